Background: an optimization exercise with open tools, aiming at small area and a short achievable clock period. Do not read the settings as production practice.
RTL that was checked went through simulation tests only; none was proved equivalent to the original.
The runs stand in the order in which they began. Some may have run side by side, so a run need not build on the results above it, and the first need not be the original design.
Some runs may be left out. An edit can pass the tests and still lose a function that they never use.
Function not checked in runs 3 to 7, 11 and 12: the RTL went through the layout flow alone.
Power figures rest on the tool's default switching activity, not on a simulated workload.

===== run.sh =====
#!/bin/bash
# synth_recipe.tcl (not shown) runs the flow's synth.tcl, then flattens the netlist and writes it again
# the make line also repeats each setting of config.mk as NAME=value (left out here)
make -C /OpenROAD-flow-scripts/flow DESIGN_CONFIG=/design/flow/config.mk WORK_HOME=/design/flow/orfs CLKGATE_MAP_FILE= SYNTH_SCRIPT=/design/flow/synth_recipe.tcl finish

===== config.mk =====
export PLATFORM = sky130hd
export DESIGN_NAME = MMU
export DESIGN_NICKNAME = MMU
export VERILOG_FILES = /design/flow/design.v
export SDC_FILE = /design/flow/constraint.sdc
export NUM_CORES = 4
export LEC_CHECK = 0
export CAP_MARGIN = 20
export CORE_MARGIN = 2
export CORE_UTILIZATION = 40
export SLEW_MARGIN = 20

===== constraint.sdc =====
create_clock -name core_clock -period 7.0 [get_ports {clk}]
set_input_delay 1.4000 -clock core_clock [delete_from_list [all_inputs] [get_ports {clk}]]
set_output_delay 1.4000 -clock core_clock [all_outputs]
set_load 0.01 [all_outputs]

===== design.v =====
`timescale 1ns / 1ns
module MAC #(parameter bit_width=8, acc_width=32)(
    clk,
    control,
    acc_in,     
    acc_out,    
    data_in,    
    wt_path_in,       
    data_out,  
    wt_path_out      
 );
   input clk;
   input control;  
   input [acc_width-1:0] acc_in;  
   input [bit_width-1:0] data_in;   
   input [bit_width-1:0] wt_path_in;    
   output reg [acc_width-1:0] acc_out;   
   output reg [bit_width-1:0] data_out;     
   output reg [bit_width-1:0] wt_path_out;       
   reg [bit_width-1:0] mac_weight;
   wire [acc_width-1:0] mlt;
   assign mlt = control ? 'h0 : data_in*mac_weight;
   always@(posedge clk) begin
      if (control) begin
         data_out    <= 'h0;
         acc_out     <= 'h0;
         mac_weight  <= wt_path_in;
         wt_path_out <= wt_path_in;
      end else begin
         data_out    <= data_in;
         acc_out     <= acc_in + mlt;
      end
   end
endmodule
`timescale 1ns / 1ns
module MMU#(parameter depth=4, bit_width=8, acc_width=32, size=4)
(
   clk,
   control,
   data_arr,
   wt_arr,
   acc_out
);
   input clk;
   input control; 
   input [(bit_width*depth)-1:0] data_arr;
   input [(bit_width*depth)-1:0] wt_arr;
   output reg [acc_width*size-1:0] acc_out;
   wire [(bit_width*depth)-1:0] mac_wt_in0, mac_wt_in1, mac_wt_in2, mac_wt_in3;
   wire [(bit_width*depth)-1:0] mac_wt_out0, mac_wt_out1, mac_wt_out2, mac_wt_out3;
   wire [(bit_width*depth)-1:0] mac_data_in0, mac_data_in1, mac_data_in2, mac_data_in3;
   wire [(bit_width*depth)-1:0] mac_data_out0, mac_data_out1, mac_data_out2, mac_data_out3;
   wire [acc_width*size-1:0] mac_acc_in0, mac_acc_in1, mac_acc_in2, mac_acc_in3;
   wire [acc_width*size-1:0] mac_acc_out0, mac_acc_out1, mac_acc_out2, mac_acc_out3;
   assign mac_acc_in0 = 'h0;
   assign mac_acc_in1 = mac_acc_out0;
   assign mac_acc_in2 = mac_acc_out1;
   assign mac_acc_in3 = mac_acc_out2;
   assign mac_data_in0 = control ? 'h0 : data_arr;  
   assign mac_data_in1 = mac_data_out0;
   assign mac_data_in2 = mac_data_out1;
   assign mac_data_in3 = mac_data_out2;
   assign mac_wt_in0 = control ? wt_arr : 'h0;
   assign mac_wt_in1 = control ? mac_wt_out0 : 'h0;
   assign mac_wt_in2 = control ? mac_wt_out1 : 'h0;
   assign mac_wt_in3 = control ? mac_wt_out2 : 'h0;
   MAC u_MAC11 (
      .clk         (clk),
      .control     (control),
      .data_in     (mac_data_in0[7:0]),
      .wt_path_in  (mac_wt_in0[7:0]),
      .acc_in      (mac_acc_in0[acc_width-1:0]),
      .data_out    (mac_data_out0[7:0]),
      .wt_path_out (mac_wt_out0[7:0]),
      .acc_out     (mac_acc_out0[acc_width-1:0])
   );
   MAC u_MAC12 (
      .clk         (clk),
      .control     (control),
      .data_in     (mac_data_in0[15:8]),
      .wt_path_in  (mac_wt_in1[7:0]),
      .acc_in      (mac_acc_in1[acc_width-1:0]),
      .data_out    (mac_data_out0[15:8]),
      .wt_path_out (mac_wt_out1[7:0]),
      .acc_out     (mac_acc_out1[acc_width-1:0])
   );
   MAC u_MAC13 (
      .clk         (clk),
      .control     (control),
      .data_in     (mac_data_in0[23:16]),
      .wt_path_in  (mac_wt_in2[7:0]),
      .acc_in      (mac_acc_in2[acc_width-1:0]),
      .data_out    (mac_data_out0[23:16]),
      .wt_path_out (mac_wt_out2[7:0]),
      .acc_out     (mac_acc_out2[acc_width-1:0])
   );
   MAC u_MAC14 (
      .clk         (clk),
      .control     (control),
      .data_in     (mac_data_in0[31:24]),
      .wt_path_in  (mac_wt_in3[7:0]),
      .acc_in      (mac_acc_in3[acc_width-1:0]),
      .data_out    (mac_data_out0[31:24]),
      .wt_path_out (mac_wt_out3[7:0]),
      .acc_out     (mac_acc_out3[acc_width-1:0])
   );
   MAC u_MAC21 (
      .clk         (clk),
      .control     (control),
      .data_in     (mac_data_in1[7:0]),
      .wt_path_in  (mac_wt_in0[15:8]),
      .acc_in      (mac_acc_in0[2*acc_width-1:acc_width]),
      .data_out    (mac_data_out1[7:0]),
      .wt_path_out (mac_wt_out0[15:8]),
      .acc_out     (mac_acc_out0[2*acc_width-1:acc_width])
   );
   MAC u_MAC22 (
      .clk         (clk),
      .control     (control),
      .data_in     (mac_data_in1[15:8]),
      .wt_path_in  (mac_wt_in1[15:8]),
      .acc_in      (mac_acc_in1[2*acc_width-1:acc_width]),
      .data_out    (mac_data_out1[15:8]),
      .wt_path_out (mac_wt_out1[15:8]),
      .acc_out     (mac_acc_out1[2*acc_width-1:acc_width])
   );
   MAC u_MAC23 (
      .clk         (clk),
      .control     (control),
      .data_in     (mac_data_in1[23:16]),
      .wt_path_in  (mac_wt_in2[15:8]),
      .acc_in      (mac_acc_in2[2*acc_width-1:acc_width]),
      .data_out    (mac_data_out1[23:16]),
      .wt_path_out (mac_wt_out2[15:8]),
      .acc_out     (mac_acc_out2[2*acc_width-1:acc_width])
   );
   MAC u_MAC24 (
      .clk         (clk),
      .control     (control),
      .data_in     (mac_data_in1[31:24]),
      .wt_path_in  (mac_wt_in3[15:8]),
      .acc_in      (mac_acc_in3[2*acc_width-1:acc_width]),
      .data_out    (mac_data_out1[31:24]),
      .wt_path_out (mac_wt_out3[15:8]),
      .acc_out     (mac_acc_out3[2*acc_width-1:acc_width])
   );
   MAC u_MAC31 (
      .clk         (clk),
      .control     (control),
      .data_in     (mac_data_in2[7:0]),
      .wt_path_in  (mac_wt_in0[23:16]),
      .acc_in      (mac_acc_in0[3*acc_width-1:2*acc_width]),
      .data_out    (mac_data_out2[7:0]),
      .wt_path_out (mac_wt_out0[23:16]),
      .acc_out     (mac_acc_out0[3*acc_width-1:2*acc_width])
   );
   MAC u_MAC32 (
      .clk         (clk),
      .control     (control),
      .data_in     (mac_data_in2[15:8]),
      .wt_path_in  (mac_wt_in1[23:16]),
      .acc_in      (mac_acc_in1[3*acc_width-1:2*acc_width]),
      .data_out    (mac_data_out2[15:8]),
      .wt_path_out (mac_wt_out1[23:16]),
      .acc_out     (mac_acc_out1[3*acc_width-1:2*acc_width])
   );
   MAC u_MAC33 (
      .clk         (clk),
      .control     (control),
      .data_in     (mac_data_in2[23:16]),
      .wt_path_in  (mac_wt_in2[23:16]),
      .acc_in      (mac_acc_in2[3*acc_width-1:2*acc_width]),
      .data_out    (mac_data_out2[23:16]),
      .wt_path_out (mac_wt_out2[23:16]),
      .acc_out     (mac_acc_out2[3*acc_width-1:2*acc_width])
   );
   MAC u_MAC34 (
      .clk         (clk),
      .control     (control),
      .data_in     (mac_data_in2[31:24]),
      .wt_path_in  (mac_wt_in3[23:16]),
      .acc_in      (mac_acc_in3[3*acc_width-1:2*acc_width]),
      .data_out    (mac_data_out2[31:24]),
      .wt_path_out (mac_wt_out3[23:16]),
      .acc_out     (mac_acc_out3[3*acc_width-1:2*acc_width])
   );
   MAC u_MAC41 (
      .clk         (clk),
      .control     (control),
      .data_in     (mac_data_in3[7:0]),
      .wt_path_in  (mac_wt_in0[31:24]),
      .acc_in      (mac_acc_in0[4*acc_width-1:3*acc_width]),
      .data_out    (mac_data_out3[7:0]),
      .wt_path_out (mac_wt_out0[31:24]),
      .acc_out     (mac_acc_out0[4*acc_width-1:3*acc_width])
   );
   MAC u_MAC42 (
      .clk         (clk),
      .control     (control),
      .data_in     (mac_data_in3[15:8]),
      .wt_path_in  (mac_wt_in1[31:24]),
      .acc_in      (mac_acc_in1[4*acc_width-1:3*acc_width]),
      .data_out    (mac_data_out3[15:8]),
      .wt_path_out (mac_wt_out1[31:24]),
      .acc_out     (mac_acc_out1[4*acc_width-1:3*acc_width])
   );
   MAC u_MAC43 (
      .clk         (clk),
      .control     (control),
      .data_in     (mac_data_in3[23:16]),
      .wt_path_in  (mac_wt_in2[31:24]),
      .acc_in      (mac_acc_in2[4*acc_width-1:3*acc_width]),
      .data_out    (mac_data_out3[23:16]),
      .wt_path_out (mac_wt_out2[31:24]),
      .acc_out     (mac_acc_out2[4*acc_width-1:3*acc_width])
   );
   MAC u_MAC44 (
      .clk         (clk),
      .control     (control),
      .data_in     (mac_data_in3[31:24]),
      .wt_path_in  (mac_wt_in3[31:24]),
      .acc_in      (mac_acc_in3[4*acc_width-1:3*acc_width]),
      .data_out    (mac_data_out3[31:24]),
      .wt_path_out (mac_wt_out3[31:24]),
      .acc_out     (mac_acc_out3[4*acc_width-1:3*acc_width])
   );
   always@(posedge clk) begin
      acc_out <= mac_acc_out3;
   end
endmodule

==> out/results.ini, run 1 <==
[timing]
setup_viol = 0
max_slew_margin_pct = 47.1
clock_skew_ns = 0.0208
hold_viol_final = 0
slew_viol_final = 0
finalCritPeriodShare_pct = 94.1
fin_crit_ns = 6.59
tightest_slew_ns = 0.792
max_freq_mhz = 152

[floorplan]
die_y_microns = 385
fp.coreArea_sq_mm = 0.144
dieArea_sq_mm = 0.148
rows = 139
start_util_pct = 40.4
io_pins = 194
fp.dieW_microns = 385

[logic_synthesis]
ys_ff_latch = 580
ys_warn_count = 2
post_synth_inst_count = 6351
yosysUniqueCellTypes = 71
synth_ff_type = dfxtp_1
synth.area.top_cells = fa_1, ha_1, dfxtp_1
async_reset_ff_share_pct = 0
yosys.area.top_type_share_pct = 20.3
synth_edf_count = 128
syn_area_per_cell_sq_um = 9.15
yosysSeqAreaShare_pct = 22.2
synth.cell_area_sq_mm = 0.0581
synth.largest_area_cell = fa_1

[layout]
fin_nets = 8011
n_fill_cell = 13800
seqCellArea_sq_mm = 0.0129
instances_no_fill = 8550
multiInputGateArea_sq_mm = 0.0413
syn_to_final_growth_pct = 11.7
drive_gt1_share_pct = 5.07

[global_routing]
grt_pass1_vias = 43900
grt_max_degree = 162
grt-ovfl-total = 0
grt_pass1_wl_microns = 224000
antenna_found_initial = 1
track_usage_pct = 18.4

[clock_tree]
clkTransAtPathRegs_ns = 0.06
cts_tree = done
cts_max_level = 3
clockRootBuffer = clkbuf_16
cts_hold_buf = 0
clock-sinks = 580
worstSkewPairLatency_ns = 0.67
numCtsBuffers = 71
clk_path_buf_depth = 3

[critical_path]
cp-end-kind = flop
crit_slowest_cell = fa_1
cp_max_fo = 5
worstSetupPathType = primary input to flop
path_delay_family = adder cells
r2r_start = u_MAC34.mac_weight[2]
path_common_cell = fa_1
crit_arrival_ns = 7.14
worstPathRequired_ns = 7.56
crit_start = data_arr[28]
path_cells = clkdlybuf4s50_1 -> nor2b_2 -> nand2_1 -> fa_1 -> fa_1 -> inv_1 -> fa_1 -> inv_1 -> fa_1 -> inv_1 -> ha_1 -> or3_1 -> o21bai_1 -> a21oi_1 -> xor2_1 -> nor2_1 -> ha_1 -> nand2_1 -> nor2_1 -> a211oi_1 -> o21ai_1 -> a311oi_2 -> mux2_2
startpoint_type = primary input
critPathMaxStageDelay_ns = 0.55
path_buf_inv = 4

[run]
cap_violations = 0

[power]
vdd_drop_max_uv = 169
leakage_nw = 31.8
power_density_mw_per_mm2 = 192
power_mw = 12.4

[detailed_routing]
viasPerCell = 5.03
vias = 43000
initialDrtViolationCount = 2242
dr.pass1.iters = 5
routed_wl_microns = 134000
drc = 0
ant_nets = 0
routedWlPerCell_microns = 15.6

[placement]
hpwl_microns = 107000
placed_cells = 8419
gp_congestion = 0.857
io_buffers = 141

[hold_path]
hold_start = u_MAC44.acc_out[12]
hold_path.class = flop to flop

[status]
status = timing/DRC/antenna clean

[state kept, by name, indices dropped and copies added (netlist names), 17 cells and up]
name             cells
u_MAC44.acc_out     19
u_MAC32.acc_out     17
u_MAC34.acc_out     19
acc_out             76
u_MAC42.acc_out     17
u_MAC14.acc_out     19
u_MAC43.acc_out     18
u_MAC23.acc_out     18
u_MAC24.acc_out     19
u_MAC13.acc_out     18
u_MAC33.acc_out     18
u_MAC12.acc_out     17
u_MAC22.acc_out     17
[stage by stage]
| stage | instance area [sq um] | utilization (%) | setup WS, ns | hold slack, ns | setup TNS [ns] |
|---|---|---|---|---|---|
| after floorplan | 58300 | - | 0.0763 | 0.310 | 0 |
| after global routing | 64900 | 45.1 | -0.0527 | 0.327 | -0.0527 |
| final | 64900 | 45.1 | 0.411 | 0.324 | 0 |
| after global placement | 62400 | 43.4 | -0.425 | 0.312 | -2.13 |
| after detailed placement | 62400 | 43.4 | -0.452 | 0.312 | -2.78 |
| after CTS | 64900 | 45.1 | 0.240 | 0.324 | 0 |
[cells by family (layout without fill, tap and decap cells)]
kind of cell    after synthesis  after routing  share of synthesized area (%)
buf+inv                    1059           1303                           7.19
xor+xnor                    227            227                           3.42
compound gates              971            971                           11.1
other cells                   1             53                        0.00645
fa+ha+maj                  1356           1356                           36.8
simple gates               2120           2120                           18.6
mux                          37             37                          0.698
flops                       580            580                           22.2
[metal layers]
| layer | routed length [microns] | track usage, % |
|---|---|---|
| met1 | 65400 | 25.9 |
| met2 | 60600 | 30.2 |
| met3 | 5360 | 1.99 |
| met4 | 2280 | 4.50 |
| met5 | 0 | 0 |
[timing repair]
action                     in CTS  in global routing
buffers inserted                0                  0
hold endpoints to repair        0                  0
setup endpoints to repair       0                  2
gates resized for setup         0                  6
[report_power, final]
part | internal (mW) | total [mW] | switching (mW)
sequential | 3.83 | 4.19 | 0.363
combinational | 2.00 | 4.43 | 2.43
clock | 2.23 | 3.83 | 1.60
total | 8.06 | 12.4 | 4.39
[layout by cell type (no fill, tap or decap), types with 15 or more instances in the layout]
master and n:
inv_1 873, ha_1 768, and2_1 649, fa_1 588
nand2_1 519, dfxtp_1 452, nor2_1 420, nor2b_1 223
a21oi_1 209, o21ai_0 182, buf_4 154, clkdlybuf4s50_1 140
xnor2_1 137, edfxtp_1 128, a21o_1 123, nor3_1 102
a211oi_1 99, xor2_1 90, clkbuf_16 79, o21a_1 64
conb_1 52, o21bai_1 42, nand4_1 39, o211ai_1 35
a31oi_1 34, and3_1 29, nand2b_1 27, a2111oi_0 24
a21boi_0 23, or3_1 23, mux2_2 23, nand3_1 22
a311oi_1 20, or4_1 16, o31ai_1 15
[worst paths after layout]
| path | end | slack, ns | cells after the start |
|---|---|---|---|
| setup / recovery | u_MAC14.acc_out[16] | 0.41 | 23 |
| hold / removal | acc_out[108] | 0.32 | 0 |
| setup reg to reg | u_MAC34.acc_out[17] | 0.69 | 22 |
| hold reg to reg | acc_out[108] | 0.32 | 0 |
[synthesized netlist by cell type (all sizes together) (39+ instances only)]
cell / n
ha: 768
fa: 588
o21a: 64
nor2: 420
inv: 873
and2: 649
xnor2: 137
a21oi: 209
buf: 66
nor3: 102
dfxtp: 452
a211oi: 101
nand4: 39
o21bai: 42
clkbuf: 119
xor2: 90
nor2b: 228
nand2: 519
edfxtp: 128
a21o: 123
o21ai: 192
[layout make-up]
| class | count | share of cell area [%] |
|---|---|---|
| multi-input combinational | 4763 | 63.6 |
| sequential | 580 | 19.9 |
| inverter | 874 | 5.06 |
| timing repair buffer | 299 | 4.09 |
| tap | 1903 | 3.67 |
| clock buffer | 90 | 3.17 |
| clock inverter | 40 | 0.578 |
| antenna | 1 | 0.00386 |
==> run 2, diff against run 1 <==
==> design.v (replaced) <==
`timescale 1ns / 1ns
module MAC #(parameter IW = 16, OW = 16)(
   input               clk,
   input               ld,       
   input               clr,      
   input               en,       
   input      [7:0]    x,
   input      [7:0]    wt_in,
   input      [IW-1:0] acc_in,
   output reg [7:0]    wt_out,
   output reg [OW-1:0] acc_out
);
   wire [7:0]    xg = (en && !clr) ? x : 8'h00;
   wire [IW-1:0] sg = clr ? {IW{1'b0}} : acc_in;
   always @(posedge clk) begin
      if (ld) wt_out <= wt_in;
      acc_out <= sg + xg * wt_out;
   end
endmodule
`timescale 1ns / 1ns
module MMU #(parameter depth=4, bit_width=8, acc_width=32, size=4)
(
   input          clk,
   input          control,
   input  [31:0]  data_arr,
   input  [31:0]  wt_arr,
   output [127:0] acc_out
);
   reg        c1;           
   reg [31:0] d1;           
   reg [31:0] dn [0:2];     
   reg [2:0]  vn;           
   always @(posedge clk) begin
      c1    <= control;
      d1    <= data_arr;
      dn[0] <= d1;
      dn[1] <= dn[0];
      dn[2] <= dn[1];
      vn    <= {vn[1:0], 1'b1} & {3{~c1}};
   end
   wire [7:0]  w  [0:3][0:4];
   wire [17:0] a  [0:3][0:4];
   genvar r, c;
   generate
      for (r = 0; r < 4; r = r + 1) begin : row
         wire [31:0] xr = (r == 0) ? d1 : dn[r-1];
         wire        er = (r == 0) ? 1'b1 : vn[r-1];
         assign w[r][0] = wt_arr[8*r +: 8];
         assign a[r][0] = 18'd0;
         for (c = 0; c < 4; c = c + 1) begin : col
            localparam IW = (c == 0) ? 1 : (c == 1) ? 16 : (c == 2) ? 17 : 18;
            localparam OW = (c == 0) ? 16 : (c == 1) ? 17 : 18;
            wire [OW-1:0] ao;
            MAC #(.IW(IW), .OW(OW)) u_mac (
               .clk     (clk),
               .ld      (control),
               .clr     (c1),
               .en      (er),
               .x       (xr[8*c +: 8]),
               .wt_in   (w[r][c]),
               .acc_in  (a[r][c][IW-1:0]),
               .wt_out  (w[r][c+1]),
               .acc_out (ao)
            );
            assign a[r][c+1] = {{(18-OW){1'b0}}, ao};
         end
         assign acc_out[32*r +: 32] = {14'd0, a[r][4]};
      end
   endgenerate
endmodule
==> run 2 against run 1 <==
Against the previous run: largest power group is now sequential cells; clock skew is 0.0063 ns higher; via count down 4.4%; maximum frequency is 0.56% higher; largest cell class unchanged; highest routed layer is now met5; first-iteration DRC count shrank 6.6%.
==> out/results.ini, run 2 <==
[clock_tree]
worstSkewPairLatency_ns = 0.68
clock-sinks = 536
clkTransAtPathRegs_ns = 0.06
cts_tree = done
numCtsBuffers = 68
cts_max_level = 3
clockRootBuffer = clkbuf_16
clk_path_buf_depth = 3

[detailed_routing]
wl_met3_microns = 5880
routedWlPerCell_microns = 16.4
wl_met2_microns = 64300
dr.pass1.iters = 5
top_layer_used = met5
met1Wirelength_microns = 58400
initialDrtViolationCount = 2094
ant_nets = 0
routed_wl_microns = 131000
vias = 41100
viasPerCell = 5.15
drc = 0

[critical_path]
crit_start = c1
startpoint_type = flop
critPathMaxStageDelay_ns = 0.54
cp-end-kind = flop
r2r_cells = 23
rrSetupSlack_ns = 0.45
r2r_start = c1
rr_endpoint = row[1].col[2].u_mac.acc_out[17]
path_buf_inv = 5
path_common_cell = fa_1
crit_slowest_cell = fa_1
path_delay_family = adder cells
worstPathRequired_ns = 7.54
crit_arrival_ns = 7.09
path_cells = nor2b_4 -> buf_12 -> buf_4 -> nand3_1 -> fa_1 -> fa_1 -> inv_1 -> fa_1 -> inv_1 -> fa_1 -> inv_1 -> ha_1 -> nand2_1 -> o211ai_1 -> a31oi_1 -> xnor2_1 -> ha_1 -> a41o_1 -> a21oi_1 -> nor2b_1 -> a31o_2 -> o41ai_4 -> o21ai_0
cp_max_fo = 49
worstSetupPathType = flop to flop

[layout]
final_cell_mix = inv_1, ha_1, and3_1
fin_nets = 7466
drive_gt1_share_pct = 3.33
top_regs = row.col.u_mac.acc_out (276), row.col.u_mac.wt_out (128), dn (96)
largest-register = row.col.u_mac.acc_out
largest_reg_flops = 276
final_util_pct = 44.3
syn_to_final_growth_pct = 10.3
mostFrequentLayoutCell = inv_1

[logic_synthesis]
yosysUniqueCellTypes = 83
synth.area.top_cells = fa_1, ha_1, dfxtp_1
ys_ff_latch = 536
synth_most_common_cell = inv_1
synth_edf_count = 128
syn_area_per_cell_sq_um = 9.41
yosysSeqAreaShare_pct = 21.5
synth.largest_area_cell = fa_1
ys_warn_count = 7
post_synth_inst_count = 5934
synth_ff_type = dfxtp_1
async_reset_ff_share_pct = 0
synth.cell_area_sq_mm = 0.0559
yosys-top-cells-count = inv_1, ha_1, and3_1
yosys.area.top_type_share_pct = 21.1

[timing]
finalCritPeriodShare_pct = 93.6
tightest_slew_ns = 0.934
tns_ns = 0
max_slew_margin_pct = 37.4
slew_viol_final = 0
max_freq_mhz = 153
rsz0062_at_grt = no
setup_viol = 0
hold_viol_final = 0
fin_crit_ns = 6.55
clock_skew_ns = 0.0271

[run]
cap_violations = 0

[floorplan]
rows = 137
die_y_microns = 378
dieArea_sq_mm = 0.143
start_util_pct = 40.2
fp.dieW_microns = 378
io_pins = 194
fp.coreArea_sq_mm = 0.139

[status]
status = timing/DRC/antenna clean

[placement]
hpwl_microns = 105000
io_buffers = 137
gp_congestion = 0.859

[global_routing]
track_usage_pct = 18.7
antenna_found_initial = 7
grt_pass1_vias = 42100
grt_pass1_wl_microns = 217000
grt_max_degree = 77
grt-ovfl-total = 0

[power]
vdd_drop_max_uv = 188
power_density_mw_per_mm2 = 187
leakage_nw = 32.5

[hold_path]
whs_endpoint = dn[0][13]
hold_path_depth = 0
hold_start = d1[13]
hold_path.class = flop to flop

## run 2: worst max-delay path by stage
| stage | to | slack [ns] | depth (start not counted) |
|---|---|---|---|
| after global placement | row[2].col[3].u_mac.acc_out[17] | 0.43 | 23 |
| after global routing | row[2].col[2].u_mac.acc_out[16] | 0.02 | 24 |
| after detailed placement | row[2].col[3].u_mac.acc_out[17] | 0.35 | 23 |
| after CTS | row[2].col[1].u_mac.acc_out[15] | 0.30 | 25 |
| after floorplan | row[1].col[3].u_mac.acc_out[17] | 0.65 | 27 |
| final | row[1].col[2].u_mac.acc_out[17] | 0.45 | 23 |
## run 2: area by class of cell
class	count	area (sq um)
Fill cell	13500	77400
Multi-Input combinational cell	4403	39900
Sequential cell	536	12000
Inverter	870	3270
Tap cell	1876	2350
Clock buffer	93	2000
Timing Repair Buffer	165	1640
Clock inverter	33	412
Antenna cell	1	2.50
## run 2: timing repair
action,in CTS,in global routing
endpoints found under the setup margin,0,7
resized for setup,0,2
hold buffers,0,0
buffers inserted,0,0
endpoints found under the hold margin,0,0
## run 2: power breakdown
part           internal [mW]  leakage [nW]  switching (mW)  total (mW)
Sequential              3.65          4.65           0.322        3.97
Clock                   2.26          1.17            1.49        3.75
Combinational           1.72          26.7            2.07        3.78
## run 2: cells by family after synthesis
group | after synthesis | share of synthesized area [%]
AND/OR/NAND/NOR | 1882 | 18.4
adder cells (fa/ha/maj) | 1356 | 38.3
buffers and inverters | 1051 | 7.44
AO/OA/AOI/OAI | 780 | 9.20
flip-flops | 536 | 21.5
XOR/XNOR | 324 | 5.08
multiplexers | 4 | 0.0784
other | 1 | 0.00671
## run 2: per-layer routing
layer	up-vias	GRT usage [%]
met3	155	2.43
met1	20200	24.2
met4	2	5.12
met5	-	0
met2	777	32.8
li1	20000	-
## run 2: through the flow
stage / cells / worst slack (ns) / hold slack (ns) / power [mW] / cell area [sq um]
detailed placement: 7849 / 0.351 / 0.335 / 7.83 / 59200
floorplan: 5989 / 0.645 / 0.324 / 6.68 / 56100
finish: 7977 / 0.448 / 0.338 / 11.5 / 61600
CTS: 7975 / 0.299 / 0.334 / 11.7 / 61600
global placement: 7849 / 0.430 / 0.332 / 7.78 / 59200
global route: 7976 / 0.0170 / 0.336 / 12.3 / 61600
==> run 3, diff against run 2 <==
==> design.v (replaced) <==
`timescale 1ns / 1ns
module MAC_0_16 (
   input              clk,
   input              ld,
   input              clr,
   input      [7:0]   x,
   input      [7:0]   wt_in,
   output reg [7:0]   wt_out,
   output reg [15:0]  acc_out
);
   wire [63:0] pp;
   genvar i;
   generate for (i = 0; i < 64; i = i + 1) begin : g_pp
      assign pp[i] = x[i/8] & wt_out[i%8];
   end endgenerate
   wire t_s1;
   wire t_c2;
   wire t_s3;
   wire t_c4;
   wire t_s5;
   wire t_c6;
   wire t_s7;
   wire t_c8;
   wire t_s9;
   wire t_c10;
   wire t_s11;
   wire t_c12;
   wire t_s13;
   wire t_c14;
   wire t_s15;
   wire t_c16;
   wire t_s17;
   wire t_c18;
   wire t_s19;
   wire t_c20;
   wire t_s21;
   wire t_c22;
   wire t_s23;
   wire t_c24;
   wire t_s25;
   wire t_c26;
   wire t_s27;
   wire t_c28;
   wire t_s29;
   wire t_c30;
   wire t_s31;
   wire t_c32;
   wire t_s33;
   wire t_c34;
   wire t_s35;
   wire t_c36;
   wire t_s37;
   wire t_c38;
   wire t_s39;
   wire t_c40;
   wire t_s41;
   wire t_c42;
   wire t_s43;
   wire t_c44;
   wire t_s45;
   wire t_c46;
   wire t_s47;
   wire t_c48;
   wire t_s49;
   wire t_c50;
   wire t_s51;
   wire t_c52;
   wire t_s53;
   wire t_c54;
   wire t_s55;
   wire t_c56;
   wire t_s57;
   wire t_c58;
   wire t_s59;
   wire t_c60;
   wire t_s61;
   wire t_c62;
   wire t_s63;
   wire t_c64;
   wire t_s65;
   wire t_c66;
   wire t_s67;
   wire t_c68;
   wire t_s69;
   wire t_c70;
   wire t_s71;
   wire t_c72;
   wire t_s73;
   wire t_c74;
   wire t_s75;
   wire t_c76;
   wire t_s77;
   wire t_c78;
   wire t_s79;
   wire t_c80;
   wire t_s81;
   wire t_c82;
   wire t_s83;
   wire t_c84;
   assign t_s1 = pp[6] ^ pp[13];
   assign t_c2 = pp[6] & pp[13];
   assign t_s3 = pp[7] ^ pp[14] ^ pp[21];
   assign t_c4 = (pp[7] & pp[14]) | (pp[7] & pp[21]) | (pp[14] & pp[21]);
   assign t_s5 = pp[28] ^ pp[35];
   assign t_c6 = pp[28] & pp[35];
   assign t_s7 = pp[15] ^ pp[22] ^ pp[29];
   assign t_c8 = (pp[15] & pp[22]) | (pp[15] & pp[29]) | (pp[22] & pp[29]);
   assign t_s9 = pp[36] ^ pp[43];
   assign t_c10 = pp[36] & pp[43];
   assign t_s11 = pp[23] ^ pp[30] ^ pp[37];
   assign t_c12 = (pp[23] & pp[30]) | (pp[23] & pp[37]) | (pp[30] & pp[37]);
   assign t_s13 = pp[4] ^ pp[11];
   assign t_c14 = pp[4] & pp[11];
   assign t_s15 = pp[5] ^ pp[12] ^ pp[19];
   assign t_c16 = (pp[5] & pp[12]) | (pp[5] & pp[19]) | (pp[12] & pp[19]);
   assign t_s17 = pp[26] ^ pp[33];
   assign t_c18 = pp[26] & pp[33];
   assign t_s19 = t_s1 ^ pp[20] ^ pp[27];
   assign t_c20 = (t_s1 & pp[20]) | (t_s1 & pp[27]) | (pp[20] & pp[27]);
   assign t_s21 = pp[34] ^ pp[41] ^ pp[48];
   assign t_c22 = (pp[34] & pp[41]) | (pp[34] & pp[48]) | (pp[41] & pp[48]);
   assign t_s23 = t_c2 ^ t_s3 ^ t_s5;
   assign t_c24 = (t_c2 & t_s3) | (t_c2 & t_s5) | (t_s3 & t_s5);
   assign t_s25 = pp[42] ^ pp[49] ^ pp[56];
   assign t_c26 = (pp[42] & pp[49]) | (pp[42] & pp[56]) | (pp[49] & pp[56]);
   assign t_s27 = t_c4 ^ t_c6 ^ t_s7;
   assign t_c28 = (t_c4 & t_c6) | (t_c4 & t_s7) | (t_c6 & t_s7);
   assign t_s29 = t_s9 ^ pp[50] ^ pp[57];
   assign t_c30 = (t_s9 & pp[50]) | (t_s9 & pp[57]) | (pp[50] & pp[57]);
   assign t_s31 = t_c8 ^ t_c10 ^ t_s11;
   assign t_c32 = (t_c8 & t_c10) | (t_c8 & t_s11) | (t_c10 & t_s11);
   assign t_s33 = pp[44] ^ pp[51] ^ pp[58];
   assign t_c34 = (pp[44] & pp[51]) | (pp[44] & pp[58]) | (pp[51] & pp[58]);
   assign t_s35 = t_c12 ^ pp[31] ^ pp[38];
   assign t_c36 = (t_c12 & pp[31]) | (t_c12 & pp[38]) | (pp[31] & pp[38]);
   assign t_s37 = pp[45] ^ pp[52] ^ pp[59];
   assign t_c38 = (pp[45] & pp[52]) | (pp[45] & pp[59]) | (pp[52] & pp[59]);
   assign t_s39 = pp[39] ^ pp[46] ^ pp[53];
   assign t_c40 = (pp[39] & pp[46]) | (pp[39] & pp[53]) | (pp[46] & pp[53]);
   assign t_s41 = pp[3] ^ pp[10];
   assign t_c42 = pp[3] & pp[10];
   assign t_s43 = t_s13 ^ pp[18] ^ pp[25];
   assign t_c44 = (t_s13 & pp[18]) | (t_s13 & pp[25]) | (pp[18] & pp[25]);
   assign t_s45 = t_c14 ^ t_s15 ^ t_s17;
   assign t_c46 = (t_c14 & t_s15) | (t_c14 & t_s17) | (t_s15 & t_s17);
   assign t_s47 = t_c16 ^ t_c18 ^ t_s19;
   assign t_c48 = (t_c16 & t_c18) | (t_c16 & t_s19) | (t_c18 & t_s19);
   assign t_s49 = t_c20 ^ t_c22 ^ t_s23;
   assign t_c50 = (t_c20 & t_c22) | (t_c20 & t_s23) | (t_c22 & t_s23);
   assign t_s51 = t_c24 ^ t_c26 ^ t_s27;
   assign t_c52 = (t_c24 & t_c26) | (t_c24 & t_s27) | (t_c26 & t_s27);
   assign t_s53 = t_c28 ^ t_c30 ^ t_s31;
   assign t_c54 = (t_c28 & t_c30) | (t_c28 & t_s31) | (t_c30 & t_s31);
   assign t_s55 = t_c32 ^ t_c34 ^ t_s35;
   assign t_c56 = (t_c32 & t_c34) | (t_c32 & t_s35) | (t_c34 & t_s35);
   assign t_s57 = t_c36 ^ t_c38 ^ t_s39;
   assign t_c58 = (t_c36 & t_c38) | (t_c36 & t_s39) | (t_c38 & t_s39);
   assign t_s59 = t_c40 ^ pp[47] ^ pp[54];
   assign t_c60 = (t_c40 & pp[47]) | (t_c40 & pp[54]) | (pp[47] & pp[54]);
   assign t_s61 = pp[2] ^ pp[9];
   assign t_c62 = pp[2] & pp[9];
   assign t_s63 = t_s41 ^ pp[17] ^ pp[24];
   assign t_c64 = (t_s41 & pp[17]) | (t_s41 & pp[24]) | (pp[17] & pp[24]);
   assign t_s65 = t_c42 ^ t_s43 ^ pp[32];
   assign t_c66 = (t_c42 & t_s43) | (t_c42 & pp[32]) | (t_s43 & pp[32]);
   assign t_s67 = t_c44 ^ t_s45 ^ pp[40];
   assign t_c68 = (t_c44 & t_s45) | (t_c44 & pp[40]) | (t_s45 & pp[40]);
   assign t_s69 = t_c46 ^ t_s47 ^ t_s21;
   assign t_c70 = (t_c46 & t_s47) | (t_c46 & t_s21) | (t_s47 & t_s21);
   assign t_s71 = t_c48 ^ t_s49 ^ t_s25;
   assign t_c72 = (t_c48 & t_s49) | (t_c48 & t_s25) | (t_s49 & t_s25);
   assign t_s73 = t_c50 ^ t_s51 ^ t_s29;
   assign t_c74 = (t_c50 & t_s51) | (t_c50 & t_s29) | (t_s51 & t_s29);
   assign t_s75 = t_c52 ^ t_s53 ^ t_s33;
   assign t_c76 = (t_c52 & t_s53) | (t_c52 & t_s33) | (t_s53 & t_s33);
   assign t_s77 = t_c54 ^ t_s55 ^ t_s37;
   assign t_c78 = (t_c54 & t_s55) | (t_c54 & t_s37) | (t_s55 & t_s37);
   assign t_s79 = t_c56 ^ t_s57 ^ pp[60];
   assign t_c80 = (t_c56 & t_s57) | (t_c56 & pp[60]) | (t_s57 & pp[60]);
   assign t_s81 = t_c58 ^ t_s59 ^ pp[61];
   assign t_c82 = (t_c58 & t_s59) | (t_c58 & pp[61]) | (t_s59 & pp[61]);
   assign t_s83 = t_c60 ^ pp[55] ^ pp[62];
   assign t_c84 = (t_c60 & pp[55]) | (t_c60 & pp[62]) | (pp[55] & pp[62]);
   wire [15:0] ra = {1'b0, t_c84, t_c82, t_c80, t_c78, t_c76, t_c74, t_c72, t_c70, t_c68, t_c66, t_c64, t_c62, t_s61, pp[1], pp[0]};
   wire [15:0] rb = {1'b0, pp[63], t_s83, t_s81, t_s79, t_s77, t_s75, t_s73, t_s71, t_s69, t_s67, t_s65, t_s63, pp[16], pp[8], 1'b0};
   always @(posedge clk) begin
      if (ld) wt_out <= wt_in;
      acc_out <= clr ? 16'd0 : ra + rb;
   end
endmodule
module MAC_16_17 (
   input              clk,
   input              ld,
   input              clr,
   input      [7:0]   x,
   input      [7:0]   wt_in,
   input      [15:0]  acc_in,
   output reg [7:0]   wt_out,
   output reg [16:0]  acc_out
);
   wire [63:0] pp;
   genvar i;
   generate for (i = 0; i < 64; i = i + 1) begin : g_pp
      assign pp[i] = x[i/8] & wt_out[i%8];
   end endgenerate
   wire t_s1;
   wire t_c2;
   wire t_s3;
   wire t_c4;
   wire t_s5;
   wire t_c6;
   wire t_s7;
   wire t_c8;
   wire t_s9;
   wire t_c10;
   wire t_s11;
   wire t_c12;
   wire t_s13;
   wire t_c14;
   wire t_s15;
   wire t_c16;
   wire t_s17;
   wire t_c18;
   wire t_s19;
   wire t_c20;
   wire t_s21;
   wire t_c22;
   wire t_s23;
   wire t_c24;
   wire t_s25;
   wire t_c26;
   wire t_s27;
   wire t_c28;
   wire t_s29;
   wire t_c30;
   wire t_s31;
   wire t_c32;
   wire t_s33;
   wire t_c34;
   wire t_s35;
   wire t_c36;
   wire t_s37;
   wire t_c38;
   wire t_s39;
   wire t_c40;
   wire t_s41;
   wire t_c42;
   wire t_s43;
   wire t_c44;
   wire t_s45;
   wire t_c46;
   wire t_s47;
   wire t_c48;
   wire t_s49;
   wire t_c50;
   wire t_s51;
   wire t_c52;
   wire t_s53;
   wire t_c54;
   wire t_s55;
   wire t_c56;
   wire t_s57;
   wire t_c58;
   wire t_s59;
   wire t_c60;
   wire t_s61;
   wire t_c62;
   wire t_s63;
   wire t_c64;
   wire t_s65;
   wire t_c66;
   wire t_s67;
   wire t_c68;
   wire t_s69;
   wire t_c70;
   wire t_s71;
   wire t_c72;
   wire t_s73;
   wire t_c74;
   wire t_s75;
   wire t_c76;
   wire t_s77;
   wire t_c78;
   wire t_s79;
   wire t_c80;
   wire t_s81;
   wire t_c82;
   wire t_s83;
   wire t_c84;
   wire t_s85;
   wire t_c86;
   wire t_s87;
   wire t_c88;
   wire t_s89;
   wire t_c90;
   wire t_s91;
   wire t_c92;
   wire t_s93;
   wire t_c94;
   wire t_s95;
   wire t_c96;
   wire t_s97;
   wire t_c98;
   wire t_s99;
   wire t_c100;
   wire t_s101;
   wire t_c102;
   wire t_s103;
   wire t_c104;
   wire t_s105;
   wire t_c106;
   wire t_s107;
   wire t_c108;
   wire t_s109;
   wire t_c110;
   wire t_s111;
   wire t_c112;
   assign t_s1 = pp[5] ^ pp[12];
   assign t_c2 = pp[5] & pp[12];
   assign t_s3 = pp[6] ^ pp[13] ^ pp[20];
   assign t_c4 = (pp[6] & pp[13]) | (pp[6] & pp[20]) | (pp[13] & pp[20]);
   assign t_s5 = pp[27] ^ pp[34];
   assign t_c6 = pp[27] & pp[34];
   assign t_s7 = pp[7] ^ pp[14] ^ pp[21];
   assign t_c8 = (pp[7] & pp[14]) | (pp[7] & pp[21]) | (pp[14] & pp[21]);
   assign t_s9 = pp[28] ^ pp[35] ^ pp[42];
   assign t_c10 = (pp[28] & pp[35]) | (pp[28] & pp[42]) | (pp[35] & pp[42]);
   assign t_s11 = pp[49] ^ pp[56];
   assign t_c12 = pp[49] & pp[56];
   assign t_s13 = pp[15] ^ pp[22] ^ pp[29];
   assign t_c14 = (pp[15] & pp[22]) | (pp[15] & pp[29]) | (pp[22] & pp[29]);
   assign t_s15 = pp[36] ^ pp[43] ^ pp[50];
   assign t_c16 = (pp[36] & pp[43]) | (pp[36] & pp[50]) | (pp[43] & pp[50]);
   assign t_s17 = pp[57] ^ acc_in[8];
   assign t_c18 = pp[57] & acc_in[8];
   assign t_s19 = pp[23] ^ pp[30] ^ pp[37];
   assign t_c20 = (pp[23] & pp[30]) | (pp[23] & pp[37]) | (pp[30] & pp[37]);
   assign t_s21 = pp[44] ^ pp[51] ^ pp[58];
   assign t_c22 = (pp[44] & pp[51]) | (pp[44] & pp[58]) | (pp[51] & pp[58]);
   assign t_s23 = pp[31] ^ pp[38] ^ pp[45];
   assign t_c24 = (pp[31] & pp[38]) | (pp[31] & pp[45]) | (pp[38] & pp[45]);
   assign t_s25 = pp[3] ^ pp[10];
   assign t_c26 = pp[3] & pp[10];
   assign t_s27 = pp[4] ^ pp[11] ^ pp[18];
   assign t_c28 = (pp[4] & pp[11]) | (pp[4] & pp[18]) | (pp[11] & pp[18]);
   assign t_s29 = pp[25] ^ pp[32];
   assign t_c30 = pp[25] & pp[32];
   assign t_s31 = t_s1 ^ pp[19] ^ pp[26];
   assign t_c32 = (t_s1 & pp[19]) | (t_s1 & pp[26]) | (pp[19] & pp[26]);
   assign t_s33 = pp[33] ^ pp[40] ^ acc_in[5];
   assign t_c34 = (pp[33] & pp[40]) | (pp[33] & acc_in[5]) | (pp[40] & acc_in[5]);
   assign t_s35 = t_c2 ^ t_s3 ^ t_s5;
   assign t_c36 = (t_c2 & t_s3) | (t_c2 & t_s5) | (t_s3 & t_s5);
   assign t_s37 = pp[41] ^ pp[48] ^ acc_in[6];
   assign t_c38 = (pp[41] & pp[48]) | (pp[41] & acc_in[6]) | (pp[48] & acc_in[6]);
   assign t_s39 = t_c4 ^ t_c6 ^ t_s7;
   assign t_c40 = (t_c4 & t_c6) | (t_c4 & t_s7) | (t_c6 & t_s7);
   assign t_s41 = t_s9 ^ t_s11 ^ acc_in[7];
   assign t_c42 = (t_s9 & t_s11) | (t_s9 & acc_in[7]) | (t_s11 & acc_in[7]);
   assign t_s43 = t_c8 ^ t_c10 ^ t_c12;
   assign t_c44 = (t_c8 & t_c10) | (t_c8 & t_c12) | (t_c10 & t_c12);
   assign t_s45 = t_s13 ^ t_s15 ^ t_s17;
   assign t_c46 = (t_s13 & t_s15) | (t_s13 & t_s17) | (t_s15 & t_s17);
   assign t_s47 = t_c14 ^ t_c16 ^ t_c18;
   assign t_c48 = (t_c14 & t_c16) | (t_c14 & t_c18) | (t_c16 & t_c18);
   assign t_s49 = t_s19 ^ t_s21 ^ acc_in[9];
   assign t_c50 = (t_s19 & t_s21) | (t_s19 & acc_in[9]) | (t_s21 & acc_in[9]);
   assign t_s51 = t_c20 ^ t_c22 ^ t_s23;
   assign t_c52 = (t_c20 & t_c22) | (t_c20 & t_s23) | (t_c22 & t_s23);
   assign t_s53 = pp[52] ^ pp[59] ^ acc_in[10];
   assign t_c54 = (pp[52] & pp[59]) | (pp[52] & acc_in[10]) | (pp[59] & acc_in[10]);
   assign t_s55 = t_c24 ^ pp[39] ^ pp[46];
   assign t_c56 = (t_c24 & pp[39]) | (t_c24 & pp[46]) | (pp[39] & pp[46]);
   assign t_s57 = pp[53] ^ pp[60] ^ acc_in[11];
   assign t_c58 = (pp[53] & pp[60]) | (pp[53] & acc_in[11]) | (pp[60] & acc_in[11]);
   assign t_s59 = pp[47] ^ pp[54] ^ pp[61];
   assign t_c60 = (pp[47] & pp[54]) | (pp[47] & pp[61]) | (pp[54] & pp[61]);
   assign t_s61 = pp[2] ^ pp[9];
   assign t_c62 = pp[2] & pp[9];
   assign t_s63 = t_s25 ^ pp[17] ^ pp[24];
   assign t_c64 = (t_s25 & pp[17]) | (t_s25 & pp[24]) | (pp[17] & pp[24]);
   assign t_s65 = t_c26 ^ t_s27 ^ t_s29;
   assign t_c66 = (t_c26 & t_s27) | (t_c26 & t_s29) | (t_s27 & t_s29);
   assign t_s67 = t_c28 ^ t_c30 ^ t_s31;
   assign t_c68 = (t_c28 & t_c30) | (t_c28 & t_s31) | (t_c30 & t_s31);
   assign t_s69 = t_c32 ^ t_c34 ^ t_s35;
   assign t_c70 = (t_c32 & t_c34) | (t_c32 & t_s35) | (t_c34 & t_s35);
   assign t_s71 = t_c36 ^ t_c38 ^ t_s39;
   assign t_c72 = (t_c36 & t_c38) | (t_c36 & t_s39) | (t_c38 & t_s39);
   assign t_s73 = t_c40 ^ t_c42 ^ t_s43;
   assign t_c74 = (t_c40 & t_c42) | (t_c40 & t_s43) | (t_c42 & t_s43);
   assign t_s75 = t_c44 ^ t_c46 ^ t_s47;
   assign t_c76 = (t_c44 & t_c46) | (t_c44 & t_s47) | (t_c46 & t_s47);
   assign t_s77 = t_c48 ^ t_c50 ^ t_s51;
   assign t_c78 = (t_c48 & t_c50) | (t_c48 & t_s51) | (t_c50 & t_s51);
   assign t_s79 = t_c52 ^ t_c54 ^ t_s55;
   assign t_c80 = (t_c52 & t_c54) | (t_c52 & t_s55) | (t_c54 & t_s55);
   assign t_s81 = t_c56 ^ t_c58 ^ t_s59;
   assign t_c82 = (t_c56 & t_c58) | (t_c56 & t_s59) | (t_c58 & t_s59);
   assign t_s83 = t_c60 ^ pp[55] ^ pp[62];
   assign t_c84 = (t_c60 & pp[55]) | (t_c60 & pp[62]) | (pp[55] & pp[62]);
   assign t_s85 = pp[1] ^ pp[8];
   assign t_c86 = pp[1] & pp[8];
   assign t_s87 = t_s61 ^ pp[16] ^ acc_in[2];
   assign t_c88 = (t_s61 & pp[16]) | (t_s61 & acc_in[2]) | (pp[16] & acc_in[2]);
   assign t_s89 = t_c62 ^ t_s63 ^ acc_in[3];
   assign t_c90 = (t_c62 & t_s63) | (t_c62 & acc_in[3]) | (t_s63 & acc_in[3]);
   assign t_s91 = t_c64 ^ t_s65 ^ acc_in[4];
   assign t_c92 = (t_c64 & t_s65) | (t_c64 & acc_in[4]) | (t_s65 & acc_in[4]);
   assign t_s93 = t_c66 ^ t_s67 ^ t_s33;
   assign t_c94 = (t_c66 & t_s67) | (t_c66 & t_s33) | (t_s67 & t_s33);
   assign t_s95 = t_c68 ^ t_s69 ^ t_s37;
   assign t_c96 = (t_c68 & t_s69) | (t_c68 & t_s37) | (t_s69 & t_s37);
   assign t_s97 = t_c70 ^ t_s71 ^ t_s41;
   assign t_c98 = (t_c70 & t_s71) | (t_c70 & t_s41) | (t_s71 & t_s41);
   assign t_s99 = t_c72 ^ t_s73 ^ t_s45;
   assign t_c100 = (t_c72 & t_s73) | (t_c72 & t_s45) | (t_s73 & t_s45);
   assign t_s101 = t_c74 ^ t_s75 ^ t_s49;
   assign t_c102 = (t_c74 & t_s75) | (t_c74 & t_s49) | (t_s75 & t_s49);
   assign t_s103 = t_c76 ^ t_s77 ^ t_s53;
   assign t_c104 = (t_c76 & t_s77) | (t_c76 & t_s53) | (t_s77 & t_s53);
   assign t_s105 = t_c78 ^ t_s79 ^ t_s57;
   assign t_c106 = (t_c78 & t_s79) | (t_c78 & t_s57) | (t_s79 & t_s57);
   assign t_s107 = t_c80 ^ t_s81 ^ acc_in[12];
   assign t_c108 = (t_c80 & t_s81) | (t_c80 & acc_in[12]) | (t_s81 & acc_in[12]);
   assign t_s109 = t_c82 ^ t_s83 ^ acc_in[13];
   assign t_c110 = (t_c82 & t_s83) | (t_c82 & acc_in[13]) | (t_s83 & acc_in[13]);
   assign t_s111 = t_c84 ^ pp[63] ^ acc_in[14];
   assign t_c112 = (t_c84 & pp[63]) | (t_c84 & acc_in[14]) | (pp[63] & acc_in[14]);
   wire [16:0] ra = {1'b0, t_c112, t_c110, t_c108, t_c106, t_c104, t_c102, t_c100, t_c98, t_c96, t_c94, t_c92, t_c90, t_c88, t_c86, t_s85, pp[0]};
   wire [16:0] rb = {1'b0, acc_in[15], t_s111, t_s109, t_s107, t_s105, t_s103, t_s101, t_s99, t_s97, t_s95, t_s93, t_s91, t_s89, t_s87, acc_in[1], acc_in[0]};
   always @(posedge clk) begin
      if (ld) wt_out <= wt_in;
      acc_out <= clr ? 17'd0 : ra + rb;
   end
endmodule
module MAC_17_18 (
   input              clk,
   input              ld,
   input              clr,
   input      [7:0]   x,
   input      [7:0]   wt_in,
   input      [16:0]  acc_in,
   output reg [7:0]   wt_out,
   output reg [17:0]  acc_out
);
   wire [63:0] pp;
   genvar i;
   generate for (i = 0; i < 64; i = i + 1) begin : g_pp
      assign pp[i] = x[i/8] & wt_out[i%8];
   end endgenerate
   wire t_s1;
   wire t_c2;
   wire t_s3;
   wire t_c4;
   wire t_s5;
   wire t_c6;
   wire t_s7;
   wire t_c8;
   wire t_s9;
   wire t_c10;
   wire t_s11;
   wire t_c12;
   wire t_s13;
   wire t_c14;
   wire t_s15;
   wire t_c16;
   wire t_s17;
   wire t_c18;
   wire t_s19;
   wire t_c20;
   wire t_s21;
   wire t_c22;
   wire t_s23;
   wire t_c24;
   wire t_s25;
   wire t_c26;
   wire t_s27;
   wire t_c28;
   wire t_s29;
   wire t_c30;
   wire t_s31;
   wire t_c32;
   wire t_s33;
   wire t_c34;
   wire t_s35;
   wire t_c36;
   wire t_s37;
   wire t_c38;
   wire t_s39;
   wire t_c40;
   wire t_s41;
   wire t_c42;
   wire t_s43;
   wire t_c44;
   wire t_s45;
   wire t_c46;
   wire t_s47;
   wire t_c48;
   wire t_s49;
   wire t_c50;
   wire t_s51;
   wire t_c52;
   wire t_s53;
   wire t_c54;
   wire t_s55;
   wire t_c56;
   wire t_s57;
   wire t_c58;
   wire t_s59;
   wire t_c60;
   wire t_s61;
   wire t_c62;
   wire t_s63;
   wire t_c64;
   wire t_s65;
   wire t_c66;
   wire t_s67;
   wire t_c68;
   wire t_s69;
   wire t_c70;
   wire t_s71;
   wire t_c72;
   wire t_s73;
   wire t_c74;
   wire t_s75;
   wire t_c76;
   wire t_s77;
   wire t_c78;
   wire t_s79;
   wire t_c80;
   wire t_s81;
   wire t_c82;
   wire t_s83;
   wire t_c84;
   wire t_s85;
   wire t_c86;
   wire t_s87;
   wire t_c88;
   wire t_s89;
   wire t_c90;
   wire t_s91;
   wire t_c92;
   wire t_s93;
   wire t_c94;
   wire t_s95;
   wire t_c96;
   wire t_s97;
   wire t_c98;
   wire t_s99;
   wire t_c100;
   wire t_s101;
   wire t_c102;
   wire t_s103;
   wire t_c104;
   wire t_s105;
   wire t_c106;
   wire t_s107;
   wire t_c108;
   wire t_s109;
   wire t_c110;
   wire t_s111;
   wire t_c112;
   assign t_s1 = pp[5] ^ pp[12];
   assign t_c2 = pp[5] & pp[12];
   assign t_s3 = pp[6] ^ pp[13] ^ pp[20];
   assign t_c4 = (pp[6] & pp[13]) | (pp[6] & pp[20]) | (pp[13] & pp[20]);
   assign t_s5 = pp[27] ^ pp[34];
   assign t_c6 = pp[27] & pp[34];
   assign t_s7 = pp[7] ^ pp[14] ^ pp[21];
   assign t_c8 = (pp[7] & pp[14]) | (pp[7] & pp[21]) | (pp[14] & pp[21]);
   assign t_s9 = pp[28] ^ pp[35] ^ pp[42];
   assign t_c10 = (pp[28] & pp[35]) | (pp[28] & pp[42]) | (pp[35] & pp[42]);
   assign t_s11 = pp[49] ^ pp[56];
   assign t_c12 = pp[49] & pp[56];
   assign t_s13 = pp[15] ^ pp[22] ^ pp[29];
   assign t_c14 = (pp[15] & pp[22]) | (pp[15] & pp[29]) | (pp[22] & pp[29]);
   assign t_s15 = pp[36] ^ pp[43] ^ pp[50];
   assign t_c16 = (pp[36] & pp[43]) | (pp[36] & pp[50]) | (pp[43] & pp[50]);
   assign t_s17 = pp[57] ^ acc_in[8];
   assign t_c18 = pp[57] & acc_in[8];
   assign t_s19 = pp[23] ^ pp[30] ^ pp[37];
   assign t_c20 = (pp[23] & pp[30]) | (pp[23] & pp[37]) | (pp[30] & pp[37]);
   assign t_s21 = pp[44] ^ pp[51] ^ pp[58];
   assign t_c22 = (pp[44] & pp[51]) | (pp[44] & pp[58]) | (pp[51] & pp[58]);
   assign t_s23 = pp[31] ^ pp[38] ^ pp[45];
   assign t_c24 = (pp[31] & pp[38]) | (pp[31] & pp[45]) | (pp[38] & pp[45]);
   assign t_s25 = pp[3] ^ pp[10];
   assign t_c26 = pp[3] & pp[10];
   assign t_s27 = pp[4] ^ pp[11] ^ pp[18];
   assign t_c28 = (pp[4] & pp[11]) | (pp[4] & pp[18]) | (pp[11] & pp[18]);
   assign t_s29 = pp[25] ^ pp[32];
   assign t_c30 = pp[25] & pp[32];
   assign t_s31 = t_s1 ^ pp[19] ^ pp[26];
   assign t_c32 = (t_s1 & pp[19]) | (t_s1 & pp[26]) | (pp[19] & pp[26]);
   assign t_s33 = pp[33] ^ pp[40] ^ acc_in[5];
   assign t_c34 = (pp[33] & pp[40]) | (pp[33] & acc_in[5]) | (pp[40] & acc_in[5]);
   assign t_s35 = t_c2 ^ t_s3 ^ t_s5;
   assign t_c36 = (t_c2 & t_s3) | (t_c2 & t_s5) | (t_s3 & t_s5);
   assign t_s37 = pp[41] ^ pp[48] ^ acc_in[6];
   assign t_c38 = (pp[41] & pp[48]) | (pp[41] & acc_in[6]) | (pp[48] & acc_in[6]);
   assign t_s39 = t_c4 ^ t_c6 ^ t_s7;
   assign t_c40 = (t_c4 & t_c6) | (t_c4 & t_s7) | (t_c6 & t_s7);
   assign t_s41 = t_s9 ^ t_s11 ^ acc_in[7];
   assign t_c42 = (t_s9 & t_s11) | (t_s9 & acc_in[7]) | (t_s11 & acc_in[7]);
   assign t_s43 = t_c8 ^ t_c10 ^ t_c12;
   assign t_c44 = (t_c8 & t_c10) | (t_c8 & t_c12) | (t_c10 & t_c12);
   assign t_s45 = t_s13 ^ t_s15 ^ t_s17;
   assign t_c46 = (t_s13 & t_s15) | (t_s13 & t_s17) | (t_s15 & t_s17);
   assign t_s47 = t_c14 ^ t_c16 ^ t_c18;
   assign t_c48 = (t_c14 & t_c16) | (t_c14 & t_c18) | (t_c16 & t_c18);
   assign t_s49 = t_s19 ^ t_s21 ^ acc_in[9];
   assign t_c50 = (t_s19 & t_s21) | (t_s19 & acc_in[9]) | (t_s21 & acc_in[9]);
   assign t_s51 = t_c20 ^ t_c22 ^ t_s23;
   assign t_c52 = (t_c20 & t_c22) | (t_c20 & t_s23) | (t_c22 & t_s23);
   assign t_s53 = pp[52] ^ pp[59] ^ acc_in[10];
   assign t_c54 = (pp[52] & pp[59]) | (pp[52] & acc_in[10]) | (pp[59] & acc_in[10]);
   assign t_s55 = t_c24 ^ pp[39] ^ pp[46];
   assign t_c56 = (t_c24 & pp[39]) | (t_c24 & pp[46]) | (pp[39] & pp[46]);
   assign t_s57 = pp[53] ^ pp[60] ^ acc_in[11];
   assign t_c58 = (pp[53] & pp[60]) | (pp[53] & acc_in[11]) | (pp[60] & acc_in[11]);
   assign t_s59 = pp[47] ^ pp[54] ^ pp[61];
   assign t_c60 = (pp[47] & pp[54]) | (pp[47] & pp[61]) | (pp[54] & pp[61]);
   assign t_s61 = pp[2] ^ pp[9];
   assign t_c62 = pp[2] & pp[9];
   assign t_s63 = t_s25 ^ pp[17] ^ pp[24];
   assign t_c64 = (t_s25 & pp[17]) | (t_s25 & pp[24]) | (pp[17] & pp[24]);
   assign t_s65 = t_c26 ^ t_s27 ^ t_s29;
   assign t_c66 = (t_c26 & t_s27) | (t_c26 & t_s29) | (t_s27 & t_s29);
   assign t_s67 = t_c28 ^ t_c30 ^ t_s31;
   assign t_c68 = (t_c28 & t_c30) | (t_c28 & t_s31) | (t_c30 & t_s31);
   assign t_s69 = t_c32 ^ t_c34 ^ t_s35;
   assign t_c70 = (t_c32 & t_c34) | (t_c32 & t_s35) | (t_c34 & t_s35);
   assign t_s71 = t_c36 ^ t_c38 ^ t_s39;
   assign t_c72 = (t_c36 & t_c38) | (t_c36 & t_s39) | (t_c38 & t_s39);
   assign t_s73 = t_c40 ^ t_c42 ^ t_s43;
   assign t_c74 = (t_c40 & t_c42) | (t_c40 & t_s43) | (t_c42 & t_s43);
   assign t_s75 = t_c44 ^ t_c46 ^ t_s47;
   assign t_c76 = (t_c44 & t_c46) | (t_c44 & t_s47) | (t_c46 & t_s47);
   assign t_s77 = t_c48 ^ t_c50 ^ t_s51;
   assign t_c78 = (t_c48 & t_c50) | (t_c48 & t_s51) | (t_c50 & t_s51);
   assign t_s79 = t_c52 ^ t_c54 ^ t_s55;
   assign t_c80 = (t_c52 & t_c54) | (t_c52 & t_s55) | (t_c54 & t_s55);
   assign t_s81 = t_c56 ^ t_c58 ^ t_s59;
   assign t_c82 = (t_c56 & t_c58) | (t_c56 & t_s59) | (t_c58 & t_s59);
   assign t_s83 = t_c60 ^ pp[55] ^ pp[62];
   assign t_c84 = (t_c60 & pp[55]) | (t_c60 & pp[62]) | (pp[55] & pp[62]);
   assign t_s85 = pp[1] ^ pp[8];
   assign t_c86 = pp[1] & pp[8];
   assign t_s87 = t_s61 ^ pp[16] ^ acc_in[2];
   assign t_c88 = (t_s61 & pp[16]) | (t_s61 & acc_in[2]) | (pp[16] & acc_in[2]);
   assign t_s89 = t_c62 ^ t_s63 ^ acc_in[3];
   assign t_c90 = (t_c62 & t_s63) | (t_c62 & acc_in[3]) | (t_s63 & acc_in[3]);
   assign t_s91 = t_c64 ^ t_s65 ^ acc_in[4];
   assign t_c92 = (t_c64 & t_s65) | (t_c64 & acc_in[4]) | (t_s65 & acc_in[4]);
   assign t_s93 = t_c66 ^ t_s67 ^ t_s33;
   assign t_c94 = (t_c66 & t_s67) | (t_c66 & t_s33) | (t_s67 & t_s33);
   assign t_s95 = t_c68 ^ t_s69 ^ t_s37;
   assign t_c96 = (t_c68 & t_s69) | (t_c68 & t_s37) | (t_s69 & t_s37);
   assign t_s97 = t_c70 ^ t_s71 ^ t_s41;
   assign t_c98 = (t_c70 & t_s71) | (t_c70 & t_s41) | (t_s71 & t_s41);
   assign t_s99 = t_c72 ^ t_s73 ^ t_s45;
   assign t_c100 = (t_c72 & t_s73) | (t_c72 & t_s45) | (t_s73 & t_s45);
   assign t_s101 = t_c74 ^ t_s75 ^ t_s49;
   assign t_c102 = (t_c74 & t_s75) | (t_c74 & t_s49) | (t_s75 & t_s49);
   assign t_s103 = t_c76 ^ t_s77 ^ t_s53;
   assign t_c104 = (t_c76 & t_s77) | (t_c76 & t_s53) | (t_s77 & t_s53);
   assign t_s105 = t_c78 ^ t_s79 ^ t_s57;
   assign t_c106 = (t_c78 & t_s79) | (t_c78 & t_s57) | (t_s79 & t_s57);
   assign t_s107 = t_c80 ^ t_s81 ^ acc_in[12];
   assign t_c108 = (t_c80 & t_s81) | (t_c80 & acc_in[12]) | (t_s81 & acc_in[12]);
   assign t_s109 = t_c82 ^ t_s83 ^ acc_in[13];
   assign t_c110 = (t_c82 & t_s83) | (t_c82 & acc_in[13]) | (t_s83 & acc_in[13]);
   assign t_s111 = t_c84 ^ pp[63] ^ acc_in[14];
   assign t_c112 = (t_c84 & pp[63]) | (t_c84 & acc_in[14]) | (pp[63] & acc_in[14]);
   wire [17:0] ra = {1'b0, acc_in[16], t_c112, t_c110, t_c108, t_c106, t_c104, t_c102, t_c100, t_c98, t_c96, t_c94, t_c92, t_c90, t_c88, t_c86, t_s85, pp[0]};
   wire [17:0] rb = {1'b0, 1'b0, acc_in[15], t_s111, t_s109, t_s107, t_s105, t_s103, t_s101, t_s99, t_s97, t_s95, t_s93, t_s91, t_s89, t_s87, acc_in[1], acc_in[0]};
   always @(posedge clk) begin
      if (ld) wt_out <= wt_in;
      acc_out <= clr ? 18'd0 : ra + rb;
   end
endmodule
module MAC_18_18 (
   input              clk,
   input              ld,
   input              clr,
   input      [7:0]   x,
   input      [7:0]   wt_in,
   input      [17:0]  acc_in,
   output reg [7:0]   wt_out,
   output reg [17:0]  acc_out
);
   wire [63:0] pp;
   genvar i;
   generate for (i = 0; i < 64; i = i + 1) begin : g_pp
      assign pp[i] = x[i/8] & wt_out[i%8];
   end endgenerate
   wire t_s1;
   wire t_c2;
   wire t_s3;
   wire t_c4;
   wire t_s5;
   wire t_c6;
   wire t_s7;
   wire t_c8;
   wire t_s9;
   wire t_c10;
   wire t_s11;
   wire t_c12;
   wire t_s13;
   wire t_c14;
   wire t_s15;
   wire t_c16;
   wire t_s17;
   wire t_c18;
   wire t_s19;
   wire t_c20;
   wire t_s21;
   wire t_c22;
   wire t_s23;
   wire t_c24;
   wire t_s25;
   wire t_c26;
   wire t_s27;
   wire t_c28;
   wire t_s29;
   wire t_c30;
   wire t_s31;
   wire t_c32;
   wire t_s33;
   wire t_c34;
   wire t_s35;
   wire t_c36;
   wire t_s37;
   wire t_c38;
   wire t_s39;
   wire t_c40;
   wire t_s41;
   wire t_c42;
   wire t_s43;
   wire t_c44;
   wire t_s45;
   wire t_c46;
   wire t_s47;
   wire t_c48;
   wire t_s49;
   wire t_c50;
   wire t_s51;
   wire t_c52;
   wire t_s53;
   wire t_c54;
   wire t_s55;
   wire t_c56;
   wire t_s57;
   wire t_c58;
   wire t_s59;
   wire t_c60;
   wire t_s61;
   wire t_c62;
   wire t_s63;
   wire t_c64;
   wire t_s65;
   wire t_c66;
   wire t_s67;
   wire t_c68;
   wire t_s69;
   wire t_c70;
   wire t_s71;
   wire t_c72;
   wire t_s73;
   wire t_c74;
   wire t_s75;
   wire t_c76;
   wire t_s77;
   wire t_c78;
   wire t_s79;
   wire t_c80;
   wire t_s81;
   wire t_c82;
   wire t_s83;
   wire t_c84;
   wire t_s85;
   wire t_c86;
   wire t_s87;
   wire t_c88;
   wire t_s89;
   wire t_c90;
   wire t_s91;
   wire t_c92;
   wire t_s93;
   wire t_c94;
   wire t_s95;
   wire t_c96;
   wire t_s97;
   wire t_c98;
   wire t_s99;
   wire t_c100;
   wire t_s101;
   wire t_c102;
   wire t_s103;
   wire t_c104;
   wire t_s105;
   wire t_c106;
   wire t_s107;
   wire t_c108;
   wire t_s109;
   wire t_c110;
   wire t_s111;
   wire t_c112;
   assign t_s1 = pp[5] ^ pp[12];
   assign t_c2 = pp[5] & pp[12];
   assign t_s3 = pp[6] ^ pp[13] ^ pp[20];
   assign t_c4 = (pp[6] & pp[13]) | (pp[6] & pp[20]) | (pp[13] & pp[20]);
   assign t_s5 = pp[27] ^ pp[34];
   assign t_c6 = pp[27] & pp[34];
   assign t_s7 = pp[7] ^ pp[14] ^ pp[21];
   assign t_c8 = (pp[7] & pp[14]) | (pp[7] & pp[21]) | (pp[14] & pp[21]);
   assign t_s9 = pp[28] ^ pp[35] ^ pp[42];
   assign t_c10 = (pp[28] & pp[35]) | (pp[28] & pp[42]) | (pp[35] & pp[42]);
   assign t_s11 = pp[49] ^ pp[56];
   assign t_c12 = pp[49] & pp[56];
   assign t_s13 = pp[15] ^ pp[22] ^ pp[29];
   assign t_c14 = (pp[15] & pp[22]) | (pp[15] & pp[29]) | (pp[22] & pp[29]);
   assign t_s15 = pp[36] ^ pp[43] ^ pp[50];
   assign t_c16 = (pp[36] & pp[43]) | (pp[36] & pp[50]) | (pp[43] & pp[50]);
   assign t_s17 = pp[57] ^ acc_in[8];
   assign t_c18 = pp[57] & acc_in[8];
   assign t_s19 = pp[23] ^ pp[30] ^ pp[37];
   assign t_c20 = (pp[23] & pp[30]) | (pp[23] & pp[37]) | (pp[30] & pp[37]);
   assign t_s21 = pp[44] ^ pp[51] ^ pp[58];
   assign t_c22 = (pp[44] & pp[51]) | (pp[44] & pp[58]) | (pp[51] & pp[58]);
   assign t_s23 = pp[31] ^ pp[38] ^ pp[45];
   assign t_c24 = (pp[31] & pp[38]) | (pp[31] & pp[45]) | (pp[38] & pp[45]);
   assign t_s25 = pp[3] ^ pp[10];
   assign t_c26 = pp[3] & pp[10];
   assign t_s27 = pp[4] ^ pp[11] ^ pp[18];
   assign t_c28 = (pp[4] & pp[11]) | (pp[4] & pp[18]) | (pp[11] & pp[18]);
   assign t_s29 = pp[25] ^ pp[32];
   assign t_c30 = pp[25] & pp[32];
   assign t_s31 = t_s1 ^ pp[19] ^ pp[26];
   assign t_c32 = (t_s1 & pp[19]) | (t_s1 & pp[26]) | (pp[19] & pp[26]);
   assign t_s33 = pp[33] ^ pp[40] ^ acc_in[5];
   assign t_c34 = (pp[33] & pp[40]) | (pp[33] & acc_in[5]) | (pp[40] & acc_in[5]);
   assign t_s35 = t_c2 ^ t_s3 ^ t_s5;
   assign t_c36 = (t_c2 & t_s3) | (t_c2 & t_s5) | (t_s3 & t_s5);
   assign t_s37 = pp[41] ^ pp[48] ^ acc_in[6];
   assign t_c38 = (pp[41] & pp[48]) | (pp[41] & acc_in[6]) | (pp[48] & acc_in[6]);
   assign t_s39 = t_c4 ^ t_c6 ^ t_s7;
   assign t_c40 = (t_c4 & t_c6) | (t_c4 & t_s7) | (t_c6 & t_s7);
   assign t_s41 = t_s9 ^ t_s11 ^ acc_in[7];
   assign t_c42 = (t_s9 & t_s11) | (t_s9 & acc_in[7]) | (t_s11 & acc_in[7]);
   assign t_s43 = t_c8 ^ t_c10 ^ t_c12;
   assign t_c44 = (t_c8 & t_c10) | (t_c8 & t_c12) | (t_c10 & t_c12);
   assign t_s45 = t_s13 ^ t_s15 ^ t_s17;
   assign t_c46 = (t_s13 & t_s15) | (t_s13 & t_s17) | (t_s15 & t_s17);
   assign t_s47 = t_c14 ^ t_c16 ^ t_c18;
   assign t_c48 = (t_c14 & t_c16) | (t_c14 & t_c18) | (t_c16 & t_c18);
   assign t_s49 = t_s19 ^ t_s21 ^ acc_in[9];
   assign t_c50 = (t_s19 & t_s21) | (t_s19 & acc_in[9]) | (t_s21 & acc_in[9]);
   assign t_s51 = t_c20 ^ t_c22 ^ t_s23;
   assign t_c52 = (t_c20 & t_c22) | (t_c20 & t_s23) | (t_c22 & t_s23);
   assign t_s53 = pp[52] ^ pp[59] ^ acc_in[10];
   assign t_c54 = (pp[52] & pp[59]) | (pp[52] & acc_in[10]) | (pp[59] & acc_in[10]);
   assign t_s55 = t_c24 ^ pp[39] ^ pp[46];
   assign t_c56 = (t_c24 & pp[39]) | (t_c24 & pp[46]) | (pp[39] & pp[46]);
   assign t_s57 = pp[53] ^ pp[60] ^ acc_in[11];
   assign t_c58 = (pp[53] & pp[60]) | (pp[53] & acc_in[11]) | (pp[60] & acc_in[11]);
   assign t_s59 = pp[47] ^ pp[54] ^ pp[61];
   assign t_c60 = (pp[47] & pp[54]) | (pp[47] & pp[61]) | (pp[54] & pp[61]);
   assign t_s61 = pp[2] ^ pp[9];
   assign t_c62 = pp[2] & pp[9];
   assign t_s63 = t_s25 ^ pp[17] ^ pp[24];
   assign t_c64 = (t_s25 & pp[17]) | (t_s25 & pp[24]) | (pp[17] & pp[24]);
   assign t_s65 = t_c26 ^ t_s27 ^ t_s29;
   assign t_c66 = (t_c26 & t_s27) | (t_c26 & t_s29) | (t_s27 & t_s29);
   assign t_s67 = t_c28 ^ t_c30 ^ t_s31;
   assign t_c68 = (t_c28 & t_c30) | (t_c28 & t_s31) | (t_c30 & t_s31);
   assign t_s69 = t_c32 ^ t_c34 ^ t_s35;
   assign t_c70 = (t_c32 & t_c34) | (t_c32 & t_s35) | (t_c34 & t_s35);
   assign t_s71 = t_c36 ^ t_c38 ^ t_s39;
   assign t_c72 = (t_c36 & t_c38) | (t_c36 & t_s39) | (t_c38 & t_s39);
   assign t_s73 = t_c40 ^ t_c42 ^ t_s43;
   assign t_c74 = (t_c40 & t_c42) | (t_c40 & t_s43) | (t_c42 & t_s43);
   assign t_s75 = t_c44 ^ t_c46 ^ t_s47;
   assign t_c76 = (t_c44 & t_c46) | (t_c44 & t_s47) | (t_c46 & t_s47);
   assign t_s77 = t_c48 ^ t_c50 ^ t_s51;
   assign t_c78 = (t_c48 & t_c50) | (t_c48 & t_s51) | (t_c50 & t_s51);
   assign t_s79 = t_c52 ^ t_c54 ^ t_s55;
   assign t_c80 = (t_c52 & t_c54) | (t_c52 & t_s55) | (t_c54 & t_s55);
   assign t_s81 = t_c56 ^ t_c58 ^ t_s59;
   assign t_c82 = (t_c56 & t_c58) | (t_c56 & t_s59) | (t_c58 & t_s59);
   assign t_s83 = t_c60 ^ pp[55] ^ pp[62];
   assign t_c84 = (t_c60 & pp[55]) | (t_c60 & pp[62]) | (pp[55] & pp[62]);
   assign t_s85 = pp[1] ^ pp[8];
   assign t_c86 = pp[1] & pp[8];
   assign t_s87 = t_s61 ^ pp[16] ^ acc_in[2];
   assign t_c88 = (t_s61 & pp[16]) | (t_s61 & acc_in[2]) | (pp[16] & acc_in[2]);
   assign t_s89 = t_c62 ^ t_s63 ^ acc_in[3];
   assign t_c90 = (t_c62 & t_s63) | (t_c62 & acc_in[3]) | (t_s63 & acc_in[3]);
   assign t_s91 = t_c64 ^ t_s65 ^ acc_in[4];
   assign t_c92 = (t_c64 & t_s65) | (t_c64 & acc_in[4]) | (t_s65 & acc_in[4]);
   assign t_s93 = t_c66 ^ t_s67 ^ t_s33;
   assign t_c94 = (t_c66 & t_s67) | (t_c66 & t_s33) | (t_s67 & t_s33);
   assign t_s95 = t_c68 ^ t_s69 ^ t_s37;
   assign t_c96 = (t_c68 & t_s69) | (t_c68 & t_s37) | (t_s69 & t_s37);
   assign t_s97 = t_c70 ^ t_s71 ^ t_s41;
   assign t_c98 = (t_c70 & t_s71) | (t_c70 & t_s41) | (t_s71 & t_s41);
   assign t_s99 = t_c72 ^ t_s73 ^ t_s45;
   assign t_c100 = (t_c72 & t_s73) | (t_c72 & t_s45) | (t_s73 & t_s45);
   assign t_s101 = t_c74 ^ t_s75 ^ t_s49;
   assign t_c102 = (t_c74 & t_s75) | (t_c74 & t_s49) | (t_s75 & t_s49);
   assign t_s103 = t_c76 ^ t_s77 ^ t_s53;
   assign t_c104 = (t_c76 & t_s77) | (t_c76 & t_s53) | (t_s77 & t_s53);
   assign t_s105 = t_c78 ^ t_s79 ^ t_s57;
   assign t_c106 = (t_c78 & t_s79) | (t_c78 & t_s57) | (t_s79 & t_s57);
   assign t_s107 = t_c80 ^ t_s81 ^ acc_in[12];
   assign t_c108 = (t_c80 & t_s81) | (t_c80 & acc_in[12]) | (t_s81 & acc_in[12]);
   assign t_s109 = t_c82 ^ t_s83 ^ acc_in[13];
   assign t_c110 = (t_c82 & t_s83) | (t_c82 & acc_in[13]) | (t_s83 & acc_in[13]);
   assign t_s111 = t_c84 ^ pp[63] ^ acc_in[14];
   assign t_c112 = (t_c84 & pp[63]) | (t_c84 & acc_in[14]) | (pp[63] & acc_in[14]);
   wire [17:0] ra = {acc_in[17], acc_in[16], t_c112, t_c110, t_c108, t_c106, t_c104, t_c102, t_c100, t_c98, t_c96, t_c94, t_c92, t_c90, t_c88, t_c86, t_s85, pp[0]};
   wire [17:0] rb = {1'b0, 1'b0, acc_in[15], t_s111, t_s109, t_s107, t_s105, t_s103, t_s101, t_s99, t_s97, t_s95, t_s93, t_s91, t_s89, t_s87, acc_in[1], acc_in[0]};
   always @(posedge clk) begin
      if (ld) wt_out <= wt_in;
      acc_out <= clr ? 18'd0 : ra + rb;
   end
endmodule
`timescale 1ns / 1ns
module MMU #(parameter depth=4, bit_width=8, acc_width=32, size=4)
(
   input          clk,
   input          control,
   input  [31:0]  data_arr,
   input  [31:0]  wt_arr,
   output [127:0] acc_out
);
   reg        c1;           
   reg [31:0] d1;           
   reg [31:0] dn [0:2];     
   always @(posedge clk) begin
      c1    <= control;
      d1    <= data_arr;
      dn[0] <= c1 ? 32'd0 : d1;
      dn[1] <= c1 ? 32'd0 : dn[0];
      dn[2] <= c1 ? 32'd0 : dn[1];
   end
   genvar r;
   generate
      for (r = 0; r < 4; r = r + 1) begin : row
         wire [31:0] xr = (r == 0) ? d1 : dn[r-1];
         wire [7:0]  w1, w2, w3, w4;
         wire [15:0] a1;
         wire [16:0] a2;
         wire [17:0] a3, a4;
         MAC_0_16 u_c0 (.clk(clk), .ld(control), .clr(c1), .x(xr[7:0]),
            .wt_in(wt_arr[8*r +: 8]), .wt_out(w1), .acc_out(a1));
         MAC_16_17 u_c1 (.clk(clk), .ld(control), .clr(c1), .x(xr[15:8]),
            .wt_in(w1), .acc_in(a1), .wt_out(w2), .acc_out(a2));
         MAC_17_18 u_c2 (.clk(clk), .ld(control), .clr(c1), .x(xr[23:16]),
            .wt_in(w2), .acc_in(a2), .wt_out(w3), .acc_out(a3));
         MAC_18_18 u_c3 (.clk(clk), .ld(control), .clr(c1), .x(xr[31:24]),
            .wt_in(w3), .acc_in(a3), .wt_out(w4), .acc_out(a4));
         assign acc_out[32*r +: 32] = {14'd0, a4};
      end
   endgenerate
endmodule
--- a/config.mk
+++ b/config.mk
@@ -6,6 +6,8 @@
 export NUM_CORES = 4
 export LEC_CHECK = 0
+export ABC_CLOCK_PERIOD_IN_PS = 3000
 export CAP_MARGIN = 20
 export CORE_MARGIN = 2
 export CORE_UTILIZATION = 40
+export SETUP_SLACK_MARGIN = 2.5
 export SLEW_MARGIN = 20
==> run 3 against run 2 <==
Against the previous run: cell count fell by 7.0%; utilization rose by 3.5 points; setup slack improved by 1.9 ns; flip-flop and latch count fell by 3; non-clock buffer count rose by 235; total power rose by 49%; critical path type unchanged; largest cell class unchanged; clock skew fell by 0.0039 ns; first-iteration DRC count fell by 33%.
==> out/results.ini, run 3 <==
[status]
status = timing/DRC/antenna clean

[global_routing]
grt-ovfl-total = 0
grt_pass1_wl_microns = 191000
grt_max_degree = 163
track_usage_pct = 18.2
grt_pass1_vias = 36800
antenna_found_initial = 3

[floorplan]
start_util_pct = 40.2
die_y_microns = 359
rows = 130
io_pins = 194
fp.coreArea_sq_mm = 0.125
fp.dieW_microns = 359
dieArea_sq_mm = 0.129

[detailed_routing]
dr.pass1.iters = 5
routedWlPerCell_microns = 15.8
wl_met2_microns = 59900
routed_wl_microns = 117000
initialDrtViolationCount = 1404
vias = 35100
viasPerCell = 4.73
wl_met3_microns = 3250
drc = 0
ant_nets = 0
met1Wirelength_microns = 51900
top_layer_used = met4

[timing]
rsz0062_at_grt = yes
max_freq_mhz = 215
setup_viol = 0
clock_skew_ns = 0.0232
tns_ns = 0
tightest_slew_ns = 0.960
finalCritPeriodShare_pct = 66.3
max_slew_margin_pct = 36.0
slew_viol_final = 0
fin_crit_ns = 4.64
hold_viol_final = 0

[clock_tree]
worstSkewPairLatency_ns = 0.66
clkTransAtPathRegs_ns = 0.06
clk_path_buf_depth = 3
cts_max_level = 3
cts_tree = done
clockRootBuffer = clkbuf_16
numCtsBuffers = 69
clock-sinks = 533

[critical_path]
cp_max_fo = 7
worstPathRequired_ns = 7.54
crit_arrival_ns = 5.18
cp-end-kind = flop
worstSetupPathType = flop to flop
startpoint_type = flop

[placement]
gp_congestion = 0.847
io_buffers = 137
hpwl_microns = 89400

[layout]
largest_reg_flops = 96
top_regs = dn (96), row.u_c2.acc_out (72), row.u_c3.acc_out (72)
drive_gt1_share_pct = 14.3
fin_nets = 6884
largest-register = dn
mostFrequentLayoutCell = inv_1
final_cell_mix = inv_1, fa_1, and2_1
final_util_pct = 47.8
syn_to_final_growth_pct = 18.8

[logic_synthesis]
ys_warn_count = 6
synth.largest_area_cell = fa_1
synth_ff_type = dfxtp_1
yosys-top-cells-count = inv_1, fa_1, and2_1
yosysUniqueCellTypes = 82
yosys.area.top_type_share_pct = 29.0
yosysSeqAreaShare_pct = 23.7
post_synth_inst_count = 5301
synth.area.top_cells = fa_1, dfxtp_1, ha_1
synth_edf_count = 128
synth.cell_area_sq_mm = 0.0505
synth_most_common_cell = inv_1
async_reset_ff_share_pct = 0
syn_area_per_cell_sq_um = 9.52
ys_ff_latch = 533

[power]
leakage_nw = 28.4
power_density_mw_per_mm2 = 285
vdd_drop_max_uv = 236

[run]
cap_violations = 0

[hold_path]
hold_path.class = flop to flop

## run 3: logic make-up (layout without fill, tap and decap cells)
group           Yosys count  count (layout)  share of synthesized area [%]
compound gates          556             556                           7.37
xor+xnor                196             196                           3.40
fa+ha+maj              1104            1104                           38.3
buf+inv                1228            1641                           9.55
flops                   533             533                           23.7
mux                      10              10                          0.213
other cells               1              58                        0.00743
simple gates           1673            1673                           17.5
## run 3: path summary, 6_finish.rpt
path              slack (ns)  cells past startpoint                      end                    start
hold / removal          0.53                      2  row[2].u_c3.acc_out[17]  row[2].u_c2.acc_out[17]
setup / recovery        2.36                     17  row[3].u_c2.acc_out[16]    row[3].u_c2.wt_out[6]
setup reg to reg        2.36                     17  row[3].u_c2.acc_out[16]    row[3].u_c2.wt_out[6]
hold reg to reg         0.53                      2  row[2].u_c3.acc_out[17]  row[2].u_c2.acc_out[17]
## run 3: per-stage QoR
| stage | setup WS, ns | instances | power [mW] | instance area [sq um] | hold slack (ns) |
|---|---|---|---|---|---|
| after floorplan | 2.49 | 5356 | 9.68 | 50700 | 0.445 |
| after global placement | 2.12 | 7033 | 11.4 | 53600 | 0.485 |
| after detailed placement | 2.11 | 7033 | 11.5 | 53600 | 0.506 |
| after CTS | 2.33 | 7297 | 16.0 | 57600 | 0.512 |
| after global routing | 2.18 | 7419 | 18.5 | 59900 | 0.547 |
| final | 2.36 | 7421 | 17.1 | 60000 | 0.525 |
## run 3: area by class of cell
type | instances | area, sq um
Inverter | 1115 | 4190
Fill cell | 11900 | 65500
Multi-Input combinational cell | 3595 | 35700
Clock buffer | 87 | 1930
Antenna cell | 2 | 5.00
Tap cell | 1650 | 2060
Sequential cell | 533 | 12100
Timing Repair Buffer | 400 | 3470
Clock inverter | 39 | 455
## run 3: what timing repair did
action / in CTS / in global routing
resized for setup: 171 / 376
buffers inserted: 138 / 122
setup endpoints to repair: 69 / 94
hold buffers: 0 / 0
pin swaps: 56 / 253
## run 3: worst max-delay path, cell delays in order (launching register included)
cell and delay (ns):
edfxtp_1 0.49, and2_4 0.19, fa_1 0.52, inv_1 0.05, fa_1 0.47, inv_1 0.05
fa_1 0.47, inv_1 0.04, fa_1 0.49, inv_2 0.05, ha_4 0.23, a2111o_1 0.37
a21oi_2 0.17, o311a_1 0.23, o31ai_2 0.09, a21o_1 0.18, a21oi_2 0.15, mux2_4 0.30
## run 3: metal layers
layer  track usage [%]  vias up
li1                  -    17000
met1              23.2    17500
met2              32.8      424
met3              2.27      131
met4              4.08        0
met5                 0        -
## run 3: report_power, final
group	internal (mW)	total [mW]	switching, mW
logic	4.38	9.33	4.95
clock network	2.27	3.77	1.50
registers	3.63	4.01	0.374
==> run 4, diff against run 3 <==
--- a/config.mk
+++ b/config.mk
@@ -6,8 +6,6 @@
 export NUM_CORES = 4
 export LEC_CHECK = 0
-export ABC_CLOCK_PERIOD_IN_PS = 3000
 export CAP_MARGIN = 20
 export CORE_MARGIN = 2
 export CORE_UTILIZATION = 40
-export SETUP_SLACK_MARGIN = 2.5
 export SLEW_MARGIN = 20
==> run 4 against run 3 <==
Against the previous run: still clean; area after synthesis is the same; first-iteration DRC count grew 0.93%; clock skew grew 0.014 ns; via count shrank 3.0%; utilization shrank 3.2 points; register-to-register slack lost 0.40 ns; worst hold slack lost 0.044 ns; total power shrank 12%; setup slack lost 0.40 ns; sequential share of layout area grew 1.2 points; critical endpoint unchanged; highest routed layer unchanged.
==> out/results.ini, run 4 <==
[global_routing]
grt_pass1_wl_microns = 185000
grt_max_degree = 148
track_usage_pct = 17.6
antenna_found_initial = 3
grt-ovfl-total = 0
grt_pass1_vias = 35900

[layout]
largest-register = dn
fin_nets = 6625
final_area_sq_mm = 0.0559
mostFrequentLayoutCell = inv_1
top_regs = dn (96), row.u_c2.acc_out (72), row.u_c3.acc_out (72)
drive_gt1_share_pct = 2.76
largest_reg_flops = 96
final_cell_mix = inv_1, fa_1, and2_1
final_util_pct = 44.6
syn_to_final_growth_pct = 10.8

[timing]
tns_ns = 0
holdWs_ns = 0.481
max_slew_margin_pct = 32.7
fin_crit_ns = 5.04
slew_viol_final = 0
hold_viol_final = 0
finalCritPeriodShare_pct = 72.0
tightest_slew_ns = 1.01
max_freq_mhz = 198
rsz0062_at_grt = no
setup_viol = 0
clock_skew_ns = 0.0372

[clock_tree]
clockRootBuffer = clkbuf_16
cts_hold_buf = 0
cts_resized = 0
cts_tree = done
clkTransAtPathRegs_ns = 0.06
clk_path_buf_depth = 3
cts_max_level = 3
worstSkewPairLatency_ns = 0.67
clock-sinks = 533
numCtsBuffers = 69
postCtsSetupRepairBufs = 0

[critical_path]
worstPathRequired_ns = 7.54
path_cells = and2_1 -> fa_1 -> inv_1 -> fa_1 -> inv_1 -> fa_1 -> inv_1 -> fa_1 -> inv_1 -> ha_1 -> a2111o_1 -> a21oi_1 -> o311a_1 -> o31ai_2 -> a21o_1 -> a21oi_1 -> mux2_2
startpoint_type = flop
crit_slowest_cell = fa_1
critPathMaxStageDelay_ns = 0.54
crit_arrival_ns = 5.58
worstSetupPathType = flop to flop
cp-end-kind = flop
cp_max_fo = 9

[logic_synthesis]
async_reset_ff_share_pct = 0
yosys-top-cells-count = inv_1, fa_1, and2_1
post_synth_inst_count = 5301
synth_ff_type = dfxtp_1
synth.cell_area_sq_mm = 0.0505
yosysSeqAreaShare_pct = 23.7
synth_edf_count = 128
synth_most_common_cell = inv_1
ys_warn_count = 6
synth.area.top_cells = fa_1, dfxtp_1, ha_1
synth.largest_area_cell = fa_1
ys_ff_latch = 533
syn_area_per_cell_sq_um = 9.52
yosysUniqueCellTypes = 82
yosys.area.top_type_share_pct = 29.0

[power]
vdd_drop_max_uv = 188
leakage_nw = 27.0
power_mw = 15.0
power_density_mw_per_mm2 = 268

[detailed_routing]
viasPerCell = 4.75
dr.pass1.iters = 5
drc = 0
routedWlPerCell_microns = 15.5
routed_wl_microns = 111000
initialDrtViolationCount = 1417
vias = 34000
ant_nets = 0

[floorplan]
fp.dieW_microns = 359
rows = 130
io_pins = 194
fp.coreArea_sq_mm = 0.125
dieArea_sq_mm = 0.129
die_y_microns = 359
start_util_pct = 40.2

[placement]
io_buffers = 137
gp_congestion = 0.839
hpwl_microns = 88300
placed_area_sq_mm = 0.0535

[hold_path]
hold_path.class = flop to flop

[run]
cap_violations = 0

[status]
status = timing/DRC/antenna clean

[run 4: path summary, 6_finish.rpt]
check                           cells past startpoint                     from                       to  slack [ns]
worst min-delay path                                2  row[3].u_c2.acc_out[17]  row[3].u_c3.acc_out[17]        0.48
worst max register to register                     17    row[3].u_c2.wt_out[7]  row[3].u_c2.acc_out[16]        1.96
worst max-delay path                               17    row[3].u_c2.wt_out[7]  row[3].u_c2.acc_out[16]        1.96
worst min register to register                      2  row[3].u_c2.acc_out[17]  row[3].u_c3.acc_out[17]        0.48
[run 4: logic make-up after synthesis]
kind of cell | after synthesis | synth area share [%]
AOI/OAI and AO/OA | 556 | 7.37
xor gates and xnor gates | 196 | 3.40
adders and majority gates | 1104 | 38.3
buffers and inverters | 1228 | 9.55
DFF | 533 | 23.7
muxes | 10 | 0.213
other | 1 | 0.00743
and+or+nand+nor | 1673 | 17.5
[run 4: metrics by stage]
step / setup slack [ns] / std cells
after floorplan: 2.27 / 5356
after global placement: 1.97 / 7034
after detailed placement: 1.96 / 7034
after CTS: 1.95 / 7162
after global routing: 1.63 / 7162
final: 1.96 / 7163
[run 4: critical path: cells and delay by family, from the launching register on]
| kind | cells | cell delay (ns) |
|---|---|---|
| fa+ha+maj | 5 | 2.33 |
| buf+inv | 4 | 0.20 |
| mux | 1 | 0.34 |
| flops | 1 | 0.51 |
| compound gates | 6 | 1.35 |
| simple gates | 1 | 0.21 |
[run 4: routing by layer]
metal	global-route usage [%]	routed length, microns
met5	0	0
met4	3.99	2100
met3	2.36	2990
met2	31.6	56200
met1	22.5	49800
[run 4: final cells by class]
| type | count | area [sq um] |
|---|---|---|
| Antenna cell | 1 | 2.50 |
| Clock buffer | 98 | 2050 |
| Clock inverter | 30 | 334 |
| Fill cell | 12100 | 69500 |
| Inverter | 1115 | 4190 |
| Multi-Input combinational cell | 3595 | 33900 |
| Sequential cell | 533 | 12000 |
| Tap cell | 1650 | 2060 |
| Timing Repair Buffer | 141 | 1430 |
[run 4: report_power, final]
group | internal [mW] | total (mW) | switching [mW]
combinational | 3.18 | 7.24 | 4.07
clock | 2.21 | 3.69 | 1.47
sequential | 3.63 | 4.05 | 0.421
total | 9.03 | 15.0 | 5.96
==> run 5: too many edits to list; what changed since run 4 <==
design.v: 967 -> 1919 lines; modules unchanged: 0
  MAC_R0_0_16: new, 191 lines, not shown
  MAC_R0_16_17: new, 248 lines, not shown
  MAC_R0_17_18: new, 248 lines, not shown
  MAC_R0_18_18: new, 248 lines, shown in part
  MAC_RN_0_16: new, 191 lines, not shown
  MAC_RN_16_17: new, 248 lines, not shown
  MAC_RN_17_18: new, 248 lines, not shown
  MAC_RN_18_18: new, 248 lines, not shown
  MMU: edited, 38 -> 47 lines
  removed: MAC_0_16, MAC_16_17, MAC_17_18, MAC_18_18
==> module MAC_R0_18_18 as of run 5, first 109 of 248 lines <==
module MAC_R0_18_18 (
   input              clk,
   input              ld,
   input              clr,
   input      [7:0]   x,
   input      [7:0]   wt_in,
   input      [17:0]  acc_in,
   output reg [7:0]   wt_out,
   output reg [17:0]  acc_out
);
   wire [63:0] pp;
   genvar i;
   generate for (i = 0; i < 64; i = i + 1) begin : g_pp
      assign pp[i] = x[i/8] & wt_out[i%8];
   end endgenerate
   reg [39:0] m;    
   wire p_s1;
   wire p_c2;
   wire p_s3;
   wire p_c4;
   wire p_s5;
   wire p_c6;
   wire p_s7;
   wire p_c8;
   wire p_s9;
   wire p_c10;
   wire p_s11;
   wire p_c12;
   wire p_s13;
   wire p_c14;
   wire p_s15;
   wire p_c16;
   wire p_s17;
   wire p_c18;
   wire p_s19;
   wire p_c20;
   wire p_s21;
   wire p_c22;
   wire p_s23;
   wire p_c24;
   wire p_s25;
   wire p_c26;
   wire p_s27;
   wire p_c28;
   wire p_s29;
   wire p_c30;
   wire p_s31;
   wire p_c32;
   wire p_s33;
   wire p_c34;
   wire p_s35;
   wire p_c36;
   wire p_s37;
   wire p_c38;
   wire p_s39;
   wire p_c40;
   wire p_s41;
   wire p_c42;
   wire p_s43;
   wire p_c44;
   wire p_s45;
   wire p_c46;
   wire p_s47;
   wire p_c48;
   wire p_s49;
   wire p_c50;
   wire p_s51;
   wire p_c52;
   wire p_s53;
   wire p_c54;
   wire p_s55;
   wire p_c56;
   wire p_s57;
   wire p_c58;
   wire p_s59;
   wire p_c60;
   wire q_s1;
   wire q_c2;
   wire q_s3;
   wire q_c4;
   wire q_s5;
   wire q_c6;
   wire q_s7;
   wire q_c8;
   wire q_s9;
   wire q_c10;
   wire q_s11;
   wire q_c12;
   wire q_s13;
   wire q_c14;
   wire q_s15;
   wire q_c16;
   wire q_s17;
   wire q_c18;
   wire q_s19;
   wire q_c20;
   wire q_s21;
   wire q_c22;
   wire q_s23;
   wire q_c24;
   wire q_s25;
   wire q_c26;
   wire q_s27;
   wire q_c28;
   wire q_s29;
   wire q_c30;
   wire q_s31;
   wire q_c32;
   wire q_s33;
==> module MMU as of run 5 <==
module MMU #(parameter depth=4, bit_width=8, acc_width=32, size=4)
(
   input          clk,
   input          control,
   input  [31:0]  data_arr,
   input  [31:0]  wt_arr,
   output [127:0] acc_out
);
   reg        c1;           
   reg [31:0] d [0:2];      
   always @(posedge clk) begin
      c1   <= control;
      d[0] <= control ? 32'd0 : data_arr;
      d[1] <= control ? 32'd0 : d[0];
      d[2] <= control ? 32'd0 : d[1];
   end
   genvar r;
   generate
      for (r = 0; r < 4; r = r + 1) begin : row
         wire [31:0] xr = (r == 0) ? data_arr : d[r-1];
         wire [7:0]  w1, w2, w3, w4;
         wire [15:0] a1;
         wire [16:0] a2;
         wire [17:0] a3, a4;
         if (r == 0) begin : g0
            MAC_R0_0_16 u_c0 (.clk(clk), .ld(control), .clr(c1), .x(xr[7:0]),
               .wt_in(wt_arr[8*r +: 8]), .wt_out(w1), .acc_out(a1));
            MAC_R0_16_17 u_c1 (.clk(clk), .ld(control), .clr(c1), .x(xr[15:8]),
               .wt_in(w1), .acc_in(a1), .wt_out(w2), .acc_out(a2));
            MAC_R0_17_18 u_c2 (.clk(clk), .ld(control), .clr(c1), .x(xr[23:16]),
               .wt_in(w2), .acc_in(a2), .wt_out(w3), .acc_out(a3));
            MAC_R0_18_18 u_c3 (.clk(clk), .ld(control), .clr(c1), .x(xr[31:24]),
               .wt_in(w3), .acc_in(a3), .wt_out(w4), .acc_out(a4));
         end else begin : gn
            MAC_RN_0_16 u_c0 (.clk(clk), .ld(control), .clr(c1), .x(xr[7:0]),
               .wt_in(wt_arr[8*r +: 8]), .wt_out(w1), .acc_out(a1));
            MAC_RN_16_17 u_c1 (.clk(clk), .ld(control), .clr(c1), .x(xr[15:8]),
               .wt_in(w1), .acc_in(a1), .wt_out(w2), .acc_out(a2));
            MAC_RN_17_18 u_c2 (.clk(clk), .ld(control), .clr(c1), .x(xr[23:16]),
               .wt_in(w2), .acc_in(a2), .wt_out(w3), .acc_out(a3));
            MAC_RN_18_18 u_c3 (.clk(clk), .ld(control), .clr(c1), .x(xr[31:24]),
               .wt_in(w3), .acc_in(a3), .wt_out(w4), .acc_out(a4));
         end
         assign acc_out[32*r +: 32] = {14'd0, a4};
      end
   endgenerate
endmodule
==> run 5 against run 4 <==
Against the previous run: critical path type unchanged; worst hold slack lost 0.018 ns; utilization grew 0.99 points; non-clock buffer count shrank 1; register-to-register slack gained 1.6 ns; largest cell class unchanged; clock-buffer cell count grew 48; global-route usage shrank 1.0 points; critical endpoint is now row[0].g0.u_c3.acc_out[16].
==> out/results.ini, run 5 <==
[status]
status = timing/DRC/antenna clean

[clock_tree]
cts_max_level = 3
numCtsBuffers = 114
clock-sinks = 1009
cts_resized = 0
clkTransAtPathRegs_ns = 0.06
cts_tree = done
worstSkewPairLatency_ns = 0.76
clockRootBuffer = clkbuf_16
cts_hold_buf = 0
clk_path_buf_depth = 3
postCtsSetupRepairBufs = 0

[detailed_routing]
routedWlPerCell_microns = 16.0
viasPerCell = 4.71
ant_nets = 0
dr.pass1.iters = 16
drc = 0
vias = 34800
routed_wl_microns = 119000
initialDrtViolationCount = 1496

[critical_path]
path_buf_inv = 0
rr_endpoint = row[0].g0.u_c3.acc_out[16]
path_cells = fa_1 -> fa_1 -> ha_1 -> o21ai_0 -> o21ai_0 -> a31oi_2 -> o21ai_1 -> a211oi_2 -> o21bai_1 -> a21oi_1 -> mux2_2
cp_max_fo = 5
crit_cells = 11
worstSetupPathType = flop to flop
critPathMaxStageDelay_ns = 0.56
crit_arrival_ns = 4.09
path_delay_family = compound AO/OA/AOI/OAI gates
crit_slowest_cell = fa_1
worstPathRequired_ns = 7.61
rrSetupSlack_ns = 3.52
r2r_cells = 11
cp-end-kind = flop
r2r_start = row[0].g0.u_c3.m[6]
startpoint_type = flop

[global_routing]
antenna_found_initial = 0
grt_pass1_wl_microns = 198000
grt_max_degree = 183
track_usage_pct = 16.6
grt-ovfl-total = 0
grt_pass1_vias = 37600

[timing]
clock_skew_ns = 0.0435
fin_crit_ns = 3.48
finalCritPeriodShare_pct = 49.7
tns_ns = 0
max_slew_margin_pct = 42.6
holdWs_ns = 0.463
tightest_slew_ns = 0.860
setup_viol = 0
rsz0062_at_grt = no
max_freq_mhz = 287
slew_viol_final = 0
hold_viol_final = 0

[layout]
drive_gt1_share_pct = 4.15
mostFrequentLayoutCell = dfxtp_1
final_cell_mix = dfxtp_1, and2_1, fa_1
diodes = 0
largest_reg_flops = 96
syn_to_final_growth_pct = 13.0
fin_nets = 6569
largest-register = d

[run]
cap_violations = 0

[logic_synthesis]
yosys.area.top_type_share_pct = 30.4
syn_area_per_cell_sq_um = 11.2
synth.cell_area_sq_mm = 0.0579
async_reset_ff_share_pct = 0
synth_most_common_cell = dfxtp_1
synth_ff_type = dfxtp_1
post_synth_inst_count = 5193
synth-compound-area-share_pct = 6.31
yosysSeqAreaShare_pct = 37.1
synth_simple_gate_area_share_pct = 16.1
synth.largest_area_cell = dfxtp_1
synthMuxAreaShare_pct = 0.0389
synth_xor_area_share_pct = 2.81
ys_ff_latch = 1009
ys_warn_count = 10
synth_top_family_by_area = adder cells
yosysUniqueCellTypes = 68
synth-adder-area-share_pct = 33.3
yosys-top-cells-count = dfxtp_1, and2_1, fa_1
synth.area.top_cells = dfxtp_1, fa_1, and2_1
synth_edf_count = 128

[floorplan]
start_util_pct = 40.3
die_y_microns = 385
fp.dieW_microns = 385
fp.coreArea_sq_mm = 0.144
rows = 139
dieArea_sq_mm = 0.148
io_pins = 194

[power]
vdd_drop_max_uv = 229
power_mw = 20.0
leakage_nw = 29.9
power_density_mw_per_mm2 = 306

[placement]
gp_congestion = 0.853
hpwl_microns = 91600
io_buffers = 137

[hold_path]
hold_start = row[0].g0.u_c0.m[0]
whs_endpoint = row[0].g0.u_c0.acc_out[0]
hold_path.class = flop to flop
hold_path_depth = 1

==> run 5: cell count changes after synthesis, moves of 31 or more <==
cell / previous run / this run
o21a_1: 15 / 46
dfxtp_1: 405 / 881
and2_1: 710 / 843
nor2_1: 257 / 310
nand2_1: 391 / 277
inv_1: 1115 / 499
==> run 5: per-stage QoR <==
| step | util, % | cells | instance area (sq um) | worst slack, ns |
|---|---|---|---|---|
| 6_report | 45.6 | 7403 | 65500 | 3.52 |
| 5_1_grt | 45.6 | 7403 | 65500 | 3.31 |
| 4_1_cts | 45.6 | 7403 | 65500 | 3.49 |
| 3_5_place_dp | 42.7 | 7186 | 61300 | 3.09 |
| 3_3_place_gp | 42.7 | 7186 | 61300 | 3.14 |
| 2_1_floorplan | - | 5248 | 58100 | 3.77 |
==> run 5: worst max path at each step <==
stage	from	end	slack (ns)
after global routing	row[0].g0.u_c1.m[9]	row[0].g0.u_c1.acc_out[16]	3.31
after CTS	row[0].g0.u_c3.m[6]	row[0].g0.u_c3.acc_out[16]	3.49
after detailed placement	data_arr[26]	row[0].g0.u_c3.m[19]	3.09
after floorplan	row[0].g0.u_c1.m[9]	row[0].g0.u_c1.acc_out[16]	3.77
final	row[0].g0.u_c3.m[6]	row[0].g0.u_c3.acc_out[16]	3.52
after global placement	data_arr[27]	row[0].g0.u_c3.m[22]	3.14
==> run 5: cell type report <==
type | instances | area [sq um]
Clock buffer | 146 | 3180
Clock inverter | 71 | 963
Fill cell | 13400 | 78200
Inverter | 499 | 1870
Multi-Input combinational cell | 3635 | 34200
Sequential cell | 1009 | 21500
Tap cell | 1903 | 2380
Timing Repair Buffer | 140 | 1420
==> run 5: report_power, final <==
part	switching [mW]	leakage, nW	internal, mW
Sequential	0.592	8.51	6.67
Clock	2.56	2.01	3.84
Combinational	3.53	19.4	2.82
Total	6.68	29.9	13.3
==> run 5: cells by family after synthesis <==
| logic type | count (synthesis) |
|---|---|
| DFF | 1009 |
| and+or+nand+nor | 1740 |
| muxes | 2 |
| adders and majority gates | 1104 |
| xor gates and xnor gates | 186 |
| other | 1 |
| buffers and inverters | 604 |
| AOI/OAI and AO/OA | 547 |
==> run 5: metal layers <==
| layer | share of wire, % | GRT usage (%) | up-vias |
|---|---|---|---|
| met4 | 2.1 | 4.55 | 0 |
| met2 | 46 | 27.0 | 510 |
| met1 | 48 | 23.3 | 17300 |
| met3 | 3.5 | 2.30 | 154 |
| li1 | - | - | 16900 |
| met5 | 0 | 0 | - |
==> run 5: worst register-to-register path, cell delays in order (launching register included) <==
cell and delay [ns]:
dfxtp_1 0.31, fa_1 0.56, fa_1 0.42, ha_1 0.36, o21ai_0 0.23, o21ai_0 0.14, a31oi_2 0.31, o21ai_1 0.18
a211oi_2 0.29, o21bai_1 0.09, a21oi_1 0.15, mux2_2 0.34
==> run 6, diff against run 5 <==
--- a/config.mk
+++ b/config.mk
@@ -9,3 +9,4 @@
 export CORE_MARGIN = 2
 export CORE_UTILIZATION = 40
+export SETUP_SLACK_MARGIN = 4.0
 export SLEW_MARGIN = 20
==> run 6 against run 5 <==
Against the previous run: still clean; utilization up 0.48 points; total power up 0.88%; area after synthesis unchanged; critical endpoint is now row[0].g0.u_c1.acc_out[16]; largest power group unchanged; highest routed layer unchanged.
==> out/results.ini, run 6 <==
[status]
status = timing/DRC/antenna clean

[clock_tree]
cts_hold_buf = 0
clockRootBuffer = clkbuf_16
cts_max_level = 3
numCtsBuffers = 113
worstSkewPairLatency_ns = 0.73
clk_path_buf_depth = 3
cts_tree = done
clock-sinks = 1009
clkTransAtPathRegs_ns = 0.06

[logic_synthesis]
ys_ff_latch = 1009
yosysUniqueCellTypes = 68
async_reset_ff_share_pct = 0
post_synth_inst_count = 5193
synth.largest_area_cell = dfxtp_1
yosysSeqAreaShare_pct = 37.1
synth_ff_type = dfxtp_1
synth_most_common_cell = dfxtp_1
yosys-top-cells-count = dfxtp_1, and2_1, fa_1
synth.area.top_cells = dfxtp_1, fa_1, and2_1
yosys.area.top_type_share_pct = 30.4
syn_area_per_cell_sq_um = 11.2
synth.cell_area_sq_mm = 0.0579
synth_edf_count = 128
ys_warn_count = 10

[critical_path]
cp_max_fo = 5
worstPathRequired_ns = 7.59
worstSetupPathType = flop to flop
path_cells = fa_1 -> fa_1 -> ha_4 -> a21oi_4 -> o21ai_2 -> a2111oi_4 -> o31ai_2 -> or3_1 -> a31o_1 -> a21oi_2 -> nor2_1
path_buf_inv = 0
crit_arrival_ns = 3.91
path_delay_family = adder cells
crit_slowest_cell = fa_1
startpoint_type = flop
critPathMaxStageDelay_ns = 0.59
path_common_cell = fa_1
cp-end-kind = flop

[run]
cap_violations = 0

[floorplan]
die_y_microns = 385
dieArea_sq_mm = 0.148
start_util_pct = 40.3
fp.dieW_microns = 385
fp.coreArea_sq_mm = 0.144
rows = 139
io_pins = 194

[detailed_routing]
vias = 35100
initialDrtViolationCount = 1693
drc = 0
routedWlPerCell_microns = 16.1
viasPerCell = 4.71
dr.pass1.iters = 16
ant_nets = 0
routed_wl_microns = 120000

[power]
power_density_mw_per_mm2 = 305
power_mw = 20.2
leakage_nw = 30.5
vdd_drop_max_uv = 255

[global_routing]
grt-ovfl-total = 0
grt_pass1_vias = 37600
antenna_found_initial = 1
grt_pass1_wl_microns = 198000
grt_max_degree = 153
track_usage_pct = 16.6

[placement]
place_ws_ns = 3.16
gp_congestion = 0.842
placed_area_sq_mm = 0.0614
placed_cells = 7186
hpwl_microns = 91800
io_buffers = 137

[timing]
setup_slack_ns = 3.68
tightest_slew_ns = 0.950
holdWs_ns = 0.453
setup_viol = 0
hold_viol_final = 0
fin_crit_ns = 3.32
tns_ns = 0
clock_skew_ns = 0.0229
slew_viol_final = 0
max_freq_mhz = 301
max_slew_margin_pct = 36.7
finalCritPeriodShare_pct = 47.4
rsz0062_at_grt = yes

[layout]
fin_nets = 6621
final_util_pct = 46.1
final_cell_mix = dfxtp_1, and2_1, fa_1
largest-register = d
largest_reg_flops = 96
syn_to_final_growth_pct = 14.2
mostFrequentLayoutCell = dfxtp_1
diodes = 0
final_area_sq_mm = 0.0662
instances_no_fill = 7453
drive_gt1_share_pct = 6.77
n_fill_cell = 13300

[hold_path]
hold_path.class = flop to flop

==> run 6: cell counts after synthesis <==
Identical to the previous run, type by type.
==> run 6: what timing repair did <==
item                       in CTS  in global routing
gates resized for setup       120                 73
setup endpoints to repair     105                 87
pin swaps                      25                 52
buffers inserted                5                 48
==> run 6: where the power goes <==
part,switching (mW),internal (mW)
combinational,3.74,3.12
clock,2.51,3.57
sequential,0.587,6.66
total,6.83,13.4
==> run 6: layout make-up <==
cell class / count / area [sq um] / share of cell area [%]
Multi-Input combinational cell: 3635 / 34800 / 52.6
Inverter: 499 / 1870 / 2.83
Clock inverter: 72 / 749 / 1.13
Tap cell: 1903 / 2380 / 3.60
Timing Repair Buffer: 193 / 1760 / 2.66
Clock buffer: 142 / 3130 / 4.73
Sequential cell: 1009 / 21500 / 32.5
==> run 6: kinds of logic after synthesis <==
kind of cell / after synthesis / share of synthesized area, %
multiplexers: 2 / 0.0389
other: 1 / 0.00647
AND/OR/NAND/NOR: 1740 / 16.1
buffers and inverters: 604 / 4.28
flip-flops: 1009 / 37.1
XOR/XNOR: 186 / 2.81
adder cells (fa/ha/maj): 1104 / 33.3
AO/OA/AOI/OAI: 547 / 6.31
==> run 6: worst paths after layout <==
check	start	slack (ns)	endpoint	depth (start not counted)
hold / removal	row[0].g0.u_c0.m[0]	0.45	row[0].g0.u_c0.acc_out[0]	1
hold reg to reg	row[0].g0.u_c0.m[0]	0.45	row[0].g0.u_c0.acc_out[0]	1
setup reg to reg	row[0].g0.u_c1.m[9]	3.68	row[0].g0.u_c1.acc_out[16]	11
setup / recovery	row[0].g0.u_c1.m[9]	3.68	row[0].g0.u_c1.acc_out[16]	11
==> run 6: worst reg2reg max path: cells and delay by family, from the launching register on <==
| kind | cells | cell delay, ns |
|---|---|---|
| adders and majority gates | 3 | 1.34 |
| and+or+nand+nor | 2 | 0.40 |
| DFF | 1 | 0.32 |
| AOI/OAI and AO/OA | 6 | 1.13 |
==> run 6: per-layer routing <==
layer  track usage (%)  wire length, microns
met5                 0                     0
met4              4.93                  2600
met3              2.13                  4020
met2              27.3                 55800
met1              23.0                 57600
==> run 7, diff against run 6 <==
--- a/design.v
+++ b/design.v
@@ -14,5 +14,5 @@
       assign pp[i] = x[i/8] & wt_out[i%8];
    end endgenerate
-   reg [39:0] m;    
+   reg [28:0] m;    
    wire p_s1;
    wire p_c2;
@@ -75,28 +75,28 @@
    wire p_s59;
    wire p_c60;
-   wire q_s1;
-   wire q_c2;
-   wire q_s3;
-   wire q_c4;
-   wire q_s5;
-   wire q_c6;
-   wire q_s7;
-   wire q_c8;
-   wire q_s9;
-   wire q_c10;
-   wire q_s11;
-   wire q_c12;
-   wire q_s13;
-   wire q_c14;
-   wire q_s15;
-   wire q_c16;
-   wire q_s17;
-   wire q_c18;
-   wire q_s19;
-   wire q_c20;
-   wire q_s21;
-   wire q_c22;
-   wire q_s23;
-   wire q_c24;
+   wire p_s61;
+   wire p_c62;
+   wire p_s63;
+   wire p_c64;
+   wire p_s65;
+   wire p_c66;
+   wire p_s67;
+   wire p_c68;
+   wire p_s69;
+   wire p_c70;
+   wire p_s71;
+   wire p_c72;
+   wire p_s73;
+   wire p_c74;
+   wire p_s75;
+   wire p_c76;
+   wire p_s77;
+   wire p_c78;
+   wire p_s79;
+   wire p_c80;
+   wire p_s81;
+   wire p_c82;
+   wire p_s83;
+   wire p_c84;
    assign p_s1 = pp[6] ^ pp[13];
    assign p_c2 = pp[6] & pp[13];
@@ -159,33 +159,33 @@
    assign p_s59 = p_c40 ^ pp[47] ^ pp[54];
    assign p_c60 = (p_c40 & pp[47]) | (p_c40 & pp[54]) | (pp[47] & pp[54]);
-   assign q_s1 = m[3] ^ m[4];
-   assign q_c2 = m[3] & m[4];
-   assign q_s3 = m[6] ^ m[7] ^ m[8];
-   assign q_c4 = (m[6] & m[7]) | (m[6] & m[8]) | (m[7] & m[8]);
-   assign q_s5 = m[9] ^ m[10] ^ m[11];
-   assign q_c6 = (m[9] & m[10]) | (m[9] & m[11]) | (m[10] & m[11]);
-   assign q_s7 = m[12] ^ m[13] ^ m[14];
-   assign q_c8 = (m[12] & m[13]) | (m[12] & m[14]) | (m[13] & m[14]);
-   assign q_s9 = m[15] ^ m[16] ^ m[17];
-   assign q_c10 = (m[15] & m[16]) | (m[15] & m[17]) | (m[16] & m[17]);
-   assign q_s11 = m[18] ^ m[19] ^ m[20];
-   assign q_c12 = (m[18] & m[19]) | (m[18] & m[20]) | (m[19] & m[20]);
-   assign q_s13 = m[21] ^ m[22] ^ m[23];
-   assign q_c14 = (m[21] & m[22]) | (m[21] & m[23]) | (m[22] & m[23]);
-   assign q_s15 = m[24] ^ m[25] ^ m[26];
-   assign q_c16 = (m[24] & m[25]) | (m[24] & m[26]) | (m[25] & m[26]);
-   assign q_s17 = m[27] ^ m[28] ^ m[29];
-   assign q_c18 = (m[27] & m[28]) | (m[27] & m[29]) | (m[28] & m[29]);
-   assign q_s19 = m[30] ^ m[31] ^ m[32];
-   assign q_c20 = (m[30] & m[31]) | (m[30] & m[32]) | (m[31] & m[32]);
-   assign q_s21 = m[33] ^ m[34] ^ m[35];
-   assign q_c22 = (m[33] & m[34]) | (m[33] & m[35]) | (m[34] & m[35]);
-   assign q_s23 = m[36] ^ m[37] ^ m[38];
-   assign q_c24 = (m[36] & m[37]) | (m[36] & m[38]) | (m[37] & m[38]);
-   wire [15:0] ra = {1'b0, q_c24, q_c22, q_c20, q_c18, q_c16, q_c14, q_c12, q_c10, q_c8, q_c6, q_c4, q_c2, q_s1, m[1], m[0]};
-   wire [15:0] rb = {1'b0, m[39], q_s23, q_s21, q_s19, q_s17, q_s15, q_s13, q_s11, q_s9, q_s7, q_s5, q_s3, m[5], m[2], 1'b0};
+   assign p_s61 = pp[2] ^ pp[9];
+   assign p_c62 = pp[2] & pp[9];
+   assign p_s63 = p_s41 ^ pp[17] ^ pp[24];
+   assign p_c64 = (p_s41 & pp[17]) | (p_s41 & pp[24]) | (pp[17] & pp[24]);
+   assign p_s65 = p_c42 ^ p_s43 ^ pp[32];
+   assign p_c66 = (p_c42 & p_s43) | (p_c42 & pp[32]) | (p_s43 & pp[32]);
+   assign p_s67 = p_c44 ^ p_s45 ^ pp[40];
+   assign p_c68 = (p_c44 & p_s45) | (p_c44 & pp[40]) | (p_s45 & pp[40]);
+   assign p_s69 = p_c46 ^ p_s47 ^ p_s21;
+   assign p_c70 = (p_c46 & p_s47) | (p_c46 & p_s21) | (p_s47 & p_s21);
+   assign p_s71 = p_c48 ^ p_s49 ^ p_s25;
+   assign p_c72 = (p_c48 & p_s49) | (p_c48 & p_s25) | (p_s49 & p_s25);
+   assign p_s73 = p_c50 ^ p_s51 ^ p_s29;
+   assign p_c74 = (p_c50 & p_s51) | (p_c50 & p_s29) | (p_s51 & p_s29);
+   assign p_s75 = p_c52 ^ p_s53 ^ p_s33;
+   assign p_c76 = (p_c52 & p_s53) | (p_c52 & p_s33) | (p_s53 & p_s33);
+   assign p_s77 = p_c54 ^ p_s55 ^ p_s37;
+   assign p_c78 = (p_c54 & p_s55) | (p_c54 & p_s37) | (p_s55 & p_s37);
+   assign p_s79 = p_c56 ^ p_s57 ^ pp[60];
+   assign p_c80 = (p_c56 & p_s57) | (p_c56 & pp[60]) | (p_s57 & pp[60]);
+   assign p_s81 = p_c58 ^ p_s59 ^ pp[61];
+   assign p_c82 = (p_c58 & p_s59) | (p_c58 & pp[61]) | (p_s59 & pp[61]);
+   assign p_s83 = p_c60 ^ pp[55] ^ pp[62];
+   assign p_c84 = (p_c60 & pp[55]) | (p_c60 & pp[62]) | (pp[55] & pp[62]);
+   wire [15:0] ra = {1'b0, m[27], m[25], m[23], m[21], m[19], m[17], m[15], m[13], m[11], m[9], m[7], m[5], m[3], m[1], m[0]};
+   wire [15:0] rb = {1'b0, m[28], m[26], m[24], m[22], m[20], m[18], m[16], m[14], m[12], m[10], m[8], m[6], m[4], m[2], 1'b0};
    always @(posedge clk) begin
       if (ld) wt_out <= wt_in;
-      m <= {pp[63], pp[62], pp[55], p_c60, pp[61], p_s59, p_c58, pp[60], p_s57, p_c56, p_s37, p_s55, p_c54, p_s33, p_s53, p_c52, p_s29, p_s51, p_c50, p_s25, p_s49, p_c48, p_s21, p_s47, p_c46, pp[40], p_s45, p_c44, pp[32], p_s43, p_c42, pp[24], pp[17], p_s41, pp[16], pp[9], pp[2], pp[8], pp[1], pp[0]};
+      m <= {pp[63], p_c84, p_s83, p_c82, p_s81, p_c80, p_s79, p_c78, p_s77, p_c76, p_s75, p_c74, p_s73, p_c72, p_s71, p_c70, p_s69, p_c68, p_s67, p_c66, p_s65, p_c64, p_s63, p_c62, pp[16], p_s61, pp[8], pp[1], pp[0]};
       acc_out <= clr ? 16'd0 : ra + rb;
    end
@@ -206,5 +206,5 @@
       assign pp[i] = x[i/8] & wt_out[i%8];
    end endgenerate
-   reg [39:0] m;    
+   reg [28:0] m;    
    wire p_s1;
    wire p_c2;
@@ -267,4 +267,28 @@
    wire p_s59;
    wire p_c60;
+   wire p_s61;
+   wire p_c62;
+   wire p_s63;
+   wire p_c64;
+   wire p_s65;
+   wire p_c66;
+   wire p_s67;
+   wire p_c68;
+   wire p_s69;
+   wire p_c70;
+   wire p_s71;
+   wire p_c72;
+   wire p_s73;
+   wire p_c74;
+   wire p_s75;
+   wire p_c76;
+   wire p_s77;
+   wire p_c78;
+   wire p_s79;
+   wire p_c80;
+   wire p_s81;
+   wire p_c82;
+   wire p_s83;
+   wire p_c84;
    wire q_s1;
    wire q_c2;
@@ -295,28 +319,4 @@
    wire q_s27;
    wire q_c28;
-   wire q_s29;
-   wire q_c30;
-   wire q_s31;
-   wire q_c32;
-   wire q_s33;
-   wire q_c34;
-   wire q_s35;
-   wire q_c36;
-   wire q_s37;
-   wire q_c38;
-   wire q_s39;
-   wire q_c40;
-   wire q_s41;
-   wire q_c42;
-   wire q_s43;
-   wire q_c44;
-   wire q_s45;
-   wire q_c46;
-   wire q_s47;
-   wire q_c48;
-   wire q_s49;
-   wire q_c50;
-   wire q_s51;
-   wire q_c52;
    assign p_s1 = pp[6] ^ pp[13];
    assign p_c2 = pp[6] & pp[13];
@@ -379,61 +379,61 @@
    assign p_s59 = p_c40 ^ pp[47] ^ pp[54];
    assign p_c60 = (p_c40 & pp[47]) | (p_c40 & pp[54]) | (pp[47] & pp[54]);
-   assign q_s1 = m[3] ^ m[4];
-   assign q_c2 = m[3] & m[4];
-   assign q_s3 = m[6] ^ m[7] ^ m[8];
-   assign q_c4 = (m[6] & m[7]) | (m[6] & m[8]) | (m[7] & m[8]);
-   assign q_s5 = m[9] ^ m[10] ^ m[11];
-   assign q_c6 = (m[9] & m[10]) | (m[9] & m[11]) | (m[10] & m[11]);
-   assign q_s7 = m[12] ^ m[13] ^ m[14];
-   assign q_c8 = (m[12] & m[13]) | (m[12] & m[14]) | (m[13] & m[14]);
-   assign q_s9 = m[15] ^ m[16] ^ m[17];
-   assign q_c10 = (m[15] & m[16]) | (m[15] & m[17]) | (m[16] & m[17]);
-   assign q_s11 = m[18] ^ m[19] ^ m[20];
-   assign q_c12 = (m[18] & m[19]) | (m[18] & m[20]) | (m[19] & m[20]);
-   assign q_s13 = m[21] ^ m[22] ^ m[23];
-   assign q_c14 = (m[21] & m[22]) | (m[21] & m[23]) | (m[22] & m[23]);
-   assign q_s15 = m[24] ^ m[25] ^ m[26];
-   assign q_c16 = (m[24] & m[25]) | (m[24] & m[26]) | (m[25] & m[26]);
-   assign q_s17 = m[27] ^ m[28] ^ m[29];
-   assign q_c18 = (m[27] & m[28]) | (m[27] & m[29]) | (m[28] & m[29]);
-   assign q_s19 = m[30] ^ m[31] ^ m[32];
-   assign q_c20 = (m[30] & m[31]) | (m[30] & m[32]) | (m[31] & m[32]);
-   assign q_s21 = m[33] ^ m[34] ^ m[35];
-   assign q_c22 = (m[33] & m[34]) | (m[33] & m[35]) | (m[34] & m[35]);
-   assign q_s23 = m[36] ^ m[37] ^ m[38];
-   assign q_c24 = (m[36] & m[37]) | (m[36] & m[38]) | (m[37] & m[38]);
-   assign q_s25 = m[1] ^ m[2];
-   assign q_c26 = m[1] & m[2];
-   assign q_s27 = q_s1 ^ m[5] ^ acc_in[2];
-   assign q_c28 = (q_s1 & m[5]) | (q_s1 & acc_in[2]) | (m[5] & acc_in[2]);
-   assign q_s29 = q_c2 ^ q_s3 ^ acc_in[3];
-   assign q_c30 = (q_c2 & q_s3) | (q_c2 & acc_in[3]) | (q_s3 & acc_in[3]);
-   assign q_s31 = q_c4 ^ q_s5 ^ acc_in[4];
-   assign q_c32 = (q_c4 & q_s5) | (q_c4 & acc_in[4]) | (q_s5 & acc_in[4]);
-   assign q_s33 = q_c6 ^ q_s7 ^ acc_in[5];
-   assign q_c34 = (q_c6 & q_s7) | (q_c6 & acc_in[5]) | (q_s7 & acc_in[5]);
-   assign q_s35 = q_c8 ^ q_s9 ^ acc_in[6];
-   assign q_c36 = (q_c8 & q_s9) | (q_c8 & acc_in[6]) | (q_s9 & acc_in[6]);
-   assign q_s37 = q_c10 ^ q_s11 ^ acc_in[7];
-   assign q_c38 = (q_c10 & q_s11) | (q_c10 & acc_in[7]) | (q_s11 & acc_in[7]);
-   assign q_s39 = q_c12 ^ q_s13 ^ acc_in[8];
-   assign q_c40 = (q_c12 & q_s13) | (q_c12 & acc_in[8]) | (q_s13 & acc_in[8]);
-   assign q_s41 = q_c14 ^ q_s15 ^ acc_in[9];
-   assign q_c42 = (q_c14 & q_s15) | (q_c14 & acc_in[9]) | (q_s15 & acc_in[9]);
-   assign q_s43 = q_c16 ^ q_s17 ^ acc_in[10];
-   assign q_c44 = (q_c16 & q_s17) | (q_c16 & acc_in[10]) | (q_s17 & acc_in[10]);
-   assign q_s45 = q_c18 ^ q_s19 ^ acc_in[11];
-   assign q_c46 = (q_c18 & q_s19) | (q_c18 & acc_in[11]) | (q_s19 & acc_in[11]);
-   assign q_s47 = q_c20 ^ q_s21 ^ acc_in[12];
-   assign q_c48 = (q_c20 & q_s21) | (q_c20 & acc_in[12]) | (q_s21 & acc_in[12]);
-   assign q_s49 = q_c22 ^ q_s23 ^ acc_in[13];
-   assign q_c50 = (q_c22 & q_s23) | (q_c22 & acc_in[13]) | (q_s23 & acc_in[13]);
-   assign q_s51 = q_c24 ^ m[39] ^ acc_in[14];
-   assign q_c52 = (q_c24 & m[39]) | (q_c24 & acc_in[14]) | (m[39] & acc_in[14]);
-   wire [16:0] ra = {1'b0, q_c52, q_c50, q_c48, q_c46, q_c44, q_c42, q_c40, q_c38, q_c36, q_c34, q_c32, q_c30, q_c28, q_c26, q_s25, m[0]};
-   wire [16:0] rb = {1'b0, acc_in[15], q_s51, q_s49, q_s47, q_s45, q_s43, q_s41, q_s39, q_s37, q_s35, q_s33, q_s31, q_s29, q_s27, acc_in[1], acc_in[0]};
+   assign p_s61 = pp[2] ^ pp[9];
+   assign p_c62 = pp[2] & pp[9];
+   assign p_s63 = p_s41 ^ pp[17] ^ pp[24];
+   assign p_c64 = (p_s41 & pp[17]) | (p_s41 & pp[24]) | (pp[17] & pp[24]);
+   assign p_s65 = p_c42 ^ p_s43 ^ pp[32];
+   assign p_c66 = (p_c42 & p_s43) | (p_c42 & pp[32]) | (p_s43 & pp[32]);
+   assign p_s67 = p_c44 ^ p_s45 ^ pp[40];
+   assign p_c68 = (p_c44 & p_s45) | (p_c44 & pp[40]) | (p_s45 & pp[40]);
+   assign p_s69 = p_c46 ^ p_s47 ^ p_s21;
+   assign p_c70 = (p_c46 & p_s47) | (p_c46 & p_s21) | (p_s47 & p_s21);
+   assign p_s71 = p_c48 ^ p_s49 ^ p_s25;
+   assign p_c72 = (p_c48 & p_s49) | (p_c48 & p_s25) | (p_s49 & p_s25);
+   assign p_s73 = p_c50 ^ p_s51 ^ p_s29;
+   assign p_c74 = (p_c50 & p_s51) | (p_c50 & p_s29) | (p_s51 & p_s29);
+   assign p_s75 = p_c52 ^ p_s53 ^ p_s33;
+   assign p_c76 = (p_c52 & p_s53) | (p_c52 & p_s33) | (p_s53 & p_s33);
+   assign p_s77 = p_c54 ^ p_s55 ^ p_s37;
+   assign p_c78 = (p_c54 & p_s55) | (p_c54 & p_s37) | (p_s55 & p_s37);
+   assign p_s79 = p_c56 ^ p_s57 ^ pp[60];
+   assign p_c80 = (p_c56 & p_s57) | (p_c56 & pp[60]) | (p_s57 & pp[60]);
+   assign p_s81 = p_c58 ^ p_s59 ^ pp[61];
+   assign p_c82 = (p_c58 & p_s59) | (p_c58 & pp[61]) | (p_s59 & pp[61]);
+   assign p_s83 = p_c60 ^ pp[55] ^ pp[62];
+   assign p_c84 = (p_c60 & pp[55]) | (p_c60 & pp[62]) | (pp[55] & pp[62]);
+   assign q_s1 = m[1] ^ m[2];
+   assign q_c2 = m[1] & m[2];
+   assign q_s3 = m[3] ^ m[4] ^ acc_in[2];
+   assign q_c4 = (m[3] & m[4]) | (m[3] & acc_in[2]) | (m[4] & acc_in[2]);
+   assign q_s5 = m[5] ^ m[6] ^ acc_in[3];
+   assign q_c6 = (m[5] & m[6]) | (m[5] & acc_in[3]) | (m[6] & acc_in[3]);
+   assign q_s7 = m[7] ^ m[8] ^ acc_in[4];
+   assign q_c8 = (m[7] & m[8]) | (m[7] & acc_in[4]) | (m[8] & acc_in[4]);
+   assign q_s9 = m[9] ^ m[10] ^ acc_in[5];
+   assign q_c10 = (m[9] & m[10]) | (m[9] & acc_in[5]) | (m[10] & acc_in[5]);
+   assign q_s11 = m[11] ^ m[12] ^ acc_in[6];
+   assign q_c12 = (m[11] & m[12]) | (m[11] & acc_in[6]) | (m[12] & acc_in[6]);
+   assign q_s13 = m[13] ^ m[14] ^ acc_in[7];
+   assign q_c14 = (m[13] & m[14]) | (m[13] & acc_in[7]) | (m[14] & acc_in[7]);
+   assign q_s15 = m[15] ^ m[16] ^ acc_in[8];
+   assign q_c16 = (m[15] & m[16]) | (m[15] & acc_in[8]) | (m[16] & acc_in[8]);
+   assign q_s17 = m[17] ^ m[18] ^ acc_in[9];
+   assign q_c18 = (m[17] & m[18]) | (m[17] & acc_in[9]) | (m[18] & acc_in[9]);
+   assign q_s19 = m[19] ^ m[20] ^ acc_in[10];
+   assign q_c20 = (m[19] & m[20]) | (m[19] & acc_in[10]) | (m[20] & acc_in[10]);
+   assign q_s21 = m[21] ^ m[22] ^ acc_in[11];
+   assign q_c22 = (m[21] & m[22]) | (m[21] & acc_in[11]) | (m[22] & acc_in[11]);
+   assign q_s23 = m[23] ^ m[24] ^ acc_in[12];
+   assign q_c24 = (m[23] & m[24]) | (m[23] & acc_in[12]) | (m[24] & acc_in[12]);
+   assign q_s25 = m[25] ^ m[26] ^ acc_in[13];
+   assign q_c26 = (m[25] & m[26]) | (m[25] & acc_in[13]) | (m[26] & acc_in[13]);
+   assign q_s27 = m[27] ^ m[28] ^ acc_in[14];
+   assign q_c28 = (m[27] & m[28]) | (m[27] & acc_in[14]) | (m[28] & acc_in[14]);
+   wire [16:0] ra = {1'b0, q_c28, q_c26, q_c24, q_c22, q_c20, q_c18, q_c16, q_c14, q_c12, q_c10, q_c8, q_c6, q_c4, q_c2, q_s1, m[0]};
+   wire [16:0] rb = {1'b0, acc_in[15], q_s27, q_s25, q_s23, q_s21, q_s19, q_s17, q_s15, q_s13, q_s11, q_s9, q_s7, q_s5, q_s3, acc_in[1], acc_in[0]};
    always @(posedge clk) begin
       if (ld) wt_out <= wt_in;
-      m <= {pp[63], pp[62], pp[55], p_c60, pp[61], p_s59, p_c58, pp[60], p_s57, p_c56, p_s37, p_s55, p_c54, p_s33, p_s53, p_c52, p_s29, p_s51, p_c50, p_s25, p_s49, p_c48, p_s21, p_s47, p_c46, pp[40], p_s45, p_c44, pp[32], p_s43, p_c42, pp[24], pp[17], p_s41, pp[16], pp[9], pp[2], pp[8], pp[1], pp[0]};
+      m <= {pp[63], p_c84, p_s83, p_c82, p_s81, p_c80, p_s79, p_c78, p_s77, p_c76, p_s75, p_c74, p_s73, p_c72, p_s71, p_c70, p_s69, p_c68, p_s67, p_c66, p_s65, p_c64, p_s63, p_c62, pp[16], p_s61, pp[8], pp[1], pp[0]};
       acc_out <= clr ? 17'd0 : ra + rb;
    end
@@ -454,5 +454,5 @@
       assign pp[i] = x[i/8] & wt_out[i%8];
    end endgenerate
-   reg [39:0] m;    
+   reg [28:0] m;    
    wire p_s1;
    wire p_c2;
@@ -515,4 +515,28 @@
    wire p_s59;
    wire p_c60;
+   wire p_s61;
+   wire p_c62;
+   wire p_s63;
+   wire p_c64;
+   wire p_s65;
+   wire p_c66;
+   wire p_s67;
+   wire p_c68;
+   wire p_s69;
+   wire p_c70;
+   wire p_s71;
+   wire p_c72;
+   wire p_s73;
+   wire p_c74;
+   wire p_s75;
+   wire p_c76;
+   wire p_s77;
+   wire p_c78;
+   wire p_s79;
+   wire p_c80;
+   wire p_s81;
+   wire p_c82;
+   wire p_s83;
+   wire p_c84;
    wire q_s1;
    wire q_c2;
@@ -543,28 +567,4 @@
    wire q_s27;
    wire q_c28;
-   wire q_s29;
-   wire q_c30;
-   wire q_s31;
-   wire q_c32;
-   wire q_s33;
-   wire q_c34;
-   wire q_s35;
-   wire q_c36;
-   wire q_s37;
-   wire q_c38;
-   wire q_s39;
-   wire q_c40;
-   wire q_s41;
-   wire q_c42;
-   wire q_s43;
-   wire q_c44;
-   wire q_s45;
-   wire q_c46;
-   wire q_s47;
-   wire q_c48;
-   wire q_s49;
-   wire q_c50;
-   wire q_s51;
-   wire q_c52;
    assign p_s1 = pp[6] ^ pp[13];
    assign p_c2 = pp[6] & pp[13];
@@ -627,61 +627,61 @@
    assign p_s59 = p_c40 ^ pp[47] ^ pp[54];
    assign p_c60 = (p_c40 & pp[47]) | (p_c40 & pp[54]) | (pp[47] & pp[54]);
-   assign q_s1 = m[3] ^ m[4];
-   assign q_c2 = m[3] & m[4];
-   assign q_s3 = m[6] ^ m[7] ^ m[8];
-   assign q_c4 = (m[6] & m[7]) | (m[6] & m[8]) | (m[7] & m[8]);
-   assign q_s5 = m[9] ^ m[10] ^ m[11];
-   assign q_c6 = (m[9] & m[10]) | (m[9] & m[11]) | (m[10] & m[11]);
-   assign q_s7 = m[12] ^ m[13] ^ m[14];
-   assign q_c8 = (m[12] & m[13]) | (m[12] & m[14]) | (m[13] & m[14]);
-   assign q_s9 = m[15] ^ m[16] ^ m[17];
-   assign q_c10 = (m[15] & m[16]) | (m[15] & m[17]) | (m[16] & m[17]);
-   assign q_s11 = m[18] ^ m[19] ^ m[20];
-   assign q_c12 = (m[18] & m[19]) | (m[18] & m[20]) | (m[19] & m[20]);
-   assign q_s13 = m[21] ^ m[22] ^ m[23];
-   assign q_c14 = (m[21] & m[22]) | (m[21] & m[23]) | (m[22] & m[23]);
-   assign q_s15 = m[24] ^ m[25] ^ m[26];
-   assign q_c16 = (m[24] & m[25]) | (m[24] & m[26]) | (m[25] & m[26]);
-   assign q_s17 = m[27] ^ m[28] ^ m[29];
-   assign q_c18 = (m[27] & m[28]) | (m[27] & m[29]) | (m[28] & m[29]);
-   assign q_s19 = m[30] ^ m[31] ^ m[32];
-   assign q_c20 = (m[30] & m[31]) | (m[30] & m[32]) | (m[31] & m[32]);
-   assign q_s21 = m[33] ^ m[34] ^ m[35];
-   assign q_c22 = (m[33] & m[34]) | (m[33] & m[35]) | (m[34] & m[35]);
-   assign q_s23 = m[36] ^ m[37] ^ m[38];
-   assign q_c24 = (m[36] & m[37]) | (m[36] & m[38]) | (m[37] & m[38]);
-   assign q_s25 = m[1] ^ m[2];
-   assign q_c26 = m[1] & m[2];
-   assign q_s27 = q_s1 ^ m[5] ^ acc_in[2];
-   assign q_c28 = (q_s1 & m[5]) | (q_s1 & acc_in[2]) | (m[5] & acc_in[2]);
-   assign q_s29 = q_c2 ^ q_s3 ^ acc_in[3];
-   assign q_c30 = (q_c2 & q_s3) | (q_c2 & acc_in[3]) | (q_s3 & acc_in[3]);
-   assign q_s31 = q_c4 ^ q_s5 ^ acc_in[4];
-   assign q_c32 = (q_c4 & q_s5) | (q_c4 & acc_in[4]) | (q_s5 & acc_in[4]);
-   assign q_s33 = q_c6 ^ q_s7 ^ acc_in[5];
-   assign q_c34 = (q_c6 & q_s7) | (q_c6 & acc_in[5]) | (q_s7 & acc_in[5]);
-   assign q_s35 = q_c8 ^ q_s9 ^ acc_in[6];
-   assign q_c36 = (q_c8 & q_s9) | (q_c8 & acc_in[6]) | (q_s9 & acc_in[6]);
-   assign q_s37 = q_c10 ^ q_s11 ^ acc_in[7];
-   assign q_c38 = (q_c10 & q_s11) | (q_c10 & acc_in[7]) | (q_s11 & acc_in[7]);
-   assign q_s39 = q_c12 ^ q_s13 ^ acc_in[8];
-   assign q_c40 = (q_c12 & q_s13) | (q_c12 & acc_in[8]) | (q_s13 & acc_in[8]);
-   assign q_s41 = q_c14 ^ q_s15 ^ acc_in[9];
-   assign q_c42 = (q_c14 & q_s15) | (q_c14 & acc_in[9]) | (q_s15 & acc_in[9]);
-   assign q_s43 = q_c16 ^ q_s17 ^ acc_in[10];
-   assign q_c44 = (q_c16 & q_s17) | (q_c16 & acc_in[10]) | (q_s17 & acc_in[10]);
-   assign q_s45 = q_c18 ^ q_s19 ^ acc_in[11];
-   assign q_c46 = (q_c18 & q_s19) | (q_c18 & acc_in[11]) | (q_s19 & acc_in[11]);
-   assign q_s47 = q_c20 ^ q_s21 ^ acc_in[12];
-   assign q_c48 = (q_c20 & q_s21) | (q_c20 & acc_in[12]) | (q_s21 & acc_in[12]);
-   assign q_s49 = q_c22 ^ q_s23 ^ acc_in[13];
-   assign q_c50 = (q_c22 & q_s23) | (q_c22 & acc_in[13]) | (q_s23 & acc_in[13]);
-   assign q_s51 = q_c24 ^ m[39] ^ acc_in[14];
-   assign q_c52 = (q_c24 & m[39]) | (q_c24 & acc_in[14]) | (m[39] & acc_in[14]);
-   wire [17:0] ra = {1'b0, acc_in[16], q_c52, q_c50, q_c48, q_c46, q_c44, q_c42, q_c40, q_c38, q_c36, q_c34, q_c32, q_c30, q_c28, q_c26, q_s25, m[0]};
-   wire [17:0] rb = {1'b0, 1'b0, acc_in[15], q_s51, q_s49, q_s47, q_s45, q_s43, q_s41, q_s39, q_s37, q_s35, q_s33, q_s31, q_s29, q_s27, acc_in[1], acc_in[0]};
+   assign p_s61 = pp[2] ^ pp[9];
+   assign p_c62 = pp[2] & pp[9];
+   assign p_s63 = p_s41 ^ pp[17] ^ pp[24];
+   assign p_c64 = (p_s41 & pp[17]) | (p_s41 & pp[24]) | (pp[17] & pp[24]);
+   assign p_s65 = p_c42 ^ p_s43 ^ pp[32];
+   assign p_c66 = (p_c42 & p_s43) | (p_c42 & pp[32]) | (p_s43 & pp[32]);
+   assign p_s67 = p_c44 ^ p_s45 ^ pp[40];
+   assign p_c68 = (p_c44 & p_s45) | (p_c44 & pp[40]) | (p_s45 & pp[40]);
+   assign p_s69 = p_c46 ^ p_s47 ^ p_s21;
+   assign p_c70 = (p_c46 & p_s47) | (p_c46 & p_s21) | (p_s47 & p_s21);
+   assign p_s71 = p_c48 ^ p_s49 ^ p_s25;
+   assign p_c72 = (p_c48 & p_s49) | (p_c48 & p_s25) | (p_s49 & p_s25);
+   assign p_s73 = p_c50 ^ p_s51 ^ p_s29;
+   assign p_c74 = (p_c50 & p_s51) | (p_c50 & p_s29) | (p_s51 & p_s29);
+   assign p_s75 = p_c52 ^ p_s53 ^ p_s33;
+   assign p_c76 = (p_c52 & p_s53) | (p_c52 & p_s33) | (p_s53 & p_s33);
+   assign p_s77 = p_c54 ^ p_s55 ^ p_s37;
+   assign p_c78 = (p_c54 & p_s55) | (p_c54 & p_s37) | (p_s55 & p_s37);
+   assign p_s79 = p_c56 ^ p_s57 ^ pp[60];
+   assign p_c80 = (p_c56 & p_s57) | (p_c56 & pp[60]) | (p_s57 & pp[60]);
+   assign p_s81 = p_c58 ^ p_s59 ^ pp[61];
+   assign p_c82 = (p_c58 & p_s59) | (p_c58 & pp[61]) | (p_s59 & pp[61]);
+   assign p_s83 = p_c60 ^ pp[55] ^ pp[62];
+   assign p_c84 = (p_c60 & pp[55]) | (p_c60 & pp[62]) | (pp[55] & pp[62]);
+   assign q_s1 = m[1] ^ m[2];
+   assign q_c2 = m[1] & m[2];
+   assign q_s3 = m[3] ^ m[4] ^ acc_in[2];
+   assign q_c4 = (m[3] & m[4]) | (m[3] & acc_in[2]) | (m[4] & acc_in[2]);
+   assign q_s5 = m[5] ^ m[6] ^ acc_in[3];
+   assign q_c6 = (m[5] & m[6]) | (m[5] & acc_in[3]) | (m[6] & acc_in[3]);
+   assign q_s7 = m[7] ^ m[8] ^ acc_in[4];
+   assign q_c8 = (m[7] & m[8]) | (m[7] & acc_in[4]) | (m[8] & acc_in[4]);
+   assign q_s9 = m[9] ^ m[10] ^ acc_in[5];
+   assign q_c10 = (m[9] & m[10]) | (m[9] & acc_in[5]) | (m[10] & acc_in[5]);
+   assign q_s11 = m[11] ^ m[12] ^ acc_in[6];
+   assign q_c12 = (m[11] & m[12]) | (m[11] & acc_in[6]) | (m[12] & acc_in[6]);
+   assign q_s13 = m[13] ^ m[14] ^ acc_in[7];
+   assign q_c14 = (m[13] & m[14]) | (m[13] & acc_in[7]) | (m[14] & acc_in[7]);
+   assign q_s15 = m[15] ^ m[16] ^ acc_in[8];
+   assign q_c16 = (m[15] & m[16]) | (m[15] & acc_in[8]) | (m[16] & acc_in[8]);
+   assign q_s17 = m[17] ^ m[18] ^ acc_in[9];
+   assign q_c18 = (m[17] & m[18]) | (m[17] & acc_in[9]) | (m[18] & acc_in[9]);
+   assign q_s19 = m[19] ^ m[20] ^ acc_in[10];
+   assign q_c20 = (m[19] & m[20]) | (m[19] & acc_in[10]) | (m[20] & acc_in[10]);
+   assign q_s21 = m[21] ^ m[22] ^ acc_in[11];
+   assign q_c22 = (m[21] & m[22]) | (m[21] & acc_in[11]) | (m[22] & acc_in[11]);
+   assign q_s23 = m[23] ^ m[24] ^ acc_in[12];
+   assign q_c24 = (m[23] & m[24]) | (m[23] & acc_in[12]) | (m[24] & acc_in[12]);
+   assign q_s25 = m[25] ^ m[26] ^ acc_in[13];
+   assign q_c26 = (m[25] & m[26]) | (m[25] & acc_in[13]) | (m[26] & acc_in[13]);
+   assign q_s27 = m[27] ^ m[28] ^ acc_in[14];
+   assign q_c28 = (m[27] & m[28]) | (m[27] & acc_in[14]) | (m[28] & acc_in[14]);
+   wire [17:0] ra = {1'b0, acc_in[16], q_c28, q_c26, q_c24, q_c22, q_c20, q_c18, q_c16, q_c14, q_c12, q_c10, q_c8, q_c6, q_c4, q_c2, q_s1, m[0]};
+   wire [17:0] rb = {1'b0, 1'b0, acc_in[15], q_s27, q_s25, q_s23, q_s21, q_s19, q_s17, q_s15, q_s13, q_s11, q_s9, q_s7, q_s5, q_s3, acc_in[1], acc_in[0]};
    always @(posedge clk) begin
       if (ld) wt_out <= wt_in;
-      m <= {pp[63], pp[62], pp[55], p_c60, pp[61], p_s59, p_c58, pp[60], p_s57, p_c56, p_s37, p_s55, p_c54, p_s33, p_s53, p_c52, p_s29, p_s51, p_c50, p_s25, p_s49, p_c48, p_s21, p_s47, p_c46, pp[40], p_s45, p_c44, pp[32], p_s43, p_c42, pp[24], pp[17], p_s41, pp[16], pp[9], pp[2], pp[8], pp[1], pp[0]};
+      m <= {pp[63], p_c84, p_s83, p_c82, p_s81, p_c80, p_s79, p_c78, p_s77, p_c76, p_s75, p_c74, p_s73, p_c72, p_s71, p_c70, p_s69, p_c68, p_s67, p_c66, p_s65, p_c64, p_s63, p_c62, pp[16], p_s61, pp[8], pp[1], pp[0]};
       acc_out <= clr ? 18'd0 : ra + rb;
    end
@@ -702,5 +702,5 @@
       assign pp[i] = x[i/8] & wt_out[i%8];
    end endgenerate
-   reg [39:0] m;    
+   reg [28:0] m;    
    wire p_s1;
    wire p_c2;
@@ -763,4 +763,28 @@
    wire p_s59;
    wire p_c60;
+   wire p_s61;
+   wire p_c62;
+   wire p_s63;
+   wire p_c64;
+   wire p_s65;
+   wire p_c66;
+   wire p_s67;
+   wire p_c68;
+   wire p_s69;
+   wire p_c70;
+   wire p_s71;
+   wire p_c72;
+   wire p_s73;
+   wire p_c74;
+   wire p_s75;
+   wire p_c76;
+   wire p_s77;
+   wire p_c78;
+   wire p_s79;
+   wire p_c80;
+   wire p_s81;
+   wire p_c82;
+   wire p_s83;
+   wire p_c84;
    wire q_s1;
    wire q_c2;
@@ -791,28 +815,4 @@
    wire q_s27;
    wire q_c28;
-   wire q_s29;
-   wire q_c30;
-   wire q_s31;
-   wire q_c32;
-   wire q_s33;
-   wire q_c34;
-   wire q_s35;
-   wire q_c36;
-   wire q_s37;
-   wire q_c38;
-   wire q_s39;
-   wire q_c40;
-   wire q_s41;
-   wire q_c42;
-   wire q_s43;
-   wire q_c44;
-   wire q_s45;
-   wire q_c46;
-   wire q_s47;
-   wire q_c48;
-   wire q_s49;
-   wire q_c50;
-   wire q_s51;
-   wire q_c52;
    assign p_s1 = pp[6] ^ pp[13];
    assign p_c2 = pp[6] & pp[13];
@@ -875,61 +875,61 @@
    assign p_s59 = p_c40 ^ pp[47] ^ pp[54];
    assign p_c60 = (p_c40 & pp[47]) | (p_c40 & pp[54]) | (pp[47] & pp[54]);
-   assign q_s1 = m[3] ^ m[4];
-   assign q_c2 = m[3] & m[4];
-   assign q_s3 = m[6] ^ m[7] ^ m[8];
-   assign q_c4 = (m[6] & m[7]) | (m[6] & m[8]) | (m[7] & m[8]);
-   assign q_s5 = m[9] ^ m[10] ^ m[11];
-   assign q_c6 = (m[9] & m[10]) | (m[9] & m[11]) | (m[10] & m[11]);
-   assign q_s7 = m[12] ^ m[13] ^ m[14];
-   assign q_c8 = (m[12] & m[13]) | (m[12] & m[14]) | (m[13] & m[14]);
-   assign q_s9 = m[15] ^ m[16] ^ m[17];
-   assign q_c10 = (m[15] & m[16]) | (m[15] & m[17]) | (m[16] & m[17]);
-   assign q_s11 = m[18] ^ m[19] ^ m[20];
-   assign q_c12 = (m[18] & m[19]) | (m[18] & m[20]) | (m[19] & m[20]);
-   assign q_s13 = m[21] ^ m[22] ^ m[23];
-   assign q_c14 = (m[21] & m[22]) | (m[21] & m[23]) | (m[22] & m[23]);
-   assign q_s15 = m[24] ^ m[25] ^ m[26];
-   assign q_c16 = (m[24] & m[25]) | (m[24] & m[26]) | (m[25] & m[26]);
-   assign q_s17 = m[27] ^ m[28] ^ m[29];
-   assign q_c18 = (m[27] & m[28]) | (m[27] & m[29]) | (m[28] & m[29]);
-   assign q_s19 = m[30] ^ m[31] ^ m[32];
-   assign q_c20 = (m[30] & m[31]) | (m[30] & m[32]) | (m[31] & m[32]);
-   assign q_s21 = m[33] ^ m[34] ^ m[35];
-   assign q_c22 = (m[33] & m[34]) | (m[33] & m[35]) | (m[34] & m[35]);
-   assign q_s23 = m[36] ^ m[37] ^ m[38];
-   assign q_c24 = (m[36] & m[37]) | (m[36] & m[38]) | (m[37] & m[38]);
-   assign q_s25 = m[1] ^ m[2];
-   assign q_c26 = m[1] & m[2];
-   assign q_s27 = q_s1 ^ m[5] ^ acc_in[2];
-   assign q_c28 = (q_s1 & m[5]) | (q_s1 & acc_in[2]) | (m[5] & acc_in[2]);
-   assign q_s29 = q_c2 ^ q_s3 ^ acc_in[3];
-   assign q_c30 = (q_c2 & q_s3) | (q_c2 & acc_in[3]) | (q_s3 & acc_in[3]);
-   assign q_s31 = q_c4 ^ q_s5 ^ acc_in[4];
-   assign q_c32 = (q_c4 & q_s5) | (q_c4 & acc_in[4]) | (q_s5 & acc_in[4]);
-   assign q_s33 = q_c6 ^ q_s7 ^ acc_in[5];
-   assign q_c34 = (q_c6 & q_s7) | (q_c6 & acc_in[5]) | (q_s7 & acc_in[5]);
-   assign q_s35 = q_c8 ^ q_s9 ^ acc_in[6];
-   assign q_c36 = (q_c8 & q_s9) | (q_c8 & acc_in[6]) | (q_s9 & acc_in[6]);
-   assign q_s37 = q_c10 ^ q_s11 ^ acc_in[7];
-   assign q_c38 = (q_c10 & q_s11) | (q_c10 & acc_in[7]) | (q_s11 & acc_in[7]);
-   assign q_s39 = q_c12 ^ q_s13 ^ acc_in[8];
-   assign q_c40 = (q_c12 & q_s13) | (q_c12 & acc_in[8]) | (q_s13 & acc_in[8]);
-   assign q_s41 = q_c14 ^ q_s15 ^ acc_in[9];
-   assign q_c42 = (q_c14 & q_s15) | (q_c14 & acc_in[9]) | (q_s15 & acc_in[9]);
-   assign q_s43 = q_c16 ^ q_s17 ^ acc_in[10];
-   assign q_c44 = (q_c16 & q_s17) | (q_c16 & acc_in[10]) | (q_s17 & acc_in[10]);
-   assign q_s45 = q_c18 ^ q_s19 ^ acc_in[11];
-   assign q_c46 = (q_c18 & q_s19) | (q_c18 & acc_in[11]) | (q_s19 & acc_in[11]);
-   assign q_s47 = q_c20 ^ q_s21 ^ acc_in[12];
-   assign q_c48 = (q_c20 & q_s21) | (q_c20 & acc_in[12]) | (q_s21 & acc_in[12]);
-   assign q_s49 = q_c22 ^ q_s23 ^ acc_in[13];
-   assign q_c50 = (q_c22 & q_s23) | (q_c22 & acc_in[13]) | (q_s23 & acc_in[13]);
-   assign q_s51 = q_c24 ^ m[39] ^ acc_in[14];
-   assign q_c52 = (q_c24 & m[39]) | (q_c24 & acc_in[14]) | (m[39] & acc_in[14]);
-   wire [17:0] ra = {acc_in[17], acc_in[16], q_c52, q_c50, q_c48, q_c46, q_c44, q_c42, q_c40, q_c38, q_c36, q_c34, q_c32, q_c30, q_c28, q_c26, q_s25, m[0]};
-   wire [17:0] rb = {1'b0, 1'b0, acc_in[15], q_s51, q_s49, q_s47, q_s45, q_s43, q_s41, q_s39, q_s37, q_s35, q_s33, q_s31, q_s29, q_s27, acc_in[1], acc_in[0]};
+   assign p_s61 = pp[2] ^ pp[9];
+   assign p_c62 = pp[2] & pp[9];
+   assign p_s63 = p_s41 ^ pp[17] ^ pp[24];
+   assign p_c64 = (p_s41 & pp[17]) | (p_s41 & pp[24]) | (pp[17] & pp[24]);
+   assign p_s65 = p_c42 ^ p_s43 ^ pp[32];
+   assign p_c66 = (p_c42 & p_s43) | (p_c42 & pp[32]) | (p_s43 & pp[32]);
+   assign p_s67 = p_c44 ^ p_s45 ^ pp[40];
+   assign p_c68 = (p_c44 & p_s45) | (p_c44 & pp[40]) | (p_s45 & pp[40]);
+   assign p_s69 = p_c46 ^ p_s47 ^ p_s21;
+   assign p_c70 = (p_c46 & p_s47) | (p_c46 & p_s21) | (p_s47 & p_s21);
+   assign p_s71 = p_c48 ^ p_s49 ^ p_s25;
+   assign p_c72 = (p_c48 & p_s49) | (p_c48 & p_s25) | (p_s49 & p_s25);
+   assign p_s73 = p_c50 ^ p_s51 ^ p_s29;
+   assign p_c74 = (p_c50 & p_s51) | (p_c50 & p_s29) | (p_s51 & p_s29);
+   assign p_s75 = p_c52 ^ p_s53 ^ p_s33;
+   assign p_c76 = (p_c52 & p_s53) | (p_c52 & p_s33) | (p_s53 & p_s33);
+   assign p_s77 = p_c54 ^ p_s55 ^ p_s37;
+   assign p_c78 = (p_c54 & p_s55) | (p_c54 & p_s37) | (p_s55 & p_s37);
+   assign p_s79 = p_c56 ^ p_s57 ^ pp[60];
+   assign p_c80 = (p_c56 & p_s57) | (p_c56 & pp[60]) | (p_s57 & pp[60]);
+   assign p_s81 = p_c58 ^ p_s59 ^ pp[61];
+   assign p_c82 = (p_c58 & p_s59) | (p_c58 & pp[61]) | (p_s59 & pp[61]);
+   assign p_s83 = p_c60 ^ pp[55] ^ pp[62];
+   assign p_c84 = (p_c60 & pp[55]) | (p_c60 & pp[62]) | (pp[55] & pp[62]);
+   assign q_s1 = m[1] ^ m[2];
+   assign q_c2 = m[1] & m[2];
+   assign q_s3 = m[3] ^ m[4] ^ acc_in[2];
+   assign q_c4 = (m[3] & m[4]) | (m[3] & acc_in[2]) | (m[4] & acc_in[2]);
+   assign q_s5 = m[5] ^ m[6] ^ acc_in[3];
+   assign q_c6 = (m[5] & m[6]) | (m[5] & acc_in[3]) | (m[6] & acc_in[3]);
+   assign q_s7 = m[7] ^ m[8] ^ acc_in[4];
+   assign q_c8 = (m[7] & m[8]) | (m[7] & acc_in[4]) | (m[8] & acc_in[4]);
+   assign q_s9 = m[9] ^ m[10] ^ acc_in[5];
+   assign q_c10 = (m[9] & m[10]) | (m[9] & acc_in[5]) | (m[10] & acc_in[5]);
+   assign q_s11 = m[11] ^ m[12] ^ acc_in[6];
+   assign q_c12 = (m[11] & m[12]) | (m[11] & acc_in[6]) | (m[12] & acc_in[6]);
+   assign q_s13 = m[13] ^ m[14] ^ acc_in[7];
+   assign q_c14 = (m[13] & m[14]) | (m[13] & acc_in[7]) | (m[14] & acc_in[7]);
+   assign q_s15 = m[15] ^ m[16] ^ acc_in[8];
+   assign q_c16 = (m[15] & m[16]) | (m[15] & acc_in[8]) | (m[16] & acc_in[8]);
+   assign q_s17 = m[17] ^ m[18] ^ acc_in[9];
+   assign q_c18 = (m[17] & m[18]) | (m[17] & acc_in[9]) | (m[18] & acc_in[9]);
+   assign q_s19 = m[19] ^ m[20] ^ acc_in[10];
+   assign q_c20 = (m[19] & m[20]) | (m[19] & acc_in[10]) | (m[20] & acc_in[10]);
+   assign q_s21 = m[21] ^ m[22] ^ acc_in[11];
+   assign q_c22 = (m[21] & m[22]) | (m[21] & acc_in[11]) | (m[22] & acc_in[11]);
+   assign q_s23 = m[23] ^ m[24] ^ acc_in[12];
+   assign q_c24 = (m[23] & m[24]) | (m[23] & acc_in[12]) | (m[24] & acc_in[12]);
+   assign q_s25 = m[25] ^ m[26] ^ acc_in[13];
+   assign q_c26 = (m[25] & m[26]) | (m[25] & acc_in[13]) | (m[26] & acc_in[13]);
+   assign q_s27 = m[27] ^ m[28] ^ acc_in[14];
+   assign q_c28 = (m[27] & m[28]) | (m[27] & acc_in[14]) | (m[28] & acc_in[14]);
+   wire [17:0] ra = {acc_in[17], acc_in[16], q_c28, q_c26, q_c24, q_c22, q_c20, q_c18, q_c16, q_c14, q_c12, q_c10, q_c8, q_c6, q_c4, q_c2, q_s1, m[0]};
+   wire [17:0] rb = {1'b0, 1'b0, acc_in[15], q_s27, q_s25, q_s23, q_s21, q_s19, q_s17, q_s15, q_s13, q_s11, q_s9, q_s7, q_s5, q_s3, acc_in[1], acc_in[0]};
    always @(posedge clk) begin
       if (ld) wt_out <= wt_in;
-      m <= {pp[63], pp[62], pp[55], p_c60, pp[61], p_s59, p_c58, pp[60], p_s57, p_c56, p_s37, p_s55, p_c54, p_s33, p_s53, p_c52, p_s29, p_s51, p_c50, p_s25, p_s49, p_c48, p_s21, p_s47, p_c46, pp[40], p_s45, p_c44, pp[32], p_s43, p_c42, pp[24], pp[17], p_s41, pp[16], pp[9], pp[2], pp[8], pp[1], pp[0]};
+      m <= {pp[63], p_c84, p_s83, p_c82, p_s81, p_c80, p_s79, p_c78, p_s77, p_c76, p_s75, p_c74, p_s73, p_c72, p_s71, p_c70, p_s69, p_c68, p_s67, p_c66, p_s65, p_c64, p_s63, p_c62, pp[16], p_s61, pp[8], pp[1], pp[0]};
       acc_out <= clr ? 18'd0 : ra + rb;
    end
--- a/config.mk
+++ b/config.mk
@@ -9,4 +9,4 @@
 export CORE_MARGIN = 2
 export CORE_UTILIZATION = 40
-export SETUP_SLACK_MARGIN = 4.0
+export SETUP_SLACK_MARGIN = 4.2
 export SLEW_MARGIN = 20
==> run 7 against run 6 <==
Against the previous run: still clean; via count is 2.7% higher; total power down 0.17%; die area shrank 0.30%; setup slack better by 0.29 ns; non-clock buffer count increased by 102; clock power up 3%; sequential power decreased by 2.8%; cell area rose by 2.8%; critical endpoint is now row[0].g0.u_c3.m[14]; largest cell class unchanged.
==> out/results.ini, run 7 <==
[timing]
finalCritPeriodShare_pct = 43.3
rsz0062_at_grt = yes
tightest_slew_ns = 1.06
max_slew_margin_pct = 29.1
max_freq_mhz = 330
tns_ns = 0
hold_viol_final = 0
slew_viol_final = 0
setup_slack_ns = 3.97
clock_skew_ns = 0.0310
fin_crit_ns = 3.03
setup_viol = 0

[critical_path]
cp-end-kind = flop
critPathMaxStageDelay_ns = 0.50
worstSetupPathType = primary input to flop
path_cells = buf_12 -> and2_4 -> fa_2 -> fa_1 -> inv_1 -> fa_1 -> inv_1 -> fa_2
path_delay_family = adder cells
worstPathRequired_ns = 7.66
path_buf_inv = 3
startpoint_type = primary input
cp_max_fo = 8
crit_slowest_cell = fa_1
crit_arrival_ns = 3.69

[placement]
io_buffers = 137
hpwl_microns = 91200
place_ws_ns = 2.58
gp_congestion = 0.823

[logic_synthesis]
yosys-top-cells-count = dfxtp_1, and2_1, fa_1
synth_most_common_cell = dfxtp_1
synth.area.top_cells = dfxtp_1, fa_1, and2_1
synth.cell_area_sq_mm = 0.0578
yosysUniqueCellTypes = 84
ys_warn_count = 10
syn_area_per_cell_sq_um = 10.8
yosys.area.top_type_share_pct = 29.0
synth_ff_type = dfxtp_1
async_reset_ff_share_pct = 0
synth.largest_area_cell = dfxtp_1
ys_ff_latch = 965
yosysSeqAreaShare_pct = 35.7
post_synth_inst_count = 5332
synth_edf_count = 128

[power]
leakage_nw = 31.3
vdd_drop_max_uv = 217
power_density_mw_per_mm2 = 296

[layout]
fin_nets = 6857
n_fill_cell = 13200
final_cell_mix = dfxtp_1, fa_1, and2_1
drive_gt1_share_pct = 15.4
diodes = 0
mostFrequentLayoutCell = dfxtp_1
syn_to_final_growth_pct = 17.8
largest_reg_flops = 96
largest-register = d

[clock_tree]
cts_hold_buf = 0
worstSkewPairLatency_ns = 0.74
numCtsBuffers = 111
clock-sinks = 965
clk_path_buf_depth = 3
cts_max_level = 3
cts_tree = done
clockRootBuffer = clkbuf_16
clkTransAtPathRegs_ns = 0.06

[global_routing]
grt-ovfl-total = 0
grt_pass1_vias = 38300
grt_pass1_wl_microns = 200000
track_usage_pct = 16.7
grt_max_degree = 110
antenna_found_initial = 4

[floorplan]
start_util_pct = 40.3
fp.dieW_microns = 384
io_pins = 194
die_y_microns = 384
dieArea_sq_mm = 0.147
rows = 139
fp.coreArea_sq_mm = 0.143

[detailed_routing]
viasPerCell = 4.69
dr.pass1.iters = 5
vias = 36100
routed_wl_microns = 121000
routedWlPerCell_microns = 15.7
drc = 0
initialDrtViolationCount = 1481
ant_nets = 0

[run]
cap_violations = 0

[hold_path]
hold_path.class = flop to flop

[status]
status = timing/DRC/antenna clean

[run 7: cell types whose count changed after synthesis, moves of 16 or more]
cell / before / now
xnor2_1: 99 / 83
a21o_1: 95 / 75
nand2_1: 277 / 357
nor2b_1: 159 / 181
xor2_1: 87 / 61
a21oi_1: 136 / 155
inv_1: 499 / 633
nor2_1: 310 / 279
dfxtp_1: 881 / 837
and2_1: 843 / 759
[run 7: layout make-up]
class                   count  area (sq um)  share of cell area [%]
clock inverters            73           932                    1.37
flip-flops and latches    965         20700                    30.4
clock buffers             138          3100                    4.55
well taps                1903          2380                    3.50
inverters                 634          2380                    3.50
multi-input cells        3680         36000                    52.9
repair buffers            295          2600                    3.82
[run 7: final timing paths]
check	start	to	slack, ns	depth (start not counted)
min reg2reg	row[2].gn.u_c0.m[0]	row[2].gn.u_c0.acc_out[0]	0.45	1
min	row[2].gn.u_c0.m[0]	row[2].gn.u_c0.acc_out[0]	0.45	1
max reg2reg	row[2].gn.u_c0.acc_out[2]	row[2].gn.u_c1.acc_out[14]	4.03	11
max	data_arr[26]	row[0].g0.u_c3.m[14]	3.97	8
[run 7: worst register-to-register path, cell delays in order (launching register included)]
cell and delay (ns):
dfxtp_2 0.32, inv_2 0.04, fa_1 0.54, inv_2 0.05
ha_4 0.22, nor2b_4 0.13, o31a_1 0.26, o41a_1 0.38
a2111oi_4 0.33, o21ai_2 0.10, a31oi_1 0.17, mux2_1 0.33
[run 7: per-stage QoR]
stage,total power [mW],utilization (%),std cells,instance area (sq um),hold WS (ns)
after global routing,21.6,47.4,7688,68000,0.470
final,20.1,47.4,7688,68000,0.454
after CTS,20.0,46.7,7630,66900,0.459
after floorplan,11.6,-,5387,58300,0.414
after detailed placement,13.4,42.9,7324,61500,0.437
after global placement,13.3,42.9,7324,61500,0.428
[run 7: kinds of logic after synthesis]
kind of cell | Yosys count | share of synthesized area, %
adders and majority gates | 1104 | 33.4
other | 1 | 0.00649
DFF | 965 | 35.7
and+or+nand+nor | 1787 | 16.6
AOI/OAI and AO/OA | 562 | 6.40
xor gates and xnor gates | 144 | 2.18
buffers and inverters | 742 | 5.21
muxes | 27 | 0.522
[run 7: per-layer routing]
metal,vias to the layer above,routed length [microns],global-route usage [%]
li1,17600,-,-
met4,6,2220,4.58
met1,17800,59100,23.4
met3,144,4230,2.55
met5,-,31,0
met2,461,55100,26.8
[run 7: repair_timing]
action | CTS | global route
setup endpoints to repair | 291 | 192
pin swaps | 97 | 162
hold endpoints to repair | 0 | 0
resized for setup | 452 | 233
buffers inserted | 93 | 58
cloned | 2 | 0
[run 7: power breakdown]
group / switching, mW / internal, mW / leakage [nW]
clock: 2.43 / 3.82 / 1.97
combinational: 3.75 / 3.10 / 21.2
sequential: 0.594 / 6.46 / 8.17
total: 6.78 / 13.4 / 31.3
--- run 8: outline of the changes from run 7 ---
design.v: 1919 -> 1573 lines; modules unchanged: 4
  MAC_R0_0_16: edited, 191 -> 103 lines
  MAC_R0_16_17: edited, 248 -> 160 lines, not shown
  MAC_R0_17_18: edited, 248 -> 160 lines, not shown
  MAC_R0_18_18: edited, 248 -> 160 lines, shown in part
  MMU: edited, 47 -> 53 lines
==> module MAC_R0_0_16 as of run 8 <==
module MAC_R0_0_16 (
   input              clk,
   input              ld,
   input              clr,
   input      [7:0]   x,
   input      [7:0]   wt_in,
   input      [9:0]   w3_in,
   output reg [9:0]   w3_out,
   output reg [7:0]   wt_out,
   output reg [15:0]  acc_out
);
   wire [9:0] w1 = {2'b00, wt_out};
   wire [9:0] w2 = {1'b0, wt_out, 1'b0};
   wire s01 = ~x[1] &  x[0];
   wire s02 =  x[1] & ~x[0];
   wire s03 =  x[1] &  x[0];
   wire [9:0] pr0 = ({10{s01}} & w1) | ({10{s02}} & w2) | ({10{s03}} & w3_out);
   wire s11 = ~x[3] &  x[2];
   wire s12 =  x[3] & ~x[2];
   wire s13 =  x[3] &  x[2];
   wire [9:0] pr1 = ({10{s11}} & w1) | ({10{s12}} & w2) | ({10{s13}} & w3_out);
   wire s21 = ~x[5] &  x[4];
   wire s22 =  x[5] & ~x[4];
   wire s23 =  x[5] &  x[4];
   wire [9:0] pr2 = ({10{s21}} & w1) | ({10{s22}} & w2) | ({10{s23}} & w3_out);
   wire s31 = ~x[7] &  x[6];
   wire s32 =  x[7] & ~x[6];
   wire s33 =  x[7] &  x[6];
   wire [9:0] pr3 = ({10{s31}} & w1) | ({10{s32}} & w2) | ({10{s33}} & w3_out);
   reg [28:0] m;    
   wire p_s1;
   wire p_c2;
   wire p_s3;
   wire p_c4;
   wire p_s5;
   wire p_c6;
   wire p_s7;
   wire p_c8;
   wire p_s9;
   wire p_c10;
   wire p_s11;
   wire p_c12;
   wire p_s13;
   wire p_c14;
   wire p_s15;
   wire p_c16;
   wire p_s17;
   wire p_c18;
   wire p_s19;
   wire p_c20;
   wire p_s21;
   wire p_c22;
   wire p_s23;
   wire p_c24;
   wire p_s25;
   wire p_c26;
   wire p_s27;
   wire p_c28;
   wire p_s29;
   wire p_c30;
   wire p_s31;
   wire p_c32;
   assign p_s1 = pr0[6] ^ pr1[4];
   assign p_c2 = pr0[6] & pr1[4];
   assign p_s3 = pr0[7] ^ pr1[5] ^ pr2[3];
   assign p_c4 = (pr0[7] & pr1[5]) | (pr0[7] & pr2[3]) | (pr1[5] & pr2[3]);
   assign p_s5 = pr0[8] ^ pr1[6] ^ pr2[4];
   assign p_c6 = (pr0[8] & pr1[6]) | (pr0[8] & pr2[4]) | (pr1[6] & pr2[4]);
   assign p_s7 = pr0[9] ^ pr1[7] ^ pr2[5];
   assign p_c8 = (pr0[9] & pr1[7]) | (pr0[9] & pr2[5]) | (pr1[7] & pr2[5]);
   assign p_s9 = pr1[8] ^ pr2[6];
   assign p_c10 = pr1[8] & pr2[6];
   assign p_s11 = pr1[9] ^ pr2[7];
   assign p_c12 = pr1[9] & pr2[7];
   assign p_s13 = pr0[4] ^ pr1[2];
   assign p_c14 = pr0[4] & pr1[2];
   assign p_s15 = pr0[5] ^ pr1[3] ^ pr2[1];
   assign p_c16 = (pr0[5] & pr1[3]) | (pr0[5] & pr2[1]) | (pr1[3] & pr2[1]);
   assign p_s17 = p_s1 ^ pr2[2] ^ pr3[0];
   assign p_c18 = (p_s1 & pr2[2]) | (p_s1 & pr3[0]) | (pr2[2] & pr3[0]);
   assign p_s19 = p_c2 ^ p_s3 ^ pr3[1];
   assign p_c20 = (p_c2 & p_s3) | (p_c2 & pr3[1]) | (p_s3 & pr3[1]);
   assign p_s21 = p_c4 ^ p_s5 ^ pr3[2];
   assign p_c22 = (p_c4 & p_s5) | (p_c4 & pr3[2]) | (p_s5 & pr3[2]);
   assign p_s23 = p_c6 ^ p_s7 ^ pr3[3];
   assign p_c24 = (p_c6 & p_s7) | (p_c6 & pr3[3]) | (p_s7 & pr3[3]);
   assign p_s25 = p_c8 ^ p_s9 ^ pr3[4];
   assign p_c26 = (p_c8 & p_s9) | (p_c8 & pr3[4]) | (p_s9 & pr3[4]);
   assign p_s27 = p_c10 ^ p_s11 ^ pr3[5];
   assign p_c28 = (p_c10 & p_s11) | (p_c10 & pr3[5]) | (p_s11 & pr3[5]);
   assign p_s29 = p_c12 ^ pr2[8] ^ pr3[6];
   assign p_c30 = (p_c12 & pr2[8]) | (p_c12 & pr3[6]) | (pr2[8] & pr3[6]);
   assign p_s31 = pr2[9] ^ pr3[7];
   assign p_c32 = pr2[9] & pr3[7];
   wire [15:0] ra = {m[28], m[26], m[24], m[22], m[20], m[18], m[16], m[14], m[12], m[10], m[8], m[6], m[4], m[2], m[1], m[0]};
   wire [15:0] rb = {1'b0, m[27], m[25], m[23], m[21], m[19], m[17], m[15], m[13], m[11], m[9], m[7], m[5], m[3], 1'b0, 1'b0};
   always @(posedge clk) begin
      if (ld) wt_out <= wt_in;
      if (ld) w3_out <= w3_in;
      m <= {pr3[9], pr3[8], p_c32, p_s31, p_c30, p_s29, p_c28, p_s27, p_c26, p_s25, p_c24, p_s23, p_c22, p_s21, p_c20, p_s19, p_c18, p_s17, p_c16, p_s15, p_c14, pr2[0], p_s13, pr1[1], pr0[3], pr1[0], pr0[2], pr0[1], pr0[0]};
      acc_out <= clr ? 16'd0 : ra + rb;
   end
endmodule
==> module MAC_R0_18_18, changes in run 8, first 72 of 277 lines <==
@@ -5,13 +5,28 @@
    input      [7:0]   x,
    input      [7:0]   wt_in,
+   input      [9:0]   w3_in,
+   output reg [9:0]   w3_out,
    input      [17:0]  acc_in,
    output reg [7:0]   wt_out,
    output reg [17:0]  acc_out
 );
-   wire [63:0] pp;
-   genvar i;
-   generate for (i = 0; i < 64; i = i + 1) begin : g_pp
-      assign pp[i] = x[i/8] & wt_out[i%8];
-   end endgenerate
+   wire [9:0] w1 = {2'b00, wt_out};
+   wire [9:0] w2 = {1'b0, wt_out, 1'b0};
+   wire s01 = ~x[1] &  x[0];
+   wire s02 =  x[1] & ~x[0];
+   wire s03 =  x[1] &  x[0];
+   wire [9:0] pr0 = ({10{s01}} & w1) | ({10{s02}} & w2) | ({10{s03}} & w3_out);
+   wire s11 = ~x[3] &  x[2];
+   wire s12 =  x[3] & ~x[2];
+   wire s13 =  x[3] &  x[2];
+   wire [9:0] pr1 = ({10{s11}} & w1) | ({10{s12}} & w2) | ({10{s13}} & w3_out);
+   wire s21 = ~x[5] &  x[4];
+   wire s22 =  x[5] & ~x[4];
+   wire s23 =  x[5] &  x[4];
+   wire [9:0] pr2 = ({10{s21}} & w1) | ({10{s22}} & w2) | ({10{s23}} & w3_out);
+   wire s31 = ~x[7] &  x[6];
+   wire s32 =  x[7] & ~x[6];
+   wire s33 =  x[7] &  x[6];
+   wire [9:0] pr3 = ({10{s31}} & w1) | ({10{s32}} & w2) | ({10{s33}} & w3_out);
    reg [28:0] m;    
    wire p_s1;
@@ -47,56 +62,4 @@
    wire p_s31;
    wire p_c32;
-   wire p_s33;
-   wire p_c34;
-   wire p_s35;
-   wire p_c36;
-   wire p_s37;
-   wire p_c38;
-   wire p_s39;
-   wire p_c40;
-   wire p_s41;
-   wire p_c42;
-   wire p_s43;
-   wire p_c44;
-   wire p_s45;
-   wire p_c46;
-   wire p_s47;
-   wire p_c48;
-   wire p_s49;
-   wire p_c50;
-   wire p_s51;
-   wire p_c52;
-   wire p_s53;
-   wire p_c54;
-   wire p_s55;
-   wire p_c56;
-   wire p_s57;
-   wire p_c58;
-   wire p_s59;
-   wire p_c60;
-   wire p_s61;
-   wire p_c62;
-   wire p_s63;
-   wire p_c64;
-   wire p_s65;
-   wire p_c66;
-   wire p_s67;
==> module MMU, changes in run 8 <==
@@ -24,12 +24,18 @@
          wire [17:0] a3, a4;
          if (r == 0) begin : g0
+            wire [9:0] t1, t2, t3, t4;
+            wire [9:0] t0 = {2'b00, wt_arr[7:0]} + {1'b0, wt_arr[7:0], 1'b0};
             MAC_R0_0_16 u_c0 (.clk(clk), .ld(control), .clr(c1), .x(xr[7:0]),
-               .wt_in(wt_arr[8*r +: 8]), .wt_out(w1), .acc_out(a1));
+               .wt_in(wt_arr[8*r +: 8]), .w3_in(t0), .wt_out(w1), .w3_out(t1),
+               .acc_out(a1));
             MAC_R0_16_17 u_c1 (.clk(clk), .ld(control), .clr(c1), .x(xr[15:8]),
-               .wt_in(w1), .acc_in(a1), .wt_out(w2), .acc_out(a2));
+               .wt_in(w1), .w3_in(t1), .acc_in(a1), .wt_out(w2), .w3_out(t2),
+               .acc_out(a2));
             MAC_R0_17_18 u_c2 (.clk(clk), .ld(control), .clr(c1), .x(xr[23:16]),
-               .wt_in(w2), .acc_in(a2), .wt_out(w3), .acc_out(a3));
+               .wt_in(w2), .w3_in(t2), .acc_in(a2), .wt_out(w3), .w3_out(t3),
+               .acc_out(a3));
             MAC_R0_18_18 u_c3 (.clk(clk), .ld(control), .clr(c1), .x(xr[31:24]),
-               .wt_in(w3), .acc_in(a3), .wt_out(w4), .acc_out(a4));
+               .wt_in(w3), .w3_in(t3), .acc_in(a3), .wt_out(w4), .w3_out(t4),
+               .acc_out(a4));
          end else begin : gn
             MAC_RN_0_16 u_c0 (.clk(clk), .ld(control), .clr(c1), .x(xr[7:0]),
--- a/config.mk
+++ b/config.mk
@@ -8,5 +8,6 @@
 export CAP_MARGIN = 20
 export CORE_MARGIN = 2
-export CORE_UTILIZATION = 40
+export CORE_UTILIZATION = 60
 export SETUP_SLACK_MARGIN = 4.2
 export SLEW_MARGIN = 20
+export TNS_END_PERCENT = 5
==> run 8 against run 7 <==
Against the previous run: worst hold slack worse by 0.0095 ns; routed wire length up 1.5%; non-clock buffer count down 83; critical endpoint is now acc_out[5]; global-route usage up 8.4 points; flip-flop and latch count up 36; utilization up 21 points; combinational power down 13%; first-iteration DRC count up 39%; via count up 3.4%; still clean on timing, DRC and antenna; clock-buffer cell count up 11.
==> out/results.ini, run 8 <==
[status]
status = timing/DRC/antenna clean

[floorplan]
dieArea_sq_mm = 0.101
start_util_pct = 60.7
fp.coreArea_sq_mm = 0.0969
die_y_microns = 317
fp.dieW_microns = 317
io_pins = 194
rows = 114

[hold_path]
hold_path_depth = 1
hold_path.class = flop to flop
whs_endpoint = row[2].gn.u_c0.acc_out[0]
hold_start = row[2].gn.u_c0.m[0]

[critical_path]
worstSetupPathType = flop to output pin
critPathMaxStageDelay_ns = 0.58
rr_endpoint = row[1].gn.u_c1.m[16]
crit_start = row[0].g0.u_c3.acc_out[5]
path_delay_family = buffers and inverters
worstPathRequired_ns = 5.60
cp_max_fo = 1
r2r_start = row[1].gn.u_c1.wt_out[5]
cp-end-kind = output pin
path_buf_inv = 1
rrSetupSlack_ns = 4.03
path_cells = clkdlybuf4s50_1
crit_arrival_ns = 1.58
startpoint_type = flop
crit_slowest_cell = clkdlybuf4s50_1
r2r_cells = 7

[placement]
io_buffers = 137
hpwl_microns = 92400
placed_area_sq_mm = 0.0612
gp_congestion = 0.881

[logic_synthesis]
yosysUniqueCellTypes = 89
yosysSeqAreaShare_pct = 36.9
yosys-top-cells-count = dfxtp_1, fa_1, and2_1
synth.cell_area_sq_mm = 0.0588
yosys.area.top_type_share_pct = 28.5
synth_edf_count = 164
syn_area_per_cell_sq_um = 10.9
ys_ff_latch = 1001
async_reset_ff_share_pct = 0
synth_ff_type = dfxtp_1
synth.largest_area_cell = dfxtp_1
synth_most_common_cell = dfxtp_1
ys_warn_count = 10
post_synth_inst_count = 5408
synth.area.top_cells = dfxtp_1, fa_1, edfxtp_1

[layout]
fin_nets = 6683
n_fill_cell = 7581
diodes = 0
largest-register = d
final_area_sq_mm = 0.0662
final_cell_mix = dfxtp_1, fa_1, and2_1
mostFrequentLayoutCell = dfxtp_1
syn_to_final_growth_pct = 12.5
largest_reg_flops = 96
drive_gt1_share_pct = 10.3

[timing]
setup_viol = 0
hold_viol_final = 0
clock_skew_ns = 0.0288
tightest_slew_ns = 0.999
holdWs_ns = 0.444
max_slew_margin_pct = 33.4
tns_ns = 0
finalCritPeriodShare_pct = 42.5
max_freq_mhz = 336
slew_viol_final = 0
fin_crit_ns = 2.98
rsz0062_at_grt = yes

[global_routing]
track_usage_pct = 25.1
grt-ovfl-total = 0
grt_pass1_vias = 38300
grt_max_degree = 109
antenna_found_initial = 0
grt_pass1_wl_microns = 201000

[clock_tree]
cts_max_level = 3
cts_hold_buf = 0
clockRootBuffer = clkbuf_16
clkTransAtPathRegs_ns = 0.06
numCtsBuffers = 109
clk_path_buf_depth = 3
clock-sinks = 1001
cts_tree = done
worstSkewPairLatency_ns = 0.69

[detailed_routing]
initialDrtViolationCount = 2061
routed_wl_microns = 122000
routedWlPerCell_microns = 17.6
vias = 37300
drc = 0
viasPerCell = 5.35
ant_nets = 0
dr.pass1.iters = 5

[power]
power_density_mw_per_mm2 = 294
vdd_drop_max_uv = 241
leakage_nw = 30.7

[run]
cap_violations = 0

-- run 8: changes by cell type after synthesis, moves of 38 or more --
cell	before	now
and2_1	759	594
mux2_2	16	120
fa_1	732	634
a21o_1	75	113
inv_1	633	530
clkbuf_1	49	111
a22o_1	0	77
-- run 8: metrics by stage --
step	instances	utilization [%]	total power, mW	setup slack, ns
floorplan	5463	-	11.7	3.91
global placement	6702	63.2	13.1	2.97
detailed placement	6702	63.2	13.2	2.89
CTS	6910	67.4	19.5	3.94
global route	6974	68.3	20.7	3.95
finish	6974	68.3	19.4	4.02
-- run 8: kinds of logic after synthesis --
kind of cell    Yosys count  share of synthesized area (%)
simple gates           1654                           14.9
mux                     143                           2.72
flops                  1001                           36.9
fa+ha+maj              1011                           29.6
xor+xnor                177                           2.64
buf+inv                 711                           4.96
compound gates          710                           8.26
other cells               1                        0.00638
-- run 8: metal layers --
| layer | track usage (%) | wire length (microns) | vias up |
|---|---|---|---|
| li1 | - | - | 18000 |
| met1 | 37.7 | 60700 | 18400 |
| met2 | 38.8 | 54100 | 682 |
| met3 | 3.28 | 5180 | 175 |
| met4 | 6.25 | 2480 | 0 |
| met5 | 0 | 0 | - |
-- run 8: power by group --
part	internal (mW)	total (mW)	switching (mW)
clock	3.81	6.21	2.39
sequential	6.66	7.29	0.637
combinational	2.66	5.94	3.28
-- run 8: worst max-delay path by stage --
stage          depth (start not counted)  slack, ns              endpoint
4_1_cts                                7       3.94  row[2].gn.u_c1.m[16]
3_3_place_gp                           6       2.97  row[0].g0.u_c1.m[17]
3_5_place_dp                           6       2.89  row[0].g0.u_c1.m[17]
5_1_grt                                7       3.95  row[2].gn.u_c3.m[18]
6_report                               1       4.02            acc_out[5]
2_1_floorplan                          7       3.91  row[0].g0.u_c0.m[13]
-- run 8: layout make-up --
type                            count  area (sq um)  area share, %
Clock inverter                     54           759           1.15
Tap cell                         1276          1600           2.41
Multi-Input combinational cell   3751         35000           52.9
Sequential cell                  1001         21700           32.8
Inverter                          531          1990           3.01
Timing Repair Buffer              212          1930           2.91
Clock buffer                      149          3180           4.80
-- run 8: timing repair --
action | CTS | global route
pin swaps | 0 | 79
buffers inserted | 5 | 64
endpoints found under the setup margin | 252 | 285
gates resized for setup | 52 | 149
==> run 9, diff against run 8 <==
--- a/config.mk
+++ b/config.mk
@@ -9,4 +9,5 @@
 export CORE_MARGIN = 2
 export CORE_UTILIZATION = 60
+export CTS_BUF_LIST = sky130_fd_sc_hd__clkbuf_4 sky130_fd_sc_hd__clkbuf_8
 export SETUP_SLACK_MARGIN = 4.2
 export SLEW_MARGIN = 20
==> run 9 against run 8 <==
Against the previous run: still clean; total power shrank 2.6%; sequential share of layout area hardly changed; setup slack gained 0.047 ns; non-clock buffer count is 12 higher; sequential power hardly changed; global-route usage up 0.28 points; routed wire length rose by 0.22%; clock skew down 0.00059 ns; cell area about the same; die area unchanged; critical endpoint is now row[0].g0.u_c1.m[17].
==> out/results.ini, run 9 <==
[detailed_routing]
routedWlPerCell_microns = 17.3
routed_wl_microns = 123000
ant_nets = 0
vias = 37700
viasPerCell = 5.31
initialDrtViolationCount = 2017
dr.pass1.iters = 5
drc = 0

[clock_tree]
numCtsBuffers = 167
clock-sinks = 1001
cts_max_level = 4
clkTransAtPathRegs_ns = 0.06
clockRootBuffer = clkbuf_8
worstSkewPairLatency_ns = 0.84
clk_path_buf_depth = 3
cts_tree = done

[timing]
holdWs_ns = 0.445
tightest_slew_ns = 0.991
max_freq_mhz = 341
max_slew_margin_pct = 33.9
setup_viol = 0
fin_crit_ns = 2.93
rsz0062_at_grt = yes
clock_skew_ns = 0.0282
slew_viol_final = 0
hold_viol_final = 0
finalCritPeriodShare_pct = 41.9
tns_ns = 0

[floorplan]
die_y_microns = 317
fp.dieW_microns = 317
fp.coreArea_sq_mm = 0.0969
start_util_pct = 60.7
rows = 114
io_pins = 194
dieArea_sq_mm = 0.101

[critical_path]
worstSetupPathType = primary input to flop
r2r_start = row[1].gn.u_c1.wt_out[5]
crit_start = data_arr[10]
worstPathRequired_ns = 7.71
crit_arrival_ns = 3.64
cp-end-kind = flop
cp_max_fo = 12
startpoint_type = primary input

[logic_synthesis]
syn_area_per_cell_sq_um = 10.9
yosys-top-cells-count = dfxtp_1, fa_1, and2_1
synthMuxAreaShare_pct = 2.72
synth.largest_area_cell = dfxtp_1
async_reset_ff_share_pct = 0
yosysUniqueCellTypes = 89
synth-compound-area-share_pct = 8.26
synth_simple_gate_area_share_pct = 14.9
synth_top_family_by_area = adder cells
ys_warn_count = 10
yosysSeqAreaShare_pct = 36.9
synth-adder-area-share_pct = 29.6
yosys.area.top_type_share_pct = 28.5
synth.area.top_cells = dfxtp_1, fa_1, edfxtp_1
synth_xor_area_share_pct = 2.64
synth_edf_count = 164
post_synth_inst_count = 5408
synth_ff_type = dfxtp_1
synth_most_common_cell = dfxtp_1
synth.cell_area_sq_mm = 0.0588
ys_ff_latch = 1001

[global_routing]
met2_usage_pct = 38.8
met3_usage_pct = 3.90
track_usage_pct = 25.4
grt_pass1_vias = 38900
antenna_found_initial = 1
busiest_layer = met2
grt-ovfl-total = 0
grt_pass1_wl_microns = 203000
grt_max_degree = 109
use_met1_pct = 37.6

[layout]
fin_nets = 6753
drive_gt1_share_pct = 12.9
final_area_sq_mm = 0.0662
mostFrequentLayoutCell = dfxtp_1
syn_to_final_growth_pct = 12.5
final_cell_mix = dfxtp_1, fa_1, and2_1
final_util_pct = 68.3
largest-register = d
largest_reg_flops = 96

[power]
vdd_drop_max_uv = 201
power_density_mw_per_mm2 = 286
power_frac_comb_pct = 31.4
leakage_nw = 31.0
switching_power_mw = 6.31
internal_power_mw = 12.6
pwr-share-seq_pct = 38.5
switching_share_pct = 33.3
p_clk_share_pct = 30.2

[placement]
io_buffers = 137
gp_congestion = 0.881
hpwl_microns = 92400
placed_area_sq_mm = 0.0612

[run]
cap_violations = 0

[hold_path]
hold_path.class = flop to flop
hold_start = row[2].gn.u_c0.m[0]

[status]
status = timing/DRC/antenna clean

run 9: timing repair:
item | 4_1_cts | 5_1_grt
buffers inserted | 66 | 15
gates resized for setup | 262 | 80
pin swaps | 75 | 30
endpoints found under the setup margin | 232 | 265
hold buffers | 0 | 0
run 9: critical path, cell delays in order:
cell and delay, ns:
clkdlybuf4s50_1 0.69, nor2b_4 0.36, a22oi_2 0.14, fa_1 0.54, inv_1 0.06, fa_1 0.46
run 9: per-stage QoR:
| stage | worst slack, ns | power [mW] | std cells |
|---|---|---|---|
| 2_1_floorplan | 3.91 | 11.7 | 5463 |
| 3_3_place_gp | 2.97 | 13.1 | 6702 |
| 3_5_place_dp | 2.89 | 13.2 | 6702 |
| 4_1_cts | 4.11 | 19.0 | 7081 |
| 5_1_grt | 4.00 | 20.2 | 7101 |
| 6_report | 4.07 | 18.9 | 7101 |
run 9: power groups by stage:
| stage | clock network [mW] | registers, mW | logic, mW |
|---|---|---|---|
| after CTS | 5.87 | 7.29 | 5.83 |
| after global placement | 0 | 7.42 | 5.69 |
| after floorplan | 0 | 7.17 | 4.51 |
| after global routing | 6.12 | 7.37 | 6.75 |
| final | 5.71 | 7.29 | 5.94 |
| after detailed placement | 0 | 7.43 | 5.78 |
run 9: worst paths after layout:
kind | to | slack (ns) | depth (start not counted)
worst max-delay path | row[0].g0.u_c1.m[17] | 4.07 | 6
worst min-delay path | row[2].gn.u_c0.acc_out[0] | 0.45 | 1
worst max register to register | row[1].gn.u_c1.m[16] | 4.09 | 7
worst min register to register | row[2].gn.u_c0.acc_out[0] | 0.45 | 1
run 9: routing by layer:
layer,vias to the layer above,part of all wire [%]
met1,18500,49
met5,-,0
met2,755,44
met4,0,2.2
met3,215,4.4
li1,18200,-
run 9: cell families after synthesis:
kind of cell | Yosys count
xor gates and xnor gates | 177
and+or+nand+nor | 1654
adders and majority gates | 1011
AOI/OAI and AO/OA | 710
buffers and inverters | 711
other | 1
DFF | 1001
muxes | 143
run 9: layout make-up:
class,count,area [sq um]
Multi-Input combinational cell,3751,35100
Sequential cell,1001,21700
Timing Repair Buffer,224,1970
Antenna cell,5,12.5
Clock inverter,52,558
Fill cell,7645,30700
Inverter,531,1990
Tap cell,1276,1600
Clock buffer,261,3220
==> run 10, diff against run 9 <==
--- a/config.mk
+++ b/config.mk
@@ -8,7 +8,5 @@
 export CAP_MARGIN = 20
 export CORE_MARGIN = 2
-export CORE_UTILIZATION = 60
-export CTS_BUF_LIST = sky130_fd_sc_hd__clkbuf_4 sky130_fd_sc_hd__clkbuf_8
+export CORE_UTILIZATION = 40
 export SETUP_SLACK_MARGIN = 4.2
 export SLEW_MARGIN = 20
-export TNS_END_PERCENT = 5
==> run 10 against run 9 <==
Against the previous run: worst hold slack worse by 0.0016 ns; global-route usage shrank 7.9 points; area after synthesis did not move; maximum frequency increased by 1.9%; largest cell class unchanged; highest routed layer is now met5.
==> out/results.ini, run 10 <==
[timing]
slew_viol_final = 0
clock_skew_ns = 0.0294
max_freq_mhz = 348
setup_slack_ns = 4.12
finalCritPeriodShare_pct = 41.1
hold_viol_final = 0
max_slew_margin_pct = 39.9
rsz0062_at_grt = yes
tightest_slew_ns = 0.901
fin_crit_ns = 2.88
holdWs_ns = 0.444
setup_viol = 0
tns_ns = 0

[layout]
drive_gt1_share_pct = 15.6
final_cell_mix = dfxtp_1, fa_1, inv_1
largest-register = d
largest_reg_flops = 96
syn_to_final_growth_pct = 16.0
diodes = 0
mostFrequentLayoutCell = dfxtp_1
fin_nets = 6740

[floorplan]
die_y_microns = 387
start_util_pct = 40.3
fp.dieW_microns = 387
rows = 140
fp.coreArea_sq_mm = 0.146
dieArea_sq_mm = 0.150
io_pins = 194

[global_routing]
grt-ovfl-total = 0
grt_pass1_vias = 39500
grt_pass1_wl_microns = 213000
antenna_found_initial = 1
track_usage_pct = 17.5
grt_max_degree = 172

[placement]
place_ws_ns = 2.85
hpwl_microns = 97200
gp_congestion = 0.841
io_buffers = 137

[logic_synthesis]
synth.cell_area_sq_mm = 0.0588
yosys.area.top_type_share_pct = 28.5
synth_most_common_cell = dfxtp_1
synth.area.top_cells = dfxtp_1, fa_1, edfxtp_1
post_synth_inst_count = 5408
async_reset_ff_share_pct = 0
yosys-top-cells-count = dfxtp_1, fa_1, and2_1
synth_ff_type = dfxtp_1
syn_area_per_cell_sq_um = 10.9
synth.largest_area_cell = dfxtp_1
ys_warn_count = 10
yosysSeqAreaShare_pct = 36.9
synth_edf_count = 164
ys_ff_latch = 1001
yosysUniqueCellTypes = 89

[clock_tree]
cts_max_level = 3
cts_hold_buf = 0
clock-sinks = 1001
clk_path_buf_depth = 3
clockRootBuffer = clkbuf_16
cts_tree = done
clkTransAtPathRegs_ns = 0.06
numCtsBuffers = 111
worstSkewPairLatency_ns = 0.73

[power]
leakage_nw = 31.2
power_mw = 19.8
vdd_drop_max_uv = 206
power_density_mw_per_mm2 = 290

[detailed_routing]
drc = 0
viasPerCell = 4.87
ant_nets = 0
initialDrtViolationCount = 1662
dr.pass1.iters = 5
vias = 37300
routed_wl_microns = 130000
routedWlPerCell_microns = 17.0

[critical_path]
cp_max_fo = 3
startpoint_type = flop
worstSetupPathType = flop to flop
crit_arrival_ns = 3.52
cp-end-kind = flop
worstPathRequired_ns = 7.64

[run]
cap_violations = 0

[hold_path]
hold_path.class = flop to flop

[status]
status = timing/DRC/antenna clean

## run 10: timing repair
action	4_1_cts	5_1_grt
gates cloned	1	0
resized for setup	298	200
setup endpoints to repair	243	183
pin swaps	167	145
buffers inserted	82	43
## run 10: cell families after synthesis
logic type,count (synthesis),share of synthesized area [%]
AND/OR/NAND/NOR,1654,14.9
adder cells (fa/ha/maj),1011,29.6
flip-flops,1001,36.9
buffers and inverters,711,4.96
AO/OA/AOI/OAI,710,8.26
XOR/XNOR,177,2.64
multiplexers,143,2.72
other,1,0.00638
## run 10: worst paths after layout
path	endpoint	startpoint	slack, ns	cells after the start
setup reg to reg	row[3].gn.u_c1.m[18]	row[3].gn.u_c1.wt_out[7]	4.12	8
setup / recovery	row[3].gn.u_c1.m[18]	row[3].gn.u_c1.wt_out[7]	4.12	8
hold reg to reg	row[2].gn.u_c0.acc_out[0]	row[2].gn.u_c0.m[0]	0.44	1
hold / removal	row[2].gn.u_c0.acc_out[0]	row[2].gn.u_c0.m[0]	0.44	1
## run 10: worst max-delay path, cell delays in order (launching register included)
cell and delay (ns):
edfxtp_1 0.47, buf_6 0.16, and2_4 0.13, fa_2 0.46, fa_1 0.49, inv_1 0.05, fa_1 0.47, inv_1 0.05
fa_2 0.53
## run 10: report_power, final
group / switching, mW / internal (mW) / total, mW
registers: 0.625 / 6.66 / 7.28
logic: 3.52 / 2.80 / 6.32
clock network: 2.48 / 3.67 / 6.15
## run 10: cell type report
cell class / count / area, sq um
Fill cell: 13500 / 77500
Multi-Input combinational cell: 3751 / 35900
Sequential cell: 1001 / 21800
Clock buffer: 144 / 3180
Tap cell: 1917 / 2400
Timing Repair Buffer: 267 / 2290
Inverter: 531 / 1990
Clock inverter: 64 / 753
## run 10: stage by stage
stage | area, sq um | util, % | instances
floorplan | 59800 | - | 5463
global placement | 62300 | 42.8 | 7341
detailed placement | 62300 | 42.8 | 7341
CTS | 67200 | 46.1 | 7632
global route | 68200 | 46.8 | 7675
finish | 68200 | 46.8 | 7675
## run 10: layer usage
metal  vias up  wire [microns]  global-route usage [%]
li1      18100               -                       -
met1     18500           63000                    24.4
met2       553           60300                    28.7
met3       157            4350                    2.22
met4         2            2590                    4.79
met5         -              10                       0
==> run 11: too many edits to list; what changed since run 10 <==
design.v: 1573 -> 2353 lines; modules unchanged: 1
  MAC_R0_0_16: edited, 103 -> 180 lines
  MAC_R0_16_17: edited, 160 -> 259 lines, not shown
  MAC_R0_17_18: edited, 160 -> 265 lines, not shown
  MAC_R0_18_18: edited, 160 -> 265 lines, not shown
  MAC_RN_0_16: edited, 191 -> 276 lines, not shown
  MAC_RN_16_17: edited, 248 -> 347 lines, not shown
  MAC_RN_17_18: edited, 248 -> 353 lines, not shown
  MAC_RN_18_18: edited, 248 -> 353 lines, shown in part
==> module MAC_R0_0_16, changes in run 11 <==
@@ -93,11 +93,88 @@
    assign p_s31 = pr2[9] ^ pr3[7];
    assign p_c32 = pr2[9] & pr3[7];
-   wire [15:0] ra = {m[28], m[26], m[24], m[22], m[20], m[18], m[16], m[14], m[12], m[10], m[8], m[6], m[4], m[2], m[1], m[0]};
-   wire [15:0] rb = {1'b0, m[27], m[25], m[23], m[21], m[19], m[17], m[15], m[13], m[11], m[9], m[7], m[5], m[3], 1'b0, 1'b0};
+   wire c_g0_0 = m[2] & m[3];
+   wire c_p0_0 = m[2] ^ m[3];
+   wire c_g0_1 = m[4] & m[5];
+   wire c_p0_1 = m[4] ^ m[5];
+   wire c_g0_2 = m[6] & m[7];
+   wire c_p0_2 = m[6] ^ m[7];
+   wire c_g0_3 = m[8] & m[9];
+   wire c_p0_3 = m[8] ^ m[9];
+   wire c_g0_4 = m[10] & m[11];
+   wire c_p0_4 = m[10] ^ m[11];
+   wire c_g0_5 = m[12] & m[13];
+   wire c_p0_5 = m[12] ^ m[13];
+   wire c_g0_6 = m[14] & m[15];
+   wire c_p0_6 = m[14] ^ m[15];
+   wire c_g0_7 = m[16] & m[17];
+   wire c_p0_7 = m[16] ^ m[17];
+   wire c_g0_8 = m[18] & m[19];
+   wire c_p0_8 = m[18] ^ m[19];
+   wire c_g0_9 = m[20] & m[21];
+   wire c_p0_9 = m[20] ^ m[21];
+   wire c_g0_10 = m[22] & m[23];
+   wire c_p0_10 = m[22] ^ m[23];
+   wire c_g0_11 = m[24] & m[25];
+   wire c_p0_11 = m[24] ^ m[25];
+   wire c_g0_12 = m[26] & m[27];
+   wire c_p0_12 = m[26] ^ m[27];
+   wire c_g0_13 = m[28] & 1'b0;
+   wire c_p0_13 = m[28] ^ 1'b0;
+   wire c_g1_1 = c_g0_1 | (c_p0_1 & c_g0_0);
+   wire c_p1_1 = c_p0_1 & c_p0_0;
+   wire c_g1_3 = c_g0_3 | (c_p0_3 & c_g0_2);
+   wire c_p1_3 = c_p0_3 & c_p0_2;
+   wire c_g1_5 = c_g0_5 | (c_p0_5 & c_g0_4);
+   wire c_p1_5 = c_p0_5 & c_p0_4;
+   wire c_g1_7 = c_g0_7 | (c_p0_7 & c_g0_6);
+   wire c_p1_7 = c_p0_7 & c_p0_6;
+   wire c_g1_9 = c_g0_9 | (c_p0_9 & c_g0_8);
+   wire c_p1_9 = c_p0_9 & c_p0_8;
+   wire c_g1_11 = c_g0_11 | (c_p0_11 & c_g0_10);
+   wire c_p1_11 = c_p0_11 & c_p0_10;
+   wire c_g1_13 = c_g0_13 | (c_p0_13 & c_g0_12);
+   wire c_p1_13 = c_p0_13 & c_p0_12;
+   wire c_g2_2 = c_g0_2 | (c_p0_2 & c_g1_1);
+   wire c_p2_2 = c_p0_2 & c_p1_1;
+   wire c_g2_3 = c_g1_3 | (c_p1_3 & c_g1_1);
+   wire c_p2_3 = c_p1_3 & c_p1_1;
+   wire c_g2_6 = c_g0_6 | (c_p0_6 & c_g1_5);
+   wire c_p2_6 = c_p0_6 & c_p1_5;
+   wire c_g2_7 = c_g1_7 | (c_p1_7 & c_g1_5);
+   wire c_p2_7 = c_p1_7 & c_p1_5;
+   wire c_g2_10 = c_g0_10 | (c_p0_10 & c_g1_9);
+   wire c_p2_10 = c_p0_10 & c_p1_9;
+   wire c_g2_11 = c_g1_11 | (c_p1_11 & c_g1_9);
+   wire c_p2_11 = c_p1_11 & c_p1_9;
+   wire c_g3_4 = c_g0_4 | (c_p0_4 & c_g2_3);
+   wire c_p3_4 = c_p0_4 & c_p2_3;
+   wire c_g3_5 = c_g1_5 | (c_p1_5 & c_g2_3);
+   wire c_p3_5 = c_p1_5 & c_p2_3;
+   wire c_g3_6 = c_g2_6 | (c_p2_6 & c_g2_3);
+   wire c_p3_6 = c_p2_6 & c_p2_3;
+   wire c_g3_7 = c_g2_7 | (c_p2_7 & c_g2_3);
+   wire c_p3_7 = c_p2_7 & c_p2_3;
+   wire c_g3_12 = c_g0_12 | (c_p0_12 & c_g2_11);
+   wire c_p3_12 = c_p0_12 & c_p2_11;
+   wire c_g3_13 = c_g1_13 | (c_p1_13 & c_g2_11);
+   wire c_p3_13 = c_p1_13 & c_p2_11;
+   wire c_g4_8 = c_g0_8 | (c_p0_8 & c_g3_7);
+   wire c_p4_8 = c_p0_8 & c_p3_7;
+   wire c_g4_9 = c_g1_9 | (c_p1_9 & c_g3_7);
+   wire c_p4_9 = c_p1_9 & c_p3_7;
+   wire c_g4_10 = c_g2_10 | (c_p2_10 & c_g3_7);
+   wire c_p4_10 = c_p2_10 & c_p3_7;
+   wire c_g4_11 = c_g2_11 | (c_p2_11 & c_g3_7);
+   wire c_p4_11 = c_p2_11 & c_p3_7;
+   wire c_g4_12 = c_g3_12 | (c_p3_12 & c_g3_7);
+   wire c_p4_12 = c_p3_12 & c_p3_7;
+   wire c_g4_13 = c_g3_13 | (c_p3_13 & c_g3_7);
+   wire c_p4_13 = c_p3_13 & c_p3_7;
+   wire [15:0] sum = {(c_p0_13 ^ c_g4_12), (c_p0_12 ^ c_g4_11), (c_p0_11 ^ c_g4_10), (c_p0_10 ^ c_g4_9), (c_p0_9 ^ c_g4_8), (c_p0_8 ^ c_g3_7), (c_p0_7 ^ c_g3_6), (c_p0_6 ^ c_g3_5), (c_p0_5 ^ c_g3_4), (c_p0_4 ^ c_g2_3), (c_p0_3 ^ c_g2_2), (c_p0_2 ^ c_g1_1), (c_p0_1 ^ c_g0_0), c_p0_0, m[1], m[0]};
    always @(posedge clk) begin
       if (ld) wt_out <= wt_in;
       if (ld) w3_out <= w3_in;
       m <= {pr3[9], pr3[8], p_c32, p_s31, p_c30, p_s29, p_c28, p_s27, p_c26, p_s25, p_c24, p_s23, p_c22, p_s21, p_c20, p_s19, p_c18, p_s17, p_c16, p_s15, p_c14, pr2[0], p_s13, pr1[1], pr0[3], pr1[0], pr0[2], pr0[1], pr0[0]};
-      acc_out <= clr ? 16'd0 : ra + rb;
+      acc_out <= clr ? 16'd0 : sum;
    end
 endmodule
==> module MAC_RN_18_18, changes in run 11, first 43 of 119 lines <==
@@ -239,10 +239,115 @@
    assign q_s27 = m[27] ^ m[28] ^ acc_in[14];
    assign q_c28 = (m[27] & m[28]) | (m[27] & acc_in[14]) | (m[28] & acc_in[14]);
-   wire [17:0] ra = {acc_in[17], acc_in[16], q_c28, q_c26, q_c24, q_c22, q_c20, q_c18, q_c16, q_c14, q_c12, q_c10, q_c8, q_c6, q_c4, q_c2, q_s1, m[0]};
-   wire [17:0] rb = {1'b0, 1'b0, acc_in[15], q_s27, q_s25, q_s23, q_s21, q_s19, q_s17, q_s15, q_s13, q_s11, q_s9, q_s7, q_s5, q_s3, acc_in[1], acc_in[0]};
+   wire c_g0_0 = m[0] & acc_in[0];
+   wire c_p0_0 = m[0] ^ acc_in[0];
+   wire c_g0_1 = q_s1 & acc_in[1];
+   wire c_p0_1 = q_s1 ^ acc_in[1];
+   wire c_g0_2 = q_c2 & q_s3;
+   wire c_p0_2 = q_c2 ^ q_s3;
+   wire c_g0_3 = q_c4 & q_s5;
+   wire c_p0_3 = q_c4 ^ q_s5;
+   wire c_g0_4 = q_c6 & q_s7;
+   wire c_p0_4 = q_c6 ^ q_s7;
+   wire c_g0_5 = q_c8 & q_s9;
+   wire c_p0_5 = q_c8 ^ q_s9;
+   wire c_g0_6 = q_c10 & q_s11;
+   wire c_p0_6 = q_c10 ^ q_s11;
+   wire c_g0_7 = q_c12 & q_s13;
+   wire c_p0_7 = q_c12 ^ q_s13;
+   wire c_g0_8 = q_c14 & q_s15;
+   wire c_p0_8 = q_c14 ^ q_s15;
+   wire c_g0_9 = q_c16 & q_s17;
+   wire c_p0_9 = q_c16 ^ q_s17;
+   wire c_g0_10 = q_c18 & q_s19;
+   wire c_p0_10 = q_c18 ^ q_s19;
+   wire c_g0_11 = q_c20 & q_s21;
+   wire c_p0_11 = q_c20 ^ q_s21;
+   wire c_g0_12 = q_c22 & q_s23;
+   wire c_p0_12 = q_c22 ^ q_s23;
+   wire c_g0_13 = q_c24 & q_s25;
+   wire c_p0_13 = q_c24 ^ q_s25;
+   wire c_g0_14 = q_c26 & q_s27;
+   wire c_p0_14 = q_c26 ^ q_s27;
+   wire c_g0_15 = q_c28 & acc_in[15];
+   wire c_p0_15 = q_c28 ^ acc_in[15];
+   wire c_g0_16 = acc_in[16] & 1'b0;
+   wire c_p0_16 = acc_in[16] ^ 1'b0;
+   wire c_g0_17 = acc_in[17] & 1'b0;
+   wire c_p0_17 = acc_in[17] ^ 1'b0;
+   wire c_g1_1 = c_g0_1 | (c_p0_1 & c_g0_0);
+   wire c_p1_1 = c_p0_1 & c_p0_0;
==> run 11 against run 10 <==
Against the previous run: flip-flop and latch count unchanged; highest routed layer unchanged; combinational power fell by 9.8%; sequential share of layout area grew 0.50 points; cell count down 3.6%; clock skew down 0.0019 ns; area after synthesis down 2.7%; critical endpoint is now row[3].gn.u_c3.acc_out[16]; clock power decreased by 4.9%; maximum frequency down 0.31%.
==> out/results.ini, run 11 <==
[status]
status = timing/DRC/antenna clean

[hold_path]
hold_path_depth = 1
hold_path.class = flop to flop

[detailed_routing]
drc = 0
routed_wl_microns = 120000
viasPerCell = 4.69
vias = 34700
dr.pass1.iters = 5
routedWlPerCell_microns = 16.2
ant_nets = 0
initialDrtViolationCount = 1487

[layout]
largest_reg_flops = 96
final_cell_mix = dfxtp_1, inv_1, fa_1
drive_gt1_share_pct = 17.3
diodes = 0
fin_nets = 6526
syn_to_final_growth_pct = 17.6
instances_no_fill = 7395
largest-register = d
mostFrequentLayoutCell = dfxtp_1
final_area_sq_mm = 0.0673

[timing]
max_slew_margin_pct = 37.9
tns_ns = 0
hold_viol_final = 0
rsz0062_at_grt = yes
setup_viol = 0
tightest_slew_ns = 0.932
max_freq_mhz = 347
finalCritPeriodShare_pct = 41.2
fin_crit_ns = 2.88
slew_viol_final = 0
clock_skew_ns = 0.0275
holdWs_ns = 0.461

[power]
power_density_mw_per_mm2 = 280
leakage_nw = 30.5
power_mw = 18.8
vdd_drop_max_uv = 212

[critical_path]
worstSetupPathType = flop to flop
cp-end-kind = flop
crit_slowest_cell = fa_1
crit_arrival_ns = 3.47
cp_max_fo = 2
worstPathRequired_ns = 7.58
startpoint_type = flop
critPathMaxStageDelay_ns = 0.59
r2r_cells = 12
path_cells = inv_2 -> fa_1 -> inv_2 -> ha_4 -> a21oi_2 -> nand4b_1 -> a21o_1 -> a31oi_4 -> o21a_1 -> or2_4 -> ha_4 -> nor2b_1

[logic_synthesis]
post_synth_inst_count = 5104
yosysSeqAreaShare_pct = 37.9
yosys.area.top_type_share_pct = 29.3
ys_warn_count = 10
async_reset_ff_share_pct = 0
synth.area.top_cells = dfxtp_1, fa_1, edfxtp_1
synth.largest_area_cell = dfxtp_1
yosysUniqueCellTypes = 63
synth_ff_type = dfxtp_1
syn_area_per_cell_sq_um = 11.2
yosys-top-cells-count = dfxtp_1, fa_1, inv_1
synth.cell_area_sq_mm = 0.0572
ys_ff_latch = 1001
synth_most_common_cell = dfxtp_1
synth_edf_count = 164

[floorplan]
io_pins = 194
die_y_microns = 382
fp.coreArea_sq_mm = 0.142
dieArea_sq_mm = 0.146
rows = 138
fp.dieW_microns = 382
start_util_pct = 40.4

[global_routing]
grt-ovfl-total = 0
grt_max_degree = 181
antenna_found_initial = 2
track_usage_pct = 16.7
grt_pass1_vias = 36900
grt_pass1_wl_microns = 198000

[clock_tree]
clockRootBuffer = clkbuf_16
cts_tree = done
worstSkewPairLatency_ns = 0.72
cts_max_level = 3
clkTransAtPathRegs_ns = 0.07
clock-sinks = 1001
clk_path_buf_depth = 3
numCtsBuffers = 110

[placement]
placed_area_sq_mm = 0.0606
placed_cells = 7023
gp_congestion = 0.839
hpwl_microns = 89500
io_buffers = 137

[run]
cap_violations = 0

-- run 11: cell types whose count changed after synthesis, sizes merged, moves of 16 or more --
cell / delta
a21o: -43
a21oi: -67
and2: -109
and3: -16
fa: +50
inv: +129
nand2: +45
nor2: -59
nor3: -23
o21ai: -79
xnor2: -24
xor2: -19
-- run 11: metal layers --
metal / up-vias / track usage, % / part of all wire, %
met3: 172 / 2.66 / 3.9
met1: 17200 / 23.9 / 49
met2: 538 / 26.3 / 45
met5: - / 0 / 0.022
met4: 4 / 4.64 / 2.1
li1: 16800 / - / -
-- run 11: logic make-up after synthesis --
kind of cell / count (synthesis) / synth area share [%]
AND/OR/NAND/NOR: 1444 / 13.1
flip-flops: 1001 / 37.9
other: 1 / 0.00656
XOR/XNOR: 134 / 2.05
multiplexers: 154 / 3.01
AO/OA/AOI/OAI: 493 / 6.16
buffers and inverters: 828 / 5.80
adder cells (fa/ha/maj): 1049 / 31.9
-- run 11: area by class of cell --
| type | instances | area (sq um) |
|---|---|---|
| clock buffers | 156 | 3220 |
| flip-flops and latches | 1001 | 21800 |
| multi-input cells | 3330 | 34300 |
| inverters | 660 | 2480 |
| repair buffers | 308 | 2620 |
| fillers | 12900 | 74500 |
| clock inverters | 50 | 507 |
| well taps | 1890 | 2360 |
-- run 11: through the flow --
| step | util (%) | setup slack, ns |
|---|---|---|
| global placement | 42.8 | 2.85 |
| finish | 47.4 | 4.12 |
| global route | 47.4 | 4.02 |
| detailed placement | 42.8 | 2.80 |
| CTS | 46.5 | 4.09 |
| floorplan | - | 3.99 |
-- run 11: timing repair --
item | 4_1_cts | 5_1_grt
resized for setup | 332 | 282
pin swaps | 120 | 202
buffers inserted | 112 | 54
setup endpoints to repair | 249 | 179
hold buffers | 0 | 0
gates cloned | 0 | 0
-- run 11: where the power goes --
group / total, mW / internal (mW) / switching (mW)
combinational: 5.70 / 2.69 / 3.01
clock: 5.85 / 3.44 / 2.40
sequential: 7.26 / 6.66 / 0.596
total: 18.8 / 12.8 / 6.01
-- run 11: final timing paths --
kind	from	endpoint	slack, ns
setup / recovery	row[3].gn.u_c2.acc_out[2]	row[3].gn.u_c3.acc_out[16]	4.12
hold / removal	row[0].g0.u_c0.m[1]	row[0].g0.u_c0.acc_out[1]	0.46
setup reg to reg	row[3].gn.u_c2.acc_out[2]	row[3].gn.u_c3.acc_out[16]	4.12
hold reg to reg	row[0].g0.u_c0.m[1]	row[0].g0.u_c0.acc_out[1]	0.46
-- run 11: critical path: cells and delay by family, from the launching register on --
| family | cells | cell delay (ns) |
|---|---|---|
| fa+ha+maj | 3 | 1.03 |
| compound gates | 4 | 0.76 |
| simple gates | 3 | 0.53 |
| flops | 1 | 0.32 |
| buf+inv | 2 | 0.09 |
## Run 12: large edit since run 11, in outline
design.v: 2353 -> 2695 lines; modules unchanged: 1
  MAC_R0_0_16: edited, 180 -> 212 lines, not shown
  MAC_R0_16_17: edited, 259 -> 301 lines, not shown
  MAC_R0_17_18: edited, 265 -> 313 lines, shown in part
  MAC_R0_18_18: edited, 265 -> 313 lines, not shown
  MAC_RN_0_16: edited, 276 -> 310 lines, not shown
  MAC_RN_16_17: edited, 347 -> 389 lines, not shown
  MAC_RN_17_18: edited, 353 -> 401 lines, not shown
  MAC_RN_18_18: edited, 353 -> 401 lines, not shown
==> module MAC_R0_17_18, changes in run 12, first 43 of 159 lines <==
@@ -188,72 +188,120 @@
    wire c_g1_1 = c_g0_1 | (c_p0_1 & c_g0_0);
    wire c_p1_1 = c_p0_1 & c_p0_0;
+   wire c_g1_2 = c_g0_2 | (c_p0_2 & c_g0_1);
+   wire c_p1_2 = c_p0_2 & c_p0_1;
    wire c_g1_3 = c_g0_3 | (c_p0_3 & c_g0_2);
    wire c_p1_3 = c_p0_3 & c_p0_2;
+   wire c_g1_4 = c_g0_4 | (c_p0_4 & c_g0_3);
+   wire c_p1_4 = c_p0_4 & c_p0_3;
    wire c_g1_5 = c_g0_5 | (c_p0_5 & c_g0_4);
    wire c_p1_5 = c_p0_5 & c_p0_4;
+   wire c_g1_6 = c_g0_6 | (c_p0_6 & c_g0_5);
+   wire c_p1_6 = c_p0_6 & c_p0_5;
    wire c_g1_7 = c_g0_7 | (c_p0_7 & c_g0_6);
    wire c_p1_7 = c_p0_7 & c_p0_6;
+   wire c_g1_8 = c_g0_8 | (c_p0_8 & c_g0_7);
+   wire c_p1_8 = c_p0_8 & c_p0_7;
    wire c_g1_9 = c_g0_9 | (c_p0_9 & c_g0_8);
    wire c_p1_9 = c_p0_9 & c_p0_8;
+   wire c_g1_10 = c_g0_10 | (c_p0_10 & c_g0_9);
+   wire c_p1_10 = c_p0_10 & c_p0_9;
    wire c_g1_11 = c_g0_11 | (c_p0_11 & c_g0_10);
    wire c_p1_11 = c_p0_11 & c_p0_10;
+   wire c_g1_12 = c_g0_12 | (c_p0_12 & c_g0_11);
+   wire c_p1_12 = c_p0_12 & c_p0_11;
    wire c_g1_13 = c_g0_13 | (c_p0_13 & c_g0_12);
    wire c_p1_13 = c_p0_13 & c_p0_12;
+   wire c_g1_14 = c_g0_14 | (c_p0_14 & c_g0_13);
+   wire c_p1_14 = c_p0_14 & c_p0_13;
    wire c_g1_15 = c_g0_15 | (c_p0_15 & c_g0_14);
    wire c_p1_15 = c_p0_15 & c_p0_14;
+   wire c_g1_16 = c_g0_16 | (c_p0_16 & c_g0_15);
+   wire c_p1_16 = c_p0_16 & c_p0_15;
    wire c_g1_17 = c_g0_17 | (c_p0_17 & c_g0_16);
    wire c_p1_17 = c_p0_17 & c_p0_16;
-   wire c_g2_2 = c_g0_2 | (c_p0_2 & c_g1_1);
-   wire c_p2_2 = c_p0_2 & c_p1_1;
+   wire c_g2_2 = c_g1_2 | (c_p1_2 & c_g0_0);
+   wire c_p2_2 = c_p1_2 & c_p0_0;
    wire c_g2_3 = c_g1_3 | (c_p1_3 & c_g1_1);
    wire c_p2_3 = c_p1_3 & c_p1_1;
-   wire c_g2_6 = c_g0_6 | (c_p0_6 & c_g1_5);
-   wire c_p2_6 = c_p0_6 & c_p1_5;
removed: run.sh
==> flow/run.sh (new file) <==
#!/bin/bash
# Layout flow: the standard flow (standard.sh), with one change to
# synthesis: Yosys's synth runs without the quick ABC pass of its fine stage
# (synth -noabc), so that extract_fa meets the full and half adders as the
# RTL writes them and maps them without inverters around them. Registers
# and everything after synthesis are as in the standard flow.
set -euo pipefail
work=$(pwd)
sed 's/yosys synth -nofsm -noshare {\*}\$args/yosys synth -nofsm -noshare -noabc {*}$args/' \
  synth_recipe.tcl > own_synth.tcl
grep -q -- '-noabc' own_synth.tcl
bash standard.sh SYNTH_SCRIPT="$work/own_synth.tcl" finish > standard.log 2>&1
==> standard.sh (new file) <==
#!/bin/bash
# synth_recipe.tcl (not shown) runs the flow's synth.tcl, then flattens the netlist and writes it again
# the make line also repeats each setting of config.mk as NAME=value (left out here)
make -C /OpenROAD-flow-scripts/flow DESIGN_CONFIG=/design/flow/config.mk WORK_HOME=/design/flow/orfs CLKGATE_MAP_FILE= SYNTH_SCRIPT=/design/flow/synth_recipe.tcl "${@:-finish}"
==> run 12 against run 11 <==
Against the previous run: clock power rose by 6.8%; critical endpoint is now row[2].gn.u_c2.m[14]; non-clock buffer count fell by 72; synthesized cell count fell by 5.6%; flip-flop and latch count did not move; maximum frequency rose by 1.6%; largest cell class unchanged.
==> out/results.ini, run 12 <==
[status]
status = timing/DRC/antenna clean

[detailed_routing]
viasPerCell = 4.92
routed_wl_microns = 123000
drc = 0
routedWlPerCell_microns = 17.5
vias = 34800
initialDrtViolationCount = 1729
ant_nets = 0
dr.pass1.iters = 5

[power]
vdd_drop_max_uv = 223
power_density_mw_per_mm2 = 295
internal_power_mw = 13.1
pwr-share-seq_pct = 37.5
switching_power_mw = 6.32
p_clk_share_pct = 32.2
power_frac_comb_pct = 30.3
leakage_nw = 29.9
switching_share_pct = 32.6

[layout]
largest_reg_flops = 96
mostFrequentLayoutCell = dfxtp_1
final_cell_mix = dfxtp_1, and2_1, fa_1
final_util_pct = 46.5
fin_nets = 6148
largest-register = d
n_fill_cell = 12800
drive_gt1_share_pct = 13.5
syn_to_final_growth_pct = 15.6
diodes = 0

[logic_synthesis]
post_synth_inst_count = 4819
yosysSeqAreaShare_pct = 38.1
ys_ff_latch = 1001
ys_warn_count = 10
synth.largest_area_cell = dfxtp_1
yosys-top-cells-count = dfxtp_1, and2_1, fa_1
synth_edf_count = 164
synth.area.top_cells = dfxtp_1, fa_1, and2_1
yosys.area.top_type_share_pct = 29.5
syn_area_per_cell_sq_um = 11.8
synth.cell_area_sq_mm = 0.0569
async_reset_ff_share_pct = 0
synth_ff_type = dfxtp_1
synth_most_common_cell = dfxtp_1
yosysUniqueCellTypes = 76

[clock_tree]
cts_max_level = 3
worstSkewPairLatency_ns = 0.74
cts_hold_buf = 0
clkTransAtPathRegs_ns = 0.06
numCtsBuffers = 113
clk_path_buf_depth = 3
clock-sinks = 1001
clockRootBuffer = clkbuf_16
cts_tree = done

[global_routing]
grt_max_degree = 143
grt-ovfl-total = 0
antenna_found_initial = 5
grt_pass1_vias = 37000
grt_pass1_wl_microns = 200000
track_usage_pct = 17.1

[timing]
setup_viol = 0
tightest_slew_ns = 0.973
tns_ns = 0
finalCritPeriodShare_pct = 40.5
slew_viol_final = 0
hold_viol_final = 0
clock_skew_ns = 0.0385
max_freq_mhz = 352
rsz0062_at_grt = yes
fin_crit_ns = 2.84
max_slew_margin_pct = 35.1

[floorplan]
io_pins = 194
fp.coreArea_sq_mm = 0.141
die_y_microns = 381
rows = 138
fp.dieW_microns = 381
dieArea_sq_mm = 0.145
start_util_pct = 40.2

[run]
cap_violations = 0

[critical_path]
startpoint_type = flop
cp-end-kind = flop
worstPathRequired_ns = 7.59
worstSetupPathType = flop to flop
crit_slowest_cell = fa_2
cp_max_fo = 4
path_cells = buf_4 -> and2_4 -> fa_2 -> fa_2 -> fa_1 -> fa_1
critPathMaxStageDelay_ns = 0.53
crit_arrival_ns = 3.42

[placement]
hpwl_microns = 93700
gp_congestion = 0.844
io_buffers = 137

[hold_path]
hold_path.class = flop to flop

[run 12: power by group through the flow]
| stage | clock [mW] | sequential, mW | combinational, mW |
|---|---|---|---|
| after floorplan | 0 | 7.17 | 4.19 |
| after global placement | 0 | 7.43 | 5.47 |
| after detailed placement | 0 | 7.43 | 5.52 |
| after CTS | 6.45 | 7.29 | 5.65 |
| after global routing | 6.67 | 7.37 | 6.65 |
| final | 6.25 | 7.28 | 5.89 |
[run 12: stage by stage]
stage	setup slack, ns	cell area, sq um	instances	total power [mW]	hold slack [ns]
after floorplan	3.89	57400	4874	11.4	0.414
after global placement	3.02	60200	6754	12.9	0.429
after detailed placement	2.93	60200	6754	12.9	0.429
after CTS	4.12	64900	7028	19.4	0.440
after global routing	4.12	65700	7059	20.7	0.466
final	4.16	65700	7059	19.4	0.437
[run 12: final timing paths]
path,slack [ns],endpoint,startpoint,depth (start not counted)
max,4.16,row[2].gn.u_c2.m[14],row[2].gn.u_c2.wt_out[7],6
max reg2reg,4.16,row[2].gn.u_c2.m[14],row[2].gn.u_c2.wt_out[7],6
min,0.44,row[3].gn.u_c0.acc_out[0],row[3].gn.u_c0.m[0],1
min reg2reg,0.44,row[3].gn.u_c0.acc_out[0],row[3].gn.u_c0.m[0],1
[run 12: per-layer routing]
metal,vias to the layer above,part of all wire [%],GRT usage (%)
li1,16800,-,-
met4,10,2.5,5.34
met1,17100,49,24.1
met5,-,0.049,0
met2,560,45,27.2
met3,195,3.7,2.42
[run 12: critical path, delay by kind of cell, from the launching register on]
family                     cells  cell delay [ns]
DFF                            1             0.47
and+or+nand+nor                1             0.15
buffers and inverters          1             0.18
adders and majority gates      4             1.90
[run 12: kinds of logic (layout without fill, tap and decap cells)]
logic type	after synthesis	in the layout	share of synthesized area, %
simple gates	1576	1576	15.6
buf+inv	207	502	1.74
other cells	1	56	0.00659
flops	1001	1001	38.1
mux	141	141	2.75
compound gates	705	705	8.41
xor+xnor	178	178	2.74
fa+ha+maj	1010	1010	30.6
[run 12: cell type report]
class	instances	area, sq um	share of cell area [%]
inverter	54	203	0.308
multi-input combinational	3666	35400	53.8
sequential	1001	21700	33.1
clock buffer	155	3370	5.12
tap	1890	2360	3.60
timing repair buffer	236	2020	3.08
clock inverter	57	669	1.02
[run 12: repair_timing]
action                     CTS  global route
setup buffers               62            31
setup endpoints to repair  243           171
pin swaps                   72           159
resized for setup          213           197
==> run 13, diff against run 12 <==
--- a/design.v
+++ b/design.v
@@ -78,18 +78,18 @@
    assign p_s15 = pr0[5] ^ pr1[3] ^ pr2[1];
    assign p_c16 = (pr0[5] & pr1[3]) | (pr0[5] & pr2[1]) | (pr1[3] & pr2[1]);
-   assign p_s17 = p_s1 ^ pr2[2] ^ pr3[0];
-   assign p_c18 = (p_s1 & pr2[2]) | (p_s1 & pr3[0]) | (pr2[2] & pr3[0]);
-   assign p_s19 = p_c2 ^ p_s3 ^ pr3[1];
-   assign p_c20 = (p_c2 & p_s3) | (p_c2 & pr3[1]) | (p_s3 & pr3[1]);
-   assign p_s21 = p_c4 ^ p_s5 ^ pr3[2];
-   assign p_c22 = (p_c4 & p_s5) | (p_c4 & pr3[2]) | (p_s5 & pr3[2]);
-   assign p_s23 = p_c6 ^ p_s7 ^ pr3[3];
-   assign p_c24 = (p_c6 & p_s7) | (p_c6 & pr3[3]) | (p_s7 & pr3[3]);
-   assign p_s25 = p_c8 ^ p_s9 ^ pr3[4];
-   assign p_c26 = (p_c8 & p_s9) | (p_c8 & pr3[4]) | (p_s9 & pr3[4]);
-   assign p_s27 = p_c10 ^ p_s11 ^ pr3[5];
-   assign p_c28 = (p_c10 & p_s11) | (p_c10 & pr3[5]) | (p_s11 & pr3[5]);
-   assign p_s29 = p_c12 ^ pr2[8] ^ pr3[6];
-   assign p_c30 = (p_c12 & pr2[8]) | (p_c12 & pr3[6]) | (pr2[8] & pr3[6]);
+   assign p_s17 = pr2[2] ^ pr3[0] ^ p_s1;
+   assign p_c18 = (pr2[2] & pr3[0]) | (pr2[2] & p_s1) | (pr3[0] & p_s1);
+   assign p_s19 = pr3[1] ^ p_c2 ^ p_s3;
+   assign p_c20 = (pr3[1] & p_c2) | (pr3[1] & p_s3) | (p_c2 & p_s3);
+   assign p_s21 = pr3[2] ^ p_c4 ^ p_s5;
+   assign p_c22 = (pr3[2] & p_c4) | (pr3[2] & p_s5) | (p_c4 & p_s5);
+   assign p_s23 = pr3[3] ^ p_c6 ^ p_s7;
+   assign p_c24 = (pr3[3] & p_c6) | (pr3[3] & p_s7) | (p_c6 & p_s7);
+   assign p_s25 = pr3[4] ^ p_s9 ^ p_c8;
+   assign p_c26 = (pr3[4] & p_s9) | (pr3[4] & p_c8) | (p_s9 & p_c8);
+   assign p_s27 = pr3[5] ^ p_c10 ^ p_s11;
+   assign p_c28 = (pr3[5] & p_c10) | (pr3[5] & p_s11) | (p_c10 & p_s11);
+   assign p_s29 = pr2[8] ^ pr3[6] ^ p_c12;
+   assign p_c30 = (pr2[8] & pr3[6]) | (pr2[8] & p_c12) | (pr3[6] & p_c12);
    assign p_s31 = pr2[9] ^ pr3[7];
    assign p_c32 = pr2[9] & pr3[7];
@@ -319,18 +319,18 @@
    assign p_s15 = pr0[5] ^ pr1[3] ^ pr2[1];
    assign p_c16 = (pr0[5] & pr1[3]) | (pr0[5] & pr2[1]) | (pr1[3] & pr2[1]);
-   assign p_s17 = p_s1 ^ pr2[2] ^ pr3[0];
-   assign p_c18 = (p_s1 & pr2[2]) | (p_s1 & pr3[0]) | (pr2[2] & pr3[0]);
-   assign p_s19 = p_c2 ^ p_s3 ^ pr3[1];
-   assign p_c20 = (p_c2 & p_s3) | (p_c2 & pr3[1]) | (p_s3 & pr3[1]);
-   assign p_s21 = p_c4 ^ p_s5 ^ pr3[2];
-   assign p_c22 = (p_c4 & p_s5) | (p_c4 & pr3[2]) | (p_s5 & pr3[2]);
-   assign p_s23 = p_c6 ^ p_s7 ^ pr3[3];
-   assign p_c24 = (p_c6 & p_s7) | (p_c6 & pr3[3]) | (p_s7 & pr3[3]);
-   assign p_s25 = p_c8 ^ p_s9 ^ pr3[4];
-   assign p_c26 = (p_c8 & p_s9) | (p_c8 & pr3[4]) | (p_s9 & pr3[4]);
-   assign p_s27 = p_c10 ^ p_s11 ^ pr3[5];
-   assign p_c28 = (p_c10 & p_s11) | (p_c10 & pr3[5]) | (p_s11 & pr3[5]);
-   assign p_s29 = p_c12 ^ pr2[8] ^ pr3[6];
-   assign p_c30 = (p_c12 & pr2[8]) | (p_c12 & pr3[6]) | (pr2[8] & pr3[6]);
+   assign p_s17 = pr2[2] ^ pr3[0] ^ p_s1;
+   assign p_c18 = (pr2[2] & pr3[0]) | (pr2[2] & p_s1) | (pr3[0] & p_s1);
+   assign p_s19 = pr3[1] ^ p_c2 ^ p_s3;
+   assign p_c20 = (pr3[1] & p_c2) | (pr3[1] & p_s3) | (p_c2 & p_s3);
+   assign p_s21 = pr3[2] ^ p_c4 ^ p_s5;
+   assign p_c22 = (pr3[2] & p_c4) | (pr3[2] & p_s5) | (p_c4 & p_s5);
+   assign p_s23 = pr3[3] ^ p_c6 ^ p_s7;
+   assign p_c24 = (pr3[3] & p_c6) | (pr3[3] & p_s7) | (p_c6 & p_s7);
+   assign p_s25 = pr3[4] ^ p_s9 ^ p_c8;
+   assign p_c26 = (pr3[4] & p_s9) | (pr3[4] & p_c8) | (p_s9 & p_c8);
+   assign p_s27 = pr3[5] ^ p_c10 ^ p_s11;
+   assign p_c28 = (pr3[5] & p_c10) | (pr3[5] & p_s11) | (p_c10 & p_s11);
+   assign p_s29 = pr2[8] ^ pr3[6] ^ p_c12;
+   assign p_c30 = (pr2[8] & pr3[6]) | (pr2[8] & p_c12) | (pr3[6] & p_c12);
    assign p_s31 = pr2[9] ^ pr3[7];
    assign p_c32 = pr2[9] & pr3[7];
@@ -620,18 +620,18 @@
    assign p_s15 = pr0[5] ^ pr1[3] ^ pr2[1];
    assign p_c16 = (pr0[5] & pr1[3]) | (pr0[5] & pr2[1]) | (pr1[3] & pr2[1]);
-   assign p_s17 = p_s1 ^ pr2[2] ^ pr3[0];
-   assign p_c18 = (p_s1 & pr2[2]) | (p_s1 & pr3[0]) | (pr2[2] & pr3[0]);
-   assign p_s19 = p_c2 ^ p_s3 ^ pr3[1];
-   assign p_c20 = (p_c2 & p_s3) | (p_c2 & pr3[1]) | (p_s3 & pr3[1]);
-   assign p_s21 = p_c4 ^ p_s5 ^ pr3[2];
-   assign p_c22 = (p_c4 & p_s5) | (p_c4 & pr3[2]) | (p_s5 & pr3[2]);
-   assign p_s23 = p_c6 ^ p_s7 ^ pr3[3];
-   assign p_c24 = (p_c6 & p_s7) | (p_c6 & pr3[3]) | (p_s7 & pr3[3]);
-   assign p_s25 = p_c8 ^ p_s9 ^ pr3[4];
-   assign p_c26 = (p_c8 & p_s9) | (p_c8 & pr3[4]) | (p_s9 & pr3[4]);
-   assign p_s27 = p_c10 ^ p_s11 ^ pr3[5];
-   assign p_c28 = (p_c10 & p_s11) | (p_c10 & pr3[5]) | (p_s11 & pr3[5]);
-   assign p_s29 = p_c12 ^ pr2[8] ^ pr3[6];
-   assign p_c30 = (p_c12 & pr2[8]) | (p_c12 & pr3[6]) | (pr2[8] & pr3[6]);
+   assign p_s17 = pr2[2] ^ pr3[0] ^ p_s1;
+   assign p_c18 = (pr2[2] & pr3[0]) | (pr2[2] & p_s1) | (pr3[0] & p_s1);
+   assign p_s19 = pr3[1] ^ p_c2 ^ p_s3;
+   assign p_c20 = (pr3[1] & p_c2) | (pr3[1] & p_s3) | (p_c2 & p_s3);
+   assign p_s21 = pr3[2] ^ p_c4 ^ p_s5;
+   assign p_c22 = (pr3[2] & p_c4) | (pr3[2] & p_s5) | (p_c4 & p_s5);
+   assign p_s23 = pr3[3] ^ p_c6 ^ p_s7;
+   assign p_c24 = (pr3[3] & p_c6) | (pr3[3] & p_s7) | (p_c6 & p_s7);
+   assign p_s25 = pr3[4] ^ p_s9 ^ p_c8;
+   assign p_c26 = (pr3[4] & p_s9) | (pr3[4] & p_c8) | (p_s9 & p_c8);
+   assign p_s27 = pr3[5] ^ p_c10 ^ p_s11;
+   assign p_c28 = (pr3[5] & p_c10) | (pr3[5] & p_s11) | (p_c10 & p_s11);
+   assign p_s29 = pr2[8] ^ pr3[6] ^ p_c12;
+   assign p_c30 = (pr2[8] & pr3[6]) | (pr2[8] & p_c12) | (pr3[6] & p_c12);
    assign p_s31 = pr2[9] ^ pr3[7];
    assign p_c32 = pr2[9] & pr3[7];
@@ -933,18 +933,18 @@
    assign p_s15 = pr0[5] ^ pr1[3] ^ pr2[1];
    assign p_c16 = (pr0[5] & pr1[3]) | (pr0[5] & pr2[1]) | (pr1[3] & pr2[1]);
-   assign p_s17 = p_s1 ^ pr2[2] ^ pr3[0];
-   assign p_c18 = (p_s1 & pr2[2]) | (p_s1 & pr3[0]) | (pr2[2] & pr3[0]);
-   assign p_s19 = p_c2 ^ p_s3 ^ pr3[1];
-   assign p_c20 = (p_c2 & p_s3) | (p_c2 & pr3[1]) | (p_s3 & pr3[1]);
-   assign p_s21 = p_c4 ^ p_s5 ^ pr3[2];
-   assign p_c22 = (p_c4 & p_s5) | (p_c4 & pr3[2]) | (p_s5 & pr3[2]);
-   assign p_s23 = p_c6 ^ p_s7 ^ pr3[3];
-   assign p_c24 = (p_c6 & p_s7) | (p_c6 & pr3[3]) | (p_s7 & pr3[3]);
-   assign p_s25 = p_c8 ^ p_s9 ^ pr3[4];
-   assign p_c26 = (p_c8 & p_s9) | (p_c8 & pr3[4]) | (p_s9 & pr3[4]);
-   assign p_s27 = p_c10 ^ p_s11 ^ pr3[5];
-   assign p_c28 = (p_c10 & p_s11) | (p_c10 & pr3[5]) | (p_s11 & pr3[5]);
-   assign p_s29 = p_c12 ^ pr2[8] ^ pr3[6];
-   assign p_c30 = (p_c12 & pr2[8]) | (p_c12 & pr3[6]) | (pr2[8] & pr3[6]);
+   assign p_s17 = pr2[2] ^ pr3[0] ^ p_s1;
+   assign p_c18 = (pr2[2] & pr3[0]) | (pr2[2] & p_s1) | (pr3[0] & p_s1);
+   assign p_s19 = pr3[1] ^ p_c2 ^ p_s3;
+   assign p_c20 = (pr3[1] & p_c2) | (pr3[1] & p_s3) | (p_c2 & p_s3);
+   assign p_s21 = pr3[2] ^ p_c4 ^ p_s5;
+   assign p_c22 = (pr3[2] & p_c4) | (pr3[2] & p_s5) | (p_c4 & p_s5);
+   assign p_s23 = pr3[3] ^ p_c6 ^ p_s7;
+   assign p_c24 = (pr3[3] & p_c6) | (pr3[3] & p_s7) | (p_c6 & p_s7);
+   assign p_s25 = pr3[4] ^ p_s9 ^ p_c8;
+   assign p_c26 = (pr3[4] & p_s9) | (pr3[4] & p_c8) | (p_s9 & p_c8);
+   assign p_s27 = pr3[5] ^ p_c10 ^ p_s11;
+   assign p_c28 = (pr3[5] & p_c10) | (pr3[5] & p_s11) | (p_c10 & p_s11);
+   assign p_s29 = pr2[8] ^ pr3[6] ^ p_c12;
+   assign p_c30 = (pr2[8] & pr3[6]) | (pr2[8] & p_c12) | (pr3[6] & p_c12);
    assign p_s31 = pr2[9] ^ pr3[7];
    assign p_c32 = pr2[9] & pr3[7];
@@ -1256,70 +1256,70 @@
    assign p_s17 = pp[26] ^ pp[33];
    assign p_c18 = pp[26] & pp[33];
-   assign p_s19 = p_s1 ^ pp[20] ^ pp[27];
-   assign p_c20 = (p_s1 & pp[20]) | (p_s1 & pp[27]) | (pp[20] & pp[27]);
-   assign p_s21 = pp[34] ^ pp[41] ^ pp[48];
-   assign p_c22 = (pp[34] & pp[41]) | (pp[34] & pp[48]) | (pp[41] & pp[48]);
-   assign p_s23 = p_c2 ^ p_s3 ^ p_s5;
-   assign p_c24 = (p_c2 & p_s3) | (p_c2 & p_s5) | (p_s3 & p_s5);
-   assign p_s25 = pp[42] ^ pp[49] ^ pp[56];
-   assign p_c26 = (pp[42] & pp[49]) | (pp[42] & pp[56]) | (pp[49] & pp[56]);
-   assign p_s27 = p_c4 ^ p_c6 ^ p_s7;
-   assign p_c28 = (p_c4 & p_c6) | (p_c4 & p_s7) | (p_c6 & p_s7);
-   assign p_s29 = p_s9 ^ pp[50] ^ pp[57];
-   assign p_c30 = (p_s9 & pp[50]) | (p_s9 & pp[57]) | (pp[50] & pp[57]);
-   assign p_s31 = p_c8 ^ p_c10 ^ p_s11;
-   assign p_c32 = (p_c8 & p_c10) | (p_c8 & p_s11) | (p_c10 & p_s11);
-   assign p_s33 = pp[44] ^ pp[51] ^ pp[58];
-   assign p_c34 = (pp[44] & pp[51]) | (pp[44] & pp[58]) | (pp[51] & pp[58]);
-   assign p_s35 = p_c12 ^ pp[31] ^ pp[38];
-   assign p_c36 = (p_c12 & pp[31]) | (p_c12 & pp[38]) | (pp[31] & pp[38]);
-   assign p_s37 = pp[45] ^ pp[52] ^ pp[59];
-   assign p_c38 = (pp[45] & pp[52]) | (pp[45] & pp[59]) | (pp[52] & pp[59]);
+   assign p_s19 = pp[20] ^ pp[27] ^ pp[34];
+   assign p_c20 = (pp[20] & pp[27]) | (pp[20] & pp[34]) | (pp[27] & pp[34]);
+   assign p_s21 = pp[41] ^ pp[48] ^ p_s1;
+   assign p_c22 = (pp[41] & pp[48]) | (pp[41] & p_s1) | (pp[48] & p_s1);
+   assign p_s23 = pp[42] ^ pp[49] ^ pp[56];
+   assign p_c24 = (pp[42] & pp[49]) | (pp[42] & pp[56]) | (pp[49] & pp[56]);
+   assign p_s25 = p_c2 ^ p_s5 ^ p_s3;
+   assign p_c26 = (p_c2 & p_s5) | (p_c2 & p_s3) | (p_s5 & p_s3);
+   assign p_s27 = pp[50] ^ pp[57] ^ p_c6;
+   assign p_c28 = (pp[50] & pp[57]) | (pp[50] & p_c6) | (pp[57] & p_c6);
+   assign p_s29 = p_s9 ^ p_c4 ^ p_s7;
+   assign p_c30 = (p_s9 & p_c4) | (p_s9 & p_s7) | (p_c4 & p_s7);
+   assign p_s31 = pp[44] ^ pp[51] ^ pp[58];
+   assign p_c32 = (pp[44] & pp[51]) | (pp[44] & pp[58]) | (pp[51] & pp[58]);
+   assign p_s33 = p_c10 ^ p_c8 ^ p_s11;
+   assign p_c34 = (p_c10 & p_c8) | (p_c10 & p_s11) | (p_c8 & p_s11);
+   assign p_s35 = pp[31] ^ pp[38] ^ pp[45];
+   assign p_c36 = (pp[31] & pp[38]) | (pp[31] & pp[45]) | (pp[38] & pp[45]);
+   assign p_s37 = pp[52] ^ pp[59] ^ p_c12;
+   assign p_c38 = (pp[52] & pp[59]) | (pp[52] & p_c12) | (pp[59] & p_c12);
    assign p_s39 = pp[39] ^ pp[46] ^ pp[53];
    assign p_c40 = (pp[39] & pp[46]) | (pp[39] & pp[53]) | (pp[46] & pp[53]);
    assign p_s41 = pp[3] ^ pp[10];
    assign p_c42 = pp[3] & pp[10];
-   assign p_s43 = p_s13 ^ pp[18] ^ pp[25];
-   assign p_c44 = (p_s13 & pp[18]) | (p_s13 & pp[25]) | (pp[18] & pp[25]);
-   assign p_s45 = p_c14 ^ p_s15 ^ p_s17;
-   assign p_c46 = (p_c14 & p_s15) | (p_c14 & p_s17) | (p_s15 & p_s17);
-   assign p_s47 = p_c16 ^ p_c18 ^ p_s19;
-   assign p_c48 = (p_c16 & p_c18) | (p_c16 & p_s19) | (p_c18 & p_s19);
-   assign p_s49 = p_c20 ^ p_c22 ^ p_s23;
-   assign p_c50 = (p_c20 & p_c22) | (p_c20 & p_s23) | (p_c22 & p_s23);
-   assign p_s51 = p_c24 ^ p_c26 ^ p_s27;
-   assign p_c52 = (p_c24 & p_c26) | (p_c24 & p_s27) | (p_c26 & p_s27);
-   assign p_s53 = p_c28 ^ p_c30 ^ p_s31;
-   assign p_c54 = (p_c28 & p_c30) | (p_c28 & p_s31) | (p_c30 & p_s31);
-   assign p_s55 = p_c32 ^ p_c34 ^ p_s35;
-   assign p_c56 = (p_c32 & p_c34) | (p_c32 & p_s35) | (p_c34 & p_s35);
-   assign p_s57 = p_c36 ^ p_c38 ^ p_s39;
-   assign p_c58 = (p_c36 & p_c38) | (p_c36 & p_s39) | (p_c38 & p_s39);
-   assign p_s59 = p_c40 ^ pp[47] ^ pp[54];
-   assign p_c60 = (p_c40 & pp[47]) | (p_c40 & pp[54]) | (pp[47] & pp[54]);
+   assign p_s43 = pp[18] ^ pp[25] ^ pp[32];
+   assign p_c44 = (pp[18] & pp[25]) | (pp[18] & pp[32]) | (pp[25] & pp[32]);
+   assign p_s45 = pp[40] ^ p_c14 ^ p_s17;
+   assign p_c46 = (pp[40] & p_c14) | (pp[40] & p_s17) | (p_c14 & p_s17);
+   assign p_s47 = p_c18 ^ p_c16 ^ p_s19;
+   assign p_c48 = (p_c18 & p_c16) | (p_c18 & p_s19) | (p_c16 & p_s19);
+   assign p_s49 = p_c20 ^ p_s23 ^ p_c22;
+   assign p_c50 = (p_c20 & p_s23) | (p_c20 & p_c22) | (p_s23 & p_c22);
+   assign p_s51 = p_c24 ^ p_s27 ^ p_c26;
+   assign p_c52 = (p_c24 & p_s27) | (p_c24 & p_c26) | (p_s27 & p_c26);
+   assign p_s53 = p_s31 ^ p_c28 ^ p_c30;
+   assign p_c54 = (p_s31 & p_c28) | (p_s31 & p_c30) | (p_c28 & p_c30);
+   assign p_s55 = p_c32 ^ p_s35 ^ p_s37;
+   assign p_c56 = (p_c32 & p_s35) | (p_c32 & p_s37) | (p_s35 & p_s37);
+   assign p_s57 = pp[60] ^ p_c36 ^ p_s39;
+   assign p_c58 = (pp[60] & p_c36) | (pp[60] & p_s39) | (p_c36 & p_s39);
+   assign p_s59 = pp[47] ^ pp[54] ^ pp[61];
+   assign p_c60 = (pp[47] & pp[54]) | (pp[47] & pp[61]) | (pp[54] & pp[61]);
    assign p_s61 = pp[2] ^ pp[9];
    assign p_c62 = pp[2] & pp[9];
-   assign p_s63 = p_s41 ^ pp[17] ^ pp[24];
-   assign p_c64 = (p_s41 & pp[17]) | (p_s41 & pp[24]) | (pp[17] & pp[24]);
-   assign p_s65 = p_c42 ^ p_s43 ^ pp[32];
-   assign p_c66 = (p_c42 & p_s43) | (p_c42 & pp[32]) | (p_s43 & pp[32]);
-   assign p_s67 = p_c44 ^ p_s45 ^ pp[40];
-   assign p_c68 = (p_c44 & p_s45) | (p_c44 & pp[40]) | (p_s45 & pp[40]);
-   assign p_s69 = p_c46 ^ p_s47 ^ p_s21;
-   assign p_c70 = (p_c46 & p_s47) | (p_c46 & p_s21) | (p_s47 & p_s21);
-   assign p_s71 = p_c48 ^ p_s49 ^ p_s25;
-   assign p_c72 = (p_c48 & p_s49) | (p_c48 & p_s25) | (p_s49 & p_s25);
-   assign p_s73 = p_c50 ^ p_s51 ^ p_s29;
-   assign p_c74 = (p_c50 & p_s51) | (p_c50 & p_s29) | (p_s51 & p_s29);
-   assign p_s75 = p_c52 ^ p_s53 ^ p_s33;
-   assign p_c76 = (p_c52 & p_s53) | (p_c52 & p_s33) | (p_s53 & p_s33);
-   assign p_s77 = p_c54 ^ p_s55 ^ p_s37;
-   assign p_c78 = (p_c54 & p_s55) | (p_c54 & p_s37) | (p_s55 & p_s37);
-   assign p_s79 = p_c56 ^ p_s57 ^ pp[60];
-   assign p_c80 = (p_c56 & p_s57) | (p_c56 & pp[60]) | (p_s57 & pp[60]);
-   assign p_s81 = p_c58 ^ p_s59 ^ pp[61];
-   assign p_c82 = (p_c58 & p_s59) | (p_c58 & pp[61]) | (p_s59 & pp[61]);
-   assign p_s83 = p_c60 ^ pp[55] ^ pp[62];
-   assign p_c84 = (p_c60 & pp[55]) | (p_c60 & pp[62]) | (pp[55] & pp[62]);
+   assign p_s63 = pp[17] ^ pp[24] ^ p_s41;
+   assign p_c64 = (pp[17] & pp[24]) | (pp[17] & p_s41) | (pp[24] & p_s41);
+   assign p_s65 = p_c42 ^ p_s13 ^ p_s43;
+   assign p_c66 = (p_c42 & p_s13) | (p_c42 & p_s43) | (p_s13 & p_s43);
+   assign p_s67 = p_c44 ^ p_s15 ^ p_s45;
+   assign p_c68 = (p_c44 & p_s15) | (p_c44 & p_s45) | (p_s15 & p_s45);
+   assign p_s69 = p_c46 ^ p_s21 ^ p_s47;
+   assign p_c70 = (p_c46 & p_s21) | (p_c46 & p_s47) | (p_s21 & p_s47);
+   assign p_s71 = p_c48 ^ p_s25 ^ p_s49;
+   assign p_c72 = (p_c48 & p_s25) | (p_c48 & p_s49) | (p_s25 & p_s49);
+   assign p_s73 = p_s29 ^ p_c50 ^ p_s51;
+   assign p_c74 = (p_s29 & p_c50) | (p_s29 & p_s51) | (p_c50 & p_s51);
+   assign p_s75 = p_s33 ^ p_c52 ^ p_s53;
+   assign p_c76 = (p_s33 & p_c52) | (p_s33 & p_s53) | (p_c52 & p_s53);
+   assign p_s77 = p_c34 ^ p_c54 ^ p_s55;
+   assign p_c78 = (p_c34 & p_c54) | (p_c34 & p_s55) | (p_c54 & p_s55);
+   assign p_s79 = p_c38 ^ p_s57 ^ p_c56;
+   assign p_c80 = (p_c38 & p_s57) | (p_c38 & p_c56) | (p_s57 & p_c56);
+   assign p_s81 = p_c40 ^ p_s59 ^ p_c58;
+   assign p_c82 = (p_c40 & p_s59) | (p_c40 & p_c58) | (p_s59 & p_c58);
+   assign p_s83 = pp[55] ^ pp[62] ^ p_c60;
+   assign p_c84 = (pp[55] & pp[62]) | (pp[55] & p_c60) | (pp[62] & p_c60);
    wire c_g0_0 = m[1] & m[2];
    wire c_p0_0 = m[1] ^ m[2];
@@ -1595,70 +1595,70 @@
    assign p_s17 = pp[26] ^ pp[33];
    assign p_c18 = pp[26] & pp[33];
-   assign p_s19 = p_s1 ^ pp[20] ^ pp[27];
-   assign p_c20 = (p_s1 & pp[20]) | (p_s1 & pp[27]) | (pp[20] & pp[27]);
-   assign p_s21 = pp[34] ^ pp[41] ^ pp[48];
-   assign p_c22 = (pp[34] & pp[41]) | (pp[34] & pp[48]) | (pp[41] & pp[48]);
-   assign p_s23 = p_c2 ^ p_s3 ^ p_s5;
-   assign p_c24 = (p_c2 & p_s3) | (p_c2 & p_s5) | (p_s3 & p_s5);
-   assign p_s25 = pp[42] ^ pp[49] ^ pp[56];
-   assign p_c26 = (pp[42] & pp[49]) | (pp[42] & pp[56]) | (pp[49] & pp[56]);
-   assign p_s27 = p_c4 ^ p_c6 ^ p_s7;
-   assign p_c28 = (p_c4 & p_c6) | (p_c4 & p_s7) | (p_c6 & p_s7);
-   assign p_s29 = p_s9 ^ pp[50] ^ pp[57];
-   assign p_c30 = (p_s9 & pp[50]) | (p_s9 & pp[57]) | (pp[50] & pp[57]);
-   assign p_s31 = p_c8 ^ p_c10 ^ p_s11;
-   assign p_c32 = (p_c8 & p_c10) | (p_c8 & p_s11) | (p_c10 & p_s11);
-   assign p_s33 = pp[44] ^ pp[51] ^ pp[58];
-   assign p_c34 = (pp[44] & pp[51]) | (pp[44] & pp[58]) | (pp[51] & pp[58]);
-   assign p_s35 = p_c12 ^ pp[31] ^ pp[38];
-   assign p_c36 = (p_c12 & pp[31]) | (p_c12 & pp[38]) | (pp[31] & pp[38]);
-   assign p_s37 = pp[45] ^ pp[52] ^ pp[59];
-   assign p_c38 = (pp[45] & pp[52]) | (pp[45] & pp[59]) | (pp[52] & pp[59]);
+   assign p_s19 = pp[20] ^ pp[27] ^ pp[34];
+   assign p_c20 = (pp[20] & pp[27]) | (pp[20] & pp[34]) | (pp[27] & pp[34]);
+   assign p_s21 = pp[41] ^ pp[48] ^ p_s1;
+   assign p_c22 = (pp[41] & pp[48]) | (pp[41] & p_s1) | (pp[48] & p_s1);
+   assign p_s23 = pp[42] ^ pp[49] ^ pp[56];
+   assign p_c24 = (pp[42] & pp[49]) | (pp[42] & pp[56]) | (pp[49] & pp[56]);
+   assign p_s25 = p_c2 ^ p_s5 ^ p_s3;
+   assign p_c26 = (p_c2 & p_s5) | (p_c2 & p_s3) | (p_s5 & p_s3);
+   assign p_s27 = pp[50] ^ pp[57] ^ p_c6;
+   assign p_c28 = (pp[50] & pp[57]) | (pp[50] & p_c6) | (pp[57] & p_c6);
+   assign p_s29 = p_s9 ^ p_c4 ^ p_s7;
+   assign p_c30 = (p_s9 & p_c4) | (p_s9 & p_s7) | (p_c4 & p_s7);
+   assign p_s31 = pp[44] ^ pp[51] ^ pp[58];
+   assign p_c32 = (pp[44] & pp[51]) | (pp[44] & pp[58]) | (pp[51] & pp[58]);
+   assign p_s33 = p_c10 ^ p_c8 ^ p_s11;
+   assign p_c34 = (p_c10 & p_c8) | (p_c10 & p_s11) | (p_c8 & p_s11);
+   assign p_s35 = pp[31] ^ pp[38] ^ pp[45];
+   assign p_c36 = (pp[31] & pp[38]) | (pp[31] & pp[45]) | (pp[38] & pp[45]);
+   assign p_s37 = pp[52] ^ pp[59] ^ p_c12;
+   assign p_c38 = (pp[52] & pp[59]) | (pp[52] & p_c12) | (pp[59] & p_c12);
    assign p_s39 = pp[39] ^ pp[46] ^ pp[53];
    assign p_c40 = (pp[39] & pp[46]) | (pp[39] & pp[53]) | (pp[46] & pp[53]);
    assign p_s41 = pp[3] ^ pp[10];
    assign p_c42 = pp[3] & pp[10];
-   assign p_s43 = p_s13 ^ pp[18] ^ pp[25];
-   assign p_c44 = (p_s13 & pp[18]) | (p_s13 & pp[25]) | (pp[18] & pp[25]);
-   assign p_s45 = p_c14 ^ p_s15 ^ p_s17;
-   assign p_c46 = (p_c14 & p_s15) | (p_c14 & p_s17) | (p_s15 & p_s17);
-   assign p_s47 = p_c16 ^ p_c18 ^ p_s19;
-   assign p_c48 = (p_c16 & p_c18) | (p_c16 & p_s19) | (p_c18 & p_s19);
-   assign p_s49 = p_c20 ^ p_c22 ^ p_s23;
-   assign p_c50 = (p_c20 & p_c22) | (p_c20 & p_s23) | (p_c22 & p_s23);
-   assign p_s51 = p_c24 ^ p_c26 ^ p_s27;
-   assign p_c52 = (p_c24 & p_c26) | (p_c24 & p_s27) | (p_c26 & p_s27);
-   assign p_s53 = p_c28 ^ p_c30 ^ p_s31;
-   assign p_c54 = (p_c28 & p_c30) | (p_c28 & p_s31) | (p_c30 & p_s31);
-   assign p_s55 = p_c32 ^ p_c34 ^ p_s35;
-   assign p_c56 = (p_c32 & p_c34) | (p_c32 & p_s35) | (p_c34 & p_s35);
-   assign p_s57 = p_c36 ^ p_c38 ^ p_s39;
-   assign p_c58 = (p_c36 & p_c38) | (p_c36 & p_s39) | (p_c38 & p_s39);
-   assign p_s59 = p_c40 ^ pp[47] ^ pp[54];
-   assign p_c60 = (p_c40 & pp[47]) | (p_c40 & pp[54]) | (pp[47] & pp[54]);
+   assign p_s43 = pp[18] ^ pp[25] ^ pp[32];
+   assign p_c44 = (pp[18] & pp[25]) | (pp[18] & pp[32]) | (pp[25] & pp[32]);
+   assign p_s45 = pp[40] ^ p_c14 ^ p_s17;
+   assign p_c46 = (pp[40] & p_c14) | (pp[40] & p_s17) | (p_c14 & p_s17);
+   assign p_s47 = p_c18 ^ p_c16 ^ p_s19;
+   assign p_c48 = (p_c18 & p_c16) | (p_c18 & p_s19) | (p_c16 & p_s19);
+   assign p_s49 = p_c20 ^ p_s23 ^ p_c22;
+   assign p_c50 = (p_c20 & p_s23) | (p_c20 & p_c22) | (p_s23 & p_c22);
+   assign p_s51 = p_c24 ^ p_s27 ^ p_c26;
+   assign p_c52 = (p_c24 & p_s27) | (p_c24 & p_c26) | (p_s27 & p_c26);
+   assign p_s53 = p_s31 ^ p_c28 ^ p_c30;
+   assign p_c54 = (p_s31 & p_c28) | (p_s31 & p_c30) | (p_c28 & p_c30);
+   assign p_s55 = p_c32 ^ p_s35 ^ p_s37;
+   assign p_c56 = (p_c32 & p_s35) | (p_c32 & p_s37) | (p_s35 & p_s37);
+   assign p_s57 = pp[60] ^ p_c36 ^ p_s39;
+   assign p_c58 = (pp[60] & p_c36) | (pp[60] & p_s39) | (p_c36 & p_s39);
+   assign p_s59 = pp[47] ^ pp[54] ^ pp[61];
+   assign p_c60 = (pp[47] & pp[54]) | (pp[47] & pp[61]) | (pp[54] & pp[61]);
    assign p_s61 = pp[2] ^ pp[9];
    assign p_c62 = pp[2] & pp[9];
-   assign p_s63 = p_s41 ^ pp[17] ^ pp[24];
-   assign p_c64 = (p_s41 & pp[17]) | (p_s41 & pp[24]) | (pp[17] & pp[24]);
-   assign p_s65 = p_c42 ^ p_s43 ^ pp[32];
-   assign p_c66 = (p_c42 & p_s43) | (p_c42 & pp[32]) | (p_s43 & pp[32]);
-   assign p_s67 = p_c44 ^ p_s45 ^ pp[40];
-   assign p_c68 = (p_c44 & p_s45) | (p_c44 & pp[40]) | (p_s45 & pp[40]);
-   assign p_s69 = p_c46 ^ p_s47 ^ p_s21;
-   assign p_c70 = (p_c46 & p_s47) | (p_c46 & p_s21) | (p_s47 & p_s21);
-   assign p_s71 = p_c48 ^ p_s49 ^ p_s25;
-   assign p_c72 = (p_c48 & p_s49) | (p_c48 & p_s25) | (p_s49 & p_s25);
-   assign p_s73 = p_c50 ^ p_s51 ^ p_s29;
-   assign p_c74 = (p_c50 & p_s51) | (p_c50 & p_s29) | (p_s51 & p_s29);
-   assign p_s75 = p_c52 ^ p_s53 ^ p_s33;
-   assign p_c76 = (p_c52 & p_s53) | (p_c52 & p_s33) | (p_s53 & p_s33);
-   assign p_s77 = p_c54 ^ p_s55 ^ p_s37;
-   assign p_c78 = (p_c54 & p_s55) | (p_c54 & p_s37) | (p_s55 & p_s37);
-   assign p_s79 = p_c56 ^ p_s57 ^ pp[60];
-   assign p_c80 = (p_c56 & p_s57) | (p_c56 & pp[60]) | (p_s57 & pp[60]);
-   assign p_s81 = p_c58 ^ p_s59 ^ pp[61];
-   assign p_c82 = (p_c58 & p_s59) | (p_c58 & pp[61]) | (p_s59 & pp[61]);
-   assign p_s83 = p_c60 ^ pp[55] ^ pp[62];
-   assign p_c84 = (p_c60 & pp[55]) | (p_c60 & pp[62]) | (pp[55] & pp[62]);
+   assign p_s63 = pp[17] ^ pp[24] ^ p_s41;
+   assign p_c64 = (pp[17] & pp[24]) | (pp[17] & p_s41) | (pp[24] & p_s41);
+   assign p_s65 = p_c42 ^ p_s13 ^ p_s43;
+   assign p_c66 = (p_c42 & p_s13) | (p_c42 & p_s43) | (p_s13 & p_s43);
+   assign p_s67 = p_c44 ^ p_s15 ^ p_s45;
+   assign p_c68 = (p_c44 & p_s15) | (p_c44 & p_s45) | (p_s15 & p_s45);
+   assign p_s69 = p_c46 ^ p_s21 ^ p_s47;
+   assign p_c70 = (p_c46 & p_s21) | (p_c46 & p_s47) | (p_s21 & p_s47);
+   assign p_s71 = p_c48 ^ p_s25 ^ p_s49;
+   assign p_c72 = (p_c48 & p_s25) | (p_c48 & p_s49) | (p_s25 & p_s49);
+   assign p_s73 = p_s29 ^ p_c50 ^ p_s51;
+   assign p_c74 = (p_s29 & p_c50) | (p_s29 & p_s51) | (p_c50 & p_s51);
+   assign p_s75 = p_s33 ^ p_c52 ^ p_s53;
+   assign p_c76 = (p_s33 & p_c52) | (p_s33 & p_s53) | (p_c52 & p_s53);
+   assign p_s77 = p_c34 ^ p_c54 ^ p_s55;
+   assign p_c78 = (p_c34 & p_c54) | (p_c34 & p_s55) | (p_c54 & p_s55);
+   assign p_s79 = p_c38 ^ p_s57 ^ p_c56;
+   assign p_c80 = (p_c38 & p_s57) | (p_c38 & p_c56) | (p_s57 & p_c56);
+   assign p_s81 = p_c40 ^ p_s59 ^ p_c58;
+   assign p_c82 = (p_c40 & p_s59) | (p_c40 & p_c58) | (p_s59 & p_c58);
+   assign p_s83 = pp[55] ^ pp[62] ^ p_c60;
+   assign p_c84 = (pp[55] & pp[62]) | (pp[55] & p_c60) | (pp[62] & p_c60);
    assign q_s1 = m[1] ^ m[2];
    assign q_c2 = m[1] & m[2];
@@ -1984,70 +1984,70 @@
    assign p_s17 = pp[26] ^ pp[33];
    assign p_c18 = pp[26] & pp[33];
-   assign p_s19 = p_s1 ^ pp[20] ^ pp[27];
-   assign p_c20 = (p_s1 & pp[20]) | (p_s1 & pp[27]) | (pp[20] & pp[27]);
-   assign p_s21 = pp[34] ^ pp[41] ^ pp[48];
-   assign p_c22 = (pp[34] & pp[41]) | (pp[34] & pp[48]) | (pp[41] & pp[48]);
-   assign p_s23 = p_c2 ^ p_s3 ^ p_s5;
-   assign p_c24 = (p_c2 & p_s3) | (p_c2 & p_s5) | (p_s3 & p_s5);
-   assign p_s25 = pp[42] ^ pp[49] ^ pp[56];
-   assign p_c26 = (pp[42] & pp[49]) | (pp[42] & pp[56]) | (pp[49] & pp[56]);
-   assign p_s27 = p_c4 ^ p_c6 ^ p_s7;
-   assign p_c28 = (p_c4 & p_c6) | (p_c4 & p_s7) | (p_c6 & p_s7);
-   assign p_s29 = p_s9 ^ pp[50] ^ pp[57];
-   assign p_c30 = (p_s9 & pp[50]) | (p_s9 & pp[57]) | (pp[50] & pp[57]);
-   assign p_s31 = p_c8 ^ p_c10 ^ p_s11;
-   assign p_c32 = (p_c8 & p_c10) | (p_c8 & p_s11) | (p_c10 & p_s11);
-   assign p_s33 = pp[44] ^ pp[51] ^ pp[58];
-   assign p_c34 = (pp[44] & pp[51]) | (pp[44] & pp[58]) | (pp[51] & pp[58]);
-   assign p_s35 = p_c12 ^ pp[31] ^ pp[38];
-   assign p_c36 = (p_c12 & pp[31]) | (p_c12 & pp[38]) | (pp[31] & pp[38]);
-   assign p_s37 = pp[45] ^ pp[52] ^ pp[59];
-   assign p_c38 = (pp[45] & pp[52]) | (pp[45] & pp[59]) | (pp[52] & pp[59]);
+   assign p_s19 = pp[20] ^ pp[27] ^ pp[34];
+   assign p_c20 = (pp[20] & pp[27]) | (pp[20] & pp[34]) | (pp[27] & pp[34]);
+   assign p_s21 = pp[41] ^ pp[48] ^ p_s1;
+   assign p_c22 = (pp[41] & pp[48]) | (pp[41] & p_s1) | (pp[48] & p_s1);
+   assign p_s23 = pp[42] ^ pp[49] ^ pp[56];
+   assign p_c24 = (pp[42] & pp[49]) | (pp[42] & pp[56]) | (pp[49] & pp[56]);
+   assign p_s25 = p_c2 ^ p_s5 ^ p_s3;
+   assign p_c26 = (p_c2 & p_s5) | (p_c2 & p_s3) | (p_s5 & p_s3);
+   assign p_s27 = pp[50] ^ pp[57] ^ p_c6;
+   assign p_c28 = (pp[50] & pp[57]) | (pp[50] & p_c6) | (pp[57] & p_c6);
+   assign p_s29 = p_s9 ^ p_c4 ^ p_s7;
+   assign p_c30 = (p_s9 & p_c4) | (p_s9 & p_s7) | (p_c4 & p_s7);
+   assign p_s31 = pp[44] ^ pp[51] ^ pp[58];
+   assign p_c32 = (pp[44] & pp[51]) | (pp[44] & pp[58]) | (pp[51] & pp[58]);
+   assign p_s33 = p_c10 ^ p_c8 ^ p_s11;
+   assign p_c34 = (p_c10 & p_c8) | (p_c10 & p_s11) | (p_c8 & p_s11);
+   assign p_s35 = pp[31] ^ pp[38] ^ pp[45];
+   assign p_c36 = (pp[31] & pp[38]) | (pp[31] & pp[45]) | (pp[38] & pp[45]);
+   assign p_s37 = pp[52] ^ pp[59] ^ p_c12;
+   assign p_c38 = (pp[52] & pp[59]) | (pp[52] & p_c12) | (pp[59] & p_c12);
    assign p_s39 = pp[39] ^ pp[46] ^ pp[53];
    assign p_c40 = (pp[39] & pp[46]) | (pp[39] & pp[53]) | (pp[46] & pp[53]);
    assign p_s41 = pp[3] ^ pp[10];
    assign p_c42 = pp[3] & pp[10];
-   assign p_s43 = p_s13 ^ pp[18] ^ pp[25];
-   assign p_c44 = (p_s13 & pp[18]) | (p_s13 & pp[25]) | (pp[18] & pp[25]);
-   assign p_s45 = p_c14 ^ p_s15 ^ p_s17;
-   assign p_c46 = (p_c14 & p_s15) | (p_c14 & p_s17) | (p_s15 & p_s17);
-   assign p_s47 = p_c16 ^ p_c18 ^ p_s19;
-   assign p_c48 = (p_c16 & p_c18) | (p_c16 & p_s19) | (p_c18 & p_s19);
-   assign p_s49 = p_c20 ^ p_c22 ^ p_s23;
-   assign p_c50 = (p_c20 & p_c22) | (p_c20 & p_s23) | (p_c22 & p_s23);
-   assign p_s51 = p_c24 ^ p_c26 ^ p_s27;
-   assign p_c52 = (p_c24 & p_c26) | (p_c24 & p_s27) | (p_c26 & p_s27);
-   assign p_s53 = p_c28 ^ p_c30 ^ p_s31;
-   assign p_c54 = (p_c28 & p_c30) | (p_c28 & p_s31) | (p_c30 & p_s31);
-   assign p_s55 = p_c32 ^ p_c34 ^ p_s35;
-   assign p_c56 = (p_c32 & p_c34) | (p_c32 & p_s35) | (p_c34 & p_s35);
-   assign p_s57 = p_c36 ^ p_c38 ^ p_s39;
-   assign p_c58 = (p_c36 & p_c38) | (p_c36 & p_s39) | (p_c38 & p_s39);
-   assign p_s59 = p_c40 ^ pp[47] ^ pp[54];
-   assign p_c60 = (p_c40 & pp[47]) | (p_c40 & pp[54]) | (pp[47] & pp[54]);
+   assign p_s43 = pp[18] ^ pp[25] ^ pp[32];
+   assign p_c44 = (pp[18] & pp[25]) | (pp[18] & pp[32]) | (pp[25] & pp[32]);
+   assign p_s45 = pp[40] ^ p_c14 ^ p_s17;
+   assign p_c46 = (pp[40] & p_c14) | (pp[40] & p_s17) | (p_c14 & p_s17);
+   assign p_s47 = p_c18 ^ p_c16 ^ p_s19;
+   assign p_c48 = (p_c18 & p_c16) | (p_c18 & p_s19) | (p_c16 & p_s19);
+   assign p_s49 = p_c20 ^ p_s23 ^ p_c22;
+   assign p_c50 = (p_c20 & p_s23) | (p_c20 & p_c22) | (p_s23 & p_c22);
+   assign p_s51 = p_c24 ^ p_s27 ^ p_c26;
+   assign p_c52 = (p_c24 & p_s27) | (p_c24 & p_c26) | (p_s27 & p_c26);
+   assign p_s53 = p_s31 ^ p_c28 ^ p_c30;
+   assign p_c54 = (p_s31 & p_c28) | (p_s31 & p_c30) | (p_c28 & p_c30);
+   assign p_s55 = p_c32 ^ p_s35 ^ p_s37;
+   assign p_c56 = (p_c32 & p_s35) | (p_c32 & p_s37) | (p_s35 & p_s37);
+   assign p_s57 = pp[60] ^ p_c36 ^ p_s39;
+   assign p_c58 = (pp[60] & p_c36) | (pp[60] & p_s39) | (p_c36 & p_s39);
+   assign p_s59 = pp[47] ^ pp[54] ^ pp[61];
+   assign p_c60 = (pp[47] & pp[54]) | (pp[47] & pp[61]) | (pp[54] & pp[61]);
    assign p_s61 = pp[2] ^ pp[9];
    assign p_c62 = pp[2] & pp[9];
-   assign p_s63 = p_s41 ^ pp[17] ^ pp[24];
-   assign p_c64 = (p_s41 & pp[17]) | (p_s41 & pp[24]) | (pp[17] & pp[24]);
-   assign p_s65 = p_c42 ^ p_s43 ^ pp[32];
-   assign p_c66 = (p_c42 & p_s43) | (p_c42 & pp[32]) | (p_s43 & pp[32]);
-   assign p_s67 = p_c44 ^ p_s45 ^ pp[40];
-   assign p_c68 = (p_c44 & p_s45) | (p_c44 & pp[40]) | (p_s45 & pp[40]);
-   assign p_s69 = p_c46 ^ p_s47 ^ p_s21;
-   assign p_c70 = (p_c46 & p_s47) | (p_c46 & p_s21) | (p_s47 & p_s21);
-   assign p_s71 = p_c48 ^ p_s49 ^ p_s25;
-   assign p_c72 = (p_c48 & p_s49) | (p_c48 & p_s25) | (p_s49 & p_s25);
-   assign p_s73 = p_c50 ^ p_s51 ^ p_s29;
-   assign p_c74 = (p_c50 & p_s51) | (p_c50 & p_s29) | (p_s51 & p_s29);
-   assign p_s75 = p_c52 ^ p_s53 ^ p_s33;
-   assign p_c76 = (p_c52 & p_s53) | (p_c52 & p_s33) | (p_s53 & p_s33);
-   assign p_s77 = p_c54 ^ p_s55 ^ p_s37;
-   assign p_c78 = (p_c54 & p_s55) | (p_c54 & p_s37) | (p_s55 & p_s37);
-   assign p_s79 = p_c56 ^ p_s57 ^ pp[60];
-   assign p_c80 = (p_c56 & p_s57) | (p_c56 & pp[60]) | (p_s57 & pp[60]);
-   assign p_s81 = p_c58 ^ p_s59 ^ pp[61];
-   assign p_c82 = (p_c58 & p_s59) | (p_c58 & pp[61]) | (p_s59 & pp[61]);
-   assign p_s83 = p_c60 ^ pp[55] ^ pp[62];
-   assign p_c84 = (p_c60 & pp[55]) | (p_c60 & pp[62]) | (pp[55] & pp[62]);
+   assign p_s63 = pp[17] ^ pp[24] ^ p_s41;
+   assign p_c64 = (pp[17] & pp[24]) | (pp[17] & p_s41) | (pp[24] & p_s41);
+   assign p_s65 = p_c42 ^ p_s13 ^ p_s43;
+   assign p_c66 = (p_c42 & p_s13) | (p_c42 & p_s43) | (p_s13 & p_s43);
+   assign p_s67 = p_c44 ^ p_s15 ^ p_s45;
+   assign p_c68 = (p_c44 & p_s15) | (p_c44 & p_s45) | (p_s15 & p_s45);
+   assign p_s69 = p_c46 ^ p_s21 ^ p_s47;
+   assign p_c70 = (p_c46 & p_s21) | (p_c46 & p_s47) | (p_s21 & p_s47);
+   assign p_s71 = p_c48 ^ p_s25 ^ p_s49;
+   assign p_c72 = (p_c48 & p_s25) | (p_c48 & p_s49) | (p_s25 & p_s49);
+   assign p_s73 = p_s29 ^ p_c50 ^ p_s51;
+   assign p_c74 = (p_s29 & p_c50) | (p_s29 & p_s51) | (p_c50 & p_s51);
+   assign p_s75 = p_s33 ^ p_c52 ^ p_s53;
+   assign p_c76 = (p_s33 & p_c52) | (p_s33 & p_s53) | (p_c52 & p_s53);
+   assign p_s77 = p_c34 ^ p_c54 ^ p_s55;
+   assign p_c78 = (p_c34 & p_c54) | (p_c34 & p_s55) | (p_c54 & p_s55);
+   assign p_s79 = p_c38 ^ p_s57 ^ p_c56;
+   assign p_c80 = (p_c38 & p_s57) | (p_c38 & p_c56) | (p_s57 & p_c56);
+   assign p_s81 = p_c40 ^ p_s59 ^ p_c58;
+   assign p_c82 = (p_c40 & p_s59) | (p_c40 & p_c58) | (p_s59 & p_c58);
+   assign p_s83 = pp[55] ^ pp[62] ^ p_c60;
+   assign p_c84 = (pp[55] & pp[62]) | (pp[55] & p_c60) | (pp[62] & p_c60);
    assign q_s1 = m[1] ^ m[2];
    assign q_c2 = m[1] & m[2];
@@ -2385,70 +2385,70 @@
    assign p_s17 = pp[26] ^ pp[33];
    assign p_c18 = pp[26] & pp[33];
-   assign p_s19 = p_s1 ^ pp[20] ^ pp[27];
-   assign p_c20 = (p_s1 & pp[20]) | (p_s1 & pp[27]) | (pp[20] & pp[27]);
-   assign p_s21 = pp[34] ^ pp[41] ^ pp[48];
-   assign p_c22 = (pp[34] & pp[41]) | (pp[34] & pp[48]) | (pp[41] & pp[48]);
-   assign p_s23 = p_c2 ^ p_s3 ^ p_s5;
-   assign p_c24 = (p_c2 & p_s3) | (p_c2 & p_s5) | (p_s3 & p_s5);
-   assign p_s25 = pp[42] ^ pp[49] ^ pp[56];
-   assign p_c26 = (pp[42] & pp[49]) | (pp[42] & pp[56]) | (pp[49] & pp[56]);
-   assign p_s27 = p_c4 ^ p_c6 ^ p_s7;
-   assign p_c28 = (p_c4 & p_c6) | (p_c4 & p_s7) | (p_c6 & p_s7);
-   assign p_s29 = p_s9 ^ pp[50] ^ pp[57];
-   assign p_c30 = (p_s9 & pp[50]) | (p_s9 & pp[57]) | (pp[50] & pp[57]);
-   assign p_s31 = p_c8 ^ p_c10 ^ p_s11;
-   assign p_c32 = (p_c8 & p_c10) | (p_c8 & p_s11) | (p_c10 & p_s11);
-   assign p_s33 = pp[44] ^ pp[51] ^ pp[58];
-   assign p_c34 = (pp[44] & pp[51]) | (pp[44] & pp[58]) | (pp[51] & pp[58]);
-   assign p_s35 = p_c12 ^ pp[31] ^ pp[38];
-   assign p_c36 = (p_c12 & pp[31]) | (p_c12 & pp[38]) | (pp[31] & pp[38]);
-   assign p_s37 = pp[45] ^ pp[52] ^ pp[59];
-   assign p_c38 = (pp[45] & pp[52]) | (pp[45] & pp[59]) | (pp[52] & pp[59]);
+   assign p_s19 = pp[20] ^ pp[27] ^ pp[34];
+   assign p_c20 = (pp[20] & pp[27]) | (pp[20] & pp[34]) | (pp[27] & pp[34]);
+   assign p_s21 = pp[41] ^ pp[48] ^ p_s1;
+   assign p_c22 = (pp[41] & pp[48]) | (pp[41] & p_s1) | (pp[48] & p_s1);
+   assign p_s23 = pp[42] ^ pp[49] ^ pp[56];
+   assign p_c24 = (pp[42] & pp[49]) | (pp[42] & pp[56]) | (pp[49] & pp[56]);
+   assign p_s25 = p_c2 ^ p_s5 ^ p_s3;
+   assign p_c26 = (p_c2 & p_s5) | (p_c2 & p_s3) | (p_s5 & p_s3);
+   assign p_s27 = pp[50] ^ pp[57] ^ p_c6;
+   assign p_c28 = (pp[50] & pp[57]) | (pp[50] & p_c6) | (pp[57] & p_c6);
+   assign p_s29 = p_s9 ^ p_c4 ^ p_s7;
+   assign p_c30 = (p_s9 & p_c4) | (p_s9 & p_s7) | (p_c4 & p_s7);
+   assign p_s31 = pp[44] ^ pp[51] ^ pp[58];
+   assign p_c32 = (pp[44] & pp[51]) | (pp[44] & pp[58]) | (pp[51] & pp[58]);
+   assign p_s33 = p_c10 ^ p_c8 ^ p_s11;
+   assign p_c34 = (p_c10 & p_c8) | (p_c10 & p_s11) | (p_c8 & p_s11);
+   assign p_s35 = pp[31] ^ pp[38] ^ pp[45];
+   assign p_c36 = (pp[31] & pp[38]) | (pp[31] & pp[45]) | (pp[38] & pp[45]);
+   assign p_s37 = pp[52] ^ pp[59] ^ p_c12;
+   assign p_c38 = (pp[52] & pp[59]) | (pp[52] & p_c12) | (pp[59] & p_c12);
    assign p_s39 = pp[39] ^ pp[46] ^ pp[53];
    assign p_c40 = (pp[39] & pp[46]) | (pp[39] & pp[53]) | (pp[46] & pp[53]);
    assign p_s41 = pp[3] ^ pp[10];
    assign p_c42 = pp[3] & pp[10];
-   assign p_s43 = p_s13 ^ pp[18] ^ pp[25];
-   assign p_c44 = (p_s13 & pp[18]) | (p_s13 & pp[25]) | (pp[18] & pp[25]);
-   assign p_s45 = p_c14 ^ p_s15 ^ p_s17;
-   assign p_c46 = (p_c14 & p_s15) | (p_c14 & p_s17) | (p_s15 & p_s17);
-   assign p_s47 = p_c16 ^ p_c18 ^ p_s19;
-   assign p_c48 = (p_c16 & p_c18) | (p_c16 & p_s19) | (p_c18 & p_s19);
-   assign p_s49 = p_c20 ^ p_c22 ^ p_s23;
-   assign p_c50 = (p_c20 & p_c22) | (p_c20 & p_s23) | (p_c22 & p_s23);
-   assign p_s51 = p_c24 ^ p_c26 ^ p_s27;
-   assign p_c52 = (p_c24 & p_c26) | (p_c24 & p_s27) | (p_c26 & p_s27);
-   assign p_s53 = p_c28 ^ p_c30 ^ p_s31;
-   assign p_c54 = (p_c28 & p_c30) | (p_c28 & p_s31) | (p_c30 & p_s31);
-   assign p_s55 = p_c32 ^ p_c34 ^ p_s35;
-   assign p_c56 = (p_c32 & p_c34) | (p_c32 & p_s35) | (p_c34 & p_s35);
-   assign p_s57 = p_c36 ^ p_c38 ^ p_s39;
-   assign p_c58 = (p_c36 & p_c38) | (p_c36 & p_s39) | (p_c38 & p_s39);
-   assign p_s59 = p_c40 ^ pp[47] ^ pp[54];
-   assign p_c60 = (p_c40 & pp[47]) | (p_c40 & pp[54]) | (pp[47] & pp[54]);
+   assign p_s43 = pp[18] ^ pp[25] ^ pp[32];
+   assign p_c44 = (pp[18] & pp[25]) | (pp[18] & pp[32]) | (pp[25] & pp[32]);
+   assign p_s45 = pp[40] ^ p_c14 ^ p_s17;
+   assign p_c46 = (pp[40] & p_c14) | (pp[40] & p_s17) | (p_c14 & p_s17);
+   assign p_s47 = p_c18 ^ p_c16 ^ p_s19;
+   assign p_c48 = (p_c18 & p_c16) | (p_c18 & p_s19) | (p_c16 & p_s19);
+   assign p_s49 = p_c20 ^ p_s23 ^ p_c22;
+   assign p_c50 = (p_c20 & p_s23) | (p_c20 & p_c22) | (p_s23 & p_c22);
+   assign p_s51 = p_c24 ^ p_s27 ^ p_c26;
+   assign p_c52 = (p_c24 & p_s27) | (p_c24 & p_c26) | (p_s27 & p_c26);
+   assign p_s53 = p_s31 ^ p_c28 ^ p_c30;
+   assign p_c54 = (p_s31 & p_c28) | (p_s31 & p_c30) | (p_c28 & p_c30);
+   assign p_s55 = p_c32 ^ p_s35 ^ p_s37;
+   assign p_c56 = (p_c32 & p_s35) | (p_c32 & p_s37) | (p_s35 & p_s37);
+   assign p_s57 = pp[60] ^ p_c36 ^ p_s39;
+   assign p_c58 = (pp[60] & p_c36) | (pp[60] & p_s39) | (p_c36 & p_s39);
+   assign p_s59 = pp[47] ^ pp[54] ^ pp[61];
+   assign p_c60 = (pp[47] & pp[54]) | (pp[47] & pp[61]) | (pp[54] & pp[61]);
    assign p_s61 = pp[2] ^ pp[9];
    assign p_c62 = pp[2] & pp[9];
-   assign p_s63 = p_s41 ^ pp[17] ^ pp[24];
-   assign p_c64 = (p_s41 & pp[17]) | (p_s41 & pp[24]) | (pp[17] & pp[24]);
-   assign p_s65 = p_c42 ^ p_s43 ^ pp[32];
-   assign p_c66 = (p_c42 & p_s43) | (p_c42 & pp[32]) | (p_s43 & pp[32]);
-   assign p_s67 = p_c44 ^ p_s45 ^ pp[40];
-   assign p_c68 = (p_c44 & p_s45) | (p_c44 & pp[40]) | (p_s45 & pp[40]);
-   assign p_s69 = p_c46 ^ p_s47 ^ p_s21;
-   assign p_c70 = (p_c46 & p_s47) | (p_c46 & p_s21) | (p_s47 & p_s21);
-   assign p_s71 = p_c48 ^ p_s49 ^ p_s25;
-   assign p_c72 = (p_c48 & p_s49) | (p_c48 & p_s25) | (p_s49 & p_s25);
-   assign p_s73 = p_c50 ^ p_s51 ^ p_s29;
-   assign p_c74 = (p_c50 & p_s51) | (p_c50 & p_s29) | (p_s51 & p_s29);
-   assign p_s75 = p_c52 ^ p_s53 ^ p_s33;
-   assign p_c76 = (p_c52 & p_s53) | (p_c52 & p_s33) | (p_s53 & p_s33);
-   assign p_s77 = p_c54 ^ p_s55 ^ p_s37;
-   assign p_c78 = (p_c54 & p_s55) | (p_c54 & p_s37) | (p_s55 & p_s37);
-   assign p_s79 = p_c56 ^ p_s57 ^ pp[60];
-   assign p_c80 = (p_c56 & p_s57) | (p_c56 & pp[60]) | (p_s57 & pp[60]);
-   assign p_s81 = p_c58 ^ p_s59 ^ pp[61];
-   assign p_c82 = (p_c58 & p_s59) | (p_c58 & pp[61]) | (p_s59 & pp[61]);
-   assign p_s83 = p_c60 ^ pp[55] ^ pp[62];
-   assign p_c84 = (p_c60 & pp[55]) | (p_c60 & pp[62]) | (pp[55] & pp[62]);
+   assign p_s63 = pp[17] ^ pp[24] ^ p_s41;
+   assign p_c64 = (pp[17] & pp[24]) | (pp[17] & p_s41) | (pp[24] & p_s41);
+   assign p_s65 = p_c42 ^ p_s13 ^ p_s43;
+   assign p_c66 = (p_c42 & p_s13) | (p_c42 & p_s43) | (p_s13 & p_s43);
+   assign p_s67 = p_c44 ^ p_s15 ^ p_s45;
+   assign p_c68 = (p_c44 & p_s15) | (p_c44 & p_s45) | (p_s15 & p_s45);
+   assign p_s69 = p_c46 ^ p_s21 ^ p_s47;
+   assign p_c70 = (p_c46 & p_s21) | (p_c46 & p_s47) | (p_s21 & p_s47);
+   assign p_s71 = p_c48 ^ p_s25 ^ p_s49;
+   assign p_c72 = (p_c48 & p_s25) | (p_c48 & p_s49) | (p_s25 & p_s49);
+   assign p_s73 = p_s29 ^ p_c50 ^ p_s51;
+   assign p_c74 = (p_s29 & p_c50) | (p_s29 & p_s51) | (p_c50 & p_s51);
+   assign p_s75 = p_s33 ^ p_c52 ^ p_s53;
+   assign p_c76 = (p_s33 & p_c52) | (p_s33 & p_s53) | (p_c52 & p_s53);
+   assign p_s77 = p_c34 ^ p_c54 ^ p_s55;
+   assign p_c78 = (p_c34 & p_c54) | (p_c34 & p_s55) | (p_c54 & p_s55);
+   assign p_s79 = p_c38 ^ p_s57 ^ p_c56;
+   assign p_c80 = (p_c38 & p_s57) | (p_c38 & p_c56) | (p_s57 & p_c56);
+   assign p_s81 = p_c40 ^ p_s59 ^ p_c58;
+   assign p_c82 = (p_c40 & p_s59) | (p_c40 & p_c58) | (p_s59 & p_c58);
+   assign p_s83 = pp[55] ^ pp[62] ^ p_c60;
+   assign p_c84 = (pp[55] & pp[62]) | (pp[55] & p_c60) | (pp[62] & p_c60);
    assign q_s1 = m[1] ^ m[2];
    assign q_c2 = m[1] & m[2];
==> run 13 against run 12 <==
Against the previous run: still clean on timing, DRC and antenna; utilization shrank 0.22 points; sequential share of layout area is 0.083 points higher; synthesized cell count barely moved; setup slack better by 0.028 ns; critical path type unchanged; critical endpoint is now row[0].g0.u_c3.acc_out[17]; largest cell class unchanged.
==> out/results.ini, run 13 <==
[timing]
fin_crit_ns = 2.81
setup_slack_ns = 4.19
clock_skew_ns = 0.0346
setup_viol = 0
finalCritPeriodShare_pct = 40.1
holdWs_ns = 0.439
rsz0062_at_grt = yes
hold_viol_final = 0
max_freq_mhz = 356
tns_ns = 0
tightest_slew_ns = 0.964
slew_viol_final = 0
max_slew_margin_pct = 35.7

[detailed_routing]
dr.pass1.iters = 5
routedWlPerCell_microns = 17.1
drc = 0
vias = 34400
wl_met3_microns = 4470
met1Wirelength_microns = 59900
viasPerCell = 4.88
wl_met2_microns = 54100
ant_nets = 0
top_layer_used = met4
initialDrtViolationCount = 1582
routed_wl_microns = 121000

[layout]
n_fill_cell = 13000
final_cell_mix = dfxtp_1, and2_1, fa_1
instances_no_fill = 7051
fin_nets = 6146
drive_gt1_share_pct = 12.7
largest-register = d
final_util_pct = 46.3
largest_reg_flops = 96
syn_to_final_growth_pct = 14.8
mostFrequentLayoutCell = dfxtp_1
final_area_sq_mm = 0.0655

[placement]
placed_area_sq_mm = 0.0604
gp_congestion = 0.811
io_buffers = 137
placed_cells = 6749
hpwl_microns = 90800
place_ws_ns = 2.96

[logic_synthesis]
yosysSeqAreaShare_pct = 38.0
yosys.area.top_type_share_pct = 29.4
ys_ff_latch = 1001
synth.cell_area_sq_mm = 0.0571
syn_area_per_cell_sq_um = 11.8
post_synth_inst_count = 4818
async_reset_ff_share_pct = 0
ys_warn_count = 10
synth.largest_area_cell = dfxtp_1
synth.area.top_cells = dfxtp_1, fa_1, and2_1
yosysUniqueCellTypes = 78
synth_ff_type = dfxtp_1
synth_most_common_cell = dfxtp_1
synth_edf_count = 164
yosys-top-cells-count = dfxtp_1, and2_1, fa_1

[hold_path]
whs_endpoint = row[1].gn.u_c0.acc_out[0]
hold_start = row[1].gn.u_c0.m[0]
hold_path_depth = 1
hold_path.class = flop to flop

[critical_path]
r2r_cells = 9
rrSetupSlack_ns = 4.19
worstPathRequired_ns = 7.56
worstSetupPathType = flop to flop
crit_slowest_cell = fa_1
critPathMaxStageDelay_ns = 0.59
path_buf_inv = 0
crit_arrival_ns = 3.37
startpoint_type = flop
r2r_start = row[0].g0.u_c3.m[6]
cp-end-kind = flop
cp_max_fo = 3
rr_endpoint = row[0].g0.u_c3.acc_out[17]
path_cells = fa_1 -> ha_4 -> a21oi_4 -> o31ai_4 -> o311a_1 -> o31ai_4 -> a31oi_4 -> a21oi_4 -> mux2_4
path_delay_family = compound AO/OA/AOI/OAI gates

[global_routing]
grt_pass1_wl_microns = 199000
grt_pass1_vias = 36900
antenna_found_initial = 2
grt-ovfl-total = 0
track_usage_pct = 16.8
grt_max_degree = 111

[floorplan]
io_pins = 194
dieArea_sq_mm = 0.146
fp.coreArea_sq_mm = 0.142
rows = 138
fp.dieW_microns = 382
start_util_pct = 40.3
die_y_microns = 382

[status]
status = timing/DRC/antenna clean

[clock_tree]
clkTransAtPathRegs_ns = 0.06
numCtsBuffers = 107
clock-sinks = 1001
cts_max_level = 3
worstSkewPairLatency_ns = 0.71
clk_path_buf_depth = 3
cts_tree = done
clockRootBuffer = clkbuf_16

[power]
leakage_nw = 30.0
power_mw = 18.9
vdd_drop_max_uv = 185
power_density_mw_per_mm2 = 289

[run]
cap_violations = 0

run 13: worst max path at each step:
stage                   startpoint                          to  slack (ns)  cells after the start
3_5_place_dp          data_arr[20]        row[0].g0.u_c2.m[15]        2.96                      5
6_report       row[0].g0.u_c3.m[6]  row[0].g0.u_c3.acc_out[17]        4.19                      9
4_1_cts        row[0].g0.u_c3.m[7]  row[0].g0.u_c3.acc_out[17]        4.02                      9
5_1_grt        row[0].g0.u_c3.m[6]  row[0].g0.u_c3.acc_out[17]        4.11                      9
2_1_floorplan         data_arr[25]        row[0].g0.u_c3.m[13]        3.89                      5
3_3_place_gp          data_arr[26]        row[0].g0.u_c3.m[13]        3.01                      5
run 13: where the power goes:
group	total (mW)	switching, mW	internal [mW]
combinational	5.92	3.17	2.75
clock	5.75	2.37	3.38
sequential	7.26	0.599	6.66
total	18.9	6.14	12.8
run 13: what timing repair did:
| item | 4_1_cts | 5_1_grt |
|---|---|---|
| setup endpoints to repair | 199 | 140 |
| hold buffers | 0 | 0 |
| resized for setup | 178 | 171 |
| pin swaps | 36 | 86 |
| endpoints found under the hold margin | 0 | 0 |
| cloned | 0 | 0 |
| setup buffers | 61 | 41 |
run 13: layer usage:
metal	vias to the layer above	track usage, %
met5	-	0
met4	0	4.38
met3	134	2.34
met2	501	26.5
met1	17000	24.2
li1	16800	-
run 13: cells by family (layout without fill, tap and decap cells):
group           after synthesis  after routing  share of synthesized area [%]
simple gates               1559           1559                           15.4
compound gates              707            707                           8.75
xor+xnor                    176            176                           2.70
mux                         150            150                           2.91
buf+inv                     214            501                           1.78
other cells                   1             57                        0.00657
fa+ha+maj                  1010           1010                           30.5
flops                      1001           1001                           38.0
run 13: final cells by class:
class | count | area (sq um) | area share (%)
timing repair buffer | 246 | 2060 | 3.15
clock buffer | 142 | 3060 | 4.68
multi-input combinational | 3658 | 35500 | 54.2
antenna | 1 | 2.50 | 0.00382
inverter | 56 | 210 | 0.321
sequential | 1001 | 21700 | 33.1
clock inverter | 57 | 557 | 0.850
tap | 1890 | 2360 | 3.61
run 13: worst register-to-register path: cells and delay by family, from the launching register on:
kind | cells | cell delay, ns
AO/OA/AOI/OAI | 6 | 1.22
adder cells (fa/ha/maj) | 2 | 0.82
multiplexers | 1 | 0.34
flip-flops | 1 | 0.31
==> run 14, diff against run 13 <==
--- a/config.mk
+++ b/config.mk
@@ -8,5 +8,7 @@
 export CAP_MARGIN = 20
 export CORE_MARGIN = 2
-export CORE_UTILIZATION = 40
+export CORE_UTILIZATION = 55
+export CTS_CLUSTER_DIAMETER = 70
+export CTS_CLUSTER_SIZE = 25
 export SETUP_SLACK_MARGIN = 4.2
 export SLEW_MARGIN = 20
==> run 14 against run 13 <==
Against the previous run: total power decreased by 5.2%; sequential power about the same; largest power group unchanged; worst hold slack got worse by 0.0088 ns; cell area decreased by 2.5%; clock-buffer cell count decreased by 54; maximum frequency decreased by 1.6%; setup slack got worse by 0.045 ns; largest cell class unchanged; die area decreased by 27%; cell count decreased by 8.2%; critical endpoint unchanged; global-route usage increased by 6.2 points.
==> out/results.ini, run 14 <==
[status]
status = timing/DRC/antenna clean

[power]
power_density_mw_per_mm2 = 281
vdd_drop_max_uv = 251
leakage_nw = 29.4
power_mw = 17.9

[critical_path]
r2r_start = row[0].g0.u_c2.acc_out[4]
cp_max_fo = 3
worstPathRequired_ns = 7.54
path_common_cell = o31ai_4
crit_start = row[0].g0.u_c2.acc_out[4]
path_delay_family = compound AO/OA/AOI/OAI gates
crit_slowest_cell = fa_1
cp-end-kind = flop
path_buf_inv = 0
worstSetupPathType = flop to flop
rrSetupSlack_ns = 4.14
path_cells = fa_1 -> ha_4 -> a21oi_4 -> o31ai_4 -> o311a_1 -> o31ai_4 -> a31oi_4 -> a21oi_2 -> mux2_2
crit_arrival_ns = 3.40
critPathMaxStageDelay_ns = 0.59
startpoint_type = flop

[timing]
finalCritPeriodShare_pct = 40.8
max_freq_mhz = 350
tns_ns = 0
max_slew_margin_pct = 48.6
hold_viol_final = 0
setup_viol = 0
fin_crit_ns = 2.86
clock_skew_ns = 0.0259
rsz0062_at_grt = yes
tightest_slew_ns = 0.770
slew_viol_final = 0

[detailed_routing]
vias = 34300
ant_nets = 0
initialDrtViolationCount = 1619
routedWlPerCell_microns = 18.4
dr.pass1.iters = 5
viasPerCell = 5.30
routed_wl_microns = 119000
drc = 0

[logic_synthesis]
ys_ff_latch = 1001
synth.cell_area_sq_mm = 0.0571
synth_edf_count = 164
yosys-top-cells-count = dfxtp_1, and2_1, fa_1
synth.largest_area_cell = dfxtp_1
async_reset_ff_share_pct = 0
synth_ff_type = dfxtp_1
synth.area.top_cells = dfxtp_1, fa_1, and2_1
yosysUniqueCellTypes = 78
ys_warn_count = 10
post_synth_inst_count = 4818
syn_area_per_cell_sq_um = 11.8
yosys.area.top_type_share_pct = 29.4
synth_most_common_cell = dfxtp_1
yosysSeqAreaShare_pct = 38.0

[hold_path]
hold_path.class = flop to flop
hold_start = row[2].gn.u_c0.m[0]

[clock_tree]
clock-sinks = 1001
worstSkewPairLatency_ns = 0.65
cts_max_level = 3
clk_path_buf_depth = 3
numCtsBuffers = 75
cts_tree = done
clkTransAtPathRegs_ns = 0.08
cts_hold_buf = 0
clockRootBuffer = clkbuf_16

[global_routing]
grt_max_degree = 145
antenna_found_initial = 2
grt_pass1_vias = 35900
grt-ovfl-total = 0
track_usage_pct = 22.9
grt_pass1_wl_microns = 196000

[run]
cap_violations = 0

[layout]
syn_to_final_growth_pct = 11.9
seqCellArea_sq_mm = 0.0217
diodes = 0
multiInputGateArea_sq_mm = 0.0354
largest_reg_flops = 96
fin_nets = 6104
largest-register = d
mostFrequentLayoutCell = dfxtp_1
drive_gt1_share_pct = 11.6
n_fill_cell = 8422
final_cell_mix = dfxtp_1, and2_1, fa_1

[floorplan]
io_pins = 194
rows = 118
fp.coreArea_sq_mm = 0.103
fp.dieW_microns = 326
dieArea_sq_mm = 0.106
start_util_pct = 55.3
die_y_microns = 326

[placement]
gp_congestion = 0.846
io_buffers = 137
hpwl_microns = 89800

[run 14: final timing paths]
check / endpoint / cells after the start
worst max-delay path: row[0].g0.u_c3.acc_out[17] / 9
worst min-delay path: row[2].gn.u_c0.acc_out[0] / 1
worst min register to register: row[2].gn.u_c0.acc_out[0] / 1
worst max register to register: row[0].g0.u_c3.acc_out[17] / 9
[run 14: cell type report]
| class | count | share of cell area (%) |
|---|---|---|
| Clock inverter | 51 | 1.08 |
| Tap cell | 1380 | 2.70 |
| Sequential cell | 1001 | 34.0 |
| Inverter | 56 | 0.329 |
| Multi-Input combinational cell | 3658 | 55.4 |
| Timing Repair Buffer | 236 | 3.16 |
| Clock buffer | 88 | 3.30 |
[run 14: metrics by stage]
step | setup slack [ns] | cells | hold WS [ns] | cell area, sq um | utilization (%)
2_1_floorplan | 3.89 | 4873 | 0.414 | 57600 | -
3_3_place_gp | 2.98 | 6239 | 0.432 | 59700 | 57.9
3_5_place_dp | 2.94 | 6239 | 0.429 | 59700 | 57.9
4_1_cts | 4.16 | 6435 | 0.444 | 63100 | 61.2
5_1_grt | 4.05 | 6470 | 0.463 | 63900 | 61.9
6_report | 4.14 | 6470 | 0.431 | 63900 | 61.9
[run 14: layer usage]
metal	track usage [%]	wire, microns	vias up
met3	2.84	4050	123
li1	-	-	16700
met1	35.2	60900	16900
met2	35.0	52000	541
met5	0	0	-
met4	4.54	1960	0
[run 14: worst register-to-register path, delay by kind of cell, from the launching register on]
family | cells | cell delay, ns
compound gates | 6 | 1.25
fa+ha+maj | 2 | 0.83
mux | 1 | 0.36
flops | 1 | 0.33
[run 14: kinds of logic (layout without fill, tap and decap cells)]
logic type / count (synthesis) / after routing / synth area share, %
multiplexers: 150 / 150 / 2.91
other: 1 / 56 / 0.00657
flip-flops: 1001 / 1001 / 38.0
AND/OR/NAND/NOR: 1559 / 1559 / 15.4
buffers and inverters: 214 / 431 / 1.78
AO/OA/AOI/OAI: 707 / 707 / 8.75
XOR/XNOR: 176 / 176 / 2.70
adder cells (fa/ha/maj): 1010 / 1010 / 30.5
[run 14: timing repair]
action	4_1_cts	5_1_grt
pin swaps	30	91
buffers inserted	57	35
setup endpoints to repair	194	138
resized for setup	177	158
[run 14: power by group]
group / internal (mW) / switching, mW / total (mW)
Clock: 2.46 / 2.37 / 4.83
Sequential: 6.65 / 0.616 / 7.26
Combinational: 2.71 / 3.14 / 5.85
==> run 15, diff against run 14 <==
--- a/config.mk
+++ b/config.mk
@@ -8,7 +8,5 @@
 export CAP_MARGIN = 20
 export CORE_MARGIN = 2
-export CORE_UTILIZATION = 55
-export CTS_CLUSTER_DIAMETER = 70
-export CTS_CLUSTER_SIZE = 25
+export CORE_UTILIZATION = 65
 export SETUP_SLACK_MARGIN = 4.2
 export SLEW_MARGIN = 20
==> run 15 against run 14 <==
Against the previous run: still clean; clock skew shrank 0.0040 ns; largest cell class unchanged; highest routed layer unchanged; largest power group unchanged; clock-buffer cell count up 59; non-clock buffer count rose by 5.
==> out/results.ini, run 15 <==
[logic_synthesis]
synth.largest_area_cell = dfxtp_1
yosys-top-cells-count = dfxtp_1, and2_1, fa_1
ys_warn_count = 10
synth_ff_type = dfxtp_1
synth.cell_area_sq_mm = 0.0571
synth_simple_gate_area_share_pct = 15.4
post_synth_inst_count = 4818
synthMuxAreaShare_pct = 2.91
ys_ff_latch = 1001
synth-compound-area-share_pct = 8.75
synth.area.top_cells = dfxtp_1, fa_1, and2_1
yosysUniqueCellTypes = 78
synth-adder-area-share_pct = 30.5
yosys.area.top_type_share_pct = 29.4
synth_xor_area_share_pct = 2.70
syn_area_per_cell_sq_um = 11.8
synth_most_common_cell = dfxtp_1
synth_edf_count = 164
async_reset_ff_share_pct = 0
yosysSeqAreaShare_pct = 38.0
synth_top_family_by_area = adder cells

[detailed_routing]
routedWlPerCell_microns = 18.3
ant_nets = 0
drc = 0
initialDrtViolationCount = 2095
viasPerCell = 5.57
routed_wl_microns = 116000
vias = 35200
dr.pass1.iters = 5

[global_routing]
grt_max_degree = 170
use_met1_pct = 39.6
busiest_layer = met2
track_usage_pct = 26.3
grt-ovfl-total = 0
met3_usage_pct = 3.79
antenna_found_initial = 1
grt_pass1_vias = 36900
met2_usage_pct = 40.8
grt_pass1_wl_microns = 192000

[timing]
tightest_slew_ns = 0.871
rsz0062_at_grt = yes
slew_viol_final = 0
setup_viol = 0
fin_crit_ns = 2.82
max_freq_mhz = 355
hold_viol_final = 0
max_slew_margin_pct = 41.9
finalCritPeriodShare_pct = 40.3
tns_ns = 0
clock_skew_ns = 0.0220

[layout]
fin_nets = 6140
diodes = 0
n_fill_cell = 6043
drive_gt1_share_pct = 12.2
syn_to_final_growth_pct = 13.0
final_cell_mix = dfxtp_1, and2_1, fa_1
final_util_pct = 74.2
largest_reg_flops = 96
largest-register = d
mostFrequentLayoutCell = dfxtp_1

[clock_tree]
cts_max_level = 3
clock-sinks = 1001
worstSkewPairLatency_ns = 0.69
cts_tree = done
clockRootBuffer = clkbuf_16
clk_path_buf_depth = 3
cts_hold_buf = 0
clkTransAtPathRegs_ns = 0.06
numCtsBuffers = 106

[status]
status = timing/DRC/antenna clean

[floorplan]
io_pins = 194
start_util_pct = 65.7
rows = 108
dieArea_sq_mm = 0.0902
die_y_microns = 300
fp.dieW_microns = 300
fp.coreArea_sq_mm = 0.0869

[power]
internal_power_mw = 12.8
switching_power_mw = 6.10
vdd_drop_max_uv = 295
power_density_mw_per_mm2 = 293
power_frac_comb_pct = 31.2
p_clk_share_pct = 30.4
pwr-share-seq_pct = 38.5
leakage_nw = 29.9
switching_share_pct = 32.3

[placement]
io_buffers = 137
hpwl_microns = 84700
gp_congestion = 0.872

[hold_path]
hold_start = row[2].gn.u_c0.m[0]
whs_endpoint = row[2].gn.u_c0.acc_out[0]
hold_path.class = flop to flop
hold_path_depth = 1

[critical_path]
rrSetupSlack_ns = 4.18
cp-end-kind = flop
rr_endpoint = row[0].g0.u_c3.acc_out[15]
crit_arrival_ns = 3.38
worstPathRequired_ns = 7.56
cp_max_fo = 3
worstSetupPathType = flop to flop
r2r_start = row[0].g0.u_c2.acc_out[4]
startpoint_type = flop
r2r_cells = 9

[run]
cap_violations = 0

[run 15: cell types whose count changed in the layout (fill, tap and decap cells not counted), sizes merged, moves of 2 or more]
cell / previous run / this run
clkbuf: 93 / 153
inv: 80 / 63
clkinv: 16 / 29
buf: 101 / 106
bufinv: 4 / 9
clkdlybuf4s15: 8 / 5
clkinvlp: 7 / 10
dlymetal6s2s: 1 / 3
[run 15: layout make-up]
class	count	area, sq um	share of cell area [%]
Sequential cell	1001	21700	33.7
Tap cell	1155	1450	2.24
Clock inverter	55	579	0.898
Timing Repair Buffer	241	2060	3.19
Clock buffer	147	3060	4.75
Inverter	56	210	0.326
Multi-Input combinational cell	3658	35400	54.9
[run 15: power groups by stage]
stage	Clock, mW	Sequential [mW]	Combinational [mW]
2_1_floorplan	0	7.17	4.18
3_3_place_gp	0	7.39	5.24
5_1_grt	6.08	7.36	6.64
6_report	5.74	7.27	5.89
3_5_place_dp	0	7.40	5.34
4_1_cts	5.85	7.27	5.56
[run 15: worst max path at each step]
stage | startpoint | endpoint | slack, ns | cells past startpoint
after floorplan | data_arr[25] | row[0].g0.u_c3.m[13] | 3.89 | 5
after global placement | data_arr[4] | row[0].g0.u_c0.m[17] | 2.98 | 6
after global routing | row[3].gn.u_c3.m[4] | row[3].gn.u_c3.acc_out[11] | 4.08 | 8
after detailed placement | data_arr[4] | row[0].g0.u_c0.m[17] | 2.93 | 6
final | row[0].g0.u_c2.acc_out[4] | row[0].g0.u_c3.acc_out[15] | 4.18 | 9
after CTS | row[0].g0.u_c2.m[9] | row[0].g0.u_c2.acc_out[16] | 4.16 | 9
[run 15: cell families after synthesis]
group                      count (synthesis)
and+or+nand+nor                         1559
xor gates and xnor gates                 176
AOI/OAI and AO/OA                        707
DFF                                     1001
muxes                                    150
other                                      1
adders and majority gates               1010
buffers and inverters                    214
[run 15: per-stage QoR]
step	instances	power [mW]	cell area [sq um]	worst slack, ns	hold WS, ns
4_1_cts	6272	18.7	63600	4.16	0.453
5_1_grt	6313	20.1	64500	4.08	0.465
6_report	6313	18.9	64500	4.18	0.449
3_3_place_gp	6012	12.6	59400	2.98	0.439
3_5_place_dp	6012	12.7	59400	2.93	0.445
2_1_floorplan	4873	11.4	57600	3.89	0.414
[run 15: worst max-delay path, stage by stage, from the launching register on]
cell	delay [ns]
dfxtp_2	0.32
fa_1	0.59
ha_4	0.23
a21oi_4	0.14
o31ai_4	0.10
o311a_1	0.34
o31ai_4	0.26
a31oi_4	0.16
a31oi_1	0.19
mux2_2	0.36
[run 15: timing repair]
| item | CTS | global route |
|---|---|---|
| endpoints found under the setup margin | 191 | 132 |
| setup buffers | 58 | 41 |
| resized for setup | 164 | 157 |
| pin swaps | 28 | 74 |
| hold endpoints to repair | 0 | 0 |
[run 15: layer usage]
layer | share of wire [%] | wire (microns)
met3 | 4.4 | 5130
met1 | 49 | 56200
met4 | 1.9 | 2200
met5 | 0 | 0
met2 | 45 | 52000
==> run 16, diff against run 15 <==
--- a/config.mk
+++ b/config.mk
@@ -8,5 +8,7 @@
 export CAP_MARGIN = 20
 export CORE_MARGIN = 2
-export CORE_UTILIZATION = 65
+export CORE_UTILIZATION = 40
+export CTS_CLUSTER_DIAMETER = 70
+export CTS_CLUSTER_SIZE = 25
 export SETUP_SLACK_MARGIN = 4.2
 export SLEW_MARGIN = 20
==> run 16 against run 15 <==
Against the previous run: highest routed layer unchanged; maximum frequency decreased by 0.85%; sequential share of layout area shrank 0.072 points; largest cell class unchanged; first-iteration DRC count shrank 19%; clock power fell by 17%; synthesized cell count unchanged; still clean on timing, DRC and antenna; non-clock buffer count unchanged; register-to-register slack lost 0.02 ns; cell area increased by 0.25%; worst hold slack worse by 0.0049 ns; critical path depth unchanged.
==> out/results.ini, run 16 <==
[clock_tree]
numCtsBuffers = 74
clkTransAtPathRegs_ns = 0.09
clockRootBuffer = clkbuf_16
cts_hold_buf = 0
cts_tree = done
clk_path_buf_depth = 3
clock-sinks = 1001
cts_max_level = 3
worstSkewPairLatency_ns = 0.69

[logic_synthesis]
async_reset_ff_share_pct = 0
ys_ff_latch = 1001
synth_ff_type = dfxtp_1
yosysSeqAreaShare_pct = 38.0
synth.largest_area_cell = dfxtp_1
yosys-top-cells-count = dfxtp_1, and2_1, fa_1
synth_edf_count = 164
yosysUniqueCellTypes = 78
post_synth_inst_count = 4818
synth_most_common_cell = dfxtp_1
ys_warn_count = 10
syn_area_per_cell_sq_um = 11.8
synth.area.top_cells = dfxtp_1, fa_1, and2_1
synth.cell_area_sq_mm = 0.0571
yosys.area.top_type_share_pct = 29.4

[floorplan]
dieArea_sq_mm = 0.146
fp.coreArea_sq_mm = 0.142
fp.dieW_microns = 382
io_pins = 194
rows = 138
die_y_microns = 382
start_util_pct = 40.3

[critical_path]
worstPathRequired_ns = 7.55
path_buf_inv = 0
worstSetupPathType = flop to flop
path_cells = fa_1 -> ha_4 -> a21oi_4 -> o31ai_4 -> o311a_1 -> o31ai_4 -> a31oi_4 -> a31oi_2 -> mux2_2
critPathMaxStageDelay_ns = 0.59
crit_slowest_cell = fa_1
cp-end-kind = flop
path_delay_family = compound AO/OA/AOI/OAI gates
cp_max_fo = 3
crit_arrival_ns = 3.39
path_common_cell = o31ai_4
startpoint_type = flop

[power]
power_mw = 17.9
pwr-share-seq_pct = 40.4
switching_power_mw = 6.22
power_frac_comb_pct = 33.0
vdd_drop_max_uv = 189
p_clk_share_pct = 26.5
power_density_mw_per_mm2 = 277
internal_power_mw = 11.7
leakage_nw = 29.5
switching_share_pct = 34.7

[global_routing]
grt_pass1_wl_microns = 198000
track_usage_pct = 16.7
grt_max_degree = 111
grt_pass1_vias = 36500
antenna_found_initial = 2
grt-ovfl-total = 0

[detailed_routing]
ant_nets = 0
routedWlPerCell_microns = 17.2
dr.pass1.iters = 5
vias = 34200
drc = 0
routed_wl_microns = 120000
viasPerCell = 4.90
initialDrtViolationCount = 1701

[hold_path]
hold_path.class = flop to flop

[timing]
max_freq_mhz = 352
hold_viol_final = 0
rsz0062_at_grt = yes
tns_ns = 0
finalCritPeriodShare_pct = 40.6
setup_viol = 0
tightest_slew_ns = 0.961
setup_slack_ns = 4.16
clock_skew_ns = 0.0377
slew_viol_final = 0
fin_crit_ns = 2.84
max_slew_margin_pct = 36.0

[layout]
final_cell_mix = dfxtp_1, and2_1, fa_1
largest_reg_flops = 96
syn_to_final_growth_pct = 13.3
drive_gt1_share_pct = 12.3
instances_no_fill = 6983
mostFrequentLayoutCell = dfxtp_1
n_fill_cell = 13100
fin_nets = 6108
largest-register = d

[status]
status = timing/DRC/antenna clean

[placement]
gp_congestion = 0.811
place_ws_ns = 2.96
io_buffers = 137
placed_cells = 6749
hpwl_microns = 90800

[run]
cap_violations = 0

-- run 16: worst register-to-register path, delay by kind of cell, from the launching register on --
| kind | cells | cell delay, ns |
|---|---|---|
| muxes | 1 | 0.35 |
| DFF | 1 | 0.33 |
| adders and majority gates | 2 | 0.82 |
| AOI/OAI and AO/OA | 6 | 1.20 |
-- run 16: routing by layer --
metal / vias to the layer above / wire length (microns) / GRT usage, %
li1: 16700 / - / -
met1: 16900 / 59900 / 24.2
met4: 0 / 1990 / 4.04
met5: - / 0 / 0
met2: 472 / 53600 / 26.1
met3: 125 / 4290 / 2.33
-- run 16: power groups by stage --
stage,Sequential [mW],Clock [mW],Combinational [mW]
after CTS,7.25,4.93,5.63
after floorplan,7.17,0,4.18
after global routing,7.34,5.14,6.70
after global placement,7.40,0,5.33
after detailed placement,7.40,0,5.41
final,7.25,4.75,5.92
-- run 16: layout make-up --
class	count	area [sq um]	share of cell area [%]
Clock inverter	55	783	1.21
Antenna cell	1	2.50	0.00387
Timing Repair Buffer	241	2030	3.14
Inverter	56	210	0.325
Clock buffer	81	1960	3.04
Sequential cell	1001	21700	33.6
Tap cell	1890	2360	3.66
Multi-Input combinational cell	3658	35600	55.0
-- run 16: logic make-up (layout without fill, tap and decap cells) --
| kind of cell | after synthesis | after routing | share of synthesized area (%) |
|---|---|---|---|
| simple gates | 1559 | 1559 | 15.4 |
| other cells | 1 | 57 | 0.00657 |
| buf+inv | 214 | 433 | 1.78 |
| xor+xnor | 176 | 176 | 2.70 |
| compound gates | 707 | 707 | 8.75 |
| flops | 1001 | 1001 | 38.0 |
| mux | 150 | 150 | 2.91 |
| fa+ha+maj | 1010 | 1010 | 30.5 |
-- run 16: timing repair --
item,in CTS,in global routing
endpoints found under the setup margin,199,139
buffers inserted,55,42
pin swaps,41,87
resized for setup,183,192
-- run 16: final timing paths --
kind                       start  depth (start not counted)                    endpoint  slack, ns
max          row[0].g0.u_c3.m[7]                          9  row[0].g0.u_c3.acc_out[15]       4.16
min          row[1].gn.u_c0.m[0]                          1   row[1].gn.u_c0.acc_out[0]       0.44
max reg2reg  row[0].g0.u_c3.m[7]                          9  row[0].g0.u_c3.acc_out[15]       4.16
min reg2reg  row[1].gn.u_c0.m[0]                          1   row[1].gn.u_c0.acc_out[0]       0.44
-- run 16: per-stage QoR --
step,util (%),hold slack [ns],instance area (sq um)
after floorplan,-,0.414,57600
after global placement,42.6,0.428,60400
after detailed placement,42.6,0.426,60400
after CTS,45.0,0.445,63700
after global routing,45.7,0.465,64600
final,45.7,0.444,64600
==> run 17, diff against run 16 <==
--- a/design.v
+++ b/design.v
@@ -124,84 +124,52 @@
    wire c_g1_1 = c_g0_1 | (c_p0_1 & c_g0_0);
    wire c_p1_1 = c_p0_1 & c_p0_0;
-   wire c_g1_2 = c_g0_2 | (c_p0_2 & c_g0_1);
-   wire c_p1_2 = c_p0_2 & c_p0_1;
    wire c_g1_3 = c_g0_3 | (c_p0_3 & c_g0_2);
    wire c_p1_3 = c_p0_3 & c_p0_2;
-   wire c_g1_4 = c_g0_4 | (c_p0_4 & c_g0_3);
-   wire c_p1_4 = c_p0_4 & c_p0_3;
    wire c_g1_5 = c_g0_5 | (c_p0_5 & c_g0_4);
    wire c_p1_5 = c_p0_5 & c_p0_4;
-   wire c_g1_6 = c_g0_6 | (c_p0_6 & c_g0_5);
-   wire c_p1_6 = c_p0_6 & c_p0_5;
    wire c_g1_7 = c_g0_7 | (c_p0_7 & c_g0_6);
    wire c_p1_7 = c_p0_7 & c_p0_6;
-   wire c_g1_8 = c_g0_8 | (c_p0_8 & c_g0_7);
-   wire c_p1_8 = c_p0_8 & c_p0_7;
    wire c_g1_9 = c_g0_9 | (c_p0_9 & c_g0_8);
    wire c_p1_9 = c_p0_9 & c_p0_8;
-   wire c_g1_10 = c_g0_10 | (c_p0_10 & c_g0_9);
-   wire c_p1_10 = c_p0_10 & c_p0_9;
    wire c_g1_11 = c_g0_11 | (c_p0_11 & c_g0_10);
    wire c_p1_11 = c_p0_11 & c_p0_10;
-   wire c_g1_12 = c_g0_12 | (c_p0_12 & c_g0_11);
-   wire c_p1_12 = c_p0_12 & c_p0_11;
    wire c_g1_13 = c_g0_13 | (c_p0_13 & c_g0_12);
    wire c_p1_13 = c_p0_13 & c_p0_12;
-   wire c_g2_2 = c_g1_2 | (c_p1_2 & c_g0_0);
-   wire c_p2_2 = c_p1_2 & c_p0_0;
+   wire c_g2_2 = c_g0_2 | (c_p0_2 & c_g1_1);
+   wire c_p2_2 = c_p0_2 & c_p1_1;
    wire c_g2_3 = c_g1_3 | (c_p1_3 & c_g1_1);
    wire c_p2_3 = c_p1_3 & c_p1_1;
-   wire c_g2_4 = c_g1_4 | (c_p1_4 & c_g1_2);
-   wire c_p2_4 = c_p1_4 & c_p1_2;
-   wire c_g2_5 = c_g1_5 | (c_p1_5 & c_g1_3);
-   wire c_p2_5 = c_p1_5 & c_p1_3;
-   wire c_g2_6 = c_g1_6 | (c_p1_6 & c_g1_4);
-   wire c_p2_6 = c_p1_6 & c_p1_4;
+   wire c_g2_6 = c_g0_6 | (c_p0_6 & c_g1_5);
+   wire c_p2_6 = c_p0_6 & c_p1_5;
    wire c_g2_7 = c_g1_7 | (c_p1_7 & c_g1_5);
    wire c_p2_7 = c_p1_7 & c_p1_5;
-   wire c_g2_8 = c_g1_8 | (c_p1_8 & c_g1_6);
-   wire c_p2_8 = c_p1_8 & c_p1_6;
-   wire c_g2_9 = c_g1_9 | (c_p1_9 & c_g1_7);
-   wire c_p2_9 = c_p1_9 & c_p1_7;
-   wire c_g2_10 = c_g1_10 | (c_p1_10 & c_g1_8);
-   wire c_p2_10 = c_p1_10 & c_p1_8;
+   wire c_g2_10 = c_g0_10 | (c_p0_10 & c_g1_9);
+   wire c_p2_10 = c_p0_10 & c_p1_9;
    wire c_g2_11 = c_g1_11 | (c_p1_11 & c_g1_9);
    wire c_p2_11 = c_p1_11 & c_p1_9;
-   wire c_g2_12 = c_g1_12 | (c_p1_12 & c_g1_10);
-   wire c_p2_12 = c_p1_12 & c_p1_10;
-   wire c_g2_13 = c_g1_13 | (c_p1_13 & c_g1_11);
-   wire c_p2_13 = c_p1_13 & c_p1_11;
-   wire c_g3_4 = c_g2_4 | (c_p2_4 & c_g0_0);
-   wire c_p3_4 = c_p2_4 & c_p0_0;
-   wire c_g3_5 = c_g2_5 | (c_p2_5 & c_g1_1);
-   wire c_p3_5 = c_p2_5 & c_p1_1;
-   wire c_g3_6 = c_g2_6 | (c_p2_6 & c_g2_2);
-   wire c_p3_6 = c_p2_6 & c_p2_2;
+   wire c_g3_4 = c_g0_4 | (c_p0_4 & c_g2_3);
+   wire c_p3_4 = c_p0_4 & c_p2_3;
+   wire c_g3_5 = c_g1_5 | (c_p1_5 & c_g2_3);
+   wire c_p3_5 = c_p1_5 & c_p2_3;
+   wire c_g3_6 = c_g2_6 | (c_p2_6 & c_g2_3);
+   wire c_p3_6 = c_p2_6 & c_p2_3;
    wire c_g3_7 = c_g2_7 | (c_p2_7 & c_g2_3);
    wire c_p3_7 = c_p2_7 & c_p2_3;
-   wire c_g3_8 = c_g2_8 | (c_p2_8 & c_g2_4);
-   wire c_p3_8 = c_p2_8 & c_p2_4;
-   wire c_g3_9 = c_g2_9 | (c_p2_9 & c_g2_5);
-   wire c_p3_9 = c_p2_9 & c_p2_5;
-   wire c_g3_10 = c_g2_10 | (c_p2_10 & c_g2_6);
-   wire c_p3_10 = c_p2_10 & c_p2_6;
-   wire c_g3_11 = c_g2_11 | (c_p2_11 & c_g2_7);
-   wire c_p3_11 = c_p2_11 & c_p2_7;
-   wire c_g3_12 = c_g2_12 | (c_p2_12 & c_g2_8);
-   wire c_p3_12 = c_p2_12 & c_p2_8;
-   wire c_g3_13 = c_g2_13 | (c_p2_13 & c_g2_9);
-   wire c_p3_13 = c_p2_13 & c_p2_9;
-   wire c_g4_8 = c_g3_8 | (c_p3_8 & c_g0_0);
-   wire c_p4_8 = c_p3_8 & c_p0_0;
-   wire c_g4_9 = c_g3_9 | (c_p3_9 & c_g1_1);
-   wire c_p4_9 = c_p3_9 & c_p1_1;
-   wire c_g4_10 = c_g3_10 | (c_p3_10 & c_g2_2);
-   wire c_p4_10 = c_p3_10 & c_p2_2;
-   wire c_g4_11 = c_g3_11 | (c_p3_11 & c_g2_3);
-   wire c_p4_11 = c_p3_11 & c_p2_3;
-   wire c_g4_12 = c_g3_12 | (c_p3_12 & c_g3_4);
-   wire c_p4_12 = c_p3_12 & c_p3_4;
-   wire c_g4_13 = c_g3_13 | (c_p3_13 & c_g3_5);
-   wire c_p4_13 = c_p3_13 & c_p3_5;
+   wire c_g3_12 = c_g0_12 | (c_p0_12 & c_g2_11);
+   wire c_p3_12 = c_p0_12 & c_p2_11;
+   wire c_g3_13 = c_g1_13 | (c_p1_13 & c_g2_11);
+   wire c_p3_13 = c_p1_13 & c_p2_11;
+   wire c_g4_8 = c_g0_8 | (c_p0_8 & c_g3_7);
+   wire c_p4_8 = c_p0_8 & c_p3_7;
+   wire c_g4_9 = c_g1_9 | (c_p1_9 & c_g3_7);
+   wire c_p4_9 = c_p1_9 & c_p3_7;
+   wire c_g4_10 = c_g2_10 | (c_p2_10 & c_g3_7);
+   wire c_p4_10 = c_p2_10 & c_p3_7;
+   wire c_g4_11 = c_g2_11 | (c_p2_11 & c_g3_7);
+   wire c_p4_11 = c_p2_11 & c_p3_7;
+   wire c_g4_12 = c_g3_12 | (c_p3_12 & c_g3_7);
+   wire c_p4_12 = c_p3_12 & c_p3_7;
+   wire c_g4_13 = c_g3_13 | (c_p3_13 & c_g3_7);
+   wire c_p4_13 = c_p3_13 & c_p3_7;
    wire [15:0] sum = {(c_p0_13 ^ c_g4_12), (c_p0_12 ^ c_g4_11), (c_p0_11 ^ c_g4_10), (c_p0_10 ^ c_g4_9), (c_p0_9 ^ c_g4_8), (c_p0_8 ^ c_g3_7), (c_p0_7 ^ c_g3_6), (c_p0_6 ^ c_g3_5), (c_p0_5 ^ c_g3_4), (c_p0_4 ^ c_g2_3), (c_p0_3 ^ c_g2_2), (c_p0_2 ^ c_g1_1), (c_p0_1 ^ c_g0_0), c_p0_0, m[1], m[0]};
    always @(posedge clk) begin
@@ -1151,5 +1119,5 @@
    genvar i;
    generate for (i = 0; i < 64; i = i + 1) begin : g_pp
-      assign pp[i] = x[i/8] & wt_out[i%8];
+      assign pp[i] = (~x[i/8]) & (~wt_out[i%8]);
    end endgenerate
    reg [28:0] m;    
@@ -1354,92 +1322,58 @@
    wire c_g1_1 = c_g0_1 | (c_p0_1 & c_g0_0);
    wire c_p1_1 = c_p0_1 & c_p0_0;
-   wire c_g1_2 = c_g0_2 | (c_p0_2 & c_g0_1);
-   wire c_p1_2 = c_p0_2 & c_p0_1;
    wire c_g1_3 = c_g0_3 | (c_p0_3 & c_g0_2);
    wire c_p1_3 = c_p0_3 & c_p0_2;
-   wire c_g1_4 = c_g0_4 | (c_p0_4 & c_g0_3);
-   wire c_p1_4 = c_p0_4 & c_p0_3;
    wire c_g1_5 = c_g0_5 | (c_p0_5 & c_g0_4);
    wire c_p1_5 = c_p0_5 & c_p0_4;
-   wire c_g1_6 = c_g0_6 | (c_p0_6 & c_g0_5);
-   wire c_p1_6 = c_p0_6 & c_p0_5;
    wire c_g1_7 = c_g0_7 | (c_p0_7 & c_g0_6);
    wire c_p1_7 = c_p0_7 & c_p0_6;
-   wire c_g1_8 = c_g0_8 | (c_p0_8 & c_g0_7);
-   wire c_p1_8 = c_p0_8 & c_p0_7;
    wire c_g1_9 = c_g0_9 | (c_p0_9 & c_g0_8);
    wire c_p1_9 = c_p0_9 & c_p0_8;
-   wire c_g1_10 = c_g0_10 | (c_p0_10 & c_g0_9);
-   wire c_p1_10 = c_p0_10 & c_p0_9;
    wire c_g1_11 = c_g0_11 | (c_p0_11 & c_g0_10);
    wire c_p1_11 = c_p0_11 & c_p0_10;
-   wire c_g1_12 = c_g0_12 | (c_p0_12 & c_g0_11);
-   wire c_p1_12 = c_p0_12 & c_p0_11;
    wire c_g1_13 = c_g0_13 | (c_p0_13 & c_g0_12);
    wire c_p1_13 = c_p0_13 & c_p0_12;
-   wire c_g1_14 = c_g0_14 | (c_p0_14 & c_g0_13);
-   wire c_p1_14 = c_p0_14 & c_p0_13;
-   wire c_g2_2 = c_g1_2 | (c_p1_2 & c_g0_0);
-   wire c_p2_2 = c_p1_2 & c_p0_0;
+   wire c_g2_2 = c_g0_2 | (c_p0_2 & c_g1_1);
+   wire c_p2_2 = c_p0_2 & c_p1_1;
    wire c_g2_3 = c_g1_3 | (c_p1_3 & c_g1_1);
    wire c_p2_3 = c_p1_3 & c_p1_1;
-   wire c_g2_4 = c_g1_4 | (c_p1_4 & c_g1_2);
-   wire c_p2_4 = c_p1_4 & c_p1_2;
-   wire c_g2_5 = c_g1_5 | (c_p1_5 & c_g1_3);
-   wire c_p2_5 = c_p1_5 & c_p1_3;
-   wire c_g2_6 = c_g1_6 | (c_p1_6 & c_g1_4);
-   wire c_p2_6 = c_p1_6 & c_p1_4;
+   wire c_g2_6 = c_g0_6 | (c_p0_6 & c_g1_5);
+   wire c_p2_6 = c_p0_6 & c_p1_5;
    wire c_g2_7 = c_g1_7 | (c_p1_7 & c_g1_5);
    wire c_p2_7 = c_p1_7 & c_p1_5;
-   wire c_g2_8 = c_g1_8 | (c_p1_8 & c_g1_6);
-   wire c_p2_8 = c_p1_8 & c_p1_6;
-   wire c_g2_9 = c_g1_9 | (c_p1_9 & c_g1_7);
-   wire c_p2_9 = c_p1_9 & c_p1_7;
-   wire c_g2_10 = c_g1_10 | (c_p1_10 & c_g1_8);
-   wire c_p2_10 = c_p1_10 & c_p1_8;
+   wire c_g2_10 = c_g0_10 | (c_p0_10 & c_g1_9);
+   wire c_p2_10 = c_p0_10 & c_p1_9;
    wire c_g2_11 = c_g1_11 | (c_p1_11 & c_g1_9);
    wire c_p2_11 = c_p1_11 & c_p1_9;
-   wire c_g2_12 = c_g1_12 | (c_p1_12 & c_g1_10);
-   wire c_p2_12 = c_p1_12 & c_p1_10;
-   wire c_g2_13 = c_g1_13 | (c_p1_13 & c_g1_11);
-   wire c_p2_13 = c_p1_13 & c_p1_11;
-   wire c_g2_14 = c_g1_14 | (c_p1_14 & c_g1_12);
-   wire c_p2_14 = c_p1_14 & c_p1_12;
-   wire c_g3_4 = c_g2_4 | (c_p2_4 & c_g0_0);
-   wire c_p3_4 = c_p2_4 & c_p0_0;
-   wire c_g3_5 = c_g2_5 | (c_p2_5 & c_g1_1);
-   wire c_p3_5 = c_p2_5 & c_p1_1;
-   wire c_g3_6 = c_g2_6 | (c_p2_6 & c_g2_2);
-   wire c_p3_6 = c_p2_6 & c_p2_2;
+   wire c_g2_14 = c_g0_14 | (c_p0_14 & c_g1_13);
+   wire c_p2_14 = c_p0_14 & c_p1_13;
+   wire c_g3_4 = c_g0_4 | (c_p0_4 & c_g2_3);
+   wire c_p3_4 = c_p0_4 & c_p2_3;
+   wire c_g3_5 = c_g1_5 | (c_p1_5 & c_g2_3);
+   wire c_p3_5 = c_p1_5 & c_p2_3;
+   wire c_g3_6 = c_g2_6 | (c_p2_6 & c_g2_3);
+   wire c_p3_6 = c_p2_6 & c_p2_3;
    wire c_g3_7 = c_g2_7 | (c_p2_7 & c_g2_3);
    wire c_p3_7 = c_p2_7 & c_p2_3;
-   wire c_g3_8 = c_g2_8 | (c_p2_8 & c_g2_4);
-   wire c_p3_8 = c_p2_8 & c_p2_4;
-   wire c_g3_9 = c_g2_9 | (c_p2_9 & c_g2_5);
-   wire c_p3_9 = c_p2_9 & c_p2_5;
-   wire c_g3_10 = c_g2_10 | (c_p2_10 & c_g2_6);
-   wire c_p3_10 = c_p2_10 & c_p2_6;
-   wire c_g3_11 = c_g2_11 | (c_p2_11 & c_g2_7);
-   wire c_p3_11 = c_p2_11 & c_p2_7;
-   wire c_g3_12 = c_g2_12 | (c_p2_12 & c_g2_8);
-   wire c_p3_12 = c_p2_12 & c_p2_8;
-   wire c_g3_13 = c_g2_13 | (c_p2_13 & c_g2_9);
-   wire c_p3_13 = c_p2_13 & c_p2_9;
-   wire c_g3_14 = c_g2_14 | (c_p2_14 & c_g2_10);
-   wire c_p3_14 = c_p2_14 & c_p2_10;
-   wire c_g4_8 = c_g3_8 | (c_p3_8 & c_g0_0);
-   wire c_p4_8 = c_p3_8 & c_p0_0;
-   wire c_g4_9 = c_g3_9 | (c_p3_9 & c_g1_1);
-   wire c_p4_9 = c_p3_9 & c_p1_1;
-   wire c_g4_10 = c_g3_10 | (c_p3_10 & c_g2_2);
-   wire c_p4_10 = c_p3_10 & c_p2_2;
-   wire c_g4_11 = c_g3_11 | (c_p3_11 & c_g2_3);
-   wire c_p4_11 = c_p3_11 & c_p2_3;
-   wire c_g4_12 = c_g3_12 | (c_p3_12 & c_g3_4);
-   wire c_p4_12 = c_p3_12 & c_p3_4;
-   wire c_g4_13 = c_g3_13 | (c_p3_13 & c_g3_5);
-   wire c_p4_13 = c_p3_13 & c_p3_5;
-   wire c_g4_14 = c_g3_14 | (c_p3_14 & c_g3_6);
-   wire c_p4_14 = c_p3_14 & c_p3_6;
+   wire c_g3_12 = c_g0_12 | (c_p0_12 & c_g2_11);
+   wire c_p3_12 = c_p0_12 & c_p2_11;
+   wire c_g3_13 = c_g1_13 | (c_p1_13 & c_g2_11);
+   wire c_p3_13 = c_p1_13 & c_p2_11;
+   wire c_g3_14 = c_g2_14 | (c_p2_14 & c_g2_11);
+   wire c_p3_14 = c_p2_14 & c_p2_11;
+   wire c_g4_8 = c_g0_8 | (c_p0_8 & c_g3_7);
+   wire c_p4_8 = c_p0_8 & c_p3_7;
+   wire c_g4_9 = c_g1_9 | (c_p1_9 & c_g3_7);
+   wire c_p4_9 = c_p1_9 & c_p3_7;
+   wire c_g4_10 = c_g2_10 | (c_p2_10 & c_g3_7);
+   wire c_p4_10 = c_p2_10 & c_p3_7;
+   wire c_g4_11 = c_g2_11 | (c_p2_11 & c_g3_7);
+   wire c_p4_11 = c_p2_11 & c_p3_7;
+   wire c_g4_12 = c_g3_12 | (c_p3_12 & c_g3_7);
+   wire c_p4_12 = c_p3_12 & c_p3_7;
+   wire c_g4_13 = c_g3_13 | (c_p3_13 & c_g3_7);
+   wire c_p4_13 = c_p3_13 & c_p3_7;
+   wire c_g4_14 = c_g3_14 | (c_p3_14 & c_g3_7);
+   wire c_p4_14 = c_p3_14 & c_p3_7;
    wire [15:0] sum = {(c_p0_14 ^ c_g4_13), (c_p0_13 ^ c_g4_12), (c_p0_12 ^ c_g4_11), (c_p0_11 ^ c_g4_10), (c_p0_10 ^ c_g4_9), (c_p0_9 ^ c_g4_8), (c_p0_8 ^ c_g3_7), (c_p0_7 ^ c_g3_6), (c_p0_6 ^ c_g3_5), (c_p0_5 ^ c_g3_4), (c_p0_4 ^ c_g2_3), (c_p0_3 ^ c_g2_2), (c_p0_2 ^ c_g1_1), (c_p0_1 ^ c_g0_0), c_p0_0, m[0]};
    always @(posedge clk) begin
@@ -1462,5 +1396,5 @@
    genvar i;
    generate for (i = 0; i < 64; i = i + 1) begin : g_pp
-      assign pp[i] = x[i/8] & wt_out[i%8];
+      assign pp[i] = (~x[i/8]) & (~wt_out[i%8]);
    end endgenerate
    reg [28:0] m;    
@@ -1851,5 +1785,5 @@
    genvar i;
    generate for (i = 0; i < 64; i = i + 1) begin : g_pp
-      assign pp[i] = x[i/8] & wt_out[i%8];
+      assign pp[i] = (~x[i/8]) & (~wt_out[i%8]);
    end endgenerate
    reg [28:0] m;    
@@ -2252,5 +2186,5 @@
    genvar i;
    generate for (i = 0; i < 64; i = i + 1) begin : g_pp
-      assign pp[i] = x[i/8] & wt_out[i%8];
+      assign pp[i] = (~x[i/8]) & (~wt_out[i%8]);
    end endgenerate
    reg [28:0] m;    
@@ -2650,15 +2584,15 @@
 );
    reg        c1;           
-   reg [31:0] d [0:2];      
+   reg [31:0] dn [0:2];     
    always @(posedge clk) begin
-      c1   <= control;
-      d[0] <= control ? 32'd0 : data_arr;
-      d[1] <= control ? 32'd0 : d[0];
-      d[2] <= control ? 32'd0 : d[1];
+      c1    <= control;
+      dn[0] <= control ? 32'hffffffff : ~data_arr;
+      dn[1] <= control ? 32'hffffffff : dn[0];
+      dn[2] <= control ? 32'hffffffff : dn[1];
    end
    genvar r;
    generate
       for (r = 0; r < 4; r = r + 1) begin : row
-         wire [31:0] xr = (r == 0) ? data_arr : d[r-1];
+         wire [31:0] xr = (r == 0) ? data_arr : dn[r-1];
          wire [7:0]  w1, w2, w3, w4;
          wire [15:0] a1;
@@ -2682,5 +2616,5 @@
          end else begin : gn
             MAC_RN_0_16 u_c0 (.clk(clk), .ld(control), .clr(c1), .x(xr[7:0]),
-               .wt_in(wt_arr[8*r +: 8]), .wt_out(w1), .acc_out(a1));
+               .wt_in(~wt_arr[8*r +: 8]), .wt_out(w1), .acc_out(a1));
             MAC_RN_16_17 u_c1 (.clk(clk), .ld(control), .clr(c1), .x(xr[15:8]),
                .wt_in(w1), .acc_in(a1), .wt_out(w2), .acc_out(a2));
--- a/config.mk
+++ b/config.mk
@@ -9,6 +9,4 @@
 export CORE_MARGIN = 2
 export CORE_UTILIZATION = 40
-export CTS_CLUSTER_DIAMETER = 70
-export CTS_CLUSTER_SIZE = 25
 export SETUP_SLACK_MARGIN = 4.2
 export SLEW_MARGIN = 20
==> run 17 against run 16 <==
Against the previous run: still clean on timing, DRC and antenna; sequential share of layout area up 1.2 points; flip-flop and latch count unchanged; die area decreased by 3.9%; critical path depth increased by 1; routed wire length is 3.5% lower; total power up 4.6%; cell area decreased by 3.3%; largest cell class unchanged.
==> out/results.ini, run 17 <==
[status]
status = timing/DRC/antenna clean

[critical_path]
path_buf_inv = 0
worstSetupPathType = flop to flop
path_delay_family = compound AO/OA/AOI/OAI gates
startpoint_type = flop
path_common_cell = a21o_1
cp-end-kind = flop
critPathMaxStageDelay_ns = 0.59
path_cells = fa_1 -> ha_4 -> a21o_1 -> a21o_1 -> a221o_1 -> a31oi_4 -> o211ai_4 -> o31ai_4 -> xor2_1 -> nor2_1
cp_max_fo = 4
crit_arrival_ns = 3.38
worstPathRequired_ns = 7.56
crit_slowest_cell = fa_1

[power]
internal_power_mw = 12.7
p_clk_share_pct = 31.8
vdd_drop_max_uv = 199
pwr-share-seq_pct = 39.0
power_frac_comb_pct = 29.2
leakage_nw = 28.8
switching_share_pct = 32.3
switching_power_mw = 6.06
power_density_mw_per_mm2 = 300

[placement]
io_buffers = 137
gp_congestion = 0.857
hpwl_microns = 87500
place_ws_ns = 2.93

[layout]
syn_to_final_growth_pct = 14.1
mostFrequentLayoutCell = nor2_1
final_cell_mix = nor2_1, dfxtp_1, fa_1
drive_gt1_share_pct = 14.0
largest-register = dn
seqCellArea_sq_mm = 0.0218
fin_nets = 5991
largest_reg_flops = 96
final_util_pct = 46.0
n_fill_cell = 12400
diodes = 0
multiInputGateArea_sq_mm = 0.0324

[timing]
tns_ns = 0
max_freq_mhz = 355
setup_viol = 0
hold_viol_final = 0
max_slew_margin_pct = 36.1
clock_skew_ns = 0.0379
setup_slack_ns = 4.18
rsz0062_at_grt = yes
tightest_slew_ns = 0.958
fin_crit_ns = 2.82
finalCritPeriodShare_pct = 40.3
holdWs_ns = 0.439
slew_viol_final = 0

[clock_tree]
numCtsBuffers = 109
cts_tree = done
clkTransAtPathRegs_ns = 0.06
worstSkewPairLatency_ns = 0.74
clockRootBuffer = clkbuf_16
cts_hold_buf = 0
cts_max_level = 3
clock-sinks = 1001
clk_path_buf_depth = 3

[floorplan]
dieArea_sq_mm = 0.140
die_y_microns = 374
fp.coreArea_sq_mm = 0.136
fp.dieW_microns = 374
io_pins = 194
start_util_pct = 40.4
rows = 135

[logic_synthesis]
yosysUniqueCellTypes = 76
ys_ff_latch = 1001
yosys-top-cells-count = nor2_1, dfxtp_1, fa_1
synth_most_common_cell = nor2_1
yosysSeqAreaShare_pct = 39.6
synth_ff_type = dfxtp_1
synth.cell_area_sq_mm = 0.0548
post_synth_inst_count = 4838
synth_edf_count = 164
synth.area.top_cells = dfxtp_1, fa_1, edfxtp_1
syn_area_per_cell_sq_um = 11.3
ys_warn_count = 10
yosys.area.top_type_share_pct = 30.6
async_reset_ff_share_pct = 0
synth.largest_area_cell = dfxtp_1

[global_routing]
grt_max_degree = 131
track_usage_pct = 16.5
grt_pass1_vias = 34400
antenna_found_initial = 2
grt_pass1_wl_microns = 187000
grt-ovfl-total = 0

[hold_path]
hold_path.class = flop to flop

[detailed_routing]
viasPerCell = 4.89
ant_nets = 0
dr.pass1.iters = 7
vias = 33100
initialDrtViolationCount = 1671
drc = 0
routed_wl_microns = 116000
routedWlPerCell_microns = 17.0

[run]
cap_violations = 0

[run 17: area by class of cell]
class	instances	area share, %
tap	1781	3.56
inverter	63	0.384
multi-input combinational	3491	51.9
clock inverter	67	1.21
timing repair buffer	241	3.29
sequential	1001	34.8
clock buffer	138	4.91
[run 17: cell families (layout without fill, tap and decap cells)]
family	after synthesis	after routing	synth area share [%]
AND/OR/NAND/NOR	1493	1493	11.8
adder cells (fa/ha/maj)	1018	1018	32.1
flip-flops	1001	1001	39.6
AO/OA/AOI/OAI	593	593	7.56
buffers and inverters	401	509	3.13
XOR/XNOR	200	200	3.20
multiplexers	131	131	2.65
other	1	56	0.00684
[run 17: stage by stage]
step                instances  area (sq um)  total power, mW
floorplan                4893         55400             11.1
global placement         6480         57300             12.5
detailed placement       6480         57300             12.6
CTS                      6711         61500             18.7
global route             6782         62500             19.9
finish                   6782         62500             18.7
[run 17: power groups by stage]
| stage | clock network [mW] | registers, mW | logic [mW] |
|---|---|---|---|
| 6_report | 5.96 | 7.31 | 5.47 |
| 5_1_grt | 6.35 | 7.40 | 6.21 |
| 4_1_cts | 6.13 | 7.32 | 5.24 |
| 3_5_place_dp | 0 | 7.46 | 5.13 |
| 3_3_place_gp | 0 | 7.45 | 5.05 |
| 2_1_floorplan | 0 | 7.12 | 4.01 |
[run 17: routing by layer]
metal  track usage, %  vias to the layer above  share of wire (%)
li1                 -                    16000                  -
met1             23.9                    16300                 49
met2             25.6                      728                 44
met3             2.20                      154                4.1
met4             5.20                        0                2.3
met5                0                        -                  0
[run 17: final timing paths]
kind	start	end	slack, ns	cells past startpoint
worst max register to register	row[1].gn.u_c2.m[12]	row[1].gn.u_c2.acc_out[15]	4.18	10
worst min-delay path	row[0].g0.u_c0.m[0]	row[0].g0.u_c0.acc_out[0]	0.44	1
worst max-delay path	row[1].gn.u_c2.m[12]	row[1].gn.u_c2.acc_out[15]	4.18	10
worst min register to register	row[0].g0.u_c0.m[0]	row[0].g0.u_c0.acc_out[0]	0.44	1
[run 17: repair_timing]
| item | in CTS | in global routing |
|---|---|---|
| endpoints found under the setup margin | 180 | 156 |
| pin swaps | 27 | 56 |
| gates resized for setup | 170 | 146 |
| buffers inserted | 26 | 71 |
==> run 18, diff against run 17 <==
--- a/design.v
+++ b/design.v
@@ -124,52 +124,84 @@
    wire c_g1_1 = c_g0_1 | (c_p0_1 & c_g0_0);
    wire c_p1_1 = c_p0_1 & c_p0_0;
+   wire c_g1_2 = c_g0_2 | (c_p0_2 & c_g0_1);
+   wire c_p1_2 = c_p0_2 & c_p0_1;
    wire c_g1_3 = c_g0_3 | (c_p0_3 & c_g0_2);
    wire c_p1_3 = c_p0_3 & c_p0_2;
+   wire c_g1_4 = c_g0_4 | (c_p0_4 & c_g0_3);
+   wire c_p1_4 = c_p0_4 & c_p0_3;
    wire c_g1_5 = c_g0_5 | (c_p0_5 & c_g0_4);
    wire c_p1_5 = c_p0_5 & c_p0_4;
+   wire c_g1_6 = c_g0_6 | (c_p0_6 & c_g0_5);
+   wire c_p1_6 = c_p0_6 & c_p0_5;
    wire c_g1_7 = c_g0_7 | (c_p0_7 & c_g0_6);
    wire c_p1_7 = c_p0_7 & c_p0_6;
+   wire c_g1_8 = c_g0_8 | (c_p0_8 & c_g0_7);
+   wire c_p1_8 = c_p0_8 & c_p0_7;
    wire c_g1_9 = c_g0_9 | (c_p0_9 & c_g0_8);
    wire c_p1_9 = c_p0_9 & c_p0_8;
+   wire c_g1_10 = c_g0_10 | (c_p0_10 & c_g0_9);
+   wire c_p1_10 = c_p0_10 & c_p0_9;
    wire c_g1_11 = c_g0_11 | (c_p0_11 & c_g0_10);
    wire c_p1_11 = c_p0_11 & c_p0_10;
+   wire c_g1_12 = c_g0_12 | (c_p0_12 & c_g0_11);
+   wire c_p1_12 = c_p0_12 & c_p0_11;
    wire c_g1_13 = c_g0_13 | (c_p0_13 & c_g0_12);
    wire c_p1_13 = c_p0_13 & c_p0_12;
-   wire c_g2_2 = c_g0_2 | (c_p0_2 & c_g1_1);
-   wire c_p2_2 = c_p0_2 & c_p1_1;
+   wire c_g2_2 = c_g1_2 | (c_p1_2 & c_g0_0);
+   wire c_p2_2 = c_p1_2 & c_p0_0;
    wire c_g2_3 = c_g1_3 | (c_p1_3 & c_g1_1);
    wire c_p2_3 = c_p1_3 & c_p1_1;
-   wire c_g2_6 = c_g0_6 | (c_p0_6 & c_g1_5);
-   wire c_p2_6 = c_p0_6 & c_p1_5;
+   wire c_g2_4 = c_g1_4 | (c_p1_4 & c_g1_2);
+   wire c_p2_4 = c_p1_4 & c_p1_2;
+   wire c_g2_5 = c_g1_5 | (c_p1_5 & c_g1_3);
+   wire c_p2_5 = c_p1_5 & c_p1_3;
+   wire c_g2_6 = c_g1_6 | (c_p1_6 & c_g1_4);
+   wire c_p2_6 = c_p1_6 & c_p1_4;
    wire c_g2_7 = c_g1_7 | (c_p1_7 & c_g1_5);
    wire c_p2_7 = c_p1_7 & c_p1_5;
-   wire c_g2_10 = c_g0_10 | (c_p0_10 & c_g1_9);
-   wire c_p2_10 = c_p0_10 & c_p1_9;
+   wire c_g2_8 = c_g1_8 | (c_p1_8 & c_g1_6);
+   wire c_p2_8 = c_p1_8 & c_p1_6;
+   wire c_g2_9 = c_g1_9 | (c_p1_9 & c_g1_7);
+   wire c_p2_9 = c_p1_9 & c_p1_7;
+   wire c_g2_10 = c_g1_10 | (c_p1_10 & c_g1_8);
+   wire c_p2_10 = c_p1_10 & c_p1_8;
    wire c_g2_11 = c_g1_11 | (c_p1_11 & c_g1_9);
    wire c_p2_11 = c_p1_11 & c_p1_9;
-   wire c_g3_4 = c_g0_4 | (c_p0_4 & c_g2_3);
-   wire c_p3_4 = c_p0_4 & c_p2_3;
-   wire c_g3_5 = c_g1_5 | (c_p1_5 & c_g2_3);
-   wire c_p3_5 = c_p1_5 & c_p2_3;
-   wire c_g3_6 = c_g2_6 | (c_p2_6 & c_g2_3);
-   wire c_p3_6 = c_p2_6 & c_p2_3;
+   wire c_g2_12 = c_g1_12 | (c_p1_12 & c_g1_10);
+   wire c_p2_12 = c_p1_12 & c_p1_10;
+   wire c_g2_13 = c_g1_13 | (c_p1_13 & c_g1_11);
+   wire c_p2_13 = c_p1_13 & c_p1_11;
+   wire c_g3_4 = c_g2_4 | (c_p2_4 & c_g0_0);
+   wire c_p3_4 = c_p2_4 & c_p0_0;
+   wire c_g3_5 = c_g2_5 | (c_p2_5 & c_g1_1);
+   wire c_p3_5 = c_p2_5 & c_p1_1;
+   wire c_g3_6 = c_g2_6 | (c_p2_6 & c_g2_2);
+   wire c_p3_6 = c_p2_6 & c_p2_2;
    wire c_g3_7 = c_g2_7 | (c_p2_7 & c_g2_3);
    wire c_p3_7 = c_p2_7 & c_p2_3;
-   wire c_g3_12 = c_g0_12 | (c_p0_12 & c_g2_11);
-   wire c_p3_12 = c_p0_12 & c_p2_11;
-   wire c_g3_13 = c_g1_13 | (c_p1_13 & c_g2_11);
-   wire c_p3_13 = c_p1_13 & c_p2_11;
-   wire c_g4_8 = c_g0_8 | (c_p0_8 & c_g3_7);
-   wire c_p4_8 = c_p0_8 & c_p3_7;
-   wire c_g4_9 = c_g1_9 | (c_p1_9 & c_g3_7);
-   wire c_p4_9 = c_p1_9 & c_p3_7;
-   wire c_g4_10 = c_g2_10 | (c_p2_10 & c_g3_7);
-   wire c_p4_10 = c_p2_10 & c_p3_7;
-   wire c_g4_11 = c_g2_11 | (c_p2_11 & c_g3_7);
-   wire c_p4_11 = c_p2_11 & c_p3_7;
-   wire c_g4_12 = c_g3_12 | (c_p3_12 & c_g3_7);
-   wire c_p4_12 = c_p3_12 & c_p3_7;
-   wire c_g4_13 = c_g3_13 | (c_p3_13 & c_g3_7);
-   wire c_p4_13 = c_p3_13 & c_p3_7;
+   wire c_g3_8 = c_g2_8 | (c_p2_8 & c_g2_4);
+   wire c_p3_8 = c_p2_8 & c_p2_4;
+   wire c_g3_9 = c_g2_9 | (c_p2_9 & c_g2_5);
+   wire c_p3_9 = c_p2_9 & c_p2_5;
+   wire c_g3_10 = c_g2_10 | (c_p2_10 & c_g2_6);
+   wire c_p3_10 = c_p2_10 & c_p2_6;
+   wire c_g3_11 = c_g2_11 | (c_p2_11 & c_g2_7);
+   wire c_p3_11 = c_p2_11 & c_p2_7;
+   wire c_g3_12 = c_g2_12 | (c_p2_12 & c_g2_8);
+   wire c_p3_12 = c_p2_12 & c_p2_8;
+   wire c_g3_13 = c_g2_13 | (c_p2_13 & c_g2_9);
+   wire c_p3_13 = c_p2_13 & c_p2_9;
+   wire c_g4_8 = c_g3_8 | (c_p3_8 & c_g0_0);
+   wire c_p4_8 = c_p3_8 & c_p0_0;
+   wire c_g4_9 = c_g3_9 | (c_p3_9 & c_g1_1);
+   wire c_p4_9 = c_p3_9 & c_p1_1;
+   wire c_g4_10 = c_g3_10 | (c_p3_10 & c_g2_2);
+   wire c_p4_10 = c_p3_10 & c_p2_2;
+   wire c_g4_11 = c_g3_11 | (c_p3_11 & c_g2_3);
+   wire c_p4_11 = c_p3_11 & c_p2_3;
+   wire c_g4_12 = c_g3_12 | (c_p3_12 & c_g3_4);
+   wire c_p4_12 = c_p3_12 & c_p3_4;
+   wire c_g4_13 = c_g3_13 | (c_p3_13 & c_g3_5);
+   wire c_p4_13 = c_p3_13 & c_p3_5;
    wire [15:0] sum = {(c_p0_13 ^ c_g4_12), (c_p0_12 ^ c_g4_11), (c_p0_11 ^ c_g4_10), (c_p0_10 ^ c_g4_9), (c_p0_9 ^ c_g4_8), (c_p0_8 ^ c_g3_7), (c_p0_7 ^ c_g3_6), (c_p0_6 ^ c_g3_5), (c_p0_5 ^ c_g3_4), (c_p0_4 ^ c_g2_3), (c_p0_3 ^ c_g2_2), (c_p0_2 ^ c_g1_1), (c_p0_1 ^ c_g0_0), c_p0_0, m[1], m[0]};
    always @(posedge clk) begin
@@ -1322,58 +1354,92 @@
    wire c_g1_1 = c_g0_1 | (c_p0_1 & c_g0_0);
    wire c_p1_1 = c_p0_1 & c_p0_0;
+   wire c_g1_2 = c_g0_2 | (c_p0_2 & c_g0_1);
+   wire c_p1_2 = c_p0_2 & c_p0_1;
    wire c_g1_3 = c_g0_3 | (c_p0_3 & c_g0_2);
    wire c_p1_3 = c_p0_3 & c_p0_2;
+   wire c_g1_4 = c_g0_4 | (c_p0_4 & c_g0_3);
+   wire c_p1_4 = c_p0_4 & c_p0_3;
    wire c_g1_5 = c_g0_5 | (c_p0_5 & c_g0_4);
    wire c_p1_5 = c_p0_5 & c_p0_4;
+   wire c_g1_6 = c_g0_6 | (c_p0_6 & c_g0_5);
+   wire c_p1_6 = c_p0_6 & c_p0_5;
    wire c_g1_7 = c_g0_7 | (c_p0_7 & c_g0_6);
    wire c_p1_7 = c_p0_7 & c_p0_6;
+   wire c_g1_8 = c_g0_8 | (c_p0_8 & c_g0_7);
+   wire c_p1_8 = c_p0_8 & c_p0_7;
    wire c_g1_9 = c_g0_9 | (c_p0_9 & c_g0_8);
    wire c_p1_9 = c_p0_9 & c_p0_8;
+   wire c_g1_10 = c_g0_10 | (c_p0_10 & c_g0_9);
+   wire c_p1_10 = c_p0_10 & c_p0_9;
    wire c_g1_11 = c_g0_11 | (c_p0_11 & c_g0_10);
    wire c_p1_11 = c_p0_11 & c_p0_10;
+   wire c_g1_12 = c_g0_12 | (c_p0_12 & c_g0_11);
+   wire c_p1_12 = c_p0_12 & c_p0_11;
    wire c_g1_13 = c_g0_13 | (c_p0_13 & c_g0_12);
    wire c_p1_13 = c_p0_13 & c_p0_12;
-   wire c_g2_2 = c_g0_2 | (c_p0_2 & c_g1_1);
-   wire c_p2_2 = c_p0_2 & c_p1_1;
+   wire c_g1_14 = c_g0_14 | (c_p0_14 & c_g0_13);
+   wire c_p1_14 = c_p0_14 & c_p0_13;
+   wire c_g2_2 = c_g1_2 | (c_p1_2 & c_g0_0);
+   wire c_p2_2 = c_p1_2 & c_p0_0;
    wire c_g2_3 = c_g1_3 | (c_p1_3 & c_g1_1);
    wire c_p2_3 = c_p1_3 & c_p1_1;
-   wire c_g2_6 = c_g0_6 | (c_p0_6 & c_g1_5);
-   wire c_p2_6 = c_p0_6 & c_p1_5;
+   wire c_g2_4 = c_g1_4 | (c_p1_4 & c_g1_2);
+   wire c_p2_4 = c_p1_4 & c_p1_2;
+   wire c_g2_5 = c_g1_5 | (c_p1_5 & c_g1_3);
+   wire c_p2_5 = c_p1_5 & c_p1_3;
+   wire c_g2_6 = c_g1_6 | (c_p1_6 & c_g1_4);
+   wire c_p2_6 = c_p1_6 & c_p1_4;
    wire c_g2_7 = c_g1_7 | (c_p1_7 & c_g1_5);
    wire c_p2_7 = c_p1_7 & c_p1_5;
-   wire c_g2_10 = c_g0_10 | (c_p0_10 & c_g1_9);
-   wire c_p2_10 = c_p0_10 & c_p1_9;
+   wire c_g2_8 = c_g1_8 | (c_p1_8 & c_g1_6);
+   wire c_p2_8 = c_p1_8 & c_p1_6;
+   wire c_g2_9 = c_g1_9 | (c_p1_9 & c_g1_7);
+   wire c_p2_9 = c_p1_9 & c_p1_7;
+   wire c_g2_10 = c_g1_10 | (c_p1_10 & c_g1_8);
+   wire c_p2_10 = c_p1_10 & c_p1_8;
    wire c_g2_11 = c_g1_11 | (c_p1_11 & c_g1_9);
    wire c_p2_11 = c_p1_11 & c_p1_9;
-   wire c_g2_14 = c_g0_14 | (c_p0_14 & c_g1_13);
-   wire c_p2_14 = c_p0_14 & c_p1_13;
-   wire c_g3_4 = c_g0_4 | (c_p0_4 & c_g2_3);
-   wire c_p3_4 = c_p0_4 & c_p2_3;
-   wire c_g3_5 = c_g1_5 | (c_p1_5 & c_g2_3);
-   wire c_p3_5 = c_p1_5 & c_p2_3;
-   wire c_g3_6 = c_g2_6 | (c_p2_6 & c_g2_3);
-   wire c_p3_6 = c_p2_6 & c_p2_3;
+   wire c_g2_12 = c_g1_12 | (c_p1_12 & c_g1_10);
+   wire c_p2_12 = c_p1_12 & c_p1_10;
+   wire c_g2_13 = c_g1_13 | (c_p1_13 & c_g1_11);
+   wire c_p2_13 = c_p1_13 & c_p1_11;
+   wire c_g2_14 = c_g1_14 | (c_p1_14 & c_g1_12);
+   wire c_p2_14 = c_p1_14 & c_p1_12;
+   wire c_g3_4 = c_g2_4 | (c_p2_4 & c_g0_0);
+   wire c_p3_4 = c_p2_4 & c_p0_0;
+   wire c_g3_5 = c_g2_5 | (c_p2_5 & c_g1_1);
+   wire c_p3_5 = c_p2_5 & c_p1_1;
+   wire c_g3_6 = c_g2_6 | (c_p2_6 & c_g2_2);
+   wire c_p3_6 = c_p2_6 & c_p2_2;
    wire c_g3_7 = c_g2_7 | (c_p2_7 & c_g2_3);
    wire c_p3_7 = c_p2_7 & c_p2_3;
-   wire c_g3_12 = c_g0_12 | (c_p0_12 & c_g2_11);
-   wire c_p3_12 = c_p0_12 & c_p2_11;
-   wire c_g3_13 = c_g1_13 | (c_p1_13 & c_g2_11);
-   wire c_p3_13 = c_p1_13 & c_p2_11;
-   wire c_g3_14 = c_g2_14 | (c_p2_14 & c_g2_11);
-   wire c_p3_14 = c_p2_14 & c_p2_11;
-   wire c_g4_8 = c_g0_8 | (c_p0_8 & c_g3_7);
-   wire c_p4_8 = c_p0_8 & c_p3_7;
-   wire c_g4_9 = c_g1_9 | (c_p1_9 & c_g3_7);
-   wire c_p4_9 = c_p1_9 & c_p3_7;
-   wire c_g4_10 = c_g2_10 | (c_p2_10 & c_g3_7);
-   wire c_p4_10 = c_p2_10 & c_p3_7;
-   wire c_g4_11 = c_g2_11 | (c_p2_11 & c_g3_7);
-   wire c_p4_11 = c_p2_11 & c_p3_7;
-   wire c_g4_12 = c_g3_12 | (c_p3_12 & c_g3_7);
-   wire c_p4_12 = c_p3_12 & c_p3_7;
-   wire c_g4_13 = c_g3_13 | (c_p3_13 & c_g3_7);
-   wire c_p4_13 = c_p3_13 & c_p3_7;
-   wire c_g4_14 = c_g3_14 | (c_p3_14 & c_g3_7);
-   wire c_p4_14 = c_p3_14 & c_p3_7;
+   wire c_g3_8 = c_g2_8 | (c_p2_8 & c_g2_4);
+   wire c_p3_8 = c_p2_8 & c_p2_4;
+   wire c_g3_9 = c_g2_9 | (c_p2_9 & c_g2_5);
+   wire c_p3_9 = c_p2_9 & c_p2_5;
+   wire c_g3_10 = c_g2_10 | (c_p2_10 & c_g2_6);
+   wire c_p3_10 = c_p2_10 & c_p2_6;
+   wire c_g3_11 = c_g2_11 | (c_p2_11 & c_g2_7);
+   wire c_p3_11 = c_p2_11 & c_p2_7;
+   wire c_g3_12 = c_g2_12 | (c_p2_12 & c_g2_8);
+   wire c_p3_12 = c_p2_12 & c_p2_8;
+   wire c_g3_13 = c_g2_13 | (c_p2_13 & c_g2_9);
+   wire c_p3_13 = c_p2_13 & c_p2_9;
+   wire c_g3_14 = c_g2_14 | (c_p2_14 & c_g2_10);
+   wire c_p3_14 = c_p2_14 & c_p2_10;
+   wire c_g4_8 = c_g3_8 | (c_p3_8 & c_g0_0);
+   wire c_p4_8 = c_p3_8 & c_p0_0;
+   wire c_g4_9 = c_g3_9 | (c_p3_9 & c_g1_1);
+   wire c_p4_9 = c_p3_9 & c_p1_1;
+   wire c_g4_10 = c_g3_10 | (c_p3_10 & c_g2_2);
+   wire c_p4_10 = c_p3_10 & c_p2_2;
+   wire c_g4_11 = c_g3_11 | (c_p3_11 & c_g2_3);
+   wire c_p4_11 = c_p3_11 & c_p2_3;
+   wire c_g4_12 = c_g3_12 | (c_p3_12 & c_g3_4);
+   wire c_p4_12 = c_p3_12 & c_p3_4;
+   wire c_g4_13 = c_g3_13 | (c_p3_13 & c_g3_5);
+   wire c_p4_13 = c_p3_13 & c_p3_5;
+   wire c_g4_14 = c_g3_14 | (c_p3_14 & c_g3_6);
+   wire c_p4_14 = c_p3_14 & c_p3_6;
    wire [15:0] sum = {(c_p0_14 ^ c_g4_13), (c_p0_13 ^ c_g4_12), (c_p0_12 ^ c_g4_11), (c_p0_11 ^ c_g4_10), (c_p0_10 ^ c_g4_9), (c_p0_9 ^ c_g4_8), (c_p0_8 ^ c_g3_7), (c_p0_7 ^ c_g3_6), (c_p0_6 ^ c_g3_5), (c_p0_5 ^ c_g3_4), (c_p0_4 ^ c_g2_3), (c_p0_3 ^ c_g2_2), (c_p0_2 ^ c_g1_1), (c_p0_1 ^ c_g0_0), c_p0_0, m[0]};
    always @(posedge clk) begin
==> run 18 against run 17 <==
Against the previous run: still clean; global-route usage is 0.26 points lower; first-iteration DRC count increased by 6.5%; total power decreased by 0.34%; combinational power grew 4%; cell area grew 0.77%; cell count is 0.94% higher; sequential share of layout area shrank 0.26 points; sequential power is essentially flat; register-to-register slack hardly changed; worst hold slack better by 0.016 ns; maximum frequency rose by 0.36%.
==> out/results.ini, run 18 <==
[logic_synthesis]
synth.area.top_cells = dfxtp_1, fa_1, edfxtp_1
synth_ff_type = dfxtp_1
post_synth_inst_count = 4905
synth.largest_area_cell = dfxtp_1
synth.cell_area_sq_mm = 0.0551
yosysSeqAreaShare_pct = 39.4
yosysUniqueCellTypes = 78
yosys.area.top_type_share_pct = 30.4
async_reset_ff_share_pct = 0
syn_area_per_cell_sq_um = 11.2
ys_warn_count = 10
ys_ff_latch = 1001
synth_edf_count = 164
synth_most_common_cell = nor2_1
yosys-top-cells-count = nor2_1, dfxtp_1, fa_1

[placement]
placed_cells = 6551
hpwl_microns = 85300
placed_area_sq_mm = 0.0576
io_buffers = 137
gp_congestion = 0.870

[detailed_routing]
viasPerCell = 4.91
routed_wl_microns = 115000
initialDrtViolationCount = 1779
ant_nets = 0
routedWlPerCell_microns = 16.8
dr.pass1.iters = 5
drc = 0
vias = 33600

[critical_path]
rr_endpoint = row[3].gn.u_c3.acc_out[14]
crit_arrival_ns = 3.46
critPathMaxStageDelay_ns = 0.57
r2r_start = row[3].gn.u_c3.m[3]
startpoint_type = flop
crit_slowest_cell = fa_1
worstPathRequired_ns = 7.65
worstSetupPathType = flop to flop
endpoint = row[3].gn.u_c3.acc_out[14]
cp_max_fo = 3
path_buf_inv = 1
rrSetupSlack_ns = 4.19
cp-end-kind = flop
crit_start = row[3].gn.u_c3.m[3]
path_cells = fa_1 -> ha_4 -> a21oi_4 -> o21bai_4 -> a211oi_4 -> o31ai_4 -> a221o_1 -> buf_6 -> a2111oi_4 -> a311o_1
crit_cells = 10
r2r_cells = 10
path_delay_family = compound AO/OA/AOI/OAI gates

[floorplan]
dieArea_sq_mm = 0.141
start_util_pct = 40.2
io_pins = 194
rows = 136
die_y_microns = 375
fp.coreArea_sq_mm = 0.137
fp.dieW_microns = 375

[layout]
final_cell_mix = nor2_1, dfxtp_1, fa_1
n_fill_cell = 12600
mostFrequentLayoutCell = nor2_1
diodes = 0
largest_reg_flops = 96
fin_nets = 6037
drive_gt1_share_pct = 14.4
instances_no_fill = 6846
largest-register = dn
final_area_sq_mm = 0.0630
syn_to_final_growth_pct = 14.4

[timing]
fin_crit_ns = 2.81
slew_viol_final = 0
holdWs_ns = 0.455
setup_viol = 0
hold_viol_final = 0
finalCritPeriodShare_pct = 40.1
tns_ns = 0
clock_skew_ns = 0.0208
rsz0062_at_grt = yes
max_slew_margin_pct = 38.5
tightest_slew_ns = 0.922
max_freq_mhz = 356

[clock_tree]
clk_path_buf_depth = 3
cts_max_level = 3
numCtsBuffers = 108
clock-sinks = 1001
cts_tree = done
worstSkewPairLatency_ns = 0.72
clkTransAtPathRegs_ns = 0.06
clockRootBuffer = clkbuf_16

[global_routing]
track_usage_pct = 16.3
grt-ovfl-total = 0
grt_pass1_vias = 35200
grt_pass1_wl_microns = 187000
grt_max_degree = 181
antenna_found_initial = 1

[hold_path]
hold_path.class = flop to flop
hold_start = row[0].g0.u_c0.m[1]

[power]
vdd_drop_max_uv = 195
leakage_nw = 28.9
power_density_mw_per_mm2 = 296
power_mw = 18.7

[status]
status = timing/DRC/antenna clean

[run]
cap_violations = 0

==> run 18: cell count changes in the layout (fill, tap and decap cells not counted), sizes merged, moves of 11 or more <==
cell    before   now
inv         74    86
fa         646   634
nand2      101    64
nor2      1040  1059
o21ai       99    84
nor3        24    36
o21bai      29    42
and3        23    35
a22o       101   112
nor2b      104    90
==> run 18: through the flow <==
| stage | setup slack [ns] | utilization (%) |
|---|---|---|
| 2_1_floorplan | 3.89 | - |
| 3_3_place_gp | 3.04 | 42.0 |
| 3_5_place_dp | 2.97 | 42.0 |
| 4_1_cts | 4.09 | 45.0 |
| 5_1_grt | 4.11 | 45.9 |
| 6_report | 4.19 | 45.9 |
==> run 18: routing by layer <==
layer | vias to the layer above | GRT usage [%] | wire [microns]
met1 | 16500 | 23.1 | 56300
li1 | 16300 | - | -
met2 | 672 | 25.7 | 51600
met4 | 2 | 4.54 | 2280
met3 | 169 | 2.58 | 4790
met5 | - | 0 | 12
==> run 18: where the power goes <==
part           switching, mW  total [mW]  internal [mW]
Sequential             0.623        7.28           6.66
Clock                   2.38        5.73           3.35
Combinational           3.02        5.67           2.65
==> run 18: how the worst min path moves through the flow <==
| stage | endpoint | slack (ns) | cells after the start |
|---|---|---|---|
| after CTS | row[0].g0.u_c0.acc_out[1] | 0.46 | 1 |
| after global routing | row[2].gn.u_c0.acc_out[0] | 0.47 | 1 |
| final | row[0].g0.u_c0.acc_out[1] | 0.46 | 1 |
| after global placement | row[0].g0.u_c0.acc_out[0] | 0.43 | 1 |
| after floorplan | row[0].g0.u_c0.acc_out[0] | 0.41 | 1 |
| after detailed placement | row[0].g0.u_c0.acc_out[1] | 0.45 | 1 |
==> run 18: final cells by class <==
type	count	area (sq um)	share of cell area (%)
Clock inverter	56	567	0.899
Clock buffer	145	3040	4.82
Timing Repair Buffer	235	2010	3.20
Multi-Input combinational cell	3536	33100	52.5
Inverter	79	297	0.471
Tap cell	1794	2240	3.56
Sequential cell	1001	21800	34.5
==> run 18: cell families after synthesis <==
group                      synth area share [%]
buffers and inverters                      3.26
DFF                                        39.4
AOI/OAI and AO/OA                          8.09
muxes                                      2.64
other                                   0.00681
adders and majority gates                  31.6
xor gates and xnor gates                   3.28
and+or+nand+nor                            11.8
==> run 18: what timing repair did <==
item,4_1_cts,5_1_grt
setup endpoints to repair,188,160
pin swaps,41,80
resized for setup,213,190
gates cloned,0,1
hold buffers,0,0
setup buffers,26,67
==> run 19, diff against run 18 <==
==> design.v: back to that of run 17 <==
--- a/config.mk
+++ b/config.mk
@@ -9,4 +9,6 @@
 export CORE_MARGIN = 2
 export CORE_UTILIZATION = 40
-export SETUP_SLACK_MARGIN = 4.2
+export CTS_CLUSTER_DIAMETER = 70
+export CTS_CLUSTER_SIZE = 25
+export SETUP_SLACK_MARGIN = 4.4
 export SLEW_MARGIN = 20
==> run 19 against run 18 <==
Against the previous run: sequential power barely moved; die area decreased by 0.50%; via count decreased by 1.3%; critical endpoint is now row[1].gn.u_c2.acc_out[15]; first-iteration DRC count fell by 3.0%; worst hold slack got worse by 0.0030 ns; still clean on timing, DRC and antenna; total power down 2.0%.
==> out/results.ini, run 19 <==
[logic_synthesis]
synth.area.top_cells = dfxtp_1, fa_1, edfxtp_1
synth_most_common_cell = nor2_1
ys_warn_count = 10
synth_edf_count = 164
post_synth_inst_count = 4838
synth.cell_area_sq_mm = 0.0548
synth_ff_type = dfxtp_1
ys_ff_latch = 1001
yosys-top-cells-count = nor2_1, dfxtp_1, fa_1
yosysUniqueCellTypes = 76
yosysSeqAreaShare_pct = 39.6
yosys.area.top_type_share_pct = 30.6
synth.largest_area_cell = dfxtp_1
async_reset_ff_share_pct = 0
syn_area_per_cell_sq_um = 11.3

[layout]
syn_to_final_growth_pct = 16.0
largest_reg_flops = 96
final_util_pct = 46.8
instances_no_fill = 6829
largest-register = dn
fin_nets = 6066
drive_gt1_share_pct = 22.8
mostFrequentLayoutCell = nor2_1
final_cell_mix = nor2_1, dfxtp_1, fa_1

[critical_path]
worstSetupPathType = flop to flop
cp_max_fo = 3
r2r_start = row[1].gn.u_c1.acc_out[6]
startpoint_type = flop
cp-end-kind = flop
worstPathRequired_ns = 7.55
crit_start = row[1].gn.u_c1.acc_out[6]
rrSetupSlack_ns = 4.19
crit_arrival_ns = 3.36
r2r_cells = 10
endpoint = row[1].gn.u_c2.acc_out[15]
rr_endpoint = row[1].gn.u_c2.acc_out[15]

[floorplan]
rows = 135
fp.dieW_microns = 374
dieArea_sq_mm = 0.140
start_util_pct = 40.4
io_pins = 194
fp.coreArea_sq_mm = 0.136
die_y_microns = 374

[power]
vdd_drop_max_uv = 158
pwr-share-seq_pct = 39.9
power_frac_comb_pct = 33.3
switching_power_mw = 6.31
switching_share_pct = 34.5
leakage_nw = 28.6
power_density_mw_per_mm2 = 288
internal_power_mw = 12.0
p_clk_share_pct = 26.7

[global_routing]
grt_pass1_vias = 34600
track_usage_pct = 16.4
grt_max_degree = 144
antenna_found_initial = 1
grt_pass1_wl_microns = 187000
grt-ovfl-total = 0

[timing]
fin_crit_ns = 2.81
max_slew_margin_pct = 42.7
finalCritPeriodShare_pct = 40.1
max_freq_mhz = 356
setup_slack_ns = 4.19
hold_viol_final = 0
clock_skew_ns = 0.0363
setup_viol = 0
slew_viol_final = 0
tns_ns = 0
rsz0062_at_grt = yes
holdWs_ns = 0.452
tightest_slew_ns = 0.860

[clock_tree]
worstSkewPairLatency_ns = 0.70
numCtsBuffers = 78
cts_max_level = 3
clockRootBuffer = clkbuf_16
clkTransAtPathRegs_ns = 0.09
clock-sinks = 1001
clk_path_buf_depth = 3
cts_hold_buf = 0
cts_tree = done

[detailed_routing]
initialDrtViolationCount = 1726
routedWlPerCell_microns = 16.9
routed_wl_microns = 115000
top_layer_used = met4
vias = 33200
drc = 0
ant_nets = 0
wl_met3_microns = 4030
viasPerCell = 4.86
met1Wirelength_microns = 57400
wl_met2_microns = 51700
dr.pass1.iters = 5

[placement]
gp_congestion = 0.869
placed_cells = 6479
hpwl_microns = 86200
io_buffers = 137
place_ws_ns = 2.92

[hold_path]
hold_path.class = flop to flop

[status]
status = timing/DRC/antenna clean

[run]
cap_violations = 0

==> run 19: changes by cell type after synthesis, moves of 9 or more <==
| cell | change |
|---|---|
| nand2_1 | +37 |
| o21ai_1 | +22 |
| nor2_1 | -19 |
| inv_1 | -17 |
| nor2b_1 | +14 |
| and3_1 | -13 |
| nor3_1 | -13 |
| fa_1 | +12 |
| o21bai_1 | -12 |
| a22o_1 | -11 |
| buf_1 | -11 |
| a2111oi_0 | -10 |
| o21ai_0 | -9 |
==> run 19: power by group through the flow <==
| stage | clock (mW) | sequential (mW) | combinational [mW] |
|---|---|---|---|
| floorplan | 0 | 7.12 | 4.07 |
| global placement | 0 | 7.45 | 5.04 |
| detailed placement | 0 | 7.45 | 5.11 |
| CTS | 5.07 | 7.30 | 5.49 |
| global route | 5.28 | 7.40 | 6.86 |
| finish | 4.89 | 7.31 | 6.09 |
==> run 19: layout make-up <==
cell class              count  area [sq um]
fillers                 12300         72200
multi-input cells        3491         33700
flip-flops and latches   1001         21900
repair buffers            347          2700
well taps                1781          2230
clock buffers              89          2070
clock inverters            56           798
inverters                  63           238
diodes                      1          2.50
==> run 19: how the worst min path moves through the flow <==
stage	startpoint	end	slack, ns	cells after the start
2_1_floorplan	row[0].g0.u_c0.m[0]	row[0].g0.u_c0.acc_out[0]	0.41	1
3_3_place_gp	row[1].gn.u_c0.m[0]	row[1].gn.u_c0.acc_out[0]	0.43	1
3_5_place_dp	row[0].g0.u_c0.m[1]	row[0].g0.u_c0.acc_out[1]	0.44	1
4_1_cts	row[0].g0.u_c0.m[1]	row[0].g0.u_c0.acc_out[1]	0.46	1
5_1_grt	row[0].g0.u_c0.m[1]	row[0].g0.u_c0.acc_out[1]	0.46	1
6_report	row[0].g0.u_c0.m[1]	row[0].g0.u_c0.acc_out[1]	0.45	1
==> run 19: cells by family (layout without fill, tap and decap cells) <==
group	count (synthesis)	after routing	synth area share, %
flops	1001	1001	39.6
other cells	1	57	0.00684
simple gates	1493	1493	11.8
fa+ha+maj	1018	1018	32.1
xor+xnor	200	200	3.20
mux	131	131	2.65
buf+inv	401	555	3.13
compound gates	593	593	7.56
==> run 19: per-stage QoR <==
step	cell area, sq um	power [mW]
final	63600	18.3
after global routing	63600	19.5
after CTS	61900	17.9
after detailed placement	57500	12.6
after global placement	57500	12.5
after floorplan	55700	11.2
==> run 19: what timing repair did <==
| item | 4_1_cts | 5_1_grt |
|---|---|---|
| resized for setup | 702 | 283 |
| pin swaps | 165 | 317 |
| buffers inserted | 111 | 93 |
| setup endpoints to repair | 318 | 219 |
==> run 19: worst max-delay path, stage by stage (launching register included) <==
cell,delay (ns)
dfxtp_2,0.34
fa_1,0.57
ha_4,0.21
a21o_1,0.18
a21o_1,0.18
a221o_1,0.38
a31oi_4,0.22
o211ai_4,0.12
o31ai_4,0.24
xor2_1,0.17
nor2_1,0.07
==> run 19: routing by layer <==
| layer | vias up | track usage, % |
|---|---|---|
| li1 | 16100 | - |
| met1 | 16400 | 24.0 |
| met2 | 602 | 25.8 |
| met3 | 123 | 2.09 |
| met4 | 0 | 4.20 |
| met5 | - | 0 |
==> run 20, diff against run 19 <==
--- a/config.mk
+++ b/config.mk
@@ -9,6 +9,6 @@
 export CORE_MARGIN = 2
 export CORE_UTILIZATION = 40
-export CTS_CLUSTER_DIAMETER = 70
-export CTS_CLUSTER_SIZE = 25
-export SETUP_SLACK_MARGIN = 4.4
+export CTS_CLUSTER_DIAMETER = 80
+export CTS_CLUSTER_SIZE = 32
+export SETUP_SLACK_MARGIN = 4.2
 export SLEW_MARGIN = 20
==> run 20 against run 19 <==
Against the previous run: register-to-register slack got worse by 0.05 ns; highest routed layer unchanged; sequential power about the same; still clean on timing, DRC and antenna; setup slack got worse by 0.051 ns; worst hold slack got worse by 0.0012 ns; total power decreased by 7.2%; routed wire length decreased by 0.20%; critical path depth unchanged; global-route usage about the same; cell count decreased by 2.1%; first-iteration DRC count decreased by 2.7%; clock-buffer cell count decreased by 28.
==> out/results.ini, run 20 <==
[critical_path]
path_cells = fa_1 -> ha_4 -> a21o_1 -> a21oi_2 -> o31ai_4 -> a31oi_4 -> o21ai_2 -> o31a_1 -> a31oi_2 -> mux2_4
critPathMaxStageDelay_ns = 0.59
rr_endpoint = row[0].g0.u_c2.acc_out[16]
startpoint_type = flop
path_delay_family = compound AO/OA/AOI/OAI gates
crit_arrival_ns = 3.47
crit_slowest_cell = fa_1
worstSetupPathType = flop to flop
worstPathRequired_ns = 7.61
cp-end-kind = flop
r2r_start = row[0].g0.u_c2.m[7]
rrSetupSlack_ns = 4.14
r2r_cells = 10
crit_cells = 10
path_buf_inv = 0
cp_max_fo = 5

[layout]
syn_to_final_growth_pct = 11.4
mostFrequentLayoutCell = nor2_1
final_area_sq_mm = 0.0610
fin_nets = 5941
final_cell_mix = nor2_1, dfxtp_1, fa_1
diodes = 0
drive_gt1_share_pct = 12.7
final_util_pct = 44.9
largest-register = dn
largest_reg_flops = 96

[clock_tree]
cts_tree = done
cts_hold_buf = 0
clkTransAtPathRegs_ns = 0.11
clockRootBuffer = clkbuf_16
numCtsBuffers = 57
cts_max_level = 2
clk_path_buf_depth = 3
worstSkewPairLatency_ns = 0.71
clock-sinks = 1001

[power]
power_density_mw_per_mm2 = 278
vdd_drop_max_uv = 223
leakage_nw = 28.0

[floorplan]
start_util_pct = 40.4
fp.dieW_microns = 374
fp.coreArea_sq_mm = 0.136
dieArea_sq_mm = 0.140
die_y_microns = 374
rows = 135
io_pins = 194

[timing]
tns_ns = 0
clock_skew_ns = 0.0506
fin_crit_ns = 2.86
max_slew_margin_pct = 36.6
setup_viol = 0
max_freq_mhz = 350
rsz0062_at_grt = yes
holdWs_ns = 0.451
tightest_slew_ns = 0.951
hold_viol_final = 0
slew_viol_final = 0
finalCritPeriodShare_pct = 40.9

[global_routing]
grt_max_degree = 131
grt_pass1_wl_microns = 186000
track_usage_pct = 16.4
antenna_found_initial = 2
grt-ovfl-total = 0
grt_pass1_vias = 33900

[detailed_routing]
routed_wl_microns = 115000
routedWlPerCell_microns = 17.2
initialDrtViolationCount = 1680
vias = 32800
viasPerCell = 4.90
dr.pass1.iters = 7
drc = 0
ant_nets = 0

[logic_synthesis]
yosys-top-cells-count = nor2_1, dfxtp_1, fa_1
synth_most_common_cell = nor2_1
syn_area_per_cell_sq_um = 11.3
ys_warn_count = 10
synth.cell_area_sq_mm = 0.0548
yosysSeqAreaShare_pct = 39.6
synth_edf_count = 164
async_reset_ff_share_pct = 0
yosysUniqueCellTypes = 76
post_synth_inst_count = 4838
yosys.area.top_type_share_pct = 30.6
synth.largest_area_cell = dfxtp_1
synth.area.top_cells = dfxtp_1, fa_1, edfxtp_1
synth_ff_type = dfxtp_1
ys_ff_latch = 1001

[hold_path]
whs_endpoint = row[0].g0.u_c0.acc_out[0]
hold_path.class = flop to flop
hold_path_depth = 1
hold_start = row[0].g0.u_c0.m[0]

[status]
status = timing/DRC/antenna clean

[placement]
hpwl_microns = 87500
gp_congestion = 0.857
placed_area_sq_mm = 0.0573
io_buffers = 137

[run]
cap_violations = 0

==> run 20: cell types whose count changed in the layout (fill, tap and decap cells not counted), moves of 43 or more <==
cell           previous run  this run
buf_4                   189       103
fa_1                    548       627
fa_2                     98        19
buf_2                    59         0
ha_1                    306       349
dlygate4sd2_1             5        72
nor2_1                  964      1036
nor2_2                   69         4
==> run 20: worst max path at each step <==
stage                    startpoint                         end  slack, ns
3_3_place_gp           data_arr[28]        row[0].g0.u_c3.m[13]       2.90
3_5_place_dp           data_arr[28]        row[0].g0.u_c3.m[13]       2.93
5_1_grt        row[1].gn.u_c2.m[12]  row[1].gn.u_c2.acc_out[15]       4.06
4_1_cts                data_arr[12]        row[0].g0.u_c1.m[15]       4.17
2_1_floorplan           data_arr[9]        row[0].g0.u_c1.m[13]       3.89
6_report        row[0].g0.u_c2.m[7]  row[0].g0.u_c2.acc_out[16]       4.14
==> run 20: area by class of cell <==
| type | count | area [sq um] |
|---|---|---|
| clock buffers | 61 | 1490 |
| clock inverters | 47 | 800 |
| fillers | 12500 | 74800 |
| inverters | 63 | 240 |
| multi-input cells | 3491 | 32400 |
| flip-flops and latches | 1001 | 21800 |
| well taps | 1781 | 2230 |
| repair buffers | 243 | 2070 |
==> run 20: logic make-up after synthesis <==
logic type	Yosys count	share of synthesized area, %
compound gates	593	7.56
xor+xnor	200	3.20
fa+ha+maj	1018	32.1
buf+inv	401	3.13
flops	1001	39.6
mux	131	2.65
other cells	1	0.00684
simple gates	1493	11.8
==> run 20: routing by layer <==
layer  global-route usage [%]  part of all wire, %  vias up
met5                        0                    0        -
met4                     3.80                  2.0        0
met3                     2.06                  3.9      124
met2                     25.7                   44      658
met1                     24.1                   50    16200
li1                         -                    -    15800
==> run 20: repair_timing <==
action	in CTS	in global routing
gates resized for setup	183	147
buffers inserted	23	76
pin swaps	29	54
endpoints found under the setup margin	187	161
cloned	0	0
==> run 20: metrics by stage <==
stage	power, mW	setup slack (ns)	cells
after floorplan	11.1	3.89	4893
after global placement	12.5	2.90	6480
after detailed placement	12.6	2.93	6480
after CTS	16.9	4.17	6611
after global routing	18.2	4.06	6687
final	17.0	4.14	6687
==> run 20: report_power, final <==
group,internal [mW],switching [mW]
registers,6.64,0.655
clock network,1.81,2.37
logic,2.54,2.96
==> run 20: worst reg2reg max path, delay by kind of cell (launching register included) <==
family	cells	cell delay, ns
compound gates	7	1.29
fa+ha+maj	2	0.82
flops	1	0.33
mux	1	0.33
==> run 21, diff against run 20 <==
--- a/config.mk
+++ b/config.mk
@@ -9,6 +9,6 @@
 export CORE_MARGIN = 2
 export CORE_UTILIZATION = 40
-export CTS_CLUSTER_DIAMETER = 80
-export CTS_CLUSTER_SIZE = 32
+export CTS_CLUSTER_DIAMETER = 70
+export CTS_CLUSTER_SIZE = 25
 export SETUP_SLACK_MARGIN = 4.2
 export SLEW_MARGIN = 20
==> run 21 against run 20 <==
Against the previous run: sequential share of layout area fell by 0.43 points; clock skew fell by 0.021 ns; die area did not move; utilization rose by 0.54 points; critical path depth did not move; clock-buffer cell count rose by 30; cell count rose by 0.76%; register-to-register slack improved by 0.03 ns; maximum frequency rose by 1.0%; cell area rose by 1.2%; non-clock buffer count rose by 1.
==> out/results.ini, run 21 <==
[run]
cap_violations = 0

[critical_path]
path_buf_inv = 0
startpoint_type = flop
cp-end-kind = flop
path_delay_family = compound AO/OA/AOI/OAI gates
crit_slowest_cell = fa_1
path_common_cell = a31oi_2
path_cells = fa_1 -> ha_4 -> a21o_1 -> a21oi_2 -> o31ai_2 -> a31oi_2 -> o21ai_2 -> o31a_1 -> a31oi_2 -> mux2_4
critPathMaxStageDelay_ns = 0.59
crit_arrival_ns = 3.43
worstPathRequired_ns = 7.59
cp_max_fo = 5
worstSetupPathType = flop to flop

[floorplan]
start_util_pct = 40.4
rows = 135
die_y_microns = 374
dieArea_sq_mm = 0.140
fp.coreArea_sq_mm = 0.136
io_pins = 194
fp.dieW_microns = 374

[clock_tree]
numCtsBuffers = 84
clockRootBuffer = clkbuf_16
cts_max_level = 3
worstSkewPairLatency_ns = 0.71
clock-sinks = 1001
cts_tree = done
clkTransAtPathRegs_ns = 0.08
clk_path_buf_depth = 3

[global_routing]
antenna_found_initial = 1
grt_max_degree = 131
grt_pass1_vias = 34200
grt_pass1_wl_microns = 187000
grt-ovfl-total = 0
track_usage_pct = 16.5

[layout]
final_util_pct = 45.5
drive_gt1_share_pct = 13.2
final_cell_mix = nor2_1, dfxtp_1, fa_1
syn_to_final_growth_pct = 12.7
largest_reg_flops = 96
diodes = 0
largest-register = dn
mostFrequentLayoutCell = nor2_1
fin_nets = 5969
n_fill_cell = 12500

[detailed_routing]
initialDrtViolationCount = 1780
vias = 33000
routed_wl_microns = 115000
ant_nets = 0
viasPerCell = 4.90
dr.pass1.iters = 5
drc = 0
routedWlPerCell_microns = 17.1

[logic_synthesis]
async_reset_ff_share_pct = 0
yosysUniqueCellTypes = 76
ys_warn_count = 10
synth_ff_type = dfxtp_1
synth.area.top_cells = dfxtp_1, fa_1, edfxtp_1
yosys.area.top_type_share_pct = 30.6
synth_edf_count = 164
post_synth_inst_count = 4838
ys_ff_latch = 1001
yosys-top-cells-count = nor2_1, dfxtp_1, fa_1
syn_area_per_cell_sq_um = 11.3
synth.largest_area_cell = dfxtp_1
synth_most_common_cell = nor2_1
yosysSeqAreaShare_pct = 39.6
synth.cell_area_sq_mm = 0.0548

[timing]
max_freq_mhz = 353
clock_skew_ns = 0.0295
hold_viol_final = 0
finalCritPeriodShare_pct = 40.4
slew_viol_final = 0
holdWs_ns = 0.443
rsz0062_at_grt = yes
setup_viol = 0
fin_crit_ns = 2.83
tns_ns = 0
setup_slack_ns = 4.17
tightest_slew_ns = 0.948
max_slew_margin_pct = 36.8

[power]
power_density_mw_per_mm2 = 290
leakage_nw = 28.5
power_mw = 17.9
vdd_drop_max_uv = 195

[placement]
place_ws_ns = 2.93
io_buffers = 137
gp_congestion = 0.857
hpwl_microns = 87500

[status]
status = timing/DRC/antenna clean

[hold_path]
hold_path.class = flop to flop

[run 21: worst paths after layout]
path,from,to,slack [ns],depth (start not counted)
max,row[0].g0.u_c1.acc_out[4],row[0].g0.u_c2.acc_out[16],4.17,10
min,row[0].g0.u_c0.m[0],row[0].g0.u_c0.acc_out[0],0.44,1
max reg2reg,row[0].g0.u_c1.acc_out[4],row[0].g0.u_c2.acc_out[16],4.17,10
min reg2reg,row[0].g0.u_c0.m[0],row[0].g0.u_c0.acc_out[0],0.44,1
[run 21: report_power, final]
part	switching [mW]	leakage, nW	internal, mW	total (mW)
clock network	2.65	1.50	2.50	5.15
registers	0.654	8.48	6.64	7.30
logic	2.95	18.5	2.50	5.45
total	6.25	28.5	11.6	17.9
[run 21: layer usage]
| layer | track usage, % | share of wire, % |
|---|---|---|
| met5 | 0 | 0 |
| met4 | 4.70 | 2.1 |
| met3 | 2.09 | 3.8 |
| met2 | 25.7 | 44 |
| met1 | 24.2 | 50 |
[run 21: repair_timing]
action,CTS,global route
gates resized for setup,168,141
hold buffers,0,0
pin swaps,30,54
setup endpoints to repair,182,156
setup buffers,26,74
[run 21: kinds of logic after synthesis]
family	Yosys count	share of synthesized area [%]
AOI/OAI and AO/OA	593	7.56
xor gates and xnor gates	200	3.20
adders and majority gates	1018	32.1
buffers and inverters	401	3.13
DFF	1001	39.6
muxes	131	2.65
other	1	0.00684
and+or+nand+nor	1493	11.8
[run 21: layout make-up]
cell class | count | area [sq um] | area share [%]
inverter | 63 | 240 | 0.389
tap | 1781 | 2230 | 3.61
timing repair buffer | 244 | 2080 | 3.37
sequential | 1001 | 21800 | 35.2
clock buffer | 91 | 2170 | 3.51
multi-input combinational | 3491 | 32400 | 52.4
clock inverter | 67 | 916 | 1.48
[run 21: through the flow]
step,cell area [sq um],cells
2_1_floorplan,55400,4893
3_3_place_gp,57300,6480
3_5_place_dp,57300,6480
4_1_cts,60800,6664
5_1_grt,61800,6738
6_report,61800,6738
==> run 22, diff against run 21 <==
--- a/config.mk
+++ b/config.mk
@@ -8,7 +8,7 @@
 export CAP_MARGIN = 20
 export CORE_MARGIN = 2
-export CORE_UTILIZATION = 40
-export CTS_CLUSTER_DIAMETER = 70
-export CTS_CLUSTER_SIZE = 25
+export CORE_UTILIZATION = 50
+export CTS_CLUSTER_DIAMETER = 80
+export CTS_CLUSTER_SIZE = 32
 export SETUP_SLACK_MARGIN = 4.2
 export SLEW_MARGIN = 20
==> run 22 against run 21 <==
Against the previous run: clock-buffer cell count down 34; largest power group unchanged; first-iteration DRC count down 1.4%; maximum frequency up 1.3%; register-to-register slack better by 0.04 ns.
==> out/results.ini, run 22 <==
[status]
status = timing/DRC/antenna clean

[critical_path]
crit_slowest_cell = fa_1
worstPathRequired_ns = 7.57
path_cells = fa_1 -> ha_4 -> a21o_1 -> a21oi_2 -> o31ai_4 -> a31oi_4 -> o21ai_2 -> o31a_1 -> a31oi_1 -> mux2_1
path_delay_family = compound AO/OA/AOI/OAI gates
critPathMaxStageDelay_ns = 0.59
path_buf_inv = 0
startpoint_type = flop
cp-end-kind = flop
worstSetupPathType = flop to flop
cp_max_fo = 5
crit_arrival_ns = 3.37

[logic_synthesis]
async_reset_ff_share_pct = 0
yosys.area.top_type_share_pct = 30.6
post_synth_inst_count = 4838
syn_area_per_cell_sq_um = 11.3
yosysUniqueCellTypes = 76
synth_most_common_cell = nor2_1
ys_warn_count = 10
ys_ff_latch = 1001
synth.cell_area_sq_mm = 0.0548
synth_edf_count = 164
synth.area.top_cells = dfxtp_1, fa_1, edfxtp_1
yosysSeqAreaShare_pct = 39.6
yosys-top-cells-count = nor2_1, dfxtp_1, fa_1
synth_ff_type = dfxtp_1
synth.largest_area_cell = dfxtp_1

[placement]
gp_congestion = 0.856
hpwl_microns = 85600
io_buffers = 137

[floorplan]
fp.dieW_microns = 335
io_pins = 194
rows = 121
dieArea_sq_mm = 0.112
start_util_pct = 50.3
die_y_microns = 335
fp.coreArea_sq_mm = 0.109

[timing]
max_slew_margin_pct = 33.3
tightest_slew_ns = 1.00
rsz0062_at_grt = yes
tns_ns = 0
clock_skew_ns = 0.0363
max_freq_mhz = 358
setup_viol = 0
fin_crit_ns = 2.80
hold_viol_final = 0
finalCritPeriodShare_pct = 39.9
slew_viol_final = 0

[power]
pwr-share-seq_pct = 44.0
internal_power_mw = 10.9
power_density_mw_per_mm2 = 276
p_clk_share_pct = 22.8
leakage_nw = 27.9
switching_share_pct = 34.5
vdd_drop_max_uv = 183
power_mw = 16.6
power_frac_comb_pct = 33.2
switching_power_mw = 5.74

[layout]
final_util_pct = 55.4
fin_nets = 5940
largest-register = dn
diodes = 0
largest_reg_flops = 96
mostFrequentLayoutCell = nor2_1
syn_to_final_growth_pct = 10.1
drive_gt1_share_pct = 12.8
final_cell_mix = nor2_1, dfxtp_1, fa_1

[global_routing]
track_usage_pct = 20.5
busiest_layer = met1
grt_pass1_wl_microns = 185000
grt_pass1_vias = 33500
met2_usage_pct = 31.5
grt-ovfl-total = 0
use_met1_pct = 31.7
met3_usage_pct = 2.37
antenna_found_initial = 0
grt_max_degree = 171

[run]
cap_violations = 0

[clock_tree]
cts_max_level = 2
numCtsBuffers = 51
clk_path_buf_depth = 3
clockRootBuffer = clkbuf_16
clkTransAtPathRegs_ns = 0.10
worstSkewPairLatency_ns = 0.70
cts_tree = done
cts_hold_buf = 0
clock-sinks = 1001

[detailed_routing]
routed_wl_microns = 114000
drc = 0
dr.pass1.iters = 7
viasPerCell = 5.18
routedWlPerCell_microns = 18.0
initialDrtViolationCount = 1755
vias = 32700
ant_nets = 0

[hold_path]
hold_path.class = flop to flop

[run 22: changes by cell type in the layout (fill, tap and decap cells not counted), sizes merged, moves of 2 or more]
cell           change
clkbuf            -33
clkdlybuf4s15      -3
clkinv             -9
bufinv             +2
dlymetal6s2s       -2
buf                +3
dlygate4sd2        +4
inv               -22
[run 22: routing by layer]
layer	vias to the layer above	share of wire, %	wire [microns]
met5	-	0	0
met2	646	44	49500
met1	16100	51	58200
li1	15800	-	-
met3	98	3.8	4370
met4	0	1.5	1660
[run 22: final timing paths]
path,to,cells past startpoint,slack [ns],from
worst max-delay path,row[0].g0.u_c2.acc_out[16],10,4.20,row[0].g0.u_c2.m[7]
worst min-delay path,row[3].gn.u_c0.acc_out[0],1,0.46,row[3].gn.u_c0.m[0]
worst max register to register,row[0].g0.u_c2.acc_out[16],10,4.20,row[0].g0.u_c2.m[7]
worst min register to register,row[3].gn.u_c0.acc_out[0],1,0.46,row[3].gn.u_c0.m[0]
[run 22: cell type report]
| cell class | count | area, sq um |
|---|---|---|
| fillers | 9257 | 48500 |
| multi-input cells | 3491 | 32500 |
| flip-flops and latches | 1001 | 21800 |
| repair buffers | 248 | 2110 |
| well taps | 1414 | 1770 |
| clock buffers | 57 | 1360 |
| clock inverters | 37 | 571 |
| inverters | 63 | 236 |
[run 22: power groups by stage]
stage	Clock (mW)	Combinational (mW)	Sequential (mW)
global placement	0	4.98	7.46
global route	4.16	6.27	7.40
floorplan	0	4.01	7.12
finish	3.80	5.52	7.32
detailed placement	0	5.04	7.47
CTS	3.95	5.18	7.32
[run 22: kinds of logic after synthesis]
| kind of cell | count (synthesis) | synth area share (%) |
|---|---|---|
| AO/OA/AOI/OAI | 593 | 7.56 |
| XOR/XNOR | 200 | 3.20 |
| flip-flops | 1001 | 39.6 |
| AND/OR/NAND/NOR | 1493 | 11.8 |
| other | 1 | 0.00684 |
| adder cells (fa/ha/maj) | 1018 | 32.1 |
| buffers and inverters | 401 | 3.13 |
| multiplexers | 131 | 2.65 |
[run 22: repair_timing]
action,in CTS,in global routing
pin swaps,26,73
resized for setup,173,165
setup endpoints to repair,183,150
buffers inserted,28,78
[run 22: stage by stage]
step           instances  setup slack (ns)  hold slack [ns]  cell area [sq um]
6_report            6311              4.20            0.458              60400
5_1_grt             6311              4.07            0.481              60400
4_1_cts             6233              4.20            0.463              59200
3_5_place_dp        6111              2.87            0.445              56900
3_3_place_gp        6111              2.89            0.430              56900
2_1_floorplan       4893              3.89            0.414              55400
==> run 23, diff against run 22 <==
--- a/config.mk
+++ b/config.mk
@@ -8,7 +8,8 @@
 export CAP_MARGIN = 20
 export CORE_MARGIN = 2
-export CORE_UTILIZATION = 50
+export CORE_UTILIZATION = 40
 export CTS_CLUSTER_DIAMETER = 80
 export CTS_CLUSTER_SIZE = 32
 export SETUP_SLACK_MARGIN = 4.2
 export SLEW_MARGIN = 20
+export TNS_END_PERCENT = 50
==> run 23 against run 22 <==
Against the previous run: still clean on timing, DRC and antenna; clock skew is 0.015 ns higher; via count is 0.18% lower; maximum frequency is 2.6% lower; area after synthesis stayed put; cell count is 5.6% higher; global-route usage is 4.6 points lower; clock-buffer cell count is 4 higher; setup slack worse by 0.073 ns; critical path depth is 5 lower; die area is 25% higher; non-clock buffer count is 25 lower; flip-flop and latch count stayed put; critical path type is now primary input to flop; critical endpoint is now row[0].g0.u_c2.m[13]; highest routed layer is now met5.
==> out/results.ini, run 23 <==
[timing]
clock_skew_ns = 0.0511
setup_viol = 0
setup_slack_ns = 4.13
finalCritPeriodShare_pct = 41.0
rsz0062_at_grt = yes
fin_crit_ns = 2.87
tns_ns = 0
max_slew_margin_pct = 29.6
slew_viol_final = 0
max_freq_mhz = 349
tightest_slew_ns = 1.06
hold_viol_final = 0

[power]
power_frac_comb_pct = 31.9
vdd_drop_max_uv = 193
switching_power_mw = 5.86
p_clk_share_pct = 24.8
switching_share_pct = 34.8
internal_power_mw = 11.0
leakage_nw = 28.1
power_density_mw_per_mm2 = 276
power_mw = 16.8
pwr-share-seq_pct = 43.4

[layout]
final_cell_mix = nor2_1, dfxtp_1, fa_1
instances_no_fill = 6667
largest_reg_flops = 96
seqCellArea_sq_mm = 0.0217
diodes = 0
largest-register = dn
syn_to_final_growth_pct = 11.1
drive_gt1_share_pct = 11.7
fin_nets = 5921
multiInputGateArea_sq_mm = 0.0324
n_fill_cell = 12500
mostFrequentLayoutCell = nor2_1

[hold_path]
hold_path_depth = 1
hold_path.class = flop to flop
whs_endpoint = row[1].gn.u_c0.acc_out[0]
hold_start = row[1].gn.u_c0.m[0]

[detailed_routing]
vias = 32600
drc = 0
routed_wl_microns = 113000
routedWlPerCell_microns = 16.9
ant_nets = 0
viasPerCell = 4.90
dr.pass1.iters = 6
initialDrtViolationCount = 1814

[global_routing]
grt-ovfl-total = 0
antenna_found_initial = 1
track_usage_pct = 16.0
grt_pass1_vias = 33600
grt_pass1_wl_microns = 183000
grt_max_degree = 143

[clock_tree]
clockRootBuffer = clkbuf_16
cts_max_level = 2
numCtsBuffers = 57
clk_path_buf_depth = 3
clkTransAtPathRegs_ns = 0.11
clock-sinks = 1001
cts_tree = done
worstSkewPairLatency_ns = 0.70

[status]
status = timing/DRC/antenna clean

[critical_path]
worstSetupPathType = primary input to flop
path_common_cell = fa_1
crit_arrival_ns = 3.46
path_cells = dlygate4sd2_1 -> nor2b_1 -> a22o_1 -> fa_1 -> fa_1
r2r_start = row[1].gn.u_c2.m[12]
startpoint_type = primary input
cp-end-kind = flop
r2r_cells = 10
rr_endpoint = row[1].gn.u_c2.acc_out[15]
crit_slowest_cell = nor2b_1
cp_max_fo = 11
worstPathRequired_ns = 7.59
rrSetupSlack_ns = 4.16
critPathMaxStageDelay_ns = 0.47

[floorplan]
io_pins = 194
dieArea_sq_mm = 0.140
die_y_microns = 374
fp.dieW_microns = 374
rows = 135
fp.coreArea_sq_mm = 0.136
start_util_pct = 40.4

[logic_synthesis]
post_synth_inst_count = 4838
synth_edf_count = 164
syn_area_per_cell_sq_um = 11.3
yosys-top-cells-count = nor2_1, dfxtp_1, fa_1
synth.area.top_cells = dfxtp_1, fa_1, edfxtp_1
synth.largest_area_cell = dfxtp_1
synth_most_common_cell = nor2_1
yosysSeqAreaShare_pct = 39.6
yosysUniqueCellTypes = 76
ys_warn_count = 10
ys_ff_latch = 1001
async_reset_ff_share_pct = 0
yosys.area.top_type_share_pct = 30.6
synth.cell_area_sq_mm = 0.0548
synth_ff_type = dfxtp_1

[run]
cap_violations = 0

[placement]
placed_cells = 6478
hpwl_microns = 86100
io_buffers = 137
place_ws_ns = 2.91
gp_congestion = 0.851

-- run 23: per-layer routing --
layer	vias to the layer above	GRT usage, %	routed length (microns)
met3	102	1.94	3870
met5	-	0	13
met2	555	25.0	50300
li1	15800	-	-
met1	16200	23.7	56500
met4	2	3.25	1880
-- run 23: repair_timing --
item / 4_1_cts / 5_1_grt
endpoints found under the setup margin: 180 / 197
setup buffers: 2 / 79
resized for setup: 116 / 185
hold buffers: 0 / 0
endpoints found under the hold margin: 0 / 0
pin swaps: 10 / 60
-- run 23: cell type report --
class,count,share of cell area [%]
Timing Repair Buffer,223,3.28
Inverter,63,0.388
Sequential cell,1001,35.7
Clock inverter,47,1.36
Multi-Input combinational cell,3491,53.1
Clock buffer,61,2.44
Tap cell,1781,3.66
-- run 23: how the worst max path moves through the flow --
stage | start | to | slack [ns] | cells after the start
2_1_floorplan | data_arr[9] | row[0].g0.u_c1.m[13] | 3.89 | 5
3_3_place_gp | data_arr[12] | row[0].g0.u_c1.m[15] | 2.94 | 5
3_5_place_dp | data_arr[12] | row[0].g0.u_c1.m[15] | 2.91 | 5
4_1_cts | row[3].gn.u_c3.acc_out[12] | acc_out[108] | 3.99 | 1
5_1_grt | row[1].gn.u_c2.m[12] | row[1].gn.u_c2.acc_out[15] | 4.03 | 10
6_report | data_arr[17] | row[0].g0.u_c2.m[13] | 4.13 | 5
-- run 23: critical path: cells and delay by family --
| kind | cells | cell delay (ns) |
|---|---|---|
| adder cells (fa/ha/maj) | 2 | 0.86 |
| AO/OA/AOI/OAI | 1 | 0.27 |
| AND/OR/NAND/NOR | 1 | 0.47 |
| buffers and inverters | 1 | 0.46 |
-- run 23: cells by family (layout without fill, tap and decap cells) --
kind of cell / Yosys count / count (layout) / share of synthesized area [%]
buffers and inverters: 401 / 394 / 3.13
adder cells (fa/ha/maj): 1018 / 1018 / 32.1
AND/OR/NAND/NOR: 1493 / 1493 / 11.8
XOR/XNOR: 200 / 200 / 3.20
AO/OA/AOI/OAI: 593 / 593 / 7.56
other: 1 / 56 / 0.00684
multiplexers: 131 / 131 / 2.65
flip-flops: 1001 / 1001 / 39.6
-- run 23: through the flow --
step | util, % | hold WS (ns) | area [sq um]
after CTS | 43.9 | 0.458 | 59600
after global routing | 44.8 | 0.476 | 60900
after global placement | 42.2 | 0.429 | 57300
after floorplan | - | 0.414 | 55300
final | 44.8 | 0.459 | 60900
after detailed placement | 42.2 | 0.430 | 57300
-- run 23: power groups by stage --
stage | Sequential (mW) | Combinational [mW] | Clock (mW)
final | 7.29 | 5.36 | 4.16
after global routing | 7.39 | 6.10 | 4.53
after CTS | 7.31 | 5.08 | 4.33
after detailed placement | 7.45 | 5.07 | 0
after global placement | 7.45 | 4.99 | 0
after floorplan | 7.12 | 4.01 | 0
==> run 24, diff against run 23 <==
--- a/config.mk
+++ b/config.mk
@@ -6,4 +6,5 @@
 export NUM_CORES = 4
 export LEC_CHECK = 0
+export ABC_AREA = 1
 export CAP_MARGIN = 20
 export CORE_MARGIN = 2
@@ -13,3 +14,2 @@
 export SETUP_SLACK_MARGIN = 4.2
 export SLEW_MARGIN = 20
-export TNS_END_PERCENT = 50
==> run 24 against run 23 <==
Against the previous run: cell count grew 21%; total power grew 5.2%; clock-buffer cell count grew 18; area after synthesis grew 3.6%; clock power grew 14%; maximum frequency grew 4.6%; worst hold slack lost 0.048 ns; die area grew 3.6%; first-iteration DRC count grew 45%; utilization shrank 0.20 points; setup slack gained 0.13 ns; critical endpoint is now row[2].gn.u_c2.m[20]; largest cell class unchanged.
==> out/results.ini, run 24 <==
[status]
status = timing/DRC/antenna clean

[placement]
placed_area_sq_mm = 0.0596
place_ws_ns = 3.19
hpwl_microns = 108000
io_buffers = 137
placed_cells = 7855
gp_congestion = 0.889

[floorplan]
rows = 138
io_pins = 194
die_y_microns = 381
dieArea_sq_mm = 0.145
fp.dieW_microns = 381
fp.coreArea_sq_mm = 0.141
start_util_pct = 40.2

[global_routing]
grt-ovfl-total = 0
grt_pass1_vias = 40100
grt_pass1_wl_microns = 222000
antenna_found_initial = 4
track_usage_pct = 19.2
grt_max_degree = 134

[timing]
max_slew_margin_pct = 29.7
tightest_slew_ns = 1.05
rsz0062_at_grt = yes
finalCritPeriodShare_pct = 39.2
setup_slack_ns = 4.26
fin_crit_ns = 2.74
tns_ns = 0
setup_viol = 0
clock_skew_ns = 0.0517
slew_viol_final = 0
hold_viol_final = 0
max_freq_mhz = 365
holdWs_ns = 0.410

[layout]
largest_reg_flops = 96
final_util_pct = 44.6
instances_no_fill = 8068
mostFrequentLayoutCell = nor2_1
n_fill_cell = 13700
fin_nets = 7202
syn_to_final_growth_pct = 11.0
final_area_sq_mm = 0.0630
final_cell_mix = nor2_1, nand2_1, dfxtp_1
drive_gt1_share_pct = 7.27
largest-register = dn

[critical_path]
worstPathRequired_ns = 7.62
startpoint_type = flop
cp-end-kind = flop
crit_arrival_ns = 3.36
worstSetupPathType = flop to flop
cp_max_fo = 5

[clock_tree]
clock-sinks = 1001
clockRootBuffer = clkbuf_16
worstSkewPairLatency_ns = 0.71
cts_tree = done
cts_hold_buf = 0
clkTransAtPathRegs_ns = 0.09
clk_path_buf_depth = 3
numCtsBuffers = 70
cts_max_level = 3

[detailed_routing]
vias = 39300
ant_nets = 0
dr.pass1.iters = 7
viasPerCell = 4.87
initialDrtViolationCount = 2637
drc = 0
routedWlPerCell_microns = 17.1
routed_wl_microns = 138000

[logic_synthesis]
ys_warn_count = 10
yosysUniqueCellTypes = 41
synth_ff_type = dfxtp_1
synth_most_common_cell = nor2_1
yosysSeqAreaShare_pct = 38.2
yosys-top-cells-count = nor2_1, nand2_1, dfxtp_1
synth_edf_count = 164
synth.area.top_cells = dfxtp_1, fa_1, edfxtp_1
synth.cell_area_sq_mm = 0.0568
post_synth_inst_count = 6069
yosys.area.top_type_share_pct = 29.5
synth.largest_area_cell = dfxtp_1
ys_ff_latch = 1001
syn_area_per_cell_sq_um = 9.36
async_reset_ff_share_pct = 0

[power]
power_mw = 17.7
vdd_drop_max_uv = 202
power_density_mw_per_mm2 = 281
leakage_nw = 30.7

[hold_path]
hold_path.class = flop to flop

[run]
cap_violations = 0

==> run 24: layout make-up <==
type | instances | area, sq um | area share, %
well taps | 1890 | 2360 | 3.75
flip-flops and latches | 1001 | 21800 | 34.5
clock buffers | 79 | 1870 | 2.97
diodes | 2 | 5.00 | 0.00794
inverters | 486 | 1840 | 2.92
repair buffers | 224 | 1960 | 3.11
multi-input cells | 4335 | 32400 | 51.4
clock inverters | 51 | 847 | 1.34
==> run 24: layer usage <==
layer | GRT usage, % | routed length [microns] | vias up
met1 | 26.8 | 65800 | 19000
li1 | - | - | 19300
met2 | 32.0 | 64800 | 894
met5 | 0 | 16 | -
met3 | 2.09 | 5510 | 141
met4 | 4.55 | 2230 | 4
==> run 24: timing repair <==
item	in CTS	in global routing
pin swaps	4	13
setup buffers	31	50
endpoints found under the setup margin	139	83
resized for setup	123	59
==> run 24: report_power, final <==
| group | leakage (nW) | internal [mW] | switching (mW) |
|---|---|---|---|
| clock | 1.30 | 2.27 | 2.50 |
| combinational | 20.9 | 2.08 | 3.58 |
| sequential | 8.49 | 6.64 | 0.636 |
| total | 30.7 | 11.0 | 6.72 |
==> run 24: logic make-up (layout without fill, tap and decap cells) <==
family	Yosys count	in the layout	share of synthesized area [%]
fa+ha+maj	1018	1018	31.0
simple gates	2603	2603	18.3
other cells	1	58	0.00660
compound gates	635	635	6.46
flops	1001	1001	38.2
buf+inv	788	840	5.67
xor+xnor	23	23	0.355
==> run 24: worst paths after layout <==
| check | startpoint | end | slack, ns | depth (start not counted) |
|---|---|---|---|---|
| max | row[2].gn.u_c2.wt_out[6] | row[2].gn.u_c2.m[20] | 4.26 | 5 |
| min | row[1].gn.u_c0.m[0] | row[1].gn.u_c0.acc_out[0] | 0.41 | 2 |
| max reg2reg | row[2].gn.u_c2.wt_out[6] | row[2].gn.u_c2.m[20] | 4.26 | 5 |
| min reg2reg | row[1].gn.u_c0.m[0] | row[1].gn.u_c0.acc_out[0] | 0.41 | 2 |
==> run 24: worst max-delay path, cell delays in order, from the launching register on <==
cell and delay (ns):
edfxtp_1 0.54, nor2_1 0.11, fa_1 0.44, fa_1 0.53, fa_1 0.52, fa_1 0.53
==> run 25, diff against run 24 <==
--- a/config.mk
+++ b/config.mk
@@ -6,8 +6,7 @@
 export NUM_CORES = 4
 export LEC_CHECK = 0
-export ABC_AREA = 1
 export CAP_MARGIN = 20
 export CORE_MARGIN = 2
-export CORE_UTILIZATION = 40
+export CORE_UTILIZATION = 60
 export CTS_CLUSTER_DIAMETER = 80
 export CTS_CLUSTER_SIZE = 32
==> run 25 against run 24 <==
Against the previous run: cell count fell by 25%; die area down 35%; total power down 9.2%; clock-buffer cell count fell by 25; first-iteration DRC count fell by 20%; combinational power decreased by 6.4%; clock power decreased by 27%; cell area decreased by 5.3%; sequential share of layout area is 1.9 points higher; non-clock buffer count is 16 higher; critical endpoint is now row[0].g0.u_c2.acc_out[16]; largest power group unchanged.
==> out/results.ini, run 25 <==
[layout]
mostFrequentLayoutCell = nor2_1
fin_nets = 5928
diodes = 0
largest-register = dn
drive_gt1_share_pct = 12.4
syn_to_final_growth_pct = 8.88
largest_reg_flops = 96
n_fill_cell = 6982
final_cell_mix = nor2_1, dfxtp_1, fa_1

[timing]
finalCritPeriodShare_pct = 40.3
clock_skew_ns = 0.0355
tns_ns = 0
max_slew_margin_pct = 45.1
hold_viol_final = 0
rsz0062_at_grt = yes
holdWs_ns = 0.456
tightest_slew_ns = 0.823
slew_viol_final = 0
setup_slack_ns = 4.18
fin_crit_ns = 2.82
setup_viol = 0
max_freq_mhz = 355

[clock_tree]
clkTransAtPathRegs_ns = 0.11
clk_path_buf_depth = 3
cts_hold_buf = 0
cts_max_level = 2
numCtsBuffers = 47
clockRootBuffer = clkbuf_16
cts_tree = done
clock-sinks = 1001
worstSkewPairLatency_ns = 0.65

[logic_synthesis]
synth_ff_type = dfxtp_1
synth.area.top_cells = dfxtp_1, fa_1, edfxtp_1
syn_area_per_cell_sq_um = 11.3
yosysUniqueCellTypes = 76
post_synth_inst_count = 4838
synth.largest_area_cell = dfxtp_1
synth.cell_area_sq_mm = 0.0548
yosys-top-cells-count = nor2_1, dfxtp_1, fa_1
async_reset_ff_share_pct = 0
yosysSeqAreaShare_pct = 39.6
ys_ff_latch = 1001
yosys.area.top_type_share_pct = 30.6
synth_edf_count = 164
synth_most_common_cell = nor2_1
ys_warn_count = 10

[power]
pwr-share-seq_pct = 45.5
switching_share_pct = 34.2
leakage_nw = 27.8
power_frac_comb_pct = 33.0
p_clk_share_pct = 21.5
power_density_mw_per_mm2 = 269
switching_power_mw = 5.49
vdd_drop_max_uv = 160
internal_power_mw = 10.6

[detailed_routing]
routedWlPerCell_microns = 18.1
drc = 0
viasPerCell = 5.41
routed_wl_microns = 110000
dr.pass1.iters = 5
initialDrtViolationCount = 2107
ant_nets = 0
vias = 32800

[critical_path]
crit_slowest_cell = fa_1
cp-end-kind = flop
path_cells = fa_1 -> ha_4 -> a21o_1 -> a21oi_1 -> o31ai_2 -> a31oi_2 -> o21ai_2 -> o31a_1 -> a31oi_1 -> mux2_1
crit_arrival_ns = 3.35
worstPathRequired_ns = 7.53
cp_max_fo = 5
worstSetupPathType = flop to flop
startpoint_type = flop
critPathMaxStageDelay_ns = 0.61

[global_routing]
grt_pass1_wl_microns = 179000
grt_max_degree = 176
track_usage_pct = 23.6
antenna_found_initial = 0
grt_pass1_vias = 33000
grt-ovfl-total = 0

[placement]
io_buffers = 137
hpwl_microns = 82100
place_ws_ns = 2.95
gp_congestion = 0.867

[status]
status = timing/DRC/antenna clean

[floorplan]
fp.dieW_microns = 306
dieArea_sq_mm = 0.0938
fp.coreArea_sq_mm = 0.0903
io_pins = 194
die_y_microns = 306
start_util_pct = 60.7
rows = 110

[hold_path]
hold_path.class = flop to flop

[run]
cap_violations = 0

[run 25: repair_timing]
item                       in CTS  in global routing
setup endpoints to repair     186                139
resized for setup             181                162
setup buffers                  32                 67
gates cloned                    0                  0
pin swaps                      27                 75
[run 25: final timing paths]
check	cells past startpoint	slack [ns]	from	endpoint
min	1	0.46	row[1].gn.u_c0.m[0]	row[1].gn.u_c0.acc_out[0]
max	10	4.18	row[0].g0.u_c2.m[7]	row[0].g0.u_c2.acc_out[16]
min reg2reg	1	0.46	row[1].gn.u_c0.m[0]	row[1].gn.u_c0.acc_out[0]
max reg2reg	10	4.18	row[0].g0.u_c2.m[7]	row[0].g0.u_c2.acc_out[16]
[run 25: power by group through the flow]
stage          sequential, mW  combinational [mW]  clock [mW]
6_report                 7.31                5.30        3.46
5_1_grt                  7.40                6.02        3.77
4_1_cts                  7.31                5.09        3.59
3_5_place_dp             7.46                4.98           0
3_3_place_gp             7.45                4.90           0
2_1_floorplan            7.12                4.01           0
[run 25: routing by layer]
| layer | vias to the layer above | global-route usage, % | routed length [microns] |
|---|---|---|---|
| met2 | 712 | 35.2 | 47000 |
| met4 | 0 | 3.77 | 1390 |
| met5 | - | 0 | 0 |
| met3 | 89 | 2.84 | 4640 |
| met1 | 16200 | 37.6 | 56500 |
| li1 | 15800 | - | - |
[run 25: layout make-up]
type                    count  area, sq um  area share [%]
inverters                  63          240           0.403
clock buffers              54         1270            2.12
flip-flops and latches   1001        21800            36.5
repair buffers            240         2060            3.45
multi-input cells        3491        32400            54.4
well taps                1176         1470            2.47
clock inverters            34          424           0.711
[run 25: per-stage QoR]
stage          cells  total power [mW]  cell area [sq um]  util (%)
2_1_floorplan   4893              11.1              55400         -
3_3_place_gp    5872              12.4              56600      62.7
6_report        6059              16.1              59700      66.1
5_1_grt         6059              17.2              59700      66.1
4_1_cts         5992              16.0              58700      65.0
3_5_place_dp    5872              12.4              56600      62.7
[run 25: kinds of logic after synthesis]
family,count (synthesis),synth area share [%]
muxes,131,2.65
adders and majority gates,1018,32.1
buffers and inverters,401,3.13
AOI/OAI and AO/OA,593,7.56
other,1,0.00684
and+or+nand+nor,1493,11.8
xor gates and xnor gates,200,3.20
DFF,1001,39.6
[run 25: critical path, delay by kind of cell (launching register included)]
kind / cells / cell delay [ns]
multiplexers: 1 / 0.33
adder cells (fa/ha/maj): 2 / 0.85
flip-flops: 1 / 0.33
AO/OA/AOI/OAI: 7 / 1.19
==> run 26, diff against run 25 <==
--- a/config.mk
+++ b/config.mk
@@ -9,6 +9,6 @@
 export CORE_MARGIN = 2
 export CORE_UTILIZATION = 60
-export CTS_CLUSTER_DIAMETER = 80
-export CTS_CLUSTER_SIZE = 32
+export CTS_CLUSTER_DIAMETER = 75
+export CTS_CLUSTER_SIZE = 28
 export SETUP_SLACK_MARGIN = 4.2
 export SLEW_MARGIN = 20
==> run 26 against run 25 <==
Against the previous run: die area did not move; cell count rose by 0.15%; highest routed layer unchanged; flip-flop and latch count did not move; global-route usage rose by 0.056 points; combinational power fell by 0.8%; maximum frequency fell by 0.85%; critical path type unchanged; clock skew fell by 0.014 ns.
==> out/results.ini, run 26 <==
[hold_path]
whs_endpoint = row[1].gn.u_c0.acc_out[0]
hold_start = row[1].gn.u_c0.m[0]
hold_path.class = flop to flop
hold_path_depth = 1

[clock_tree]
cts_max_level = 2
cts_hold_buf = 0
clkTransAtPathRegs_ns = 0.11
clock-sinks = 1001
worstSkewPairLatency_ns = 0.66
clk_path_buf_depth = 3
numCtsBuffers = 52
clockRootBuffer = clkbuf_16
cts_tree = done

[critical_path]
crit_arrival_ns = 3.35
rrSetupSlack_ns = 4.16
startpoint_type = flop
r2r_start = row[1].gn.u_c2.m[11]
rr_endpoint = row[1].gn.u_c2.acc_out[15]
cp_max_fo = 4
cp-end-kind = flop
worstSetupPathType = flop to flop
worstPathRequired_ns = 7.51
r2r_cells = 10

[run]
cap_violations = 0

[layout]
largest-register = dn
diodes = 0
seqCellArea_sq_mm = 0.0218
final_util_pct = 66.1
multiInputGateArea_sq_mm = 0.0324
largest_reg_flops = 96
fin_nets = 5934
n_fill_cell = 7016
mostFrequentLayoutCell = nor2_1
syn_to_final_growth_pct = 8.86
final_cell_mix = nor2_1, dfxtp_1, fa_1
drive_gt1_share_pct = 12.1

[placement]
io_buffers = 137
hpwl_microns = 82100
place_ws_ns = 2.95
gp_congestion = 0.867

[logic_synthesis]
async_reset_ff_share_pct = 0
synth_ff_type = dfxtp_1
post_synth_inst_count = 4838
yosys.area.top_type_share_pct = 30.6
synth.largest_area_cell = dfxtp_1
ys_warn_count = 10
ys_ff_latch = 1001
yosysUniqueCellTypes = 76
synth.cell_area_sq_mm = 0.0548
yosysSeqAreaShare_pct = 39.6
synth_most_common_cell = nor2_1
syn_area_per_cell_sq_um = 11.3
synth_edf_count = 164
synth.area.top_cells = dfxtp_1, fa_1, edfxtp_1
yosys-top-cells-count = nor2_1, dfxtp_1, fa_1

[timing]
slew_viol_final = 0
rsz0062_at_grt = yes
clock_skew_ns = 0.0216
fin_crit_ns = 2.84
setup_viol = 0
tns_ns = 0
max_freq_mhz = 352
setup_slack_ns = 4.16
max_slew_margin_pct = 45.0
hold_viol_final = 0
tightest_slew_ns = 0.824
finalCritPeriodShare_pct = 40.6

[floorplan]
rows = 110
io_pins = 194
dieArea_sq_mm = 0.0938
die_y_microns = 306
start_util_pct = 60.7
fp.dieW_microns = 306
fp.coreArea_sq_mm = 0.0903

[power]
power_density_mw_per_mm2 = 270
vdd_drop_max_uv = 215
leakage_nw = 27.8

[detailed_routing]
viasPerCell = 5.41
vias = 32900
routedWlPerCell_microns = 18.1
drc = 0
dr.pass1.iters = 7
routed_wl_microns = 110000
ant_nets = 0
initialDrtViolationCount = 2173

[global_routing]
grt_pass1_wl_microns = 179000
track_usage_pct = 23.6
grt_pass1_vias = 33000
grt_max_degree = 176
grt-ovfl-total = 0
antenna_found_initial = 0

[status]
status = timing/DRC/antenna clean

[run 26: cell counts after synthesis]
No cell type changed its count.
[run 26: metal layers]
metal	global-route usage [%]	routed length [microns]
met1	37.7	56300
met2	35.1	46900
met4	4.42	1730
met3	2.73	4720
met5	0	0
[run 26: worst max-delay path by stage]
| stage | start | to | slack (ns) | depth (start not counted) |
|---|---|---|---|---|
| after floorplan | data_arr[9] | row[0].g0.u_c1.m[13] | 3.89 | 5 |
| after global placement | data_arr[18] | row[0].g0.u_c2.m[17] | 2.98 | 5 |
| after detailed placement | data_arr[12] | row[0].g0.u_c1.m[15] | 2.95 | 5 |
| after CTS | row[1].gn.u_c2.m[12] | row[1].gn.u_c2.acc_out[15] | 4.14 | 10 |
| after global routing | row[1].gn.u_c2.m[11] | row[1].gn.u_c2.acc_out[15] | 4.06 | 10 |
| final | row[1].gn.u_c2.m[11] | row[1].gn.u_c2.acc_out[15] | 4.16 | 10 |
[run 26: power breakdown]
part           internal (mW)  leakage [nW]  switching, mW
registers               6.64          8.48          0.667
clock network           1.51         0.854           2.05
logic                   2.48          18.5           2.77
[run 26: logic make-up (layout without fill, tap and decap cells)]
logic type	after synthesis	in the layout	share of synthesized area [%]
flops	1001	1001	39.6
compound gates	593	593	7.56
mux	131	131	2.65
xor+xnor	200	200	3.20
other cells	1	56	0.00684
simple gates	1493	1493	11.8
fa+ha+maj	1018	1018	32.1
buf+inv	401	400	3.13
[run 26: layout make-up]
| cell class | instances | share of cell area (%) |
|---|---|---|
| multi-input combinational | 3491 | 54.2 |
| sequential | 1001 | 36.5 |
| timing repair buffer | 241 | 3.48 |
| tap | 1176 | 2.47 |
| clock buffer | 62 | 2.30 |
| clock inverter | 34 | 0.654 |
| inverter | 63 | 0.403 |
[run 26: per-stage QoR]
step | instance area [sq um] | hold slack, ns | power (mW) | std cells
2_1_floorplan | 55400 | 0.414 | 11.1 | 4893
3_3_place_gp | 56600 | 0.432 | 12.4 | 5872
3_5_place_dp | 56600 | 0.436 | 12.4 | 5872
4_1_cts | 58700 | 0.456 | 16.1 | 5992
5_1_grt | 59700 | 0.457 | 17.3 | 6068
6_report | 59700 | 0.454 | 16.1 | 6068
[run 26: timing repair]
item | 4_1_cts | 5_1_grt
resized for setup | 178 | 138
setup buffers | 24 | 76
endpoints found under the setup margin | 177 | 147
pin swaps | 27 | 52
[run 26: critical path: stages, from the launching register on]
cell and delay, ns:
dfxtp_2 0.34, fa_1 0.58, ha_4 0.22, a21o_1 0.16, a21o_1 0.17, a221o_1 0.35, a31oi_4 0.20, o211ai_4 0.13
o31ai_4 0.26, xor2_1 0.22, nor2_1 0.06
==> run 27, diff against run 26 <==
--- a/config.mk
+++ b/config.mk
@@ -8,7 +8,7 @@
 export CAP_MARGIN = 20
 export CORE_MARGIN = 2
-export CORE_UTILIZATION = 60
-export CTS_CLUSTER_DIAMETER = 75
-export CTS_CLUSTER_SIZE = 28
+export CORE_UTILIZATION = 70
+export CTS_CLUSTER_DIAMETER = 80
+export CTS_CLUSTER_SIZE = 32
 export SETUP_SLACK_MARGIN = 4.2
 export SLEW_MARGIN = 20
==> run 27 against run 26 <==
Against the previous run: still clean on timing, DRC and antenna; first-iteration DRC count up 2.3%; clock-buffer cell count shrank 8; register-to-register slack improved by 0.06 ns; global-route usage grew 3.3 points; non-clock buffer count increased by 12; utilization increased by 11 points; maximum frequency rose by 2.1%; clock power decreased by 6.4%; critical path type unchanged; critical endpoint is now row[1].gn.u_c1.acc_out[12].
==> out/results.ini, run 27 <==
[placement]
gp_congestion = 0.882
placed_area_sq_mm = 0.0564
io_buffers = 137
placed_cells = 5739
place_ws_ns = 2.90
hpwl_microns = 80800

[timing]
max_freq_mhz = 359
slew_viol_final = 0
setup_viol = 0
finalCritPeriodShare_pct = 39.8
fin_crit_ns = 2.79
hold_viol_final = 0
tightest_slew_ns = 0.800
setup_slack_ns = 4.21
tns_ns = 0
clock_skew_ns = 0.0332
rsz0062_at_grt = yes
holdWs_ns = 0.448
max_slew_margin_pct = 46.6

[layout]
final_area_sq_mm = 0.0594
fin_nets = 5939
mostFrequentLayoutCell = nor2_1
instances_no_fill = 5929
drive_gt1_share_pct = 12.4
multiInputGateArea_sq_mm = 0.0324
final_cell_mix = nor2_1, dfxtp_1, fa_1
largest-register = dn
seqCellArea_sq_mm = 0.0218
largest_reg_flops = 96
final_util_pct = 76.7
syn_to_final_growth_pct = 8.41
diodes = 0
n_fill_cell = 5188

[logic_synthesis]
ys_ff_latch = 1001
yosys-top-cells-count = nor2_1, dfxtp_1, fa_1
synth_most_common_cell = nor2_1
yosysSeqAreaShare_pct = 39.6
syn_area_per_cell_sq_um = 11.3
synth.largest_area_cell = dfxtp_1
synth.cell_area_sq_mm = 0.0548
async_reset_ff_share_pct = 0
synth.area.top_cells = dfxtp_1, fa_1, edfxtp_1
synth_edf_count = 164
synth_ff_type = dfxtp_1
post_synth_inst_count = 4838
yosysUniqueCellTypes = 76
ys_warn_count = 10
yosys.area.top_type_share_pct = 30.6

[detailed_routing]
vias = 33400
drc = 0
viasPerCell = 5.63
routed_wl_microns = 108000
routedWlPerCell_microns = 18.3
ant_nets = 0
dr.pass1.iters = 5
initialDrtViolationCount = 2223

[critical_path]
cp_max_fo = 3
crit_slowest_cell = fa_1
rr_endpoint = row[1].gn.u_c1.acc_out[12]
worstPathRequired_ns = 7.52
r2r_start = row[1].gn.u_c0.acc_out[3]
startpoint_type = flop
rrSetupSlack_ns = 4.21
cp-end-kind = flop
crit_arrival_ns = 3.31
path_cells = fa_1 -> ha_1 -> a21o_1 -> a2111oi_4 -> o31ai_4 -> o311ai_4 -> buf_4 -> xor2_1 -> nor2_1
critPathMaxStageDelay_ns = 0.51
r2r_cells = 9
worstSetupPathType = flop to flop

[global_routing]
track_usage_pct = 27.0
grt_pass1_vias = 33500
grt_max_degree = 156
grt_pass1_wl_microns = 176000
met2_usage_pct = 40.7
grt-ovfl-total = 0
met3_usage_pct = 3.56
antenna_found_initial = 0
use_met1_pct = 42.3
busiest_layer = met1

[clock_tree]
clkTransAtPathRegs_ns = 0.12
worstSkewPairLatency_ns = 0.65
clock-sinks = 1001
numCtsBuffers = 45
cts_tree = done
clockRootBuffer = clkbuf_16
cts_max_level = 2
clk_path_buf_depth = 3

[hold_path]
hold_path.class = flop to flop
whs_endpoint = row[3].gn.u_c0.acc_out[0]
hold_path_depth = 1
hold_start = row[3].gn.u_c0.m[0]

[floorplan]
die_y_microns = 284
io_pins = 194
dieArea_sq_mm = 0.0805
start_util_pct = 70.7
fp.dieW_microns = 284
fp.coreArea_sq_mm = 0.0775
rows = 102

[power]
vdd_drop_max_uv = 166
power_mw = 16.0
leakage_nw = 27.8
power_density_mw_per_mm2 = 269

[run]
cap_violations = 0

[status]
status = timing/DRC/antenna clean

[run 27: changes by cell type in the layout (fill, tap and decap cells not counted), sizes merged]
cell and delta:
buf +15, clkinv -7, clkbuf -5, clkdlybuf4s15 -4, clkinvlp -3, inv +3, clkdlybuf4s18 -1, clkdlybuf4s50 +1
dlygate4sd2 -1, dlymetal6s2s -1
[run 27: worst max-delay path: cells and delay by family, from the launching register on]
kind / cells / cell delay [ns]
AOI/OAI and AO/OA: 4 / 1.08
and+or+nand+nor: 1 / 0.05
xor gates and xnor gates: 1 / 0.13
DFF: 1 / 0.36
adders and majority gates: 2 / 0.89
buffers and inverters: 1 / 0.16
[run 27: cells by family after synthesis]
| family | share of synthesized area, % |
|---|---|
| multiplexers | 2.65 |
| flip-flops | 39.6 |
| other | 0.00684 |
| AO/OA/AOI/OAI | 7.56 |
| AND/OR/NAND/NOR | 11.8 |
| XOR/XNOR | 3.20 |
| buffers and inverters | 3.13 |
| adder cells (fa/ha/maj) | 32.1 |
[run 27: per-layer routing]
layer / up-vias / wire, microns
met2: 1079 / 47800
li1: 15800 / -
met3: 108 / 6710
met5: - / 0
met1: 16400 / 52200
met4: 0 / 1540
[run 27: layout make-up]
| cell class | instances | area share [%] |
|---|---|---|
| clock inverter | 27 | 0.558 |
| tap | 1040 | 2.19 |
| clock buffer | 54 | 2.08 |
| multi-input combinational | 3491 | 54.6 |
| inverter | 63 | 0.398 |
| timing repair buffer | 253 | 3.56 |
| sequential | 1001 | 36.6 |
[run 27: what timing repair did]
action	CTS	global route
buffers inserted	38	71
hold buffers	0	0
setup endpoints to repair	173	153
resized for setup	174	164
pin swaps	26	59
[run 27: how the worst max path moves through the flow]
| stage | start | end | slack [ns] | depth (start not counted) |
|---|---|---|---|---|
| 2_1_floorplan | data_arr[9] | row[0].g0.u_c1.m[13] | 3.89 | 5 |
| 3_3_place_gp | data_arr[28] | row[0].g0.u_c3.m[13] | 2.93 | 5 |
| 3_5_place_dp | data_arr[28] | row[0].g0.u_c3.m[13] | 2.90 | 5 |
| 4_1_cts | data_arr[25] | row[0].g0.u_c3.m[13] | 4.16 | 5 |
| 5_1_grt | row[1].gn.u_c0.acc_out[3] | row[1].gn.u_c1.acc_out[12] | 4.09 | 9 |
| 6_report | row[1].gn.u_c0.acc_out[3] | row[1].gn.u_c1.acc_out[12] | 4.21 | 9 |
[run 27: power breakdown]
part | total (mW) | switching [mW] | internal (mW)
Combinational | 5.34 | 2.81 | 2.53
Clock | 3.34 | 1.97 | 1.37
Sequential | 7.30 | 0.656 | 6.64
Total | 16.0 | 5.43 | 10.5
==> run 28, diff against run 27 <==
--- a/config.mk
+++ b/config.mk
@@ -8,5 +8,5 @@
 export CAP_MARGIN = 20
 export CORE_MARGIN = 2
-export CORE_UTILIZATION = 70
+export CORE_UTILIZATION = 80
 export CTS_CLUSTER_DIAMETER = 80
 export CTS_CLUSTER_SIZE = 32
==> run 28 against run 27 <==
Against the previous run: still clean on timing, DRC and antenna; die area decreased by 12%; combinational power increased by 4.5%; clock skew decreased by 0.0044 ns; via count increased by 6.4%; maximum frequency decreased by 4.4%; clock-buffer cell count increased by 6.
==> out/results.ini, run 28 <==
[critical_path]
worstSetupPathType = flop to flop
r2r_cells = 12
crit_arrival_ns = 3.39
cp-end-kind = flop
worstPathRequired_ns = 7.48
r2r_start = row[2].gn.u_c2.acc_out[5]
rrSetupSlack_ns = 4.09
rr_endpoint = row[2].gn.u_c3.acc_out[14]
cp_max_fo = 4
startpoint_type = flop

[layout]
drive_gt1_share_pct = 13.2
syn_to_final_growth_pct = 8.40
final_cell_mix = nor2_1, dfxtp_1, fa_1
final_area_sq_mm = 0.0594
n_fill_cell = 3065
fin_nets = 5945
diodes = 0
seqCellArea_sq_mm = 0.0218
multiInputGateArea_sq_mm = 0.0326
instances_no_fill = 5768
largest_reg_flops = 96
mostFrequentLayoutCell = nor2_1
largest-register = dn
final_util_pct = 88.0

[hold_path]
hold_path.class = flop to flop
hold_start = row[0].g0.u_c0.m[1]
hold_path_depth = 1
whs_endpoint = row[0].g0.u_c0.acc_out[1]

[detailed_routing]
viasPerCell = 6.16
vias = 35500
routed_wl_microns = 120000
drc = 0
initialDrtViolationCount = 3034
dr.pass1.iters = 6
routedWlPerCell_microns = 20.7
ant_nets = 0

[timing]
fin_crit_ns = 2.91
tightest_slew_ns = 0.944
holdWs_ns = 0.457
hold_viol_final = 0
max_slew_margin_pct = 37.0
finalCritPeriodShare_pct = 41.6
setup_viol = 0
rsz0062_at_grt = yes
setup_slack_ns = 4.09
clock_skew_ns = 0.0288
slew_viol_final = 0
max_freq_mhz = 343
tns_ns = 0

[power]
power_density_mw_per_mm2 = 271
leakage_nw = 27.8
power_mw = 16.1
vdd_drop_max_uv = 217

[floorplan]
dieArea_sq_mm = 0.0706
fp.dieW_microns = 266
io_pins = 194
die_y_microns = 266
rows = 95
start_util_pct = 81.2
fp.coreArea_sq_mm = 0.0675

[clock_tree]
cts_hold_buf = 0
clockRootBuffer = clkbuf_16
worstSkewPairLatency_ns = 0.63
cts_max_level = 2
clkTransAtPathRegs_ns = 0.11
cts_tree = done
numCtsBuffers = 42
clk_path_buf_depth = 3
clock-sinks = 1001

[global_routing]
grt_pass1_vias = 35400
track_usage_pct = 33.0
grt_pass1_wl_microns = 185000
grt_max_degree = 144
grt-ovfl-total = 0
antenna_found_initial = 0

[logic_synthesis]
yosys.area.top_type_share_pct = 30.6
async_reset_ff_share_pct = 0
synth_ff_type = dfxtp_1
synth.area.top_cells = dfxtp_1, fa_1, edfxtp_1
synth.largest_area_cell = dfxtp_1
syn_area_per_cell_sq_um = 11.3
synth_most_common_cell = nor2_1
post_synth_inst_count = 4838
ys_warn_count = 10
synth_edf_count = 164
yosys-top-cells-count = nor2_1, dfxtp_1, fa_1
ys_ff_latch = 1001
yosysSeqAreaShare_pct = 39.6
yosysUniqueCellTypes = 76
synth.cell_area_sq_mm = 0.0548

[placement]
io_buffers = 137
hpwl_microns = 83600
placed_cells = 5569
place_ws_ns = 2.93
placed_area_sq_mm = 0.0562
gp_congestion = 0.897

[status]
status = timing/DRC/antenna clean

[run]
cap_violations = 0

[run 28: cell types whose count changed in the layout (fill, tap and decap cells not counted), moves of 5 or more]
| cell | delta |
|---|---|
| a21oi_1 | -8 |
| a21oi_2 | +7 |
| buf_4 | +5 |
| clkbuf_1 | +10 |
| dfxtp_1 | -8 |
| dfxtp_2 | +7 |
| ha_4 | +5 |
| nor2_1 | -10 |
| nor2_2 | +10 |
[run 28: metal layers]
metal	vias to the layer above	global-route usage, %	share of wire, %
met3	263	4.58	7.9
met5	-	0	0
met1	17700	48.3	42
li1	15800	-	-
met4	0	7.39	2.5
met2	1759	53.5	48
[run 28: cells by family after synthesis]
| group | after synthesis | share of synthesized area [%] |
|---|---|---|
| flops | 1001 | 39.6 |
| simple gates | 1493 | 11.8 |
| mux | 131 | 2.65 |
| buf+inv | 401 | 3.13 |
| compound gates | 593 | 7.56 |
| xor+xnor | 200 | 3.20 |
| other cells | 1 | 0.00684 |
| fa+ha+maj | 1018 | 32.1 |
[run 28: power breakdown]
group          switching [mW]  internal [mW]
Clock                    1.88           1.32
Combinational            3.00           2.58
Sequential              0.674           6.65
Total                    5.55           10.6
[run 28: worst max path at each step]
stage / start / end / depth (start not counted)
global route: row[2].gn.u_c1.acc_out[9] / row[2].gn.u_c2.acc_out[16] / 10
CTS: row[1].gn.u_c1.m[4] / row[1].gn.u_c1.acc_out[14] / 10
finish: row[2].gn.u_c2.acc_out[5] / row[2].gn.u_c3.acc_out[14] / 12
global placement: data_arr[28] / row[0].g0.u_c3.m[13] / 5
detailed placement: data_arr[18] / row[0].g0.u_c2.m[17] / 5
floorplan: data_arr[9] / row[0].g0.u_c1.m[13] / 5
[run 28: area by class of cell]
cell class | count | share of cell area [%]
clock buffer | 60 | 1.99
timing repair buffer | 262 | 3.75
multi-input combinational | 3491 | 54.9
sequential | 1001 | 36.6
inverter | 63 | 0.398
tap | 873 | 1.84
clock inverter | 18 | 0.457
[run 28: worst max-delay path: stages (launching register included)]
cell	delay (ns)
dfxtp_1	0.35
fa_1	0.49
ha_1	0.36
o21ai_1	0.32
a21boi_2	0.15
a21oi_2	0.22
nor2b_2	0.08
o31ai_2	0.18
buf_4	0.19
buf_6	0.11
a21oi_2	0.06
xnor2_1	0.21
nor2_1	0.06
[run 28: what timing repair did]
item | 4_1_cts | 5_1_grt
setup buffers | 49 | 72
gates resized for setup | 196 | 186
pin swaps | 39 | 88
hold endpoints to repair | 0 | 0
endpoints found under the setup margin | 193 | 149
==> run 29, diff against run 28 <==
--- a/config.mk
+++ b/config.mk
@@ -8,7 +8,7 @@
 export CAP_MARGIN = 20
 export CORE_MARGIN = 2
-export CORE_UTILIZATION = 80
+export CORE_UTILIZATION = 70
 export CTS_CLUSTER_DIAMETER = 80
 export CTS_CLUSTER_SIZE = 32
-export SETUP_SLACK_MARGIN = 4.2
+export SETUP_SLACK_MARGIN = 4.3
 export SLEW_MARGIN = 20
==> run 29 against run 28 <==
Against the previous run: setup slack improved by 0.10 ns; register-to-register slack improved by 0.10 ns; first-iteration DRC count fell by 24%; non-clock buffer count rose by 31; highest routed layer is now met5; area after synthesis did not move; clock-buffer cell count fell by 7; routed wire length fell by 6.5%; flip-flop and latch count did not move; cell count rose by 3.6%.
==> out/results.ini, run 29 <==
[logic_synthesis]
yosysSeqAreaShare_pct = 39.6
ys_ff_latch = 1001
synth_most_common_cell = nor2_1
synth.largest_area_cell = dfxtp_1
syn_area_per_cell_sq_um = 11.3
yosys.area.top_type_share_pct = 30.6
synth.cell_area_sq_mm = 0.0548
async_reset_ff_share_pct = 0
yosys-top-cells-count = nor2_1, dfxtp_1, fa_1
synth_ff_type = dfxtp_1
synth.area.top_cells = dfxtp_1, fa_1, edfxtp_1
yosysUniqueCellTypes = 76
synth_edf_count = 164
post_synth_inst_count = 4838
ys_warn_count = 10

[layout]
n_fill_cell = 5056
final_cell_mix = nor2_1, dfxtp_1, fa_1
final_util_pct = 78.1
mostFrequentLayoutCell = nor2_1
drive_gt1_share_pct = 16.6
syn_to_final_growth_pct = 10.4
largest_reg_flops = 96
fin_nets = 5981
largest-register = dn

[global_routing]
grt_max_degree = 142
grt_pass1_vias = 34000
grt_pass1_wl_microns = 180000
antenna_found_initial = 2
grt-ovfl-total = 0
track_usage_pct = 27.5

[timing]
slew_viol_final = 0
setup_viol = 0
fin_crit_ns = 2.81
finalCritPeriodShare_pct = 40.2
max_slew_margin_pct = 38.4
hold_viol_final = 0
tightest_slew_ns = 0.924
clock_skew_ns = 0.0352
max_freq_mhz = 356
rsz0062_at_grt = yes
tns_ns = 0

[critical_path]
r2r_cells = 10
cp-end-kind = flop
crit_start = row[0].g0.u_c2.m[7]
crit_arrival_ns = 3.33
cp_max_fo = 4
startpoint_type = flop
worstSetupPathType = flop to flop
worstPathRequired_ns = 7.52
r2r_start = row[0].g0.u_c2.m[7]

[power]
leakage_nw = 28.0
p_clk_share_pct = 21.3
switching_power_mw = 5.68
switching_share_pct = 34.4
internal_power_mw = 10.8
vdd_drop_max_uv = 246
power_frac_comb_pct = 34.4
pwr-share-seq_pct = 44.3
power_density_mw_per_mm2 = 273

[detailed_routing]
vias = 33900
ant_nets = 0
routedWlPerCell_microns = 18.7
routed_wl_microns = 112000
initialDrtViolationCount = 2305
dr.pass1.iters = 5
viasPerCell = 5.67
drc = 0

[placement]
hpwl_microns = 80900
io_buffers = 137
gp_congestion = 0.876

[clock_tree]
clockRootBuffer = clkbuf_16
clock-sinks = 1001
clkTransAtPathRegs_ns = 0.10
worstSkewPairLatency_ns = 0.65
clk_path_buf_depth = 3
numCtsBuffers = 47
cts_tree = done
cts_max_level = 2

[floorplan]
dieArea_sq_mm = 0.0805
start_util_pct = 70.7
fp.coreArea_sq_mm = 0.0775
io_pins = 194
rows = 102
fp.dieW_microns = 284
die_y_microns = 284

[hold_path]
hold_path.class = flop to flop
hold_path_depth = 1
hold_start = row[3].gn.u_c0.m[0]

[run]
cap_violations = 0

[status]
status = timing/DRC/antenna clean

==> run 29: cell count changes in the layout (fill, tap and decap cells not counted), sizes merged, moves of 2 or more <==
cell / change
clkdlybuf4s15: -2
clkdlybuf4s50: -4
clkbuf: -5
dlygate4sd2: -5
clkinvlp: +2
buf: +41
inv: +15
==> run 29: cell type report <==
cell class	count	area (sq um)	area share, %
clock inverters	34	422	0.697
multi-input cells	3491	33000	54.6
repair buffers	293	2430	4.02
well taps	1040	1300	2.15
clock buffers	53	1260	2.09
diodes	1	2.50	0.00414
inverters	63	240	0.397
flip-flops and latches	1001	21800	36.1
==> run 29: stage by stage <==
step	setup WS, ns	power [mW]	instance area [sq um]	hold WS, ns	instances
after detailed placement	2.93	12.4	56500	0.423	5736
after CTS	4.15	16.1	59300	0.449	5907
final	4.19	16.5	60500	0.447	5976
after floorplan	3.89	11.2	55500	0.414	4893
after global routing	4.11	17.6	60500	0.467	5976
after global placement	2.94	12.3	56500	0.427	5736
==> run 29: timing repair <==
item / in CTS / in global routing
pin swaps: 61 / 175
setup buffers: 84 / 68
hold buffers: 0 / 0
resized for setup: 306 / 237
setup endpoints to repair: 273 / 181
gates cloned: 0 / 0
==> run 29: cell families (layout without fill, tap and decap cells) <==
logic type | after synthesis | in the layout | synth area share, %
AND/OR/NAND/NOR | 1493 | 1493 | 11.8
multiplexers | 131 | 131 | 2.65
AO/OA/AOI/OAI | 593 | 593 | 7.56
adder cells (fa/ha/maj) | 1018 | 1018 | 32.1
XOR/XNOR | 200 | 200 | 3.20
buffers and inverters | 401 | 443 | 3.13
other | 1 | 57 | 0.00684
flip-flops | 1001 | 1001 | 39.6
==> run 29: power by group through the flow <==
stage / Combinational, mW / Clock, mW / Sequential [mW]
final: 5.69 / 3.52 / 7.31
after global routing: 6.38 / 3.81 / 7.40
after CTS: 5.25 / 3.60 / 7.30
after detailed placement: 5.00 / 0 / 7.45
after global placement: 4.87 / 0 / 7.43
after floorplan: 4.03 / 0 / 7.12
==> run 29: worst paths after layout <==
kind | to | slack, ns
worst max register to register | row[0].g0.u_c2.acc_out[16] | 4.19
worst max-delay path | row[0].g0.u_c2.acc_out[16] | 4.19
worst min-delay path | row[3].gn.u_c0.acc_out[0] | 0.45
worst min register to register | row[3].gn.u_c0.acc_out[0] | 0.45
==> run 29: routing by layer <==
layer / share of wire [%] / global-route usage, %
met5: 0.012 / 0
met4: 1.5 / 5.08
met3: 6.2 / 3.71
met2: 45 / 42.1
met1: 47 / 42.7
==> run 29: worst max-delay path, cell delays in order, from the launching register on <==
cell and delay, ns:
dfxtp_2 0.34, fa_1 0.60, ha_4 0.24, a21o_1 0.17, a21oi_2 0.18, o31ai_4 0.11
a31oi_4 0.17, o21ai_2 0.08, o31a_1 0.27, a31oi_1 0.18, mux2_1 0.35
==> run 30, diff against run 29 <==
--- a/config.mk
+++ b/config.mk
@@ -11,4 +11,4 @@
 export CTS_CLUSTER_DIAMETER = 80
 export CTS_CLUSTER_SIZE = 32
-export SETUP_SLACK_MARGIN = 4.3
+export SETUP_SLACK_MARGIN = 4.0
 export SLEW_MARGIN = 20
==> run 30 against run 29 <==
Against the previous run: sequential power barely moved; worst hold slack improved by 0.016 ns; largest cell class unchanged; area after synthesis did not move; cell area fell by 3.9%; synthesized cell count did not move; maximum frequency fell by 5.1%; routed wire length fell by 5.7%; non-clock buffer count fell by 145; still clean; first-iteration DRC count fell by 6.8%.
==> out/results.ini, run 30 <==
[logic_synthesis]
synth.cell_area_sq_mm = 0.0548
ys_warn_count = 10
syn_area_per_cell_sq_um = 11.3
async_reset_ff_share_pct = 0
synth_most_common_cell = nor2_1
yosysUniqueCellTypes = 76
ys_ff_latch = 1001
yosysSeqAreaShare_pct = 39.6
yosys-top-cells-count = nor2_1, dfxtp_1, fa_1
synth.area.top_cells = dfxtp_1, fa_1, edfxtp_1
synth.largest_area_cell = dfxtp_1
synth_edf_count = 164
yosys.area.top_type_share_pct = 30.6
synth_ff_type = dfxtp_1
post_synth_inst_count = 4838

[floorplan]
fp.coreArea_sq_mm = 0.0775
fp.dieW_microns = 284
io_pins = 194
rows = 102
die_y_microns = 284
start_util_pct = 70.7
dieArea_sq_mm = 0.0805

[timing]
tns_ns = 0
holdWs_ns = 0.463
rsz0062_at_grt = yes
slew_viol_final = 0
tightest_slew_ns = 0.996
hold_viol_final = 0
max_slew_margin_pct = 33.6
clock_skew_ns = 0.0259
setup_viol = 0
fin_crit_ns = 2.96
finalCritPeriodShare_pct = 42.3
max_freq_mhz = 338

[placement]
hpwl_microns = 80900
io_buffers = 137
placed_cells = 5740
gp_congestion = 0.881

[layout]
largest-register = dn
n_fill_cell = 5373
drive_gt1_share_pct = 6.98
mostFrequentLayoutCell = nor2_1
syn_to_final_growth_pct = 6.10
final_cell_mix = nor2_1, dfxtp_1, fa_1
fin_nets = 5834
instances_no_fill = 5827
largest_reg_flops = 96
final_util_pct = 75.1
diodes = 0

[clock_tree]
worstSkewPairLatency_ns = 0.64
clockRootBuffer = clkbuf_16
cts_hold_buf = 0
cts_max_level = 2
clock-sinks = 1001
numCtsBuffers = 45
clk_path_buf_depth = 3
cts_tree = done
clkTransAtPathRegs_ns = 0.12

[power]
power_density_mw_per_mm2 = 272
power_mw = 15.8
vdd_drop_max_uv = 203
leakage_nw = 27.1

[detailed_routing]
routedWlPerCell_microns = 18.1
drc = 0
dr.pass1.iters = 5
initialDrtViolationCount = 2148
ant_nets = 0
viasPerCell = 5.63
routed_wl_microns = 106000
vias = 32800

[critical_path]
path_cells = clkdlybuf4s15_1 -> mux2_2 -> a22o_1 -> fa_1 -> fa_1
crit_arrival_ns = 3.48
path_delay_family = adder cells
path_buf_inv = 1
path_common_cell = fa_1
worstPathRequired_ns = 7.52
cp_max_fo = 12
cp-end-kind = flop
crit_slowest_cell = clkdlybuf4s15_1
crit_cells = 5
r2r_cells = 10
startpoint_type = primary input
critPathMaxStageDelay_ns = 0.54
worstSetupPathType = primary input to flop

[global_routing]
grt_pass1_vias = 33200
track_usage_pct = 26.6
antenna_found_initial = 0
grt-ovfl-total = 0
grt_pass1_wl_microns = 174000
grt_max_degree = 138

[hold_path]
hold_path.class = flop to flop
hold_path_depth = 1

[status]
status = timing/DRC/antenna clean

[run]
cap_violations = 0

## run 30: worst paths after layout
path                              from                          to  slack [ns]
min                row[1].gn.u_c0.m[0]   row[1].gn.u_c0.acc_out[0]        0.46
min reg2reg        row[1].gn.u_c0.m[0]   row[1].gn.u_c0.acc_out[0]        0.46
max reg2reg  row[0].g0.u_c1.acc_out[4]  row[0].g0.u_c2.acc_out[16]        4.05
max                       data_arr[28]        row[0].g0.u_c3.m[15]        4.04
## run 30: final cells by class
class | instances | area, sq um | share of cell area, %
clock buffer | 60 | 1300 | 2.23
clock inverter | 24 | 323 | 0.555
multi-input combinational | 3491 | 31800 | 54.8
timing repair buffer | 148 | 1460 | 2.52
inverter | 63 | 236 | 0.407
sequential | 1001 | 21700 | 37.3
tap | 1040 | 1300 | 2.24
## run 30: cells by family (layout without fill, tap and decap cells)
group | after synthesis | count (layout) | synth area share [%]
simple gates | 1493 | 1493 | 11.8
fa+ha+maj | 1018 | 1018 | 32.1
flops | 1001 | 1001 | 39.6
compound gates | 593 | 593 | 7.56
buf+inv | 401 | 295 | 3.13
xor+xnor | 200 | 200 | 3.20
mux | 131 | 131 | 2.65
other cells | 1 | 56 | 0.00684
## run 30: repair_timing
| action | CTS | global route |
|---|---|---|
| resized for setup | 27 | 43 |
| pin swaps | 1 | 9 |
| endpoints found under the setup margin | 51 | 46 |
| setup buffers | 1 | 2 |
## run 30: metrics by stage
stage / worst slack, ns / cell area [sq um]
2_1_floorplan: 3.89 / 55300
3_3_place_gp: 2.96 / 56300
3_5_place_dp: 2.97 / 56300
4_1_cts: 3.97 / 58000
5_1_grt: 3.90 / 58100
6_report: 4.04 / 58100
## run 30: routing by layer
layer / share of wire, % / vias up / GRT usage (%)
met5: 0 / - / 0
met1: 49 / 16100 / 41.9
met4: 1.4 / 0 / 4.68
li1: - / 15600 / -
met2: 44 / 979 / 40.1
met3: 5.9 / 109 / 3.56
## run 30: power by group
part | total, mW | switching [mW] | internal [mW]
logic | 5.12 | 2.70 | 2.42
registers | 7.30 | 0.664 | 6.64
clock network | 3.41 | 1.98 | 1.43
total | 15.8 | 5.34 | 10.5
==> run 31, diff against run 30 <==
--- a/config.mk
+++ b/config.mk
@@ -11,4 +11,4 @@
 export CTS_CLUSTER_DIAMETER = 80
 export CTS_CLUSTER_SIZE = 32
-export SETUP_SLACK_MARGIN = 4.0
+export SETUP_SLACK_MARGIN = 4.1
 export SLEW_MARGIN = 20
==> run 31 against run 30 <==
Against the previous run: still clean on timing, DRC and antenna; total power rose by 1.2%; via count rose by 1.3%; cell count rose by 0.74%; global-route usage barely moved; non-clock buffer count rose by 41; critical path type is now flop to flop.
==> out/results.ini, run 31 <==
[power]
internal_power_mw = 10.6
power_density_mw_per_mm2 = 273
switching_power_mw = 5.44
switching_share_pct = 33.9
pwr-share-seq_pct = 45.6
power_mw = 16.0
power_frac_comb_pct = 32.4
p_clk_share_pct = 22.0
leakage_nw = 27.5
vdd_drop_max_uv = 210

[timing]
setup_viol = 0
max_slew_margin_pct = 38.1
tightest_slew_ns = 0.928
holdWs_ns = 0.434
slew_viol_final = 0
clock_skew_ns = 0.0184
rsz0062_at_grt = yes
fin_crit_ns = 2.88
hold_viol_final = 0
setup_slack_ns = 4.12
tns_ns = 0
finalCritPeriodShare_pct = 41.2
max_freq_mhz = 347

[critical_path]
path_common_cell = a21o_1
startpoint_type = flop
worstSetupPathType = flop to flop
worstPathRequired_ns = 7.51
path_cells = fa_1 -> ha_4 -> a21o_1 -> a21o_1 -> a2111oi_4 -> o31ai_4 -> o311ai_4 -> o21ai_2 -> xnor2_1 -> nor2_1
crit_start = row[1].gn.u_c1.m[4]
cp-end-kind = flop
critPathMaxStageDelay_ns = 0.60
rrSetupSlack_ns = 4.12
r2r_cells = 10
crit_slowest_cell = fa_1
crit_arrival_ns = 3.40
r2r_start = row[1].gn.u_c1.m[4]
cp_max_fo = 3

[logic_synthesis]
synth_edf_count = 164
yosys.area.top_type_share_pct = 30.6
post_synth_inst_count = 4838
yosys-top-cells-count = nor2_1, dfxtp_1, fa_1
synth.area.top_cells = dfxtp_1, fa_1, edfxtp_1
synth_most_common_cell = nor2_1
synth_ff_type = dfxtp_1
yosysUniqueCellTypes = 76
yosysSeqAreaShare_pct = 39.6
ys_warn_count = 10
async_reset_ff_share_pct = 0
syn_area_per_cell_sq_um = 11.3
synth.cell_area_sq_mm = 0.0548
synth.largest_area_cell = dfxtp_1
ys_ff_latch = 1001

[floorplan]
dieArea_sq_mm = 0.0805
die_y_microns = 284
fp.dieW_microns = 284
fp.coreArea_sq_mm = 0.0775
rows = 102
io_pins = 194
start_util_pct = 70.7

[run]
cap_violations = 0

[clock_tree]
cts_tree = done
cts_hold_buf = 0
clockRootBuffer = clkbuf_16
clk_path_buf_depth = 3
cts_max_level = 2
clkTransAtPathRegs_ns = 0.11
numCtsBuffers = 46
clock-sinks = 1001
worstSkewPairLatency_ns = 0.64

[layout]
drive_gt1_share_pct = 9.05
diodes = 0
final_cell_mix = nor2_1, dfxtp_1, fa_1
largest-register = dn
fin_nets = 5876
largest_reg_flops = 96
mostFrequentLayoutCell = nor2_1
syn_to_final_growth_pct = 7.11

[placement]
place_ws_ns = 2.96
hpwl_microns = 80800
io_buffers = 137
gp_congestion = 0.877

[hold_path]
hold_path_depth = 1
hold_path.class = flop to flop
hold_start = row[3].gn.u_c0.m[0]

[global_routing]
grt-ovfl-total = 0
grt_pass1_vias = 32900
track_usage_pct = 26.6
antenna_found_initial = 0
grt_pass1_wl_microns = 175000
grt_max_degree = 160

[detailed_routing]
ant_nets = 0
viasPerCell = 5.67
top_layer_used = met4
vias = 33300
routed_wl_microns = 107000
initialDrtViolationCount = 2152
wl_met2_microns = 47600
routedWlPerCell_microns = 18.2
wl_met3_microns = 6180
drc = 0
met1Wirelength_microns = 52000
dr.pass1.iters = 5

[status]
status = timing/DRC/antenna clean

run 31: through the flow:
step	util, %	cell area [sq um]	cells
after floorplan	-	55300	4893
after global placement	72.7	56400	5736
after detailed placement	72.7	56400	5736
after CTS	74.9	58000	5823
after global routing	75.8	58700	5870
final	75.8	58700	5870
run 31: worst paths after layout:
kind                                end
max          row[1].gn.u_c1.acc_out[14]
min           row[3].gn.u_c0.acc_out[0]
max reg2reg  row[1].gn.u_c1.acc_out[14]
min reg2reg   row[3].gn.u_c0.acc_out[0]
run 31: logic make-up (layout without fill, tap and decap cells):
family	after synthesis	in the layout	share of synthesized area, %
buffers and inverters	401	338	3.13
XOR/XNOR	200	200	3.20
other	1	56	0.00684
adder cells (fa/ha/maj)	1018	1018	32.1
multiplexers	131	131	2.65
AND/OR/NAND/NOR	1493	1493	11.8
flip-flops	1001	1001	39.6
AO/OA/AOI/OAI	593	593	7.56
run 31: layer usage:
| layer | vias up | global-route usage, % |
|---|---|---|
| li1 | 15700 | - |
| met1 | 16500 | 42.1 |
| met2 | 990 | 40.5 |
| met3 | 95 | 3.48 |
| met4 | 0 | 3.92 |
| met5 | - | 0 |
run 31: worst max-delay path: cells and delay by family (launching register included):
kind	cells	cell delay [ns]
AND/OR/NAND/NOR	1	0.06
adder cells (fa/ha/maj)	2	0.83
AO/OA/AOI/OAI	6	1.38
XOR/XNOR	1	0.14
flip-flops	1	0.34
run 31: area by class of cell:
type / count / area, sq um
Tap cell: 1040 / 1300
Multi-Input combinational cell: 3491 / 32100
Fill cell: 5242 / 18800
Clock buffer: 60 / 1320
Inverter: 63 / 236
Timing Repair Buffer: 189 / 1650
Sequential cell: 1001 / 21700
Clock inverter: 26 / 385
run 31: power groups by stage:
stage | clock (mW) | sequential [mW] | combinational, mW
3_5_place_dp | 0 | 7.45 | 4.97
5_1_grt | 3.81 | 7.40 | 5.89
2_1_floorplan | 0 | 7.12 | 4.01
3_3_place_gp | 0 | 7.43 | 4.84
4_1_cts | 3.60 | 7.31 | 4.97
6_report | 3.52 | 7.31 | 5.19
run 31: repair_timing:
item	CTS	global route
pin swaps	3	40
buffers inserted	1	47
hold endpoints to repair	0	0
gates resized for setup	123	84
setup endpoints to repair	133	79

## separate check: timing with driven ports
Ports are ideal in the flow. The routed layouts listed here were re-timed in OpenROAD.
Step 1: set_driving_cell puts a clkbuf_16 on clk and a buf_2 on each other input, an assumption about the parent block.
Step 2, shift: input delay + t, output delay - t, t = (earliest + latest rising clock arrival at the registers) / 2. This alone moves slack from input paths to output paths.
Three values: no drivers, after step 1, after step 2; two values: the first two.
| run | t, ns | setup slack, ns | worst hold slack (ns) | worst setup path at the end | slew at the worst register clock pin (ns) |
|---|---|---|---|---|---|
| run 1 | 0.732 | 0.411 / 0.463 / -0.268 | 0.324 / 0.324 / 0.324 | input to register | 0.07 / 0.07 |
| run 2 | 0.738 | 0.448 / 0.448 / 0.448 | 0.338 / 0.338 / 0.338 | register to register | 0.07 / 0.07 |
| run 3 | 0.720 | 2.359 / 2.359 / 2.359 | 0.525 / 0.525 / 0.525 | register to register | 0.06 / 0.06 |
| run 4 | 0.722 | 1.957 / 1.957 / 1.957 | 0.481 / 0.481 / 0.481 | register to register | 0.06 / 0.06 |
| run 5 | 0.808 | 3.519 / 3.519 / 3.051 | 0.463 / 0.463 / 0.463 | input to register | 0.06 / 0.06 |
| run 6 | 0.786 | 3.681 / 3.681 / 3.289 | 0.453 / 0.453 / 0.453 | input to register | 0.07 / 0.07 |
| run 7 | 0.792 | 3.970 / 3.985 / 3.193 | 0.454 / 0.454 / 0.454 | input to register | 0.07 / 0.07 |
| run 8 | 0.738 | 4.023 / 3.959 / 3.420 | 0.444 / 0.444 / 0.444 | input to register | 0.07 / 0.07 |
| run 9 | 0.895 | 4.070 / 4.093 / 3.220 | 0.445 / 0.445 / 0.445 | input to register | 0.07 / 0.07 |
| run 10 | 0.790 | 4.124 / 4.124 / 3.504 | 0.444 / 0.444 / 0.444 | input to register | 0.07 / 0.07 |
| run 11 | 0.777 | 4.115 / 4.115 / 3.488 | 0.461 / 0.461 / 0.461 | input to register | 0.07 / 0.07 |
| run 12 | 0.796 | 4.162 / 4.162 / 3.519 | 0.437 / 0.437 / 0.437 | input to register | 0.07 / 0.07 |
| run 13 | 0.770 | 4.190 / 4.190 / 3.532 | 0.439 / 0.439 / 0.439 | input to register | 0.07 / 0.07 |
| run 14 | 0.712 | 4.145 / 4.145 / 3.538 | 0.431 / 0.431 / 0.431 | input to register | 0.09 / 0.09 |
| run 15 | 0.740 | 4.181 / 4.181 / 3.554 | 0.449 / 0.449 / 0.449 | input to register | 0.06 / 0.06 |
| run 16 | 0.744 | 4.157 / 4.157 / 3.512 | 0.444 / 0.444 / 0.444 | input to register | 0.09 / 0.09 |
| run 17 | 0.795 | 4.180 / 4.178 / 3.505 | 0.439 / 0.439 / 0.439 | input to register | 0.06 / 0.06 |
| run 18 | 0.786 | 4.190 / 4.190 / 3.509 | 0.455 / 0.455 / 0.455 | input to register | 0.07 / 0.07 |
| run 19 | 0.750 | 4.190 / 4.190 / 3.697 | 0.452 / 0.452 / 0.452 | input to register | 0.10 / 0.10 |
| run 20 | 0.759 | 4.139 / 4.139 / 3.515 | 0.451 / 0.451 / 0.451 | input to register | 0.11 / 0.11 |
| run 21 | 0.767 | 4.169 / 4.169 / 3.483 | 0.443 / 0.443 / 0.443 | input to register | 0.09 / 0.09 |
| run 22 | 0.744 | 4.204 / 4.204 / 3.502 | 0.458 / 0.458 / 0.458 | input to register | 0.12 / 0.12 |
| run 23 | 0.740 | 4.131 / 4.161 / 3.422 | 0.459 / 0.459 / 0.459 | input to register | 0.12 / 0.12 |
| run 24 | 0.750 | 4.257 / 4.215 / 3.533 | 0.410 / 0.410 / 0.410 | input to register | 0.11 / 0.11 |
| run 25 | 0.703 | 4.180 / 4.180 / 3.557 | 0.456 / 0.456 / 0.456 | input to register | 0.12 / 0.12 |
| run 26 | 0.714 | 4.156 / 4.156 / 3.539 | 0.454 / 0.454 / 0.454 | input to register | 0.11 / 0.11 |
| run 27 | 0.701 | 4.214 / 4.214 / 3.548 | 0.448 / 0.448 / 0.448 | input to register | 0.12 / 0.12 |
| run 28 | 0.686 | 4.085 / 4.085 / 3.564 | 0.457 / 0.457 / 0.457 | input to register | 0.12 / 0.12 |
| run 29 | 0.703 | 4.188 / 4.188 / 3.671 | 0.447 / 0.447 / 0.447 | input to register | 0.12 / 0.12 |
| run 30 | 0.700 | 4.038 / 4.000 / 3.381 | 0.463 / 0.463 / 0.463 | input to register | 0.12 / 0.12 |
| run 31 | 0.701 | 4.117 / 4.117 / 3.494 | 0.434 / 0.434 / 0.434 | input to register | 0.12 / 0.12 |
With both steps, setup timing fails in run 1, where it was met with ideal ports. The setup slack of run 9, which loses most, moves by +0.023 ns with the drivers and by -0.850 ns with both steps.
